This is an optimization exercise on Yosys and OpenROAD, whose aim is small area, a short achievable clock period and few clock cycles per item, not a production implementation. In this exercise RTL edits were held to simulation tests only and were not proved equivalent to the original. The runs stand in the order in which they began. Some may have run side by side, so a run need not build on the results above it, and the first need not be the original design. Not every run is shown, and edits may drop behaviour that the tests do not exercise.

`flow/config.mk`:
```
export PLATFORM = sky130hd
export DESIGN_NAME = R_CORDIC_Unit
export DESIGN_NICKNAME = R_CORDIC_Unit
export VERILOG_FILES = /design/flow/design.v
export SDC_FILE = /design/flow/constraint.sdc
export NUM_CORES = 4
export LEC_CHECK = 0
export CAP_MARGIN = 20
export CORE_MARGIN = 2
export CORE_UTILIZATION = 40
export SLEW_MARGIN = 20
```
`flow/constraint.sdc`:
```
create_clock -name core_clock -period 10.0 [get_ports {clk}]
set_input_delay 2.0000 -clock core_clock [delete_from_list [all_inputs] [get_ports {clk}]]
set_output_delay 2.0000 -clock core_clock [all_outputs]
set_load 0.01 [all_outputs]
```
`flow/design.v`:
```
module LUT (
    input [3:0]       sel,
    input             en,
    input             clk,
    input             rst,
    output reg [31:0] value
);
    reg [31:0] mem1 [14:0];
    reg ON;
    always@(posedge clk or posedge rst)begin
        if(rst)begin
            mem1[0]<=32'b00101101000000000000000000000000;
            mem1[1]<=32'b00011010100100001111000011110101;
            mem1[2]<=32'b00001110000010010010011010100101;
            mem1[3]<=32'b00000111001000000010001111010000;
            mem1[4]<=32'b00000011100100110111101010111111;
            mem1[5]<=32'b00000001110010010101110010101101;
            mem1[6]<=32'b00000000111001001001001011100101;
            mem1[7]<=32'b00000000011100100010110100010110;
            mem1[8]<=32'b00000000001110010001110100111111;
            mem1[9]<=32'b00000000000111001100001111011101;
            mem1[10]<=32'b00000000000011100010010010000111;
            mem1[11]<=32'b00000000000001110010001010010000;
            mem1[12]<=32'b00000000000000111001000101111100;
            mem1[13]<=32'b00000000000000011110011001101110;
            mem1[14]<=32'b00000000000000001110010101010111;     
        end
    end
    always@(posedge clk or posedge rst)begin
        if(rst)begin
            ON <= 0;
        end
        else begin
            if(en)begin
                ON <= 1;
            end
        end
    end
    always@(*)begin
        if(ON)begin
            value = mem1[sel];
        end
        else 
            value = 0;
    end
endmodule
module R_CORDIC (
    input signed [31:0]      i_data_1, 
    input signed [31:0]      i_data_2,
    input signed [31:0]      angle,
    input                    en,
    input                    rst,
    input                    clk,
    input signed [31:0]      LUT,
    output reg signed [31:0] o_data_1,
    output reg signed [31:0] o_data_2,
    output reg               done_flag,
    output [3:0]             sel
);
    localparam signed [31:0] COS_ANG = 32'b00000000100110110111010011101111;  
    reg [3:0] counter;
    reg signed [31:0] buff_data_1;
    reg signed [31:0] buff_data_2;
    reg signed [31:0] buff_angle;
    wire signed [63:0] product1,product2;
    reg ON;
    always@(posedge clk or posedge rst)begin
        if(rst)begin
            buff_data_1 <=32'h0;
            buff_data_2 <=32'h0;
            done_flag   <= 0;
            buff_angle  <= 32'h0;
            o_data_1    <= 32'h0;
            o_data_2    <= 32'h0;
            counter     <= 0;
            ON          <=0;
        end
        else begin
            if(ON)begin
                if(counter == 15)begin
                    o_data_1 <= product1[31:0];
                    o_data_2 <= product2[31:0];
                    counter  <= 0;
                    done_flag <= 1;
                    buff_angle <=0;
                    ON <= 0;
                end
                else begin
                    if(counter == 0)begin
                        if(angle[31])begin
                            buff_data_1 <= i_data_1 - (i_data_2>>>(counter));
                            buff_data_2 <= i_data_2 + (i_data_1>>>(counter));
                            buff_angle  <= angle + LUT; 
                        end
                        else begin
                            buff_data_1 <= i_data_1 + (i_data_2>>>(counter));
                            buff_data_2 <= i_data_2 - (i_data_1>>>(counter));
                            buff_angle  <= angle - LUT;    
                        end
                    end
                    else begin
                        if(buff_angle[31])begin
                            buff_data_1 <= buff_data_1 - (buff_data_2>>>(counter));
                            buff_data_2 <= buff_data_2 + (buff_data_1>>>(counter));
                            buff_angle  <= buff_angle + LUT;
                        end
                        else begin
                            buff_data_1 <= buff_data_1 + (buff_data_2>>>(counter));
                            buff_data_2 <= buff_data_2 - (buff_data_1>>>(counter));
                            buff_angle  <= buff_angle - LUT;
                        end
                    end
                    counter <= counter + 1;
                end
            end
            if(en)begin
                ON <= 1;
                buff_angle <= angle;
            end
            if(done_flag)begin
                done_flag<=0;
                buff_angle<=0;
                buff_data_1<=0;
                buff_data_2<=0;
            end
        end
    end
    assign sel = counter;
    assign product1 = (COS_ANG*buff_data_1)>>>24;
    assign product2 = (COS_ANG*buff_data_2)>>>24;
endmodule
module R_CORDIC_Unit (
    input signed [31:0]      i_data_1, 
    input signed [31:0]      i_data_2,
    input signed [31:0]      angle,
    input                    en,
    input                    rst,
    input                    clk,
    output signed [31:0]     o_data_1,
    output signed [31:0]     o_data_2,
    output                   done_flag
);
    wire [31:0] LUT1;
    wire [3:0]  sel;    
    R_CORDIC rotcor (
        .i_data_1(i_data_1),
        .i_data_2(i_data_2),
        .angle(angle),
        .en(en),
        .rst(rst),
        .clk(clk),
        .LUT(LUT1),
        .o_data_1(o_data_1),
        .o_data_2(o_data_2),
        .done_flag(done_flag),
        .sel(sel)
    );
    LUT lut (
        .sel(sel),
        .en(en),
        .clk(clk),
        .rst(rst),
        .value(LUT1)
    );
endmodule
```
`flow/run.sh`:
```
#!/bin/bash
# synth_recipe.tcl (not shown) runs the flow's synth.tcl, then flattens the netlist and writes it again
# the make line also repeats each setting of config.mk as NAME=value (left out here)
make -C /OpenROAD-flow-scripts/flow DESIGN_CONFIG=/design/flow/config.mk WORK_HOME=/design/flow/orfs CLKGATE_MAP_FILE= SYNTH_SCRIPT=/design/flow/synth_recipe.tcl finish
```
==> results.toml, run 1 <==
[setup_path]
path_delay_family = "adder cells"
cpMaxStageDelayCell = "dfrtp_1"
path_common_cell = "fa_1"
path_cells = "fa_1 > fa_1 > inv_1 > fa_1 > fa_1 > inv_1 > fa_1 > fa_1 > inv_1 > fa_1 > inv_1 > ha_1 > a21o_1 > a21o_1 > a221oi_1 > or3b_2 > nor3_1 > buf_4 > o21ai_0 > a311oi_1 > o221ai_1 > a21oi_1 > xnor2_1 > o21ai_0"
critPathLaunchType = "flop"
critPathCaptureType = "flop"
rr_worst_depth = 24
critical_path_required_ps = 10420
worst-path-stages = 24
rrSetupSlack_ps = 1490
cpPeakStageDelay_ps = 1020
arrival_ps = 8930
path_class = "flop to flop"
crit_fanout = 19
critPathBufInv = 5

[sta]
drv_slew = 0
fin_skew_ps = 23.4
slew-limit-headroom_pct = 20.2
fmax_mhz = 118
rsz0062_at_grt = "no"
tightest_slew_ps = 1200
hold_viol_final = 0
setup_tns_ps = 0
fin_crit_sh_pct = 85.1
fin_crit_ps = 8510
finalSetupViolations = 0

[synthesis]
ys_types = 90
ys_ff_latch = 167
synthFlopType = "dfrtp_1"
syn_area_per_cell_um2 = 9.06
synth_warnings = 3
async_flop_share_pct = 100
yosysSeqAreaShare_pct = 7.02
syn_area_um2 = 59500
syn_nets = 8331
synth_edf_count = 0
synth_cells = 6568

[clock_tree]
clk_pin_slew_worst_paths_ps = 80
cts_resized = 0
numClockSinks = 167
clockBufferDepth = 2
postCtsHoldBufs = 0
cts_tree = "yes"
cts_root_buffer = "clkbuf_16"
clock_latency_ps = 570
post_cts_buffers = 0
cts_buffers = 17
cts.htree.levels = 4

[finish]
drive_above_1_share_pct = 5.47
syn_to_final_growth_pct = 7.42
layout.nets = 8389
n_fill_cell = 14600
design_area_um2 = 64000

[placement]
port_buffers = 163
gp_congestion = 0.990
placed_area_um2 = 63300
dpl.hpwl_mm = 158

[global_routing]
grt_max_degree = 86
grt_pass1_vias = 49000
antenna_found_initial = 25
gr-total-overflow = 0
grt_usage_pct = 25.8
grt_pass1_wl_mm = 300

[routing]
drc = 0
vias = 48100
drt.antenna.violating_nets = 0
drt_wl_total_mm = 194
drt-wirelength-per-cell_um = 22.6
drt-pass1-iter-count = 7
drt_iter0_markers = 3686
vias_per_cell = 5.61

[floorplanning]
initial_core_util_pct = 40.3
die_area_um2 = 152000
die_w_um = 390
ios = 164
core-area_um2 = 148000
die_y_um = 390
std_cell_rows = 141

[run_status]
status = "finished clean"

[hold_path]
whs_path_depth = 2
hp-class = "flop to flop"

[flow_run]
maxCapViolCount = 0
==> layout by cell type, fill, tap and decap left out, types with 14 or more instances in the layout <==
master and count:
a211oi_1 93, a21o_1 163, a21oi_1 387, a221o_1 15, a221oi_1 25, a22oi_1 18, a311oi_1 14, a31oi_1 53
and2_1 45, and3_1 63, buf_4 80, clkbuf_16 17, clkdlybuf4s50_1 162, dfrtp_1 159, fa_1 792, ha_1 872
inv_1 1221, mux2_2 43, mux2i_1 104, mux4_2 135, nand2_1 385, nand2b_1 32, nand3_1 61, nand4_1 29
nor2_1 360, nor2b_1 32, nor3_1 71, o211ai_1 26, o21a_1 42, o21ai_0 288, o21bai_1 36, o22ai_1 20
or2_2 26, or3_1 17, xnor2_1 308, xor2_1 196
==> area by class of cell <==
| class | instances | area (µm²) | area share (%) |
|---|---|---|---|
| sequential | 167 | 4200 | 6.57 |
| tap | 1930 | 2410 | 3.78 |
| timing repair buffer | 244 | 2250 | 3.51 |
| multi-input combinational | 4968 | 49800 | 77.9 |
| clock inverter | 14 | 186 | 0.292 |
| inverter | 1228 | 4620 | 7.22 |
| clock buffer | 18 | 429 | 0.671 |
| antenna | 9 | 22.5 | 0.0352 |
==> metrics by stage <==
step	hold slack, ps	utilization [%]	instances	worst slack (ps)
final	482	43.3	8578	1490
after global placement	457	42.8	8537	1520
after detailed placement	466	42.8	8537	1430
after floorplan	507	-	6568	1710
after global routing	506	43.3	8578	1010
after CTS	489	43.2	8569	1440
==> path summary, 6_finish.rpt <==
check / startpoint / endpoint
max: rotcor.buff_data_2[29] / rotcor.o_data_2[31]
min: rotcor.o_data_1[10] / rotcor.o_data_1[10]
max reg2reg: rotcor.buff_data_2[29] / rotcor.o_data_2[31]
min reg2reg: rotcor.o_data_1[10] / rotcor.o_data_1[10]
max in group asynchronous: rst / rotcor.done_flag
min in group asynchronous: rst / rotcor.o_data_2[0]
==> metal layers <==
metal | share of wire (%) | track usage (%)
met4 | 2.5 | 6.93
met5 | 0.089 | 0
met1 | 44 | 35.9
met3 | 7.0 | 4.35
met2 | 47 | 41.6
==> logic make-up after synthesis <==
family,count (synthesis),synth area share [%]
mux,286,7.85
flops,167,7.02
simple gates,1186,9.21
fa+ha+maj,1665,45.0
buf+inv,1433,9.33
xor+xnor,504,7.41
compound gates,1327,14.2
==> synth_stat cells (42+ instances only) <==
| cell | instances | area (µm²) |
|---|---|---|
| inv_1 | 1223 | 4590 |
| ha_1 | 872 | 10900 |
| fa_1 | 792 | 15900 |
| a21oi_1 | 387 | 1940 |
| nand2_1 | 387 | 1450 |
| nor2_1 | 364 | 1370 |
| xnor2_1 | 308 | 2700 |
| o21ai_0 | 288 | 1440 |
| xor2_1 | 196 | 1720 |
| dfrtp_1 | 167 | 4180 |
| a21o_1 | 163 | 1220 |
| mux4_2 | 135 | 3040 |
| clkbuf_1 | 113 | 424 |
| mux2i_1 | 104 | 1040 |
| a211oi_1 | 93 | 698 |
| nor3_1 | 72 | 360 |
| and3_1 | 63 | 394 |
| nand3_1 | 61 | 305 |
| a31oi_1 | 53 | 332 |
| and2_1 | 46 | 288 |
| mux2_2 | 43 | 484 |
| o21a_1 | 42 | 315 |
==> tightest hold or removal path, cell delays in order, from the launching register on <==
cell	delay, ps
dfrtp_1	340
nand2_1	50
o21ai_0	60
==> flip-flops by register name, indices dropped and copies added (netlist names) <==
signal,flops
rotcor.o_data_1,32
rotcor.done_flag,1
rotcor.buff_angle,32
lut.ON,1
rotcor.o_data_2,32
rotcor.ON,1
rotcor.buff_data_1,32
rotcor.counter,4
rotcor.buff_data_2,32
Testbench counts, summed over its fixed seeds: cycles 8,712, items 512.
Power of run 1 is not shown: default switching activity piles up to over one toggle a cycle in this logic, so the estimate is an artifact.
==> run 2, diff against run 1 <==
==> flow/design.v (replaced) <==
module LUT (
    input      [3:0]  sel,
    input             neg,
    output     [31:0] value
);
    reg [31:0] t;
    always @(*) begin
        case (sel)
            4'd0:  t = 32'h2D000000;
            4'd1:  t = 32'h1A90F0F5;
            4'd2:  t = 32'h0E0926A5;
            4'd3:  t = 32'h072023D0;
            4'd4:  t = 32'h03937ABF;
            4'd5:  t = 32'h01C95CAD;
            4'd6:  t = 32'h00E492E5;
            4'd7:  t = 32'h00722D16;
            4'd8:  t = 32'h00391D3F;
            4'd9:  t = 32'h001CC3DD;
            4'd10: t = 32'h000E2487;
            4'd11: t = 32'h00072290;
            4'd12: t = 32'h0003917C;
            4'd13: t = 32'h0001E66E;
            4'd14: t = 32'h0000E557;
            default: t = 32'h0;
        endcase
    end
    assign value = neg ? t : -t;
endmodule
module R_CORDIC (
    input  signed [31:0] x,
    output signed [31:0] y
);
    wire signed [55:0] e = {{24{x[31]}}, x};
    wire signed [55:0] p = (e <<< 23) + (e <<< 21) - (e <<< 18) - (e <<< 15)
                         - (e <<< 12) + (e <<< 10) + (e <<< 8) - (e <<< 4) - e;
    assign y = p[55:24];
endmodule
module R_CORDIC_Unit (
    input signed [31:0]      i_data_1,
    input signed [31:0]      i_data_2,
    input signed [31:0]      angle,
    input                    en,
    input                    rst,
    input                    clk,
    output signed [31:0]     o_data_1,
    output signed [31:0]     o_data_2,
    output                   done_flag
);
    reg        busy, done;
    reg  [4:0] cnt;
    reg signed [31:0] bx, by, ba;
    wire neg = ba[31];
    wire [31:0] t;
    LUT lut (.sel(cnt[3:0]), .neg(neg), .value(t));
    wire signed [31:0] sx = bx >>> cnt[3:0];
    wire signed [31:0] sy = by >>> cnt[3:0];
    wire [32:0] ax = {bx, 1'b1} + {sy ^ {32{ neg}},  neg};
    wire [32:0] ay = {by, 1'b1} + {sx ^ {32{~neg}}, ~neg};
    wire [31:0] nx = ax[32:1];
    wire [31:0] ny = ay[32:1];
    wire [31:0] na = ba + t;
    wire signed [31:0] kx;
    R_CORDIC gain (.x(bx), .y(kx));
    wire mul = cnt[4] | (&cnt[3:0]);
    always @(posedge clk or posedge rst) begin
        if (rst) begin
            busy <= 1'b0;
            done <= 1'b0;
            cnt  <= 5'd0;
        end else begin
            done <= busy && cnt == 5'd16;
            if (en) begin
                busy <= 1'b1;
                cnt  <= 5'd0;
            end else if (busy) begin
                cnt <= cnt + 5'd1;
                if (cnt == 5'd16) busy <= 1'b0;
            end
        end
    end
    always @(posedge clk) begin
        if (en) begin
            bx <= i_data_1;
            by <= i_data_2;
            ba <= angle;
        end else if (mul) begin
            bx <= by;
            by <= kx;
        end else begin
            bx <= nx;
            by <= ny;
            ba <= na;
        end
    end
    assign o_data_1  = bx;
    assign o_data_2  = by;
    assign done_flag = done;
endmodule
==> results.toml, run 2 <==
[synthesis]
ys_ff_latch = 103
yosysTopAreaCellShare_pct = 19.0
syn_area_um2 = 21800
ys_types = 85
yosysSeqAreaShare_pct = 11.1
synth_common_cells = "inv_1, nand2_1, ha_1"
async_flop_share_pct = 6.80
synth_warnings = 2
syn_area_per_cell_um2 = 8.42
synth_top_area_cell = "fa_1"
syn_nets = 3114
post-synth-top-count-cell = "inv_1"
synthTopCellsByArea = "fa_1, ha_1, xnor2_1, dfxtp_1, inv_1"
synthFlopType = "dfxtp_1"
synth_cells = 2590
synth_edf_count = 32

[routing]
drt_wl_total_mm = 77.0
drt-wirelength-per-cell_um = 22.7
drt_iter0_markers = 1834
drt-pass1-iter-count = 5
drc = 0
drt.antenna.violating_nets = 0
vias_per_cell = 5.79
vias = 19700

[global_routing]
grt_pass1_wl_mm = 119
grt_max_degree = 85
grt_pass1_vias = 19800
grt_usage_pct = 27.8
antenna_found_initial = 1
gr-total-overflow = 0

[finish]
fin_util_pct = 45.5
syn_to_final_growth_pct = 12.2
layout.nets = 3222
n_fill_cell = 5333
layout_commonest_cell = "inv_1"
drive_above_1_share_pct = 5.44
biggestRegsByFlops = "ba: 32 flops, bx: 32 flops, by: 32 flops"
mostFrequentLayoutCells = "inv_1, nand2_1, ha_1"

[sta]
hold_viol_final = 0
fin_crit_sh_pct = 69.1
tightest_slew_ps = 1240
fin_skew_ps = 18.1
rsz0062_at_grt = "no"
drv_slew = 0
setup_tns_ps = 0
fmax_mhz = 145
fin_crit_ps = 6910
whs_ps = 562
slew-limit-headroom_pct = 16.7
finalSetupViolations = 0

[clock_tree]
numClockSinks = 103
postCtsHoldBufs = 0
clock_latency_ps = 420
clk_pin_slew_worst_paths_ps = 90
cts_tree = "yes"
cts_resized = 0
cts.htree.levels = 3
clockBufferDepth = 2
cts_root_buffer = "clkbuf_16"
post_cts_buffers = 0
cts_buffers = 9

[placement]
gp_congestion = 0.944
port_buffers = 163
dpl.hpwl_mm = 59.8

[setup_path]
critPathLaunchType = "flop"
path_class = "flop to flop"
critPathBufInv = 5
path_common_cell = "inv_1"
cpPeakStageDelay_ps = 1030
cpMaxStageDelayCell = "a211oi_1"
critical_path_required_ps = 10300
crit_fanout = 10
arrival_ps = 7200
path_delay_family = "compound AO/OA/AOI/OAI gates"
path_cells = "inv_1 > fa_1 > inv_1 > ha_1 > inv_1 > fa_1 > inv_1 > fa_1 > inv_1 > ha_1 > a21oi_1 > o21ai_0 > a211oi_1 > a311o_1 > o21ai_0 > a211oi_1 > o21bai_1 > o41ai_1 > xnor2_1 > a22oi_1 > o21ai_0"
critPathCaptureType = "flop"

[run_status]
status = "finished clean"

[floorplanning]
core-area_um2 = 53800
die_y_um = 238
std_cell_rows = 85
die_area_um2 = 56400
die_w_um = 238
ios = 164
initial_core_util_pct = 40.5

[hold_path]
hp-class = "flop to flop"

[flow_run]
maxCapViolCount = 0
==> run 2: cell families after synthesis <==
group                      after synthesis  share of synthesized area, %
AOI/OAI and AO/OA                      675                          19.5
xor gates and xnor gates               220                          8.83
adders and majority gates              425                          31.5
buffers and inverters                  445                          7.80
DFF                                    103                          11.1
muxes                                  151                          9.34
and+or+nand+nor                        571                          11.9
==> run 2: worst paths after layout <==
| check | from | endpoint | slack (ps) | depth (start not counted) |
|---|---|---|---|---|
| setup / recovery | bx[15] | by[30] | 3090 | 21 |
| hold / removal | cnt[4] | cnt[4] | 560 | 2 |
| setup reg to reg | bx[15] | by[30] | 3090 | 21 |
| hold reg to reg | cnt[4] | cnt[4] | 560 | 2 |
| max in group asynchronous | rst | cnt[0] | 7840 | 2 |
| min in group asynchronous | rst | cnt[4] | 1860 | 2 |
==> run 2: area by class of cell <==
type	count	area, µm²	share of cell area (%)
Antenna cell	1	2.50	0.0102
Clock buffer	10	229	0.936
Clock inverter	6	36.3	0.148
Inverter	339	1270	5.20
Multi-Input combinational cell	2042	17700	72.3
Sequential cell	103	2430	9.92
Tap cell	696	871	3.56
Timing Repair Buffer	203	1930	7.90
==> run 2: metal layers <==
metal	vias to the layer above	routed length, µm	GRT usage (%)
li1	9137	-	-
met1	9552	34200	38.2
met2	848	33800	43.3
met3	141	5820	5.12
met4	0	3200	10.9
met5	-	0	0.519
==> run 2: per-stage QoR <==
stage | std cells | worst slack [ps] | cell area (µm²)
after floorplan | 2590 | 3600 | 21800
after global placement | 3383 | 3390 | 24200
after detailed placement | 3383 | 3260 | 24200
after CTS | 3399 | 3230 | 24500
after global routing | 3399 | 2740 | 24500
final | 3400 | 3090 | 24500
==> run 2: worst register-to-register path, delay by kind of cell (launching register included) <==
kind,cells,cell delay [ps]
AOI/OAI and AO/OA,10,3020
adders and majority gates,5,2250
DFF,1,810
buffers and inverters,5,590
xor gates and xnor gates,1,120
Testbench counts for the RTL of run 2, summed over its fixed seeds: cycles 9,224, items 512.
Power of run 2 is left out for the same reason.
==> run 3, diff against run 2 <==
--- a/flow/design.v
+++ b/flow/design.v
@@ -27,13 +27,479 @@
     assign value = neg ? t : -t;
 endmodule
 module R_CORDIC (
-    input  signed [31:0] x,
-    output signed [31:0] y
+    input  [31:0] x,
+    output [31:0] s,
+    output [31:0] c,
+    output        cin
 );
-    wire signed [55:0] e = {{24{x[31]}}, x};
-    wire signed [55:0] p = (e <<< 23) + (e <<< 21) - (e <<< 18) - (e <<< 15)
-                         - (e <<< 12) + (e <<< 10) + (e <<< 8) - (e <<< 4) - e;
-    assign y = p[55:24];
+    wire w1 = x[31] ^ ~x[27];
+    wire w2 = x[31] & ~x[27];
+    wire w3 = ~x[28] ^ x[24];
+    wire w4 = ~x[28] & x[24];
+    wire w5 = ~x[29] ^ x[25];
+    wire w6 = ~x[29] & x[25];
+    wire w7 = ~x[30] ^ x[26];
+    wire w8 = ~x[30] & x[26];
+    wire w9 = ~x[15] ^ ~x[11];
+    wire w10 = ~x[15] & ~x[11];
+    wire w11 = ~x[16] ^ ~x[12];
+    wire w12 = ~x[16] & ~x[12];
+    wire w13 = ~x[17] ^ ~x[13];
+    wire w14 = ~x[17] & ~x[13];
+    wire w15 = ~x[18] ^ ~x[14] ^ x[10];
+    wire w16 = (~x[18] & ~x[14]) | (~x[18] & x[10]) | (~x[14] & x[10]);
+    wire w17 = x[8] ^ ~x[6];
+    wire w18 = x[8] & ~x[6];
+    wire w19 = ~x[19] ^ ~x[15] ^ x[11];
+    wire w20 = (~x[19] & ~x[15]) | (~x[19] & x[11]) | (~x[15] & x[11]);
+    wire w21 = x[9] ^ ~x[7];
+    wire w22 = x[9] & ~x[7];
+    wire w23 = ~x[20] ^ ~x[16] ^ x[12];
+    wire w24 = (~x[20] & ~x[16]) | (~x[20] & x[12]) | (~x[16] & x[12]);
+    wire w25 = x[10] ^ ~x[8];
+    wire w26 = x[10] & ~x[8];
+    wire w27 = ~x[21] ^ ~x[17] ^ x[13];
+    wire w28 = (~x[21] & ~x[17]) | (~x[21] & x[13]) | (~x[17] & x[13]);
+    wire w29 = x[11] ^ ~x[9] ^ ~x[6];
+    wire w30 = (x[11] & ~x[9]) | (x[11] & ~x[6]) | (~x[9] & ~x[6]);
+    wire w31 = ~x[22] ^ ~x[18] ^ x[14];
+    wire w32 = (~x[22] & ~x[18]) | (~x[22] & x[14]) | (~x[18] & x[14]);
+    wire w33 = x[12] ^ ~x[10] ^ ~x[7];
+    wire w34 = (x[12] & ~x[10]) | (x[12] & ~x[7]) | (~x[10] & ~x[7]);
+    wire w35 = ~x[23] ^ ~x[19] ^ x[15];
+    wire w36 = (~x[23] & ~x[19]) | (~x[23] & x[15]) | (~x[19] & x[15]);
+    wire w37 = x[13] ^ ~x[11] ^ ~x[8];
+    wire w38 = (x[13] & ~x[11]) | (x[13] & ~x[8]) | (~x[11] & ~x[8]);
+    wire w39 = ~x[5] ^ x[2];
+    wire w40 = ~x[5] & x[2];
+    wire w41 = ~x[24] ^ ~x[20] ^ x[16];
+    wire w42 = (~x[24] & ~x[20]) | (~x[24] & x[16]) | (~x[20] & x[16]);
+    wire w43 = x[14] ^ ~x[12] ^ ~x[9];
+    wire w44 = (x[14] & ~x[12]) | (x[14] & ~x[9]) | (~x[12] & ~x[9]);
+    wire w45 = ~x[6] ^ x[3] ^ x[1];
+    wire w46 = (~x[6] & x[3]) | (~x[6] & x[1]) | (x[3] & x[1]);
+    wire w47 = ~x[25] ^ ~x[21] ^ x[17];
+    wire w48 = (~x[25] & ~x[21]) | (~x[25] & x[17]) | (~x[21] & x[17]);
+    wire w49 = x[15] ^ ~x[13] ^ ~x[10];
+    wire w50 = (x[15] & ~x[13]) | (x[15] & ~x[10]) | (~x[13] & ~x[10]);
+    wire w51 = ~x[7] ^ x[4] ^ x[2];
+    wire w52 = (~x[7] & x[4]) | (~x[7] & x[2]) | (x[4] & x[2]);
+    wire w53 = ~x[26] ^ ~x[22] ^ x[18];
+    wire w54 = (~x[26] & ~x[22]) | (~x[26] & x[18]) | (~x[22] & x[18]);
+    wire w55 = x[16] ^ ~x[14] ^ ~x[11];
+    wire w56 = (x[16] & ~x[14]) | (x[16] & ~x[11]) | (~x[14] & ~x[11]);
+    wire w57 = ~x[8] ^ x[5] ^ x[3];
+    wire w58 = (~x[8] & x[5]) | (~x[8] & x[3]) | (x[5] & x[3]);
+    wire w59 = ~x[27] ^ ~x[23] ^ x[19];
+    wire w60 = (~x[27] & ~x[23]) | (~x[27] & x[19]) | (~x[23] & x[19]);
+    wire w61 = x[17] ^ ~x[15] ^ ~x[12];
+    wire w62 = (x[17] & ~x[15]) | (x[17] & ~x[12]) | (~x[15] & ~x[12]);
+    wire w63 = ~x[9] ^ x[6] ^ x[4];
+    wire w64 = (~x[9] & x[6]) | (~x[9] & x[4]) | (x[6] & x[4]);
+    wire w65 = ~x[28] ^ ~x[24] ^ x[20];
+    wire w66 = (~x[28] & ~x[24]) | (~x[28] & x[20]) | (~x[24] & x[20]);
+    wire w67 = x[18] ^ ~x[16] ^ ~x[13];
+    wire w68 = (x[18] & ~x[16]) | (x[18] & ~x[13]) | (~x[16] & ~x[13]);
+    wire w69 = ~x[10] ^ x[7] ^ x[5];
+    wire w70 = (~x[10] & x[7]) | (~x[10] & x[5]) | (x[7] & x[5]);
+    wire w71 = ~x[29] ^ ~x[25] ^ x[21];
+    wire w72 = (~x[29] & ~x[25]) | (~x[29] & x[21]) | (~x[25] & x[21]);
+    wire w73 = x[19] ^ ~x[17] ^ ~x[14];
+    wire w74 = (x[19] & ~x[17]) | (x[19] & ~x[14]) | (~x[17] & ~x[14]);
+    wire w75 = ~x[11] ^ x[8] ^ x[6];
+    wire w76 = (~x[11] & x[8]) | (~x[11] & x[6]) | (x[8] & x[6]);
+    wire w77 = ~x[30] ^ ~x[26] ^ x[22];
+    wire w78 = (~x[30] & ~x[26]) | (~x[30] & x[22]) | (~x[26] & x[22]);
+    wire w79 = x[20] ^ ~x[18] ^ ~x[15];
+    wire w80 = (x[20] & ~x[18]) | (x[20] & ~x[15]) | (~x[18] & ~x[15]);
+    wire w81 = ~x[12] ^ x[9] ^ x[7];
+    wire w82 = (~x[12] & x[9]) | (~x[12] & x[7]) | (x[9] & x[7]);
+    wire w83 = w1 ^ x[23] ^ x[21];
+    wire w84 = (w1 & x[23]) | (w1 & x[21]) | (x[23] & x[21]);
+    wire w85 = ~x[19] ^ ~x[16] ^ ~x[13];
+    wire w86 = (~x[19] & ~x[16]) | (~x[19] & ~x[13]) | (~x[16] & ~x[13]);
+    wire w87 = x[10] ^ x[8] ^ 1'b1;
+    wire w88 = (x[10] & x[8]) | (x[10] & 1'b1) | (x[8] & 1'b1);
+    wire w89 = w3 ^ x[22] ^ ~x[20];
+    wire w90 = (w3 & x[22]) | (w3 & ~x[20]) | (x[22] & ~x[20]);
+    wire w91 = ~x[17] ^ ~x[14] ^ x[11];
+    wire w92 = (~x[17] & ~x[14]) | (~x[17] & x[11]) | (~x[14] & x[11]);
+    wire w93 = x[9] ^ 1'b1 ^ w2;
+    wire w94 = (x[9] & 1'b1) | (x[9] & w2) | (1'b1 & w2);
+    wire w95 = w5 ^ x[23] ^ ~x[21];
+    wire w96 = (w5 & x[23]) | (w5 & ~x[21]) | (x[23] & ~x[21]);
+    wire w97 = ~x[18] ^ ~x[15] ^ x[12];
+    wire w98 = (~x[18] & ~x[15]) | (~x[18] & x[12]) | (~x[15] & x[12]);
+    wire w99 = x[10] ^ 1'b1 ^ w4;
+    wire w100 = (x[10] & 1'b1) | (x[10] & w4) | (1'b1 & w4);
+    wire w101 = w7 ^ x[24] ^ ~x[22];
+    wire w102 = (w7 & x[24]) | (w7 & ~x[22]) | (x[24] & ~x[22]);
+    wire w103 = ~x[19] ^ ~x[16] ^ x[13];
+    wire w104 = (~x[19] & ~x[16]) | (~x[19] & x[13]) | (~x[16] & x[13]);
+    wire w105 = x[11] ^ 1'b1 ^ w6;
+    wire w106 = (x[11] & 1'b1) | (x[11] & w6) | (1'b1 & w6);
+    wire w107 = x[31] ^ x[27] ^ x[25];
+    wire w108 = (x[31] & x[27]) | (x[31] & x[25]) | (x[27] & x[25]);
+    wire w109 = ~x[23] ^ ~x[20] ^ ~x[17];
+    wire w110 = (~x[23] & ~x[20]) | (~x[23] & ~x[17]) | (~x[20] & ~x[17]);
+    wire w111 = x[14] ^ x[12] ^ w8;
+    wire w112 = (x[14] & x[12]) | (x[14] & w8) | (x[12] & w8);
+    wire w113 = x[28] ^ x[26] ^ ~x[24];
+    wire w114 = (x[28] & x[26]) | (x[28] & ~x[24]) | (x[26] & ~x[24]);
+    wire w115 = ~x[21] ^ ~x[18] ^ x[15];
+    wire w116 = (~x[21] & ~x[18]) | (~x[21] & x[15]) | (~x[18] & x[15]);
+    wire w117 = x[13] ^ 1'b1;
+    wire w118 = x[13] & 1'b1;
+    wire w119 = x[29] ^ x[27] ^ ~x[25];
+    wire w120 = (x[29] & x[27]) | (x[29] & ~x[25]) | (x[27] & ~x[25]);
+    wire w121 = ~x[22] ^ ~x[19] ^ x[16];
+    wire w122 = (~x[22] & ~x[19]) | (~x[22] & x[16]) | (~x[19] & x[16]);
+    wire w123 = x[14] ^ 1'b1;
+    wire w124 = x[14] & 1'b1;
+    wire w125 = x[30] ^ x[28] ^ ~x[26];
+    wire w126 = (x[30] & x[28]) | (x[30] & ~x[26]) | (x[28] & ~x[26]);
+    wire w127 = ~x[23] ^ ~x[20] ^ x[17];
+    wire w128 = (~x[23] & ~x[20]) | (~x[23] & x[17]) | (~x[20] & x[17]);
+    wire w129 = x[15] ^ 1'b1;
+    wire w130 = x[15] & 1'b1;
+    wire w131 = ~x[31] ^ x[29] ^ ~x[27];
+    wire w132 = (~x[31] & x[29]) | (~x[31] & ~x[27]) | (x[29] & ~x[27]);
+    wire w133 = ~x[24] ^ ~x[21] ^ x[18];
+    wire w134 = (~x[24] & ~x[21]) | (~x[24] & x[18]) | (~x[21] & x[18]);
+    wire w135 = x[30] ^ ~x[28] ^ ~x[25];
+    wire w136 = (x[30] & ~x[28]) | (x[30] & ~x[25]) | (~x[28] & ~x[25]);
+    wire w137 = ~x[22] ^ x[19];
+    wire w138 = ~x[22] & x[19];
+    wire w139 = ~x[31] ^ ~x[29] ^ ~x[26];
+    wire w140 = (~x[31] & ~x[29]) | (~x[31] & ~x[26]) | (~x[29] & ~x[26]);
+    wire w141 = ~x[30] ^ ~x[27];
+    wire w142 = ~x[30] & ~x[27];
+    wire w143 = ~x[12] ^ ~x[8] ^ x[4];
+    wire w144 = (~x[12] & ~x[8]) | (~x[12] & x[4]) | (~x[8] & x[4]);
+    wire w145 = ~x[13] ^ ~x[9] ^ x[5];
+    wire w146 = (~x[13] & ~x[9]) | (~x[13] & x[5]) | (~x[9] & x[5]);
+    wire w147 = ~x[14] ^ ~x[10] ^ x[6];
+    wire w148 = (~x[14] & ~x[10]) | (~x[14] & x[6]) | (~x[10] & x[6]);
+    wire w149 = w9 ^ x[7] ^ x[5];
+    wire w150 = (w9 & x[7]) | (w9 & x[5]) | (x[7] & x[5]);
+    wire w151 = ~x[3] ^ ~x[0];
+    wire w152 = ~x[3] & ~x[0];
+    wire w153 = w11 ^ x[8] ^ x[6];
+    wire w154 = (w11 & x[8]) | (w11 & x[6]) | (x[8] & x[6]);
+    wire w155 = ~x[4] ^ ~x[1] ^ w10;
+    wire w156 = (~x[4] & ~x[1]) | (~x[4] & w10) | (~x[1] & w10);
+    wire w157 = w13 ^ x[9] ^ x[7];
+    wire w158 = (w13 & x[9]) | (w13 & x[7]) | (x[9] & x[7]);
+    wire w159 = ~x[5] ^ ~x[2] ^ w12;
+    wire w160 = (~x[5] & ~x[2]) | (~x[5] & w12) | (~x[2] & w12);
+    wire w161 = w15 ^ w17 ^ ~x[3];
+    wire w162 = (w15 & w17) | (w15 & ~x[3]) | (w17 & ~x[3]);
+    wire w163 = ~x[0] ^ 1'b1 ^ w14;
+    wire w164 = (~x[0] & 1'b1) | (~x[0] & w14) | (1'b1 & w14);
+    wire w165 = w19 ^ w21 ^ ~x[4];
+    wire w166 = (w19 & w21) | (w19 & ~x[4]) | (w21 & ~x[4]);
+    wire w167 = ~x[1] ^ w16 ^ w18;
+    wire w168 = (~x[1] & w16) | (~x[1] & w18) | (w16 & w18);
+    wire w169 = w23 ^ w25 ^ ~x[5];
+    wire w170 = (w23 & w25) | (w23 & ~x[5]) | (w25 & ~x[5]);
+    wire w171 = ~x[2] ^ w20 ^ w22;
+    wire w172 = (~x[2] & w20) | (~x[2] & w22) | (w20 & w22);
+    wire w173 = w27 ^ w29 ^ ~x[3];
+    wire w174 = (w27 & w29) | (w27 & ~x[3]) | (w29 & ~x[3]);
+    wire w175 = x[0] ^ w24 ^ w26;
+    wire w176 = (x[0] & w24) | (x[0] & w26) | (w24 & w26);
+    wire w177 = w31 ^ w33 ^ ~x[4];
+    wire w178 = (w31 & w33) | (w31 & ~x[4]) | (w33 & ~x[4]);
+    wire w179 = x[1] ^ w28 ^ w30;
+    wire w180 = (x[1] & w28) | (x[1] & w30) | (w28 & w30);
+    wire w181 = w35 ^ w37 ^ w39;
+    wire w182 = (w35 & w37) | (w35 & w39) | (w37 & w39);
+    wire w183 = x[0] ^ w32 ^ w34;
+    wire w184 = (x[0] & w32) | (x[0] & w34) | (w32 & w34);
+    wire w185 = w41 ^ w43 ^ w45;
+    wire w186 = (w41 & w43) | (w41 & w45) | (w43 & w45);
+    wire w187 = w36 ^ w38 ^ w40;
+    wire w188 = (w36 & w38) | (w36 & w40) | (w38 & w40);
+    wire w189 = w47 ^ w49 ^ w51;
+    wire w190 = (w47 & w49) | (w47 & w51) | (w49 & w51);
+    wire w191 = w42 ^ w44 ^ w46;
+    wire w192 = (w42 & w44) | (w42 & w46) | (w44 & w46);
+    wire w193 = w53 ^ w55 ^ w57;
+    wire w194 = (w53 & w55) | (w53 & w57) | (w55 & w57);
+    wire w195 = w48 ^ w50 ^ w52;
+    wire w196 = (w48 & w50) | (w48 & w52) | (w50 & w52);
+    wire w197 = w59 ^ w61 ^ w63;
+    wire w198 = (w59 & w61) | (w59 & w63) | (w61 & w63);
+    wire w199 = w54 ^ w56 ^ w58;
+    wire w200 = (w54 & w56) | (w54 & w58) | (w56 & w58);
+    wire w201 = w65 ^ w67 ^ w69;
+    wire w202 = (w65 & w67) | (w65 & w69) | (w67 & w69);
+    wire w203 = w60 ^ w62 ^ w64;
+    wire w204 = (w60 & w62) | (w60 & w64) | (w62 & w64);
+    wire w205 = w71 ^ w73 ^ w75;
+    wire w206 = (w71 & w73) | (w71 & w75) | (w73 & w75);
+    wire w207 = w66 ^ w68 ^ w70;
+    wire w208 = (w66 & w68) | (w66 & w70) | (w68 & w70);
+    wire w209 = w77 ^ w79 ^ w81;
+    wire w210 = (w77 & w79) | (w77 & w81) | (w79 & w81);
+    wire w211 = w72 ^ w74 ^ w76;
+    wire w212 = (w72 & w74) | (w72 & w76) | (w74 & w76);
+    wire w213 = w83 ^ w85 ^ w87;
+    wire w214 = (w83 & w85) | (w83 & w87) | (w85 & w87);
+    wire w215 = w78 ^ w80 ^ w82;
+    wire w216 = (w78 & w80) | (w78 & w82) | (w80 & w82);
+    wire w217 = w89 ^ w91 ^ w93;
+    wire w218 = (w89 & w91) | (w89 & w93) | (w91 & w93);
+    wire w219 = w84 ^ w86 ^ w88;
+    wire w220 = (w84 & w86) | (w84 & w88) | (w86 & w88);
+    wire w221 = w95 ^ w97 ^ w99;
+    wire w222 = (w95 & w97) | (w95 & w99) | (w97 & w99);
+    wire w223 = w90 ^ w92 ^ w94;
+    wire w224 = (w90 & w92) | (w90 & w94) | (w92 & w94);
+    wire w225 = w101 ^ w103 ^ w105;
+    wire w226 = (w101 & w103) | (w101 & w105) | (w103 & w105);
+    wire w227 = w96 ^ w98 ^ w100;
+    wire w228 = (w96 & w98) | (w96 & w100) | (w98 & w100);
+    wire w229 = w107 ^ w109 ^ w111;
+    wire w230 = (w107 & w109) | (w107 & w111) | (w109 & w111);
+    wire w231 = w102 ^ w104 ^ w106;
+    wire w232 = (w102 & w104) | (w102 & w106) | (w104 & w106);
+    wire w233 = w113 ^ w115 ^ w117;
+    wire w234 = (w113 & w115) | (w113 & w117) | (w115 & w117);
+    wire w235 = w108 ^ w110 ^ w112;
+    wire w236 = (w108 & w110) | (w108 & w112) | (w110 & w112);
+    wire w237 = w119 ^ w121 ^ w123;
+    wire w238 = (w119 & w121) | (w119 & w123) | (w121 & w123);
+    wire w239 = w114 ^ w116 ^ w118;
+    wire w240 = (w114 & w116) | (w114 & w118) | (w116 & w118);
+    wire w241 = w125 ^ w127 ^ w129;
+    wire w242 = (w125 & w127) | (w125 & w129) | (w127 & w129);
+    wire w243 = w120 ^ w122 ^ w124;
+    wire w244 = (w120 & w122) | (w120 & w124) | (w122 & w124);
+    wire w245 = w131 ^ w133 ^ x[16];
+    wire w246 = (w131 & w133) | (w131 & x[16]) | (w133 & x[16]);
+    wire w247 = w126 ^ w128 ^ w130;
+    wire w248 = (w126 & w128) | (w126 & w130) | (w128 & w130);
+    wire w249 = w135 ^ w137 ^ x[17];
+    wire w250 = (w135 & w137) | (w135 & x[17]) | (w137 & x[17]);
+    wire w251 = 1'b1 ^ w132 ^ w134;
+    wire w252 = (1'b1 & w132) | (1'b1 & w134) | (w132 & w134);
+    wire w253 = w139 ^ ~x[23] ^ x[20];
+    wire w254 = (w139 & ~x[23]) | (w139 & x[20]) | (~x[23] & x[20]);
+    wire w255 = x[18] ^ w136 ^ w138;
+    wire w256 = (x[18] & w136) | (x[18] & w138) | (w136 & w138);
+    wire w257 = w141 ^ ~x[24] ^ x[21];
+    wire w258 = (w141 & ~x[24]) | (w141 & x[21]) | (~x[24] & x[21]);
+    wire w259 = x[19] ^ 1'b1 ^ w140;
+    wire w260 = (x[19] & 1'b1) | (x[19] & w140) | (1'b1 & w140);
+    wire w261 = x[31] ^ ~x[28] ^ ~x[25];
+    wire w262 = (x[31] & ~x[28]) | (x[31] & ~x[25]) | (~x[28] & ~x[25]);
+    wire w263 = x[22] ^ x[20] ^ w142;
+    wire w264 = (x[22] & x[20]) | (x[22] & w142) | (x[20] & w142);
+    wire w265 = ~x[29] ^ ~x[26] ^ x[23];
+    wire w266 = (~x[29] & ~x[26]) | (~x[29] & x[23]) | (~x[26] & x[23]);
+    wire w267 = x[21] ^ 1'b1;
+    wire w268 = x[21] & 1'b1;
+    wire w269 = ~x[30] ^ ~x[27] ^ x[24];
+    wire w270 = (~x[30] & ~x[27]) | (~x[30] & x[24]) | (~x[27] & x[24]);
+    wire w271 = x[22] ^ 1'b1;
+    wire w272 = x[22] & 1'b1;
+    wire w273 = x[31] ^ ~x[28] ^ x[25];
+    wire w274 = (x[31] & ~x[28]) | (x[31] & x[25]) | (~x[28] & x[25]);
+    wire w275 = ~x[29] ^ x[26];
+    wire w276 = ~x[29] & x[26];
+    wire w277 = ~x[30] ^ x[27];
+    wire w278 = ~x[30] & x[27];
+    wire w279 = ~x[10] ^ ~x[6];
+    wire w280 = ~x[10] & ~x[6];
+    wire w281 = ~x[11] ^ ~x[7] ^ x[3];
+    wire w282 = (~x[11] & ~x[7]) | (~x[11] & x[3]) | (~x[7] & x[3]);
+    wire w283 = w143 ^ x[2] ^ ~x[0];
+    wire w284 = (w143 & x[2]) | (w143 & ~x[0]) | (x[2] & ~x[0]);
+    wire w285 = w145 ^ x[3] ^ ~x[1];
+    wire w286 = (w145 & x[3]) | (w145 & ~x[1]) | (x[3] & ~x[1]);
+    wire w287 = w147 ^ x[4] ^ ~x[2];
+    wire w288 = (w147 & x[4]) | (w147 & ~x[2]) | (x[4] & ~x[2]);
+    wire w289 = w149 ^ w151 ^ 1'b1;
+    wire w290 = (w149 & w151) | (w149 & 1'b1) | (w151 & 1'b1);
+    wire w291 = w153 ^ w155 ^ w150;
+    wire w292 = (w153 & w155) | (w153 & w150) | (w155 & w150);
+    wire w293 = w157 ^ w159 ^ w154;
+    wire w294 = (w157 & w159) | (w157 & w154) | (w159 & w154);
+    wire w295 = w161 ^ w163 ^ w158;
+    wire w296 = (w161 & w163) | (w161 & w158) | (w163 & w158);
+    wire w297 = w165 ^ w167 ^ w162;
+    wire w298 = (w165 & w167) | (w165 & w162) | (w167 & w162);
+    wire w299 = w169 ^ w171 ^ w166;
+    wire w300 = (w169 & w171) | (w169 & w166) | (w171 & w166);
+    wire w301 = w173 ^ w175 ^ w170;
+    wire w302 = (w173 & w175) | (w173 & w170) | (w175 & w170);
+    wire w303 = w177 ^ w179 ^ w174;
+    wire w304 = (w177 & w179) | (w177 & w174) | (w179 & w174);
+    wire w305 = w181 ^ w183 ^ w178;
+    wire w306 = (w181 & w183) | (w181 & w178) | (w183 & w178);
+    wire w307 = w185 ^ w187 ^ w182;
+    wire w308 = (w185 & w187) | (w185 & w182) | (w187 & w182);
+    wire w309 = w189 ^ w191 ^ w186;
+    wire w310 = (w189 & w191) | (w189 & w186) | (w191 & w186);
+    wire w311 = w193 ^ w195 ^ w190;
+    wire w312 = (w193 & w195) | (w193 & w190) | (w195 & w190);
+    wire w313 = w197 ^ w199 ^ w194;
+    wire w314 = (w197 & w199) | (w197 & w194) | (w199 & w194);
+    wire w315 = w201 ^ w203 ^ w198;
+    wire w316 = (w201 & w203) | (w201 & w198) | (w203 & w198);
+    wire w317 = w205 ^ w207 ^ w202;
+    wire w318 = (w205 & w207) | (w205 & w202) | (w207 & w202);
+    wire w319 = w209 ^ w211 ^ w206;
+    wire w320 = (w209 & w211) | (w209 & w206) | (w211 & w206);
+    wire w321 = w213 ^ w215 ^ w210;
+    wire w322 = (w213 & w215) | (w213 & w210) | (w215 & w210);
+    wire w323 = w217 ^ w219 ^ w214;
+    wire w324 = (w217 & w219) | (w217 & w214) | (w219 & w214);
+    wire w325 = w221 ^ w223 ^ w218;
+    wire w326 = (w221 & w223) | (w221 & w218) | (w223 & w218);
+    wire w327 = w225 ^ w227 ^ w222;
+    wire w328 = (w225 & w227) | (w225 & w222) | (w227 & w222);
+    wire w329 = w229 ^ w231 ^ w226;
+    wire w330 = (w229 & w231) | (w229 & w226) | (w231 & w226);
+    wire w331 = w233 ^ w235 ^ w230;
+    wire w332 = (w233 & w235) | (w233 & w230) | (w235 & w230);
+    wire w333 = w237 ^ w239 ^ w234;
+    wire w334 = (w237 & w239) | (w237 & w234) | (w239 & w234);
+    wire w335 = w241 ^ w243 ^ w238;
+    wire w336 = (w241 & w243) | (w241 & w238) | (w243 & w238);
+    wire w337 = w245 ^ w247 ^ w242;
+    wire w338 = (w245 & w247) | (w245 & w242) | (w247 & w242);
+    wire w339 = w249 ^ w251 ^ w246;
+    wire w340 = (w249 & w251) | (w249 & w246) | (w251 & w246);
+    wire w341 = w253 ^ w255 ^ w250;
+    wire w342 = (w253 & w255) | (w253 & w250) | (w255 & w250);
+    wire w343 = w257 ^ w259 ^ w254;
+    wire w344 = (w257 & w259) | (w257 & w254) | (w259 & w254);
+    wire w345 = w261 ^ w263 ^ w258;
+    wire w346 = (w261 & w263) | (w261 & w258) | (w263 & w258);
+    wire w347 = w265 ^ w267 ^ w262;
+    wire w348 = (w265 & w267) | (w265 & w262) | (w267 & w262);
+    wire w349 = w269 ^ w271 ^ w266;
+    wire w350 = (w269 & w271) | (w269 & w266) | (w271 & w266);
+    wire w351 = w273 ^ x[23] ^ w270;
+    wire w352 = (w273 & x[23]) | (w273 & w270) | (x[23] & w270);
+    wire w353 = w275 ^ x[24] ^ 1'b1;
+    wire w354 = (w275 & x[24]) | (w275 & 1'b1) | (x[24] & 1'b1);
+    wire w355 = w277 ^ x[25] ^ 1'b1;
+    wire w356 = (w277 & x[25]) | (w277 & 1'b1) | (x[25] & 1'b1);
+    wire w357 = x[31] ^ x[28] ^ x[26];
+    wire w358 = (x[31] & x[28]) | (x[31] & x[26]) | (x[28] & x[26]);
+    wire w359 = x[29] ^ x[27];
+    wire w360 = x[29] & x[27];
+    wire w361 = x[30] ^ x[28];
+    wire w362 = x[30] & x[28];
+    wire w363 = ~x[4] ^ ~x[0];
+    wire w364 = ~x[4] & ~x[0];
+    wire w365 = ~x[5] ^ ~x[1];
+    wire w366 = ~x[5] & ~x[1];
+    wire w367 = ~x[6] ^ ~x[2];
+    wire w368 = ~x[6] & ~x[2];
+    wire w369 = ~x[7] ^ ~x[3];
+    wire w370 = ~x[7] & ~x[3];
+    wire w371 = ~x[8] ^ ~x[4] ^ x[0];
+    wire w372 = (~x[8] & ~x[4]) | (~x[8] & x[0]) | (~x[4] & x[0]);
+    wire w373 = ~x[9] ^ ~x[5] ^ x[1];
+    wire w374 = (~x[9] & ~x[5]) | (~x[9] & x[1]) | (~x[5] & x[1]);
+    wire w375 = w279 ^ x[2] ^ x[0];
+    wire w376 = (w279 & x[2]) | (w279 & x[0]) | (x[2] & x[0]);
+    wire w377 = w281 ^ x[1] ^ w280;
+    wire w378 = (w281 & x[1]) | (w281 & w280) | (x[1] & w280);
+    wire w379 = w283 ^ 1'b1 ^ w282;
+    wire w380 = (w283 & 1'b1) | (w283 & w282) | (1'b1 & w282);
+    wire w381 = w285 ^ w144 ^ w284;
+    wire w382 = (w285 & w144) | (w285 & w284) | (w144 & w284);
+    wire w383 = w287 ^ w146 ^ w286;
+    wire w384 = (w287 & w146) | (w287 & w286) | (w146 & w286);
+    wire w385 = w289 ^ w148 ^ w288;
+    wire w386 = (w289 & w148) | (w289 & w288) | (w148 & w288);
+    wire w387 = w291 ^ w152 ^ w290;
+    wire w388 = (w291 & w152) | (w291 & w290) | (w152 & w290);
+    wire w389 = w293 ^ w156 ^ w292;
+    wire w390 = (w293 & w156) | (w293 & w292) | (w156 & w292);
+    wire w391 = w295 ^ w160 ^ w294;
+    wire w392 = (w295 & w160) | (w295 & w294) | (w160 & w294);
+    wire w393 = w297 ^ w164 ^ w296;
+    wire w394 = (w297 & w164) | (w297 & w296) | (w164 & w296);
+    wire w395 = w299 ^ w168 ^ w298;
+    wire w396 = (w299 & w168) | (w299 & w298) | (w168 & w298);
+    wire w397 = w301 ^ w172 ^ w300;
+    wire w398 = (w301 & w172) | (w301 & w300) | (w172 & w300);
+    wire w399 = w303 ^ w176 ^ w302;
+    wire w400 = (w303 & w176) | (w303 & w302) | (w176 & w302);
+    wire w401 = w305 ^ w180 ^ w304;
+    wire w402 = (w305 & w180) | (w305 & w304) | (w180 & w304);
+    wire w403 = w307 ^ w184 ^ w306;
+    wire w404 = (w307 & w184) | (w307 & w306) | (w184 & w306);
+    wire w405 = w309 ^ w188 ^ w308;
+    wire w406 = (w309 & w188) | (w309 & w308) | (w188 & w308);
+    wire w407 = w311 ^ w192 ^ w310;
+    wire w408 = (w311 & w192) | (w311 & w310) | (w192 & w310);
+    wire w409 = w313 ^ w196 ^ w312;
+    wire w410 = (w313 & w196) | (w313 & w312) | (w196 & w312);
+    wire w411 = w315 ^ w200 ^ w314;
+    wire w412 = (w315 & w200) | (w315 & w314) | (w200 & w314);
+    wire w413 = w317 ^ w204 ^ w316;
+    wire w414 = (w317 & w204) | (w317 & w316) | (w204 & w316);
+    wire w415 = w319 ^ w208 ^ w318;
+    wire w416 = (w319 & w208) | (w319 & w318) | (w208 & w318);
+    wire w417 = w321 ^ w212 ^ w320;
+    wire w418 = (w321 & w212) | (w321 & w320) | (w212 & w320);
+    wire w419 = w323 ^ w216 ^ w322;
+    wire w420 = (w323 & w216) | (w323 & w322) | (w216 & w322);
+    wire w421 = w325 ^ w220 ^ w324;
+    wire w422 = (w325 & w220) | (w325 & w324) | (w220 & w324);
+    wire w423 = w327 ^ w224 ^ w326;
+    wire w424 = (w327 & w224) | (w327 & w326) | (w224 & w326);
+    wire w425 = w329 ^ w228 ^ w328;
+    wire w426 = (w329 & w228) | (w329 & w328) | (w228 & w328);
+    wire w427 = w331 ^ w232 ^ w330;
+    wire w428 = (w331 & w232) | (w331 & w330) | (w232 & w330);
+    wire w429 = w333 ^ w236 ^ w332;
+    wire w430 = (w333 & w236) | (w333 & w332) | (w236 & w332);
+    wire w431 = w335 ^ w240 ^ w334;
+    wire w432 = (w335 & w240) | (w335 & w334) | (w240 & w334);
+    wire w433 = w337 ^ w244 ^ w336;
+    wire w434 = (w337 & w244) | (w337 & w336) | (w244 & w336);
+    wire w435 = w339 ^ w248 ^ w338;
+    wire w436 = (w339 & w248) | (w339 & w338) | (w248 & w338);
+    wire w437 = w341 ^ w252 ^ w340;
+    wire w438 = (w341 & w252) | (w341 & w340) | (w252 & w340);
+    wire w439 = w343 ^ w256 ^ w342;
+    wire w440 = (w343 & w256) | (w343 & w342) | (w256 & w342);
+    wire w441 = w345 ^ w260 ^ w344;
+    wire w442 = (w345 & w260) | (w345 & w344) | (w260 & w344);
+    wire w443 = w347 ^ w264 ^ w346;
+    wire w444 = (w347 & w264) | (w347 & w346) | (w264 & w346);
+    wire w445 = w349 ^ w268 ^ w348;
+    wire w446 = (w349 & w268) | (w349 & w348) | (w268 & w348);
+    wire w447 = w351 ^ w272 ^ w350;
+    wire w448 = (w351 & w272) | (w351 & w350) | (w272 & w350);
+    wire w449 = w353 ^ w274 ^ w352;
+    wire w450 = (w353 & w274) | (w353 & w352) | (w274 & w352);
+    wire w451 = w355 ^ w276 ^ w354;
+    wire w452 = (w355 & w276) | (w355 & w354) | (w276 & w354);
+    wire w453 = w357 ^ w278 ^ w356;
+    wire w454 = (w357 & w278) | (w357 & w356) | (w278 & w356);
+    wire w455 = w359 ^ 1'b1 ^ w358;
+    wire w456 = (w359 & 1'b1) | (w359 & w358) | (1'b1 & w358);
+    wire w457 = w361 ^ 1'b1 ^ w360;
+    wire w458 = (w361 & 1'b1) | (w361 & w360) | (1'b1 & w360);
+    wire w459 = ~x[31] ^ x[29] ^ w362;
+    wire w460 = (~x[31] & x[29]) | (~x[31] & w362) | (x[29] & w362);
+    wire w461 = x[30] ^ 1'b1;
+    wire w462 = x[30] & 1'b1;
+    wire [23:0] la = {w401, w399, w397, w395, w393, w391, w389, w387, w385, w383, w381, w379, w377, w375, w373, w371, w369, w367, w365, w363, ~x[3], ~x[2], ~x[1], ~x[0]};
+    wire [23:0] lb = {w400, w398, w396, w394, w392, w390, w388, w386, w384, w382, w380, w378, w376, w374, w372, w370, w368, w366, w364, 1'b1, 1'b0, 1'b0, 1'b0, 1'b1};
+    wire [24:0] lsum = {1'b0, la} + {1'b0, lb};
+    assign cin = lsum[24];
+    assign s = {1'b1, ~x[31], w461, w459, w457, w455, w453, w451, w449, w447, w445, w443, w441, w439, w437, w435, w433, w431, w429, w427, w425, w423, w421, w419, w417, w415, w413, w411, w409, w407, w405, w403};
+    assign c = {1'b0, w462, w460, w458, w456, w454, w452, w450, w448, w446, w444, w442, w440, w438, w436, w434, w432, w430, w428, w426, w424, w422, w420, w418, w416, w414, w412, w410, w408, w406, w404, w402};
 endmodule
 module R_CORDIC_Unit (
     input signed [31:0]      i_data_1,
@@ -49,6 +515,8 @@
     reg        busy, done;
     reg  [4:0] cnt;
     reg signed [31:0] bx, by, ba;
+    reg        [31:0] pc;
+    reg               pci;
     wire neg = ba[31];
     wire [31:0] t;
     LUT lut (.sel(cnt[3:0]), .neg(neg), .value(t));
@@ -59,33 +527,41 @@
     wire [31:0] nx = ax[32:1];
     wire [31:0] ny = ay[32:1];
     wire [31:0] na = ba + t;
-    wire signed [31:0] kx;
-    R_CORDIC gain (.x(bx), .y(kx));
-    wire mul = cnt[4] | (&cnt[3:0]);
+    wire [31:0] ks, kc;
+    wire        kci;
+    R_CORDIC gain (.x(bx), .s(ks), .c(kc), .cin(kci));
+    wire [32:0] kp = {ba, 1'b1} + {pc, pci};
+    wire [31:0] kx = kp[32:1];
+    wire m1  = cnt == 5'd15;
+    wire mul = cnt[4] | m1;           
+    wire fin = cnt[4];                
     always @(posedge clk or posedge rst) begin
         if (rst) begin
             busy <= 1'b0;
             done <= 1'b0;
             cnt  <= 5'd0;
         end else begin
-            done <= busy && cnt == 5'd16;
+            done <= busy && cnt == 5'd17;
             if (en) begin
                 busy <= 1'b1;
                 cnt  <= 5'd0;
             end else if (busy) begin
                 cnt <= cnt + 5'd1;
-                if (cnt == 5'd16) busy <= 1'b0;
+                if (cnt == 5'd17) busy <= 1'b0;
             end
         end
     end
     always @(posedge clk) begin
+        pc  <= kc;
+        pci <= kci;
         if (en) begin
             bx <= i_data_1;
             by <= i_data_2;
             ba <= angle;
         end else if (mul) begin
             bx <= by;
-            by <= kx;
+            by <= fin ? kx : ny;
+            ba <= ks;
         end else begin
             bx <= nx;
             by <= ny;
--- a/flow/config.mk
+++ b/flow/config.mk
@@ -8,4 +8,5 @@
 export CAP_MARGIN = 20
 export CORE_MARGIN = 2
 export CORE_UTILIZATION = 40
+export SETUP_SLACK_MARGIN = 5
 export SLEW_MARGIN = 20
==> results.toml, run 3 <==
[run_status]
status = "finished clean"

[floorplanning]
initial_core_util_pct = 40.5
die_area_um2 = 53900
die_w_um = 232
ios = 164
std_cell_rows = 83
die_y_um = 232
core-area_um2 = 51400

[synthesis]
post-synth-top-count-cell = "inv_1"
synth_common_cells = "inv_1, ha_1, nand2_1"
async_flop_share_pct = 5.19
syn_nets = 2924
synthTopCellsByArea = "fa_1, ha_1, dfxtp_1, xnor2_1, mux2i_1"
syn_area_per_cell_um2 = 8.59
ys_types = 81
synthMuxAreaShare_pct = 9.79
ys_ff_latch = 135
synth_top_area_cell = "fa_1"
syn_area_um2 = 20800
yosys.area_share.adder_pct = 30.8
synth_warnings = 2
synthFlopType = "dfxtp_1"
synthSimpleGateAreaFrac_pct = 11.6
synth_edf_count = 0
synth_top_family_by_area = "adder cells"
synth_compound_area_share_pct = 19.4
synth_cells = 2426
yosysTopAreaCellShare_pct = 18.4
synth_xor_area_share_pct = 8.37
yosysSeqAreaShare_pct = 13.1

[finish]
layout_commonest_cell = "inv_1"
diodes = 0
drive_above_1_share_pct = 10.3
fin_util_pct = 48.3
n_fill_cell = 4960
biggestRegsByFlops = "ba: 32 flops, bx: 32 flops, by: 32 flops"
syn_to_final_growth_pct = 19.3
mostFrequentLayoutCells = "inv_1, nand2_1, ha_1"
layout.nets = 3081

[sta]
slew-limit-headroom_pct = 31.6
finalSetupViolations = 0
tightest_slew_ps = 1020
setup_tns_ps = 0
fin_crit_ps = 4860
fin_skew_ps = 21.8
hold_viol_final = 0
rsz0062_at_grt = "yes"
drv_slew = 0
fmax_mhz = 206
fin_crit_sh_pct = 48.6

[setup_path]
crit_fanout = 32
cpMaxStageDelayCell = "dfrtp_4"
path_common_cell = "mux2_2"
critical_path_required_ps = 10370
critPathBufInv = 2
critPathLaunchType = "flop"
reg2reg_from = "cnt[0]"
critPathCaptureType = "flop"
path_delay_family = "compound AO/OA/AOI/OAI gates"
r2r-end = "by[24]"
cpPeakStageDelay_ps = 480
rrSetupSlack_ps = 5140
path_class = "flop to flop"
path_cells = "buf_4 > buf_16 > mux2_2 > o22ai_1 > nor3_1 > nor2_2 > xnor2_1 > ha_1 > nor2b_1 > o21ai_0 > a21boi_1 > o41a_1 > a31o_2 > o311ai_2 > nand3_1 > a31oi_1 > xor2_1 > mux2i_1 > mux2_2"
arrival_ps = 5220
rr_worst_depth = 19

[hold_path]
whs_path_depth = 2
min_from = "cnt[4]"
holdPathEnd = "cnt[4]"
hp-class = "flop to flop"

[global_routing]
grt_usage_pct = 28.5
grt_max_degree = 75
antenna_found_initial = 0
grt_pass1_vias = 18700
grt_pass1_wl_mm = 115
gr-total-overflow = 0

[routing]
drt.antenna.violating_nets = 0
vias_per_cell = 5.82
drt_iter0_markers = 1830
drc = 0
drt_wl_total_mm = 76.9
drt-wirelength-per-cell_um = 23.5
vias = 19100
drt-pass1-iter-count = 6

[placement]
port_buffers = 163
dpl.hpwl_mm = 58.3
gp_congestion = 0.960

[clock_tree]
cts_tree = "yes"
numClockSinks = 135
cts_buffers = 17
cts.htree.levels = 4
clk_pin_slew_worst_paths_ps = 70
clock_latency_ps = 480
cts_root_buffer = "clkbuf_16"
postCtsHoldBufs = 0
clockBufferDepth = 2

[flow_run]
maxCapViolCount = 0
[run 3: layout make-up]
| cell class | count | area, µm² | area share, % |
|---|---|---|---|
| Tap cell | 680 | 851 | 3.42 |
| Clock buffer | 20 | 467 | 1.88 |
| Clock inverter | 11 | 149 | 0.599 |
| Timing Repair Buffer | 247 | 2510 | 10.1 |
| Inverter | 253 | 983 | 3.96 |
| Multi-Input combinational cell | 1929 | 17100 | 68.9 |
| Sequential cell | 135 | 2760 | 11.1 |
[run 3: tightest hold or removal path: stages, from the launching register on]
cell and delay (ps):
dfrtp_1 390, mux2i_1 80, nor2_1 80
[run 3: metal layers]
layer  share of wire [%]  global-route usage [%]
met2                  45                    44.4
met1                  45                    39.9
met5                   0                       0
met4                 3.0                    8.85
met3                 7.6                    5.16
[run 3: how the worst max path moves through the flow]
| stage | depth (start not counted) | from | endpoint |
|---|---|---|---|
| 6_report | 19 | cnt[0] | by[24] |
| 5_1_grt | 21 | bx[17] | by[24] |
| 4_1_cts | 21 | cnt[3] | ba[31] |
| 3_5_place_dp | 21 | cnt[3] | ba[31] |
| 3_3_place_gp | 23 | cnt[1] | ba[31] |
| 2_1_floorplan | 21 | cnt[0] | by[24] |
[run 3: cell families (layout without fill, tap and decap cells)]
logic type                 after synthesis  in the layout
AOI/OAI and AO/OA                      640            640
xor gates and xnor gates               199            199
adders and majority gates              399            399
buffers and inverters                  362            531
DFF                                    135            135
muxes                                  159            159
and+or+nand+nor                        532            532
[run 3: timing repair]
action | CTS | global route
hold endpoints to repair | 0 | 0
setup endpoints to repair | 57 | 30
setup buffers | 18 | 27
pin swaps | 7 | 30
gates cloned | 4 | 2
resized for setup | 61 | 59
[run 3: stage by stage]
step                cell area, µm²  hold WS, ps  setup WS [ps]  instances
floorplan                    20900          530           5000       2426
global placement             23200          556           4200       3193
detailed placement           23200          567           4010       3193
CTS                          24300          584           5000       3246
global route                 24800          596           4910       3275
finish                       24800          585           5140       3275
Testbench counts for the RTL of run 3, summed over its fixed seeds: cycles 9,736, items 512.
Power of run 3 is left out for the same reason.
==> run 4, diff against run 3 <==
--- a/flow/config.mk
+++ b/flow/config.mk
@@ -7,6 +7,7 @@
 export LEC_CHECK = 0
 export CAP_MARGIN = 20
 export CORE_MARGIN = 2
-export CORE_UTILIZATION = 40
+export CORE_UTILIZATION = 60
+export PLACE_DENSITY = 0.7
 export SETUP_SLACK_MARGIN = 5
 export SLEW_MARGIN = 20
==> results.toml, run 4 <==
[synthesis]
yosysTopAreaCellShare_pct = 18.4
synth_common_cells = "inv_1, ha_1, nand2_1"
post-synth-top-count-cell = "inv_1"
synthFlopType = "dfxtp_1"
async_flop_share_pct = 5.19
synthTopCellsByArea = "fa_1, ha_1, dfxtp_1, xnor2_1, mux2i_1"
syn_nets = 2924
synth_cells = 2426
yosysSeqAreaShare_pct = 13.1
ys_types = 81
synth_warnings = 2
syn_area_per_cell_um2 = 8.59
syn_area_um2 = 20800
ys_ff_latch = 135
synth_edf_count = 0
synth_top_area_cell = "fa_1"

[finish]
syn_to_final_growth_pct = 17.4
layout.nets = 3075
mostFrequentLayoutCells = "inv_1, nand2_1, ha_1"
layout_commonest_cell = "inv_1"
biggestRegsByFlops = "ba: 32 flops, bx: 32 flops, by: 32 flops"
drive_above_1_share_pct = 9.92

[hold_path]
hp-class = "flop to flop"

[clock_tree]
cts_tree = "yes"
cts.htree.levels = 4
clockBufferDepth = 2
cts_buffers = 17
clk_pin_slew_worst_paths_ps = 70
cts_root_buffer = "clkbuf_16"
postCtsHoldBufs = 0
clock_latency_ps = 460
numClockSinks = 135

[placement]
port_buffers = 163
dpl.hpwl_mm = 54.8
gp_congestion = 0.989

[run_status]
status = "finished clean"

[routing]
vias_per_cell = 6.35
drc = 0
drt_wl_total_mm = 74.1
drt.antenna.violating_nets = 0
drt_iter0_markers = 2284
drt-wirelength-per-cell_um = 24.3
vias = 19400
drt-pass1-iter-count = 6

[sta]
fin_crit_sh_pct = 48.1
finalSetupViolations = 0
drv_slew = 0
slew-limit-headroom_pct = 23.8
tightest_slew_ps = 1140
fin_skew_ps = 23.6
rsz0062_at_grt = "yes"
setup_tns_ps = 0
fin_crit_ps = 4810
hold_viol_final = 0
fmax_mhz = 208

[setup_path]
critPathCaptureType = "flop"
path_class = "flop to flop"
critical_path_required_ps = 10310
crit_fanout = 6
arrival_ps = 5120
critPathLaunchType = "flop"

[global_routing]
antenna_found_initial = 0
grt_pass1_wl_mm = 112
grt_max_degree = 71
gr-total-overflow = 0
grt_pass1_vias = 19100
grt_usage_pct = 41.1

[floorplanning]
core-area_um2 = 34400
die_area_um2 = 36200
initial_core_util_pct = 60.6
die_y_um = 190
std_cell_rows = 68
ios = 164
die_w_um = 190

[flow_run]
maxCapViolCount = 0
-- run 4: cell counts after synthesis --
No cell type changed its count.
-- run 4: final timing paths --
kind	from	end	slack, ps	cells past startpoint
setup / recovery	cnt[0]	ba[29]	5190	23
hold / removal	cnt[4]	done	580	2
setup reg to reg	cnt[0]	ba[29]	5190	23
hold reg to reg	cnt[4]	done	580	2
max in group asynchronous	rst	cnt[0]	7920	2
min in group asynchronous	rst	cnt[4]	1840	2
-- run 4: area by class of cell --
class                      instances  area (µm²)
tap                              455         569
antenna                            1        2.50
inverter                         253         973
sequential                       135        2760
clock inverter                    12         106
fill                            2756        9920
clock buffer                      20         468
multi-input combinational       1929       17000
timing repair buffer             241        2530
-- run 4: cells by family after synthesis --
group,after synthesis,synth area share (%)
compound gates,640,19.4
xor+xnor,199,8.37
fa+ha+maj,399,30.8
buf+inv,362,6.80
flops,135,13.1
mux,159,9.79
simple gates,532,11.6
-- run 4: repair_timing --
item,4_1_cts,5_1_grt
pin swaps,4,12
setup endpoints to repair,47,31
setup buffers,11,19
resized for setup,47,58
gates cloned,6,4
-- run 4: per-layer routing --
layer | GRT usage, % | routed length, µm | vias up
li1 | - | - | 8694
met1 | 53.7 | 29400 | 9329
met2 | 64.5 | 32900 | 1091
met3 | 8.50 | 7600 | 239
met4 | 21.3 | 4210 | 0
met5 | 0 | 0 | -
-- run 4: metrics by stage --
step,utilization (%),std cells,hold slack (ps),worst slack (ps),area (µm²)
finish,71.1,3046,581,5190,24400
global route,71.1,3045,611,4980,24400
CTS,69.7,3022,582,4970,24000
detailed placement,66.6,2973,566,3970,22900
global placement,66.6,2973,560,4100,22900
floorplan,-,2426,530,5000,20900
-- run 4: critical path, cell delays in order (launching register included) --
cell and delay (ps):
dfrtp_4 460, buf_4 130, ha_4 140, inv_1 80, ha_2 220, a21oi_2 160
nor2b_4 180, nand2_1 90, nor4_4 290, nor2b_4 230, a31oi_1 110, xor2_1 160
ha_1 360, a21o_1 200, a21o_1 190, a21oi_2 150, o21ai_1 90, a211o_1 320
a31oi_4 220, o21ai_2 130, o41ai_4 340, xnor2_1 100, a211oi_1 250, a21oi_1 60
Power of run 4 is left out for the same reason.
==> run 5, diff against run 4 <==
==> flow/flow/run.sh (new file) <==
#!/bin/bash
set -euo pipefail
export SETUP_SLACK_MARGIN=7
bash standard.sh > standard.log 2>&1
==> flow/standard.sh (new file) <==
#!/bin/bash
# synth_recipe.tcl (not shown) runs the flow's synth.tcl, then flattens the netlist and writes it again
# the make line also repeats each setting of config.mk as NAME=value (left out here)
make -C /OpenROAD-flow-scripts/flow DESIGN_CONFIG=/design/flow/config.mk WORK_HOME=/design/flow/orfs CLKGATE_MAP_FILE= SYNTH_SCRIPT=/design/flow/synth_recipe.tcl "${@:-finish}"
--- a/flow/config.mk
+++ b/flow/config.mk
@@ -9,5 +9,4 @@
 export CORE_MARGIN = 2
 export CORE_UTILIZATION = 60
 export PLACE_DENSITY = 0.7
-export SETUP_SLACK_MARGIN = 5
 export SLEW_MARGIN = 20
removed: flow/run.sh
==> results.toml, run 5 <==
[sta]
fmax_mhz = 189
setup_tns_ps = 0
rsz0062_at_grt = "yes"
slew-limit-headroom_pct = 3.13
fin_crit_ps = 5280
whs_ps = 602
fin_skew_ps = 14.8
drv_slew = 0
finalSetupViolations = 0
tightest_slew_ps = 1440
fin_crit_sh_pct = 52.8
hold_viol_final = 0

[clock_tree]
clock_latency_ps = 470
clockBufferDepth = 2
cts_root_buffer = "clkbuf_16"
cts.htree.levels = 4
numClockSinks = 135
clk_pin_slew_worst_paths_ps = 70
cts_buffers = 17
cts_tree = "yes"
postCtsHoldBufs = 0

[synthesis]
synth_edf_count = 0
synthFlopType = "dfxtp_1"
syn_area_per_cell_um2 = 8.59
syn_nets = 2924
synth_warnings = 2
ys_ff_latch = 135
yosysTopAreaCellShare_pct = 18.4
ys_types = 81
yosysSeqAreaShare_pct = 13.1
synth_cells = 2426
post-synth-top-count-cell = "inv_1"
syn_area_um2 = 20800
synth_common_cells = "inv_1, ha_1, nand2_1"
async_flop_share_pct = 5.19
synthTopCellsByArea = "fa_1, ha_1, dfxtp_1, xnor2_1, mux2i_1"
synth_top_area_cell = "fa_1"

[placement]
dpl.hpwl_mm = 54.2
dp_cells = 2951
port_buffers = 163
gp_congestion = 0.956

[global_routing]
grtUsageMet3_pct = 17.1
grt_usage_pct = 48.2
grt_pass1_vias = 21700
grt_util_met1_pct = 56.9
gr-total-overflow = 0
grt_max_degree = 85
antenna_found_initial = 4
grt_busiest_layer = "met2"
grt_util_met2_pct = 74.5
grt_pass1_wl_mm = 129

[hold_path]
min_from = "cnt[4]"
whs_path_depth = 2
hp-class = "flop to flop"
holdPathEnd = "cnt[4]"

[setup_path]
path_class = "flop to flop"
critical_path_required_ps = 10350
reg2reg_from = "cnt[1]"
rrSetupSlack_ps = 4720
critPathCaptureType = "flop"
crit_fanout = 10
rr_worst_depth = 19
r2r-end = "bx[18]"
critPathLaunchType = "flop"
arrival_ps = 5620

[routing]
drc = 0
vias_per_cell = 6.65
vias = 22300
drt.antenna.violating_nets = 0
drt-wirelength-per-cell_um = 27.8
drt_iter0_markers = 2674
drt-pass1-iter-count = 7
drt_wl_total_mm = 93.4

[finish]
n_fill_cell = 1917
drive_above_1_share_pct = 31.4
layout_commonest_cell = "buf_4"
fin_cells = 3357
biggestRegsByFlops = "ba: 32 flops, bx: 32 flops, by: 32 flops"
mostFrequentLayoutCells = "buf_4, inv_1, nand2_1"
multi_input_area_um2 = 18200
regArea_um2 = 2990
layout.nets = 3382
syn_to_final_growth_pct = 39.2

[floorplanning]
core-area_um2 = 34400
die_w_um = 190
std_cell_rows = 68
die_y_um = 190
die_area_um2 = 36200
ios = 164
initial_core_util_pct = 60.6

[run_status]
status = "finished clean"

[flow_run]
maxCapViolCount = 0
run 5: kinds of logic after synthesis:
kind of cell | after synthesis | synth area share, %
mux | 159 | 9.79
compound gates | 640 | 19.4
fa+ha+maj | 399 | 30.8
flops | 135 | 13.1
simple gates | 532 | 11.6
xor+xnor | 199 | 8.37
buf+inv | 362 | 6.80
run 5: area by class of cell:
type / count / area share [%]
multi-input cells: 1929 / 62.6
repair buffers: 547 / 19.5
flip-flops and latches: 135 / 10.3
inverters: 253 / 3.57
well taps: 455 / 1.96
clock buffers: 17 / 1.47
clock inverters: 15 / 0.475
diodes: 5 / 0.0431
repair inverters: 1 / 0.0302
run 5: per-layer routing:
metal | wire, µm | up-vias
met5 | 184 | -
li1 | - | 9327
met1 | 32000 | 10800
met4 | 8150 | 8
met2 | 39800 | 1643
met3 | 13300 | 586
run 5: worst max-delay path: stages, from the launching register on:
cell     delay, ps
dfrtp_2        440
buf_12         150
buf_4          120
buf_4          160
buf_16         150
buf_12         130
mux4_2         280
and2_1         190
a211o_1        300
o21ai_1        110
xnor2_1         90
ha_1           370
o21a_1         230
o21a_1         170
o21a_1         240
o21ai_0       1120
o21a_1         290
xnor2_1         70
mux2_2         260
mux2_2         270
run 5: timing repair:
action | 4_1_cts | 5_1_grt
buffers inserted | 284 | 77
endpoints found under the setup margin | 183 | 179
pin swaps | 123 | 115
gates cloned | 7 | 1
resized for setup | 767 | 172
run 5: per-stage QoR:
stage / area, µm² / setup WS, ps / utilization (%)
2_1_floorplan: 21400 / 5280 / -
3_3_place_gp: 23100 / 4370 / 67.2
3_5_place_dp: 23100 / 4230 / 67.2
4_1_cts: 27700 / 5360 / 80.7
5_1_grt: 29000 / 4740 / 84.3
6_report: 29000 / 4720 / 84.4
run 5: worst max-delay path by stage:
stage / start / end / slack (ps) / cells past startpoint
after floorplan: cnt[0] / ba[29] / 5280 / 24
after global placement: cnt[1] / ba[29] / 4370 / 23
after detailed placement: cnt[1] / ba[31] / 4230 / 23
after CTS: cnt[2] / ba[31] / 5360 / 20
after global routing: cnt[1] / bx[18] / 4740 / 19
final: cnt[1] / bx[18] / 4720 / 19
Power of run 5 is left out for the same reason.
==> run 6, diff against run 5 <==
--- a/flow/design.v
+++ b/flow/design.v
@@ -517,58 +517,49 @@
     reg signed [31:0] bx, by, ba;
     reg        [31:0] pc;
     reg               pci;
-    wire neg = ba[31];
+    wire last = cnt == 5'd16;
+    wire [31:0] ux = busy ? bx : i_data_1;
+    wire [31:0] uy = busy ? by : i_data_2;
+    wire [31:0] ua = busy ? ba : angle;
+    wire [31:0] sx = busy ? bx >>> cnt[3:0] : i_data_1;
+    wire [31:0] sy = busy ? by >>> cnt[3:0] : i_data_2;
+    wire neg = ua[31];
     wire [31:0] t;
     LUT lut (.sel(cnt[3:0]), .neg(neg), .value(t));
-    wire signed [31:0] sx = bx >>> cnt[3:0];
-    wire signed [31:0] sy = by >>> cnt[3:0];
-    wire [32:0] ax = {bx, 1'b1} + {sy ^ {32{ neg}},  neg};
-    wire [32:0] ay = {by, 1'b1} + {sx ^ {32{~neg}}, ~neg};
-    wire [31:0] nx = ax[32:1];
-    wire [31:0] ny = ay[32:1];
-    wire [31:0] na = ba + t;
+    wire [32:0] ax = {ux, 1'b1} + {sy ^ {32{ neg}},  neg};
+    wire [32:0] ay = {uy, 1'b1} + {sx ^ {32{~neg}}, ~neg};
+    wire [31:0] na = ua + t;
     wire [31:0] ks, kc;
     wire        kci;
     R_CORDIC gain (.x(bx), .s(ks), .c(kc), .cin(kci));
     wire [32:0] kp = {ba, 1'b1} + {pc, pci};
     wire [31:0] kx = kp[32:1];
-    wire m1  = cnt == 5'd15;
-    wire mul = cnt[4] | m1;           
-    wire fin = cnt[4];                
+    wire m1 = cnt == 5'd15;
+    wire m2 = cnt[4];
     always @(posedge clk or posedge rst) begin
         if (rst) begin
             busy <= 1'b0;
             done <= 1'b0;
             cnt  <= 5'd0;
         end else begin
-            done <= busy && cnt == 5'd17;
-            if (en) begin
-                busy <= 1'b1;
-                cnt  <= 5'd0;
-            end else if (busy) begin
-                cnt <= cnt + 5'd1;
-                if (cnt == 5'd17) busy <= 1'b0;
-            end
+            busy <= en || (busy && !last);
+            done <= busy && last;
+            cnt  <= en ? 5'd1 : (busy && !last) ? cnt + 5'd1 : 5'd0;
         end
     end
     always @(posedge clk) begin
         pc  <= kc;
         pci <= kci;
-        if (en) begin
-            bx <= i_data_1;
-            by <= i_data_2;
-            ba <= angle;
-        end else if (mul) begin
-            bx <= by;
-            by <= fin ? kx : ny;
+        by  <= ay[32:1];
+        if (m1 | m2) begin
+            bx <= m2 ? kx : by;
             ba <= ks;
         end else begin
-            bx <= nx;
-            by <= ny;
+            bx <= ax[32:1];
             ba <= na;
         end
     end
     assign o_data_1  = bx;
-    assign o_data_2  = by;
+    assign o_data_2  = kx;
     assign done_flag = done;
 endmodule
==> flow/run.sh (new file) <==
#!/bin/bash
# synth_recipe.tcl (not shown) runs the flow's synth.tcl, then flattens the netlist and writes it again
# the make line also repeats each setting of config.mk as NAME=value (left out here)
make -C /OpenROAD-flow-scripts/flow DESIGN_CONFIG=/design/flow/config.mk WORK_HOME=/design/flow/orfs CLKGATE_MAP_FILE= SYNTH_SCRIPT=/design/flow/synth_recipe.tcl finish
--- a/flow/config.mk
+++ b/flow/config.mk
@@ -9,4 +9,5 @@
 export CORE_MARGIN = 2
 export CORE_UTILIZATION = 60
 export PLACE_DENSITY = 0.7
+export SETUP_SLACK_MARGIN = 5
 export SLEW_MARGIN = 20
removed: flow/flow/run.sh
removed: flow/standard.sh
==> results.toml, run 6 <==
[global_routing]
grt_max_degree = 75
grt_pass1_wl_mm = 119
grt_pass1_vias = 20700
gr-total-overflow = 0
grt_usage_pct = 41.6
antenna_found_initial = 0

[floorplanning]
ios = 164
initial_core_util_pct = 60.8
std_cell_rows = 69
die_area_um2 = 37500
die_w_um = 194
core-area_um2 = 35500
die_y_um = 194

[synthesis]
ys_ff_latch = 135
syn_area_per_cell_um2 = 8.72
post-synth-top-count-cell = "inv_1"
synth_top_area_cell = "fa_1"
synth_warnings = 2
async_flop_share_pct = 5.19
synth_edf_count = 0
synth_common_cells = "inv_1, ha_1, nand2_1"
yosysTopAreaCellShare_pct = 17.7
ys_types = 76
synthFlopType = "dfxtp_1"
syn_area_um2 = 21600
synthTopCellsByArea = "fa_1, dfxtp_1, ha_1, xnor2_1, mux2_2"
yosysSeqAreaShare_pct = 12.7
syn_nets = 2964
synth_cells = 2472

[finish]
design_area_um2 = 27100
biggestRegsByFlops = "ba: 32 flops, bx: 32 flops, by: 32 flops"
multi_input_area_um2 = 18900
drive_above_1_share_pct = 22.2
layout_commonest_cell = "inv_1"
n_fill_cell = 2512
mostFrequentLayoutCells = "inv_1, nand2_1, fa_1"
diodes = 0
layout.nets = 3199
fin_cells = 3181
regArea_um2 = 2770
syn_to_final_growth_pct = 25.6

[run_status]
status = "finished clean"

[clock_tree]
cts_root_buffer = "clkbuf_16"
clk_pin_slew_worst_paths_ps = 70
cts_buffers = 17
postCtsHoldBufs = 0
clock_latency_ps = 470
cts.htree.levels = 4
cts_tree = "yes"
clockBufferDepth = 2
numClockSinks = 135

[routing]
vias_per_cell = 6.52
vias = 20700
drt-wirelength-per-cell_um = 25.5
drt-pass1-iter-count = 7
drt_iter0_markers = 2298
drt_wl_total_mm = 81.2
drc = 0
drt.antenna.violating_nets = 0

[sta]
fin_skew_ps = 14.0
finalSetupViolations = 0
hold_viol_final = 0
drv_slew = 0
rsz0062_at_grt = "yes"
fin_crit_sh_pct = 53.4
tightest_slew_ps = 933
fmax_mhz = 187
slew-limit-headroom_pct = 37.7
setup_tns_ps = 0
fin_crit_ps = 5340

[setup_path]
path_cells = "ha_1 > a211oi_1 > nor2b_1 > o31ai_1 > o31ai_4 > buf_6 > o31ai_4 > buf_4 > buf_6 > a21o_1 > a21oi_2 > xnor2_2 > buf_2"
path_class = "flop to output port"
arrival_ps = 3340
crit_fanout = 6
critPathLaunchType = "flop"
critical_path_required_ps = 8000
critPathBufInv = 4
critPathCaptureType = "output port"
path_delay_family = "compound AO/OA/AOI/OAI gates"
cpPeakStageDelay_ps = 420
cpMaxStageDelayCell = "ha_1"

[placement]
port_buffers = 163
dpl.hpwl_mm = 56.8
gp_congestion = 0.962
dp_cells = 3005
placed_area_um2 = 23600

[hold_path]
hp-class = "flop to flop"

[flow_run]
maxCapViolCount = 0
[run 6: changes by cell type after synthesis, moves of 9 or more]
| cell | before | now |
|---|---|---|
| nor3_1 | 26 | 35 |
| a31oi_1 | 34 | 15 |
| o21ai_0 | 165 | 155 |
| mux2_2 | 24 | 107 |
| nand3_1 | 37 | 25 |
| nand2_1 | 208 | 198 |
| xnor2_1 | 152 | 169 |
| o22ai_1 | 17 | 7 |
| mux2i_1 | 98 | 116 |
| a21oi_1 | 174 | 185 |
| a22oi_1 | 12 | 2 |
[run 6: cell families (layout without fill, tap and decap cells)]
group	count (synthesis)	in the layout	share of synthesized area [%]
DFF	135	135	12.7
xor gates and xnor gates	208	208	8.45
and+or+nand+nor	524	524	11.1
AOI/OAI and AO/OA	582	582	16.8
buffers and inverters	368	616	6.57
muxes	262	262	14.9
adders and majority gates	393	393	29.5
[run 6: tightest hold or removal path: cells and delay by family (launching register included)]
family | cells | cell delay, ps
muxes | 1 | 130
DFF | 1 | 350
AOI/OAI and AO/OA | 1 | 80
[run 6: layout make-up]
class	instances	share of cell area, %
Clock inverter	12	0.827
Inverter	253	3.60
Clock buffer	20	1.65
Sequential cell	135	10.2
Timing Repair Buffer	331	11.9
Multi-Input combinational cell	1969	69.7
Tap cell	461	2.13
[run 6: repair_timing]
item / in CTS / in global routing
endpoints found under the setup margin: 98 / 57
pin swaps: 69 / 114
resized for setup: 226 / 171
cloned: 5 / 2
setup buffers: 79 / 58
[run 6: worst paths after layout]
kind | start | to | slack, ps | cells after the start
worst max-delay path | ba[12] | o_data_2[25] | 4660 | 13
worst min-delay path | by[8] | bx[8] | 620 | 2
worst max register to register | cnt[1] | ba[31] | 4910 | 26
worst min register to register | by[8] | bx[8] | 620 | 2
max in group asynchronous | rst | cnt[0] | 7950 | 2
min in group asynchronous | rst | cnt[3] | 1780 | 2
[run 6: layer usage]
| layer | part of all wire (%) | track usage (%) | vias to the layer above |
|---|---|---|---|
| met1 | 38 | 54.9 | 10000 |
| met5 | 0 | 0 | - |
| li1 | - | - | 9039 |
| met4 | 5.3 | 19.2 | 0 |
| met3 | 11 | 9.54 | 314 |
| met2 | 45 | 65.1 | 1347 |
[run 6: through the flow]
| step | utilization (%) | hold slack [ps] | setup WS [ps] |
|---|---|---|---|
| global route | 76.3 | 650 | 4560 |
| detailed placement | 66.6 | 597 | 3150 |
| global placement | 66.6 | 567 | 3210 |
| CTS | 73.0 | 612 | 4720 |
| finish | 76.3 | 620 | 4660 |
| floorplan | - | 502 | 4870 |
Testbench counts for the RTL of run 6, summed over its fixed seeds: cycles 8,712, items 512.
Power of run 6 is left out for the same reason.
==> run 7, diff against run 6 <==
--- a/flow/config.mk
+++ b/flow/config.mk
@@ -5,6 +5,7 @@
 export SDC_FILE = /design/flow/constraint.sdc
 export NUM_CORES = 4
 export LEC_CHECK = 0
+export ABC_AREA = 1
 export CAP_MARGIN = 20
 export CORE_MARGIN = 2
 export CORE_UTILIZATION = 60
==> results.toml, run 7 <==
[global_routing]
antenna_found_initial = 3
grt_pass1_vias = 23200
grt_max_degree = 123
gr-total-overflow = 0
grt_pass1_wl_mm = 133
grt_usage_pct = 45.7

[clock_tree]
clock_latency_ps = 470
cts_tree = "yes"
clockBufferDepth = 2
numClockSinks = 135
cts_buffers = 17
cts_root_buffer = "clkbuf_16"
clk_pin_slew_worst_paths_ps = 70
cts.htree.levels = 4

[synthesis]
ys_ff_latch = 135
syn_area_per_cell_um2 = 6.82
yosysTopAreaCellShare_pct = 17.2
async_flop_share_pct = 5.19
ys_types = 60
syn_nets = 3749
syn_area_um2 = 22200
synth_warnings = 2
synth_edf_count = 0
synthTopCellsByArea = "fa_1, nand2_1, dfxtp_1, ha_1, o21ai_0"
synth_top_area_cell = "fa_1"
synth_common_cells = "nand2_1, inv_1, o21ai_0"
synthFlopType = "dfxtp_1"
synth_cells = 3257
yosysSeqAreaShare_pct = 12.3
post-synth-top-count-cell = "nand2_1"

[flow_run]
maxCapViolCount = 0

[floorplanning]
die_y_um = 196
die_area_um2 = 38600
std_cell_rows = 70
ios = 164
initial_core_util_pct = 60.8
die_w_um = 196
core-area_um2 = 36500

[routing]
drt_iter0_markers = 3682
drt_wl_total_mm = 89.9
drt-pass1-iter-count = 14
drt.antenna.violating_nets = 0
vias = 24200
drt-wirelength-per-cell_um = 23.2
drc = 0
vias_per_cell = 6.26

[setup_path]
path_delay_family = "buffers and inverters"
arrival_ps = 3100
crit_fanout = 3
critPathCaptureType = "output port"
critPathLaunchType = "flop"
path_cells = "inv_1 > fa_2 > o21ai_2 > nand2_1 > o211ai_1 > buf_4 > buf_4 > nand3_1 > nand2_4 > xor2_2 > clkdlybuf4s50_1"
critPathBufInv = 4
cpMaxStageDelayCell = "clkdlybuf4s50_1"
path_class = "flop to output port"
path_common_cell = "buf_4"
cpPeakStageDelay_ps = 610
critical_path_required_ps = 8000

[finish]
n_fill_cell = 3048
biggestRegsByFlops = "ba: 32 flops, bx: 32 flops, by: 32 flops"
fin_cells = 3873
diodes = 0
syn_to_final_growth_pct = 16.3
layout_commonest_cell = "nand2_1"
regArea_um2 = 2760
design_area_um2 = 25800
layout.nets = 3884
multi_input_area_um2 = 17800
mostFrequentLayoutCells = "nand2_1, inv_1, o21ai_0"
drive_above_1_share_pct = 8.11
fin_util_pct = 70.8

[sta]
fin_skew_ps = 15.4
slew-limit-headroom_pct = 29.3
rsz0062_at_grt = "yes"
setup_tns_ps = 0
fmax_mhz = 196
finalSetupViolations = 0
fin_crit_ps = 5100
drv_slew = 0
hold_viol_final = 0
fin_crit_sh_pct = 51.0
tightest_slew_ps = 1060

[placement]
dpl.hpwl_mm = 68.7
gp_congestion = 1.04
dp_cells = 3802
placed_area_um2 = 24200
port_buffers = 163

[hold_path]
hp-class = "flop to flop"

[run_status]
status = "finished clean"
## run 7: changes by cell type after synthesis, sizes merged, moves of 36 or more
| cell | delta |
|---|---|
| nand2 | +584 |
| o21ai | +252 |
| inv | +229 |
| xnor2 | -129 |
| mux2 | -110 |
| xor2 | +95 |
| nand3 | +91 |
| mux2i | -85 |
| a21o | -52 |
| nor2 | +48 |
| mux4 | -36 |
## run 7: area by class of cell
cell class	instances	share of cell area [%]
well taps	468	2.27
inverters	484	7.10
clock inverters	14	0.586
multi-input cells	2521	68.8
repair buffers	233	8.91
clock buffers	18	1.66
flip-flops and latches	135	10.7
## run 7: worst register-to-register path, stage by stage (launching register included)
cell and delay [ps]:
dfrtp_4 570, inv_8 170, ha_2 350, nor2_2 160, nor2_1 90, nand2_1 130, nand2_1 120, inv_2 100
ha_1 170, nand3_1 140, nor2_2 170, nand4_2 130, nor2_2 130, nand3_2 110, nor2_4 140, a31oi_4 150
xor2_2 210, ha_2 440, nand2_2 110, nor2_1 110, inv_1 100, nor3_2 230, nand4_1 250, nand2_1 120
nand2_1 50, nand3_1 100, o21ai_0 100
## run 7: final timing paths
check / slack (ps) / cells past startpoint / end / from
max reg2reg: 5190 / 26 / ba[28] / cnt[0]
max: 4900 / 11 / o_data_2[9] / pc[0]
min in group asynchronous: 1800 / 2 / cnt[1] / rst
max in group asynchronous: 7900 / 2 / busy / rst
min: 610 / 4 / bx[0] / by[0]
min reg2reg: 610 / 4 / bx[0] / by[0]
## run 7: timing repair
action	4_1_cts	5_1_grt
hold buffers	0	0
cloned	3	2
setup buffers	14	20
gates resized for setup	91	94
pin swaps	14	20
setup endpoints to repair	83	57
endpoints found under the hold margin	0	0
## run 7: stage by stage
step	setup slack [ps]	hold slack [ps]
floorplan	5090	488
global route	4850	633
global placement	3590	609
finish	4900	615
detailed placement	3480	604
CTS	4870	618
## run 7: layer usage
layer | track usage [%] | up-vias | part of all wire (%)
li1 | - | 10800 | -
met1 | 58.3 | 11200 | 37
met2 | 68.9 | 1790 | 42
met3 | 12.8 | 450 | 14
met4 | 27.4 | 6 | 7.1
met5 | 0 | - | 0.048
## run 7: logic make-up after synthesis
| kind of cell | synth area share (%) |
|---|---|
| simple gates | 21.5 |
| compound gates | 18.8 |
| buf+inv | 10.5 |
| flops | 12.3 |
| fa+ha+maj | 28.6 |
| mux | 1.40 |
| xor+xnor | 6.86 |
Power of run 7 is left out for the same reason.
==> run 8, diff against run 7 <==
--- a/flow/design.v
+++ b/flow/design.v
@@ -1,30 +1,27 @@
 module LUT (
     input      [3:0]  sel,
-    input             neg,
-    output     [31:0] value
+    output reg [31:0] value
 );
-    reg [31:0] t;
     always @(*) begin
         case (sel)
-            4'd0:  t = 32'h2D000000;
-            4'd1:  t = 32'h1A90F0F5;
-            4'd2:  t = 32'h0E0926A5;
-            4'd3:  t = 32'h072023D0;
-            4'd4:  t = 32'h03937ABF;
-            4'd5:  t = 32'h01C95CAD;
-            4'd6:  t = 32'h00E492E5;
-            4'd7:  t = 32'h00722D16;
-            4'd8:  t = 32'h00391D3F;
-            4'd9:  t = 32'h001CC3DD;
-            4'd10: t = 32'h000E2487;
-            4'd11: t = 32'h00072290;
-            4'd12: t = 32'h0003917C;
-            4'd13: t = 32'h0001E66E;
-            4'd14: t = 32'h0000E557;
-            default: t = 32'h0;
+            4'd0:  value = 32'h2D000000;
+            4'd1:  value = 32'h1A90F0F5;
+            4'd2:  value = 32'h0E0926A5;
+            4'd3:  value = 32'h072023D0;
+            4'd4:  value = 32'h03937ABF;
+            4'd5:  value = 32'h01C95CAD;
+            4'd6:  value = 32'h00E492E5;
+            4'd7:  value = 32'h00722D16;
+            4'd8:  value = 32'h00391D3F;
+            4'd9:  value = 32'h001CC3DD;
+            4'd10: value = 32'h000E2487;
+            4'd11: value = 32'h00072290;
+            4'd12: value = 32'h0003917C;
+            4'd13: value = 32'h0001E66E;
+            4'd14: value = 32'h0000E557;
+            default: value = 32'h0;
         endcase
     end
-    assign value = neg ? t : -t;
 endmodule
 module R_CORDIC (
     input  [31:0] x,
@@ -515,51 +512,58 @@
     reg        busy, done;
     reg  [4:0] cnt;
     reg signed [31:0] bx, by, ba;
-    reg        [31:0] pc;
-    reg               pci;
-    wire last = cnt == 5'd16;
-    wire [31:0] ux = busy ? bx : i_data_1;
-    wire [31:0] uy = busy ? by : i_data_2;
-    wire [31:0] ua = busy ? ba : angle;
-    wire [31:0] sx = busy ? bx >>> cnt[3:0] : i_data_1;
-    wire [31:0] sy = busy ? by >>> cnt[3:0] : i_data_2;
-    wire neg = ua[31];
+    reg               bc;
+    wire neg = ba[31];
     wire [31:0] t;
-    LUT lut (.sel(cnt[3:0]), .neg(neg), .value(t));
-    wire [32:0] ax = {ux, 1'b1} + {sy ^ {32{ neg}},  neg};
-    wire [32:0] ay = {uy, 1'b1} + {sx ^ {32{~neg}}, ~neg};
-    wire [31:0] na = ua + t;
+    LUT lut (.sel(cnt[3:0]), .value(t));
+    wire signed [31:0] sx = bx >>> cnt[3:0];
+    wire signed [31:0] sy = by >>> cnt[3:0];
+    wire [32:0] ax = {bx, 1'b1} + {sy ^ {32{ neg}},  neg};
+    wire [32:0] ay = {by, 1'b1} + {sx ^ {32{~neg}}, ~neg};
+    wire [32:0] aa = {ba, 1'b1} + {t  ^ {32{~neg}}, ~neg};
     wire [31:0] ks, kc;
     wire        kci;
     R_CORDIC gain (.x(bx), .s(ks), .c(kc), .cin(kci));
-    wire [32:0] kp = {ba, 1'b1} + {pc, pci};
-    wire [31:0] kx = kp[32:1];
+    wire [32:0] kp = {ba, 1'b1} + {by, bc};
     wire m1 = cnt == 5'd15;
-    wire m2 = cnt[4];
+    wire m2 = cnt == 5'd16;
+    wire m3 = cnt == 5'd17;
     always @(posedge clk or posedge rst) begin
         if (rst) begin
             busy <= 1'b0;
             done <= 1'b0;
             cnt  <= 5'd0;
         end else begin
-            busy <= en || (busy && !last);
-            done <= busy && last;
-            cnt  <= en ? 5'd1 : (busy && !last) ? cnt + 5'd1 : 5'd0;
+            done <= busy && m3;
+            if (en) begin
+                busy <= 1'b1;
+                cnt  <= 5'd0;
+            end else if (busy) begin
+                cnt <= cnt + 5'd1;
+                if (m3) busy <= 1'b0;
+            end
         end
     end
     always @(posedge clk) begin
-        pc  <= kc;
-        pci <= kci;
-        by  <= ay[32:1];
-        if (m1 | m2) begin
-            bx <= m2 ? kx : by;
+        bc <= kci;
+        if (en) begin
+            bx <= i_data_1;
+            by <= i_data_2;
+            ba <= angle;
+        end else if (m1 | m2) begin
+            bx <= m1 ? by : kp[32:1];
+            by <= kc;
+            ba <= ks;
+        end else if (m3) begin
+            by <= kp[32:1];
             ba <= ks;
         end else begin
             bx <= ax[32:1];
-            ba <= na;
+            by <= ay[32:1];
+            ba <= aa[32:1];
         end
     end
     assign o_data_1  = bx;
-    assign o_data_2  = kx;
+    assign o_data_2  = by;
     assign done_flag = done;
 endmodule
--- a/flow/config.mk
+++ b/flow/config.mk
@@ -5,7 +5,6 @@
 export SDC_FILE = /design/flow/constraint.sdc
 export NUM_CORES = 4
 export LEC_CHECK = 0
-export ABC_AREA = 1
 export CAP_MARGIN = 20
 export CORE_MARGIN = 2
 export CORE_UTILIZATION = 60
==> results.toml, run 8 <==
[run_status]
status = "finished clean"

[placement]
port_buffers = 163
dpl.hpwl_mm = 59.3
placed_area_um2 = 22700
gp_congestion = 1.02
dp_cells = 3016

[flow_run]
maxCapViolCount = 0

[routing]
vias = 20000
drt.antenna.violating_nets = 0
wl_met3_mm = 8.47
drc = 0
drt_wl_total_mm = 78.7
vias_per_cell = 6.51
route.met2.wl_mm = 33.7
drt-wirelength-per-cell_um = 25.6
drt-pass1-iter-count = 6
wl_met1_mm = 29.4
top_layer_used = "met4"
drt_iter0_markers = 2442

[sta]
fin_crit_ps = 4810
finalSetupViolations = 0
whs_ps = 690
tightest_slew_ps = 1100
fin_skew_ps = 22.4
fmax_mhz = 208
slew-limit-headroom_pct = 26.4
hold_viol_final = 0
drv_slew = 0
setup_tns_ps = 0
fin_crit_sh_pct = 48.1
rsz0062_at_grt = "yes"

[global_routing]
grt_max_degree = 84
grt_usage_pct = 43.4
gr-total-overflow = 0
antenna_found_initial = 0
grt_pass1_wl_mm = 116
grt_pass1_vias = 19300

[synthesis]
synth_cells = 2496
post-synth-top-count-cell = "nand2_1"
syn_nets = 2987
yosysSeqAreaShare_pct = 11.7
synth_common_cells = "nand2_1, inv_1, o21ai_0"
syn_area_per_cell_um2 = 8.33
synthFlopType = "dfxtp_1"
syn_area_um2 = 20800
synthTopCellsByArea = "fa_1, ha_1, xnor2_1, dfxtp_1, o21ai_0"
ys_ff_latch = 104
synth_warnings = 2
ys_types = 85
async_flop_share_pct = 6.73
yosysTopAreaCellShare_pct = 18.3
synth_edf_count = 32
synth_top_area_cell = "fa_1"

[finish]
syn_to_final_growth_pct = 13.0
fin_cells = 3070
layout_commonest_cell = "nand2_1"
diodes = 0
design_area_um2 = 23500
mostFrequentLayoutCells = "nand2_1, inv_1, a21oi_1"
drive_above_1_share_pct = 6.92
biggestRegsByFlops = "ba: 32 flops, bx: 32 flops, by: 32 flops"
layout.nets = 3101

[clock_tree]
cts.htree.levels = 3
postCtsHoldBufs = 0
cts_root_buffer = "clkbuf_16"
clk_pin_slew_worst_paths_ps = 90
cts_tree = "yes"
clockBufferDepth = 2
numClockSinks = 104
cts_buffers = 9
clock_latency_ps = 410

[setup_path]
critPathLaunchType = "flop"
path_class = "flop to flop"
arrival_ps = 4920
crit_fanout = 20
critPathCaptureType = "flop"
critical_path_required_ps = 10110

[floorplanning]
initial_core_util_pct = 60.5
core-area_um2 = 34400
die_area_um2 = 36200
std_cell_rows = 68
die_y_um = 190
die_w_um = 190
ios = 164

[hold_path]
hp-class = "flop to flop"
run 8: cell types whose count changed after synthesis, moves of 63 or more:
cell / previous run / this run
dfxtp_1: 128 / 65
nand2_1: 777 / 265
nand3_1: 113 / 36
xor2_1: 134 / 54
xnor2_1: 40 / 159
o21ai_0: 389 / 210
inv_1: 472 / 231
run 8: worst max-delay path, stage by stage (launching register included):
cell and delay [ps]:
dfrtp_4 500, buf_16 200, mux2_2 360, o21ai_0 400, mux4_2 340, xnor2_1 70, ha_1 390, nand2_1 130
o21ai_1 180, nand3_1 200, a311oi_4 460, o211ai_1 140, buf_4 170, o311ai_1 270, o211ai_1 180, o21ai_0 230
xor2_1 100, o22ai_1 130, a21oi_1 60
run 8: final cells by class:
type,instances,area (µm²)
multi-input combinational,2033,17100
sequential,104,2450
timing repair buffer,228,2210
clock buffer,10,229
clock inverter,6,52.6
tap,455,569
fill,2930,10900
inverter,234,900
run 8: kinds of logic after synthesis:
| group | share of synthesized area (%) |
|---|---|
| compound gates | 21.5 |
| fa+ha+maj | 30.5 |
| mux | 8.44 |
| flops | 11.7 |
| buf+inv | 6.67 |
| simple gates | 12.2 |
| xor+xnor | 8.97 |
run 8: path summary, 6_finish.rpt:
check                      endpoint    from  slack [ps]  cells after the start
min in group asynchronous      done     rst        1840                      2
max                          bx[30]  cnt[0]        5190                     18
min                          ba[31]  ba[30]         690                      2
max reg2reg                  bx[30]  cnt[0]        5190                     18
min reg2reg                  ba[31]  ba[30]         690                      2
max in group asynchronous    cnt[0]     rst        7860                      2
run 8: layer usage:
metal  vias up  track usage, %
met3       320            8.91
met5         -               0
met2      1268            64.9
li1       8938               -
met4         0            34.2
met1      9475            54.7
run 8: what timing repair did:
item / 4_1_cts / 5_1_grt
cloned: 1 / 1
endpoints found under the setup margin: 54 / 31
pin swaps: 0 / 5
buffers inserted: 4 / 32
gates resized for setup: 14 / 30
run 8: per-stage QoR:
stage                     utilization, %  worst slack [ps]
after global routing                68.4              4900
final                               68.4              5190
after detailed placement            66.1              4170
after CTS                           67.3              4970
after floorplan                        -              5070
after global placement              66.1              4270
Testbench counts for the RTL of run 8, summed over its fixed seeds: cycles 9,736, items 512.
Power of run 8 is left out for the same reason.
==> run 9, diff against run 8 <==
--- a/flow/design.v
+++ b/flow/design.v
@@ -23,6 +23,172 @@
         endcase
     end
 endmodule
+module add_sk (input [31:0] a, input [31:0] b, input cin, output [31:0] s);
+  wire [31:0] p = a ^ b;
+  wire [31:0] g0 = a & b;
+  wire gc0 = g0[0] | (p[0] & cin);
+  wire g_0_1 = g0[1] | (p[1] & gc0);
+  wire p_0_1 = p[1] & p[0];
+  wire g_0_3 = g0[3] | (p[3] & g0[2]);
+  wire p_0_3 = p[3] & p[2];
+  wire g_0_5 = g0[5] | (p[5] & g0[4]);
+  wire p_0_5 = p[5] & p[4];
+  wire g_0_7 = g0[7] | (p[7] & g0[6]);
+  wire p_0_7 = p[7] & p[6];
+  wire g_0_9 = g0[9] | (p[9] & g0[8]);
+  wire p_0_9 = p[9] & p[8];
+  wire g_0_11 = g0[11] | (p[11] & g0[10]);
+  wire p_0_11 = p[11] & p[10];
+  wire g_0_13 = g0[13] | (p[13] & g0[12]);
+  wire p_0_13 = p[13] & p[12];
+  wire g_0_15 = g0[15] | (p[15] & g0[14]);
+  wire p_0_15 = p[15] & p[14];
+  wire g_0_17 = g0[17] | (p[17] & g0[16]);
+  wire p_0_17 = p[17] & p[16];
+  wire g_0_19 = g0[19] | (p[19] & g0[18]);
+  wire p_0_19 = p[19] & p[18];
+  wire g_0_21 = g0[21] | (p[21] & g0[20]);
+  wire p_0_21 = p[21] & p[20];
+  wire g_0_23 = g0[23] | (p[23] & g0[22]);
+  wire p_0_23 = p[23] & p[22];
+  wire g_0_25 = g0[25] | (p[25] & g0[24]);
+  wire p_0_25 = p[25] & p[24];
+  wire g_0_27 = g0[27] | (p[27] & g0[26]);
+  wire p_0_27 = p[27] & p[26];
+  wire g_0_29 = g0[29] | (p[29] & g0[28]);
+  wire p_0_29 = p[29] & p[28];
+  wire g_0_31 = g0[31] | (p[31] & g0[30]);
+  wire p_0_31 = p[31] & p[30];
+  wire g_1_2 = g0[2] | (p[2] & g_0_1);
+  wire p_1_2 = p[2] & p_0_1;
+  wire g_1_3 = g_0_3 | (p_0_3 & g_0_1);
+  wire p_1_3 = p_0_3 & p_0_1;
+  wire g_1_6 = g0[6] | (p[6] & g_0_5);
+  wire p_1_6 = p[6] & p_0_5;
+  wire g_1_7 = g_0_7 | (p_0_7 & g_0_5);
+  wire p_1_7 = p_0_7 & p_0_5;
+  wire g_1_10 = g0[10] | (p[10] & g_0_9);
+  wire p_1_10 = p[10] & p_0_9;
+  wire g_1_11 = g_0_11 | (p_0_11 & g_0_9);
+  wire p_1_11 = p_0_11 & p_0_9;
+  wire g_1_14 = g0[14] | (p[14] & g_0_13);
+  wire p_1_14 = p[14] & p_0_13;
+  wire g_1_15 = g_0_15 | (p_0_15 & g_0_13);
+  wire p_1_15 = p_0_15 & p_0_13;
+  wire g_1_18 = g0[18] | (p[18] & g_0_17);
+  wire p_1_18 = p[18] & p_0_17;
+  wire g_1_19 = g_0_19 | (p_0_19 & g_0_17);
+  wire p_1_19 = p_0_19 & p_0_17;
+  wire g_1_22 = g0[22] | (p[22] & g_0_21);
+  wire p_1_22 = p[22] & p_0_21;
+  wire g_1_23 = g_0_23 | (p_0_23 & g_0_21);
+  wire p_1_23 = p_0_23 & p_0_21;
+  wire g_1_26 = g0[26] | (p[26] & g_0_25);
+  wire p_1_26 = p[26] & p_0_25;
+  wire g_1_27 = g_0_27 | (p_0_27 & g_0_25);
+  wire p_1_27 = p_0_27 & p_0_25;
+  wire g_1_30 = g0[30] | (p[30] & g_0_29);
+  wire p_1_30 = p[30] & p_0_29;
+  wire g_1_31 = g_0_31 | (p_0_31 & g_0_29);
+  wire p_1_31 = p_0_31 & p_0_29;
+  wire g_2_4 = g0[4] | (p[4] & g_1_3);
+  wire p_2_4 = p[4] & p_1_3;
+  wire g_2_5 = g_0_5 | (p_0_5 & g_1_3);
+  wire p_2_5 = p_0_5 & p_1_3;
+  wire g_2_6 = g_1_6 | (p_1_6 & g_1_3);
+  wire p_2_6 = p_1_6 & p_1_3;
+  wire g_2_7 = g_1_7 | (p_1_7 & g_1_3);
+  wire p_2_7 = p_1_7 & p_1_3;
+  wire g_2_12 = g0[12] | (p[12] & g_1_11);
+  wire p_2_12 = p[12] & p_1_11;
+  wire g_2_13 = g_0_13 | (p_0_13 & g_1_11);
+  wire p_2_13 = p_0_13 & p_1_11;
+  wire g_2_14 = g_1_14 | (p_1_14 & g_1_11);
+  wire p_2_14 = p_1_14 & p_1_11;
+  wire g_2_15 = g_1_15 | (p_1_15 & g_1_11);
+  wire p_2_15 = p_1_15 & p_1_11;
+  wire g_2_20 = g0[20] | (p[20] & g_1_19);
+  wire p_2_20 = p[20] & p_1_19;
+  wire g_2_21 = g_0_21 | (p_0_21 & g_1_19);
+  wire p_2_21 = p_0_21 & p_1_19;
+  wire g_2_22 = g_1_22 | (p_1_22 & g_1_19);
+  wire p_2_22 = p_1_22 & p_1_19;
+  wire g_2_23 = g_1_23 | (p_1_23 & g_1_19);
+  wire p_2_23 = p_1_23 & p_1_19;
+  wire g_2_28 = g0[28] | (p[28] & g_1_27);
+  wire p_2_28 = p[28] & p_1_27;
+  wire g_2_29 = g_0_29 | (p_0_29 & g_1_27);
+  wire p_2_29 = p_0_29 & p_1_27;
+  wire g_2_30 = g_1_30 | (p_1_30 & g_1_27);
+  wire p_2_30 = p_1_30 & p_1_27;
+  wire g_2_31 = g_1_31 | (p_1_31 & g_1_27);
+  wire p_2_31 = p_1_31 & p_1_27;
+  wire g_3_8 = g0[8] | (p[8] & g_2_7);
+  wire p_3_8 = p[8] & p_2_7;
+  wire g_3_9 = g_0_9 | (p_0_9 & g_2_7);
+  wire p_3_9 = p_0_9 & p_2_7;
+  wire g_3_10 = g_1_10 | (p_1_10 & g_2_7);
+  wire p_3_10 = p_1_10 & p_2_7;
+  wire g_3_11 = g_1_11 | (p_1_11 & g_2_7);
+  wire p_3_11 = p_1_11 & p_2_7;
+  wire g_3_12 = g_2_12 | (p_2_12 & g_2_7);
+  wire p_3_12 = p_2_12 & p_2_7;
+  wire g_3_13 = g_2_13 | (p_2_13 & g_2_7);
+  wire p_3_13 = p_2_13 & p_2_7;
+  wire g_3_14 = g_2_14 | (p_2_14 & g_2_7);
+  wire p_3_14 = p_2_14 & p_2_7;
+  wire g_3_15 = g_2_15 | (p_2_15 & g_2_7);
+  wire p_3_15 = p_2_15 & p_2_7;
+  wire g_3_24 = g0[24] | (p[24] & g_2_23);
+  wire p_3_24 = p[24] & p_2_23;
+  wire g_3_25 = g_0_25 | (p_0_25 & g_2_23);
+  wire p_3_25 = p_0_25 & p_2_23;
+  wire g_3_26 = g_1_26 | (p_1_26 & g_2_23);
+  wire p_3_26 = p_1_26 & p_2_23;
+  wire g_3_27 = g_1_27 | (p_1_27 & g_2_23);
+  wire p_3_27 = p_1_27 & p_2_23;
+  wire g_3_28 = g_2_28 | (p_2_28 & g_2_23);
+  wire p_3_28 = p_2_28 & p_2_23;
+  wire g_3_29 = g_2_29 | (p_2_29 & g_2_23);
+  wire p_3_29 = p_2_29 & p_2_23;
+  wire g_3_30 = g_2_30 | (p_2_30 & g_2_23);
+  wire p_3_30 = p_2_30 & p_2_23;
+  wire g_3_31 = g_2_31 | (p_2_31 & g_2_23);
+  wire p_3_31 = p_2_31 & p_2_23;
+  wire g_4_16 = g0[16] | (p[16] & g_3_15);
+  wire p_4_16 = p[16] & p_3_15;
+  wire g_4_17 = g_0_17 | (p_0_17 & g_3_15);
+  wire p_4_17 = p_0_17 & p_3_15;
+  wire g_4_18 = g_1_18 | (p_1_18 & g_3_15);
+  wire p_4_18 = p_1_18 & p_3_15;
+  wire g_4_19 = g_1_19 | (p_1_19 & g_3_15);
+  wire p_4_19 = p_1_19 & p_3_15;
+  wire g_4_20 = g_2_20 | (p_2_20 & g_3_15);
+  wire p_4_20 = p_2_20 & p_3_15;
+  wire g_4_21 = g_2_21 | (p_2_21 & g_3_15);
+  wire p_4_21 = p_2_21 & p_3_15;
+  wire g_4_22 = g_2_22 | (p_2_22 & g_3_15);
+  wire p_4_22 = p_2_22 & p_3_15;
+  wire g_4_23 = g_2_23 | (p_2_23 & g_3_15);
+  wire p_4_23 = p_2_23 & p_3_15;
+  wire g_4_24 = g_3_24 | (p_3_24 & g_3_15);
+  wire p_4_24 = p_3_24 & p_3_15;
+  wire g_4_25 = g_3_25 | (p_3_25 & g_3_15);
+  wire p_4_25 = p_3_25 & p_3_15;
+  wire g_4_26 = g_3_26 | (p_3_26 & g_3_15);
+  wire p_4_26 = p_3_26 & p_3_15;
+  wire g_4_27 = g_3_27 | (p_3_27 & g_3_15);
+  wire p_4_27 = p_3_27 & p_3_15;
+  wire g_4_28 = g_3_28 | (p_3_28 & g_3_15);
+  wire p_4_28 = p_3_28 & p_3_15;
+  wire g_4_29 = g_3_29 | (p_3_29 & g_3_15);
+  wire p_4_29 = p_3_29 & p_3_15;
+  wire g_4_30 = g_3_30 | (p_3_30 & g_3_15);
+  wire p_4_30 = p_3_30 & p_3_15;
+  wire g_4_31 = g_3_31 | (p_3_31 & g_3_15);
+  wire p_4_31 = p_3_31 & p_3_15;
+  assign s = p ^ {g_4_30, g_4_29, g_4_28, g_4_27, g_4_26, g_4_25, g_4_24, g_4_23, g_4_22, g_4_21, g_4_20, g_4_19, g_4_18, g_4_17, g_4_16, g_3_15, g_3_14, g_3_13, g_3_12, g_3_11, g_3_10, g_3_9, g_3_8, g_2_7, g_2_6, g_2_5, g_2_4, g_1_3, g_1_2, g_0_1, gc0, cin};
+endmodule
 module R_CORDIC (
     input  [31:0] x,
     output [31:0] s,
@@ -513,21 +679,29 @@
     reg  [4:0] cnt;
     reg signed [31:0] bx, by, ba;
     reg               bc;
-    wire neg = ba[31];
-    wire [31:0] t;
-    LUT lut (.sel(cnt[3:0]), .value(t));
-    wire signed [31:0] sx = bx >>> cnt[3:0];
-    wire signed [31:0] sy = by >>> cnt[3:0];
-    wire [32:0] ax = {bx, 1'b1} + {sy ^ {32{ neg}},  neg};
-    wire [32:0] ay = {by, 1'b1} + {sx ^ {32{~neg}}, ~neg};
-    wire [32:0] aa = {ba, 1'b1} + {t  ^ {32{~neg}}, ~neg};
-    wire [31:0] ks, kc;
-    wire        kci;
-    R_CORDIC gain (.x(bx), .s(ks), .c(kc), .cin(kci));
-    wire [32:0] kp = {ba, 1'b1} + {by, bc};
+    reg        [31:0] t;       
+    reg        [3:0]  shx;     
+    reg        [3:0]  shy_n;   
+    reg               fin;     
     wire m1 = cnt == 5'd15;
     wire m2 = cnt == 5'd16;
     wire m3 = cnt == 5'd17;
+    wire [4:0]  cnt_n = en ? 5'd0 : busy ? cnt + 5'd1 : cnt;
+    wire        fin_n = !en && busy && (m1 || m2);
+    wire [31:0] t_n;
+    LUT lut (.sel(cnt_n[3:0]), .value(t_n));
+    wire neg  = ba[31];
+    wire negx = neg & ~fin;
+    wire cinx = negx | (fin & bc);
+    wire signed [31:0] sx = bx >>> shx;
+    wire signed [31:0] sy = by >>> ~shy_n;
+    wire [31:0] nx, ny, na;
+    add_sk add_x (.a(bx), .b(sy ^ {32{negx}}), .cin(cinx), .s(nx));
+    add_sk add_y (.a(by), .b(sx ^ {32{~neg}}), .cin(~neg), .s(ny));
+    add_sk add_a (.a(ba), .b(t  ^ {32{~neg}}), .cin(~neg), .s(na));
+    wire [31:0] ks, kc;
+    wire        kci;
+    R_CORDIC gain (.x(ba), .s(ks), .c(kc), .cin(kci));
     always @(posedge clk or posedge rst) begin
         if (rst) begin
             busy <= 1'b0;
@@ -535,35 +709,37 @@
             cnt  <= 5'd0;
         end else begin
             done <= busy && m3;
-            if (en) begin
+            cnt  <= cnt_n;
+            if (en)
                 busy <= 1'b1;
-                cnt  <= 5'd0;
-            end else if (busy) begin
-                cnt <= cnt + 5'd1;
-                if (m3) busy <= 1'b0;
-            end
+            else if (m3)
+                busy <= 1'b0;
         end
     end
     always @(posedge clk) begin
-        bc <= kci;
+        bc    <= kci;
+        t     <= t_n;
+        fin   <= fin_n;
+        shx   <= cnt_n[3:0];
+        shy_n <= fin_n ? 4'hF : ~cnt_n[3:0];
         if (en) begin
             bx <= i_data_1;
             by <= i_data_2;
             ba <= angle;
         end else if (m1 | m2) begin
-            bx <= m1 ? by : kp[32:1];
+            bx <= ks;
             by <= kc;
-            ba <= ks;
-        end else if (m3) begin
-            by <= kp[32:1];
-            ba <= ks;
+            ba <= m1 ? by : nx;
         end else begin
-            bx <= ax[32:1];
-            by <= ay[32:1];
-            ba <= aa[32:1];
+            bx <= nx;
+            by <= ny;
+            if (cnt == 5'd14)
+                ba <= nx;
+            else if (!m3)
+                ba <= na;
         end
     end
-    assign o_data_1  = bx;
-    assign o_data_2  = by;
+    assign o_data_1  = ba;
+    assign o_data_2  = bx;
     assign done_flag = done;
 endmodule
==> results.toml, run 9 <==
[setup_path]
worst-path-stages = 16
cpPeakStageDelay_ps = 510
arrival_ps = 5110
reg2reg_from = "shy_n[0]"
rrSetupSlack_ps = 5090
critPathBufInv = 1
startpoint = "shy_n[0]"
critical_path_required_ps = 10210
path_cells = "buf_12 > mux4_2 > mux2_2 > o21ai_1 > xor2_1 > fa_1 > fa_1 > nand2b_1 > a21o_1 > a211oi_4 > o311a_1 > o2111ai_1 > a21oi_1 > a21o_1 > xor2_1 > a221o_1"
r2r-end = "ba[30]"
cpMaxStageDelayCell = "mux4_2"
path_delay_family = "compound AO/OA/AOI/OAI gates"
setup.worst_path.end = "ba[30]"
rr_worst_depth = 16
critPathLaunchType = "flop"
crit_fanout = 12
critPathCaptureType = "flop"
path_class = "flop to flop"

[synthesis]
yosys.area_share.adder_pct = 32.3
synth_cells = 2099
synth_common_cells = "inv_1, fa_1, nand2_1"
synthTopCellsByArea = "fa_1, dfxtp_1, ha_1, xnor2_1, edfxtp_1"
synth_top_family_by_area = "adder cells"
synth_top_area_cell = "fa_1"
synth_xor_area_share_pct = 7.51
synth_compound_area_share_pct = 16.2
synthMuxAreaShare_pct = 9.92
ys_types = 77
yosysSeqAreaShare_pct = 16.9
synth_warnings = 2
syn_nets = 2566
syn_area_um2 = 19000
synthSimpleGateAreaFrac_pct = 10.0
post-synth-top-count-cell = "inv_1"
synth_edf_count = 32
synthFlopType = "dfxtp_1"
yosysTopAreaCellShare_pct = 21.6
async_flop_share_pct = 4.90
ys_ff_latch = 143
syn_area_per_cell_um2 = 9.05

[routing]
drt-wirelength-per-cell_um = 26.1
drc = 0
vias = 16800
vias_per_cell = 6.40
drt-pass1-iter-count = 10
drt_iter0_markers = 1828
drt_wl_total_mm = 68.6
drt.antenna.violating_nets = 0

[clock_tree]
cts_root_buffer = "clkbuf_16"
numClockSinks = 143
cts.htree.levels = 4
cts_buffers = 17
cts_tree = "yes"
clk_pin_slew_worst_paths_ps = 70
clockBufferDepth = 2
clock_latency_ps = 470

[global_routing]
grt_pass1_wl_mm = 101
grt_max_degree = 106
antenna_found_initial = 0
grt_usage_pct = 41.9
gr-total-overflow = 0
grt_pass1_vias = 16500

[sta]
drv_slew = 0
fin_skew_ps = 16.7
finalSetupViolations = 0
fmax_mhz = 204
hold_viol_final = 0
slew-limit-headroom_pct = 26.9
setup_slack_ps = 5090
tightest_slew_ps = 1100
rsz0062_at_grt = "yes"
setup_tns_ps = 0
fin_crit_sh_pct = 49.1
fin_crit_ps = 4910

[placement]
dpl.hpwl_mm = 53.7
preCtsSetupSlack_ps = 4740
port_buffers = 163
dp_cells = 2580
gp_congestion = 1.00

[finish]
layout.nets = 2680
syn_to_final_growth_pct = 14.0
layout_commonest_cell = "inv_1"
biggestRegsByFlops = "ba: 32 flops, bx: 32 flops, by: 32 flops"
drive_above_1_share_pct = 6.96
diodes = 0
mostFrequentLayoutCells = "inv_1, fa_1, nand2_1"
fin_cells = 2628

[floorplanning]
core-area_um2 = 31400
ios = 164
die_area_um2 = 33100
std_cell_rows = 65
die_w_um = 182
initial_core_util_pct = 60.5
die_y_um = 182

[run_status]
status = "finished clean"

[flow_run]
maxCapViolCount = 0

[hold_path]
hp-class = "flop to flop"
[run 9: cell count changes after synthesis, sizes merged, moves of 19 or more]
cell	delta
nand2	-70
xnor2	-49
nor2	-19
ha	-39
a21oi	-62
dfxtp	+39
o21ai	-52
a21o	-47
[run 9: repair_timing]
item | in CTS | in global routing
hold buffers | 0 | 0
setup buffers | 1 | 13
cloned | 1 | 1
pin swaps | 2 | 2
endpoints found under the setup margin | 14 | 26
gates resized for setup | 5 | 11
[run 9: through the flow]
stage / hold slack, ps / utilization, % / cell area [µm²]
2_1_floorplan: 542 / - / 19000
3_3_place_gp: 554 / 66.5 / 20900
3_5_place_dp: 572 / 66.5 / 20900
4_1_cts: 581 / 68.5 / 21500
5_1_grt: 632 / 69.0 / 21700
6_report: 574 / 69.0 / 21700
[run 9: routing by layer]
layer / vias to the layer above / track usage, % / wire length (µm)
met4: 0 / 20.4 / 3760
li1: 7392 / - / -
met5: - / 0 / 0
met2: 1150 / 65.8 / 30600
met1: 8047 / 54.9 / 26600
met3: 227 / 9.69 / 7610
[run 9: area by class of cell]
cell class	instances	area (µm²)
Multi-Input combinational cell	1609	14500
Fill cell	2525	9730
Sequential cell	143	3220
Timing Repair Buffer	198	1930
Inverter	244	923
Clock buffer	21	504
Tap cell	402	503
Clock inverter	11	86.3
[run 9: how the worst min path moves through the flow]
stage	start	end	slack (ps)	depth (start not counted)
floorplan	cnt[4]	cnt[4]	540	2
global placement	cnt[4]	cnt[4]	550	2
detailed placement	cnt[4]	cnt[4]	570	2
CTS	cnt[4]	cnt[4]	580	2
global route	cnt[4]	cnt[4]	630	2
finish	cnt[4]	cnt[4]	570	2
[run 9: cells by family after synthesis]
family	Yosys count
AOI/OAI and AO/OA	497
xor gates and xnor gates	163
adders and majority gates	368
buffers and inverters	348
DFF	143
muxes	146
and+or+nand+nor	434
[run 9: tightest hold or removal path, stage by stage (launching register included)]
cell and delay (ps):
dfrtp_1 370, nor2_1 100, a211oi_1 60
Testbench counts for the RTL of run 9, summed over its fixed seeds: cycles 9,736, items 512.
Power of run 9 is left out for the same reason.
==> run 10, diff against run 9 <==
--- a/flow/config.mk
+++ b/flow/config.mk
@@ -5,6 +5,7 @@
 export SDC_FILE = /design/flow/constraint.sdc
 export NUM_CORES = 4
 export LEC_CHECK = 0
+export ABC_AREA = 1
 export CAP_MARGIN = 20
 export CORE_MARGIN = 2
 export CORE_UTILIZATION = 60
==> results.toml, run 10 <==
[run_status]
status = "finished clean"

[clock_tree]
clk_pin_slew_worst_paths_ps = 70
cts_buffers = 17
cts.htree.levels = 4
numClockSinks = 143
cts_root_buffer = "clkbuf_16"
cts_tree = "yes"
clock_latency_ps = 470
clockBufferDepth = 2

[placement]
gp_congestion = 1.04
dpl.hpwl_mm = 57.3
port_buffers = 163
dp_cells = 3241
preCtsSetupSlack_ps = 4000

[sta]
fmax_mhz = 212
rsz0062_at_grt = "yes"
hold_viol_final = 0
fin_skew_ps = 12.7
finalSetupViolations = 0
tightest_slew_ps = 945
fin_crit_ps = 4710
fin_crit_sh_pct = 47.1
setup_slack_ps = 5290
slew-limit-headroom_pct = 36.7
drv_slew = 0
setup_tns_ps = 0

[synthesis]
synth_compound_area_share_pct = 12.6
syn_nets = 3194
synth_top_area_cell = "fa_1"
synth_edf_count = 32
synth_top_family_by_area = "adder cells"
synthFlopType = "dfxtp_1"
yosysTopAreaCellShare_pct = 20.5
synth_common_cells = "nand2_1, inv_1, fa_1"
synth_cells = 2727
synthTopCellsByArea = "fa_1, nand2_1, dfxtp_1, ha_1, inv_1"
synth_warnings = 2
syn_area_per_cell_um2 = 7.33
yosys.area_share.adder_pct = 30.7
yosysSeqAreaShare_pct = 16.1
post-synth-top-count-cell = "nand2_1"
synth_xor_area_share_pct = 5.32
synthSimpleGateAreaFrac_pct = 23.0
ys_ff_latch = 143
ys_types = 61
synthMuxAreaShare_pct = 1.20
async_flop_share_pct = 4.90
syn_area_um2 = 20000

[routing]
drt_wl_total_mm = 72.4
drc = 0
drt_iter0_markers = 2215
drt-pass1-iter-count = 8
vias_per_cell = 5.91
vias = 19600
drt-wirelength-per-cell_um = 21.9
drt.antenna.violating_nets = 0

[hold_path]
hp-class = "flop to flop"
holdPathEnd = "done"
min_from = "cnt[4]"
whs_path_depth = 2

[floorplanning]
initial_core_util_pct = 61.1
core-area_um2 = 32700
die_area_um2 = 34800
die_w_um = 186
ios = 164
std_cell_rows = 66
die_y_um = 186

[finish]
drive_above_1_share_pct = 5.37
regArea_um2 = 3230
fin_cells = 3310
multi_input_area_um2 = 14600
layout_commonest_cell = "nand2_1"
syn_to_final_growth_pct = 13.4
layout.nets = 3321
n_fill_cell = 2871
mostFrequentLayoutCells = "nand2_1, inv_1, fa_1"
biggestRegsByFlops = "ba: 32 flops, bx: 32 flops, by: 32 flops"

[flow_run]
maxCapViolCount = 0

[setup_path]
crit_fanout = 7
path_class = "flop to flop"
critPathCaptureType = "flop"
reg2reg_from = "ba[11]"
rr_worst_depth = 14
critical_path_required_ps = 10290
arrival_ps = 5000
r2r-end = "bc"
critPathLaunchType = "flop"
rrSetupSlack_ps = 5290

[global_routing]
grt_max_degree = 78
grt_pass1_wl_mm = 109
grt_usage_pct = 41.5
gr-total-overflow = 0
antenna_found_initial = 1
grt_pass1_vias = 19100
-- run 10: cell families after synthesis --
group | after synthesis
simple gates | 1100
compound gates | 441
mux | 24
xor+xnor | 118
buf+inv | 533
fa+ha+maj | 368
flops | 143
-- run 10: critical path, cell delays in order, from the launching register on --
cell and delay (ps):
edfxtp_1 630, inv_1 340, fa_1 600, inv_1 60, fa_1 490, fa_1 570
inv_1 90, fa_1 510, ha_1 330, nand2_1 90, inv_1 40, nand3_1 110
a21oi_1 90, a2111oi_2 360, nand3_1 230
-- run 10: cell type report --
cell class,instances,area share (%)
repair inverters,2,0.0552
repair buffers,215,8.93
well taps,442,2.44
flip-flops and latches,143,14.2
diodes,1,0.0110
multi-input cells,2051,64.3
inverters,424,7.14
clock buffers,21,2.32
clock inverters,11,0.541
-- run 10: what timing repair did --
item                       4_1_cts  5_1_grt
setup endpoints to repair       59       31
setup buffers                    5       29
hold buffers                     0        0
cloned                           1        1
gates resized for setup          6       11
pin swaps                        1        0
-- run 10: layer usage --
layer | vias up | track usage (%) | part of all wire, %
li1 | 8946 | - | -
met3 | 277 | 10.5 | 11
met1 | 9120 | 51.9 | 37
met5 | - | 0 | 0
met4 | 0 | 24.6 | 6.8
met2 | 1227 | 65.2 | 45
-- run 10: how the worst max path moves through the flow --
stage | start | slack (ps) | end
6_report | ba[11] | 5290 | bc
5_1_grt | shy_n[1] | 4980 | ba[17]
4_1_cts | shy_n[0] | 4880 | ba[17]
3_5_place_dp | ba[31] | 4000 | ba[17]
3_3_place_gp | ba[31] | 4190 | ba[17]
2_1_floorplan | ba[17] | 6010 | bc
-- run 10: metrics by stage --
stage               hold WS (ps)  instance area, µm²  utilization [%]
floorplan                    541               20000                -
global placement             618               21700             66.3
detailed placement           633               21700             66.3
CTS                          643               22400             68.5
global route                 653               22700             69.3
finish                       640               22700             69.3
Power of run 10 is left out for the same reason.
==> run 11, diff against run 10 <==
--- a/flow/design.v
+++ b/flow/design.v
@@ -679,7 +679,6 @@
     reg  [4:0] cnt;
     reg signed [31:0] bx, by, ba;
     reg               bc;
-    reg        [31:0] t;       
     reg        [3:0]  shx;     
     reg        [3:0]  shy_n;   
     reg               fin;     
@@ -688,8 +687,8 @@
     wire m3 = cnt == 5'd17;
     wire [4:0]  cnt_n = en ? 5'd0 : busy ? cnt + 5'd1 : cnt;
     wire        fin_n = !en && busy && (m1 || m2);
-    wire [31:0] t_n;
-    LUT lut (.sel(cnt_n[3:0]), .value(t_n));
+    wire [31:0] t;
+    LUT lut (.sel(cnt[3:0]), .value(t));
     wire neg  = ba[31];
     wire negx = neg & ~fin;
     wire cinx = negx | (fin & bc);
@@ -718,7 +717,6 @@
     end
     always @(posedge clk) begin
         bc    <= kci;
-        t     <= t_n;
         fin   <= fin_n;
         shx   <= cnt_n[3:0];
         shy_n <= fin_n ? 4'hF : ~cnt_n[3:0];
--- a/flow/config.mk
+++ b/flow/config.mk
@@ -5,7 +5,6 @@
 export SDC_FILE = /design/flow/constraint.sdc
 export NUM_CORES = 4
 export LEC_CHECK = 0
-export ABC_AREA = 1
 export CAP_MARGIN = 20
 export CORE_MARGIN = 2
 export CORE_UTILIZATION = 60
==> results.toml, run 11 <==
[clock_tree]
cts_buffers = 17
numClockSinks = 113
clockBufferDepth = 2
clk_pin_slew_worst_paths_ps = 60
postCtsHoldBufs = 0
cts_tree = "yes"
cts_root_buffer = "clkbuf_16"
cts.htree.levels = 4
clock_latency_ps = 460

[floorplanning]
std_cell_rows = 64
die_w_um = 179
core-area_um2 = 30400
initial_core_util_pct = 60.5
die_area_um2 = 32100
die_y_um = 179
ios = 164

[run_status]
status = "finished clean"

[setup_path]
path_class = "flop to flop"
rr_worst_depth = 18
arrival_ps = 4970
critPathCaptureType = "flop"
crit_fanout = 19
critPathLaunchType = "flop"
critical_path_required_ps = 10180

[placement]
dpl.hpwl_mm = 52.0
gp_congestion = 0.969
port_buffers = 163
dp_cells = 2545

[synthesis]
syn_nets = 2546
ys_types = 79
ys_ff_latch = 113
async_flop_share_pct = 6.19
synthTopCellsByArea = "fa_1, ha_1, dfxtp_1, xnor2_1, edfxtp_1"
synth_top_area_cell = "fa_1"
yosysTopAreaCellShare_pct = 22.3
syn_area_um2 = 18400
post-synth-top-count-cell = "inv_1"
synth_warnings = 2
synth_cells = 2080
syn_area_per_cell_um2 = 8.86
yosysSeqAreaShare_pct = 14.2
synthFlopType = "dfxtp_1"
synth_edf_count = 32
synth_common_cells = "inv_1, fa_1, nand2_1"

[sta]
whs_ps = 671
tightest_slew_ps = 1020
drv_slew = 0
finalSetupViolations = 0
setup_tns_ps = 0
slew-limit-headroom_pct = 31.7
fin_crit_ps = 4790
hold_viol_final = 0
rsz0062_at_grt = "yes"
fmax_mhz = 209
fin_skew_ps = 14.5
fin_crit_sh_pct = 47.9

[finish]
biggestRegsByFlops = "ba: 32 flops, bx: 32 flops, by: 32 flops"
fin_cells = 2592
syn_to_final_growth_pct = 14.3
drive_above_1_share_pct = 7.65
diodes = 0
layout_commonest_cell = "inv_1"
layout.nets = 2649
mostFrequentLayoutCells = "inv_1, fa_1, nand2_1"

[routing]
drt_iter0_markers = 2022
drt.antenna.violating_nets = 0
vias = 16700
drc = 0
vias_per_cell = 6.46
drt_wl_total_mm = 66.9
drt-pass1-iter-count = 6
drt-wirelength-per-cell_um = 25.8

[global_routing]
grt_max_degree = 81
antenna_found_initial = 0
gr-total-overflow = 0
grt_usage_pct = 42.2
grt_pass1_vias = 16300
grt_pass1_wl_mm = 97.9

[hold_path]
whs_path_depth = 2
hp-class = "flop to flop"

[flow_run]
maxCapViolCount = 0
==> run 11: cell types whose count changed after synthesis, moves of 29 or more <==
cell / delta
clkbuf_1: +36
xnor2_1: +74
nor2_1: -31
mux4_2: +32
mux2i_1: +44
inv_1: -174
nand3_1: -151
a21oi_1: +29
dfxtp_1: -30
nand2_1: -509
==> run 11: per-layer routing <==
| metal | routed length [µm] | GRT usage, % |
|---|---|---|
| met2 | 29300 | 64.6 |
| met4 | 4230 | 23.9 |
| met5 | 0 | 0 |
| met1 | 26500 | 55.5 |
| met3 | 6890 | 9.18 |
==> run 11: metrics by stage <==
step / setup WS (ps) / util [%] / area [µm²]
3_5_place_dp: 4700 / 66.5 / 20200
2_1_floorplan: 5310 / - / 18400
3_3_place_gp: 4860 / 66.5 / 20200
6_report: 5210 / 69.2 / 21100
4_1_cts: 4990 / 68.6 / 20900
5_1_grt: 4940 / 69.2 / 21100
==> run 11: layout make-up <==
cell class                 instances  area (µm²)
timing repair buffer             197        1950
multi-input combinational       1615       14500
inverter                         238         905
sequential                       113        2630
fill                            2507        9370
tap                              396         495
timing repair inverter             1        5.00
clock buffer                      19         433
clock inverter                    13         183
==> run 11: worst max-delay path, stage by stage, from the launching register on <==
cell,delay [ps]
dfxtp_2,400
buf_12,210
mux4_2,530
mux2_2,290
o21ai_1,150
xor2_1,110
fa_1,410
fa_1,390
nand2b_1,190
a21oi_2,200
o41ai_4,120
o21ai_2,190
a221o_2,240
inv_1,80
fa_1,370
xor2_1,230
o21ai_0,100
o21ai_0,180
o21ai_0,90
==> run 11: repair_timing <==
item                       in CTS  in global routing
resized for setup               2                 17
setup endpoints to repair      11                 31
setup buffers                   0                 12
gates cloned                    1                  2
pin swaps                       1                  2
==> run 11: worst paths after layout <==
path	from	end	slack [ps]
min	cnt[4]	cnt[4]	670
min in group asynchronous	rst	cnt[4]	1770
min reg2reg	cnt[4]	cnt[4]	670
max reg2reg	shy_n[0]	ba[17]	5210
max in group asynchronous	rst	cnt[0]	8010
max	shy_n[0]	ba[17]	5210
==> run 11: logic make-up (layout without fill, tap and decap cells) <==
family | Yosys count | count (layout) | share of synthesized area [%]
compound gates | 508 | 508 | 17.2
simple gates | 451 | 452 | 10.8
flops | 113 | 113 | 14.2
fa+ha+maj | 367 | 367 | 33.3
xor+xnor | 163 | 163 | 7.75
buf+inv | 353 | 468 | 7.55
mux | 125 | 125 | 9.13
Testbench counts for the RTL of run 11, summed over its fixed seeds: cycles 9,736, items 512.
Power of run 11 is left out for the same reason.
==> run 12, diff against run 11 <==
==> flow/flow/run.sh (new file) <==
#!/bin/bash
# The standard layout; the only change is the cell used to buffer the
# ports (a plain buf_1 instead of the default choice). Every input and
# output port is still buffered. Make's output goes to standard.log.
set -euo pipefail
export BUFFER_PORTS_ARGS="-buffer_cell sky130_fd_sc_hd__buf_1"
bash standard.sh > standard.log 2>&1
==> flow/standard.sh (new file) <==
#!/bin/bash
# synth_recipe.tcl (not shown) runs the flow's synth.tcl, then flattens the netlist and writes it again
# the make line also repeats each setting of config.mk as NAME=value (left out here)
make -C /OpenROAD-flow-scripts/flow DESIGN_CONFIG=/design/flow/config.mk WORK_HOME=/design/flow/orfs CLKGATE_MAP_FILE= SYNTH_SCRIPT=/design/flow/synth_recipe.tcl "${@:-finish}"
removed: flow/run.sh
==> results.toml, run 12 <==
[run_status]
status = "finished clean"

[placement]
port_buffers = 163
dpl.hpwl_mm = 53.3
gp_congestion = 1.00

[sta]
fin_crit_ps = 4810
rsz0062_at_grt = "no"
tightest_slew_ps = 993
fin_crit_sh_pct = 48.1
drv_slew = 0
hold_viol_final = 0
finalSetupViolations = 0
fin_skew_ps = 14.9
fmax_mhz = 208
setup_tns_ps = 0
slew-limit-headroom_pct = 33.8

[setup_path]
cpPeakStageDelay_ps = 510
path_cells = "buf_12 > mux4_2 > mux2_2 > o21ai_1 > xor2_1 > fa_1 > fa_1 > nand2b_1 > a21oi_2 > o41ai_4 > o21ai_2 > a221o_2 > inv_1 > fa_1 > xor2_2 > o21ai_0 > o21ai_0 > o21ai_0"
critPathCaptureType = "flop"
path_delay_family = "compound AO/OA/AOI/OAI gates"
cpMaxStageDelayCell = "mux4_2"
arrival_ps = 4970
critPathBufInv = 2
path_class = "flop to flop"
rrSetupSlack_ps = 5190
crit_fanout = 12
critical_path_required_ps = 10150
critPathLaunchType = "flop"

[finish]
syn_to_final_growth_pct = 9.04
drive_above_1_share_pct = 8.13
mostFrequentLayoutCells = "inv_1, fa_1, nand2_1"
n_fill_cell = 2644
biggestRegsByFlops = "ba: 32 flops, bx: 32 flops, by: 32 flops"
layout.nets = 2655
layout_commonest_cell = "inv_1"
diodes = 0

[floorplanning]
die_y_um = 179
core-area_um2 = 30400
die_area_um2 = 32100
initial_core_util_pct = 60.5
die_w_um = 179
std_cell_rows = 64
ios = 164

[routing]
drt-wirelength-per-cell_um = 25.8
drc = 0
drt.antenna.violating_nets = 0
vias_per_cell = 6.48
drt_iter0_markers = 2017
drt_wl_total_mm = 67.0
drt-pass1-iter-count = 6
vias = 16800

[clock_tree]
cts_buffers = 17
clock_latency_ps = 430
cts_tree = "yes"
clk_pin_slew_worst_paths_ps = 70
clockBufferDepth = 2
postCtsHoldBufs = 0
numClockSinks = 113
cts_root_buffer = "clkbuf_16"
cts.htree.levels = 4

[global_routing]
grt_busiest_layer = "met2"
grt_pass1_wl_mm = 97.6
grt_pass1_vias = 16000
grt_max_degree = 75
grt_usage_pct = 42.1
grt_util_met1_pct = 56.9
grtUsageMet3_pct = 8.08
grt_util_met2_pct = 64.1
gr-total-overflow = 0
antenna_found_initial = 1

[synthesis]
synthFlopType = "dfxtp_1"
yosysSeqAreaShare_pct = 14.2
post-synth-top-count-cell = "inv_1"
ys_types = 79
synth_common_cells = "inv_1, fa_1, nand2_1"
syn_nets = 2546
synthTopCellsByArea = "fa_1, ha_1, dfxtp_1, xnor2_1, edfxtp_1"
yosysTopAreaCellShare_pct = 22.3
async_flop_share_pct = 6.19
synth_edf_count = 32
synth_cells = 2080
syn_area_um2 = 18400
syn_area_per_cell_um2 = 8.86
ys_ff_latch = 113
synth_top_area_cell = "fa_1"
synth_warnings = 2

[hold_path]
hp-class = "flop to flop"

[flow_run]
maxCapViolCount = 0
==> run 12: cell counts after synthesis <==
No cell type changed its count.
==> run 12: worst reg2reg max path, stage by stage, from the launching register on <==
cell      delay, ps
dfxtp_2         390
buf_12          160
mux4_2          510
mux2_2          290
o21ai_1         150
xor2_1          100
fa_1            430
fa_1            380
nand2b_1        190
a21oi_2         200
o41ai_4         120
o21ai_2         190
a221o_2         280
inv_1           110
fa_1            430
xor2_2          210
o21ai_0         130
o21ai_0         180
o21ai_0          90
==> run 12: cell families (layout without fill, tap and decap cells) <==
logic type               Yosys count  in the layout  share of synthesized area (%)
adder cells (fa/ha/maj)          367            367                           33.3
buffers and inverters            353            475                           7.55
flip-flops                       113            113                           14.2
AO/OA/AOI/OAI                    508            508                           17.2
XOR/XNOR                         163            163                           7.75
AND/OR/NAND/NOR                  451            451                           10.8
multiplexers                     125            125                           9.13
==> run 12: path summary, 6_finish.rpt <==
check                         start  endpoint  cells after the start
max                        shy_n[0]    ba[17]                     18
max reg2reg                shy_n[0]    ba[17]                     18
min reg2reg                  cnt[4]      done                      2
max in group asynchronous       rst    cnt[1]                      2
min                          cnt[4]      done                      2
min in group asynchronous       rst      done                      2
==> run 12: per-stage QoR <==
stage	utilization, %	cells	hold WS (ps)	area (µm²)	setup WS (ps)
2_1_floorplan	-	2080	570	18400	5310
5_1_grt	66.0	2598	723	20100	4960
3_3_place_gp	63.2	2545	657	19200	5010
3_5_place_dp	63.2	2545	676	19200	4900
4_1_cts	65.1	2577	686	19800	5000
6_report	66.0	2598	678	20100	5190
==> run 12: cell type report <==
| class | count | area [µm²] | share of cell area (%) |
|---|---|---|---|
| Multi-Input combinational cell | 1614 | 14500 | 72.1 |
| Sequential cell | 113 | 2630 | 13.1 |
| Timing Repair Buffer | 205 | 1010 | 5.01 |
| Inverter | 238 | 905 | 4.50 |
| Tap cell | 396 | 495 | 2.47 |
| Clock buffer | 18 | 450 | 2.24 |
| Clock inverter | 14 | 118 | 0.585 |
==> run 12: layer usage <==
layer  up-vias  wire length, µm
met5         -               11
met2      1083            29500
met4         2             4070
met3       211             7050
met1      8195            26300
li1       7345                -
==> run 12: repair_timing <==
item,4_1_cts,5_1_grt
endpoints found under the setup margin,1,33
gates resized for setup,2,17
gates cloned,0,1
pin swaps,0,1
buffers inserted,0,19
Power of run 12 is left out for the same reason.
==> run 13, diff against run 12 <==
==> flow/run.sh (new file) <==
#!/bin/bash
# synth_recipe.tcl (not shown) runs the flow's synth.tcl, then flattens the netlist and writes it again
# the make line also repeats each setting of config.mk as NAME=value (left out here)
make -C /OpenROAD-flow-scripts/flow DESIGN_CONFIG=/design/flow/config.mk WORK_HOME=/design/flow/orfs CLKGATE_MAP_FILE= SYNTH_SCRIPT=/design/flow/synth_recipe.tcl finish
--- a/flow/config.mk
+++ b/flow/config.mk
@@ -7,7 +7,7 @@
 export LEC_CHECK = 0
 export CAP_MARGIN = 20
 export CORE_MARGIN = 2
-export CORE_UTILIZATION = 60
-export PLACE_DENSITY = 0.7
+export CORE_UTILIZATION = 75
+export PLACE_DENSITY = 0.85
 export SETUP_SLACK_MARGIN = 5
 export SLEW_MARGIN = 20
removed: flow/flow/run.sh
removed: flow/standard.sh
==> results.toml, run 13 <==
[setup_path]
path_cells = "inv_1 > fa_1 > fa_1 > fa_1 > inv_1 > fa_1 > inv_1 > ha_1 > a21o_1 > a211o_1 > nor2_1 > a31oi_2"
cpPeakStageDelay_ps = 700
path_common_cell = "fa_1"
arrival_ps = 5260
critPathLaunchType = "flop"
cpMaxStageDelayCell = "inv_1"
critical_path_required_ps = 10220
critPathBufInv = 3
critPathCaptureType = "flop"
path_class = "flop to flop"
path_delay_family = "adder cells"
crit_fanout = 6

[clock_tree]
clk_pin_slew_worst_paths_ps = 60
clockBufferDepth = 2
cts_tree = "yes"
numClockSinks = 113
cts_root_buffer = "clkbuf_16"
clock_latency_ps = 450
cts.htree.levels = 4
postCtsHoldBufs = 0
cts_buffers = 17

[synthesis]
yosysSeqAreaShare_pct = 14.2
synthFlopType = "dfxtp_1"
synth_top_area_cell = "fa_1"
synth_common_cells = "inv_1, fa_1, nand2_1"
syn_area_per_cell_um2 = 8.86
syn_area_um2 = 18400
synth_cells = 2080
yosysTopAreaCellShare_pct = 22.3
async_flop_share_pct = 6.19
post-synth-top-count-cell = "inv_1"
synthTopCellsByArea = "fa_1, ha_1, dfxtp_1, xnor2_1, edfxtp_1"
synth_warnings = 2
ys_types = 79
ys_ff_latch = 113
syn_nets = 2546
synth_edf_count = 32

[global_routing]
gr-total-overflow = 0
grt_pass1_wl_mm = 105
antenna_found_initial = 7
grt_usage_pct = 55.2
grt_pass1_vias = 17800
grt_max_degree = 97

[run_status]
status = "finished clean"

[routing]
drt_iter0_markers = 3259
drt_wl_total_mm = 71.9
drt.antenna.violating_nets = 0
drt-pass1-iter-count = 14
vias_per_cell = 7.24
drt-wirelength-per-cell_um = 28.4
vias = 18300
drc = 0

[floorplanning]
core-area_um2 = 24200
die_w_um = 161
ios = 164
initial_core_util_pct = 76.0
std_cell_rows = 57
die_area_um2 = 25800
die_y_um = 161

[sta]
fmax_mhz = 199
finalSetupViolations = 0
tightest_slew_ps = 1090
fin_crit_sh_pct = 50.4
fin_crit_ps = 5040
slew-limit-headroom_pct = 27.1
fin_skew_ps = 17.6
rsz0062_at_grt = "yes"
drv_slew = 0
setup_tns_ps = 0
hold_viol_final = 0

[flow_run]
maxCapViolCount = 0

[finish]
mostFrequentLayoutCells = "inv_1, fa_1, nand2_1"
biggestRegsByFlops = "ba: 32 flops, bx: 32 flops, by: 32 flops"
n_fill_cell = 1339
drive_above_1_share_pct = 8.22
regArea_um2 = 2630
design_area_um2 = 21000
multi_input_area_um2 = 14500
syn_to_final_growth_pct = 13.8
layout_commonest_cell = "inv_1"
layout.nets = 2656

[hold_path]
hp-class = "flop to flop"

[placement]
placed_area_um2 = 20100
dpl.hpwl_mm = 52.7
port_buffers = 163
gp_congestion = 1.03
## run 13: what timing repair did
action | 4_1_cts | 5_1_grt
setup buffers | 0 | 22
pin swaps | 1 | 1
resized for setup | 1 | 23
cloned | 1 | 1
endpoints found under the setup margin | 12 | 37
## run 13: final timing paths
kind	start	endpoint	slack [ps]	cells past startpoint
setup / recovery	ba[17]	bc	4960	12
hold reg to reg	busy	done	700	2
setup reg to reg	ba[17]	bc	4960	12
max in group asynchronous	rst	cnt[2]	8000	2
min in group asynchronous	rst	cnt[2]	1780	2
hold / removal	busy	done	700	2
## run 13: worst register-to-register path, delay by kind of cell (launching register included)
kind                     cells  cell delay, ps
AND/OR/NAND/NOR              1             130
flip-flops                   1             590
adder cells (fa/ha/maj)      5            2490
buffers and inverters        3             830
AO/OA/AOI/OAI                3             780
## run 13: metal layers
metal  wire length, µm  GRT usage (%)
met2             29800           80.0
met5                96           1.70
met1             22700           65.4
met3             12200           24.8
met4              7190           39.3
## run 13: cells by family (layout without fill, tap and decap cells)
family                   after synthesis  after routing  share of synthesized area, %
AO/OA/AOI/OAI                        508            508                          17.2
multiplexers                         125            125                          9.13
adder cells (fa/ha/maj)              367            367                          33.3
XOR/XNOR                             163            163                          7.75
flip-flops                           113            113                          14.2
buffers and inverters                353            475                          7.55
AND/OR/NAND/NOR                      451            452                          10.8
other                                  0              4                             0
## run 13: final cells by class
cell class	count	area share (%)
multi-input cells	1615	69.1
well taps	324	1.93
repair inverters	1	0.0239
flip-flops and latches	113	12.6
clock buffers	18	2.09
diodes	4	0.0477
repair buffers	204	9.43
inverters	238	4.31
clock inverters	14	0.495
## run 13: per-stage QoR
| stage | hold WS (ps) | utilization (%) | instances | setup slack [ps] |
|---|---|---|---|---|
| floorplan | 570 | - | 2080 | 5310 |
| global placement | 640 | 83.0 | 2471 | 4910 |
| detailed placement | 687 | 83.0 | 2471 | 4770 |
| CTS | 699 | 85.3 | 2504 | 4910 |
| global route | 733 | 86.4 | 2527 | 4930 |
| finish | 703 | 86.5 | 2531 | 4960 |
Power of run 13 is left out for the same reason.
==> run 14, diff against run 13 <==
==> flow/flow/run.sh (new file) <==
#!/bin/bash
set -euo pipefail
export BUFFER_PORTS_ARGS="-buffer_cell sky130_fd_sc_hd__buf_1"
export SETUP_SLACK_MARGIN=6
bash standard.sh > standard.log 2>&1
==> flow/standard.sh (new file) <==
#!/bin/bash
# synth_recipe.tcl (not shown) runs the flow's synth.tcl, then flattens the netlist and writes it again
# the make line also repeats each setting of config.mk as NAME=value (left out here)
make -C /OpenROAD-flow-scripts/flow DESIGN_CONFIG=/design/flow/config.mk WORK_HOME=/design/flow/orfs CLKGATE_MAP_FILE= SYNTH_SCRIPT=/design/flow/synth_recipe.tcl "${@:-finish}"
--- a/flow/config.mk
+++ b/flow/config.mk
@@ -7,7 +7,6 @@
 export LEC_CHECK = 0
 export CAP_MARGIN = 20
 export CORE_MARGIN = 2
-export CORE_UTILIZATION = 75
-export PLACE_DENSITY = 0.85
-export SETUP_SLACK_MARGIN = 5
+export CORE_UTILIZATION = 60
+export PLACE_DENSITY = 0.7
 export SLEW_MARGIN = 20
removed: flow/run.sh
==> results.toml, run 14 <==
[floorplanning]
die_y_um = 179
core-area_um2 = 30400
die_area_um2 = 32100
initial_core_util_pct = 60.5
ios = 164
std_cell_rows = 64
die_w_um = 179

[routing]
vias_per_cell = 6.52
drt_wl_total_mm = 73.7
drc = 0
vias = 17900
drt.antenna.violating_nets = 0
drt-pass1-iter-count = 6
drt_iter0_markers = 2313
drt-wirelength-per-cell_um = 26.9

[global_routing]
grt_max_degree = 84
antenna_found_initial = 1
grt_pass1_wl_mm = 105
grt_usage_pct = 45.4
grt_pass1_vias = 17100
gr-total-overflow = 0

[clock_tree]
clock_latency_ps = 460
numClockSinks = 113
cts_buffers = 17
clockBufferDepth = 2
cts_tree = "yes"
cts.htree.levels = 4
cts_root_buffer = "clkbuf_16"
clk_pin_slew_worst_paths_ps = 80

[placement]
dp_cells = 2543
dpl.hpwl_mm = 52.5
gp_congestion = 1.02
port_buffers = 163

[synthesis]
syn_nets = 2546
synth_common_cells = "inv_1, fa_1, nand2_1"
post-synth-top-count-cell = "inv_1"
syn_area_um2 = 18400
synth_top_area_cell = "fa_1"
synth_cells = 2080
async_flop_share_pct = 6.19
yosysSeqAreaShare_pct = 14.2
synthTopCellsByArea = "fa_1, ha_1, dfxtp_1, xnor2_1, edfxtp_1"
yosysTopAreaCellShare_pct = 22.3
synth_edf_count = 32
syn_area_per_cell_um2 = 8.86
synthFlopType = "dfxtp_1"
synth_warnings = 2
ys_types = 79
ys_ff_latch = 113

[sta]
tightest_slew_ps = 1220
hold_viol_final = 0
rsz0062_at_grt = "yes"
fmax_mhz = 231
fin_crit_ps = 4320
setup_tns_ps = 0
fin_crit_sh_pct = 43.2
slew-limit-headroom_pct = 18.1
drv_slew = 0
finalSetupViolations = 0
fin_skew_ps = 22.5

[finish]
syn_to_final_growth_pct = 23.2
layout.nets = 2799
layout_commonest_cell = "inv_1"
biggestRegsByFlops = "ba: 32 flops, bx: 32 flops, by: 32 flops"
fin_cells = 2743
fin_util_pct = 74.6
mostFrequentLayoutCells = "inv_1, fa_1, nand2_1"
drive_above_1_share_pct = 21.9

[run_status]
status = "finished clean"

[setup_path]
path_class = "flop to flop"
critical_path_required_ps = 10210
arrival_ps = 4530
critPathCaptureType = "flop"
crit_fanout = 6
critPathLaunchType = "flop"

[flow_run]
maxCapViolCount = 0

[hold_path]
hp-class = "flop to flop"
[run 14: cell count changes in the layout (fill, tap and decap cells not counted), moves of 21 or more]
cell / previous run / this run
buf_1: 0 / 162
clkdlybuf4s50_1: 162 / 0
buf_4: 36 / 150
o21ai_0: 149 / 102
a21oi_1: 147 / 121
o21ai_1: 7 / 28
[run 14: cell families after synthesis]
kind of cell / Yosys count / synth area share, %
compound gates: 508 / 17.2
simple gates: 451 / 10.8
fa+ha+maj: 367 / 33.3
buf+inv: 353 / 7.55
xor+xnor: 163 / 7.75
mux: 125 / 9.13
flops: 113 / 14.2
[run 14: layout make-up]
class / count / area (µm²)
multi-input cells: 1614 / 15700
fillers: 2257 / 7730
flip-flops and latches: 113 / 2640
repair buffers: 348 / 2360
inverters: 238 / 970
well taps: 396 / 495
clock buffers: 17 / 425
clock inverters: 15 / 146
repair inverters: 1 / 7.51
diodes: 1 / 2.50
[run 14: timing repair]
action,CTS,global route
hold endpoints to repair,0,0
pin swaps,41,89
hold buffers,0,0
endpoints found under the setup margin,86,75
gates cloned,8,1
resized for setup,137,195
buffers inserted,115,43
[run 14: stage by stage]
stage | hold slack [ps] | worst slack (ps) | cell area (µm²)
6_report | 674 | 5680 | 22700
2_1_floorplan | 570 | 5870 | 18600
3_3_place_gp | 660 | 5000 | 19300
3_5_place_dp | 662 | 4980 | 19300
5_1_grt | 725 | 5510 | 22700
4_1_cts | 674 | 5800 | 21500
[run 14: path summary, 6_finish.rpt]
| kind | from | endpoint | slack, ps | cells after the start |
|---|---|---|---|---|
| worst min register to register | busy | done | 670 | 2 |
| max in group asynchronous | rst | cnt[2] | 8340 | 2 |
| min in group asynchronous | rst | cnt[2] | 1440 | 2 |
| worst max register to register | shy_n[0] | ba[30] | 5680 | 19 |
| worst max-delay path | shy_n[0] | ba[30] | 5680 | 19 |
| worst min-delay path | busy | done | 670 | 2 |
[run 14: critical path, stage by stage, from the launching register on]
cell,delay (ps)
dfxtp_4,430
bufbuf_16,300
buf_4,110
mux2i_1,230
a21oi_1,120
mux2_2,310
o21ai_2,160
xor2_1,270
fa_2,270
nand2b_4,150
a21oi_4,60
o41ai_4,280
buf_4,210
buf_6,100
o22ai_4,100
o21ai_4,210
a31oi_1,110
or3_1,390
a31oi_1,170
o21ai_0,100
[run 14: layer usage]
metal	global-route usage (%)	part of all wire, %	vias to the layer above
li1	-	-	7617
met1	59.5	38	8732
met2	68.0	43	1265
met3	11.0	12	275
met4	27.5	7.2	2
met5	0	0.022	-
Power of run 14 is left out for the same reason.
==> run 15, diff against run 14 <==
--- a/flow/design.v
+++ b/flow/design.v
@@ -1,24 +1,24 @@
 module LUT (
-    input      [3:0]  sel,
+    input      [4:0]  sel,
     output reg [31:0] value
 );
     always @(*) begin
         case (sel)
-            4'd0:  value = 32'h2D000000;
-            4'd1:  value = 32'h1A90F0F5;
-            4'd2:  value = 32'h0E0926A5;
-            4'd3:  value = 32'h072023D0;
-            4'd4:  value = 32'h03937ABF;
-            4'd5:  value = 32'h01C95CAD;
-            4'd6:  value = 32'h00E492E5;
-            4'd7:  value = 32'h00722D16;
-            4'd8:  value = 32'h00391D3F;
-            4'd9:  value = 32'h001CC3DD;
-            4'd10: value = 32'h000E2487;
-            4'd11: value = 32'h00072290;
-            4'd12: value = 32'h0003917C;
-            4'd13: value = 32'h0001E66E;
-            4'd14: value = 32'h0000E557;
+            5'd0:  value = 32'h2D000000;
+            5'd1:  value = 32'h1A90F0F5;
+            5'd2:  value = 32'h0E0926A5;
+            5'd3:  value = 32'h072023D0;
+            5'd4:  value = 32'h03937ABF;
+            5'd5:  value = 32'h01C95CAD;
+            5'd6:  value = 32'h00E492E5;
+            5'd7:  value = 32'h00722D16;
+            5'd8:  value = 32'h00391D3F;
+            5'd9:  value = 32'h001CC3DD;
+            5'd10: value = 32'h000E2487;
+            5'd11: value = 32'h00072290;
+            5'd12: value = 32'h0003917C;
+            5'd13: value = 32'h0001E66E;
+            5'd14: value = 32'h0000E557;
             default: value = 32'h0;
         endcase
     end
@@ -682,14 +682,16 @@
     reg        [3:0]  shx;     
     reg        [3:0]  shy_n;   
     reg               fin;     
+    reg               hold;    
     wire m1 = cnt == 5'd15;
     wire m2 = cnt == 5'd16;
     wire m3 = cnt == 5'd17;
     wire [4:0]  cnt_n = en ? 5'd0 : busy ? cnt + 5'd1 : cnt;
     wire        fin_n = !en && busy && (m1 || m2);
     wire [31:0] t;
-    LUT lut (.sel(cnt[3:0]), .value(t));
+    LUT lut (.sel(cnt), .value(t));
     wire neg  = ba[31];
+    wire nega = neg | hold;
     wire negx = neg & ~fin;
     wire cinx = negx | (fin & bc);
     wire signed [31:0] sx = bx >>> shx;
@@ -697,7 +699,7 @@
     wire [31:0] nx, ny, na;
     add_sk add_x (.a(bx), .b(sy ^ {32{negx}}), .cin(cinx), .s(nx));
     add_sk add_y (.a(by), .b(sx ^ {32{~neg}}), .cin(~neg), .s(ny));
-    add_sk add_a (.a(ba), .b(t  ^ {32{~neg}}), .cin(~neg), .s(na));
+    add_sk add_a (.a(ba), .b(t  ^ {32{~nega}}), .cin(~nega), .s(na));
     wire [31:0] ks, kc;
     wire        kci;
     R_CORDIC gain (.x(ba), .s(ks), .c(kc), .cin(kci));
@@ -718,6 +720,7 @@
     always @(posedge clk) begin
         bc    <= kci;
         fin   <= fin_n;
+        hold  <= !en && busy && m2;
         shx   <= cnt_n[3:0];
         shy_n <= fin_n ? 4'hF : ~cnt_n[3:0];
         if (en) begin
@@ -731,10 +734,7 @@
         end else begin
             bx <= nx;
             by <= ny;
-            if (cnt == 5'd14)
-                ba <= nx;
-            else if (!m3)
-                ba <= na;
+            ba <= cnt == 5'd14 ? nx : na;
         end
     end
     assign o_data_1  = ba;
==> flow/flow/run.sh (replaced) <==
#!/bin/bash
# The standard layout; the only change is the cell used to buffer the
# ports (a plain buf_1 instead of the default choice). Every input and
# output port is still buffered. Make's output goes to standard.log.
set -euo pipefail
export BUFFER_PORTS_ARGS="-buffer_cell sky130_fd_sc_hd__buf_1"
bash standard.sh > standard.log 2>&1
--- a/flow/config.mk
+++ b/flow/config.mk
@@ -9,4 +9,5 @@
 export CORE_MARGIN = 2
 export CORE_UTILIZATION = 60
 export PLACE_DENSITY = 0.7
+export SETUP_SLACK_MARGIN = 5
 export SLEW_MARGIN = 20
==> results.toml, run 15 <==
[setup_path]
arrival_ps = 5100
critPathLaunchType = "flop"
cpPeakStageDelay_ps = 690
path_class = "flop to flop"
path_cells = "inv_1 > ha_1 > inv_1 > fa_1 > inv_1 > fa_1 > inv_1 > fa_1 > inv_1 > ha_1 > a21o_1 > a21oi_1 > o311ai_0 > a31oi_1 > o21ai_0 > o311a_1"
rrSetupSlack_ps = 5210
path_common_cell = "inv_1"
critical_path_required_ps = 10300
crit_fanout = 7
cpMaxStageDelayCell = "dfxtp_1"
critPathCaptureType = "flop"

[synthesis]
post-synth-top-count-cell = "inv_1"
yosysTopAreaCellShare_pct = 22.8
ys_ff_latch = 114
synth_edf_count = 0
ys_types = 71
synth_compound_area_share_pct = 16.6
synth_cells = 2041
syn_area_per_cell_um2 = 8.83
synth_xor_area_share_pct = 7.72
synth_warnings = 2
async_flop_share_pct = 6.14
synthTopCellsByArea = "fa_1, dfxtp_1, ha_1, mux2i_1, inv_1"
syn_area_um2 = 18000
yosys.area_share.adder_pct = 34.0
synth_top_family_by_area = "adder cells"
syn_nets = 2507
synthFlopType = "dfxtp_1"
synth_common_cells = "inv_1, fa_1, nand2_1"
synthMuxAreaShare_pct = 11.0
synthSimpleGateAreaFrac_pct = 10.5
yosysSeqAreaShare_pct = 12.9
synth_top_area_cell = "fa_1"

[finish]
syn_to_final_growth_pct = 8.98
mostFrequentLayoutCells = "inv_1, fa_1, nand2_1"
layout.nets = 2618
biggestRegsByFlops = "ba: 32 flops, bx: 32 flops, by: 32 flops"
n_fill_cell = 2600
layout_commonest_cell = "inv_1"
fin_cells = 2555
diodes = 0
drive_above_1_share_pct = 6.93
fin_util_pct = 66.3

[sta]
tightest_slew_ps = 985
setup_tns_ps = 0
slew-limit-headroom_pct = 34.2
fin_crit_sh_pct = 47.9
fmax_mhz = 209
hold_viol_final = 0
fin_skew_ps = 15.5
setup_slack_ps = 5210
fin_crit_ps = 4790
drv_slew = 0
finalSetupViolations = 0
rsz0062_at_grt = "yes"

[flow_run]
maxCapViolCount = 0

[global_routing]
grt_pass1_vias = 15700
grt_max_degree = 82
grt_pass1_wl_mm = 93.0
antenna_found_initial = 1
grt_usage_pct = 40.3
gr-total-overflow = 0

[floorplanning]
die_area_um2 = 31500
die_y_um = 177
core-area_um2 = 29600
std_cell_rows = 63
ios = 164
die_w_um = 177
initial_core_util_pct = 60.8

[placement]
dp_cells = 2507
port_buffers = 163
gp_congestion = 1.00
preCtsSetupSlack_ps = 4870
dpl.hpwl_mm = 50.0

[routing]
drt-wirelength-per-cell_um = 24.7
drt_iter0_markers = 1697
vias = 16100
vias_per_cell = 6.29
drt.antenna.violating_nets = 0
drc = 0
drt-pass1-iter-count = 9
drt_wl_total_mm = 63.0

[clock_tree]
numClockSinks = 114
clock_latency_ps = 450
cts.htree.levels = 4
cts_tree = "yes"
postCtsHoldBufs = 0
clockBufferDepth = 2
cts_root_buffer = "clkbuf_16"
clk_pin_slew_worst_paths_ps = 50
cts_buffers = 17

[run_status]
status = "finished clean"

[hold_path]
hp-class = "flop to flop"
[run 15: cell types whose count changed after synthesis, sizes merged, moves of 11 or more]
| cell | change |
|---|---|
| dfxtp | +33 |
| edfxtp | -32 |
| mux2i | +32 |
| o21ai | -31 |
| nand2 | -17 |
| xnor2 | -16 |
| xor2 | +12 |
| a221oi | -11 |
| clkbuf | -11 |
[run 15: kinds of logic after synthesis]
kind of cell             Yosys count
flip-flops                       114
AND/OR/NAND/NOR                  425
multiplexers                     157
adder cells (fa/ha/maj)          367
AO/OA/AOI/OAI                    474
XOR/XNOR                         159
buffers and inverters            345
[run 15: metal layers]
metal / vias to the layer above / share of wire [%] / GRT usage (%)
li1: 7202 / - / -
met1: 7769 / 41 / 54.1
met2: 917 / 44 / 61.8
met3: 190 / 9.4 / 8.68
met4: 2 / 5.8 / 20.3
met5: - / 0.021 / 0
[run 15: layout make-up]
class | count | area, µm² | area share, %
Clock buffer | 23 | 468 | 2.38
Sequential cell | 114 | 2330 | 11.9
Timing Repair Buffer | 196 | 908 | 4.62
Clock inverter | 9 | 106 | 0.541
Inverter | 240 | 907 | 4.62
Multi-Input combinational cell | 1583 | 14400 | 73.5
Tap cell | 390 | 488 | 2.48
[run 15: final timing paths]
path / startpoint / end / cells past startpoint
min in group asynchronous: rst / cnt[2] / 2
worst min-delay path: by[1] / ba[1] / 2
max in group asynchronous: rst / cnt[1] / 2
worst min register to register: by[1] / ba[1] / 2
worst max register to register: ba[13] / bc / 16
worst max-delay path: ba[13] / bc / 16
[run 15: timing repair]
item                                    4_1_cts  5_1_grt
gates resized for setup                       2       16
pin swaps                                     1        2
buffers inserted                              0       15
endpoints found under the setup margin       20       36
gates cloned                                  1        0
endpoints found under the hold margin         0        0
[run 15: worst max-delay path: cells and delay by family, from the launching register on]
kind,cells,cell delay [ps]
adder cells (fa/ha/maj),5,2200
AO/OA/AOI/OAI,6,1180
flip-flops,1,690
buffers and inverters,5,580
[run 15: through the flow]
step | hold slack (ps) | area, µm²
after floorplan | 470 | 18000
after global placement | 577 | 18900
after detailed placement | 563 | 18900
after CTS | 577 | 19500
after global routing | 607 | 19700
final | 585 | 19700
Testbench counts for the RTL of run 15, summed over its fixed seeds: cycles 9,736, items 512.
Power of run 15 is left out for the same reason.
==> run 16, diff against run 15 <==
--- a/flow/config.mk
+++ b/flow/config.mk
@@ -8,6 +8,8 @@
 export CAP_MARGIN = 20
 export CORE_MARGIN = 2
 export CORE_UTILIZATION = 60
+export CTS_CLUSTER_DIAMETER = 100
+export CTS_CLUSTER_SIZE = 30
 export PLACE_DENSITY = 0.7
 export SETUP_SLACK_MARGIN = 5
 export SLEW_MARGIN = 20
==> results.toml, run 16 <==
[sta]
fmax_mhz = 209
setup_tns_ps = 0
tightest_slew_ps = 985
hold_viol_final = 0
drv_slew = 0
fin_crit_sh_pct = 47.9
fin_crit_ps = 4790
slew-limit-headroom_pct = 34.2
rsz0062_at_grt = "yes"
fin_skew_ps = 15.5
whs_ps = 585
finalSetupViolations = 0

[placement]
dpl.hpwl_mm = 50.0
port_buffers = 163
placed_area_um2 = 18900
dp_cells = 2507
gp_congestion = 1.00

[floorplanning]
core-area_um2 = 29600
die_area_um2 = 31500
ios = 164
std_cell_rows = 63
die_y_um = 177
initial_core_util_pct = 60.8
die_w_um = 177

[finish]
diodes = 0
n_fill_cell = 2600
fin_cells = 2555
mostFrequentLayoutCells = "inv_1, fa_1, nand2_1"
biggestRegsByFlops = "ba: 32 flops, bx: 32 flops, by: 32 flops"
syn_to_final_growth_pct = 8.98
design_area_um2 = 19700
drive_above_1_share_pct = 6.93
layout_commonest_cell = "inv_1"
layout.nets = 2618

[synthesis]
yosysTopAreaCellShare_pct = 22.8
async_flop_share_pct = 6.14
synth_warnings = 2
synth_cells = 2041
post-synth-top-count-cell = "inv_1"
syn_area_um2 = 18000
ys_types = 71
synth_edf_count = 0
ys_ff_latch = 114
syn_area_per_cell_um2 = 8.83
synth_top_area_cell = "fa_1"
synth_common_cells = "inv_1, fa_1, nand2_1"
synthTopCellsByArea = "fa_1, dfxtp_1, ha_1, mux2i_1, inv_1"
syn_nets = 2507
synthFlopType = "dfxtp_1"
yosysSeqAreaShare_pct = 12.9

[routing]
wl_met1_mm = 25.6
vias_per_cell = 6.29
route.met2.wl_mm = 27.7
drt.antenna.violating_nets = 0
top_layer_used = "met5"
drt-pass1-iter-count = 9
drt_iter0_markers = 1697
drc = 0
wl_met3_mm = 5.92
vias = 16100
drt_wl_total_mm = 63.0
drt-wirelength-per-cell_um = 24.7

[flow_run]
maxCapViolCount = 0

[setup_path]
path_cells = "inv_1 > ha_1 > inv_1 > fa_1 > inv_1 > fa_1 > inv_1 > fa_1 > inv_1 > ha_1 > a21o_1 > a21oi_1 > o311ai_0 > a31oi_1 > o21ai_0 > o311a_1"
path_common_cell = "inv_1"
cpMaxStageDelayCell = "dfxtp_1"
path_class = "flop to flop"
critPathLaunchType = "flop"
cpPeakStageDelay_ps = 690
crit_fanout = 7
arrival_ps = 5100
critical_path_required_ps = 10300
critPathCaptureType = "flop"

[global_routing]
gr-total-overflow = 0
grt_max_degree = 82
grt_usage_pct = 40.3
grt_pass1_wl_mm = 93.0
antenna_found_initial = 1
grt_pass1_vias = 15700

[clock_tree]
cts.htree.levels = 4
cts_tree = "yes"
clk_pin_slew_worst_paths_ps = 50
cts_buffers = 17
numClockSinks = 114
postCtsHoldBufs = 0
clock_latency_ps = 450
clockBufferDepth = 2
cts_root_buffer = "clkbuf_16"

[run_status]
status = "finished clean"

[hold_path]
hp-class = "flop to flop"
-- run 16: cell counts after synthesis --
No cell type changed its count.
-- run 16: cell families (layout without fill, tap and decap cells) --
family | count (synthesis) | count (layout) | share of synthesized area (%)
fa+ha+maj | 367 | 367 | 34.0
compound gates | 474 | 474 | 16.6
buf+inv | 345 | 468 | 7.37
simple gates | 425 | 426 | 10.5
mux | 157 | 157 | 11.0
flops | 114 | 114 | 12.9
xor+xnor | 159 | 159 | 7.72
-- run 16: worst max-delay path: cells and delay by family (launching register included) --
kind	cells	cell delay, ps
buffers and inverters	5	580
DFF	1	690
adders and majority gates	5	2200
AOI/OAI and AO/OA	6	1180
-- run 16: layout make-up --
cell class                      count  area [µm²]  area share, %
Inverter                          240         907           4.62
Tap cell                          390         488           2.48
Clock inverter                      9         106          0.541
Clock buffer                       23         468           2.38
Timing Repair Buffer              196         908           4.62
Sequential cell                   114        2330           11.9
Multi-Input combinational cell   1583       14400           73.5
-- run 16: final timing paths --
| path | from | endpoint | slack, ps | depth (start not counted) |
|---|---|---|---|---|
| worst max-delay path | ba[13] | bc | 5210 | 16 |
| worst min-delay path | by[1] | ba[1] | 590 | 2 |
| worst max register to register | ba[13] | bc | 5210 | 16 |
| worst min register to register | by[1] | ba[1] | 590 | 2 |
| max in group asynchronous | rst | cnt[1] | 8310 | 2 |
| min in group asynchronous | rst | cnt[2] | 1450 | 2 |
-- run 16: timing repair --
item                       4_1_cts  5_1_grt
setup endpoints to repair       20       36
pin swaps                        1        2
gates cloned                     1        0
hold endpoints to repair         0        0
gates resized for setup          2       16
buffers inserted                 0       15
-- run 16: routing by layer --
layer	track usage, %	up-vias
met3	8.68	190
met1	54.1	7769
met4	20.3	2
li1	-	7202
met5	0	-
met2	61.8	917
-- run 16: per-stage QoR --
step | setup slack, ps | utilization, %
finish | 5210 | 66.3
global route | 4960 | 66.3
CTS | 5010 | 65.7
detailed placement | 4870 | 63.7
global placement | 4990 | 63.7
floorplan | 5360 | -
Power of run 16 is left out for the same reason.
==> run 17, diff against run 16 <==
==> flow/flow/run.sh (replaced) <==
#!/bin/bash
set -euo pipefail
export BUFFER_PORTS_ARGS="-buffer_cell sky130_fd_sc_hd__buf_1"
export SETUP_SLACK_MARGIN=5.5
bash standard.sh > standard.log 2>&1
--- a/flow/config.mk
+++ b/flow/config.mk
@@ -8,8 +8,5 @@
 export CAP_MARGIN = 20
 export CORE_MARGIN = 2
 export CORE_UTILIZATION = 60
-export CTS_CLUSTER_DIAMETER = 100
-export CTS_CLUSTER_SIZE = 30
 export PLACE_DENSITY = 0.7
-export SETUP_SLACK_MARGIN = 5
 export SLEW_MARGIN = 20
==> results.toml, run 17 <==
[run_status]
status = "finished clean"

[routing]
vias_per_cell = 6.39
drt-pass1-iter-count = 6
drt-wirelength-per-cell_um = 25.3
drt.antenna.violating_nets = 0
drt_iter0_markers = 1943
drt_wl_total_mm = 65.9
drc = 0
vias = 16700

[finish]
biggestRegsByFlops = "ba: 32 flops, bx: 32 flops, by: 32 flops"
mostFrequentLayoutCells = "inv_1, fa_1, nand2_1"
syn_to_final_growth_pct = 12.6
fin_util_pct = 68.5
layout_commonest_cell = "inv_1"
layout.nets = 2670
diodes = 0
drive_above_1_share_pct = 11.5

[synthesis]
synth_cells = 2041
syn_nets = 2507
syn_area_per_cell_um2 = 8.83
synth_top_area_cell = "fa_1"
post-synth-top-count-cell = "inv_1"
synth_edf_count = 0
syn_area_um2 = 18000
ys_ff_latch = 114
synth_common_cells = "inv_1, fa_1, nand2_1"
synthFlopType = "dfxtp_1"
async_flop_share_pct = 6.14
yosysTopAreaCellShare_pct = 22.8
synth_warnings = 2
ys_types = 71
synthTopCellsByArea = "fa_1, dfxtp_1, ha_1, mux2i_1, inv_1"
yosysSeqAreaShare_pct = 12.9

[sta]
fin_crit_ps = 4390
hold_viol_final = 0
tightest_slew_ps = 1010
setup_tns_ps = 0
rsz0062_at_grt = "no"
slew-limit-headroom_pct = 32.7
fin_crit_sh_pct = 43.9
drv_slew = 0
finalSetupViolations = 0
fmax_mhz = 228
whs_ps = 629
fin_skew_ps = 12.8

[flow_run]
maxCapViolCount = 0

[clock_tree]
clockBufferDepth = 2
cts_root_buffer = "clkbuf_16"
clock_latency_ps = 460
clk_pin_slew_worst_paths_ps = 60
cts_buffers = 17
numClockSinks = 114
cts.htree.levels = 4
cts_tree = "yes"
postCtsHoldBufs = 0

[floorplanning]
std_cell_rows = 63
die_area_um2 = 31500
initial_core_util_pct = 60.8
die_w_um = 177
die_y_um = 177
core-area_um2 = 29600
ios = 164

[placement]
gp_congestion = 0.997
port_buffers = 163
dpl.hpwl_mm = 50.9

[setup_path]
critical_path_required_ps = 10390
arrival_ps = 4780
crit_fanout = 14
critPathCaptureType = "flop"
path_class = "flop to flop"
critPathLaunchType = "flop"

[global_routing]
grt_pass1_vias = 16000
grt_max_degree = 98
gr-total-overflow = 0
grt_pass1_wl_mm = 96.6
grt_usage_pct = 42.1
antenna_found_initial = 0

[hold_path]
hp-class = "flop to flop"
[run 17: changes by cell type in the layout (fill, tap and decap cells not counted), moves of 9 or more]
| cell | before | now |
|---|---|---|
| buf_4 | 30 | 76 |
| dfxtp_1 | 104 | 94 |
| inv_1 | 231 | 221 |
| clkinvlp_4 | 4 | 13 |
| dfxtp_2 | 1 | 10 |
[run 17: final timing paths]
| path | from | end | slack [ps] | cells past startpoint |
|---|---|---|---|---|
| hold reg to reg | by[1] | ba[1] | 630 | 2 |
| max in group asynchronous | rst | cnt[3] | 8310 | 2 |
| min in group asynchronous | rst | cnt[2] | 1450 | 2 |
| hold / removal | by[1] | ba[1] | 630 | 2 |
| setup / recovery | shx[0] | by[31] | 5610 | 14 |
| setup reg to reg | shx[0] | by[31] | 5610 | 14 |
[run 17: per-layer routing]
metal,global-route usage (%),part of all wire [%]
met1,56.6,40
met2,64.2,44
met3,7.20,10
met4,24.2,6.2
met5,0,0
[run 17: through the flow]
| stage | worst slack (ps) | cells | cell area (µm²) |
|---|---|---|---|
| floorplan | 5550 | 2041 | 18000 |
| global placement | 4960 | 2510 | 18900 |
| detailed placement | 4780 | 2510 | 18900 |
| CTS | 5470 | 2551 | 19600 |
| global route | 5480 | 2607 | 20300 |
| finish | 5610 | 2607 | 20300 |
[run 17: worst max-delay path, stage by stage (launching register included)]
cell and delay [ps]:
dfxtp_2 410, buf_12 180, mux4_2 580, mux4_2 510, xnor2_2 220, ha_1 260
nor2b_1 140, o2111ai_1 290, a31oi_2 190, a21oi_2 230, o21ba_4 230, o31ai_4 90
a311o_1 430, or4_1 480, nand3_1 70
[run 17: cell type report]
type / instances / area, µm²
well taps: 390 / 488
flip-flops and latches: 114 / 2350
inverters: 240 / 948
clock buffers: 21 / 460
repair buffers: 248 / 1340
fillers: 2492 / 9330
clock inverters: 11 / 128
multi-input cells: 1583 / 14600
[run 17: cells by family after synthesis]
group	count (synthesis)	synth area share, %
compound gates	474	16.6
simple gates	425	10.5
fa+ha+maj	367	34.0
buf+inv	345	7.37
xor+xnor	159	7.72
mux	157	11.0
flops	114	12.9
[run 17: repair_timing]
| item | in CTS | in global routing |
|---|---|---|
| buffers inserted | 8 | 54 |
| pin swaps | 1 | 9 |
| gates resized for setup | 24 | 63 |
| cloned | 1 | 2 |
| setup endpoints to repair | 71 | 56 |
Power of run 17 is left out for the same reason.
==> run 18, diff against run 17 <==
==> flow/flow/run.sh (replaced) <==
#!/bin/bash
set -euo pipefail
export BUFFER_PORTS_ARGS="-buffer_cell sky130_fd_sc_hd__buf_1"
export SETUP_SLACK_MARGIN=5.25
bash standard.sh > standard.log 2>&1
==> results.toml, run 18 <==
[synthesis]
yosysSeqAreaShare_pct = 12.9
synth_edf_count = 0
syn_area_per_cell_um2 = 8.83
synth_top_area_cell = "fa_1"
yosysTopAreaCellShare_pct = 22.8
post-synth-top-count-cell = "inv_1"
syn_area_um2 = 18000
synth_common_cells = "inv_1, fa_1, nand2_1"
ys_types = 71
synth_warnings = 2
syn_nets = 2507
async_flop_share_pct = 6.14
synth_cells = 2041
synthTopCellsByArea = "fa_1, dfxtp_1, ha_1, mux2i_1, inv_1"
synthFlopType = "dfxtp_1"
ys_ff_latch = 114

[setup_path]
rrSetupSlack_ps = 5360
setup.worst_path.end = "bc"
rr_worst_depth = 12
crit_fanout = 8
critPathLaunchType = "flop"
arrival_ps = 4940
critical_path_required_ps = 10300
path_cells = "inv_1 > fa_1 > fa_1 > inv_1 > fa_1 > fa_1 > inv_1 > ha_1 > a211o_1 > nor3_1 > o21ai_0 > o311a_1"
path_common_cell = "fa_1"
critPathCaptureType = "flop"
r2r-end = "bc"
startpoint = "ba[22]"
reg2reg_from = "ba[22]"
path_class = "flop to flop"
cpPeakStageDelay_ps = 740
cpMaxStageDelayCell = "dfxtp_1"

[finish]
diodes = 0
layout_commonest_cell = "inv_1"
mostFrequentLayoutCells = "inv_1, fa_1, nand2_1"
layout.nets = 2631
n_fill_cell = 2571
biggestRegsByFlops = "ba: 32 flops, bx: 32 flops, by: 32 flops"
drive_above_1_share_pct = 8.31
syn_to_final_growth_pct = 9.92

[sta]
rsz0062_at_grt = "yes"
fin_skew_ps = 14.9
fin_crit_sh_pct = 46.4
setup_tns_ps = 0
fin_crit_ps = 4640
slew-limit-headroom_pct = 33.9
finalSetupViolations = 0
hold_viol_final = 0
tightest_slew_ps = 989
drv_slew = 0
fmax_mhz = 216

[hold_path]
whs_path_depth = 2
hp-class = "flop to flop"

[clock_tree]
cts_buffers = 17
cts_root_buffer = "clkbuf_16"
cts.htree.levels = 4
clock_latency_ps = 450
numClockSinks = 114
cts_tree = "yes"
clockBufferDepth = 2
clk_pin_slew_worst_paths_ps = 60

[floorplanning]
die_area_um2 = 31500
std_cell_rows = 63
initial_core_util_pct = 60.8
die_w_um = 177
ios = 164
core-area_um2 = 29600
die_y_um = 177

[routing]
vias = 16200
vias_per_cell = 6.31
drt_iter0_markers = 1746
drt-wirelength-per-cell_um = 24.7
drt_wl_total_mm = 63.6
drt.antenna.violating_nets = 0
drt-pass1-iter-count = 8
drc = 0

[flow_run]
maxCapViolCount = 0

[placement]
dpl.hpwl_mm = 50.0
port_buffers = 163
gp_congestion = 1.00

[global_routing]
gr-total-overflow = 0
grt_max_degree = 82
grt_usage_pct = 40.7
antenna_found_initial = 1
grt_pass1_vias = 15800
grt_pass1_wl_mm = 93.8

[run_status]
status = "finished clean"
## run 18: cell counts after synthesis
No cell type changed its count.
## run 18: logic make-up after synthesis
logic type | share of synthesized area (%)
buf+inv | 7.37
simple gates | 10.5
xor+xnor | 7.72
flops | 12.9
mux | 11.0
fa+ha+maj | 34.0
compound gates | 16.6
## run 18: metal layers
layer	GRT usage, %	vias up	part of all wire [%]
met5	0	-	0.079
met4	20.6	2	5.7
met3	8.74	190	9.7
met2	62.0	932	44
met1	54.9	7859	40
li1	-	7233	-
## run 18: how the worst min path moves through the flow
stage,slack [ps],from,to
final,580,by[1],ba[1]
after global routing,610,by[1],ba[1]
after CTS,580,by[1],ba[1]
after detailed placement,560,by[1],ba[1]
after global placement,580,by[1],ba[1]
after floorplan,470,by[1],ba[1]
## run 18: timing repair
item                                    in CTS  in global routing
cloned                                       2                  0
buffers inserted                             7                 20
gates resized for setup                     14                 28
endpoints found under the setup margin      58                 34
pin swaps                                    1                  4
hold buffers                                 0                  0
## run 18: area by class of cell
type	instances	area [µm²]	share of cell area (%)
clock buffer	23	468	2.36
sequential	114	2340	11.8
timing repair buffer	208	992	5.01
inverter	240	917	4.63
timing repair inverter	1	5.00	0.0253
tap	390	488	2.46
clock inverter	9	106	0.537
multi-input combinational	1583	14500	73.2
## run 18: critical path: cells and delay by family (launching register included)
kind	cells	cell delay [ps]
fa+ha+maj	5	2500
flops	1	740
compound gates	3	580
buf+inv	3	510
simple gates	1	150
## run 18: per-stage QoR
| stage | setup slack [ps] | instances | utilization [%] | hold WS (ps) | cell area [µm²] |
|---|---|---|---|---|---|
| after floorplan | 5360 | 2041 | - | 470 | 18000 |
| after CTS | 5270 | 2548 | 66.0 | 577 | 19600 |
| after global routing | 5210 | 2568 | 66.9 | 607 | 19800 |
| after detailed placement | 4870 | 2507 | 63.7 | 563 | 18900 |
| after global placement | 4990 | 2507 | 63.7 | 577 | 18900 |
| final | 5360 | 2568 | 66.9 | 578 | 19800 |
Power of run 18 is left out for the same reason.
==> run 19, diff against run 18 <==
==> flow/flow/run.sh (replaced) <==
#!/bin/bash
set -euo pipefail
export BUFFER_PORTS_ARGS="-buffer_cell sky130_fd_sc_hd__buf_1"
export SETUP_SLACK_MARGIN=5.75
bash standard.sh > standard.log 2>&1
==> results.toml, run 19 <==
[synthesis]
synthTopCellsByArea = "fa_1, dfxtp_1, ha_1, mux2i_1, inv_1"
synth_warnings = 2
synth_edf_count = 0
synth_top_area_cell = "fa_1"
syn_area_per_cell_um2 = 8.83
yosysTopAreaCellShare_pct = 22.8
syn_nets = 2507
async_flop_share_pct = 6.14
ys_types = 71
syn_area_um2 = 18000
synth_common_cells = "inv_1, fa_1, nand2_1"
yosysSeqAreaShare_pct = 12.9
synth_cells = 2041
ys_ff_latch = 114
synthFlopType = "dfxtp_1"
post-synth-top-count-cell = "inv_1"

[sta]
fin_skew_ps = 11.3
tightest_slew_ps = 1000
rsz0062_at_grt = "yes"
setup_tns_ps = 0
slew-limit-headroom_pct = 33.1
drv_slew = 0
fin_crit_ps = 4220
finalSetupViolations = 0
fmax_mhz = 237
hold_viol_final = 0
fin_crit_sh_pct = 42.2

[placement]
gp_congestion = 0.994
dpl.hpwl_mm = 50.7
port_buffers = 163

[run_status]
status = "finished clean"

[finish]
layout.nets = 2692
mostFrequentLayoutCells = "inv_1, fa_1, nand2_1"
diodes = 0
layout_commonest_cell = "inv_1"
drive_above_1_share_pct = 15.1
biggestRegsByFlops = "ba: 32 flops, bx: 32 flops, by: 32 flops"
syn_to_final_growth_pct = 15.9

[global_routing]
grt_pass1_wl_mm = 97.9
grt_pass1_vias = 16200
antenna_found_initial = 0
grt_usage_pct = 42.6
gr-total-overflow = 0
grt_max_degree = 90

[setup_path]
arrival_ps = 4550
path_class = "flop to flop"
critPathLaunchType = "flop"
rrSetupSlack_ps = 5780
setup.worst_path.end = "ba[27]"
crit_fanout = 6
rr_worst_depth = 17
critPathCaptureType = "flop"
r2r-end = "ba[27]"
startpoint = "shy_n[0]"
critical_path_required_ps = 10320
reg2reg_from = "shy_n[0]"

[routing]
drt_iter0_markers = 2168
drc = 0
drt.antenna.violating_nets = 0
vias = 17000
drt-pass1-iter-count = 7
vias_per_cell = 6.45
drt_wl_total_mm = 67.6
drt-wirelength-per-cell_um = 25.7

[floorplanning]
die_y_um = 177
die_area_um2 = 31500
initial_core_util_pct = 60.8
core-area_um2 = 29600
std_cell_rows = 63
die_w_um = 177
ios = 164

[clock_tree]
cts_buffers = 17
clock_latency_ps = 460
numClockSinks = 114
clockBufferDepth = 2
postCtsHoldBufs = 0
cts_tree = "yes"
clk_pin_slew_worst_paths_ps = 70
cts_root_buffer = "clkbuf_16"
cts.htree.levels = 4

[hold_path]
hp-class = "flop to flop"

[flow_run]
maxCapViolCount = 0
## run 19: cell counts after synthesis
No cell type changed its count.
## run 19: metal layers
layer | share of wire, % | track usage [%] | vias to the layer above
met4 | 6.4 | 24.1 | 2
met5 | 0.024 | 0 | -
li1 | - | - | 7364
met3 | 11 | 10.4 | 237
met1 | 39 | 56.8 | 8207
met2 | 44 | 63.5 | 1149
## run 19: through the flow
step                      worst slack [ps]  area (µm²)  hold slack [ps]  utilization, %  instances
after global routing                  5630       20900              594            70.5       2629
after detailed placement              4930       18900              558            63.7       2507
final                                 5780       20900              591            70.5       2629
after CTS                             5750       20000              573            67.3       2574
after floorplan                       5750       18100              470               -       2041
after global placement                4970       18900              578            63.7       2507
## run 19: worst min path at each step
stage | start | end | depth (start not counted)
finish | by[1] | ba[1] | 2
floorplan | by[1] | ba[1] | 2
global route | by[1] | ba[1] | 2
CTS | by[1] | ba[1] | 2
global placement | by[1] | ba[1] | 2
detailed placement | by[1] | ba[1] | 2
## run 19: worst max-delay path, stage by stage (launching register included)
cell,delay [ps]
dfxtp_4,420
buf_6,170
buf_12,140
mux4_2,510
mux2_4,320
o21ai_2,160
xnor2_2,150
ha_2,320
nand2b_4,100
a21oi_4,60
o211a_4,260
a2111oi_4,300
buf_6,190
a2bb2oi_4,250
o21bai_1,100
xor2_1,180
a222oi_1,330
a21oi_1,100
## run 19: layout make-up
class	instances	area (µm²)
inverters	240	983
fillers	2376	8750
flip-flops and latches	114	2370
well taps	390	488
clock inverters	9	81.3
clock buffers	23	478
repair buffers	270	1560
multi-input cells	1583	14900
## run 19: repair_timing
item / CTS / global route
endpoints found under the setup margin: 81 / 59
gates cloned: 2 / 2
buffers inserted: 33 / 53
gates resized for setup: 62 / 125
pin swaps: 11 / 38
hold endpoints to repair: 0 / 0
## run 19: cell families (layout without fill, tap and decap cells)
family | Yosys count | in the layout | synth area share (%)
compound gates | 474 | 474 | 16.6
simple gates | 425 | 426 | 10.5
fa+ha+maj | 367 | 367 | 34.0
buf+inv | 345 | 542 | 7.37
xor+xnor | 159 | 159 | 7.72
mux | 157 | 157 | 11.0
flops | 114 | 114 | 12.9
Power of run 19 is left out for the same reason.
==> run 20, diff against run 19 <==
--- a/flow/design.v
+++ b/flow/design.v
@@ -1,26 +1,25 @@
 module LUT (
-    input      [4:0]  sel,
+    input      [3:0]  lo_n,     
+    input      [3:0]  hi_n,     
     output reg [31:0] value
 );
     always @(*) begin
-        case (sel)
-            5'd0:  value = 32'h2D000000;
-            5'd1:  value = 32'h1A90F0F5;
-            5'd2:  value = 32'h0E0926A5;
-            5'd3:  value = 32'h072023D0;
-            5'd4:  value = 32'h03937ABF;
-            5'd5:  value = 32'h01C95CAD;
-            5'd6:  value = 32'h00E492E5;
-            5'd7:  value = 32'h00722D16;
-            5'd8:  value = 32'h00391D3F;
-            5'd9:  value = 32'h001CC3DD;
-            5'd10: value = 32'h000E2487;
-            5'd11: value = 32'h00072290;
-            5'd12: value = 32'h0003917C;
-            5'd13: value = 32'h0001E66E;
-            5'd14: value = 32'h0000E557;
-            default: value = 32'h0;
-        endcase
+        value = 32'h0;
+        if (!hi_n[0] && !lo_n[0]) value = value | 32'h2D000000;   
+        if (!hi_n[0] && !lo_n[1]) value = value | 32'h1A90F0F5;   
+        if (!hi_n[0] && !lo_n[2]) value = value | 32'h0E0926A5;   
+        if (!hi_n[0] && !lo_n[3]) value = value | 32'h072023D0;   
+        if (!hi_n[1] && !lo_n[0]) value = value | 32'h03937ABF;   
+        if (!hi_n[1] && !lo_n[1]) value = value | 32'h01C95CAD;   
+        if (!hi_n[1] && !lo_n[2]) value = value | 32'h00E492E5;   
+        if (!hi_n[1] && !lo_n[3]) value = value | 32'h00722D16;   
+        if (!hi_n[2] && !lo_n[0]) value = value | 32'h00391D3F;   
+        if (!hi_n[2] && !lo_n[1]) value = value | 32'h001CC3DD;   
+        if (!hi_n[2] && !lo_n[2]) value = value | 32'h000E2487;   
+        if (!hi_n[2] && !lo_n[3]) value = value | 32'h00072290;   
+        if (!hi_n[3] && !lo_n[0]) value = value | 32'h0003917C;   
+        if (!hi_n[3] && !lo_n[1]) value = value | 32'h0001E66E;   
+        if (!hi_n[3] && !lo_n[2]) value = value | 32'h0000E557;   
     end
 endmodule
 module add_sk (input [31:0] a, input [31:0] b, input cin, output [31:0] s);
@@ -189,6 +188,26 @@
   wire p_4_31 = p_3_31 & p_3_15;
   assign s = p ^ {g_4_30, g_4_29, g_4_28, g_4_27, g_4_26, g_4_25, g_4_24, g_4_23, g_4_22, g_4_21, g_4_20, g_4_19, g_4_18, g_4_17, g_4_16, g_3_15, g_3_14, g_3_13, g_3_12, g_3_11, g_3_10, g_3_9, g_3_8, g_2_7, g_2_6, g_2_5, g_2_4, g_1_3, g_1_2, g_0_1, gc0, cin};
 endmodule
+module rsh (
+    input  [31:0] d,
+    input  [3:0]  lo,
+    input  [3:0]  hi,
+    output [31:0] q
+);
+    wire [46:0] de = {{15{d[31]}}, d};
+    wire [43:0] t;
+    genvar j;
+    generate
+        for (j = 0; j < 44; j = j + 1) begin : s1
+            assign t[j] = (lo[0] & de[j]) | (lo[1] & de[j + 1]) |
+                          (lo[2] & de[j + 2]) | (lo[3] & de[j + 3]);
+        end
+        for (j = 0; j < 32; j = j + 1) begin : s2
+            assign q[j] = (hi[0] & t[j]) | (hi[1] & t[j + 4]) |
+                          (hi[2] & t[j + 8]) | (hi[3] & t[j + 12]);
+        end
+    endgenerate
+endmodule
 module R_CORDIC (
     input  [31:0] x,
     output [31:0] s,
@@ -659,8 +678,55 @@
     wire w462 = x[30] & 1'b1;
     wire [23:0] la = {w401, w399, w397, w395, w393, w391, w389, w387, w385, w383, w381, w379, w377, w375, w373, w371, w369, w367, w365, w363, ~x[3], ~x[2], ~x[1], ~x[0]};
     wire [23:0] lb = {w400, w398, w396, w394, w392, w390, w388, w386, w384, w382, w380, w378, w376, w374, w372, w370, w368, w366, w364, 1'b1, 1'b0, 1'b0, 1'b0, 1'b1};
-    wire [24:0] lsum = {1'b0, la} + {1'b0, lb};
-    assign cin = lsum[24];
+    wire [23:0] lg = la & lb;
+    wire [23:0] lp = la | lb;
+    wire cg1 = lg[1] | (lp[1] & lg[0]);
+    wire cp1 = lp[1] & lp[0];
+    wire cg2 = lg[3] | (lp[3] & lg[2]);
+    wire cp2 = lp[3] & lp[2];
+    wire cg3 = lg[5] | (lp[5] & lg[4]);
+    wire cp3 = lp[5] & lp[4];
+    wire cg4 = lg[7] | (lp[7] & lg[6]);
+    wire cp4 = lp[7] & lp[6];
+    wire cg5 = lg[9] | (lp[9] & lg[8]);
+    wire cp5 = lp[9] & lp[8];
+    wire cg6 = lg[11] | (lp[11] & lg[10]);
+    wire cp6 = lp[11] & lp[10];
+    wire cg7 = lg[13] | (lp[13] & lg[12]);
+    wire cp7 = lp[13] & lp[12];
+    wire cg8 = lg[15] | (lp[15] & lg[14]);
+    wire cp8 = lp[15] & lp[14];
+    wire cg9 = lg[17] | (lp[17] & lg[16]);
+    wire cp9 = lp[17] & lp[16];
+    wire cg10 = lg[19] | (lp[19] & lg[18]);
+    wire cp10 = lp[19] & lp[18];
+    wire cg11 = lg[21] | (lp[21] & lg[20]);
+    wire cp11 = lp[21] & lp[20];
+    wire cg12 = lg[23] | (lp[23] & lg[22]);
+    wire cp12 = lp[23] & lp[22];
+    wire cg13 = cg2 | (cp2 & cg1);
+    wire cp13 = cp2 & cp1;
+    wire cg14 = cg4 | (cp4 & cg3);
+    wire cp14 = cp4 & cp3;
+    wire cg15 = cg6 | (cp6 & cg5);
+    wire cp15 = cp6 & cp5;
+    wire cg16 = cg8 | (cp8 & cg7);
+    wire cp16 = cp8 & cp7;
+    wire cg17 = cg10 | (cp10 & cg9);
+    wire cp17 = cp10 & cp9;
+    wire cg18 = cg12 | (cp12 & cg11);
+    wire cp18 = cp12 & cp11;
+    wire cg19 = cg14 | (cp14 & cg13);
+    wire cp19 = cp14 & cp13;
+    wire cg20 = cg16 | (cp16 & cg15);
+    wire cp20 = cp16 & cp15;
+    wire cg21 = cg18 | (cp18 & cg17);
+    wire cp21 = cp18 & cp17;
+    wire cg22 = cg20 | (cp20 & cg19);
+    wire cp22 = cp20 & cp19;
+    wire cg23 = cg21 | (cp21 & cg22);
+    wire cp23 = cp21 & cp22;
+    assign cin = cg23;
     assign s = {1'b1, ~x[31], w461, w459, w457, w455, w453, w451, w449, w447, w445, w443, w441, w439, w437, w435, w433, w431, w429, w427, w425, w423, w421, w419, w417, w415, w413, w411, w409, w407, w405, w403};
     assign c = {1'b0, w462, w460, w458, w456, w454, w452, w450, w448, w446, w444, w442, w440, w438, w436, w434, w432, w430, w428, w426, w424, w422, w420, w418, w416, w414, w412, w410, w408, w406, w404, w402};
 endmodule
@@ -679,30 +745,35 @@
     reg  [4:0] cnt;
     reg signed [31:0] bx, by, ba;
     reg               bc;
-    reg        [3:0]  shx;     
-    reg        [3:0]  shy_n;   
+    reg        [3:0]  sxl, sxh;    
+    reg        [3:0]  syl, syh;    
+    reg        [3:0]  tl_n, th_n;  
     reg               fin;     
     reg               hold;    
+    reg               sgx;     
+    reg               sgy_n;   
+    reg               sga_n;   
     wire m1 = cnt == 5'd15;
     wire m2 = cnt == 5'd16;
     wire m3 = cnt == 5'd17;
     wire [4:0]  cnt_n = en ? 5'd0 : busy ? cnt + 5'd1 : cnt;
-    wire        fin_n = !en && busy && (m1 || m2);
+    wire        fin_n  = !en && busy && (m1 || m2);
+    wire        hold_n = !en && busy && m2;
     wire [31:0] t;
-    LUT lut (.sel(cnt), .value(t));
-    wire neg  = ba[31];
-    wire nega = neg | hold;
-    wire negx = neg & ~fin;
-    wire cinx = negx | (fin & bc);
-    wire signed [31:0] sx = bx >>> shx;
-    wire signed [31:0] sy = by >>> ~shy_n;
+    LUT lut (.lo_n(tl_n), .hi_n(th_n), .value(t));
+    wire cinx = sgx | (fin & bc);
+    wire [31:0] sx, sy;
+    rsh rsh_x (.d(bx), .lo(sxl), .hi(sxh), .q(sx));
+    rsh rsh_y (.d(by), .lo(syl), .hi(syh), .q(sy));
     wire [31:0] nx, ny, na;
-    add_sk add_x (.a(bx), .b(sy ^ {32{negx}}), .cin(cinx), .s(nx));
-    add_sk add_y (.a(by), .b(sx ^ {32{~neg}}), .cin(~neg), .s(ny));
-    add_sk add_a (.a(ba), .b(t  ^ {32{~nega}}), .cin(~nega), .s(na));
+    add_sk add_x (.a(bx), .b(sy ^ {32{sgx}}),   .cin(cinx),  .s(nx));
+    add_sk add_y (.a(by), .b(sx ^ {32{sgy_n}}), .cin(sgy_n), .s(ny));
+    add_sk add_a (.a(ba), .b(t  ^ {32{sga_n}}), .cin(sga_n), .s(na));
     wire [31:0] ks, kc;
     wire        kci;
     R_CORDIC gain (.x(ba), .s(ks), .c(kc), .cin(kci));
+    wire [31:0] ba_n = en ? angle : m1 ? by : (m2 || cnt == 5'd14) ? nx : na;
+    wire        sg_n = en ? angle[31] : na[31];
     always @(posedge clk or posedge rst) begin
         if (rst) begin
             busy <= 1'b0;
@@ -720,21 +791,26 @@
     always @(posedge clk) begin
         bc    <= kci;
         fin   <= fin_n;
-        hold  <= !en && busy && m2;
-        shx   <= cnt_n[3:0];
-        shy_n <= fin_n ? 4'hF : ~cnt_n[3:0];
+        hold  <= hold_n;
+        sxl   <= 4'd1 << cnt_n[1:0];
+        sxh   <= 4'd1 << cnt_n[3:2];
+        syl   <= fin_n ? 4'd1 : 4'd1 << cnt_n[1:0];
+        syh   <= fin_n ? 4'd1 : 4'd1 << cnt_n[3:2];
+        tl_n  <= fin_n ? 4'b0111 : ~(4'd1 << cnt_n[1:0]);
+        th_n  <= fin_n ? 4'b0111 : ~(4'd1 << cnt_n[3:2]);
+        sgx   <= sg_n & ~fin_n;
+        sgy_n <= ~sg_n;
+        sga_n <= ~(sg_n | hold_n);
+        ba    <= ba_n;
         if (en) begin
             bx <= i_data_1;
             by <= i_data_2;
-            ba <= angle;
         end else if (m1 | m2) begin
             bx <= ks;
             by <= kc;
-            ba <= m1 ? by : nx;
         end else begin
             bx <= nx;
             by <= ny;
-            ba <= cnt == 5'd14 ? nx : na;
         end
     end
     assign o_data_1  = ba;
==> flow/flow/run.sh (replaced) <==
#!/bin/bash
set -euo pipefail
export BUFFER_PORTS_ARGS="-buffer_cell sky130_fd_sc_hd__buf_1"
export SETUP_SLACK_MARGIN=5.5
bash standard.sh > standard.log 2>&1
==> results.toml, run 20 <==
[floorplanning]
std_cell_rows = 63
ios = 164
initial_core_util_pct = 60.8
die_area_um2 = 31300
core-area_um2 = 29500
die_w_um = 177
die_y_um = 177

[synthesis]
async_flop_share_pct = 5.30
yosysTopAreaCellShare_pct = 22.9
synth_top_family_by_area = "adder cells"
synth_common_cells = "inv_1, fa_1, nand2_1"
synth_top_area_cell = "fa_1"
yosysSeqAreaShare_pct = 14.9
synth_warnings = 2
ys_types = 75
synth_compound_area_share_pct = 24.3
synthMuxAreaShare_pct = 1.83
synth_edf_count = 0
synthTopCellsByArea = "fa_1, dfxtp_1, ha_1, a22oi_1, xnor2_1"
ys_ff_latch = 132
syn_area_um2 = 17900
syn_nets = 2539
syn_area_per_cell_um2 = 8.54
synthSimpleGateAreaFrac_pct = 10.6
synth_xor_area_share_pct = 7.87
yosys.area_share.adder_pct = 32.7
post-synth-top-count-cell = "inv_1"
synth_cells = 2098
synthFlopType = "dfxtp_1"

[clock_tree]
clockBufferDepth = 2
numClockSinks = 132
cts_buffers = 17
cts.htree.levels = 4
clock_latency_ps = 460
clk_pin_slew_worst_paths_ps = 80
cts_tree = "yes"
postCtsHoldBufs = 0
cts_root_buffer = "clkbuf_16"

[routing]
drt_iter0_markers = 2361
drt_wl_total_mm = 67.1
drt-wirelength-per-cell_um = 25.9
drt.antenna.violating_nets = 0
drt-pass1-iter-count = 8
drc = 0
vias_per_cell = 6.68
vias = 17300

[global_routing]
grt_usage_pct = 43.0
grt_pass1_vias = 16400
grt_pass1_wl_mm = 99.2
antenna_found_initial = 0
grt_max_degree = 101
gr-total-overflow = 0

[finish]
syn_to_final_growth_pct = 8.67
layout.nets = 2625
diodes = 0
drive_above_1_share_pct = 5.74
biggestRegsByFlops = "ba: 32 flops, bx: 32 flops, by: 32 flops"
design_area_um2 = 19500
layout_commonest_cell = "inv_1"
fin_util_pct = 66.0
mostFrequentLayoutCells = "inv_1, fa_1, nand2_1"
n_fill_cell = 2570

[setup_path]
critical_path_required_ps = 10340
cpPeakStageDelay_ps = 520
critPathLaunchType = "flop"
critPathBufInv = 0
rrSetupSlack_ps = 5550
crit_fanout = 17
r2r-end = "ba[31]"
path_delay_family = "compound AO/OA/AOI/OAI gates"
path_class = "flop to flop"
rr_worst_depth = 14
reg2reg_from = "th_n[2]"
path_common_cell = "a21oi_1"
arrival_ps = 4790
critPathCaptureType = "flop"
cpMaxStageDelayCell = "dfxtp_2"
path_cells = "a21oi_1 > or3_1 > nor3_1 > xnor2_1 > ha_1 > a21oi_1 > o21ai_1 > a221oi_2 > o21ai_1 > or3_1 > and3_4 > a2111oi_2 > a21oi_1 > a221o_1"

[placement]
port_buffers = 163
gp_congestion = 0.993
preCtsSetupSlack_ps = 4980
placed_area_um2 = 18700
dpl.hpwl_mm = 52.1

[hold_path]
holdPathEnd = "cnt[4]"
whs_path_depth = 2
min_from = "cnt[4]"
hp-class = "flop to flop"

[sta]
fin_skew_ps = 18.6
fin_crit_ps = 4450
hold_viol_final = 0
finalSetupViolations = 0
fmax_mhz = 225
slew-limit-headroom_pct = 29.5
rsz0062_at_grt = "yes"
setup_slack_ps = 5550
fin_crit_sh_pct = 44.5
tightest_slew_ps = 1050
drv_slew = 0
setup_tns_ps = 0

[flow_run]
maxCapViolCount = 0

[run_status]
status = "finished clean"
-- run 20: cell count changes in the layout (fill, tap and decap cells not counted), moves of 21 or more --
| cell | change |
|---|---|
| buf_4 | -68 |
| mux4_2 | -30 |
| xnor2_1 | +25 |
| mux2i_1 | -64 |
| a22oi_1 | +134 |
| inv_1 | +21 |
| a221oi_1 | +34 |
| nand2_1 | +24 |
| a22o_1 | +28 |
-- run 20: logic make-up (layout without fill, tap and decap cells) --
kind of cell             after synthesis  in the layout
adder cells (fa/ha/maj)              346            346
AND/OR/NAND/NOR                      428            428
multiplexers                          31             31
XOR/XNOR                             161            161
buffers and inverters                363            462
flip-flops                           132            132
AO/OA/AOI/OAI                        637            637
-- run 20: stage by stage --
stage	instances	hold slack, ps
2_1_floorplan	2098	512
3_3_place_gp	2546	542
3_5_place_dp	2546	543
4_1_cts	2578	553
5_1_grt	2587	614
6_report	2587	554
-- run 20: how the worst max path moves through the flow --
stage / startpoint / to / slack (ps) / cells after the start
CTS: th_n[3] / ba[31] / 5380 / 14
finish: th_n[2] / ba[31] / 5550 / 14
global placement: tl_n[1] / ba[31] / 5080 / 14
global route: syl[2] / ba[17] / 5440 / 17
floorplan: ba[18] / bc / 5890 / 13
detailed placement: tl_n[1] / ba[31] / 4980 / 14
-- run 20: worst min-delay path, delay by kind of cell (launching register included) --
| kind | cells | cell delay, ps |
|---|---|---|
| compound gates | 1 | 50 |
| flops | 1 | 380 |
| simple gates | 1 | 80 |
-- run 20: final cells by class --
class,instances,area (µm²),share of cell area [%]
multi-input combinational,1603,13900,71.6
clock inverter,14,141,0.726
sequential,132,2730,14.0
tap,390,488,2.51
timing repair buffer,192,837,4.30
inverter,238,905,4.65
clock buffer,18,439,2.26
-- run 20: routing by layer --
layer	up-vias	global-route usage [%]	wire, µm
met5	-	0	0
met4	0	25.4	4500
met3	213	9.09	6820
met2	1181	67.5	30400
met1	8366	54.8	25400
li1	7519	-	-
-- run 20: repair_timing --
| item | 4_1_cts | 5_1_grt |
|---|---|---|
| pin swaps | 0 | 5 |
| buffers inserted | 0 | 9 |
| resized for setup | 12 | 39 |
| setup endpoints to repair | 40 | 42 |
Testbench counts for the RTL of run 20, summed over its fixed seeds: cycles 9,736, items 512.
Power of run 20 is left out for the same reason.
==> run 21, diff against run 20 <==
==> flow/flow/run.sh (replaced) <==
#!/bin/bash
set -euo pipefail
export BUFFER_PORTS_ARGS="-buffer_cell sky130_fd_sc_hd__buf_1"
export SETUP_SLACK_MARGIN=6
bash standard.sh > standard.log 2>&1
==> results.toml, run 21 <==
[run_status]
status = "finished clean"

[floorplanning]
die_w_um = 177
core-area_um2 = 29500
ios = 164
std_cell_rows = 63
die_area_um2 = 31300
die_y_um = 177
initial_core_util_pct = 60.8

[setup_path]
startpoint = "syl[0]"
arrival_ps = 4510
critPathCaptureType = "flop"
critPathLaunchType = "flop"
path_class = "flop to flop"
rrSetupSlack_ps = 5850
reg2reg_from = "syl[0]"
critical_path_required_ps = 10350
crit_fanout = 32

[clock_tree]
cts.htree.levels = 4
cts_buffers = 17
cts_tree = "yes"
cts_root_buffer = "clkbuf_16"
clk_pin_slew_worst_paths_ps = 70
clockBufferDepth = 2
clock_latency_ps = 470
numClockSinks = 132
postCtsHoldBufs = 0

[synthesis]
synthTopCellsByArea = "fa_1, dfxtp_1, ha_1, a22oi_1, xnor2_1"
ys_types = 75
synth_common_cells = "inv_1, fa_1, nand2_1"
synth_xor_area_share_pct = 7.87
async_flop_share_pct = 5.30
syn_nets = 2539
syn_area_per_cell_um2 = 8.54
synth_warnings = 2
synth_cells = 2098
synth_top_area_cell = "fa_1"
synthSimpleGateAreaFrac_pct = 10.6
yosysTopAreaCellShare_pct = 22.9
synth_edf_count = 0
synthFlopType = "dfxtp_1"
yosys.area_share.adder_pct = 32.7
synth_top_family_by_area = "adder cells"
syn_area_um2 = 17900
ys_ff_latch = 132
synth_compound_area_share_pct = 24.3
synthMuxAreaShare_pct = 1.83
yosysSeqAreaShare_pct = 14.9
post-synth-top-count-cell = "inv_1"

[routing]
drt-pass1-iter-count = 9
vias_per_cell = 6.69
drt_iter0_markers = 2334
drt_wl_total_mm = 69.8
drc = 0
drt-wirelength-per-cell_um = 26.2
drt.antenna.violating_nets = 0
vias = 17800

[hold_path]
hp-class = "flop to flop"
min_from = "cnt[4]"

[finish]
diodes = 0
syn_to_final_growth_pct = 16.3
layout.nets = 2701
biggestRegsByFlops = "ba: 32 flops, bx: 32 flops, by: 32 flops"
mostFrequentLayoutCells = "inv_1, fa_1, nand2_1"
layout_commonest_cell = "inv_1"
drive_above_1_share_pct = 14.7

[sta]
slew-limit-headroom_pct = 19.3
fin_crit_ps = 4150
rsz0062_at_grt = "yes"
hold_viol_final = 0
finalSetupViolations = 0
setup_tns_ps = 0
fmax_mhz = 241
drv_slew = 0
tightest_slew_ps = 1200
fin_skew_ps = 17.4
fin_crit_sh_pct = 41.5

[global_routing]
gr-total-overflow = 0
grt_max_degree = 87
grt_pass1_wl_mm = 103
grt_usage_pct = 44.5
antenna_found_initial = 0
grt_pass1_vias = 17000

[flow_run]
maxCapViolCount = 0

[placement]
port_buffers = 163
gp_congestion = 0.994
dpl.hpwl_mm = 52.6
-- run 21: cell counts after synthesis --
Identical to the previous run, type by type.
-- run 21: final cells by class --
cell class,instances,area [µm²]
Clock buffer,19,443
Clock inverter,13,150
Fill cell,2471,8640
Inverter,238,957
Multi-Input combinational cell,1603,14500
Sequential cell,132,2800
Tap cell,390,488
Timing Repair Buffer,268,1510
-- run 21: layer usage --
metal | share of wire (%) | GRT usage (%)
met3 | 11 | 10.7
met5 | 0 | 0
met2 | 44 | 66.8
met1 | 37 | 57.0
met4 | 7.7 | 29.8
-- run 21: cell families (layout without fill, tap and decap cells) --
logic type,Yosys count,in the layout
adder cells (fa/ha/maj),346,346
multiplexers,31,31
AND/OR/NAND/NOR,428,428
buffers and inverters,363,538
flip-flops,132,132
AO/OA/AOI/OAI,637,637
XOR/XNOR,161,161
-- run 21: worst paths after layout --
kind                       endpoint  cells after the start
min in group asynchronous    cnt[2]                      2
max                          bx[29]                     19
min                          cnt[4]                      2
max in group asynchronous    cnt[0]                      2
min reg2reg                  cnt[4]                      2
max reg2reg                  bx[29]                     19
-- run 21: timing repair --
item | CTS | global route
gates cloned | 1 | 2
pin swaps | 21 | 46
buffers inserted | 36 | 48
gates resized for setup | 115 | 117
endpoints found under the setup margin | 76 | 69
-- run 21: stage by stage --
stage | utilization (%) | std cells | instance area, µm² | worst slack, ps | hold WS (ps)
global route | 70.7 | 2663 | 20800 | 5700 | 619
finish | 70.7 | 2663 | 20800 | 5850 | 551
global placement | 63.4 | 2544 | 18700 | 5410 | 538
CTS | 67.7 | 2613 | 20000 | 5910 | 552
floorplan | - | 2098 | 17900 | 6020 | 512
detailed placement | 63.4 | 2544 | 18700 | 5270 | 543
-- run 21: worst max-delay path: stages, from the launching register on --
cell and delay, ps:
dfxtp_1 320, buf_6 190, a22oi_2 210, nand2_2 120
a22oi_2 150, nand2_2 100, xnor2_2 160, fa_2 420
fa_2 430, nor2b_4 150, o2111ai_4 160, a31oi_4 280
a21o_1 220, buf_6 130, a31oi_4 110, buf_4 180
o21bai_4 150, xnor2_2 170, a21oi_2 90, mux2_4 280
Power of run 21 is left out for the same reason.
==> run 22, diff against run 21 <==
--- a/flow/design.v
+++ b/flow/design.v
@@ -1,25 +1,24 @@
 module LUT (
-    input      [3:0]  lo_n,     
-    input      [3:0]  hi_n,     
+    input      [14:0] step,     
     output reg [31:0] value
 );
     always @(*) begin
         value = 32'h0;
-        if (!hi_n[0] && !lo_n[0]) value = value | 32'h2D000000;   
-        if (!hi_n[0] && !lo_n[1]) value = value | 32'h1A90F0F5;   
-        if (!hi_n[0] && !lo_n[2]) value = value | 32'h0E0926A5;   
-        if (!hi_n[0] && !lo_n[3]) value = value | 32'h072023D0;   
-        if (!hi_n[1] && !lo_n[0]) value = value | 32'h03937ABF;   
-        if (!hi_n[1] && !lo_n[1]) value = value | 32'h01C95CAD;   
-        if (!hi_n[1] && !lo_n[2]) value = value | 32'h00E492E5;   
-        if (!hi_n[1] && !lo_n[3]) value = value | 32'h00722D16;   
-        if (!hi_n[2] && !lo_n[0]) value = value | 32'h00391D3F;   
-        if (!hi_n[2] && !lo_n[1]) value = value | 32'h001CC3DD;   
-        if (!hi_n[2] && !lo_n[2]) value = value | 32'h000E2487;   
-        if (!hi_n[2] && !lo_n[3]) value = value | 32'h00072290;   
-        if (!hi_n[3] && !lo_n[0]) value = value | 32'h0003917C;   
-        if (!hi_n[3] && !lo_n[1]) value = value | 32'h0001E66E;   
-        if (!hi_n[3] && !lo_n[2]) value = value | 32'h0000E557;   
+        if (step[0]) value = value | 32'h2D000000;
+        if (step[1]) value = value | 32'h1A90F0F5;
+        if (step[2]) value = value | 32'h0E0926A5;
+        if (step[3]) value = value | 32'h072023D0;
+        if (step[4]) value = value | 32'h03937ABF;
+        if (step[5]) value = value | 32'h01C95CAD;
+        if (step[6]) value = value | 32'h00E492E5;
+        if (step[7]) value = value | 32'h00722D16;
+        if (step[8]) value = value | 32'h00391D3F;
+        if (step[9]) value = value | 32'h001CC3DD;
+        if (step[10]) value = value | 32'h000E2487;
+        if (step[11]) value = value | 32'h00072290;
+        if (step[12]) value = value | 32'h0003917C;
+        if (step[13]) value = value | 32'h0001E66E;
+        if (step[14]) value = value | 32'h0000E557;
     end
 endmodule
 module add_sk (input [31:0] a, input [31:0] b, input cin, output [31:0] s);
@@ -747,7 +746,7 @@
     reg               bc;
     reg        [3:0]  sxl, sxh;    
     reg        [3:0]  syl, syh;    
-    reg        [3:0]  tl_n, th_n;  
+    reg        [14:0] oh;          
     reg               fin;     
     reg               hold;    
     reg               sgx;     
@@ -760,7 +759,7 @@
     wire        fin_n  = !en && busy && (m1 || m2);
     wire        hold_n = !en && busy && m2;
     wire [31:0] t;
-    LUT lut (.lo_n(tl_n), .hi_n(th_n), .value(t));
+    LUT lut (.step(oh), .value(t));
     wire cinx = sgx | (fin & bc);
     wire [31:0] sx, sy;
     rsh rsh_x (.d(bx), .lo(sxl), .hi(sxh), .q(sx));
@@ -796,8 +795,7 @@
         sxh   <= 4'd1 << cnt_n[3:2];
         syl   <= fin_n ? 4'd1 : 4'd1 << cnt_n[1:0];
         syh   <= fin_n ? 4'd1 : 4'd1 << cnt_n[3:2];
-        tl_n  <= fin_n ? 4'b0111 : ~(4'd1 << cnt_n[1:0]);
-        th_n  <= fin_n ? 4'b0111 : ~(4'd1 << cnt_n[3:2]);
+        oh    <= en ? 15'd1 : oh << 1;
         sgx   <= sg_n & ~fin_n;
         sgy_n <= ~sg_n;
         sga_n <= ~(sg_n | hold_n);
==> flow/flow/run.sh (replaced) <==
#!/bin/bash
set -euo pipefail
export BUFFER_PORTS_ARGS="-buffer_cell sky130_fd_sc_hd__buf_1"
export SETUP_SLACK_MARGIN=5.5
bash standard.sh > standard.log 2>&1
==> results.toml, run 22 <==
[placement]
dpl.hpwl_mm = 49.5
port_buffers = 163
gp_congestion = 0.994

[floorplanning]
die_y_um = 177
die_area_um2 = 31400
die_w_um = 177
std_cell_rows = 63
initial_core_util_pct = 60.9
ios = 164
core-area_um2 = 29600

[routing]
vias = 16800
drc = 0
drt_wl_total_mm = 63.2
drt_iter0_markers = 1957
vias_per_cell = 6.47
drt.antenna.violating_nets = 0
drt-pass1-iter-count = 7
drt-wirelength-per-cell_um = 24.4

[synthesis]
ys_types = 84
synth_edf_count = 0
synth_common_cells = "inv_1, fa_1, nand2_1"
yosysSeqAreaShare_pct = 15.7
synth_cells = 2091
yosysTopAreaCellShare_pct = 22.8
synth_compound_area_share_pct = 23.1
synth_top_area_cell = "fa_1"
synthFlopType = "dfxtp_1"
syn_area_per_cell_um2 = 8.60
syn_nets = 2532
async_flop_share_pct = 5.04
synth_top_family_by_area = "adder cells"
synthMuxAreaShare_pct = 1.83
synthSimpleGateAreaFrac_pct = 11.4
yosys.area_share.adder_pct = 32.5
ys_ff_latch = 139
post-synth-top-count-cell = "inv_1"
syn_area_um2 = 18000
synth_warnings = 2
synthTopCellsByArea = "fa_1, dfxtp_1, ha_1, a22oi_1, xnor2_1"
synth_xor_area_share_pct = 8.08

[clock_tree]
cts_tree = "yes"
cts.htree.levels = 4
clk_pin_slew_worst_paths_ps = 80
cts_root_buffer = "clkbuf_16"
cts_buffers = 17
clockBufferDepth = 2
numClockSinks = 139
postCtsHoldBufs = 0
clock_latency_ps = 470

[finish]
layout.nets = 2626
diodes = 0
mostFrequentLayoutCells = "inv_1, fa_1, nand2_1"
layout_commonest_cell = "inv_1"
drive_above_1_share_pct = 5.37
multi_input_area_um2 = 13900
biggestRegsByFlops = "ba: 32 flops, bx: 32 flops, by: 32 flops"
syn_to_final_growth_pct = 8.74
n_fill_cell = 2588
regArea_um2 = 2830

[setup_path]
arrival_ps = 4730
critPathLaunchType = "flop"
rr_worst_depth = 11
startpoint = "ba[19]"
critPathCaptureType = "flop"
path_class = "flop to flop"
critical_path_required_ps = 10340
setup.worst_path.end = "bc"
r2r-end = "bc"
rrSetupSlack_ps = 5610
crit_fanout = 8
reg2reg_from = "ba[19]"

[sta]
slew-limit-headroom_pct = 34.2
setup_tns_ps = 0
finalSetupViolations = 0
fin_crit_ps = 4390
tightest_slew_ps = 983
fin_skew_ps = 26.7
rsz0062_at_grt = "no"
fmax_mhz = 228
hold_viol_final = 0
drv_slew = 0
fin_crit_sh_pct = 43.9

[global_routing]
antenna_found_initial = 0
grt_usage_pct = 40.7
grt_max_degree = 88
gr-total-overflow = 0
grt_pass1_wl_mm = 94.3
grt_pass1_vias = 16200

[hold_path]
hp-class = "flop to flop"

[flow_run]
maxCapViolCount = 0

[run_status]
status = "finished clean"
run 22: critical path, stage by stage (launching register included):
cell and delay, ps:
dfxtp_1 670, inv_1 350, fa_1 550, fa_1 540
inv_1 60, fa_1 520, fa_1 570, nand2_1 80
a311o_1 380, and2_1 170, o311ai_1 210, o221ai_1 150
run 22: logic make-up (layout without fill, tap and decap cells):
| family | count (synthesis) | count (layout) |
|---|---|---|
| buffers and inverters | 348 | 455 |
| AND/OR/NAND/NOR | 455 | 455 |
| XOR/XNOR | 166 | 166 |
| adder cells (fa/ha/maj) | 344 | 344 |
| AO/OA/AOI/OAI | 607 | 607 |
| multiplexers | 32 | 32 |
| flip-flops | 139 | 139 |
run 22: metal layers:
metal / GRT usage [%] / part of all wire (%) / up-vias
li1: - / - / 7456
met1: 51.3 / 39 / 8036
met2: 63.5 / 45 / 1049
met5: 0 / 0 / -
met3: 8.38 / 9.5 / 214
met4: 26.5 / 7.1 / 0
run 22: worst min-delay path by stage:
stage | from | endpoint | slack, ps | cells after the start
global route | oh[0] | oh[1] | 570 | 1
CTS | oh[0] | oh[1] | 540 | 1
detailed placement | oh[0] | oh[1] | 520 | 1
finish | oh[0] | oh[1] | 530 | 1
floorplan | oh[11] | oh[12] | 500 | 1
global placement | oh[0] | oh[1] | 520 | 1
run 22: timing repair:
| item | in CTS | in global routing |
|---|---|---|
| buffers inserted | 1 | 2 |
| setup endpoints to repair | 20 | 46 |
| gates resized for setup | 5 | 30 |
| gates cloned | 0 | 0 |
| pin swaps | 2 | 2 |
run 22: through the flow:
stage | cell area (µm²) | setup slack [ps] | std cells | utilization [%] | hold WS [ps]
global route | 19600 | 5500 | 2588 | 66.2 | 567
finish | 19600 | 5610 | 2588 | 66.2 | 526
detailed placement | 18800 | 5360 | 2553 | 63.7 | 522
global placement | 18800 | 5370 | 2553 | 63.7 | 523
CTS | 19400 | 5460 | 2586 | 65.8 | 536
floorplan | 18000 | 5830 | 2091 | - | 498
run 22: area by class of cell:
| type | count | share of cell area [%] |
|---|---|---|
| clock inverters | 11 | 0.748 |
| flip-flops and latches | 139 | 14.5 |
| clock buffers | 21 | 2.25 |
| well taps | 390 | 2.49 |
| inverters | 233 | 4.47 |
| repair buffers | 190 | 4.26 |
| multi-input cells | 1604 | 71.3 |
Testbench counts for the RTL of run 22, summed over its fixed seeds: cycles 9,736, items 512.
Power of run 22 is left out for the same reason.
==> run 23, diff against run 22 <==
--- a/flow/design.v
+++ b/flow/design.v
@@ -193,18 +193,21 @@
     input  [3:0]  hi,
     output [31:0] q
 );
+    wire [31:0] t;
     wire [46:0] de = {{15{d[31]}}, d};
-    wire [43:0] t;
+    wire [43:0] te = {{12{d[31]}}, t};
     genvar j;
     generate
-        for (j = 0; j < 44; j = j + 1) begin : s1
+        for (j = 0; j < 31; j = j + 1) begin : s1
             assign t[j] = (lo[0] & de[j]) | (lo[1] & de[j + 1]) |
                           (lo[2] & de[j + 2]) | (lo[3] & de[j + 3]);
         end
-        for (j = 0; j < 32; j = j + 1) begin : s2
-            assign q[j] = (hi[0] & t[j]) | (hi[1] & t[j + 4]) |
-                          (hi[2] & t[j + 8]) | (hi[3] & t[j + 12]);
+        assign t[31] = d[31];
+        for (j = 0; j < 31; j = j + 1) begin : s2
+            assign q[j] = (hi[0] & te[j]) | (hi[1] & te[j + 4]) |
+                          (hi[2] & te[j + 8]) | (hi[3] & te[j + 12]);
         end
+        assign q[31] = d[31];
     endgenerate
 endmodule
 module R_CORDIC (
==> results.toml, run 23 <==
[finish]
syn_to_final_growth_pct = 12.2
diodes = 0
multi_input_area_um2 = 13800
layout_commonest_cell = "nand2_1"
n_fill_cell = 2475
drive_above_1_share_pct = 8.47
regArea_um2 = 2870
layout.nets = 2694
mostFrequentLayoutCells = "nand2_1, fa_1, inv_1"
biggestRegsByFlops = "ba: 32 flops, bx: 32 flops, by: 32 flops"

[setup_path]
path_delay_family = "adder cells"
critical_path_required_ps = 10400
arrival_ps = 4840
critPathBufInv = 3
critPathLaunchType = "flop"
cpPeakStageDelay_ps = 570
critPathCaptureType = "flop"
path_cells = "clkinvlp_4 > ha_1 > inv_1 > fa_1 > inv_1 > fa_1 > fa_1 > nand2b_1 > o21ai_0 > a21oi_1 > o21ai_0 > maj3_1 > maj3_1 > o31ai_2 > maj3_1"
cpMaxStageDelayCell = "fa_1"
path_class = "flop to flop"
crit_fanout = 7

[global_routing]
gr-total-overflow = 0
grt_usage_pct = 43.0
antenna_found_initial = 0
grt_pass1_wl_mm = 99.8
grt_pass1_vias = 16700
grt_max_degree = 78

[synthesis]
synth_edf_count = 0
async_flop_share_pct = 5.04
syn_nets = 2536
yosysSeqAreaShare_pct = 15.8
synth_top_area_cell = "fa_1"
ys_types = 74
syn_area_per_cell_um2 = 8.51
synth_common_cells = "nand2_1, inv_1, fa_1"
ys_ff_latch = 139
yosysTopAreaCellShare_pct = 23.0
syn_area_um2 = 17800
synthFlopType = "dfxtp_1"
synth_warnings = 2
synthTopCellsByArea = "fa_1, dfxtp_1, ha_1, a22oi_1, nand2_1"
synth_cells = 2095
post-synth-top-count-cell = "nand2_1"

[clock_tree]
postCtsHoldBufs = 0
clock_latency_ps = 460
clk_pin_slew_worst_paths_ps = 70
cts_root_buffer = "clkbuf_16"
numClockSinks = 139
cts_tree = "yes"
cts_buffers = 17
clockBufferDepth = 2
cts.htree.levels = 4

[floorplanning]
core-area_um2 = 29400
die_y_um = 176
die_area_um2 = 31100
initial_core_util_pct = 60.6
std_cell_rows = 63
die_w_um = 176
ios = 164

[sta]
fin_crit_ps = 4440
hold_viol_final = 0
drv_slew = 0
fin_skew_ps = 18.9
setup_tns_ps = 0
tightest_slew_ps = 938
finalSetupViolations = 0
rsz0062_at_grt = "yes"
fmax_mhz = 225
fin_crit_sh_pct = 44.4
slew-limit-headroom_pct = 37.2

[routing]
vias = 17100
vias_per_cell = 6.43
drt-wirelength-per-cell_um = 25.1
drt_wl_total_mm = 66.6
drt.antenna.violating_nets = 0
drt_iter0_markers = 2168
drc = 0
drt-pass1-iter-count = 6

[placement]
dpl.hpwl_mm = 51.2
port_buffers = 163
gp_congestion = 0.993

[flow_run]
maxCapViolCount = 0

[run_status]
status = "finished clean"

[hold_path]
hp-class = "flop to flop"
## run 23: changes by cell type in the layout (fill, tap and decap cells not counted), moves of 10 or more
cell        delta
buf_4         +61
nand2_1       +36
inv_1         -30
nand3_1       +21
clkinvlp_4    +15
a22oi_1       +13
xnor2_1       -11
a221oi_1      -10
dfxtp_4       +10
xor2_1        +10
## run 23: layer usage
layer	vias up	part of all wire [%]	track usage [%]
met3	220	11	10.1
met1	8172	38	55.2
met2	1122	46	68.9
met5	-	0	0
met4	0	5.0	19.9
li1	7567	-	-
## run 23: worst reg2reg max path, delay by kind of cell, from the launching register on
family	cells	cell delay, ps
fa+ha+maj	7	2850
buf+inv	3	340
compound gates	4	620
flops	1	460
simple gates	1	130
## run 23: per-stage QoR
step / setup slack, ps / instance area [µm²] / std cells / utilization, % / hold slack (ps)
2_1_floorplan: 5580 / 17800 / 2095 / - / 461
4_1_cts: 5450 / 19400 / 2599 / 66.0 / 497
3_5_place_dp: 5070 / 18700 / 2558 / 63.5 / 494
3_3_place_gp: 5200 / 18700 / 2558 / 63.5 / 497
5_1_grt: 5440 / 20000 / 2656 / 68.0 / 504
6_report: 5560 / 20000 / 2656 / 68.0 / 495
## run 23: path summary, 6_finish.rpt
path	from	slack, ps	cells after the start	end
worst max-delay path	ba[13]	5560	15	bc
worst max register to register	ba[13]	5560	15	bc
max in group asynchronous	rst	8350	2	cnt[0]
min in group asynchronous	rst	1440	2	busy
worst min register to register	oh[10]	500	1	oh[11]
worst min-delay path	oh[10]	500	1	oh[11]
## run 23: final cells by class
cell class / instances / share of cell area [%]
Multi-Input combinational cell: 1625 / 69.3
Sequential cell: 139 / 14.4
Timing Repair Buffer: 251 / 6.50
Inverter: 219 / 4.41
Tap cell: 390 / 2.44
Clock buffer: 20 / 2.18
Clock inverter: 12 / 0.820
## run 23: logic make-up after synthesis
logic type,synth area share [%]
multiplexers,1.72
adder cells (fa/ha/maj),33.1
AND/OR/NAND/NOR,12.6
flip-flops,15.8
XOR/XNOR,8.01
buffers and inverters,7.10
AO/OA/AOI/OAI,21.6
## run 23: what timing repair did
item	4_1_cts	5_1_grt
hold endpoints to repair	0	0
cloned	0	0
resized for setup	25	40
setup endpoints to repair	46	40
setup buffers	9	57
pin swaps	0	5
Testbench counts for the RTL of run 23, summed over its fixed seeds: cycles 9,736, items 512.
Power of run 23 is left out for the same reason.
==> run 24, diff against run 23 <==
--- a/flow/design.v
+++ b/flow/design.v
@@ -193,21 +193,18 @@
     input  [3:0]  hi,
     output [31:0] q
 );
-    wire [31:0] t;
     wire [46:0] de = {{15{d[31]}}, d};
-    wire [43:0] te = {{12{d[31]}}, t};
+    wire [43:0] t;
     genvar j;
     generate
-        for (j = 0; j < 31; j = j + 1) begin : s1
+        for (j = 0; j < 44; j = j + 1) begin : s1
             assign t[j] = (lo[0] & de[j]) | (lo[1] & de[j + 1]) |
                           (lo[2] & de[j + 2]) | (lo[3] & de[j + 3]);
         end
-        assign t[31] = d[31];
-        for (j = 0; j < 31; j = j + 1) begin : s2
-            assign q[j] = (hi[0] & te[j]) | (hi[1] & te[j + 4]) |
-                          (hi[2] & te[j + 8]) | (hi[3] & te[j + 12]);
+        for (j = 0; j < 32; j = j + 1) begin : s2
+            assign q[j] = (hi[0] & t[j]) | (hi[1] & t[j + 4]) |
+                          (hi[2] & t[j + 8]) | (hi[3] & t[j + 12]);
         end
-        assign q[31] = d[31];
     endgenerate
 endmodule
 module R_CORDIC (
--- a/flow/config.mk
+++ b/flow/config.mk
@@ -8,5 +8,6 @@
 export CAP_MARGIN = 20
 export CORE_MARGIN = 2
 export CORE_UTILIZATION = 60
+export CTS_BUF_LIST = sky130_fd_sc_hd__clkbuf_8 sky130_fd_sc_hd__clkbuf_16
 export PLACE_DENSITY = 0.7
 export SLEW_MARGIN = 20
==> results.toml, run 24 <==
[synthesis]
ys_ff_latch = 139
syn_nets = 2532
syn_area_per_cell_um2 = 8.60
post-synth-top-count-cell = "inv_1"
syn_area_um2 = 18000
synth_warnings = 2
yosysTopAreaCellShare_pct = 22.8
synthFlopType = "dfxtp_1"
yosysSeqAreaShare_pct = 15.7
synth_edf_count = 0
synth_top_area_cell = "fa_1"
ys_types = 84
synth_common_cells = "inv_1, fa_1, nand2_1"
synth_cells = 2091
synthTopCellsByArea = "fa_1, dfxtp_1, ha_1, a22oi_1, xnor2_1"
async_flop_share_pct = 5.04

[sta]
fin_skew_ps = 26.2
drv_slew = 0
fin_crit_ps = 4380
fin_crit_sh_pct = 43.8
setup_tns_ps = 0
slew-limit-headroom_pct = 33.8
whs_ps = 526
setup_slack_ps = 5620
finalSetupViolations = 0
fmax_mhz = 228
rsz0062_at_grt = "no"
hold_viol_final = 0
tightest_slew_ps = 989

[routing]
drt-pass1-iter-count = 7
drt.antenna.violating_nets = 0
vias_per_cell = 6.46
drt-wirelength-per-cell_um = 24.4
top_layer_used = "met4"
drc = 0
wl_met1_mm = 24.1
drt_iter0_markers = 1884
route.met2.wl_mm = 28.0
vias = 16700
drt_wl_total_mm = 63.0
wl_met3_mm = 6.18

[finish]
layout.nets = 2626
syn_to_final_growth_pct = 8.72
biggestRegsByFlops = "ba: 32 flops, bx: 32 flops, by: 32 flops"
layout_commonest_cell = "inv_1"
drive_above_1_share_pct = 5.32
n_fill_cell = 2588
diodes = 0
mostFrequentLayoutCells = "inv_1, fa_1, nand2_1"

[placement]
port_buffers = 163
preCtsSetupSlack_ps = 5360
dpl.hpwl_mm = 49.5
gp_congestion = 0.994

[clock_tree]
clockBufferDepth = 2
cts_tree = "yes"
clock_latency_ps = 470
cts.htree.levels = 4
postCtsHoldBufs = 0
cts_root_buffer = "clkbuf_16"
numClockSinks = 139
clk_pin_slew_worst_paths_ps = 80
cts_buffers = 17

[setup_path]
path_delay_family = "adder cells"
path_cells = "inv_1 > fa_1 > fa_1 > inv_1 > fa_1 > fa_1 > nand2_1 > a311o_1 > and2_1 > o311ai_1 > o221ai_1"
crit_fanout = 8
critPathCaptureType = "flop"
cpMaxStageDelayCell = "dfxtp_1"
path_class = "flop to flop"
cpPeakStageDelay_ps = 680
critPathLaunchType = "flop"
path_common_cell = "fa_1"
critical_path_required_ps = 10340
arrival_ps = 4720
critPathBufInv = 2

[global_routing]
grt_pass1_wl_mm = 94.3
antenna_found_initial = 0
grt_max_degree = 88
grt_pass1_vias = 16200
gr-total-overflow = 0
grt_usage_pct = 40.7

[floorplanning]
ios = 164
die_y_um = 177
core-area_um2 = 29600
std_cell_rows = 63
die_w_um = 177
initial_core_util_pct = 60.9
die_area_um2 = 31400

[hold_path]
hp-class = "flop to flop"

[flow_run]
maxCapViolCount = 0

[run_status]
status = "finished clean"
## run 24: changes by cell type after synthesis, sizes merged, moves of 11 or more
| cell | before | now |
|---|---|---|
| nand2 | 233 | 198 |
| nand3 | 36 | 16 |
| a22oi | 156 | 142 |
| inv | 219 | 233 |
| a21oi | 125 | 137 |
| xnor2 | 92 | 103 |
## run 24: cells by family after synthesis
kind of cell	after synthesis	synth area share, %
buffers and inverters	348	7.44
multiplexers	32	1.83
AO/OA/AOI/OAI	607	23.1
adder cells (fa/ha/maj)	344	32.5
XOR/XNOR	166	8.08
flip-flops	139	15.7
AND/OR/NAND/NOR	455	11.4
## run 24: stage by stage
| stage | util [%] | instance area (µm²) | instances |
|---|---|---|---|
| after floorplan | - | 18000 | 2091 |
| after global placement | 63.7 | 18800 | 2553 |
| after detailed placement | 63.7 | 18800 | 2553 |
| after CTS | 65.8 | 19400 | 2586 |
| after global routing | 66.2 | 19600 | 2588 |
| final | 66.2 | 19600 | 2588 |
## run 24: worst register-to-register path: cells and delay by family, from the launching register on
family,cells,cell delay [ps]
adders and majority gates,4,2180
AOI/OAI and AO/OA,3,740
DFF,1,680
and+or+nand+nor,2,240
buffers and inverters,2,420
## run 24: final timing paths
path	start	endpoint	slack, ps	cells after the start
worst max-delay path	ba[19]	bc	5620	11
worst min-delay path	oh[0]	oh[1]	530	1
worst max register to register	ba[19]	bc	5620	11
worst min register to register	oh[0]	oh[1]	530	1
max in group asynchronous	rst	busy	8350	2
min in group asynchronous	rst	cnt[2]	1440	2
## run 24: repair_timing
| item | 4_1_cts | 5_1_grt |
|---|---|---|
| pin swaps | 2 | 2 |
| gates resized for setup | 5 | 29 |
| setup endpoints to repair | 20 | 46 |
| hold endpoints to repair | 0 | 0 |
| setup buffers | 1 | 2 |
## run 24: cell type report
cell class | count | area [µm²] | share of cell area, %
sequential | 139 | 2830 | 14.5
tap | 390 | 488 | 2.49
timing repair buffer | 190 | 833 | 4.26
inverter | 233 | 875 | 4.47
clock buffer | 17 | 425 | 2.17
multi-input combinational | 1604 | 13900 | 71.3
clock inverter | 15 | 161 | 0.825
## run 24: routing by layer
| metal | track usage (%) | vias to the layer above |
|---|---|---|
| met4 | 26.9 | 0 |
| met3 | 8.38 | 227 |
| met1 | 51.3 | 7969 |
| met2 | 63.4 | 1070 |
| li1 | - | 7450 |
| met5 | 0 | - |
Testbench counts for the RTL of run 24, summed over its fixed seeds: cycles 9,736, items 512.
Power of run 24 is left out for the same reason.
==> run 25, diff against run 24 <==
==> flow/flow/run.sh (replaced) <==
#!/bin/bash
set -euo pipefail
export BUFFER_PORTS_ARGS="-buffer_cell sky130_fd_sc_hd__buf_1"
export SETUP_SLACK_MARGIN=5.75
bash standard.sh > standard.log 2>&1
--- a/flow/config.mk
+++ b/flow/config.mk
@@ -8,6 +8,5 @@
 export CAP_MARGIN = 20
 export CORE_MARGIN = 2
 export CORE_UTILIZATION = 60
-export CTS_BUF_LIST = sky130_fd_sc_hd__clkbuf_8 sky130_fd_sc_hd__clkbuf_16
 export PLACE_DENSITY = 0.7
 export SLEW_MARGIN = 20
==> results.toml, run 25 <==
[routing]
drt-pass1-iter-count = 8
drt_iter0_markers = 1931
vias_per_cell = 6.44
drt_wl_total_mm = 64.4
vias = 16800
drt.antenna.violating_nets = 0
drt-wirelength-per-cell_um = 24.6
drc = 0

[sta]
fmax_mhz = 240
hold_viol_final = 0
setup_tns_ps = 0
fin_crit_sh_pct = 41.7
fin_crit_ps = 4170
slew-limit-headroom_pct = 33.2
rsz0062_at_grt = "yes"
fin_skew_ps = 22.7
finalSetupViolations = 0
tightest_slew_ps = 999
setup_slack_ps = 5830
drv_slew = 0

[global_routing]
antenna_found_initial = 0
grt_max_degree = 88
gr-total-overflow = 0
grt_pass1_vias = 16200
grt_pass1_wl_mm = 94.7
grt_usage_pct = 40.9

[flow_run]
maxCapViolCount = 0

[hold_path]
hp-class = "flop to flop"

[clock_tree]
postCtsHoldBufs = 0
clockBufferDepth = 2
clock_latency_ps = 460
cts.htree.levels = 4
cts_root_buffer = "clkbuf_16"
cts_tree = "yes"
numClockSinks = 139
cts_buffers = 17
clk_pin_slew_worst_paths_ps = 80

[synthesis]
synthSimpleGateAreaFrac_pct = 11.4
synth_top_family_by_area = "adder cells"
yosysTopAreaCellShare_pct = 22.8
synth_common_cells = "inv_1, fa_1, nand2_1"
synth_warnings = 2
synth_edf_count = 0
synth_top_area_cell = "fa_1"
synthTopCellsByArea = "fa_1, dfxtp_1, ha_1, a22oi_1, xnor2_1"
ys_ff_latch = 139
syn_area_per_cell_um2 = 8.60
syn_nets = 2532
yosysSeqAreaShare_pct = 15.7
yosys.area_share.adder_pct = 32.5
synth_cells = 2091
syn_area_um2 = 18000
async_flop_share_pct = 5.04
post-synth-top-count-cell = "inv_1"
synth_xor_area_share_pct = 8.08
ys_types = 84
synthFlopType = "dfxtp_1"
synth_compound_area_share_pct = 23.1
synthMuxAreaShare_pct = 1.83

[setup_path]
arrival_ps = 4500
critPathCaptureType = "flop"
critPathLaunchType = "flop"
rr_worst_depth = 11
r2r-end = "bc"
reg2reg_from = "ba[15]"
rrSetupSlack_ps = 5830
critical_path_required_ps = 10330
startpoint = "ba[15]"
setup.worst_path.end = "bc"
path_class = "flop to flop"
crit_fanout = 7

[finish]
regArea_um2 = 2860
biggestRegsByFlops = "ba: 32 flops, bx: 32 flops, by: 32 flops"
layout.nets = 2651
fin_util_pct = 68.1
mostFrequentLayoutCells = "inv_1, fa_1, nand2_1"
syn_to_final_growth_pct = 11.8
diodes = 0
design_area_um2 = 20100
layout_commonest_cell = "inv_1"
n_fill_cell = 2522
multi_input_area_um2 = 14200
drive_above_1_share_pct = 8.95

[floorplanning]
initial_core_util_pct = 60.9
std_cell_rows = 63
core-area_um2 = 29600
die_w_um = 177
die_area_um2 = 31400
die_y_um = 177
ios = 164

[placement]
gp_congestion = 0.994
dpl.hpwl_mm = 49.5
placed_area_um2 = 18800
preCtsSetupSlack_ps = 5360
port_buffers = 163

[run_status]
status = "finished clean"
## run 25: cell counts after synthesis
Identical to the previous run, type by type.
## run 25: critical path: stages (launching register included)
cell and delay, ps:
dfxtp_2 530, inv_1 310, fa_1 520, fa_1 540, inv_1 70, fa_1 520
fa_1 580, nand2_1 80, a311o_1 390, and2_1 170, o311ai_1 210, o221ai_1 150
## run 25: how the worst min path moves through the flow
stage / cells after the start / end / startpoint / slack (ps)
after global placement: 1 / oh[1] / oh[0] / 520
final: 1 / oh[5] / oh[4] / 520
after global routing: 1 / oh[5] / oh[4] / 540
after CTS: 1 / oh[1] / oh[0] / 540
after floorplan: 1 / oh[12] / oh[11] / 500
after detailed placement: 1 / oh[1] / oh[0] / 520
## run 25: per-stage QoR
stage          hold WS, ps  instances
6_report               524       2613
5_1_grt                543       2613
4_1_cts                536       2590
3_5_place_dp           522       2553
2_1_floorplan          498       2091
3_3_place_gp           523       2553
## run 25: timing repair
action | 4_1_cts | 5_1_grt
buffers inserted | 5 | 21
resized for setup | 36 | 77
endpoints found under the setup margin | 51 | 50
pin swaps | 3 | 28
gates cloned | 0 | 2
## run 25: cells by family (layout without fill, tap and decap cells)
kind of cell / Yosys count / in the layout
simple gates: 455 / 455
mux: 32 / 32
buf+inv: 348 / 480
compound gates: 607 / 607
fa+ha+maj: 344 / 344
flops: 139 / 139
xor+xnor: 166 / 166
## run 25: area by class of cell
| class | count | area share (%) |
|---|---|---|
| clock inverter | 11 | 0.728 |
| multi-input combinational | 1604 | 70.7 |
| tap | 390 | 2.43 |
| timing repair buffer | 215 | 5.33 |
| clock buffer | 21 | 2.19 |
| inverter | 233 | 4.42 |
| sequential | 139 | 14.2 |
## run 25: metal layers
metal / vias up / GRT usage [%] / wire [µm]
met2: 981 / 63.4 / 28700
met3: 226 / 9.30 / 6130
met1: 8117 / 51.2 / 24800
li1: 7504 / - / -
met4: 0 / 27.3 / 4770
met5: - / 0 / 0
Power of run 25 is left out for the same reason.
==> run 26, diff against run 25 <==
==> flow/flow/run.sh (replaced) <==
#!/bin/bash
set -euo pipefail
export BUFFER_PORTS_ARGS="-buffer_cell sky130_fd_sc_hd__buf_1"
export SETUP_SLACK_MARGIN=6
bash standard.sh > standard.log 2>&1
==> results.toml, run 26 <==
[synthesis]
async_flop_share_pct = 5.04
synth_top_area_cell = "fa_1"
syn_area_per_cell_um2 = 8.60
synth_cells = 2091
yosysTopAreaCellShare_pct = 22.8
synth_common_cells = "inv_1, fa_1, nand2_1"
synth_edf_count = 0
synth_warnings = 2
ys_ff_latch = 139
syn_area_um2 = 18000
synthFlopType = "dfxtp_1"
synthTopCellsByArea = "fa_1, dfxtp_1, ha_1, a22oi_1, xnor2_1"
post-synth-top-count-cell = "inv_1"
ys_types = 84
syn_nets = 2532
yosysSeqAreaShare_pct = 15.7

[setup_path]
r2r-end = "ba[28]"
cpPeakStageDelay_ps = 410
critPathCaptureType = "flop"
crit_fanout = 8
startpoint = "syl[2]"
setup.worst_path.end = "ba[28]"
path_cells = "buf_12 > a22oi_2 > nand2_2 > a22oi_2 > nand2_2 > xnor2_2 > fa_2 > fa_2 > nand2b_4 > a21oi_4 > o21ai_4 > a211oi_4 > buf_6 > nor2_4 > o31ai_4 > a31oi_1 > xnor2_1 > nand2_1 > a31oi_1"
path_class = "flop to flop"
critical_path_required_ps = 10380
reg2reg_from = "syl[2]"
rrSetupSlack_ps = 5900
arrival_ps = 4480
rr_worst_depth = 19
critPathLaunchType = "flop"
cpMaxStageDelayCell = "fa_2"

[flow_run]
maxCapViolCount = 0

[clock_tree]
postCtsHoldBufs = 0
clock_latency_ps = 460
cts_tree = "yes"
cts_root_buffer = "clkbuf_16"
clk_pin_slew_worst_paths_ps = 70
cts.htree.levels = 4
numClockSinks = 139
cts_buffers = 17
clockBufferDepth = 2

[routing]
vias_per_cell = 6.53
drt_wl_total_mm = 67.3
drc = 0
drt-wirelength-per-cell_um = 25.0
drt.antenna.violating_nets = 0
vias = 17600
drt_iter0_markers = 2038
drt-pass1-iter-count = 9

[sta]
setup_slack_ps = 5900
fin_crit_sh_pct = 41.0
rsz0062_at_grt = "yes"
hold_viol_final = 0
fin_crit_ps = 4100
fin_skew_ps = 18.1
fmax_mhz = 244
slew-limit-headroom_pct = 24.7
tightest_slew_ps = 1130
drv_slew = 0
finalSetupViolations = 0
setup_tns_ps = 0

[floorplanning]
die_y_um = 177
die_w_um = 177
std_cell_rows = 63
ios = 164
die_area_um2 = 31400
initial_core_util_pct = 60.9
core-area_um2 = 29600

[global_routing]
gr-total-overflow = 0
grt_usage_pct = 42.5
grt_pass1_wl_mm = 98.2
antenna_found_initial = 1
grt_pass1_vias = 16500
grt_max_degree = 110

[finish]
n_fill_cell = 2363
layout_commonest_cell = "inv_1"
multi_input_area_um2 = 14500
biggestRegsByFlops = "ba: 32 flops, bx: 32 flops, by: 32 flops"
drive_above_1_share_pct = 16.4
mostFrequentLayoutCells = "inv_1, fa_1, nand2_1"
fin_util_pct = 71.7
regArea_um2 = 2910
syn_to_final_growth_pct = 17.7
layout.nets = 2732

[placement]
dpl.hpwl_mm = 50.6
gp_congestion = 1.03
preCtsSetupSlack_ps = 5070
port_buffers = 163

[run_status]
status = "finished clean"

[hold_path]
hp-class = "flop to flop"
[run 26: cell counts after synthesis]
Identical to the previous run, type by type.
[run 26: cell families (layout without fill, tap and decap cells)]
group	after synthesis	after routing	synth area share, %
AOI/OAI and AO/OA	607	607	23.1
and+or+nand+nor	455	455	11.4
buffers and inverters	348	561	7.44
adders and majority gates	344	344	32.5
xor gates and xnor gates	166	166	8.08
DFF	139	139	15.7
muxes	32	32	1.83
other	0	1	0
[run 26: critical path: cells and delay by family (launching register included)]
| family | cells | cell delay, ps |
|---|---|---|
| AOI/OAI and AO/OA | 8 | 1520 |
| xor gates and xnor gates | 2 | 410 |
| buffers and inverters | 2 | 320 |
| DFF | 1 | 380 |
| adders and majority gates | 2 | 760 |
| and+or+nand+nor | 5 | 620 |
[run 26: worst min-delay path by stage]
stage	from	to	slack, ps	cells after the start
final	oh[6]	oh[7]	560	1
after floorplan	oh[11]	oh[12]	500	1
after global placement	oh[11]	oh[12]	530	1
after CTS	oh[6]	oh[7]	550	1
after detailed placement	oh[11]	oh[12]	540	1
after global routing	oh[6]	oh[7]	580	1
[run 26: metal layers]
| layer | GRT usage (%) | vias up | wire length [µm] |
|---|---|---|---|
| li1 | - | 7669 | - |
| met1 | 53.4 | 8571 | 25200 |
| met2 | 67.8 | 1087 | 30600 |
| met3 | 8.18 | 259 | 6350 |
| met4 | 25.8 | 0 | 5120 |
| met5 | 0 | - | 0 |
[run 26: what timing repair did]
action / in CTS / in global routing
buffers inserted: 26 / 83
pin swaps: 21 / 65
resized for setup: 89 / 143
cloned: 0 / 2
setup endpoints to repair: 76 / 61
[run 26: cell type report]
cell class              count  share of cell area [%]
diodes                      1                  0.0118
repair buffers            296                    8.10
inverters                 233                    4.45
multi-input cells        1604                    68.6
flip-flops and latches    139                    13.7
clock inverters            13                   0.738
clock buffers              19                    2.09
well taps                 390                    2.30
[run 26: metrics by stage]
step	std cells	cell area, µm²	hold WS, ps
after global placement	2551	18800	535
after floorplan	2091	18000	498
after global routing	2694	21200	581
after detailed placement	2551	18800	535
after CTS	2609	19900	549
final	2695	21200	557
Power of run 26 is left out for the same reason.
==> run 27, diff against run 26 <==
==> flow/flow/run.sh (replaced) <==
#!/bin/bash
set -euo pipefail
export BUFFER_PORTS_ARGS="-buffer_cell sky130_fd_sc_hd__buf_1"
export SETUP_SLACK_MARGIN=6.25
bash standard.sh > standard.log 2>&1
==> results.toml, run 27 <==
[clock_tree]
numClockSinks = 139
clock_latency_ps = 470
cts_root_buffer = "clkbuf_16"
clk_pin_slew_worst_paths_ps = 70
postCtsHoldBufs = 0
cts_tree = "yes"
cts_buffers = 17
cts.htree.levels = 4
clockBufferDepth = 2

[flow_run]
maxCapViolCount = 0

[routing]
vias = 17900
drt.antenna.violating_nets = 0
vias_per_cell = 6.56
drt_wl_total_mm = 70.2
drt-pass1-iter-count = 10
drt_iter0_markers = 2193
drc = 0
drt-wirelength-per-cell_um = 25.6

[synthesis]
synth_cells = 2091
synth_edf_count = 0
syn_nets = 2532
synthFlopType = "dfxtp_1"
async_flop_share_pct = 5.04
synth_common_cells = "inv_1, fa_1, nand2_1"
synthTopCellsByArea = "fa_1, dfxtp_1, ha_1, a22oi_1, xnor2_1"
post-synth-top-count-cell = "inv_1"
synth_warnings = 2
yosysTopAreaCellShare_pct = 22.8
ys_types = 84
synth_top_area_cell = "fa_1"
yosysSeqAreaShare_pct = 15.7
syn_area_um2 = 18000
syn_area_per_cell_um2 = 8.60
ys_ff_latch = 139

[setup_path]
reg2reg_from = "syl[3]"
rr_worst_depth = 19
arrival_ps = 4390
critPathCaptureType = "flop"
path_cells = "buf_12 > a22oi_1 > nand2_2 > a22o_1 > a221oi_2 > xnor2_1 > ha_1 > nand3_1 > or3_4 > a211oi_4 > buf_6 > nor2_4 > o31ai_4 > buf_6 > buf_4 > a31oi_4 > xnor2_2 > nand2b_4 > a22o_1"
path_delay_family = "compound AO/OA/AOI/OAI gates"
cpMaxStageDelayCell = "or3_4"
setup.worst_path.end = "ba[26]"
critPathLaunchType = "flop"
startpoint = "syl[3]"
rrSetupSlack_ps = 5970
path_class = "flop to flop"
r2r-end = "ba[26]"
cpPeakStageDelay_ps = 430
critical_path_required_ps = 10360
worst-path-stages = 19
crit_fanout = 16
critPathBufInv = 4

[finish]
diodes = 0
biggestRegsByFlops = "ba: 32 flops, bx: 32 flops, by: 32 flops"
layout.nets = 2776
mostFrequentLayoutCells = "inv_1, fa_1, nand2_1"
drive_above_1_share_pct = 22.8
layout_commonest_cell = "inv_1"
syn_to_final_growth_pct = 24.5

[sta]
hold_viol_final = 0
slew-limit-headroom_pct = 28.8
fmax_mhz = 248
drv_slew = 0
fin_crit_sh_pct = 40.3
rsz0062_at_grt = "yes"
fin_crit_ps = 4030
tightest_slew_ps = 1060
fin_skew_ps = 14.2
finalSetupViolations = 0
setup_tns_ps = 0

[global_routing]
grt_pass1_wl_mm = 102
grt_pass1_vias = 17500
antenna_found_initial = 0
gr-total-overflow = 0
grt_usage_pct = 44.4
grt_max_degree = 71

[run_status]
status = "finished clean"

[placement]
dpl.hpwl_mm = 49.9
port_buffers = 163
gp_congestion = 0.988

[floorplanning]
std_cell_rows = 63
die_area_um2 = 31400
initial_core_util_pct = 60.9
core-area_um2 = 29600
ios = 164
die_w_um = 177
die_y_um = 177

[hold_path]
min_from = "oh[9]"
hp-class = "flop to flop"
==> run 27: area by class of cell <==
type                            instances  area (µm²)
Clock inverter                         13         154
Tap cell                              390         488
Clock buffer                           19         443
Fill cell                            2171        7150
Sequential cell                       139        2950
Multi-Input combinational cell       1604       15200
Inverter                              233         948
Timing Repair Buffer                  340        2220
==> run 27: cells by family after synthesis <==
family	Yosys count	share of synthesized area [%]
compound gates	607	23.1
simple gates	455	11.4
buf+inv	348	7.44
fa+ha+maj	344	32.5
xor+xnor	166	8.08
flops	139	15.7
mux	32	1.83
==> run 27: worst register-to-register path, stage by stage (launching register included) <==
cell and delay, ps:
dfxtp_4 380, buf_12 160, a22oi_1 220, nand2_2 160, a22o_1 230, a221oi_2 260
xnor2_1 110, ha_1 320, nand3_1 140, or3_4 430, a211oi_4 220, buf_6 160
nor2_4 60, o31ai_4 220, buf_6 150, buf_4 110, a31oi_4 80, xnor2_2 180
nand2b_4 160, a22o_1 180
==> run 27: timing repair <==
action | in CTS | in global routing
pin swaps | 91 | 127
resized for setup | 264 | 156
gates cloned | 4 | 1
endpoints found under the setup margin | 83 | 73
setup buffers | 99 | 52
==> run 27: worst min-delay path by stage <==
stage,cells past startpoint,end
floorplan,1,oh[12]
global placement,1,oh[11]
detailed placement,1,oh[11]
CTS,1,oh[6]
global route,1,oh[2]
finish,1,oh[10]
==> run 27: layer usage <==
layer / GRT usage [%] / routed length [µm] / up-vias
met4: 32.1 / 5790 / 0
li1: - / - / 7763
met1: 55.1 / 25600 / 8640
met2: 68.5 / 31500 / 1205
met5: 0 / 0 / -
met3: 9.69 / 7320 / 340
==> run 27: per-stage QoR <==
stage / area (µm²) / worst slack (ps) / utilization (%) / hold WS (ps) / instances
final: 22400 / 5970 / 75.8 / 551 / 2738
after global routing: 22400 / 5830 / 75.8 / 574 / 2738
after CTS: 21300 / 6030 / 72.2 / 552 / 2685
after detailed placement: 18800 / 5120 / 63.8 / 559 / 2550
after global placement: 18800 / 5260 / 63.8 / 535 / 2550
after floorplan: 18000 / 6220 / - / 498 / 2091
Power of run 27 is left out for the same reason.
==> run 28, diff against run 27 <==
--- a/flow/design.v
+++ b/flow/design.v
@@ -741,25 +741,31 @@
     output                   done_flag
 );
     reg        busy, done;
-    reg  [4:0] cnt;
     reg signed [31:0] bx, by, ba;
     reg               bc;
     reg        [3:0]  sxl, sxh;    
     reg        [3:0]  syl, syh;    
-    reg        [14:0] oh;          
+    reg        [17:0] oh;          
     reg               fin;     
     reg               hold;    
     reg               sgx;     
     reg               sgy_n;   
     reg               sga_n;   
-    wire m1 = cnt == 5'd15;
-    wire m2 = cnt == 5'd16;
-    wire m3 = cnt == 5'd17;
-    wire [4:0]  cnt_n = en ? 5'd0 : busy ? cnt + 5'd1 : cnt;
+    wire m1 = oh[15];
+    wire m2 = oh[16];
+    wire m3 = oh[17];
     wire        fin_n  = !en && busy && (m1 || m2);
     wire        hold_n = !en && busy && m2;
+    wire [3:0]  nl = en ? 4'd1 : {oh[2] | oh[6] | oh[10],
+                                  oh[1] | oh[5] | oh[9]  | oh[13],
+                                  oh[0] | oh[4] | oh[8]  | oh[12],
+                                  oh[3] | oh[7] | oh[11]};
+    wire [3:0]  nh = en ? 4'd1 : {oh[11] | oh[12] | oh[13],
+                                  oh[7]  | oh[8]  | oh[9]  | oh[10],
+                                  oh[3]  | oh[4]  | oh[5]  | oh[6],
+                                  oh[0]  | oh[1]  | oh[2]};
     wire [31:0] t;
-    LUT lut (.step(oh), .value(t));
+    LUT lut (.step(oh[14:0]), .value(t));
     wire cinx = sgx | (fin & bc);
     wire [31:0] sx, sy;
     rsh rsh_x (.d(bx), .lo(sxl), .hi(sxh), .q(sx));
@@ -771,16 +777,14 @@
     wire [31:0] ks, kc;
     wire        kci;
     R_CORDIC gain (.x(ba), .s(ks), .c(kc), .cin(kci));
-    wire [31:0] ba_n = en ? angle : m1 ? by : (m2 || cnt == 5'd14) ? nx : na;
+    wire [31:0] ba_n = en ? angle : m1 ? by : (m2 || oh[14]) ? nx : na;
     wire        sg_n = en ? angle[31] : na[31];
     always @(posedge clk or posedge rst) begin
         if (rst) begin
             busy <= 1'b0;
             done <= 1'b0;
-            cnt  <= 5'd0;
         end else begin
             done <= busy && m3;
-            cnt  <= cnt_n;
             if (en)
                 busy <= 1'b1;
             else if (m3)
@@ -791,11 +795,11 @@
         bc    <= kci;
         fin   <= fin_n;
         hold  <= hold_n;
-        sxl   <= 4'd1 << cnt_n[1:0];
-        sxh   <= 4'd1 << cnt_n[3:2];
-        syl   <= fin_n ? 4'd1 : 4'd1 << cnt_n[1:0];
-        syh   <= fin_n ? 4'd1 : 4'd1 << cnt_n[3:2];
-        oh    <= en ? 15'd1 : oh << 1;
+        sxl   <= nl;
+        sxh   <= nh;
+        syl   <= fin_n ? 4'd1 : nl;
+        syh   <= fin_n ? 4'd1 : nh;
+        oh    <= en ? 18'd1 : oh << 1;
         sgx   <= sg_n & ~fin_n;
         sgy_n <= ~sg_n;
         sga_n <= ~(sg_n | hold_n);
==> flow/flow/run.sh (replaced) <==
#!/bin/bash
set -euo pipefail
export BUFFER_PORTS_ARGS="-buffer_cell sky130_fd_sc_hd__buf_1"
export SETUP_SLACK_MARGIN=5.75
bash standard.sh > standard.log 2>&1
==> results.toml, run 28 <==
[synthesis]
syn_area_per_cell_um2 = 8.60
synthTopCellsByArea = "fa_1, dfxtp_1, ha_1, a22oi_1, xnor2_1"
yosysSeqAreaShare_pct = 15.5
syn_nets = 2504
synth_edf_count = 0
synth_warnings = 2
yosysTopAreaCellShare_pct = 23.1
post-synth-top-count-cell = "inv_1"
synth_top_area_cell = "fa_1"
synth_cells = 2068
synth_common_cells = "inv_1, nand2_1, fa_1"
synthMuxAreaShare_pct = 1.53
synth_xor_area_share_pct = 7.74
ys_ff_latch = 137
syn_area_um2 = 17800
async_flop_share_pct = 1.46
synth_top_family_by_area = "adder cells"
yosys.area_share.adder_pct = 32.7
synth_compound_area_share_pct = 23.2
ys_types = 69
synthSimpleGateAreaFrac_pct = 12.0
synthFlopType = "dfxtp_1"

[finish]
layout.nets = 2624
biggestRegsByFlops = "ba: 32 flops, bx: 32 flops, by: 32 flops"
syn_to_final_growth_pct = 11.7
diodes = 0
drive_above_1_share_pct = 9.18
layout_commonest_cell = "inv_1"
mostFrequentLayoutCells = "inv_1, nand2_1, fa_1"

[floorplanning]
initial_core_util_pct = 60.5
std_cell_rows = 63
ios = 164
core-area_um2 = 29400
die_y_um = 176
die_area_um2 = 31000
die_w_um = 176

[setup_path]
critical_path_required_ps = 10410
critPathLaunchType = "flop"
critPathCaptureType = "flop"
arrival_ps = 4950
path_class = "flop to flop"
crit_fanout = 3

[sta]
finalSetupViolations = 0
hold_viol_final = 0
setup_tns_ps = 0
fin_crit_sh_pct = 45.4
tightest_slew_ps = 1060
rsz0062_at_grt = "yes"
fmax_mhz = 220
drv_slew = 0
slew-limit-headroom_pct = 29.4
fin_crit_ps = 4540
fin_skew_ps = 14.7

[placement]
port_buffers = 163
gp_congestion = 1.00
dpl.hpwl_mm = 51.2

[clock_tree]
cts_root_buffer = "clkbuf_16"
clk_pin_slew_worst_paths_ps = 70
cts.htree.levels = 4
postCtsHoldBufs = 0
cts_buffers = 17
cts_tree = "yes"
clock_latency_ps = 470
clockBufferDepth = 2
numClockSinks = 137

[routing]
drt.antenna.violating_nets = 0
drt-pass1-iter-count = 6
drt_wl_total_mm = 66.5
vias = 17000
drt-wirelength-per-cell_um = 25.7
drt_iter0_markers = 2001
drc = 0
vias_per_cell = 6.55

[global_routing]
antenna_found_initial = 0
grt_pass1_vias = 16300
grt_max_degree = 95
grt_pass1_wl_mm = 98.7
gr-total-overflow = 0
grt_usage_pct = 43.0

[run_status]
status = "finished clean"

[flow_run]
maxCapViolCount = 0

[hold_path]
hp-class = "flop to flop"
## run 28: cell count changes after synthesis, sizes merged, moves of 6 or more
cell    before  now
a211oi      23   16
a21oi      137  115
a22oi      142  149
a31oi       17    8
inv        233  226
nand2      198  208
nand3       16   23
nor2       116   87
nor3        25   31
o21a        13   20
or3          6   13
## run 28: through the flow
stage | cells | hold slack (ps) | worst slack (ps) | util (%) | instance area (µm²)
2_1_floorplan | 2068 | 400 | 5720 | - | 17800
3_3_place_gp | 2523 | 428 | 5240 | 63.3 | 18600
3_5_place_dp | 2523 | 426 | 5140 | 63.3 | 18600
4_1_cts | 2577 | 437 | 5470 | 66.2 | 19500
5_1_grt | 2591 | 473 | 5260 | 67.5 | 19900
6_report | 2591 | 437 | 5460 | 67.5 | 19900
## run 28: worst max-delay path: stages, from the launching register on
cell       delay, ps
dfxtp_4          400
inv_8             40
fa_1             470
fa_1             490
inv_1             50
fa_1             500
fa_1             460
a222oi_1         340
o211ai_1         230
a2111oi_2        420
a2111oi_2         80
maj3_2           300
maj3_2           290
maj3_2           300
a21oi_2          110
## run 28: path summary, 6_finish.rpt
| kind | to | slack (ps) | depth (start not counted) | startpoint |
|---|---|---|---|---|
| max | bc | 5460 | 14 | ba[15] |
| min | busy | 440 | 1 | oh[17] |
| max reg2reg | bc | 5460 | 14 | ba[15] |
| min reg2reg | busy | 440 | 1 | oh[17] |
| max in group asynchronous | done | 8530 | 2 | rst |
| min in group asynchronous | busy | 1350 | 2 | rst |
## run 28: metal layers
metal | up-vias | part of all wire, % | global-route usage, %
li1 | 7476 | - | -
met1 | 8164 | 39 | 57.7
met2 | 1108 | 44 | 64.5
met3 | 236 | 9.8 | 7.88
met4 | 0 | 7.2 | 26.7
met5 | - | 0 | 0
## run 28: cells by family after synthesis
| logic type | Yosys count |
|---|---|
| mux | 27 |
| flops | 137 |
| fa+ha+maj | 342 |
| simple gates | 462 |
| compound gates | 600 |
| xor+xnor | 157 |
| buf+inv | 343 |
## run 28: area by class of cell
| cell class | count | area, µm² |
|---|---|---|
| clock buffers | 18 | 429 |
| clock inverters | 14 | 138 |
| fillers | 2533 | 9550 |
| inverters | 227 | 912 |
| multi-input cells | 1588 | 14000 |
| flip-flops and latches | 137 | 2840 |
| well taps | 390 | 488 |
| repair buffers | 217 | 1030 |
## run 28: repair_timing
| item | 4_1_cts | 5_1_grt |
|---|---|---|
| endpoints found under the setup margin | 72 | 67 |
| setup buffers | 22 | 14 |
| gates resized for setup | 44 | 65 |
| pin swaps | 7 | 12 |
| hold endpoints to repair | 0 | 0 |
Testbench counts for the RTL of run 28, summed over its fixed seeds: cycles 9,736, items 512.
Power of run 28 is left out for the same reason.
==> run 29, diff against run 28 <==
==> flow/design.v: back to that of run 22 <==
--- a/flow/config.mk
+++ b/flow/config.mk
@@ -8,5 +8,6 @@
 export CAP_MARGIN = 20
 export CORE_MARGIN = 2
 export CORE_UTILIZATION = 60
+export CTS_BUF_LIST = sky130_fd_sc_hd__clkbuf_8
 export PLACE_DENSITY = 0.7
 export SLEW_MARGIN = 20
==> results.toml, run 29 <==
[run_status]
status = "finished clean"

[floorplanning]
std_cell_rows = 63
initial_core_util_pct = 60.9
core-area_um2 = 29600
die_w_um = 177
ios = 164
die_y_um = 177
die_area_um2 = 31400

[setup_path]
cpMaxStageDelayCell = "fa_2"
reg2reg_from = "syl[2]"
path_class = "flop to flop"
r2r-end = "bx[27]"
arrival_ps = 4620
critPathLaunchType = "flop"
critPathCaptureType = "flop"
critical_path_required_ps = 10420
cpPeakStageDelay_ps = 420
critPathBufInv = 2
crit_fanout = 8
rrSetupSlack_ps = 5800
rr_worst_depth = 19
path_cells = "buf_12 > a22oi_2 > nand2_2 > a22oi_2 > nand2_2 > xnor2_2 > fa_2 > fa_2 > nand2b_4 > a21oi_4 > o21ai_4 > a211oi_4 > buf_6 > nor2_4 > o31ai_4 > a21oi_2 > xor2_1 > mux2i_1 > mux2_2"
path_delay_family = "compound AO/OA/AOI/OAI gates"

[finish]
diodes = 0
fin_cells = 2613
layout.nets = 2651
syn_to_final_growth_pct = 10.9
drive_above_1_share_pct = 9.18
mostFrequentLayoutCells = "inv_1, fa_1, nand2_1"
biggestRegsByFlops = "ba: 32 flops, bx: 32 flops, by: 32 flops"
fin_util_pct = 67.5
n_fill_cell = 2551
design_area_um2 = 20000
layout_commonest_cell = "inv_1"

[clock_tree]
cts.htree.levels = 4
cts_tree = "yes"
cts_root_buffer = "clkbuf_8"
postCtsHoldBufs = 0
numClockSinks = 139
clock_latency_ps = 530
clk_pin_slew_worst_paths_ps = 100
clockBufferDepth = 2
cts_buffers = 17

[sta]
drv_slew = 0
fin_crit_ps = 4200
finalSetupViolations = 0
setup_tns_ps = 0
rsz0062_at_grt = "yes"
hold_viol_final = 0
fin_skew_ps = 39.8
fin_crit_sh_pct = 42.0
tightest_slew_ps = 990
fmax_mhz = 238
slew-limit-headroom_pct = 33.8

[synthesis]
ys_ff_latch = 139
synthFlopType = "dfxtp_1"
synth_edf_count = 0
synthTopCellsByArea = "fa_1, dfxtp_1, ha_1, a22oi_1, xnor2_1"
synth_warnings = 2
syn_nets = 2532
synth_top_area_cell = "fa_1"
post-synth-top-count-cell = "inv_1"
ys_types = 84
synth_cells = 2091
yosysSeqAreaShare_pct = 15.7
yosysTopAreaCellShare_pct = 22.8
syn_area_per_cell_um2 = 8.60
syn_area_um2 = 18000
synth_common_cells = "inv_1, fa_1, nand2_1"
async_flop_share_pct = 5.04

[hold_path]
min_from = "oh[4]"
hp-class = "flop to flop"
whs_path_depth = 1
holdPathEnd = "oh[5]"

[placement]
gp_congestion = 0.994
dpl.hpwl_mm = 49.5
placed_area_um2 = 18800
port_buffers = 163
dp_cells = 2553

[global_routing]
grt_usage_pct = 40.9
grt_pass1_vias = 16200
gr-total-overflow = 0
grt_max_degree = 88
antenna_found_initial = 0
grt_pass1_wl_mm = 94.6

[routing]
drt-wirelength-per-cell_um = 24.5
drt_wl_total_mm = 63.9
drt.antenna.violating_nets = 0
drt_iter0_markers = 1847
drc = 0
vias = 16800
drt-pass1-iter-count = 7
vias_per_cell = 6.41

[flow_run]
maxCapViolCount = 0
-- run 29: changes by cell type after synthesis, sizes merged, moves of 6 or more --
cell,previous run,this run
nor2,87,116
a21oi,115,137
nand2,208,198
a31oi,8,17
a211oi,16,23
a22oi,149,142
inv,226,233
nand3,23,16
o21a,20,13
or3,13,6
nor3,31,25
-- run 29: how the worst max path moves through the flow --
stage          slack, ps  depth (start not counted)  endpoint  startpoint
2_1_floorplan       5830                         18    ba[17]       oh[4]
3_5_place_dp        5360                         16    by[29]      sxl[1]
5_1_grt             5590                         19    bx[27]      syl[2]
4_1_cts             5750                         16     sga_n       oh[1]
6_report            5800                         19    bx[27]      syl[2]
3_3_place_gp        5370                         18    bx[28]      syl[2]
-- run 29: timing repair --
action,CTS,global route
gates resized for setup,37,82
buffers inserted,4,22
endpoints found under the setup margin,51,52
pin swaps,4,32
cloned,0,2
-- run 29: routing by layer --
metal / vias up / global-route usage [%] / share of wire, %
li1: 7490 / - / -
met1: 8044 / 51.6 / 38
met2: 994 / 63.1 / 45
met3: 224 / 8.98 / 9.7
met4: 0 / 27.2 / 7.4
met5: - / 0 / 0
-- run 29: cell families (layout without fill, tap and decap cells) --
group / after synthesis / after routing / share of synthesized area [%]
buffers and inverters: 348 / 480 / 7.44
adder cells (fa/ha/maj): 344 / 344 / 32.5
AND/OR/NAND/NOR: 455 / 455 / 11.4
multiplexers: 32 / 32 / 1.83
flip-flops: 139 / 139 / 15.7
AO/OA/AOI/OAI: 607 / 607 / 23.1
XOR/XNOR: 166 / 166 / 8.08
-- run 29: cell type report --
class                           instances  area [µm²]  area share, %
Sequential cell                       139        2860           14.3
Timing Repair Buffer                  215        1080           5.39
Inverter                              233         886           4.44
Clock inverter                         15         161          0.809
Multi-Input combinational cell       1604       14200           71.4
Clock buffer                           17         234           1.17
Tap cell                              390         488           2.44
-- run 29: through the flow --
step	setup WS [ps]	hold slack, ps
floorplan	5830	498
global placement	5370	523
detailed placement	5360	522
CTS	5750	539
global route	5590	547
finish	5800	531
Testbench counts for the RTL of run 29, summed over its fixed seeds: cycles 9,736, items 512.
Power of run 29 is left out for the same reason.
==> run 30, diff against run 29 <==
--- a/flow/design.v
+++ b/flow/design.v
@@ -211,7 +211,7 @@
     input  [31:0] x,
     output [31:0] s,
     output [31:0] c,
-    output        cin
+    output [4:0]  cin       
 );
     wire w1 = x[31] ^ ~x[27];
     wire w2 = x[31] & ~x[27];
@@ -687,45 +687,41 @@
     wire cp3 = lp[5] & lp[4];
     wire cg4 = lg[7] | (lp[7] & lg[6]);
     wire cp4 = lp[7] & lp[6];
-    wire cg5 = lg[9] | (lp[9] & lg[8]);
-    wire cp5 = lp[9] & lp[8];
-    wire cg6 = lg[11] | (lp[11] & lg[10]);
-    wire cp6 = lp[11] & lp[10];
-    wire cg7 = lg[13] | (lp[13] & lg[12]);
-    wire cp7 = lp[13] & lp[12];
-    wire cg8 = lg[15] | (lp[15] & lg[14]);
-    wire cp8 = lp[15] & lp[14];
-    wire cg9 = lg[17] | (lp[17] & lg[16]);
-    wire cp9 = lp[17] & lp[16];
-    wire cg10 = lg[19] | (lp[19] & lg[18]);
-    wire cp10 = lp[19] & lp[18];
-    wire cg11 = lg[21] | (lp[21] & lg[20]);
-    wire cp11 = lp[21] & lp[20];
-    wire cg12 = lg[23] | (lp[23] & lg[22]);
-    wire cp12 = lp[23] & lp[22];
-    wire cg13 = cg2 | (cp2 & cg1);
-    wire cp13 = cp2 & cp1;
-    wire cg14 = cg4 | (cp4 & cg3);
-    wire cp14 = cp4 & cp3;
-    wire cg15 = cg6 | (cp6 & cg5);
-    wire cp15 = cp6 & cp5;
-    wire cg16 = cg8 | (cp8 & cg7);
-    wire cp16 = cp8 & cp7;
-    wire cg17 = cg10 | (cp10 & cg9);
-    wire cp17 = cp10 & cp9;
-    wire cg18 = cg12 | (cp12 & cg11);
-    wire cp18 = cp12 & cp11;
-    wire cg19 = cg14 | (cp14 & cg13);
-    wire cp19 = cp14 & cp13;
-    wire cg20 = cg16 | (cp16 & cg15);
-    wire cp20 = cp16 & cp15;
-    wire cg21 = cg18 | (cp18 & cg17);
-    wire cp21 = cp18 & cp17;
-    wire cg22 = cg20 | (cp20 & cg19);
-    wire cp22 = cp20 & cp19;
-    wire cg23 = cg21 | (cp21 & cg22);
-    wire cp23 = cp21 & cp22;
-    assign cin = cg23;
+    wire cg5 = cg2 | (cp2 & cg1);
+    wire cp5 = cp2 & cp1;
+    wire cg6 = cg4 | (cp4 & cg3);
+    wire cp6 = cp4 & cp3;
+    wire cg7 = cg6 | (cp6 & cg5);
+    wire cp7 = cp6 & cp5;
+    wire cg8 = lg[9] | (lp[9] & lg[8]);
+    wire cp8 = lp[9] & lp[8];
+    wire cg9 = lg[11] | (lp[11] & lg[10]);
+    wire cp9 = lp[11] & lp[10];
+    wire cg10 = lg[13] | (lp[13] & lg[12]);
+    wire cp10 = lp[13] & lp[12];
+    wire cg11 = lg[15] | (lp[15] & lg[14]);
+    wire cp11 = lp[15] & lp[14];
+    wire cg12 = cg9 | (cp9 & cg8);
+    wire cp12 = cp9 & cp8;
+    wire cg13 = cg11 | (cp11 & cg10);
+    wire cp13 = cp11 & cp10;
+    wire cg14 = cg13 | (cp13 & cg12);
+    wire cp14 = cp13 & cp12;
+    wire cg15 = lg[17] | (lp[17] & lg[16]);
+    wire cp15 = lp[17] & lp[16];
+    wire cg16 = lg[19] | (lp[19] & lg[18]);
+    wire cp16 = lp[19] & lp[18];
+    wire cg17 = lg[21] | (lp[21] & lg[20]);
+    wire cp17 = lp[21] & lp[20];
+    wire cg18 = lg[23] | (lp[23] & lg[22]);
+    wire cp18 = lp[23] & lp[22];
+    wire cg19 = cg16 | (cp16 & cg15);
+    wire cp19 = cp16 & cp15;
+    wire cg20 = cg18 | (cp18 & cg17);
+    wire cp20 = cp18 & cp17;
+    wire cg21 = cg20 | (cp20 & cg19);
+    wire cp21 = cp20 & cp19;
+    assign cin = {cg21, cp21, cg14, cp14, cg7};
     assign s = {1'b1, ~x[31], w461, w459, w457, w455, w453, w451, w449, w447, w445, w443, w441, w439, w437, w435, w433, w431, w429, w427, w425, w423, w421, w419, w417, w415, w413, w411, w409, w407, w405, w403};
     assign c = {1'b0, w462, w460, w458, w456, w454, w452, w450, w448, w446, w444, w442, w440, w438, w436, w434, w432, w430, w428, w426, w424, w422, w420, w418, w416, w414, w412, w410, w408, w406, w404, w402};
 endmodule
@@ -741,26 +737,33 @@
     output                   done_flag
 );
     reg        busy, done;
-    reg  [4:0] cnt;
     reg signed [31:0] bx, by, ba;
-    reg               bc;
+    reg        [4:0]  bc;          
     reg        [3:0]  sxl, sxh;    
     reg        [3:0]  syl, syh;    
-    reg        [14:0] oh;          
+    reg        [17:0] oh;          
     reg               fin;     
     reg               hold;    
     reg               sgx;     
     reg               sgy_n;   
     reg               sga_n;   
-    wire m1 = cnt == 5'd15;
-    wire m2 = cnt == 5'd16;
-    wire m3 = cnt == 5'd17;
-    wire [4:0]  cnt_n = en ? 5'd0 : busy ? cnt + 5'd1 : cnt;
+    wire m1 = oh[15];
+    wire m2 = oh[16];
+    wire m3 = oh[17];
     wire        fin_n  = !en && busy && (m1 || m2);
     wire        hold_n = !en && busy && m2;
+    wire [3:0]  nl = en ? 4'd1 : {oh[2] | oh[6] | oh[10],
+                                  oh[1] | oh[5] | oh[9]  | oh[13],
+                                  oh[0] | oh[4] | oh[8]  | oh[12],
+                                  oh[3] | oh[7] | oh[11]};
+    wire [3:0]  nh = en ? 4'd1 : {oh[11] | oh[12] | oh[13],
+                                  oh[7]  | oh[8]  | oh[9]  | oh[10],
+                                  oh[3]  | oh[4]  | oh[5]  | oh[6],
+                                  oh[0]  | oh[1]  | oh[2]};
     wire [31:0] t;
-    LUT lut (.step(oh), .value(t));
-    wire cinx = sgx | (fin & bc);
+    LUT lut (.step(oh[14:0]), .value(t));
+    wire c24  = bc[4] | (bc[3] & (bc[2] | (bc[1] & bc[0])));
+    wire cinx = sgx | (fin & c24);
     wire [31:0] sx, sy;
     rsh rsh_x (.d(bx), .lo(sxl), .hi(sxh), .q(sx));
     rsh rsh_y (.d(by), .lo(syl), .hi(syh), .q(sy));
@@ -769,18 +772,16 @@
     add_sk add_y (.a(by), .b(sx ^ {32{sgy_n}}), .cin(sgy_n), .s(ny));
     add_sk add_a (.a(ba), .b(t  ^ {32{sga_n}}), .cin(sga_n), .s(na));
     wire [31:0] ks, kc;
-    wire        kci;
+    wire [4:0]  kci;
     R_CORDIC gain (.x(ba), .s(ks), .c(kc), .cin(kci));
-    wire [31:0] ba_n = en ? angle : m1 ? by : (m2 || cnt == 5'd14) ? nx : na;
+    wire [31:0] ba_n = en ? angle : m1 ? by : (m2 || oh[14]) ? nx : na;
     wire        sg_n = en ? angle[31] : na[31];
     always @(posedge clk or posedge rst) begin
         if (rst) begin
             busy <= 1'b0;
             done <= 1'b0;
-            cnt  <= 5'd0;
         end else begin
             done <= busy && m3;
-            cnt  <= cnt_n;
             if (en)
                 busy <= 1'b1;
             else if (m3)
@@ -791,11 +792,11 @@
         bc    <= kci;
         fin   <= fin_n;
         hold  <= hold_n;
-        sxl   <= 4'd1 << cnt_n[1:0];
-        sxh   <= 4'd1 << cnt_n[3:2];
-        syl   <= fin_n ? 4'd1 : 4'd1 << cnt_n[1:0];
-        syh   <= fin_n ? 4'd1 : 4'd1 << cnt_n[3:2];
-        oh    <= en ? 15'd1 : oh << 1;
+        sxl   <= nl;
+        sxh   <= nh;
+        syl   <= fin_n ? 4'd1 : nl;
+        syh   <= fin_n ? 4'd1 : nh;
+        oh    <= en ? 18'd1 : oh << 1;
         sgx   <= sg_n & ~fin_n;
         sgy_n <= ~sg_n;
         sga_n <= ~(sg_n | hold_n);
==> results.toml, run 30 <==
[run_status]
status = "finished clean"

[global_routing]
grt_pass1_wl_mm = 100
grt_usage_pct = 44.0
gr-total-overflow = 0
grt_pass1_vias = 16300
antenna_found_initial = 0
grt_max_degree = 91

[sta]
finalSetupViolations = 0
hold_viol_final = 0
tightest_slew_ps = 1170
fin_crit_ps = 4250
fin_skew_ps = 27.0
setup_tns_ps = 0
slew-limit-headroom_pct = 21.1
fmax_mhz = 235
drv_slew = 0
fin_crit_sh_pct = 42.5
rsz0062_at_grt = "yes"

[synthesis]
synth_top_area_cell = "fa_1"
synth_edf_count = 0
async_flop_share_pct = 1.42
post-synth-top-count-cell = "inv_1"
synthTopCellsByArea = "fa_1, dfxtp_1, ha_1, a22oi_1, xnor2_1"
yosysSeqAreaShare_pct = 15.9
syn_area_per_cell_um2 = 8.66
syn_area_um2 = 17800
synth_common_cells = "inv_1, nand2_1, fa_1"
syn_nets = 2495
synth_cells = 2059
ys_ff_latch = 141
synth_warnings = 2
ys_types = 82
yosysTopAreaCellShare_pct = 23.0
synthFlopType = "dfxtp_1"

[routing]
drt.antenna.violating_nets = 0
drt_wl_total_mm = 69.4
drt-wirelength-per-cell_um = 26.9
drc = 0
drt_iter0_markers = 2486
drt-pass1-iter-count = 9
vias = 17200
vias_per_cell = 6.65

[floorplanning]
initial_core_util_pct = 60.4
ios = 164
die_w_um = 176
std_cell_rows = 63
die_y_um = 176
die_area_um2 = 31100
core-area_um2 = 29500

[finish]
diodes = 0
syn_to_final_growth_pct = 10.9
mostFrequentLayoutCells = "inv_1, nand2_1, fa_1"
layout.nets = 2616
multi_input_area_um2 = 13900
regArea_um2 = 2960
n_fill_cell = 2604
biggestRegsByFlops = "ba: 32 flops, bx: 32 flops, by: 32 flops"
layout_commonest_cell = "inv_1"
drive_above_1_share_pct = 11.3

[setup_path]
critPathLaunchType = "flop"
critical_path_required_ps = 10440
cpPeakStageDelay_ps = 520
path_common_cell = "or3_4"
critPathBufInv = 0
crit_fanout = 4
path_cells = "or3_4 > or3_4 > or4b_4 > xor2_2 > ha_1 > nor2b_1 > o2111ai_2 > a21o_1 > nand2_2 > o221a_2 > or2_4 > fa_2 > nand2_1 > o211ai_1 > o21ai_1 > o21ai_0"
path_class = "flop to flop"
path_delay_family = "simple AND/OR/NAND/NOR gates"
arrival_ps = 4690
critPathCaptureType = "flop"
cpMaxStageDelayCell = "fa_2"

[clock_tree]
clockBufferDepth = 2
clock_latency_ps = 520
numClockSinks = 141
clk_pin_slew_worst_paths_ps = 110
cts_tree = "yes"
cts.htree.levels = 4
cts_buffers = 17
cts_root_buffer = "clkbuf_8"

[placement]
port_buffers = 163
dpl.hpwl_mm = 52.8
gp_congestion = 1.04

[flow_run]
maxCapViolCount = 0

[hold_path]
hp-class = "flop to flop"
## run 30: cell type report
type,count,share of cell area (%)
timing repair buffer,217,5.39
clock buffer,17,1.18
inverter,226,4.51
tap,390,2.47
multi-input combinational,1577,70.5
sequential,141,15.0
clock inverter,15,0.918
## run 30: stage by stage
stage	area [µm²]	utilization [%]	hold WS, ps	instances	setup WS, ps
final	19800	67.0	449	2583	5750
after global routing	19800	67.0	469	2583	5620
after CTS	19300	65.4	451	2562	5710
after detailed placement	18600	63.0	435	2510	5320
after global placement	18600	63.0	423	2510	5430
after floorplan	17800	-	400	2059	5750
## run 30: path summary, 6_finish.rpt
check                       start      to  slack, ps  depth (start not counted)
min reg2reg                oh[17]    busy        450                          1
min in group asynchronous     rst    busy       1280                          2
max reg2reg                 oh[1]  ba[16]       5750                         16
min                        oh[17]    busy        450                          1
max in group asynchronous     rst    done       8610                          2
max                         oh[1]  ba[16]       5750                         16
## run 30: cells by family (layout without fill, tap and decap cells)
logic type | Yosys count | in the layout | synth area share, %
flops | 141 | 141 | 15.9
mux | 24 | 24 | 1.37
compound gates | 590 | 590 | 23.1
xor+xnor | 167 | 167 | 8.21
fa+ha+maj | 345 | 345 | 32.7
simple gates | 451 | 451 | 11.2
buf+inv | 341 | 475 | 7.46
## run 30: repair_timing
| item | 4_1_cts | 5_1_grt |
|---|---|---|
| setup endpoints to repair | 55 | 56 |
| pin swaps | 9 | 25 |
| resized for setup | 55 | 93 |
| hold buffers | 0 | 0 |
| setup buffers | 20 | 21 |
## run 30: worst register-to-register path, stage by stage (launching register included)
cell       delay (ps)
dfxtp_4           360
or3_4             390
or3_4             370
or4b_4            510
xor2_2            180
ha_1              290
nor2b_1           170
o2111ai_2         190
a21o_1            230
nand2_2            80
o221a_2           260
or2_4             260
fa_2              520
nand2_1            50
o211ai_1           90
o21ai_1            90
o21ai_0           160
## run 30: per-layer routing
metal / global-route usage, % / share of wire [%] / up-vias
li1: - / - / 7384
met1: 59.4 / 38 / 8168
met2: 64.4 / 42 / 1358
met3: 10.0 / 13 / 262
met4: 26.5 / 7.2 / 0
met5: 0 / 0 / -
Testbench counts for the RTL of run 30, summed over its fixed seeds: cycles 9,736, items 512.
Power of run 30 is left out for the same reason.
==> run 31, diff against run 30 <==
==> flow/flow/run.sh (replaced) <==
#!/bin/bash
set -euo pipefail
export BUFFER_PORTS_ARGS="-buffer_cell sky130_fd_sc_hd__buf_1"
export SETUP_SLACK_MARGIN=5.5
bash standard.sh > standard.log 2>&1
==> results.toml, run 31 <==
[run_status]
status = "finished clean"

[placement]
port_buffers = 163
dpl.hpwl_mm = 53.0
dp_cells = 2517
gp_congestion = 1.03

[setup_path]
rr_worst_depth = 12
crit_fanout = 5
reg2reg_from = "ba[7]"
critPathCaptureType = "flop"
arrival_ps = 4830
critPathLaunchType = "flop"
r2r-end = "bc[4]"
rrSetupSlack_ps = 5580
path_class = "flop to flop"
critical_path_required_ps = 10410

[clock_tree]
clock_latency_ps = 520
numClockSinks = 141
clk_pin_slew_worst_paths_ps = 100
cts.htree.levels = 4
cts_root_buffer = "clkbuf_8"
cts_buffers = 17
clockBufferDepth = 2
cts_tree = "yes"

[sta]
tightest_slew_ps = 996
fin_skew_ps = 18.8
rsz0062_at_grt = "yes"
hold_viol_final = 0
fin_crit_sh_pct = 44.2
fmax_mhz = 226
fin_crit_ps = 4420
slew-limit-headroom_pct = 33.6
setup_tns_ps = 0
drv_slew = 0
finalSetupViolations = 0

[synthesis]
synthTopCellsByArea = "fa_1, dfxtp_1, ha_1, a22oi_1, xnor2_1"
synthFlopType = "dfxtp_1"
yosysSeqAreaShare_pct = 15.9
syn_area_per_cell_um2 = 8.66
synth_top_area_cell = "fa_1"
yosysTopAreaCellShare_pct = 23.0
synth_warnings = 2
synth_edf_count = 0
synth_common_cells = "inv_1, nand2_1, fa_1"
post-synth-top-count-cell = "inv_1"
syn_nets = 2495
async_flop_share_pct = 1.42
ys_ff_latch = 141
ys_types = 82
synth_cells = 2059
syn_area_um2 = 17800

[finish]
layout_commonest_cell = "inv_1"
layout.nets = 2621
mostFrequentLayoutCells = "inv_1, nand2_1, fa_1"
fin_util_pct = 66.1
drive_above_1_share_pct = 8.46
n_fill_cell = 2559
fin_cells = 2589
syn_to_final_growth_pct = 9.35
biggestRegsByFlops = "ba: 32 flops, bx: 32 flops, by: 32 flops"

[floorplanning]
std_cell_rows = 63
initial_core_util_pct = 60.4
die_area_um2 = 31100
die_y_um = 176
core-area_um2 = 29500
die_w_um = 176
ios = 164

[global_routing]
grt_usage_pct = 43.7
antenna_found_initial = 1
grt_max_degree = 91
gr-total-overflow = 0
grt_pass1_vias = 16200
grt_pass1_wl_mm = 99.2

[hold_path]
min_from = "oh[17]"
holdPathEnd = "busy"
hp-class = "flop to flop"
whs_path_depth = 1

[routing]
vias = 17000
drt_wl_total_mm = 67.7
drt-pass1-iter-count = 8
drt_iter0_markers = 2339
drt.antenna.violating_nets = 0
drc = 0
drt-wirelength-per-cell_um = 26.2
vias_per_cell = 6.56

[flow_run]
maxCapViolCount = 0
[run 31: changes by cell type in the layout (fill, tap and decap cells not counted), moves of 11 or more]
cell	delta
buf_4	+12
dfxtp_4	-11
dfxtp_2	-19
dfxtp_1	+30
[run 31: worst max-delay path by stage]
stage / start / endpoint / slack [ps] / cells past startpoint
6_report: ba[7] / bc[4] / 5580 / 12
5_1_grt: ba[11] / bc[4] / 5420 / 14
4_1_cts: ba[1] / bc[4] / 5450 / 13
3_5_place_dp: ba[18] / bc[4] / 5170 / 13
3_3_place_gp: ba[18] / bc[4] / 5270 / 13
2_1_floorplan: ba[17] / bc[4] / 5520 / 14
[run 31: stage by stage]
stage	hold slack, ps	cell area [µm²]	setup WS [ps]
CTS	441	19100	5450
floorplan	400	17800	5520
detailed placement	426	18600	5170
global placement	428	18600	5270
global route	460	19500	5420
finish	442	19500	5580
[run 31: cell type report]
cell class	count	area, µm²	share of cell area (%)
Clock buffer	18	248	1.27
Clock inverter	14	111	0.571
Timing Repair Buffer	222	1070	5.49
Antenna cell	1	2.50	0.0128
Tap cell	390	488	2.50
Inverter	226	901	4.62
Multi-Input combinational cell	1577	13800	70.7
Sequential cell	141	2900	14.9
[run 31: cells by family (layout without fill, tap and decap cells)]
family / after synthesis / after routing / synth area share, %
compound gates: 590 / 590 / 23.1
other cells: 0 / 1 / 0
fa+ha+maj: 345 / 345 / 32.7
flops: 141 / 141 / 15.9
buf+inv: 341 / 480 / 7.46
simple gates: 451 / 451 / 11.2
xor+xnor: 167 / 167 / 8.21
mux: 24 / 24 / 1.37
[run 31: routing by layer]
metal	global-route usage [%]	routed length [µm]	vias up
met5	0	0	-
li1	-	-	7376
met3	8.55	7230	226
met2	65.3	29400	1187
met1	59.0	26500	8182
met4	25.9	4690	0
[run 31: what timing repair did]
action                                  in CTS  in global routing
pin swaps                                    0                  4
endpoints found under the setup margin       4                 27
gates resized for setup                     19                 54
setup buffers                                7                 32
hold buffers                                 0                  0
[run 31: worst max-delay path, cell delays in order, from the launching register on]
cell and delay (ps):
dfxtp_1 560, clkinvlp_4 280, fa_1 600, inv_1 60, fa_1 500, fa_1 510
maj3_1 340, a21oi_1 150, a21oi_1 60, o21a_1 190, maj3_1 360, maj3_1 360
maj3_1 350
Power of run 31 is left out for the same reason.
==> run 32, diff against run 31 <==
==> flow/flow/run.sh (replaced) <==
#!/bin/bash
set -euo pipefail
export BUFFER_PORTS_ARGS="-buffer_cell sky130_fd_sc_hd__buf_1"
export SETUP_SLACK_MARGIN=5.75
bash standard.sh > standard.log 2>&1
--- a/flow/config.mk
+++ b/flow/config.mk
@@ -9,5 +9,5 @@
 export CORE_MARGIN = 2
 export CORE_UTILIZATION = 60
 export CTS_BUF_LIST = sky130_fd_sc_hd__clkbuf_8
-export PLACE_DENSITY = 0.7
+export PLACE_DENSITY = 0.8
 export SLEW_MARGIN = 20
==> results.toml, run 32 <==
[global_routing]
grt_pass1_wl_mm = 101
grt_max_degree = 94
grt_usage_pct = 44.1
grt_pass1_vias = 16500
antenna_found_initial = 0
gr-total-overflow = 0

[setup_path]
arrival_ps = 4650
critPathLaunchType = "flop"
critical_path_required_ps = 10400
crit_fanout = 4
path_class = "flop to flop"
critPathCaptureType = "flop"

[sta]
fin_crit_ps = 4250
slew-limit-headroom_pct = 17.4
finalSetupViolations = 0
fmax_mhz = 235
setup_tns_ps = 0
fin_crit_sh_pct = 42.5
hold_viol_final = 0
fin_skew_ps = 24.6
tightest_slew_ps = 1230
rsz0062_at_grt = "yes"
drv_slew = 0

[synthesis]
syn_area_per_cell_um2 = 8.66
ys_types = 82
post-synth-top-count-cell = "inv_1"
synth_top_area_cell = "fa_1"
yosysSeqAreaShare_pct = 15.9
yosysTopAreaCellShare_pct = 23.0
synth_warnings = 2
synth_common_cells = "inv_1, nand2_1, fa_1"
ys_ff_latch = 141
async_flop_share_pct = 1.42
syn_area_um2 = 17800
synthFlopType = "dfxtp_1"
syn_nets = 2495
synthTopCellsByArea = "fa_1, dfxtp_1, ha_1, a22oi_1, xnor2_1"
synth_edf_count = 0
synth_cells = 2059

[floorplanning]
std_cell_rows = 63
core-area_um2 = 29500
die_w_um = 176
ios = 164
die_y_um = 176
die_area_um2 = 31100
initial_core_util_pct = 60.4

[finish]
diodes = 0
syn_to_final_growth_pct = 10.5
mostFrequentLayoutCells = "inv_1, nand2_1, fa_1"
drive_above_1_share_pct = 10.3
n_fill_cell = 2507
biggestRegsByFlops = "ba: 32 flops, bx: 32 flops, by: 32 flops"
layout.nets = 2616
layout_commonest_cell = "inv_1"

[clock_tree]
clockBufferDepth = 2
clock_latency_ps = 510
numClockSinks = 141
cts_tree = "yes"
postCtsHoldBufs = 0
clk_pin_slew_worst_paths_ps = 100
cts_root_buffer = "clkbuf_8"
cts_buffers = 17
cts.htree.levels = 4

[routing]
drt_iter0_markers = 2524
drt.antenna.violating_nets = 0
vias = 16900
drt-pass1-iter-count = 10
vias_per_cell = 6.56
drt_wl_total_mm = 68.6
drt-wirelength-per-cell_um = 26.6
drc = 0

[hold_path]
hp-class = "flop to flop"

[run_status]
status = "finished clean"

[placement]
port_buffers = 163
dpl.hpwl_mm = 52.6
gp_congestion = 1.01

[flow_run]
maxCapViolCount = 0
run 32: cell type report:
| class | count | area, µm² | share of cell area (%) |
|---|---|---|---|
| Clock inverter | 13 | 143 | 0.725 |
| Tap cell | 390 | 488 | 2.48 |
| Inverter | 226 | 890 | 4.52 |
| Clock buffer | 19 | 262 | 1.33 |
| Multi-Input combinational cell | 1577 | 13900 | 70.6 |
| Sequential cell | 141 | 2950 | 15.0 |
| Timing Repair Buffer | 217 | 1050 | 5.36 |
run 32: what timing repair did:
action,CTS,global route
endpoints found under the setup margin,68,69
resized for setup,58,67
buffers inserted,22,19
pin swaps,5,17
run 32: cell families (layout without fill, tap and decap cells):
group	count (synthesis)	count (layout)	synth area share (%)
adders and majority gates	345	345	32.7
xor gates and xnor gates	167	167	8.21
DFF	141	141	15.9
AOI/OAI and AO/OA	590	590	23.1
muxes	24	24	1.37
and+or+nand+nor	451	451	11.2
buffers and inverters	341	475	7.46
run 32: metrics by stage:
stage,std cells,instance area (µm²),hold slack (ps),setup WS [ps],utilization [%]
after CTS,2563,19300,448,5730,65.4
after floorplan,2059,17800,400,5750,-
after detailed placement,2509,18600,433,5320,63.0
final,2583,19700,443,5750,66.8
after global placement,2509,18600,425,5360,63.0
after global routing,2583,19700,477,5590,66.8
run 32: worst max-delay path: stages (launching register included):
cell	delay (ps)
dfxtp_4	400
inv_4	60
ha_1	270
inv_1	50
fa_1	490
fa_1	520
fa_1	560
nor2_1	60
maj3_2	320
a21oi_2	110
a21oi_1	40
o21a_1	190
maj3_1	360
maj3_1	360
maj3_1	350
run 32: routing by layer:
metal  track usage [%]  wire, µm  share of wire, %
met1              57.7     26500                39
met2              66.5     29400                43
met3              11.0      7750                11
met4              25.6      4940               7.2
met5                 0         0                 0
run 32: final timing paths:
path	cells after the start	slack, ps	start	end
worst min-delay path	1	440	oh[17]	busy
max in group asynchronous	2	8600	rst	done
worst max register to register	14	5750	ba[16]	bc[4]
worst min register to register	1	440	oh[17]	busy
min in group asynchronous	2	1300	rst	busy
worst max-delay path	14	5750	ba[16]	bc[4]
Power of run 32 is left out for the same reason.
==> run 33, diff against run 32 <==
--- a/flow/config.mk
+++ b/flow/config.mk
@@ -5,9 +5,9 @@
 export SDC_FILE = /design/flow/constraint.sdc
 export NUM_CORES = 4
 export LEC_CHECK = 0
-export CAP_MARGIN = 20
+export CAP_MARGIN = 5
 export CORE_MARGIN = 2
 export CORE_UTILIZATION = 60
 export CTS_BUF_LIST = sky130_fd_sc_hd__clkbuf_8
-export PLACE_DENSITY = 0.8
-export SLEW_MARGIN = 20
+export PLACE_DENSITY = 0.7
+export SLEW_MARGIN = 5
==> results.toml, run 33 <==
[setup_path]
cpMaxStageDelayCell = "fa_2"
path_common_cell = "or3_4"
rrSetupSlack_ps = 5750
r2r-end = "ba[16]"
critical_path_required_ps = 10440
arrival_ps = 4690
path_cells = "or3_4 > or3_4 > or4b_4 > xor2_2 > ha_1 > nor2b_1 > o2111ai_2 > a21o_1 > nand2_2 > o221a_2 > or2_4 > fa_2 > nand2_1 > o211ai_1 > o21ai_1 > o21ai_0"
setup.worst_path.end = "ba[16]"
critPathCaptureType = "flop"
reg2reg_from = "oh[1]"
critPathLaunchType = "flop"
path_class = "flop to flop"
startpoint = "oh[1]"
cpPeakStageDelay_ps = 520
rr_worst_depth = 16
crit_fanout = 4

[sta]
fin_crit_ps = 4250
slew-limit-headroom_pct = 21.1
fin_crit_sh_pct = 42.5
hold_viol_final = 0
fmax_mhz = 235
finalSetupViolations = 0
setup_tns_ps = 0
fin_skew_ps = 27.0
rsz0062_at_grt = "yes"
drv_slew = 0
tightest_slew_ps = 1170

[global_routing]
grt_max_degree = 91
antenna_found_initial = 0
gr-total-overflow = 0
grt_usage_pct = 44.0
grt_pass1_vias = 16300
grt_pass1_wl_mm = 100

[routing]
drt.antenna.violating_nets = 0
drt_iter0_markers = 2486
drt-pass1-iter-count = 9
drt-wirelength-per-cell_um = 26.9
drc = 0
vias_per_cell = 6.65
drt_wl_total_mm = 69.4
vias = 17200

[finish]
regArea_um2 = 2960
design_area_um2 = 19800
mostFrequentLayoutCells = "inv_1, nand2_1, fa_1"
multi_input_area_um2 = 13900
layout.nets = 2616
biggestRegsByFlops = "ba: 32 flops, bx: 32 flops, by: 32 flops"
diodes = 0
layout_commonest_cell = "inv_1"
syn_to_final_growth_pct = 10.9
drive_above_1_share_pct = 11.3
n_fill_cell = 2604

[hold_path]
hp-class = "flop to flop"

[synthesis]
yosysSeqAreaShare_pct = 15.9
post-synth-top-count-cell = "inv_1"
synth_common_cells = "inv_1, nand2_1, fa_1"
synth_top_area_cell = "fa_1"
syn_nets = 2495
synth_edf_count = 0
synthFlopType = "dfxtp_1"
synthTopCellsByArea = "fa_1, dfxtp_1, ha_1, a22oi_1, xnor2_1"
synth_cells = 2059
ys_ff_latch = 141
synth_warnings = 2
syn_area_um2 = 17800
yosysTopAreaCellShare_pct = 23.0
syn_area_per_cell_um2 = 8.66
async_flop_share_pct = 1.42
ys_types = 82

[floorplanning]
initial_core_util_pct = 60.4
die_w_um = 176
std_cell_rows = 63
core-area_um2 = 29500
die_y_um = 176
ios = 164
die_area_um2 = 31100

[clock_tree]
postCtsHoldBufs = 0
numClockSinks = 141
cts_buffers = 17
cts.htree.levels = 4
cts_root_buffer = "clkbuf_8"
cts_tree = "yes"
clk_pin_slew_worst_paths_ps = 110
clock_latency_ps = 520
clockBufferDepth = 2

[placement]
gp_congestion = 1.04
dpl.hpwl_mm = 52.8
placed_area_um2 = 18600
port_buffers = 163

[flow_run]
maxCapViolCount = 0

[run_status]
status = "finished clean"
==> run 33: cell families (layout without fill, tap and decap cells) <==
kind of cell	Yosys count	in the layout	synth area share, %
AND/OR/NAND/NOR	451	451	11.2
XOR/XNOR	167	167	8.21
multiplexers	24	24	1.37
adder cells (fa/ha/maj)	345	345	32.7
flip-flops	141	141	15.9
buffers and inverters	341	475	7.46
AO/OA/AOI/OAI	590	590	23.1
==> run 33: area by class of cell <==
class	count	share of cell area (%)
inverters	226	4.51
repair buffers	217	5.39
well taps	390	2.47
clock inverters	15	0.918
multi-input cells	1577	70.5
clock buffers	17	1.18
flip-flops and latches	141	15.0
==> run 33: what timing repair did <==
action / CTS / global route
pin swaps: 9 / 25
setup buffers: 20 / 21
setup endpoints to repair: 55 / 56
resized for setup: 55 / 93
==> run 33: how the worst min path moves through the flow <==
stage	from	to	slack, ps	cells after the start
after floorplan	oh[17]	busy	400	1
final	oh[17]	busy	450	1
after detailed placement	oh[17]	busy	430	1
after global placement	oh[17]	busy	420	1
after global routing	oh[17]	busy	470	1
after CTS	oh[17]	busy	450	1
==> run 33: through the flow <==
stage | worst slack (ps) | utilization (%) | cells | hold WS, ps
floorplan | 5750 | - | 2059 | 400
global placement | 5430 | 63.0 | 2510 | 423
detailed placement | 5320 | 63.0 | 2510 | 435
CTS | 5710 | 65.4 | 2562 | 451
global route | 5620 | 67.0 | 2583 | 469
finish | 5750 | 67.0 | 2583 | 449
==> run 33: critical path: cells and delay by family, from the launching register on <==
family	cells	cell delay, ps
compound gates	6	1020
xor+xnor	1	180
simple gates	7	1830
fa+ha+maj	2	810
flops	1	360
==> run 33: metal layers <==
layer  up-vias  GRT usage [%]  share of wire (%)
li1       7384              -                  -
met1      8168           59.4                 38
met2      1358           64.4                 42
met3       262           10.0                 13
met4         0           26.5                7.2
met5         -              0                  0
Power of run 33 is left out for the same reason.
==> run 34, diff against run 33 <==
--- a/flow/config.mk
+++ b/flow/config.mk
@@ -5,9 +5,9 @@
 export SDC_FILE = /design/flow/constraint.sdc
 export NUM_CORES = 4
 export LEC_CHECK = 0
-export CAP_MARGIN = 5
+export CAP_MARGIN = 20
 export CORE_MARGIN = 2
 export CORE_UTILIZATION = 60
 export CTS_BUF_LIST = sky130_fd_sc_hd__clkbuf_8
-export PLACE_DENSITY = 0.7
-export SLEW_MARGIN = 5
+export PLACE_DENSITY = 0.9
+export SLEW_MARGIN = 20
==> results.toml, run 34 <==
[routing]
drc = 0
vias_per_cell = 6.64
drt_wl_total_mm = 66.4
vias = 17300
drt_iter0_markers = 2709
drt-pass1-iter-count = 10
drt.antenna.violating_nets = 0
drt-wirelength-per-cell_um = 25.5

[sta]
drv_slew = 0
tightest_slew_ps = 1110
finalSetupViolations = 0
setup_slack_ps = 5720
fin_skew_ps = 22.1
setup_tns_ps = 0
fmax_mhz = 234
rsz0062_at_grt = "yes"
slew-limit-headroom_pct = 25.9
hold_viol_final = 0
fin_crit_ps = 4280
fin_crit_sh_pct = 42.8

[clock_tree]
clockBufferDepth = 2
postCtsHoldBufs = 0
clock_latency_ps = 530
cts_root_buffer = "clkbuf_8"
cts.htree.levels = 4
cts_tree = "yes"
cts_buffers = 17
clk_pin_slew_worst_paths_ps = 90
numClockSinks = 141

[synthesis]
syn_nets = 2495
syn_area_per_cell_um2 = 8.66
synth_common_cells = "inv_1, nand2_1, fa_1"
synth_top_area_cell = "fa_1"
syn_area_um2 = 17800
synthFlopType = "dfxtp_1"
synth_edf_count = 0
synthTopCellsByArea = "fa_1, dfxtp_1, ha_1, a22oi_1, xnor2_1"
synth_warnings = 2
ys_ff_latch = 141
synth_cells = 2059
async_flop_share_pct = 1.42
yosysSeqAreaShare_pct = 15.9
yosysTopAreaCellShare_pct = 23.0
post-synth-top-count-cell = "inv_1"
ys_types = 82

[floorplanning]
die_w_um = 176
ios = 164
die_area_um2 = 31100
die_y_um = 176
initial_core_util_pct = 60.4
core-area_um2 = 29500
std_cell_rows = 63

[global_routing]
grt_usage_pct = 41.8
grt_pass1_wl_mm = 96.4
antenna_found_initial = 1
grt_pass1_vias = 16300
grt_max_degree = 100
gr-total-overflow = 0

[finish]
biggestRegsByFlops = "ba: 32 flops, bx: 32 flops, by: 32 flops"
diodes = 0
multi_input_area_um2 = 14000
layout_commonest_cell = "inv_1"
fin_cells = 2609
drive_above_1_share_pct = 12.1
layout.nets = 2643
regArea_um2 = 2940
syn_to_final_growth_pct = 12.7
n_fill_cell = 2440
mostFrequentLayoutCells = "inv_1, nand2_1, fa_1"
fin_util_pct = 68.1

[setup_path]
critPathCaptureType = "flop"
path_delay_family = "simple AND/OR/NAND/NOR gates"
cpMaxStageDelayCell = "fa_1"
reg2reg_from = "oh[1]"
cpPeakStageDelay_ps = 630
critical_path_required_ps = 10350
rr_worst_depth = 13
crit_fanout = 5
path_class = "flop to flop"
arrival_ps = 4630
rrSetupSlack_ps = 5720
critPathLaunchType = "flop"
r2r-end = "ba[4]"
path_cells = "or3_4 > or3_4 > nor3_1 > mux2i_1 > fa_1 > nor2b_1 > o21a_1 > nor2_1 > fa_1 > nand2_1 > and3_1 > a211oi_1 > a21oi_1"
critPathBufInv = 0
startpoint = "oh[1]"

[hold_path]
min_from = "oh[17]"
whs_path_depth = 1
holdPathEnd = "busy"
hp-class = "flop to flop"

[placement]
preCtsSetupSlack_ps = 5410
dpl.hpwl_mm = 50.7
port_buffers = 163
gp_congestion = 1.09
dp_cells = 2516

[flow_run]
maxCapViolCount = 0

[run_status]
status = "finished clean"
run 34: layout make-up:
type | count | area share, %
repair buffers | 244 | 6.72
inverters | 226 | 4.44
well taps | 390 | 2.43
flip-flops and latches | 141 | 14.6
clock inverters | 11 | 0.542
clock buffers | 20 | 1.37
multi-input cells | 1577 | 69.9
run 34: worst max path at each step:
stage,to,slack (ps),cells past startpoint
2_1_floorplan,bc[4],5750,13
6_report,ba[4],5720,13
3_3_place_gp,bc[4],5440,13
4_1_cts,bc[4],5600,12
3_5_place_dp,bc[4],5410,13
5_1_grt,ba[29],5560,18
run 34: through the flow:
step | area (µm²) | hold slack [ps]
after floorplan | 17800 | 400
after global placement | 18600 | 421
after global routing | 20100 | 474
after detailed placement | 18600 | 439
after CTS | 19200 | 449
final | 20100 | 444
run 34: cells by family (layout without fill, tap and decap cells):
family                     after synthesis  in the layout  share of synthesized area (%)
adders and majority gates              345            345                           32.7
AOI/OAI and AO/OA                      590            590                           23.1
buffers and inverters                  341            501                           7.46
xor gates and xnor gates               167            167                           8.21
and+or+nand+nor                        451            451                           11.2
muxes                                   24             24                           1.37
DFF                                    141            141                           15.9
run 34: routing by layer:
metal	track usage, %	vias up	share of wire, %
li1	-	7426	-
met1	54.3	8246	37
met2	63.4	1342	44
met3	8.07	310	11
met4	28.5	0	8.5
met5	0	-	0
run 34: timing repair:
| action | CTS | global route |
|---|---|---|
| buffers inserted | 16 | 43 |
| cloned | 0 | 3 |
| gates resized for setup | 39 | 119 |
| endpoints found under the setup margin | 36 | 69 |
| pin swaps | 8 | 45 |
Power of run 34 is left out for the same reason.
==> run 35, diff against run 34 <==
--- a/flow/config.mk
+++ b/flow/config.mk
@@ -7,7 +7,7 @@
 export LEC_CHECK = 0
 export CAP_MARGIN = 20
 export CORE_MARGIN = 2
-export CORE_UTILIZATION = 60
+export CORE_UTILIZATION = 50
 export CTS_BUF_LIST = sky130_fd_sc_hd__clkbuf_8
-export PLACE_DENSITY = 0.9
+export PLACE_DENSITY = 0.8
 export SLEW_MARGIN = 20
==> results.toml, run 35 <==
[run_status]
status = "finished clean"

[synthesis]
syn_area_per_cell_um2 = 8.66
synth_cells = 2059
syn_area_um2 = 17800
syn_nets = 2495
ys_ff_latch = 141
synth_top_area_cell = "fa_1"
yosysTopAreaCellShare_pct = 23.0
synthFlopType = "dfxtp_1"
async_flop_share_pct = 1.42
synth_common_cells = "inv_1, nand2_1, fa_1"
synthTopCellsByArea = "fa_1, dfxtp_1, ha_1, a22oi_1, xnor2_1"
synth_edf_count = 0
post-synth-top-count-cell = "inv_1"
ys_types = 82
synth_warnings = 2
yosysSeqAreaShare_pct = 15.9

[flow_run]
maxCapViolCount = 0

[floorplanning]
std_cell_rows = 69
initial_core_util_pct = 50.5
core-area_um2 = 35300
ios = 164
die_y_um = 193
die_w_um = 193
die_area_um2 = 37200

[setup_path]
critical_path_required_ps = 10380
arrival_ps = 4650
critPathCaptureType = "flop"
critPathLaunchType = "flop"
path_class = "flop to flop"
crit_fanout = 8

[sta]
fin_skew_ps = 22.3
finalSetupViolations = 0
fin_crit_ps = 4270
fmax_mhz = 234
rsz0062_at_grt = "yes"
setup_slack_ps = 5730
setup_tns_ps = 0
hold_viol_final = 0
fin_crit_sh_pct = 42.7
tightest_slew_ps = 1110
slew-limit-headroom_pct = 25.7
drv_slew = 0

[clock_tree]
clock_latency_ps = 500
cts_tree = "yes"
cts_buffers = 17
clockBufferDepth = 2
clk_pin_slew_worst_paths_ps = 100
numClockSinks = 141
cts.htree.levels = 4
cts_root_buffer = "clkbuf_8"

[global_routing]
grt_usage_pct = 36.0
antenna_found_initial = 0
grt_max_degree = 72
grt_pass1_wl_mm = 98.2
gr-total-overflow = 0
grt_pass1_vias = 16100

[finish]
diodes = 0
layout_commonest_cell = "nand2_1"
mostFrequentLayoutCells = "nand2_1, inv_1, fa_1"
layout.nets = 2638
n_fill_cell = 3180
drive_above_1_share_pct = 10.8
fin_util_pct = 56.5
syn_to_final_growth_pct = 11.9
biggestRegsByFlops = "ba: 32 flops, bx: 32 flops, by: 32 flops"

[routing]
drt_iter0_markers = 1936
vias_per_cell = 6.32
drt-wirelength-per-cell_um = 24.7
drt.antenna.violating_nets = 0
drt-pass1-iter-count = 10
drc = 0
vias = 16900
drt_wl_total_mm = 66.2

[placement]
preCtsSetupSlack_ps = 5470
dpl.hpwl_mm = 52.2
port_buffers = 163
gp_congestion = 1.08

[hold_path]
hp-class = "flop to flop"
==> run 35: cell types whose count changed in the layout (fill, tap and decap cells not counted), sizes merged <==
cell	before	now
clkinvlp	10	9
buf	240	238
inv	224	226
bufinv	1	2
clkinv	2	3
clkbuf	24	19
==> run 35: path summary, 6_finish.rpt <==
| check | endpoint | cells past startpoint | slack, ps | from |
|---|---|---|---|---|
| max | bc[4] | 9 | 5730 | ba[22] |
| min | busy | 1 | 460 | oh[17] |
| max reg2reg | bc[4] | 9 | 5730 | ba[22] |
| min reg2reg | busy | 1 | 460 | oh[17] |
| max in group asynchronous | busy | 2 | 8570 | rst |
| min in group asynchronous | done | 2 | 1330 | rst |
==> run 35: layout make-up <==
type | count | area, µm² | share of cell area (%)
multi-input combinational | 1577 | 13900 | 69.9
clock inverter | 14 | 156 | 0.784
sequential | 141 | 2930 | 14.7
inverter | 226 | 897 | 4.50
timing repair buffer | 239 | 1210 | 6.06
clock buffer | 18 | 248 | 1.24
tap | 461 | 577 | 2.89
==> run 35: metal layers <==
metal	vias up	global-route usage, %	wire length (µm)
li1	7410	-	-
met2	1038	54.8	29100
met1	8250	47.4	26000
met3	209	5.89	6130
met4	0	23.2	5020
met5	-	0	0
==> run 35: repair_timing <==
item / in CTS / in global routing
hold buffers: 0 / 0
endpoints found under the setup margin: 37 / 51
buffers inserted: 10 / 44
gates resized for setup: 39 / 84
pin swaps: 5 / 30
==> run 35: worst max-delay path: stages, from the launching register on <==
cell and delay [ps]:
dfxtp_1 760, inv_1 380, fa_1 600, fa_1 560, inv_1 60, fa_1 500, fa_1 550, inv_1 50
maj3_1 330, maj3_1 350
==> run 35: metrics by stage <==
step,area (µm²),hold WS [ps],std cells
6_report,20000,465,2676
2_1_floorplan,17800,400,2059
3_3_place_gp,18700,432,2590
3_5_place_dp,18700,458,2590
4_1_cts,19300,467,2632
5_1_grt,20000,476,2676
==> run 35: kinds of logic (layout without fill, tap and decap cells) <==
family	count (synthesis)	after routing	share of synthesized area, %
AO/OA/AOI/OAI	590	590	23.1
AND/OR/NAND/NOR	451	451	11.2
adder cells (fa/ha/maj)	345	345	32.7
buffers and inverters	341	497	7.46
XOR/XNOR	167	167	8.21
flip-flops	141	141	15.9
multiplexers	24	24	1.37
Power of run 35 is left out for the same reason.
==> run 36, diff against run 35 <==
--- a/flow/design.v
+++ b/flow/design.v
@@ -211,7 +211,7 @@
     input  [31:0] x,
     output [31:0] s,
     output [31:0] c,
-    output [4:0]  cin       
+    output [10:0] cin       
 );
     wire w1 = x[31] ^ ~x[27];
     wire w2 = x[31] & ~x[27];
@@ -683,45 +683,39 @@
     wire cp1 = lp[1] & lp[0];
     wire cg2 = lg[3] | (lp[3] & lg[2]);
     wire cp2 = lp[3] & lp[2];
-    wire cg3 = lg[5] | (lp[5] & lg[4]);
-    wire cp3 = lp[5] & lp[4];
-    wire cg4 = lg[7] | (lp[7] & lg[6]);
-    wire cp4 = lp[7] & lp[6];
-    wire cg5 = cg2 | (cp2 & cg1);
-    wire cp5 = cp2 & cp1;
-    wire cg6 = cg4 | (cp4 & cg3);
-    wire cp6 = cp4 & cp3;
-    wire cg7 = cg6 | (cp6 & cg5);
-    wire cp7 = cp6 & cp5;
-    wire cg8 = lg[9] | (lp[9] & lg[8]);
-    wire cp8 = lp[9] & lp[8];
-    wire cg9 = lg[11] | (lp[11] & lg[10]);
-    wire cp9 = lp[11] & lp[10];
+    wire cg3 = cg2 | (cp2 & cg1);
+    wire cp3 = cp2 & cp1;
+    wire cg4 = lg[5] | (lp[5] & lg[4]);
+    wire cp4 = lp[5] & lp[4];
+    wire cg5 = lg[7] | (lp[7] & lg[6]);
+    wire cp5 = lp[7] & lp[6];
+    wire cg6 = cg5 | (cp5 & cg4);
+    wire cp6 = cp5 & cp4;
+    wire cg7 = lg[9] | (lp[9] & lg[8]);
+    wire cp7 = lp[9] & lp[8];
+    wire cg8 = lg[11] | (lp[11] & lg[10]);
+    wire cp8 = lp[11] & lp[10];
+    wire cg9 = cg8 | (cp8 & cg7);
+    wire cp9 = cp8 & cp7;
     wire cg10 = lg[13] | (lp[13] & lg[12]);
     wire cp10 = lp[13] & lp[12];
     wire cg11 = lg[15] | (lp[15] & lg[14]);
     wire cp11 = lp[15] & lp[14];
-    wire cg12 = cg9 | (cp9 & cg8);
-    wire cp12 = cp9 & cp8;
-    wire cg13 = cg11 | (cp11 & cg10);
-    wire cp13 = cp11 & cp10;
-    wire cg14 = cg13 | (cp13 & cg12);
-    wire cp14 = cp13 & cp12;
-    wire cg15 = lg[17] | (lp[17] & lg[16]);
-    wire cp15 = lp[17] & lp[16];
-    wire cg16 = lg[19] | (lp[19] & lg[18]);
-    wire cp16 = lp[19] & lp[18];
-    wire cg17 = lg[21] | (lp[21] & lg[20]);
-    wire cp17 = lp[21] & lp[20];
-    wire cg18 = lg[23] | (lp[23] & lg[22]);
-    wire cp18 = lp[23] & lp[22];
-    wire cg19 = cg16 | (cp16 & cg15);
-    wire cp19 = cp16 & cp15;
-    wire cg20 = cg18 | (cp18 & cg17);
-    wire cp20 = cp18 & cp17;
-    wire cg21 = cg20 | (cp20 & cg19);
-    wire cp21 = cp20 & cp19;
-    assign cin = {cg21, cp21, cg14, cp14, cg7};
+    wire cg12 = cg11 | (cp11 & cg10);
+    wire cp12 = cp11 & cp10;
+    wire cg13 = lg[17] | (lp[17] & lg[16]);
+    wire cp13 = lp[17] & lp[16];
+    wire cg14 = lg[19] | (lp[19] & lg[18]);
+    wire cp14 = lp[19] & lp[18];
+    wire cg15 = cg14 | (cp14 & cg13);
+    wire cp15 = cp14 & cp13;
+    wire cg16 = lg[21] | (lp[21] & lg[20]);
+    wire cp16 = lp[21] & lp[20];
+    wire cg17 = lg[23] | (lp[23] & lg[22]);
+    wire cp17 = lp[23] & lp[22];
+    wire cg18 = cg17 | (cp17 & cg16);
+    wire cp18 = cp17 & cp16;
+    assign cin = {cg18, cp18, cg15, cp15, cg12, cp12, cg9, cp9, cg6, cp6, cg3};
     assign s = {1'b1, ~x[31], w461, w459, w457, w455, w453, w451, w449, w447, w445, w443, w441, w439, w437, w435, w433, w431, w429, w427, w425, w423, w421, w419, w417, w415, w413, w411, w409, w407, w405, w403};
     assign c = {1'b0, w462, w460, w458, w456, w454, w452, w450, w448, w446, w444, w442, w440, w438, w436, w434, w432, w430, w428, w426, w424, w422, w420, w418, w416, w414, w412, w410, w408, w406, w404, w402};
 endmodule
@@ -738,7 +732,7 @@
 );
     reg        busy, done;
     reg signed [31:0] bx, by, ba;
-    reg        [4:0]  bc;          
+    reg        [10:0] bc;          
     reg        [3:0]  sxl, sxh;    
     reg        [3:0]  syl, syh;    
     reg        [17:0] oh;          
@@ -762,7 +756,8 @@
                                   oh[0]  | oh[1]  | oh[2]};
     wire [31:0] t;
     LUT lut (.step(oh[14:0]), .value(t));
-    wire c24  = bc[4] | (bc[3] & (bc[2] | (bc[1] & bc[0])));
+    wire c24  = bc[10] | (bc[9] & (bc[8] | (bc[7] & (bc[6] | (bc[5] & (bc[4] |
+                (bc[3] & (bc[2] | (bc[1] & bc[0])))))))));
     wire cinx = sgx | (fin & c24);
     wire [31:0] sx, sy;
     rsh rsh_x (.d(bx), .lo(sxl), .hi(sxh), .q(sx));
@@ -772,7 +767,7 @@
     add_sk add_y (.a(by), .b(sx ^ {32{sgy_n}}), .cin(sgy_n), .s(ny));
     add_sk add_a (.a(ba), .b(t  ^ {32{sga_n}}), .cin(sga_n), .s(na));
     wire [31:0] ks, kc;
-    wire [4:0]  kci;
+    wire [10:0] kci;
     R_CORDIC gain (.x(ba), .s(ks), .c(kc), .cin(kci));
     wire [31:0] ba_n = en ? angle : m1 ? by : (m2 || oh[14]) ? nx : na;
     wire        sg_n = en ? angle[31] : na[31];
--- a/flow/config.mk
+++ b/flow/config.mk
@@ -7,7 +7,7 @@
 export LEC_CHECK = 0
 export CAP_MARGIN = 20
 export CORE_MARGIN = 2
-export CORE_UTILIZATION = 50
+export CORE_UTILIZATION = 60
 export CTS_BUF_LIST = sky130_fd_sc_hd__clkbuf_8
 export PLACE_DENSITY = 0.8
 export SLEW_MARGIN = 20
==> results.toml, run 36 <==
[synthesis]
post-synth-top-count-cell = "inv_1"
synth_edf_count = 0
synth_top_area_cell = "fa_1"
syn_nets = 2537
async_flop_share_pct = 1.36
ys_types = 85
synth_warnings = 2
synthFlopType = "dfxtp_1"
synth_cells = 2101
synthTopCellsByArea = "fa_1, dfxtp_1, ha_1, a22oi_1, xnor2_1"
syn_area_um2 = 18000
yosysTopAreaCellShare_pct = 22.7
synth_common_cells = "inv_1, nand2_1, fa_1"
ys_ff_latch = 147
yosysSeqAreaShare_pct = 16.4
syn_area_per_cell_um2 = 8.59

[setup_path]
cpMaxStageDelayCell = "dfxtp_1"
path_delay_family = "compound AO/OA/AOI/OAI gates"
path_class = "flop to flop"
critPathLaunchType = "flop"
critPathCaptureType = "flop"
path_common_cell = "nand2_1"
critPathBufInv = 0
path_cells = "a22oi_1 > nand2_1 > a22o_1 > a221oi_1 > xnor2_1 > ha_1 > and2_0 > o21ai_2 > nand2_1 > a31oi_2 > o21bai_1 > fa_1 > xnor2_2 > nor2_1 > a21oi_1 > o21ai_0"
crit_fanout = 7
critical_path_required_ps = 10390
arrival_ps = 4540
cpPeakStageDelay_ps = 460

[clock_tree]
clockBufferDepth = 2
numClockSinks = 147
clock_latency_ps = 540
cts_buffers = 17
clk_pin_slew_worst_paths_ps = 110
cts_root_buffer = "clkbuf_8"
cts.htree.levels = 4
cts_tree = "yes"

[sta]
fmax_mhz = 241
fin_crit_ps = 4150
whs_ps = 456
fin_skew_ps = 30.1
rsz0062_at_grt = "yes"
drv_slew = 0
tightest_slew_ps = 1100
hold_viol_final = 0
setup_tns_ps = 0
fin_crit_sh_pct = 41.5
slew-limit-headroom_pct = 25.7
finalSetupViolations = 0

[finish]
layout.nets = 2622
diodes = 0
fin_util_pct = 65.9
mostFrequentLayoutCells = "inv_1, nand2_1, fa_1"
biggestRegsByFlops = "ba: 32 flops, bx: 32 flops, by: 32 flops"
layout_commonest_cell = "inv_1"
drive_above_1_share_pct = 6.32
syn_to_final_growth_pct = 8.30

[placement]
gp_congestion = 1.05
dpl.hpwl_mm = 50.8
port_buffers = 163

[global_routing]
grt_pass1_vias = 16700
grt_pass1_wl_mm = 97.3
antenna_found_initial = 0
grt_util_met2_pct = 63.7
grt_max_degree = 94
gr-total-overflow = 0
grt_usage_pct = 41.8
grt_util_met1_pct = 53.3
grtUsageMet3_pct = 8.57
grt_busiest_layer = "met2"

[routing]
drt-pass1-iter-count = 8
drt_iter0_markers = 2538
drt-wirelength-per-cell_um = 25.3
drt.antenna.violating_nets = 0
drt_wl_total_mm = 65.5
drc = 0
vias = 17200
vias_per_cell = 6.65

[hold_path]
hp-class = "flop to flop"

[floorplanning]
die_y_um = 177
std_cell_rows = 63
die_area_um2 = 31500
initial_core_util_pct = 60.9
core-area_um2 = 29600
ios = 164
die_w_um = 177

[flow_run]
maxCapViolCount = 0

[run_status]
status = "finished clean"
-- run 36: changes by cell type after synthesis, moves of 10 or more --
cell / previous run / this run
xnor2_1: 112 / 101
nand2b_1: 2 / 14
clkbuf_1: 96 / 109
o21ai_0: 96 / 73
nor3_1: 27 / 37
a21oi_1: 120 / 137
-- run 36: layout make-up --
cell class                 instances  area, µm²
multi-input combinational       1608      14000
fill                            2480      10100
sequential                       147       2990
inverter                         223        841
timing repair buffer             189        826
tap                              390        488
clock buffer                      17        234
clock inverter                    15        156
-- run 36: metal layers --
metal / share of wire, % / vias up
li1: - / 7493
met1: 37 / 8222
met2: 44 / 1199
met3: 11 / 294
met4: 8.1 / 0
met5: 0 / -
-- run 36: final timing paths --
kind,start,endpoint,slack (ps),cells after the start
worst max register to register,bx[16],by[17],5850,16
max in group asynchronous,rst,busy,8610,2
worst min register to register,oh[17],busy,460,1
worst min-delay path,oh[17],busy,460,1
min in group asynchronous,rst,done,1280,2
worst max-delay path,bx[16],by[17],5850,16
-- run 36: stage by stage --
stage          setup WS [ps]  instances  cell area [µm²]
6_report                5850       2589            19500
3_5_place_dp            5290       2548            18800
3_3_place_gp            5390       2548            18800
2_1_floorplan           6040       2101            18000
4_1_cts                 5770       2581            19300
5_1_grt                 5680       2589            19500
-- run 36: cell families (layout without fill, tap and decap cells) --
group / after synthesis / count (layout) / synth area share (%)
flops: 147 / 147 / 16.4
fa+ha+maj: 337 / 337 / 31.9
simple gates: 500 / 500 / 12.6
xor+xnor: 157 / 157 / 7.66
compound gates: 590 / 590 / 22.8
buf+inv: 346 / 444 / 7.32
mux: 24 / 24 / 1.37
-- run 36: worst reg2reg max path: stages, from the launching register on --
cell and delay (ps):
dfxtp_1 460, a22oi_1 270, nand2_1 150, a22o_1 200
a221oi_1 360, xnor2_1 140, ha_1 390, and2_0 210
o21ai_2 210, nand2_1 200, a31oi_2 280, o21bai_1 140
fa_1 460, xnor2_2 260, nor2_1 70, a21oi_1 130
o21ai_0 80
-- run 36: repair_timing --
| item | CTS | global route |
|---|---|---|
| hold buffers | 0 | 0 |
| endpoints found under the setup margin | 45 | 48 |
| setup buffers | 1 | 8 |
| pin swaps | 4 | 13 |
| resized for setup | 20 | 45 |
Testbench counts for the RTL of run 36, summed over its fixed seeds: cycles 9,736, items 512.
Power of run 36 is left out for the same reason.
==> run 37, diff against run 36 <==
--- a/flow/design.v
+++ b/flow/design.v
@@ -211,7 +211,7 @@
     input  [31:0] x,
     output [31:0] s,
     output [31:0] c,
-    output [10:0] cin       
+    output [4:0]  cin       
 );
     wire w1 = x[31] ^ ~x[27];
     wire w2 = x[31] & ~x[27];
@@ -683,39 +683,45 @@
     wire cp1 = lp[1] & lp[0];
     wire cg2 = lg[3] | (lp[3] & lg[2]);
     wire cp2 = lp[3] & lp[2];
-    wire cg3 = cg2 | (cp2 & cg1);
-    wire cp3 = cp2 & cp1;
-    wire cg4 = lg[5] | (lp[5] & lg[4]);
-    wire cp4 = lp[5] & lp[4];
-    wire cg5 = lg[7] | (lp[7] & lg[6]);
-    wire cp5 = lp[7] & lp[6];
-    wire cg6 = cg5 | (cp5 & cg4);
-    wire cp6 = cp5 & cp4;
-    wire cg7 = lg[9] | (lp[9] & lg[8]);
-    wire cp7 = lp[9] & lp[8];
-    wire cg8 = lg[11] | (lp[11] & lg[10]);
-    wire cp8 = lp[11] & lp[10];
-    wire cg9 = cg8 | (cp8 & cg7);
-    wire cp9 = cp8 & cp7;
+    wire cg3 = lg[5] | (lp[5] & lg[4]);
+    wire cp3 = lp[5] & lp[4];
+    wire cg4 = lg[7] | (lp[7] & lg[6]);
+    wire cp4 = lp[7] & lp[6];
+    wire cg5 = cg2 | (cp2 & cg1);
+    wire cp5 = cp2 & cp1;
+    wire cg6 = cg4 | (cp4 & cg3);
+    wire cp6 = cp4 & cp3;
+    wire cg7 = cg6 | (cp6 & cg5);
+    wire cp7 = cp6 & cp5;
+    wire cg8 = lg[9] | (lp[9] & lg[8]);
+    wire cp8 = lp[9] & lp[8];
+    wire cg9 = lg[11] | (lp[11] & lg[10]);
+    wire cp9 = lp[11] & lp[10];
     wire cg10 = lg[13] | (lp[13] & lg[12]);
     wire cp10 = lp[13] & lp[12];
     wire cg11 = lg[15] | (lp[15] & lg[14]);
     wire cp11 = lp[15] & lp[14];
-    wire cg12 = cg11 | (cp11 & cg10);
-    wire cp12 = cp11 & cp10;
-    wire cg13 = lg[17] | (lp[17] & lg[16]);
-    wire cp13 = lp[17] & lp[16];
-    wire cg14 = lg[19] | (lp[19] & lg[18]);
-    wire cp14 = lp[19] & lp[18];
-    wire cg15 = cg14 | (cp14 & cg13);
-    wire cp15 = cp14 & cp13;
-    wire cg16 = lg[21] | (lp[21] & lg[20]);
-    wire cp16 = lp[21] & lp[20];
-    wire cg17 = lg[23] | (lp[23] & lg[22]);
-    wire cp17 = lp[23] & lp[22];
-    wire cg18 = cg17 | (cp17 & cg16);
-    wire cp18 = cp17 & cp16;
-    assign cin = {cg18, cp18, cg15, cp15, cg12, cp12, cg9, cp9, cg6, cp6, cg3};
+    wire cg12 = cg9 | (cp9 & cg8);
+    wire cp12 = cp9 & cp8;
+    wire cg13 = cg11 | (cp11 & cg10);
+    wire cp13 = cp11 & cp10;
+    wire cg14 = cg13 | (cp13 & cg12);
+    wire cp14 = cp13 & cp12;
+    wire cg15 = lg[17] | (lp[17] & lg[16]);
+    wire cp15 = lp[17] & lp[16];
+    wire cg16 = lg[19] | (lp[19] & lg[18]);
+    wire cp16 = lp[19] & lp[18];
+    wire cg17 = lg[21] | (lp[21] & lg[20]);
+    wire cp17 = lp[21] & lp[20];
+    wire cg18 = lg[23] | (lp[23] & lg[22]);
+    wire cp18 = lp[23] & lp[22];
+    wire cg19 = cg16 | (cp16 & cg15);
+    wire cp19 = cp16 & cp15;
+    wire cg20 = cg18 | (cp18 & cg17);
+    wire cp20 = cp18 & cp17;
+    wire cg21 = cg20 | (cp20 & cg19);
+    wire cp21 = cp20 & cp19;
+    assign cin = {cg21, cp21, cg14, cp14, cg7};
     assign s = {1'b1, ~x[31], w461, w459, w457, w455, w453, w451, w449, w447, w445, w443, w441, w439, w437, w435, w433, w431, w429, w427, w425, w423, w421, w419, w417, w415, w413, w411, w409, w407, w405, w403};
     assign c = {1'b0, w462, w460, w458, w456, w454, w452, w450, w448, w446, w444, w442, w440, w438, w436, w434, w432, w430, w428, w426, w424, w422, w420, w418, w416, w414, w412, w410, w408, w406, w404, w402};
 endmodule
@@ -732,10 +738,11 @@
 );
     reg        busy, done;
     reg signed [31:0] bx, by, ba;
-    reg        [10:0] bc;          
+    reg        [4:0]  bc;          
     reg        [3:0]  sxl, sxh;    
     reg        [3:0]  syl, syh;    
     reg        [17:0] oh;          
+    reg        [31:0] t;           
     reg               fin;     
     reg               hold;    
     reg               sgx;     
@@ -754,10 +761,10 @@
                                   oh[7]  | oh[8]  | oh[9]  | oh[10],
                                   oh[3]  | oh[4]  | oh[5]  | oh[6],
                                   oh[0]  | oh[1]  | oh[2]};
-    wire [31:0] t;
-    LUT lut (.step(oh[14:0]), .value(t));
-    wire c24  = bc[10] | (bc[9] & (bc[8] | (bc[7] & (bc[6] | (bc[5] & (bc[4] |
-                (bc[3] & (bc[2] | (bc[1] & bc[0])))))))));
+    wire [17:0] oh_n = en ? 18'd1 : oh << 1;
+    wire [31:0] t_n;
+    LUT lut (.step(oh_n[14:0]), .value(t_n));
+    wire c24  = bc[4] | (bc[3] & (bc[2] | (bc[1] & bc[0])));
     wire cinx = sgx | (fin & c24);
     wire [31:0] sx, sy;
     rsh rsh_x (.d(bx), .lo(sxl), .hi(sxh), .q(sx));
@@ -767,7 +774,7 @@
     add_sk add_y (.a(by), .b(sx ^ {32{sgy_n}}), .cin(sgy_n), .s(ny));
     add_sk add_a (.a(ba), .b(t  ^ {32{sga_n}}), .cin(sga_n), .s(na));
     wire [31:0] ks, kc;
-    wire [10:0] kci;
+    wire [4:0]  kci;
     R_CORDIC gain (.x(ba), .s(ks), .c(kc), .cin(kci));
     wire [31:0] ba_n = en ? angle : m1 ? by : (m2 || oh[14]) ? nx : na;
     wire        sg_n = en ? angle[31] : na[31];
@@ -791,7 +798,8 @@
         sxh   <= nh;
         syl   <= fin_n ? 4'd1 : nl;
         syh   <= fin_n ? 4'd1 : nh;
-        oh    <= en ? 18'd1 : oh << 1;
+        oh    <= oh_n;
+        t     <= t_n;
         sgx   <= sg_n & ~fin_n;
         sgy_n <= ~sg_n;
         sga_n <= ~(sg_n | hold_n);
==> results.toml, run 37 <==
[routing]
drt.antenna.violating_nets = 0
vias = 17300
drt-pass1-iter-count = 7
drt_wl_total_mm = 63.6
drt_iter0_markers = 2079
vias_per_cell = 6.59
drt-wirelength-per-cell_um = 24.3
drc = 0

[floorplanning]
die_y_um = 179
die_area_um2 = 32200
ios = 164
std_cell_rows = 64
core-area_um2 = 30400
initial_core_util_pct = 60.6
die_w_um = 179

[clock_tree]
cts.htree.levels = 4
cts_buffers = 17
clk_pin_slew_worst_paths_ps = 110
cts_tree = "yes"
clockBufferDepth = 2
clock_latency_ps = 500
numClockSinks = 170
cts_root_buffer = "clkbuf_8"

[run_status]
status = "finished clean"

[synthesis]
ys_types = 69
synth_warnings = 2
async_flop_share_pct = 1.18
synth_top_area_cell = "fa_1"
ys_ff_latch = 170
synth_common_cells = "inv_1, nand2_1, fa_1"
synthTopCellsByArea = "fa_1, dfxtp_1, ha_1, a22oi_1, inv_1"
syn_nets = 2539
post-synth-top-count-cell = "inv_1"
syn_area_per_cell_um2 = 8.77
synth_edf_count = 0
yosysTopAreaCellShare_pct = 22.2
syn_area_um2 = 18400
yosysSeqAreaShare_pct = 18.5
synth_cells = 2103
synthFlopType = "dfxtp_1"

[sta]
drv_slew = 0
slew-limit-headroom_pct = 21.2
fmax_mhz = 237
finalSetupViolations = 0
rsz0062_at_grt = "yes"
fin_crit_sh_pct = 42.3
fin_skew_ps = 16.8
setup_tns_ps = 0
fin_crit_ps = 4230
setup_slack_ps = 5770
tightest_slew_ps = 1170
hold_viol_final = 0

[setup_path]
crit_fanout = 31
rrSetupSlack_ps = 5770
critPathCaptureType = "flop"
path_class = "flop to flop"
rr_worst_depth = 15
critical_path_required_ps = 10360
arrival_ps = 4590
critPathLaunchType = "flop"

[finish]
syn_to_final_growth_pct = 8.42
diodes = 0
layout_commonest_cell = "inv_1"
layout.nets = 2650
fin_cells = 2621
biggestRegsByFlops = "ba: 32 flops, bx: 32 flops, by: 32 flops"
mostFrequentLayoutCells = "inv_1, nand2_1, fa_1"
drive_above_1_share_pct = 6.16

[global_routing]
gr-total-overflow = 0
antenna_found_initial = 0
grt_max_degree = 100
grt_usage_pct = 39.7
grt_pass1_wl_mm = 94.9
grt_pass1_vias = 16600

[placement]
preCtsSetupSlack_ps = 5410
dp_cells = 2569
gp_congestion = 1.04
dpl.hpwl_mm = 50.2
port_buffers = 163

[flow_run]
maxCapViolCount = 0

[hold_path]
whs_path_depth = 1
hp-class = "flop to flop"
==> run 37: kinds of logic (layout without fill, tap and decap cells) <==
| family | count (synthesis) | in the layout | share of synthesized area [%] |
|---|---|---|---|
| flip-flops | 170 | 170 | 18.5 |
| XOR/XNOR | 153 | 153 | 7.26 |
| AND/OR/NAND/NOR | 465 | 465 | 11.4 |
| AO/OA/AOI/OAI | 589 | 589 | 22.1 |
| multiplexers | 34 | 34 | 1.86 |
| adder cells (fa/ha/maj) | 344 | 344 | 31.6 |
| buffers and inverters | 348 | 470 | 7.20 |
==> run 37: critical path, stage by stage, from the launching register on <==
cell      delay [ps]
dfxtp_4          470
a22oi_1          270
nand2_2          160
a22o_1           250
a221oi_1         270
xnor2_1          230
ha_1             300
nand2_1           70
o21ai_1           80
a221o_1          370
o211a_1          310
o2111a_2         300
o21a_1           180
or4_1            490
a311oi_2         270
a21oi_1           60
==> run 37: repair_timing <==
action | 4_1_cts | 5_1_grt
hold buffers | 0 | 0
buffers inserted | 0 | 22
cloned | 0 | 0
setup endpoints to repair | 51 | 51
pin swaps | 0 | 2
resized for setup | 12 | 46
==> run 37: final timing paths <==
path                          end    from
setup reg to reg           by[28]  sxl[3]
max in group asynchronous    busy     rst
hold reg to reg              busy  oh[17]
setup / recovery           by[28]  sxl[3]
hold / removal               busy  oh[17]
min in group asynchronous    done     rst
==> run 37: metal layers <==
metal / track usage, % / share of wire (%) / vias up
met3: 8.95 / 11 / 265
met5: 0 / 0 / -
met1: 50.7 / 37 / 8239
li1: - / - / 7542
met2: 60.2 / 43 / 1224
met4: 26.8 / 8.1 / 0
==> run 37: stage by stage <==
step,instance area [µm²],util (%),hold WS [ps]
2_1_floorplan,18400,-,400
3_3_place_gp,19300,63.3,421
3_5_place_dp,19300,63.4,435
4_1_cts,19700,64.7,451
5_1_grt,20000,65.7,489
6_report,20000,65.7,447
==> run 37: final cells by class <==
cell class	instances	area, µm²
well taps	396	495
clock buffers	17	234
flip-flops and latches	170	3470
multi-input cells	1585	13800
inverters	236	912
repair buffers	204	931
fillers	2575	10400
clock inverters	13	165
Testbench counts for the RTL of run 37, summed over its fixed seeds: cycles 9,736, items 512.
Power of run 37 is left out for the same reason.
==> run 38, diff against run 37 <==
==> flow/design.v: back to that of run 36 <==
==> flow/flow/run.sh (replaced) <==
#!/bin/bash
set -euo pipefail
export BUFFER_PORTS_ARGS="-buffer_cell sky130_fd_sc_hd__buf_1"
export SETUP_SLACK_MARGIN=6
bash standard.sh > standard.log 2>&1
==> results.toml, run 38 <==
[run_status]
status = "finished clean"

[synthesis]
post-synth-top-count-cell = "inv_1"
yosysTopAreaCellShare_pct = 22.7
ys_ff_latch = 147
syn_nets = 2537
synth_warnings = 2
syn_area_um2 = 18000
synth_edf_count = 0
ys_types = 85
synthTopCellsByArea = "fa_1, dfxtp_1, ha_1, a22oi_1, xnor2_1"
synth_cells = 2101
async_flop_share_pct = 1.36
yosysSeqAreaShare_pct = 16.4
syn_area_per_cell_um2 = 8.59
synthFlopType = "dfxtp_1"
synth_common_cells = "inv_1, nand2_1, fa_1"
synth_top_area_cell = "fa_1"

[setup_path]
rr_worst_depth = 19
r2r-end = "ba[23]"
crit_fanout = 33
reg2reg_from = "syl[0]"
path_class = "flop to flop"
rrSetupSlack_ps = 6020
critical_path_required_ps = 10430
critPathLaunchType = "flop"
arrival_ps = 4410
critPathCaptureType = "flop"

[routing]
drt_wl_total_mm = 67.0
vias = 17500
drt_iter0_markers = 2600
drt-pass1-iter-count = 12
vias_per_cell = 6.68
drc = 0
drt-wirelength-per-cell_um = 25.6
drt.antenna.violating_nets = 0

[sta]
finalSetupViolations = 0
tightest_slew_ps = 987
slew-limit-headroom_pct = 34.0
rsz0062_at_grt = "yes"
setup_slack_ps = 6020
fmax_mhz = 251
drv_slew = 0
fin_crit_ps = 3980
hold_viol_final = 0
fin_crit_sh_pct = 39.8
fin_skew_ps = 29.8
setup_tns_ps = 0

[floorplanning]
core-area_um2 = 29600
std_cell_rows = 63
die_area_um2 = 31500
initial_core_util_pct = 60.9
die_y_um = 177
die_w_um = 177
ios = 164

[finish]
mostFrequentLayoutCells = "inv_1, fa_1, nand2_1"
syn_to_final_growth_pct = 11.9
drive_above_1_share_pct = 11.6
layout_commonest_cell = "inv_1"
regArea_um2 = 3020
n_fill_cell = 2401
biggestRegsByFlops = "ba: 32 flops, bx: 32 flops, by: 32 flops"
diodes = 0
layout.nets = 2647
multi_input_area_um2 = 14400

[hold_path]
whs_path_depth = 1
holdPathEnd = "busy"
hp-class = "flop to flop"
min_from = "oh[17]"

[global_routing]
grt_usage_pct = 42.1
grt_pass1_vias = 16900
antenna_found_initial = 0
grt_pass1_wl_mm = 98.0
grt_max_degree = 94
gr-total-overflow = 0

[clock_tree]
cts_root_buffer = "clkbuf_8"
cts_buffers = 17
cts.htree.levels = 4
cts_tree = "yes"
clockBufferDepth = 2
postCtsHoldBufs = 0
numClockSinks = 147
clock_latency_ps = 540
clk_pin_slew_worst_paths_ps = 120

[placement]
gp_congestion = 1.05
preCtsSetupSlack_ps = 5290
dpl.hpwl_mm = 50.8
port_buffers = 163

[flow_run]
maxCapViolCount = 0
[run 38: worst max-delay path by stage]
| stage | from | end | slack (ps) |
|---|---|---|---|
| detailed placement | sxl[1] | by[29] | 5290 |
| global route | syl[3] | ba[30] | 5850 |
| global placement | sxl[1] | by[29] | 5390 |
| CTS | sxh[2] | by[29] | 5930 |
| finish | syl[0] | ba[23] | 6020 |
| floorplan | syl[0] | bx[23] | 6040 |
[run 38: kinds of logic (layout without fill, tap and decap cells)]
group	Yosys count	count (layout)	synth area share (%)
DFF	147	147	16.4
muxes	24	24	1.37
and+or+nand+nor	500	500	12.6
AOI/OAI and AO/OA	590	590	22.8
adders and majority gates	337	337	31.9
xor gates and xnor gates	157	157	7.66
buffers and inverters	346	469	7.32
[run 38: through the flow]
| stage | instances | util (%) | hold slack (ps) | cell area [µm²] |
|---|---|---|---|---|
| final | 2614 | 68.1 | 455 | 20200 |
| after global routing | 2614 | 68.1 | 510 | 20200 |
| after CTS | 2590 | 65.7 | 456 | 19500 |
| after detailed placement | 2548 | 63.4 | 442 | 18800 |
| after global placement | 2548 | 63.4 | 427 | 18800 |
| after floorplan | 2101 | - | 400 | 18000 |
[run 38: area by class of cell]
cell class,instances,area share [%]
clock inverters,15,0.774
repair buffers,214,5.27
inverters,223,4.17
multi-input cells,1608,71.2
flip-flops and latches,147,15.0
clock buffers,17,1.16
well taps,390,2.42
[run 38: critical path: stages (launching register included)]
cell,delay [ps]
dfxtp_2,350
buf_12,170
a22oi_1,170
nand2_1,130
a22oi_2,190
nand2_1,90
xnor2_1,150
fa_2,380
fa_2,370
nand2b_4,170
a21oi_4,140
buf_4,160
o21ai_4,90
a211oi_4,290
o21ai_1,130
o211ai_1,200
buf_4,180
o41a_1,150
o211ai_1,90
o31a_1,270
[run 38: per-layer routing]
| layer | GRT usage (%) | part of all wire, % | wire length [µm] |
|---|---|---|---|
| met1 | 53.5 | 37 | 24500 |
| met2 | 64.5 | 44 | 29500 |
| met3 | 8.91 | 12 | 7730 |
| met4 | 28.2 | 7.9 | 5270 |
| met5 | 0 | 0 | 0 |
[run 38: timing repair]
action / in CTS / in global routing
setup endpoints to repair: 75 / 81
gates resized for setup: 55 / 124
pin swaps: 11 / 46
buffers inserted: 10 / 24
Testbench counts for the RTL of run 38, summed over its fixed seeds: cycles 9,736, items 512.
Power of run 38 is left out for the same reason.
==> run 39, diff against run 38 <==
==> flow/flow/run.sh (replaced) <==
#!/bin/bash
set -euo pipefail
export BUFFER_PORTS_ARGS="-buffer_cell sky130_fd_sc_hd__buf_1"
export SETUP_SLACK_MARGIN=5.75
bash standard.sh > standard.log 2>&1
--- a/flow/config.mk
+++ b/flow/config.mk
@@ -8,6 +8,5 @@
 export CAP_MARGIN = 20
 export CORE_MARGIN = 2
 export CORE_UTILIZATION = 60
-export CTS_BUF_LIST = sky130_fd_sc_hd__clkbuf_8
 export PLACE_DENSITY = 0.8
 export SLEW_MARGIN = 20
==> results.toml, run 39 <==
[run_status]
status = "finished clean"

[sta]
rsz0062_at_grt = "yes"
setup_tns_ps = 0
finalSetupViolations = 0
fin_crit_ps = 4120
fin_skew_ps = 24.4
hold_viol_final = 0
fin_crit_sh_pct = 41.2
slew-limit-headroom_pct = 27.1
drv_slew = 0
tightest_slew_ps = 1080
fmax_mhz = 243

[clock_tree]
cts_buffers = 17
clockBufferDepth = 2
cts_tree = "yes"
clock_latency_ps = 480
cts.htree.levels = 4
clk_pin_slew_worst_paths_ps = 80
numClockSinks = 147
cts_root_buffer = "clkbuf_16"

[setup_path]
critPathCaptureType = "flop"
setup.worst_path.end = "ba[23]"
rr_worst_depth = 19
critPathLaunchType = "flop"
critical_path_required_ps = 10370
r2r-end = "ba[23]"
startpoint = "syl[0]"
reg2reg_from = "syl[0]"
rrSetupSlack_ps = 5880
crit_fanout = 33
path_class = "flop to flop"
arrival_ps = 4490

[floorplanning]
std_cell_rows = 63
die_w_um = 177
die_y_um = 177
ios = 164
core-area_um2 = 29600
die_area_um2 = 31500
initial_core_util_pct = 60.9

[global_routing]
grt_max_degree = 94
antenna_found_initial = 0
grt_busiest_layer = "met2"
grtUsageMet3_pct = 7.95
grt_pass1_vias = 16800
grt_util_met2_pct = 64.4
grt_util_met1_pct = 53.3
gr-total-overflow = 0
grt_usage_pct = 41.8
grt_pass1_wl_mm = 97.5

[synthesis]
synth_top_area_cell = "fa_1"
syn_nets = 2537
yosysTopAreaCellShare_pct = 22.7
synthFlopType = "dfxtp_1"
synth_warnings = 2
synth_edf_count = 0
synth_common_cells = "inv_1, nand2_1, fa_1"
syn_area_per_cell_um2 = 8.59
synthTopCellsByArea = "fa_1, dfxtp_1, ha_1, a22oi_1, xnor2_1"
async_flop_share_pct = 1.36
ys_types = 85
ys_ff_latch = 147
post-synth-top-count-cell = "inv_1"
yosysSeqAreaShare_pct = 16.4
synth_cells = 2101
syn_area_um2 = 18000

[routing]
vias = 17300
drt_wl_total_mm = 65.6
drt-pass1-iter-count = 8
drc = 0
drt.antenna.violating_nets = 0
drt_iter0_markers = 2467
drt-wirelength-per-cell_um = 25.4
vias_per_cell = 6.68

[placement]
gp_congestion = 1.05
dpl.hpwl_mm = 50.8
dp_cells = 2548
port_buffers = 163

[finish]
diodes = 0
fin_cells = 2586
layout_commonest_cell = "inv_1"
mostFrequentLayoutCells = "inv_1, nand2_1, fa_1"
layout.nets = 2619
syn_to_final_growth_pct = 9.08
biggestRegsByFlops = "ba: 32 flops, bx: 32 flops, by: 32 flops"
n_fill_cell = 2456
fin_util_pct = 66.4
drive_above_1_share_pct = 6.06

[flow_run]
maxCapViolCount = 0

[hold_path]
hp-class = "flop to flop"
run 39: per-layer routing:
layer	routed length, µm	up-vias
met2	29000	1259
met4	5080	0
met3	7190	280
met5	0	-
met1	24400	8256
li1	-	7491
run 39: worst max-delay path, cell delays in order (launching register included):
cell	delay [ps]
dfxtp_1	320
buf_6	190
a22oi_2	270
nand2_2	130
a22oi_2	130
nand2_1	90
xnor2_1	150
fa_1	420
fa_1	430
nand2b_4	180
a21oi_4	130
buf_4	140
o21ai_2	100
a211oi_2	290
o21ai_1	130
o211ai_1	190
buf_4	170
o41a_1	170
o211ai_1	100
o31a_1	260
run 39: cells by family (layout without fill, tap and decap cells):
| kind of cell | Yosys count | count (layout) | synth area share, % |
|---|---|---|---|
| AOI/OAI and AO/OA | 590 | 590 | 22.8 |
| buffers and inverters | 346 | 441 | 7.32 |
| xor gates and xnor gates | 157 | 157 | 7.66 |
| adders and majority gates | 337 | 337 | 31.9 |
| muxes | 24 | 24 | 1.37 |
| and+or+nand+nor | 500 | 500 | 12.6 |
| DFF | 147 | 147 | 16.4 |
run 39: layout make-up:
class	instances	area (µm²)	area share (%)
Multi-Input combinational cell	1608	14000	71.0
Tap cell	390	488	2.48
Clock buffer	17	425	2.16
Timing Repair Buffer	186	803	4.08
Sequential cell	147	2990	15.2
Inverter	223	841	4.27
Clock inverter	15	156	0.795
run 39: worst min path at each step:
stage,startpoint,cells after the start,end
6_report,oh[17],1,busy
5_1_grt,oh[17],1,busy
4_1_cts,oh[17],1,busy
3_5_place_dp,oh[17],1,busy
3_3_place_gp,oh[17],1,busy
2_1_floorplan,oh[17],1,busy
run 39: metrics by stage:
step           area (µm²)  hold slack, ps  worst slack, ps
3_5_place_dp        18800             442             5290
6_report            19700             449             5880
4_1_cts             19400             452             5660
5_1_grt             19700             506             5680
2_1_floorplan       18000             400             6040
3_3_place_gp        18800             427             5390
run 39: what timing repair did:
item                                    CTS  global route
setup buffers                             1             5
endpoints found under the hold margin     0             0
gates resized for setup                  19            41
endpoints found under the setup margin   44            50
pin swaps                                 3            11
hold buffers                              0             0
Power of run 39 is left out for the same reason.
==> run 40, diff against run 39 <==
==> flow/flow/run.sh (replaced) <==
#!/bin/bash
set -euo pipefail
export BUFFER_PORTS_ARGS="-buffer_cell sky130_fd_sc_hd__buf_1"
export SETUP_SLACK_MARGIN=6
bash standard.sh > standard.log 2>&1
==> results.toml, run 40 <==
[run_status]
status = "finished clean"

[placement]
port_buffers = 163
dp_cells = 2548
preCtsSetupSlack_ps = 5290
gp_congestion = 1.05
dpl.hpwl_mm = 50.8

[finish]
layout.nets = 2670
layout_commonest_cell = "inv_1"
drive_above_1_share_pct = 12.4
biggestRegsByFlops = "ba: 32 flops, bx: 32 flops, by: 32 flops"
fin_cells = 2637
mostFrequentLayoutCells = "inv_1, fa_1, nand2_1"
diodes = 0
syn_to_final_growth_pct = 14.6
fin_util_pct = 69.7
n_fill_cell = 2328

[setup_path]
critical_path_required_ps = 10400
critPathCaptureType = "flop"
arrival_ps = 4530
path_class = "flop to flop"
critPathLaunchType = "flop"
crit_fanout = 8
rrSetupSlack_ps = 5880

[synthesis]
yosysTopAreaCellShare_pct = 22.7
syn_area_um2 = 18000
synthFlopType = "dfxtp_1"
synth_edf_count = 0
async_flop_share_pct = 1.36
synth_top_area_cell = "fa_1"
ys_types = 85
syn_nets = 2537
synth_warnings = 2
yosysSeqAreaShare_pct = 16.4
synthTopCellsByArea = "fa_1, dfxtp_1, ha_1, a22oi_1, xnor2_1"
synth_cells = 2101
synth_common_cells = "inv_1, nand2_1, fa_1"
syn_area_per_cell_um2 = 8.59
post-synth-top-count-cell = "inv_1"
ys_ff_latch = 147

[sta]
drv_slew = 0
fin_skew_ps = 22.4
rsz0062_at_grt = "yes"
fmax_mhz = 243
fin_crit_sh_pct = 41.2
setup_tns_ps = 0
fin_crit_ps = 4120
finalSetupViolations = 0
hold_viol_final = 0
setup_slack_ps = 5880
slew-limit-headroom_pct = 28.9
tightest_slew_ps = 1060

[routing]
drt_iter0_markers = 2617
drt.antenna.violating_nets = 0
drc = 0
vias_per_cell = 6.71
drt-pass1-iter-count = 8
drt-wirelength-per-cell_um = 25.7
drt_wl_total_mm = 67.7
vias = 17700

[global_routing]
antenna_found_initial = 0
gr-total-overflow = 0
grt_pass1_vias = 17000
grt_pass1_wl_mm = 98.2
grt_usage_pct = 42.1
grt_max_degree = 94

[floorplanning]
die_y_um = 177
ios = 164
initial_core_util_pct = 60.9
std_cell_rows = 63
die_w_um = 177
die_area_um2 = 31500
core-area_um2 = 29600

[clock_tree]
clock_latency_ps = 480
cts_root_buffer = "clkbuf_16"
cts.htree.levels = 4
clockBufferDepth = 2
cts_tree = "yes"
clk_pin_slew_worst_paths_ps = 80
numClockSinks = 147
cts_buffers = 17

[hold_path]
hp-class = "flop to flop"

[flow_run]
maxCapViolCount = 0
[run 40: cell types whose count changed in the layout (fill, tap and decap cells not counted), sizes merged]
| cell | previous run | this run |
|---|---|---|
| inv | 231 | 228 |
| clkinv | 4 | 5 |
| clkinvlp | 3 | 5 |
| buf | 185 | 233 |
| clkbuf | 18 | 21 |
[run 40: cells by family (layout without fill, tap and decap cells)]
logic type / after synthesis / after routing / share of synthesized area [%]
flip-flops: 147 / 147 / 16.4
AO/OA/AOI/OAI: 590 / 590 / 22.8
buffers and inverters: 346 / 492 / 7.32
multiplexers: 24 / 24 / 1.37
adder cells (fa/ha/maj): 337 / 337 / 31.9
AND/OR/NAND/NOR: 500 / 500 / 12.6
XOR/XNOR: 157 / 157 / 7.66
[run 40: layer usage]
| metal | GRT usage, % | part of all wire [%] |
|---|---|---|
| met1 | 53.3 | 37 |
| met2 | 64.4 | 44 |
| met3 | 8.20 | 11 |
| met4 | 30.3 | 8.3 |
| met5 | 0 | 0 |
[run 40: worst paths after layout]
check,depth (start not counted),end,startpoint
max,17,ba[30],syl[3]
min,1,busy,oh[17]
max reg2reg,17,ba[30],syl[3]
min reg2reg,1,busy,oh[17]
max in group asynchronous,2,busy,rst
min in group asynchronous,2,done,rst
[run 40: final cells by class]
class                      instances  area [µm²]  area share [%]
multi-input combinational       1608       14400            69.8
inverter                         223         850            4.11
timing repair buffer             237        1310            6.31
sequential                       147        3010            14.6
clock buffer                      17         425            2.06
clock inverter                    15         156           0.757
tap                              390         488            2.36
[run 40: through the flow]
step	instance area, µm²	hold WS (ps)
floorplan	18000	400
global placement	18800	427
detailed placement	18800	442
CTS	19700	452
global route	20700	506
finish	20700	453
[run 40: what timing repair did]
item	CTS	global route
gates resized for setup	50	133
buffers inserted	8	46
pin swaps	13	54
hold buffers	0	0
gates cloned	0	3
endpoints found under the setup margin	74	77
hold endpoints to repair	0	0
[run 40: critical path: stages (launching register included)]
cell       delay [ps]
dfxtp_4           380
buf_12            150
or3_4             400
a22o_1            250
a222oi_1          270
nand2_1           110
xor2_1            150
ha_1              350
nand4_1           160
buf_4             210
nor3_4            220
nand2_2           100
o2111ai_4         290
a311oi_4          160
buf_6             170
nor4b_2           300
o21ai_0           190
a21oi_2           170
Power of run 40 is left out for the same reason.

-- afterwards: timing with drivers on the ports --
Ports are ideal in the flow. The routed layouts listed here were re-timed in OpenROAD. Step 1: set_driving_cell puts a clkbuf_16 on clk and a buf_2 on each other input, an assumption about the parent block. Step 2 moves the port delays by t, midway between the first and last clock arrival at a register: inputs arrive t later, outputs are due t later. That takes back most of the time a late clock gives input paths. Slacks: ideal ports / drivers / drivers and shift; pairs: ideal ports / drivers.
run | shift t [ns] | setup WS [ns] | hold WS [ns] | clock arrival spread, ns | worst data-port slew with drivers (ns)
run 1 | 0.645 | 1.494 / 1.494 / 1.494 | 0.482 / 0.482 / 0.482 | 0.026 / 0.026 | 0.16
run 2 | 0.467 | 3.092 / 3.092 / 3.092 | 0.562 / 0.562 / 0.562 | 0.019 / 0.019 | 0.06
run 3 | 0.524 | 5.140 / 5.140 / 5.140 | 0.585 / 0.585 / 0.585 | 0.022 / 0.022 | 0.04
run 4 | 0.506 | 5.193 / 5.193 / 5.193 | 0.581 / 0.581 / 0.581 | 0.024 / 0.023 | 0.05
run 5 | 0.516 | 4.722 / 4.722 / 4.722 | 0.602 / 0.602 / 0.602 | 0.015 / 0.015 | 0.05
run 6 | 0.519 | 4.661 / 4.603 / 4.374 | 0.620 / 0.620 / 0.620 | 0.014 / 0.014 | 0.07
run 7 | 0.520 | 4.904 / 4.847 / 4.491 | 0.615 / 0.615 / 0.615 | 0.016 / 0.016 | 0.05
run 8 | 0.460 | 5.194 / 5.194 / 5.168 | 0.690 / 0.690 / 0.690 | 0.023 / 0.023 | 0.06
run 9 | 0.512 | 5.095 / 5.095 / 4.992 | 0.574 / 0.574 / 0.574 | 0.017 / 0.017 | 0.06
run 10 | 0.514 | 5.287 / 5.287 / 5.287 | 0.640 / 0.640 / 0.640 | 0.013 / 0.013 | 0.05
run 11 | 0.502 | 5.209 / 5.209 / 5.079 | 0.671 / 0.671 / 0.671 | 0.015 / 0.014 | 0.06
run 12 | 0.480 | 5.185 / 5.185 / 5.185 | 0.678 / 0.678 / 0.678 | 0.015 / 0.015 | 0.06
run 13 | 0.487 | 4.965 / 4.965 / 4.965 | 0.703 / 0.703 / 0.703 | 0.018 / 0.017 | 0.07
run 14 | 0.506 | 5.676 / 5.676 / 5.676 | 0.674 / 0.674 / 0.674 | 0.023 / 0.023 | 0.05
run 15 | 0.500 | 5.208 / 5.208 / 5.208 | 0.585 / 0.585 / 0.585 | 0.015 / 0.016 | 0.05
run 16 | 0.500 | 5.208 / 5.208 / 5.208 | 0.585 / 0.585 / 0.585 | 0.015 / 0.016 | 0.05
run 17 | 0.504 | 5.614 / 5.614 / 5.474 | 0.629 / 0.629 / 0.629 | 0.012 / 0.013 | 0.06
run 18 | 0.496 | 5.363 / 5.363 / 5.363 | 0.578 / 0.578 / 0.578 | 0.015 / 0.015 | 0.05
run 19 | 0.512 | 5.777 / 5.777 / 5.355 | 0.591 / 0.591 / 0.591 | 0.011 / 0.011 | 0.05
run 20 | 0.506 | 5.546 / 5.546 / 5.546 | 0.554 / 0.554 / 0.554 | 0.018 / 0.018 | 0.06
run 21 | 0.516 | 5.846 / 5.846 / 5.531 | 0.551 / 0.551 / 0.551 | 0.017 / 0.017 | 0.06
run 22 | 0.508 | 5.614 / 5.614 / 5.614 | 0.526 / 0.526 / 0.526 | 0.026 / 0.027 | 0.07
run 23 | 0.512 | 5.560 / 5.560 / 5.560 | 0.495 / 0.495 / 0.495 | 0.019 / 0.019 | 0.07
run 24 | 0.508 | 5.618 / 5.618 / 5.618 | 0.526 / 0.526 / 0.526 | 0.026 / 0.027 | 0.07
run 25 | 0.504 | 5.830 / 5.830 / 5.830 | 0.524 / 0.524 / 0.524 | 0.023 / 0.023 | 0.07
run 26 | 0.508 | 5.901 / 5.901 / 5.677 | 0.557 / 0.557 / 0.557 | 0.018 / 0.018 | 0.08
run 27 | 0.517 | 5.968 / 5.968 / 5.855 | 0.551 / 0.551 / 0.551 | 0.014 / 0.014 | 0.08
run 28 | 0.518 | 5.464 / 5.464 / 5.464 | 0.437 / 0.437 / 0.437 | 0.015 / 0.015 | 0.06
run 29 | 0.561 | 5.796 / 5.796 / 5.796 | 0.531 / 0.531 / 0.531 | 0.040 / 0.040 | 0.07
run 30 | 0.555 | 5.754 / 5.754 / 5.611 | 0.449 / 0.449 / 0.449 | 0.027 / 0.027 | 0.07
run 31 | 0.557 | 5.578 / 5.578 / 5.578 | 0.442 / 0.442 / 0.442 | 0.019 / 0.019 | 0.08
run 32 | 0.551 | 5.749 / 5.749 / 5.537 | 0.443 / 0.443 / 0.443 | 0.025 / 0.025 | 0.05
run 33 | 0.555 | 5.754 / 5.754 / 5.611 | 0.449 / 0.449 / 0.449 | 0.027 / 0.027 | 0.07
run 34 | 0.561 | 5.719 / 5.719 / 5.646 | 0.444 / 0.444 / 0.444 | 0.022 / 0.022 | 0.04
run 35 | 0.541 | 5.731 / 5.731 / 5.487 | 0.465 / 0.465 / 0.465 | 0.023 / 0.022 | 0.06
run 36 | 0.572 | 5.849 / 5.849 / 5.536 | 0.456 / 0.456 / 0.456 | 0.030 / 0.030 | 0.06
run 37 | 0.540 | 5.772 / 5.772 / 5.650 | 0.447 / 0.447 / 0.447 | 0.017 / 0.017 | 0.05
run 38 | 0.576 | 6.018 / 6.018 / 5.518 | 0.455 / 0.455 / 0.455 | 0.030 / 0.030 | 0.08
run 39 | 0.526 | 5.877 / 5.877 / 5.530 | 0.449 / 0.449 / 0.449 | 0.024 / 0.025 | 0.06
run 40 | 0.527 | 5.878 / 5.878 / 5.517 | 0.453 / 0.453 / 0.453 | 0.022 / 0.022 | 0.07
After both steps every run listed still meets setup and hold. For run 38, which loses most, drivers alone change the setup slack by 0.000 ns; drivers and shift together by -0.500 ns.
